Background: an optimization exercise with open tools, aiming at small area and a short achievable clock period. Do not read the settings as production practice.
Where RTL was checked, it was by simulation tests only, not by an equivalence proof against the original.
Order is by start time. A run may have started before the one above it ended, and the first run may already hold edits.
The series may have gaps, and a smaller design here may also do less where the tests do not look.
Only the layout flow was run in runs 2, 3, 5, 12, 15, 18, 19, 25 to 28, 38, 39 and 41; the RTL was not checked for function there.
Power and IR drop assume default switching activity.

<file path="flow/constraint.sdc">
create_clock -name core_clock -period 4.5 [get_ports {clk}]
set_input_delay 0.9000 -clock core_clock [delete_from_list [all_inputs] [get_ports {clk}]]
set_output_delay 0.9000 -clock core_clock [all_outputs]
set_load 0.01 [all_outputs]
</file>
<file path="flow/run.sh">
#!/bin/bash
# synth_recipe.tcl (not shown) runs the flow's synth.tcl, then flattens the netlist and writes it again
# the make line also repeats each setting of config.mk as NAME=value (left out here)
make -C /OpenROAD-flow-scripts/flow DESIGN_CONFIG=/design/flow/config.mk WORK_HOME=/design/flow/orfs CLKGATE_MAP_FILE= SYNTH_SCRIPT=/design/flow/synth_recipe.tcl finish
</file>
<file path="flow/design.v">
module multiplier_int(
  clk,
  aresetn,
  opp_a,
  opp_b,
  out
);
  parameter OPP_W = 4;
  input clk;
  input aresetn;
  input [OPP_W - 1:0] opp_a;
  input [OPP_W - 1:0] opp_b;
  output [2 * OPP_W - 1:0] out;
  reg [OPP_W - 1:0] opp_a_pipe [0:OPP_W - 1];
  reg [OPP_W - 1:0] opp_b_pipe [0:OPP_W - 1];
  reg opp_a_sign [0:OPP_W];
  reg opp_b_sign [0:OPP_W];
  reg [2 * OPP_W - 1:0] acc [0:OPP_W - 1];
  reg [2 * OPP_W - 1:0] p_product [0:OPP_W - 1];
  integer i;
  always@(posedge clk, negedge aresetn) begin
    if(aresetn == 0) begin
      for(i = 0; i < OPP_W; i = i + 1) begin
        opp_a_pipe[i] <= 0;
        opp_b_pipe[i] <= 0;
        acc[i] <= 0;
      end
      for(i = 0; i <= OPP_W; i = i + 1) begin
        opp_a_sign[i] <= 0;
        opp_b_sign[i] <= 0;
      end
    end else begin
      opp_a_pipe[0] <= opp_a[OPP_W - 1] ? -opp_a : opp_a;
      opp_b_pipe[0] <= opp_b[OPP_W - 1] ? -opp_b : opp_b;
      opp_a_sign[0] <= opp_a[OPP_W - 1];
      opp_b_sign[0] <= opp_b[OPP_W - 1];
      for(i = 1; i < OPP_W; i = i + 1) begin
        opp_a_pipe[i] <= opp_a_pipe[i - 1];
        opp_b_pipe[i] <= opp_b_pipe[i - 1];
        opp_a_sign[i] <= opp_a_sign[i - 1];
        opp_b_sign[i] <= opp_b_sign[i - 1];
      end
      opp_a_sign[OPP_W] <= opp_a_sign[OPP_W - 1];
      opp_b_sign[OPP_W] <= opp_b_sign[OPP_W - 1];
      acc[0] <= p_product[0];
      for(i = 1; i < OPP_W; i = i + 1) begin
        acc[i] <= acc[i - 1] + p_product[i];
      end
    end
  end
  assign out = (opp_a_sign[OPP_W] ^ opp_b_sign[OPP_W]) ? 
    -acc[OPP_W - 1] : acc[OPP_W - 1];
  always@(*) begin
    for(i = 0; i < OPP_W; i = i + 1) begin
      p_product[i] = (opp_a_pipe[i] & {OPP_W{opp_b_pipe[i][i]}}) << i;
    end
  end
endmodule
module multiply_accumulate(
  clk,
  aresetn,
  reset,
  data,
  multi,
  result,
  overflow
);
  parameter I_OPP_W = 16;
  parameter O_OPP_W = 2 * I_OPP_W;
  input clk;
  input aresetn;
  input reset;
  input [I_OPP_W - 1:0] data;
  input [I_OPP_W - 1:0] multi;
  output reg [O_OPP_W - 1:0] result;
  output reg overflow;
  wire [2 * I_OPP_W - 1:0] product;
  always@(posedge clk, negedge aresetn) begin
    if(aresetn == 0) begin
      result <= 0;
      overflow <= 0;
    end else if(reset == 1) begin
      result <= 0;
      overflow <= 0;
    end else begin
      result <= result + product;
      overflow <= result[O_OPP_W - 1] ^ product[2 * I_OPP_W - 1];
    end
  end
  multiplier_int#(
    .OPP_W(I_OPP_W)
  ) u0(
    .clk(clk),
    .aresetn(aresetn),
    .opp_a(data),
    .opp_b(multi),
    .out(product)
  );
endmodule
</file>
<file path="flow/config.mk">
export PLATFORM = sky130hd
export DESIGN_NAME = multiply_accumulate
export DESIGN_NICKNAME = multiply_accumulate
export VERILOG_FILES = /design/flow/design.v
export SDC_FILE = /design/flow/constraint.sdc
export NUM_CORES = 4
export LEC_CHECK = 0
export CAP_MARGIN = 20
export CORE_MARGIN = 2
export CORE_UTILIZATION = 40
export SLEW_MARGIN = 20
</file>
==> results of run 1 <==
[sequential cells by signal (all words and copies together), names as in the netlist]
signal / flops
result: 32
u0.opp_b_pipe: 136
u0.opp_b_sign: 17
u0.opp_a_sign: 17
u0.opp_a_pipe: 256
u0.acc: 391
overflow: 1
[final cells by class]
| type | count | area (sq um) | share of cell area (%) |
|---|---|---|---|
| inverter | 118 | 442.9 | 1.072 |
| timing repair buffer | 86 | 918.4 | 2.223 |
| clock inverter | 44 | 666.9 | 1.614 |
| clock buffer | 115 | 2485 | 6.014 |
| antenna | 1 | 2.502 | 0.006056 |
| sequential | 850 | 21270 | 51.48 |
| multi-input combinational | 1953 | 14080 | 34.07 |
| tap | 1165 | 1458 | 3.528 |
[worst max path at each step]
| stage | to | depth (start not counted) |
|---|---|---|
| detailed placement | result[27] | 15 |
| global placement | result[27] | 15 |
| finish | result[27] | 15 |
| global route | result[27] | 15 |
| CTS | result[27] | 15 |
| floorplan | result[27] | 16 |
[layer usage]
metal	vias up	global-route usage, %	wire, um
li1	10430	-	-
met1	10296	14.08	22580
met2	259	25.42	32130
met3	132	2.523	1867
met4	0	5.299	2164
met5	-	0	0
[power groups by stage]
| stage | clock [uW] | sequential [uW] | combinational, uW |
|---|---|---|---|
| final | 7690 | 10500 | 8900 |
| after global routing | 8310 | 10700 | 10100 |
| after CTS | 7960 | 10500 | 8980 |
| after detailed placement | 0 | 10600 | 8910 |
| after global placement | 0 | 10600 | 8850 |
| after floorplan | 0 | 10400 | 6940 |
[critical path: stages (launching register included)]
cell and delay [ps]:
dfrtp_1 410, or4_4 530, or3_4 360, or3_4 370, nor2b_4 190, nor2_1 70, xor2_1 150, ha_1 390
a21oi_1 250, o21ai_0 180, nor2b_1 180, nor4b_1 300, nor2_1 170, o31ai_1 270, xor2_1 180, nor2_1 50
[cell families (layout without fill, tap and decap cells)]
kind of cell             after synthesis  after routing
flip-flops                           850            850
AND/OR/NAND/NOR                      808            808
AO/OA/AOI/OAI                        563            563
adder cells (fa/ha/maj)              295            295
XOR/XNOR                             287            287
buffers and inverters                150            363
other                                  0              1
[through the flow]
| step | std cells | utilization, % | setup slack (ps) |
|---|---|---|---|
| floorplan | 2953 | - | 725.3 |
| finish | 4332 | 46.61 | 310.2 |
| global route | 4331 | 46.61 | 49.14 |
| CTS | 4331 | 46.61 | 309.7 |
| global placement | 4172 | 43.05 | 419.0 |
| detailed placement | 4172 | 43.05 | 335.1 |
[placed cells by master, fill, tap and decap left out, drive strengths merged, types with 3 or more instances in the layout]
cell and count:
ha 279, nand4 22, nor2 202, nand3 44, or4 5, nand2 121, fa 16, o21bai 31
o31a 3, nor2b 29, a31oi 35, nor3b 7, o21a 22, or3 17, or2 4, dfrtp 850
o211ai 26, nand2b 17, a21oi 189, xor2 67, a211oi 9, o41ai 10, a41o 3, a21o 82
clkdlybuf4s50 66, and3 8, o311ai 16, buf 20, nor3 65, bufinv 15, inv 121, clkinvlp 3
clkinv 23, xnor2 220, o31ai 14, o21ai 100, clkbuf 115, and2 247, and4 3, nor4 15
==> metrics.md, run 1 <==
| Metric | Value |
|---|---|
| Outcome | complete, no violations |
| Synth Area in Compound Gates | 9.954% |
| Largest family of logic cells by synthesized area | simple AND/OR/NAND/NOR gates |
| Synth Flop Type | dfrtp_1 |
| Largest net degree at the start of global routing | 126 |
| Reg clk slew, reported paths | 60 ps |
| Syn nets | 3283 |
| Drt drc | 0 |
| Register area share after synthesis | 59.23% |
| Nets | 3428 |
| Final period util | 93.11% |
| CP max FO | 8 |
| Max_slew headroom | 40.98% |
| Synthesized area per cell | 12.16 sq um |
| Top cell type's share of synthesized area | 59.23% |
| Area contributors post-synth | dfrtp_1 59%, ha_1 9.7%, xnor2_1 5.4% |
| All-Layer GR Usage | 13.22% |
| Least-Margin Pin Slew | 863.0 ps |
| Endpoint class of the critical path | register |
| WL/cell | 13.56 um |
| Worst setup SP type | register |
| Pwr dens | 654.8 mW/mm^2 |
| Final ANT Viol Nets | 0 |
| Final instance area | 0.04132 sq mm |
| Post-Syn Instances | 2953 |
| Yosys warns | 8 |
| Post-synthesis xor/xnor area fraction | 7.000% |
| Clock Path Buffers | 3 |
| Mux cell area share after synthesis | 0% |
| Number of vias per cell | 4.875 |
| 1st-iter DRT viols | 795 |
| WL final | 58740 um |
| Number of synthesized flops with an enable pin | 0 |
| Number of global-route vias before repair | 22326 |
| Netlist Area Pre-Place | 0.03591 sq mm |
| Setup Crit Path Kind | register to register |
| CP Launch Point | u0.acc[15][6] |
| Drt pass-1 iters | 4 |
| Remaining Overflow, GRT | 0 |
| Clock power share | 28.4% |
| R2r endpoint | result[27] |
| Tot Pwr | 27060 uW |
| Rows | 109 |
| Post-DP Area | 0.03817 sq mm |
| Post-cts resize count | 0 |
| Post-route setup TNS | 0 ps |
| Worst Hold Class | input port to async pin |
| IO Pins | 68 |
| Hold Vio Cnt, Final | 0 |
| Cts bufs inserted | 89 |
| First-pass GRT wire length | 102700 um |
| Share of layout cells above drive strength 1 | 5.970% |
| Worst EP arrival | 4680 ps |
| Clock Skew | 19.62 ps |
| Global placement routability congestion | 0.8450 |
| Fmax achieved | 238.7 MHz |
| Clock Sink Count | 850 |
| Max VDD drop | 0.3761 mV |
| DR vias | 21117 |
| Async set or reset register ratio after synthesis | 100.0% |
| RR Startpoint | u0.acc[15][6] |
| Die Ht | 303.6 um |
| Core area | 0.08865 sq mm |
| Hold WS | 250.1 ps |
| Leak | 0.01917 uW |
| # fillers | 8021 |
| Worst-Skew Late Latency | 620 ps |
| Synth Area in Simple Gates | 11.63% |
| Starting Density | 40.51% |
| Root Buffer | clkbuf_16 |
| Initial antenna violation count | 0 |
| Net switching power | 8647 uW |
| Max-cap violations | 0 |
| Seq pwr share | 38.7% |
| Pint | 18410 uW |
| P&R area growth vs syn | 15.07% |
| Reg2Reg Setup Slack | 310 ps |
| Synth Area in Adders | 10.61% |
| Seq cells post-synth | 850 |
| CP required | 4990 ps |
| Final setup violation count | 0 |
| Setup bufs post-CTS | 0 |
| Hold-fix buffers, CTS | 0 |
| Die width | 303.6 um |
| Gate power share | 32.9% |
| Post-synth cell types | 62 |
| Placed wire-length estimate | 42910 um |
| Final min period | 4190 ps |
| Die area | 0.09219 sq mm |
| H-tree levels | 3 |
| Sw frac | 31.96% |
| RSZ-0062 raised after global routing | no |
| Count leader, synth | dfrtp_1 |
| Final Max Tran Viols | 0 |
| Post-synth top area cell | dfrtp_1 |
| Worst reg2reg path depth | 15 |
| Post-synth top cells | 850 x dfrtp_1, 279 x ha_1, 247 x and2_1, 220 x xnor2_1, 202 x nor2_1 |
| IO buf count | 67 |
| CTS tree | yes |
## Run 2: large edit since run 1, in outline
flow/design.v: 99 -> 1008 lines; modules unchanged: 0
  multiplier_int: edited, 58 -> 951 lines, shown in part
  multiply_accumulate: edited, 41 -> 57 lines, not shown
==> module multiplier_int as of run 2, first 123 of 951 lines <==
module multiplier_int(clk, a, b, p);
  input clk;
  input [15:0] a;
  input [15:0] b;
  output [31:0] p;
  reg [15:0] a_r;
  reg [15:0] b_r;
  wire one0;
  wire two0;
  wire neg0;
  wire pp0_0;
  wire pp0_1;
  wire pp0_2;
  wire pp0_3;
  wire pp0_4;
  wire pp0_5;
  wire pp0_6;
  wire pp0_7;
  wire pp0_8;
  wire pp0_9;
  wire pp0_10;
  wire pp0_11;
  wire pp0_12;
  wire pp0_13;
  wire pp0_14;
  wire pp0_15;
  wire pp0_16;
  wire one1;
  wire two1;
  wire neg1;
  wire pp1_0;
  wire pp1_1;
  wire pp1_2;
  wire pp1_3;
  wire pp1_4;
  wire pp1_5;
  wire pp1_6;
  wire pp1_7;
  wire pp1_8;
  wire pp1_9;
  wire pp1_10;
  wire pp1_11;
  wire pp1_12;
  wire pp1_13;
  wire pp1_14;
  wire pp1_15;
  wire pp1_16;
  wire one2;
  wire two2;
  wire neg2;
  wire pp2_0;
  wire pp2_1;
  wire pp2_2;
  wire pp2_3;
  wire pp2_4;
  wire pp2_5;
  wire pp2_6;
  wire pp2_7;
  wire pp2_8;
  wire pp2_9;
  wire pp2_10;
  wire pp2_11;
  wire pp2_12;
  wire pp2_13;
  wire pp2_14;
  wire pp2_15;
  wire pp2_16;
  wire one3;
  wire two3;
  wire neg3;
  wire pp3_0;
  wire pp3_1;
  wire pp3_2;
  wire pp3_3;
  wire pp3_4;
  wire pp3_5;
  wire pp3_6;
  wire pp3_7;
  wire pp3_8;
  wire pp3_9;
  wire pp3_10;
  wire pp3_11;
  wire pp3_12;
  wire pp3_13;
  wire pp3_14;
  wire pp3_15;
  wire pp3_16;
  wire one4;
  wire two4;
  wire neg4;
  wire pp4_0;
  wire pp4_1;
  wire pp4_2;
  wire pp4_3;
  wire pp4_4;
  wire pp4_5;
  wire pp4_6;
  wire pp4_7;
  wire pp4_8;
  wire pp4_9;
  wire pp4_10;
  wire pp4_11;
  wire pp4_12;
  wire pp4_13;
  wire pp4_14;
  wire pp4_15;
  wire pp4_16;
  wire one5;
  wire two5;
  wire neg5;
  wire pp5_0;
  wire pp5_1;
  wire pp5_2;
  wire pp5_3;
  wire pp5_4;
  wire pp5_5;
  wire pp5_6;
  wire pp5_7;
  wire pp5_8;
  wire pp5_9;
  wire pp5_10;
  wire pp5_11;
  wire pp5_12;
--- a/flow/config.mk
+++ b/flow/config.mk
@@ -9,3 +9,4 @@
 export CORE_MARGIN = 2
 export CORE_UTILIZATION = 40
+export SETUP_SLACK_MARGIN = 2.0
 export SLEW_MARGIN = 20
==> metrics.md, run 2 <==
| Metric | Value |
|---|---|
| Number of vias per cell | 5.267 (+8.0%) |
| Share of layout cells above drive strength 1 | 28.97% (+23 points) |
| CP Launch Point | u0.a_r[9] |
| Cts bufs inserted | 60 (-33%) |
| Final min period | 2976 ps (-1214 ps) |
| Max stage delay on crit path | 600 ps (+70 ps) |
| Core area | 0.05880 sq mm (-34%) |
| RR Startpoint | u0.a_r[9] |
| Yosys warns | 3 (-5) |
| Reg clk slew, reported paths | 60 ps (about the same) |
| Final Max Tran Viols | 0 (unchanged) |
| Root Buffer | clkbuf_16 |
| Top cell type's share of synthesized area | 49.12% (-10 points) |
| Worst-path cell chain | buf_12 > buf_12 > a21oi_2 > a21oi_1 > o22ai_1 > a21oi_2 > fa_1 > inv_2 > fa_1 > inv_2 > fa_2 |
| First-pass GRT wire length | 91350 um (-11%) |
| Area contributors post-synth | dfxtp_1 49%, fa_1 7.2%, ha_1 4.5% |
| Max VDD drop | 0.4931 mV (+31%) |
| Global placement routability congestion | 0.8735 (+3.4%) |
| Syn nets | 2502 (-24%) |
| Worst setup SP type | register |
| Post-route setup TNS | 0 ps (unchanged) |
| CP max FO | 5 (-3) |
| 1st-iter DRT viols | 1427 (+79%) |
| CTS tree | yes |
| Netlist Area Pre-Place | 0.02368 sq mm (-34%) |
| Largest registers | pd (465), result (32) |
| Ant. Diodes | 0 (-1) |
| Final worst slack | 1524 ps (+1214 ps) |
| Clock Sink Count | 620 (-27%) |
| Max reg flops | 465 (+19%) |
| R2r endpoint | u0.t3_13_0 |
| Worst EP arrival | 3520 ps (-1160 ps) |
| Final ANT Viol Nets | 0 (unchanged) |
| Leak | 0.01341 uW (-30%) |
| Largest net degree at the start of global routing | 46 (-63%) |
| RSZ-0062 raised after global routing | yes |
| # fillers | 4918 (-39%) |
| Synthesized area per cell | 10.31 sq um (-15%) |
| Least-Margin Pin Slew | 945.1 ps (+82.15 ps) |
| Critical path endpoint | u0.t3_13_0 |
| Count leader, synth | dfxtp_1 |
| Outcome | complete, no violations |
| Synth Flop Type | dfxtp_1 |
| Worst reg2reg path depth | 11 (-4) |
| Setup slack at placement | 1112 ps (+776.7 ps) |
| Setup Crit Path Kind | register to register |
| Number of synthesized flops with an enable pin | 0 (unchanged) |
| Clock Path Buffers | 3 (unchanged) |
| Die Ht | 247.3 um (-19%) |
| Pwr dens | 783.2 mW/mm^2 (+20%) |
| DR vias | 17597 (-17%) |
| Drt drc | 0 (unchanged) |
| Starting Density | 40.27% (-0.24 points) |
| Final period util | 66.13% (-27 points) |
| Rows | 89 (-18%) |
| Post-synth cell types | 70 (+13%) |
| Max-cap violations | 0 (unchanged) |
| Worst Hold Class | register to register |
| Register area share after synthesis | 53.24% (-6.0 points) |
| Remaining Overflow, GRT | 0 (unchanged) |
| Most frequent cells in the layout | 554 x dfxtp_1, 181 x nor2_1, 147 x buf_4 |
| Most common cell after layout, fill and taps aside | dfxtp_1 |
| Number of global-route vias before repair | 16960 (-24%) |
| WL/cell | 17.93 um (+32%) |
| Nets | 2726 (-20%) |
| Endpoint class of the critical path | register |
| Final setup violation count | 0 (unchanged) |
| H-tree levels | 2 (-1) |
| IO buf count | 67 (unchanged) |
| Max_slew headroom | 36.99% (-4.0 points) |
| Placed wire-length estimate | 35670 um (-17%) |
| Die area | 0.06116 sq mm (-34%) |
| Reg2Reg Setup Slack | 1520 ps (+1210 ps) |
| Clock Skew | 20.10 ps (+0.4822 ps) |
| Seq cells post-synth | 620 (-27%) |
| Fmax achieved | 336.0 MHz (+41%) |
| Initial antenna violation count | 0 (unchanged) |
| Post-synth top area cell | dfxtp_1 |
| Drt pass-1 iters | 5 (+1) |
| Async set or reset register ratio after synthesis | 6.290% (-94 points) |
| P&R area growth vs syn | 35.73% |
| IO Pins | 68 (unchanged) |
| CP required | 5050 ps (+60 ps) |
| All-Layer GR Usage | 18.89% (+5.7 points) |
| Post-synth top cells | 581 x dfxtp_1, 196 x nor2_1, 193 x a21oi_1, 152 x nand2_1, 133 x clkbuf_1 |
| Slowest-stage cell, CP | fa_1 |
| Die width | 247.3 um (-19%) |
| WL final | 59920 um (+2.0%) |
| Worst-Skew Late Latency | 620 ps (about the same) |
| Post-Syn Instances | 2296 (-22%) |
| Hold Vio Cnt, Final | 0 (unchanged) |
| Largest Register | pd |
run 2: cell types whose count changed after synthesis, sizes merged, moves of 38 or more:
cell	change
dfrtp	-811
dfxtp	+581
and2	-202
ha	-193
xnor2	-162
clkbuf	+102
fa	+69
nor3	-52
o22ai	+52
a21o	-46
a211oi	+39
a221oi	+38
run 2: metrics by stage:
step	hold slack (ps)	utilization [%]	power, uW	std cells	instance area, sq um
after floorplan	309.6	-	14460	2296	24240
after global placement	309.7	42.93	16120	3007	25240
final	307.0	54.66	25170	3341	32140
after CTS	301.9	51.91	23870	3265	30520
after detailed placement	312.1	42.93	16370	3007	25240
after global routing	302.9	54.66	26750	3341	32140
run 2: critical path: cells and delay by family, from the launching register on:
family,cells,cell delay (ps)
fa+ha+maj,3,1690
compound gates,4,500
buf+inv,4,380
flops,1,350
run 2: power breakdown:
group	switching [uW]	internal (uW)	leakage [uW]
Sequential	727	8040	0.00541
Combinational	5450	5280	0.00687
Clock	2130	3540	0.00114
Total	8310	16900	0.0134
run 2: how the worst min path moves through the flow:
stage | startpoint | end | slack [ps] | cells after the start
after floorplan | pd[9][0] | pd[10][0] | 310 | 0
after global placement | pd[12][28] | pd[13][28] | 310 | 0
after detailed placement | pd[9][2] | pd[10][2] | 310 | 0
after CTS | pd[0][2] | pd[1][2] | 300 | 0
after global routing | pd[0][2] | pd[1][2] | 300 | 0
final | pd[4][22] | pd[5][22] | 310 | 0
run 2: layout make-up:
type                       instances  area (sq um)  share of cell area, %
sequential                       620         12700                  39.51
multi-input combinational       1408         11980                  37.28
timing repair buffer             328          3709                  11.54
clock buffer                      79          1734                  5.396
tap                              773         967.2                  3.009
clock inverter                    31         609.3                  1.896
inverter                          99         422.9                  1.316
timing repair inverter             3         20.02                0.06229
run 2: cells by family (layout without fill, tap and decap cells):
group / Yosys count / in the layout / share of synthesized area, %
fa+ha+maj: 207 / 207 / 13.25
mux: 5 / 5 / 0.2272
xor+xnor: 89 / 89 / 3.292
compound gates: 607 / 607 / 16.38
flops: 620 / 620 / 53.24
buf+inv: 270 / 540 / 4.365
simple gates: 498 / 500 / 9.242
run 2: timing repair:
item	CTS	global route
cloned	17	9
pin swaps	109	144
buffers inserted	131	67
hold buffers	0	0
gates resized for setup	387	211
endpoints found under the setup margin	90	94
run 2: layer usage:
layer / GRT usage [%] / up-vias / wire length [um]
li1: - / 8338 / -
met2: 33.69 / 583 / 29710
met4: 9.105 / 0 / 2963
met3: 2.843 / 186 / 3364
met5: 0 / - / 0
met1: 22.16 / 8490 / 23880
==> run 3, diff against run 2 <==
--- a/flow/config.mk
+++ b/flow/config.mk
@@ -9,4 +9,3 @@
 export CORE_MARGIN = 2
 export CORE_UTILIZATION = 40
-export SETUP_SLACK_MARGIN = 2.0
 export SLEW_MARGIN = 20
==> metrics.md, run 3 <==
| Metric | Value |
|---|---|
| Number of global-route vias before repair | 15469 (-8.8%) |
| Largest Register | pd |
| Largest net degree at the start of global routing | 45 (-2.2%) |
| Seq cells post-synth | 620 (unchanged) |
| Rows | 89 (unchanged) |
| Worst-Skew Late Latency | 630 ps (about the same) |
| First-pass GRT wire length | 81030 um (-11%) |
| Synthesized area per cell | 10.31 sq um (unchanged) |
| Setup Crit Path Kind | register to register |
| Global placement routability congestion | 0.9166 (+4.9%) |
| Least-Margin Pin Slew | 979.8 ps (+34.64 ps) |
| Final setup violation count | 0 (unchanged) |
| Hold-fix buffers, CTS | 0 (unchanged) |
| CP required | 5000 ps (-50 ps) |
| Post-route setup TNS | 0 ps (unchanged) |
| Number of synthesized flops with an enable pin | 0 (unchanged) |
| All-Layer GR Usage | 16.63% (-2.3 points) |
| Share of layout cells above drive strength 1 | 7.656% (-21 points) |
| Worst EP arrival | 4350 ps (+830 ps) |
| Die area | 0.06116 sq mm (unchanged) |
| Die width | 247.3 um (unchanged) |
| Final min period | 3853 ps (+876.7 ps) |
| Top cell type's share of synthesized area | 49.12% (unchanged) |
| Register area share after synthesis | 53.24% (unchanged) |
| WL final | 50410 um (-16%) |
| Area of the multi-input gates | 0.01004 sq mm (-16%) |
| Die Ht | 247.3 um (unchanged) |
| Outcome | complete, no violations |
| FF+latch area | 0.01261 sq mm (-0.65%) |
| RSZ-0062 raised after global routing | no |
| Fmax achieved | 259.6 MHz (-23%) |
| Endpoint class of the critical path | register |
| Count leader, synth | dfxtp_1 |
| Hold WS | 305.5 ps (-1.528 ps) |
| Max VDD drop | 0.3907 mV (-21%) |
| Max_slew headroom | 34.59% (-2.4 points) |
| P&R area growth vs syn | 14.65% |
| Crit-path most repeated cell | fa_1 |
| Setup bufs post-CTS | 0 (-100%) |
| 1st-iter DRT viols | 957 (-33%) |
| Remaining Overflow, GRT | 0 (unchanged) |
| Tot Pwr | 21060 uW (-16%) |
| H-tree levels | 2 (unchanged) |
| Syn nets | 2502 (unchanged) |
| WL/cell | 16.14 um (-10%) |
| Ant. Diodes | 0 (unchanged) |
| Max reg flops | 465 (unchanged) |
| Post-Syn Instances | 2296 (unchanged) |
| Nets | 2509 (-8.0%) |
| Drt drc | 0 (unchanged) |
| Synth Flop Type | dfxtp_1 |
| Post-synth top cells | 581 x dfxtp_1, 196 x nor2_1, 193 x a21oi_1, 152 x nand2_1, 133 x clkbuf_1 |
| Clock Skew | 26.36 ps (+6.256 ps) |
| Drt pass-1 iters | 5 (unchanged) |
| IO buf count | 67 (unchanged) |
| Clock Path Buffers | 3 (unchanged) |
| Post-synth top area cell | dfxtp_1 |
| Most common cell after layout, fill and taps aside | dfxtp_1 |
| Pwr dens | 775.7 mW/mm^2 (-0.96%) |
| Max stage delay on crit path | 960 ps (+360 ps) |
| Post-synth cell types | 70 (unchanged) |
| Most frequent cells in the layout | 575 x dfxtp_1, 196 x nor2_1, 193 x a21oi_1 |
| Leak | 0.01128 uW (-16%) |
| Core area | 0.05880 sq mm (unchanged) |
| Worst-path cell chain | inv_1 > o311a_1 > o22ai_1 > fa_1 > fa_1 > inv_1 > fa_1 |
| Netlist Area Pre-Place | 0.02368 sq mm (unchanged) |
| Reg clk slew, reported paths | 60 ps (about the same) |
| Clock Sink Count | 620 (unchanged) |
| Final period util | 85.61% (+19 points) |
| Max-cap violations | 0 (unchanged) |
| Root Buffer | clkbuf_16 |
| Yosys warns | 3 (unchanged) |
| Async set or reset register ratio after synthesis | 6.290% (unchanged) |
| Final Max Tran Viols | 0 (unchanged) |
| Starting Density | 40.27% (unchanged) |
| Cts bufs inserted | 61 (+1.7%) |
| CP max FO | 28 (+23) |
| CTS tree | yes |
| Slowest-stage cell, CP | dfxtp_1 |
| Placed wire-length estimate | 35850 um (+0.49%) |
| Initial antenna violation count | 0 (unchanged) |
| Final ANT Viol Nets | 0 (unchanged) |
| Worst Hold Class | register to register |
| # fillers | 5421 (+10%) |
| Area contributors post-synth | dfxtp_1 49%, fa_1 7.2%, ha_1 4.5% |
| Worst setup SP type | register |
| DR vias | 16079 (-8.6%) |
| Hold Vio Cnt, Final | 0 (unchanged) |
| IO Pins | 68 (unchanged) |
| Post-cts resize count | 0 (-100%) |
| Number of vias per cell | 5.147 (-2.3%) |
| Largest registers | pd (465), result (32) |
run 3: cell families after synthesis:
kind of cell	after synthesis	share of synthesized area, %
AOI/OAI and AO/OA	607	16.38
xor gates and xnor gates	89	3.292
adders and majority gates	207	13.25
buffers and inverters	270	4.365
DFF	620	53.24
muxes	5	0.2272
and+or+nand+nor	498	9.242
run 3: layout make-up:
class / instances / share of cell area [%]
inverter: 99 / 1.369
clock buffer: 78 / 6.309
sequential: 620 / 46.47
tap: 773 / 3.563
clock inverter: 33 / 1.539
multi-input combinational: 1406 / 36.98
timing repair buffer: 115 / 3.779
run 3: metal layers:
layer  share of wire, %  global-route usage (%)  wire length [um]  vias to the layer above
li1                   -                       -                 -                     7882
met2                 47                   28.23             23790                      470
met3                5.9                   2.909              2959                      120
met5                  0                       0                 0                        -
met4                3.6                   7.045              1796                        0
met1                 43                   20.84             21860                     7607
run 3: per-stage QoR:
step | instances | cell area, sq um | util (%) | setup WS, ps
after global placement | 3013 | 25020 | 42.55 | 808.2
final | 3124 | 27150 | 46.17 | 647.5
after global routing | 3124 | 27150 | 46.17 | 448.6
after floorplan | 2296 | 23680 | - | 1261
after CTS | 3124 | 27150 | 46.17 | 693.2
after detailed placement | 3013 | 25020 | 42.55 | 716.4
run 3: worst paths after layout:
path                       startpoint          to  slack (ps)  cells after the start
min in group asynchronous     aresetn   result[3]         440                      1
hold / removal              pd[6][13]   pd[7][13]         310                      0
hold reg to reg             pd[6][13]   pd[7][13]         310                      0
max in group asynchronous     aresetn      cnt[0]        3450                      1
setup reg to reg            u0.b_r[4]  u0.t3_17_0         650                      7
setup / recovery            u0.b_r[4]  u0.t3_17_0         650                      7
run 3: worst max-delay path, delay by kind of cell (launching register included):
family,cells,cell delay [ps]
adders and majority gates,3,1450
buffers and inverters,2,660
AOI/OAI and AO/OA,2,640
DFF,1,960
run 3: power breakdown:
| part | switching (uW) | internal, uW | total, uW | leakage, uW |
|---|---|---|---|---|
| logic | 4000 | 3120 | 7120 | 0.00484 |
| registers | 716 | 8040 | 8760 | 0.00540 |
| clock network | 2110 | 3070 | 5180 | 0.00105 |
| total | 6830 | 14200 | 21100 | 0.0113 |
==> run 4: too many edits to list; what changed since run 3 <==
flow/design.v: 1008 -> 967 lines; modules unchanged: 0
  multiplier_int: edited, 951 -> 904 lines, shown in part
  multiply_accumulate: edited, 57 -> 63 lines, not shown
==> module multiplier_int, changes in run 4, first 97 of 436 lines <==
@@ -1,12 +1,10 @@
-module multiplier_int(clk, a, b, p);
+module multiplier_int(clk, a, one, two, neg, b, p);
   input clk;
   input [15:0] a;
+  input [7:0] one, two, neg;
   input [15:0] b;
   output [31:0] p;
   reg [15:0] a_r;
-  reg [15:0] b_r;
-  wire one0;
-  wire two0;
-  wire neg0;
+  reg [7:0] one_r, two_r, neg_r;
   wire pp0_0;
   wire pp0_1;
@@ -26,7 +24,4 @@
   wire pp0_15;
   wire pp0_16;
-  wire one1;
-  wire two1;
-  wire neg1;
   wire pp1_0;
   wire pp1_1;
@@ -46,7 +41,4 @@
   wire pp1_15;
   wire pp1_16;
-  wire one2;
-  wire two2;
-  wire neg2;
   wire pp2_0;
   wire pp2_1;
@@ -66,7 +58,4 @@
   wire pp2_15;
   wire pp2_16;
-  wire one3;
-  wire two3;
-  wire neg3;
   wire pp3_0;
   wire pp3_1;
@@ -86,7 +75,4 @@
   wire pp3_15;
   wire pp3_16;
-  wire one4;
-  wire two4;
-  wire neg4;
   wire pp4_0;
   wire pp4_1;
@@ -106,7 +92,4 @@
   wire pp4_15;
   wire pp4_16;
-  wire one5;
-  wire two5;
-  wire neg5;
   wire pp5_0;
   wire pp5_1;
@@ -126,7 +109,4 @@
   wire pp5_15;
   wire pp5_16;
-  wire one6;
-  wire two6;
-  wire neg6;
   wire pp6_0;
   wire pp6_1;
@@ -146,7 +126,4 @@
   wire pp6_15;
   wire pp6_16;
-  wire one7;
-  wire two7;
-  wire neg7;
   wire pp7_0;
   wire pp7_1;
@@ -476,21 +453,21 @@
   always @(posedge clk) begin
     a_r <= a;
-    b_r <= b;
+    one_r <= one; two_r <= two; neg_r <= neg;
     t3_0_0 <= pp0_0;
-    t3_0_1 <= neg0;
+    t3_0_1 <= neg_r[0];
     t3_1_0 <= pp0_1;
     t3_2_0 <= pp0_2;
     t3_2_1 <= pp1_0;
-    t3_2_2 <= neg1;
+    t3_2_2 <= neg_r[1];
     t3_3_0 <= pp0_3;
     t3_3_1 <= pp1_1;
     t3_4_0 <= s121;
     t3_4_1 <= pp2_0;
-    t3_4_2 <= neg2;
+    t3_4_2 <= neg_r[2];
     t3_5_0 <= s123;
     t3_5_1 <= pp2_1;
     t3_5_2 <= c122;
     t3_6_0 <= s125;
-    t3_6_1 <= neg3;
+    t3_6_1 <= neg_r[3];
--- a/flow/config.mk
+++ b/flow/config.mk
@@ -9,3 +9,4 @@
 export CORE_MARGIN = 2
 export CORE_UTILIZATION = 40
+export SETUP_SLACK_MARGIN = 2.0
 export SLEW_MARGIN = 20
==> metrics.md, run 4 <==
| Metric | Value |
|---|---|
| Die width | 238.2 um (-3.7%) |
| Post-Syn Instances | 1793 (-22%) |
| 1st-iter DRT viols | 634 (-34%) |
| Setup Crit Path Kind | register to register |
| Starting Density | 40.60% (+0.33 points) |
| Reg clk slew, reported paths | 60 ps (about the same) |
| Hold Vio Cnt, Final | 0 (unchanged) |
| IO buf count | 67 (unchanged) |
| CTS tree | yes |
| Synth Flop Type | dfxtp_1 |
| Final setup violation count | 0 (unchanged) |
| Endpoint class of the critical path | register |
| Post-DP Area | 0.02331 sq mm (-6.8%) |
| All-Layer GR Usage | 14.72% (-1.9 points) |
| Post-synthesis xor/xnor area fraction | 7.746% (+4.5 points) |
| Die area | 0.05672 sq mm (-7.3%) |
| Synth Area in Compound Gates | 11.01% (-5.4 points) |
| Netlist Area Pre-Place | 0.02193 sq mm (-7.4%) |
| Hold WS | 275.6 ps (-29.92 ps) |
| Outcome | complete, no violations |
| Root Buffer | clkbuf_16 |
| Final min period | 2593 ps (-1259 ps) |
| Die Ht | 238.2 um (-3.7%) |
| Register area share after synthesis | 58.91% (+5.7 points) |
| Top cell type's share of synthesized area | 50.93% (+1.8 points) |
| Worst EP arrival | 3100 ps (-1250 ps) |
| Most common cell after layout, fill and taps aside | dfxtp_1 |
| P&R area growth vs syn | 24.02% |
| Count leader, synth | dfxtp_1 |
| Synth Area in Simple Gates | 5.910% (-3.3 points) |
| Initial antenna violation count | 0 (unchanged) |
| Ant. Diodes | 0 (unchanged) |
| DR vias | 12954 (-19%) |
| CP max FO | 4 (-86%) |
| Synth Area in Adders | 12.66% (-0.59 points) |
| Area contributors post-synth | dfxtp_1 51%, dfrtp_1 8.0%, fa_1 7.8% |
| WL/cell | 15.64 um (-3.1%) |
| Nets | 2131 (-15%) |
| RSZ-0062 raised after global routing | yes |
| Syn nets | 1999 (-20%) |
| Drt pass-1 iters | 5 (unchanged) |
| Clock Sink Count | 628 (+1.3%) |
| Clock Path Buffers | 3 (unchanged) |
| Core area | 0.05403 sq mm (-8.1%) |
| CP required | 5010 ps (about the same) |
| Util after Layout | 50.35% (+4.2 points) |
| Post-synth top cells | 558 x dfxtp_1, 124 x a22oi_1, 124 x xnor2_1, 95 x clkbuf_1, 86 x ha_1 |
| Worst Hold Class | register to register |
| Post-synth cell types | 62 (-11%) |
| Async set or reset register ratio after synthesis | 11.15% (+4.9 points) |
| Fmax achieved | 385.6 MHz (+49%) |
| Seq cells post-synth | 628 (+1.3%) |
| Max reg flops | 434 (-6.7%) |
| Rows | 85 (-4.5%) |
| Post-synth top area cell | dfxtp_1 |
| Max_slew headroom | 51.57% (+17 points) |
| Mux cell area share after synthesis | 0.4563% (+0.23 points) |
| Max-cap violations | 0 (unchanged) |
| Global placement routability congestion | 0.8484 (-7.4%) |
| Clock Skew | 50.74 ps (+24.39 ps) |
| WL final | 41810 um (-17%) |
| Final Max Tran Viols | 0 (unchanged) |
| Share of layout cells above drive strength 1 | 20.88% (+13 points) |
| Number of global-route vias before repair | 13308 (-14%) |
| First-pass GRT wire length | 67390 um (-17%) |
| Drt drc | 0 (unchanged) |
| # fillers | 4728 (-13%) |
| Largest family of logic cells by synthesized area | adder cells |
| Number of synthesized flops with an enable pin | 0 (unchanged) |
| H-tree levels | 2 (unchanged) |
| Least-Margin Pin Slew | 726.4 ps (-253.3 ps) |
| Remaining Overflow, GRT | 0 (unchanged) |
| Worst-Skew Late Latency | 630 ps (about the same) |
| IO Pins | 68 (unchanged) |
| Worst setup SP type | register |
| Synthesized area per cell | 12.23 sq um (+19%) |
| Largest registers | pd (434), q (32), result (32) |
| Post-route setup TNS | 0 ps (unchanged) |
| Cts bufs inserted | 61 (unchanged) |
| Final ANT Viol Nets | 0 (unchanged) |
| Largest Register | pd |
| Number of vias per cell | 4.844 (-5.9%) |
| Placed wire-length estimate | 27380 um (-24%) |
| Yosys warns | 3 (unchanged) |
| Largest net degree at the start of global routing | 41 (-8.9%) |
| Hold-fix buffers, CTS | 0 (unchanged) |
| Final instance area | 0.02720 sq mm (+0.20%) |
| Most frequent cells in the layout | 523 x dfxtp_1, 114 x xnor2_1, 90 x buf_4 |
| Final period util | 57.63% (-28 points) |
[run 4: changes by cell type after synthesis, sizes merged, moves of 31 or more]
cell    before  now
xor2        31   70
xnor2       58  124
nand2      152   57
clkbuf     134   95
o22ai       52    2
maj3        36    0
o21ai      123   47
a221oi      38    6
a211oi      48    8
nor2       196   55
dfrtp       39   70
a21oi      194   68
a22oi       17  124
[run 4: logic make-up after synthesis]
kind of cell,Yosys count
DFF,628
and+or+nand+nor,253
AOI/OAI and AO/OA,351
muxes,9
xor gates and xnor gates,194
adders and majority gates,171
buffers and inverters,187
[run 4: path summary, 6_finish.rpt]
| kind | end | startpoint | cells past startpoint | slack (ps) |
|---|---|---|---|---|
| max | result[25] | q[1] | 7 | 1910 |
| min reg2reg | pd[2][25] | pd[1][25] | 0 | 280 |
| min in group asynchronous | result[4] | aresetn | 1 | 330 |
| min | pd[2][25] | pd[1][25] | 0 | 280 |
| max in group asynchronous | q[1] | aresetn | 2 | 3180 |
| max reg2reg | result[25] | q[1] | 7 | 1910 |
[run 4: layer usage]
| metal | vias up | part of all wire, % | GRT usage [%] |
|---|---|---|---|
| met1 | 6227 | 43 | 17.14 |
| met2 | 277 | 50 | 26.31 |
| met4 | 0 | 3.7 | 6.799 |
| met5 | - | 0 | 0 |
| met3 | 105 | 3.8 | 2.603 |
| li1 | 6345 | - | - |
[run 4: layout make-up]
class | instances | area, sq um | share of cell area (%)
Tap cell | 696 | 870.8 | 3.201
Clock inverter | 24 | 292.8 | 1.076
Timing Repair Buffer | 172 | 1553 | 5.708
Inverter | 84 | 315.3 | 1.159
Clock buffer | 92 | 1886 | 6.931
Multi-Input combinational cell | 978 | 9241 | 33.97
Sequential cell | 628 | 13050 | 47.95
[run 4: repair_timing]
| item | CTS | global route |
|---|---|---|
| setup endpoints to repair | 66 | 62 |
| endpoints found under the hold margin | 0 | 0 |
| buffers inserted | 76 | 19 |
| gates resized for setup | 156 | 105 |
| pin swaps | 57 | 59 |
[run 4: worst max-delay path: stages (launching register included)]
cell	delay [ps]
dfrtp_2	440
ha_4	250
a211o_1	290
a211o_1	340
a21o_4	260
a2111oi_4	400
a31oi_1	160
mux2_1	340
[run 4: through the flow]
stage          setup slack (ps)  instances
2_1_floorplan              1960       1793
3_3_place_gp               1443       2463
3_5_place_dp               1397       2463
4_1_cts                    1862       2655
5_1_grt                    1856       2674
6_report                   1907       2674
Power of run 4 is not shown: the default activity estimate is doubtful for this run.
==> run 5, diff against run 4 <==
--- a/flow/design.v
+++ b/flow/design.v
@@ -367,175 +367,337 @@
   wire s223;
   wire c224;
-  reg t3_0_0;
-  reg t3_0_1;
-  reg t3_1_0;
-  reg t3_2_0;
-  reg t3_2_1;
-  reg t3_2_2;
-  reg t3_3_0;
-  reg t3_3_1;
-  reg t3_4_0;
-  reg t3_4_1;
-  reg t3_4_2;
-  reg t3_5_0;
-  reg t3_5_1;
-  reg t3_5_2;
-  reg t3_6_0;
-  reg t3_6_1;
-  reg t3_6_2;
-  reg t3_7_0;
-  reg t3_7_1;
-  reg t3_7_2;
-  reg t3_8_0;
-  reg t3_8_1;
-  reg t3_8_2;
-  reg t3_9_0;
-  reg t3_9_1;
-  reg t3_9_2;
-  reg t3_10_0;
-  reg t3_10_1;
-  reg t3_10_2;
-  reg t3_11_0;
-  reg t3_11_1;
-  reg t3_11_2;
-  reg t3_12_0;
-  reg t3_12_1;
-  reg t3_12_2;
-  reg t3_13_0;
-  reg t3_13_1;
-  reg t3_13_2;
-  reg t3_14_0;
-  reg t3_14_1;
-  reg t3_14_2;
-  reg t3_15_0;
-  reg t3_15_1;
-  reg t3_15_2;
-  reg t3_16_0;
-  reg t3_16_1;
-  reg t3_16_2;
-  reg t3_17_0;
-  reg t3_17_1;
-  reg t3_17_2;
-  reg t3_18_0;
-  reg t3_18_1;
-  reg t3_18_2;
-  reg t3_19_0;
-  reg t3_19_1;
-  reg t3_19_2;
-  reg t3_20_0;
-  reg t3_20_1;
-  reg t3_20_2;
-  reg t3_21_0;
-  reg t3_21_1;
-  reg t3_21_2;
-  reg t3_22_0;
-  reg t3_22_1;
-  reg t3_22_2;
-  reg t3_23_0;
-  reg t3_23_1;
-  reg t3_23_2;
-  reg t3_24_0;
-  reg t3_24_1;
-  reg t3_24_2;
-  reg t3_25_0;
-  reg t3_25_1;
-  reg t3_25_2;
-  reg t3_26_0;
-  reg t3_26_1;
-  reg t3_26_2;
-  reg t3_27_0;
-  reg t3_27_2;
-  reg t3_28_0;
-  reg t3_28_1;
-  reg t3_28_2;
-  reg t3_29_0;
-  reg t3_30_0;
+  reg t2_0_0;
+  reg t2_0_1;
+  reg t2_1_0;
+  reg t2_2_0;
+  reg t2_2_1;
+  reg t2_2_2;
+  reg t2_3_0;
+  reg t2_3_1;
+  reg t2_4_0;
+  reg t2_4_1;
+  reg t2_4_2;
+  reg t2_4_3;
+  reg t2_5_0;
+  reg t2_5_1;
+  reg t2_5_2;
+  reg t2_6_0;
+  reg t2_6_1;
+  reg t2_6_2;
+  reg t2_6_3;
+  reg t2_7_0;
+  reg t2_7_1;
+  reg t2_7_2;
+  reg t2_7_3;
+  reg t2_8_0;
+  reg t2_8_1;
+  reg t2_8_2;
+  reg t2_8_3;
+  reg t2_9_0;
+  reg t2_9_1;
+  reg t2_9_2;
+  reg t2_9_3;
+  reg t2_10_0;
+  reg t2_10_1;
+  reg t2_10_2;
+  reg t2_10_3;
+  reg t2_11_0;
+  reg t2_11_1;
+  reg t2_11_2;
+  reg t2_11_3;
+  reg t2_12_0;
+  reg t2_12_1;
+  reg t2_12_2;
+  reg t2_12_3;
+  reg t2_13_0;
+  reg t2_13_1;
+  reg t2_13_2;
+  reg t2_13_3;
+  reg t2_14_0;
+  reg t2_14_1;
+  reg t2_14_2;
+  reg t2_14_3;
+  reg t2_15_0;
+  reg t2_15_1;
+  reg t2_15_2;
+  reg t2_15_3;
+  reg t2_16_0;
+  reg t2_16_1;
+  reg t2_16_2;
+  reg t2_16_3;
+  reg t2_17_0;
+  reg t2_17_1;
+  reg t2_17_2;
+  reg t2_17_3;
+  reg t2_18_0;
+  reg t2_18_1;
+  reg t2_18_2;
+  reg t2_18_3;
+  reg t2_19_0;
+  reg t2_19_1;
+  reg t2_19_2;
+  reg t2_19_3;
+  reg t2_20_0;
+  reg t2_20_1;
+  reg t2_20_2;
+  reg t2_20_3;
+  reg t2_21_0;
+  reg t2_21_1;
+  reg t2_21_2;
+  reg t2_21_3;
+  reg t2_22_0;
+  reg t2_22_1;
+  reg t2_22_2;
+  reg t2_22_3;
+  reg t2_23_0;
+  reg t2_23_1;
+  reg t2_23_2;
+  reg t2_23_3;
+  reg t2_24_0;
+  reg t2_24_1;
+  reg t2_24_2;
+  reg t2_24_3;
+  reg t2_25_0;
+  reg t2_25_1;
+  reg t2_25_3;
+  reg t2_26_0;
+  reg t2_26_1;
+  reg t2_26_2;
+  reg t2_26_3;
+  reg t2_27_0;
+  reg t2_27_1;
+  reg t2_28_0;
+  reg t2_28_1;
+  reg t2_29_0;
+  reg t2_30_0;
+  reg t4_0_0;
+  reg t4_0_1;
+  reg t4_1_0;
+  reg t4_2_0;
+  reg t4_2_1;
+  reg t4_3_0;
+  reg t4_3_1;
+  reg t4_4_0;
+  reg t4_4_1;
+  reg t4_5_0;
+  reg t4_5_1;
+  reg t4_6_0;
+  reg t4_6_1;
+  reg t4_7_0;
+  reg t4_7_1;
+  reg t4_8_0;
+  reg t4_8_1;
+  reg t4_9_0;
+  reg t4_9_1;
+  reg t4_10_0;
+  reg t4_10_1;
+  reg t4_11_0;
+  reg t4_11_1;
+  reg t4_12_0;
+  reg t4_12_1;
+  reg t4_13_0;
+  reg t4_13_1;
+  reg t4_14_0;
+  reg t4_14_1;
+  reg t4_15_0;
+  reg t4_15_1;
+  reg t4_16_0;
+  reg t4_16_1;
+  reg t4_17_0;
+  reg t4_17_1;
+  reg t4_18_0;
+  reg t4_18_1;
+  reg t4_19_0;
+  reg t4_19_1;
+  reg t4_20_0;
+  reg t4_20_1;
+  reg t4_21_0;
+  reg t4_21_1;
+  reg t4_22_0;
+  reg t4_22_1;
+  reg t4_23_0;
+  reg t4_23_1;
+  reg t4_24_0;
+  reg t4_24_1;
+  reg t4_25_0;
+  reg t4_25_1;
+  reg t4_26_0;
+  reg t4_26_1;
+  reg t4_27_0;
+  reg t4_27_1;
+  reg t4_28_0;
+  reg t4_28_1;
+  reg t4_29_0;
+  reg t4_29_1;
+  reg t4_30_0;
+  reg t4_30_1;
   always @(posedge clk) begin
     a_r <= a;
     one_r <= one; two_r <= two; neg_r <= neg;
-    t3_0_0 <= pp0_0;
-    t3_0_1 <= neg_r[0];
-    t3_1_0 <= pp0_1;
-    t3_2_0 <= pp0_2;
-    t3_2_1 <= pp1_0;
-    t3_2_2 <= neg_r[1];
-    t3_3_0 <= pp0_3;
-    t3_3_1 <= pp1_1;
-    t3_4_0 <= s121;
-    t3_4_1 <= pp2_0;
-    t3_4_2 <= neg_r[2];
-    t3_5_0 <= s123;
-    t3_5_1 <= pp2_1;
-    t3_5_2 <= c122;
-    t3_6_0 <= s125;
-    t3_6_1 <= neg_r[3];
-    t3_6_2 <= c124;
-    t3_7_0 <= s127;
-    t3_7_1 <= c50;
-    t3_7_2 <= c126;
-    t3_8_0 <= s129;
-    t3_8_1 <= c52;
-    t3_8_2 <= c128;
-    t3_9_0 <= s131;
-    t3_9_1 <= c56;
-    t3_9_2 <= c130;
-    t3_10_0 <= s133;
-    t3_10_1 <= c60;
-    t3_10_2 <= c132;
-    t3_11_0 <= s135;
-    t3_11_1 <= c64;
-    t3_11_2 <= c134;
-    t3_12_0 <= s137;
-    t3_12_1 <= c68;
-    t3_12_2 <= c136;
-    t3_13_0 <= s139;
-    t3_13_1 <= c72;
-    t3_13_2 <= c138;
-    t3_14_0 <= s141;
-    t3_14_1 <= c76;
-    t3_14_2 <= c140;
-    t3_15_0 <= s143;
-    t3_15_1 <= c80;
-    t3_15_2 <= c142;
-    t3_16_0 <= s145;
-    t3_16_1 <= c84;
-    t3_16_2 <= c144;
-    t3_17_0 <= s147;
-    t3_17_1 <= c88;
-    t3_17_2 <= c146;
-    t3_18_0 <= s149;
-    t3_18_1 <= c92;
-    t3_18_2 <= c148;
-    t3_19_0 <= s151;
-    t3_19_1 <= c96;
-    t3_19_2 <= c150;
-    t3_20_0 <= s153;
-    t3_20_1 <= c100;
-    t3_20_2 <= c152;
-    t3_21_0 <= s155;
-    t3_21_1 <= c104;
-    t3_21_2 <= c154;
-    t3_22_0 <= s157;
-    t3_22_1 <= c108;
-    t3_22_2 <= c156;
-    t3_23_0 <= s159;
-    t3_23_1 <= c112;
-    t3_23_2 <= c158;
-    t3_24_0 <= s161;
-    t3_24_1 <= c116;
-    t3_24_2 <= c160;
-    t3_25_0 <= s163;
-    t3_25_1 <= c118;
-    t3_25_2 <= c162;
-    t3_26_0 <= s165;
-    t3_26_1 <= c120;
-    t3_26_2 <= c164;
-    t3_27_0 <= s167;
-    t3_27_2 <= c166;
-    t3_28_0 <= pp6_16;
-    t3_28_1 <= pp7_14;
-    t3_28_2 <= c168;
-    t3_29_0 <= pp7_15;
-    t3_30_0 <= pp7_16;
+    t2_0_0 <= pp0_0;
+    t2_0_1 <= neg_r[0];
+    t2_1_0 <= pp0_1;
+    t2_2_0 <= pp0_2;
+    t2_2_1 <= pp1_0;
+    t2_2_2 <= neg_r[1];
+    t2_3_0 <= pp0_3;
+    t2_3_1 <= pp1_1;
+    t2_4_0 <= pp0_4;
+    t2_4_1 <= pp1_2;
+    t2_4_2 <= pp2_0;
+    t2_4_3 <= neg_r[2];
+    t2_5_0 <= pp0_5;
+    t2_5_1 <= pp1_3;
+    t2_5_2 <= pp2_1;
+    t2_6_0 <= s49;
+    t2_6_1 <= pp2_2;
+    t2_6_2 <= pp3_0;
+    t2_6_3 <= neg_r[3];
+    t2_7_0 <= s51;
+    t2_7_1 <= pp2_3;
+    t2_7_2 <= pp3_1;
+    t2_7_3 <= c50;
+    t2_8_0 <= s53;
+    t2_8_1 <= s55;
+    t2_8_2 <= neg_r[4];
+    t2_8_3 <= c52;
+    t2_9_0 <= s57;
+    t2_9_1 <= s59;
+    t2_9_2 <= c54;
+    t2_9_3 <= c56;
+    t2_10_0 <= s61;
+    t2_10_1 <= s63;
+    t2_10_2 <= c58;
+    t2_10_3 <= c60;
+    t2_11_0 <= s65;
+    t2_11_1 <= s67;
+    t2_11_2 <= c62;
+    t2_11_3 <= c64;
+    t2_12_0 <= s69;
+    t2_12_1 <= s71;
+    t2_12_2 <= c66;
+    t2_12_3 <= c68;
+    t2_13_0 <= s73;
+    t2_13_1 <= s75;
+    t2_13_2 <= c70;
+    t2_13_3 <= c72;
+    t2_14_0 <= s77;
+    t2_14_1 <= s79;
+    t2_14_2 <= c74;
+    t2_14_3 <= c76;
+    t2_15_0 <= s81;
+    t2_15_1 <= s83;
+    t2_15_2 <= c78;
+    t2_15_3 <= c80;
+    t2_16_0 <= s85;
+    t2_16_1 <= s87;
+    t2_16_2 <= c82;
+    t2_16_3 <= c84;
+    t2_17_0 <= s89;
+    t2_17_1 <= s91;
+    t2_17_2 <= c86;
+    t2_17_3 <= c88;
+    t2_18_0 <= s93;
+    t2_18_1 <= s95;
+    t2_18_2 <= c90;
+    t2_18_3 <= c92;
+    t2_19_0 <= s97;
+    t2_19_1 <= s99;
+    t2_19_2 <= c94;
+    t2_19_3 <= c96;
+    t2_20_0 <= s101;
+    t2_20_1 <= s103;
+    t2_20_2 <= c98;
+    t2_20_3 <= c100;
+    t2_21_0 <= s105;
+    t2_21_1 <= s107;
+    t2_21_2 <= c102;
+    t2_21_3 <= c104;
+    t2_22_0 <= s109;
+    t2_22_1 <= s111;
+    t2_22_2 <= c106;
+    t2_22_3 <= c108;
+    t2_23_0 <= s113;
+    t2_23_1 <= s115;
+    t2_23_2 <= c110;
+    t2_23_3 <= c112;
+    t2_24_0 <= s117;
+    t2_24_1 <= pp7_10;
+    t2_24_2 <= c114;
+    t2_24_3 <= c116;
+    t2_25_0 <= s119;
+    t2_25_1 <= pp7_11;
+    t2_25_3 <= c118;
+    t2_26_0 <= pp5_16;
+    t2_26_1 <= pp6_14;
+    t2_26_2 <= pp7_12;
+    t2_26_3 <= c120;
+    t2_27_0 <= pp6_15;
+    t2_27_1 <= pp7_13;
+    t2_28_0 <= pp6_16;
+    t2_28_1 <= pp7_14;
+    t2_29_0 <= pp7_15;
+    t2_30_0 <= pp7_16;
+    t4_0_0 <= t2_0_0;
+    t4_0_1 <= t2_0_1;
+    t4_1_0 <= t2_1_0;
+    t4_2_0 <= s169;
+    t4_2_1 <= t2_2_2;
+    t4_3_0 <= s171;
+    t4_3_1 <= c170;
+    t4_4_0 <= s173;
+    t4_4_1 <= c172;
+    t4_5_0 <= s175;
+    t4_5_1 <= c174;
+    t4_6_0 <= s177;
+    t4_6_1 <= c176;
+    t4_7_0 <= s179;
+    t4_7_1 <= c178;
+    t4_8_0 <= s181;
+    t4_8_1 <= c180;
+    t4_9_0 <= s183;
+    t4_9_1 <= c182;
+    t4_10_0 <= s185;
+    t4_10_1 <= c184;
+    t4_11_0 <= s187;
+    t4_11_1 <= c186;
+    t4_12_0 <= s189;
+    t4_12_1 <= c188;
+    t4_13_0 <= s191;
+    t4_13_1 <= c190;
+    t4_14_0 <= s193;
+    t4_14_1 <= c192;
+    t4_15_0 <= s195;
+    t4_15_1 <= c194;
+    t4_16_0 <= s197;
+    t4_16_1 <= c196;
+    t4_17_0 <= s199;
+    t4_17_1 <= c198;
+    t4_18_0 <= s201;
+    t4_18_1 <= c200;
+    t4_19_0 <= s203;
+    t4_19_1 <= c202;
+    t4_20_0 <= s205;
+    t4_20_1 <= c204;
+    t4_21_0 <= s207;
+    t4_21_1 <= c206;
+    t4_22_0 <= s209;
+    t4_22_1 <= c208;
+    t4_23_0 <= s211;
+    t4_23_1 <= c210;
+    t4_24_0 <= s213;
+    t4_24_1 <= c212;
+    t4_25_0 <= s215;
+    t4_25_1 <= c214;
+    t4_26_0 <= s217;
+    t4_26_1 <= c216;
+    t4_27_0 <= s219;
+    t4_27_1 <= c218;
+    t4_28_0 <= s221;
+    t4_28_1 <= c220;
+    t4_29_0 <= s223;
+    t4_29_1 <= c222;
+    t4_30_0 <= t2_30_0;
+    t4_30_1 <= c224;
   end
   assign pp0_0 = (one_r[0] & a_r[0]) ^ neg_r[0];
@@ -795,110 +957,110 @@
   assign s119 = pp5_15 ^ pp6_13;
   assign c120 = pp5_15 & pp6_13;
-  assign s121 = pp0_4 ^ pp1_2;
-  assign c122 = pp0_4 & pp1_2;
-  assign s123 = pp0_5 ^ pp1_3;
-  assign c124 = pp0_5 & pp1_3;
-  assign s125 = s49 ^ pp2_2 ^ pp3_0;
-  assign c126 = (s49 & pp2_2) | (s49 & pp3_0) | (pp2_2 & pp3_0);
-  assign s127 = s51 ^ pp2_3 ^ pp3_1;
-  assign c128 = (s51 & pp2_3) | (s51 & pp3_1) | (pp2_3 & pp3_1);
-  assign s129 = s53 ^ s55 ^ neg_r[4];
-  assign c130 = (s53 & s55) | (s53 & neg_r[4]) | (s55 & neg_r[4]);
-  assign s131 = s57 ^ s59 ^ c54;
-  assign c132 = (s57 & s59) | (s57 & c54) | (s59 & c54);
-  assign s133 = s61 ^ s63 ^ c58;
-  assign c134 = (s61 & s63) | (s61 & c58) | (s63 & c58);
-  assign s135 = s65 ^ s67 ^ c62;
-  assign c136 = (s65 & s67) | (s65 & c62) | (s67 & c62);
-  assign s137 = s69 ^ s71 ^ c66;
-  assign c138 = (s69 & s71) | (s69 & c66) | (s71 & c66);
-  assign s139 = s73 ^ s75 ^ c70;
-  assign c140 = (s73 & s75) | (s73 & c70) | (s75 & c70);
-  assign s141 = s77 ^ s79 ^ c74;
-  assign c142 = (s77 & s79) | (s77 & c74) | (s79 & c74);
-  assign s143 = s81 ^ s83 ^ c78;
-  assign c144 = (s81 & s83) | (s81 & c78) | (s83 & c78);
-  assign s145 = s85 ^ s87 ^ c82;
-  assign c146 = (s85 & s87) | (s85 & c82) | (s87 & c82);
-  assign s147 = s89 ^ s91 ^ c86;
-  assign c148 = (s89 & s91) | (s89 & c86) | (s91 & c86);
-  assign s149 = s93 ^ s95 ^ c90;
-  assign c150 = (s93 & s95) | (s93 & c90) | (s95 & c90);
-  assign s151 = s97 ^ s99 ^ c94;
-  assign c152 = (s97 & s99) | (s97 & c94) | (s99 & c94);
-  assign s153 = s101 ^ s103 ^ c98;
-  assign c154 = (s101 & s103) | (s101 & c98) | (s103 & c98);
-  assign s155 = s105 ^ s107 ^ c102;
-  assign c156 = (s105 & s107) | (s105 & c102) | (s107 & c102);
-  assign s157 = s109 ^ s111 ^ c106;
-  assign c158 = (s109 & s111) | (s109 & c106) | (s111 & c106);
-  assign s159 = s113 ^ s115 ^ c110;
-  assign c160 = (s113 & s115) | (s113 & c110) | (s115 & c110);
-  assign s161 = s117 ^ pp7_10 ^ c114;
-  assign c162 = (s117 & pp7_10) | (s117 & c114) | (pp7_10 & c114);
-  assign s163 = s119 ^ pp7_11 ^ 1'b1;
-  assign c164 = (s119 & pp7_11) | (s119 & 1'b1) | (pp7_11 & 1'b1);
-  assign s165 = pp5_16 ^ pp6_14 ^ pp7_12;
-  assign c166 = (pp5_16 & pp6_14) | (pp5_16 & pp7_12) | (pp6_14 & pp7_12);
-  assign s167 = pp6_15 ^ pp7_13;
-  assign c168 = pp6_15 & pp7_13;
-  assign s169 = t3_2_0 ^ t3_2_1;
-  assign c170 = t3_2_0 & t3_2_1;
-  assign s171 = t3_3_0 ^ t3_3_1;
-  assign c172 = t3_3_0 & t3_3_1;
-  assign s173 = t3_4_0 ^ t3_4_1 ^ t3_4_2;
-  assign c174 = (t3_4_0 & t3_4_1) | (t3_4_0 & t3_4_2) | (t3_4_1 & t3_4_2);
-  assign s175 = t3_5_0 ^ t3_5_1 ^ t3_5_2;
-  assign c176 = (t3_5_0 & t3_5_1) | (t3_5_0 & t3_5_2) | (t3_5_1 & t3_5_2);
-  assign s177 = t3_6_0 ^ t3_6_1 ^ t3_6_2;
-  assign c178 = (t3_6_0 & t3_6_1) | (t3_6_0 & t3_6_2) | (t3_6_1 & t3_6_2);
-  assign s179 = t3_7_0 ^ t3_7_1 ^ t3_7_2;
-  assign c180 = (t3_7_0 & t3_7_1) | (t3_7_0 & t3_7_2) | (t3_7_1 & t3_7_2);
-  assign s181 = t3_8_0 ^ t3_8_1 ^ t3_8_2;
-  assign c182 = (t3_8_0 & t3_8_1) | (t3_8_0 & t3_8_2) | (t3_8_1 & t3_8_2);
-  assign s183 = t3_9_0 ^ t3_9_1 ^ t3_9_2;
-  assign c184 = (t3_9_0 & t3_9_1) | (t3_9_0 & t3_9_2) | (t3_9_1 & t3_9_2);
-  assign s185 = t3_10_0 ^ t3_10_1 ^ t3_10_2;
-  assign c186 = (t3_10_0 & t3_10_1) | (t3_10_0 & t3_10_2) | (t3_10_1 & t3_10_2);
-  assign s187 = t3_11_0 ^ t3_11_1 ^ t3_11_2;
-  assign c188 = (t3_11_0 & t3_11_1) | (t3_11_0 & t3_11_2) | (t3_11_1 & t3_11_2);
-  assign s189 = t3_12_0 ^ t3_12_1 ^ t3_12_2;
-  assign c190 = (t3_12_0 & t3_12_1) | (t3_12_0 & t3_12_2) | (t3_12_1 & t3_12_2);
-  assign s191 = t3_13_0 ^ t3_13_1 ^ t3_13_2;
-  assign c192 = (t3_13_0 & t3_13_1) | (t3_13_0 & t3_13_2) | (t3_13_1 & t3_13_2);
-  assign s193 = t3_14_0 ^ t3_14_1 ^ t3_14_2;
-  assign c194 = (t3_14_0 & t3_14_1) | (t3_14_0 & t3_14_2) | (t3_14_1 & t3_14_2);
-  assign s195 = t3_15_0 ^ t3_15_1 ^ t3_15_2;
-  assign c196 = (t3_15_0 & t3_15_1) | (t3_15_0 & t3_15_2) | (t3_15_1 & t3_15_2);
-  assign s197 = t3_16_0 ^ t3_16_1 ^ t3_16_2;
-  assign c198 = (t3_16_0 & t3_16_1) | (t3_16_0 & t3_16_2) | (t3_16_1 & t3_16_2);
-  assign s199 = t3_17_0 ^ t3_17_1 ^ t3_17_2;
-  assign c200 = (t3_17_0 & t3_17_1) | (t3_17_0 & t3_17_2) | (t3_17_1 & t3_17_2);
-  assign s201 = t3_18_0 ^ t3_18_1 ^ t3_18_2;
-  assign c202 = (t3_18_0 & t3_18_1) | (t3_18_0 & t3_18_2) | (t3_18_1 & t3_18_2);
-  assign s203 = t3_19_0 ^ t3_19_1 ^ t3_19_2;
-  assign c204 = (t3_19_0 & t3_19_1) | (t3_19_0 & t3_19_2) | (t3_19_1 & t3_19_2);
-  assign s205 = t3_20_0 ^ t3_20_1 ^ t3_20_2;
-  assign c206 = (t3_20_0 & t3_20_1) | (t3_20_0 & t3_20_2) | (t3_20_1 & t3_20_2);
-  assign s207 = t3_21_0 ^ t3_21_1 ^ t3_21_2;
-  assign c208 = (t3_21_0 & t3_21_1) | (t3_21_0 & t3_21_2) | (t3_21_1 & t3_21_2);
-  assign s209 = t3_22_0 ^ t3_22_1 ^ t3_22_2;
-  assign c210 = (t3_22_0 & t3_22_1) | (t3_22_0 & t3_22_2) | (t3_22_1 & t3_22_2);
-  assign s211 = t3_23_0 ^ t3_23_1 ^ t3_23_2;
-  assign c212 = (t3_23_0 & t3_23_1) | (t3_23_0 & t3_23_2) | (t3_23_1 & t3_23_2);
-  assign s213 = t3_24_0 ^ t3_24_1 ^ t3_24_2;
-  assign c214 = (t3_24_0 & t3_24_1) | (t3_24_0 & t3_24_2) | (t3_24_1 & t3_24_2);
-  assign s215 = t3_25_0 ^ t3_25_1 ^ t3_25_2;
-  assign c216 = (t3_25_0 & t3_25_1) | (t3_25_0 & t3_25_2) | (t3_25_1 & t3_25_2);
-  assign s217 = t3_26_0 ^ t3_26_1 ^ t3_26_2;
-  assign c218 = (t3_26_0 & t3_26_1) | (t3_26_0 & t3_26_2) | (t3_26_1 & t3_26_2);
-  assign s219 = t3_27_0 ^ 1'b1 ^ t3_27_2;
-  assign c220 = (t3_27_0 & 1'b1) | (t3_27_0 & t3_27_2) | (1'b1 & t3_27_2);
-  assign s221 = t3_28_0 ^ t3_28_1 ^ t3_28_2;
-  assign c222 = (t3_28_0 & t3_28_1) | (t3_28_0 & t3_28_2) | (t3_28_1 & t3_28_2);
-  assign s223 = t3_29_0 ^ 1'b1;
-  assign c224 = t3_29_0 & 1'b1;
-  wire [31:0] rowA = {1'b1, t3_30_0, s223, s221, s219, s217, s215, s213, s211, s209, s207, s205, s203, s201, s199, s197, s195, s193, s191, s189, s187, s185, s183, s181, s179, s177, s175, s173, s171, s169, t3_1_0, t3_0_0};
-  wire [31:0] rowB = {1'b0, c224, c222, c220, c218, c216, c214, c212, c210, c208, c206, c204, c202, c200, c198, c196, c194, c192, c190, c188, c186, c184, c182, c180, c178, c176, c174, c172, c170, t3_2_2, 1'b0, t3_0_1};
+  assign s121 = t2_4_0 ^ t2_4_1;
+  assign c122 = t2_4_0 & t2_4_1;
+  assign s123 = t2_5_0 ^ t2_5_1;
+  assign c124 = t2_5_0 & t2_5_1;
+  assign s125 = t2_6_0 ^ t2_6_1 ^ t2_6_2;
+  assign c126 = (t2_6_0 & t2_6_1) | (t2_6_0 & t2_6_2) | (t2_6_1 & t2_6_2);
+  assign s127 = t2_7_0 ^ t2_7_1 ^ t2_7_2;
+  assign c128 = (t2_7_0 & t2_7_1) | (t2_7_0 & t2_7_2) | (t2_7_1 & t2_7_2);
+  assign s129 = t2_8_0 ^ t2_8_1 ^ t2_8_2;
+  assign c130 = (t2_8_0 & t2_8_1) | (t2_8_0 & t2_8_2) | (t2_8_1 & t2_8_2);
+  assign s131 = t2_9_0 ^ t2_9_1 ^ t2_9_2;
+  assign c132 = (t2_9_0 & t2_9_1) | (t2_9_0 & t2_9_2) | (t2_9_1 & t2_9_2);
+  assign s133 = t2_10_0 ^ t2_10_1 ^ t2_10_2;
+  assign c134 = (t2_10_0 & t2_10_1) | (t2_10_0 & t2_10_2) | (t2_10_1 & t2_10_2);
+  assign s135 = t2_11_0 ^ t2_11_1 ^ t2_11_2;
+  assign c136 = (t2_11_0 & t2_11_1) | (t2_11_0 & t2_11_2) | (t2_11_1 & t2_11_2);
+  assign s137 = t2_12_0 ^ t2_12_1 ^ t2_12_2;
+  assign c138 = (t2_12_0 & t2_12_1) | (t2_12_0 & t2_12_2) | (t2_12_1 & t2_12_2);
+  assign s139 = t2_13_0 ^ t2_13_1 ^ t2_13_2;
+  assign c140 = (t2_13_0 & t2_13_1) | (t2_13_0 & t2_13_2) | (t2_13_1 & t2_13_2);
+  assign s141 = t2_14_0 ^ t2_14_1 ^ t2_14_2;
+  assign c142 = (t2_14_0 & t2_14_1) | (t2_14_0 & t2_14_2) | (t2_14_1 & t2_14_2);
+  assign s143 = t2_15_0 ^ t2_15_1 ^ t2_15_2;
+  assign c144 = (t2_15_0 & t2_15_1) | (t2_15_0 & t2_15_2) | (t2_15_1 & t2_15_2);
+  assign s145 = t2_16_0 ^ t2_16_1 ^ t2_16_2;
+  assign c146 = (t2_16_0 & t2_16_1) | (t2_16_0 & t2_16_2) | (t2_16_1 & t2_16_2);
+  assign s147 = t2_17_0 ^ t2_17_1 ^ t2_17_2;
+  assign c148 = (t2_17_0 & t2_17_1) | (t2_17_0 & t2_17_2) | (t2_17_1 & t2_17_2);
+  assign s149 = t2_18_0 ^ t2_18_1 ^ t2_18_2;
+  assign c150 = (t2_18_0 & t2_18_1) | (t2_18_0 & t2_18_2) | (t2_18_1 & t2_18_2);
+  assign s151 = t2_19_0 ^ t2_19_1 ^ t2_19_2;
+  assign c152 = (t2_19_0 & t2_19_1) | (t2_19_0 & t2_19_2) | (t2_19_1 & t2_19_2);
+  assign s153 = t2_20_0 ^ t2_20_1 ^ t2_20_2;
+  assign c154 = (t2_20_0 & t2_20_1) | (t2_20_0 & t2_20_2) | (t2_20_1 & t2_20_2);
+  assign s155 = t2_21_0 ^ t2_21_1 ^ t2_21_2;
+  assign c156 = (t2_21_0 & t2_21_1) | (t2_21_0 & t2_21_2) | (t2_21_1 & t2_21_2);
+  assign s157 = t2_22_0 ^ t2_22_1 ^ t2_22_2;
+  assign c158 = (t2_22_0 & t2_22_1) | (t2_22_0 & t2_22_2) | (t2_22_1 & t2_22_2);
+  assign s159 = t2_23_0 ^ t2_23_1 ^ t2_23_2;
+  assign c160 = (t2_23_0 & t2_23_1) | (t2_23_0 & t2_23_2) | (t2_23_1 & t2_23_2);
+  assign s161 = t2_24_0 ^ t2_24_1 ^ t2_24_2;
+  assign c162 = (t2_24_0 & t2_24_1) | (t2_24_0 & t2_24_2) | (t2_24_1 & t2_24_2);
+  assign s163 = t2_25_0 ^ t2_25_1 ^ 1'b1;
+  assign c164 = (t2_25_0 & t2_25_1) | (t2_25_0 & 1'b1) | (t2_25_1 & 1'b1);
+  assign s165 = t2_26_0 ^ t2_26_1 ^ t2_26_2;
+  assign c166 = (t2_26_0 & t2_26_1) | (t2_26_0 & t2_26_2) | (t2_26_1 & t2_26_2);
+  assign s167 = t2_27_0 ^ t2_27_1;
+  assign c168 = t2_27_0 & t2_27_1;
+  assign s169 = t2_2_0 ^ t2_2_1;
+  assign c170 = t2_2_0 & t2_2_1;
+  assign s171 = t2_3_0 ^ t2_3_1;
+  assign c172 = t2_3_0 & t2_3_1;
+  assign s173 = s121 ^ t2_4_2 ^ t2_4_3;
+  assign c174 = (s121 & t2_4_2) | (s121 & t2_4_3) | (t2_4_2 & t2_4_3);
+  assign s175 = s123 ^ t2_5_2 ^ c122;
+  assign c176 = (s123 & t2_5_2) | (s123 & c122) | (t2_5_2 & c122);
+  assign s177 = s125 ^ t2_6_3 ^ c124;
+  assign c178 = (s125 & t2_6_3) | (s125 & c124) | (t2_6_3 & c124);
+  assign s179 = s127 ^ t2_7_3 ^ c126;
+  assign c180 = (s127 & t2_7_3) | (s127 & c126) | (t2_7_3 & c126);
+  assign s181 = s129 ^ t2_8_3 ^ c128;
+  assign c182 = (s129 & t2_8_3) | (s129 & c128) | (t2_8_3 & c128);
+  assign s183 = s131 ^ t2_9_3 ^ c130;
+  assign c184 = (s131 & t2_9_3) | (s131 & c130) | (t2_9_3 & c130);
+  assign s185 = s133 ^ t2_10_3 ^ c132;
+  assign c186 = (s133 & t2_10_3) | (s133 & c132) | (t2_10_3 & c132);
+  assign s187 = s135 ^ t2_11_3 ^ c134;
+  assign c188 = (s135 & t2_11_3) | (s135 & c134) | (t2_11_3 & c134);
+  assign s189 = s137 ^ t2_12_3 ^ c136;
+  assign c190 = (s137 & t2_12_3) | (s137 & c136) | (t2_12_3 & c136);
+  assign s191 = s139 ^ t2_13_3 ^ c138;
+  assign c192 = (s139 & t2_13_3) | (s139 & c138) | (t2_13_3 & c138);
+  assign s193 = s141 ^ t2_14_3 ^ c140;
+  assign c194 = (s141 & t2_14_3) | (s141 & c140) | (t2_14_3 & c140);
+  assign s195 = s143 ^ t2_15_3 ^ c142;
+  assign c196 = (s143 & t2_15_3) | (s143 & c142) | (t2_15_3 & c142);
+  assign s197 = s145 ^ t2_16_3 ^ c144;
+  assign c198 = (s145 & t2_16_3) | (s145 & c144) | (t2_16_3 & c144);
+  assign s199 = s147 ^ t2_17_3 ^ c146;
+  assign c200 = (s147 & t2_17_3) | (s147 & c146) | (t2_17_3 & c146);
+  assign s201 = s149 ^ t2_18_3 ^ c148;
+  assign c202 = (s149 & t2_18_3) | (s149 & c148) | (t2_18_3 & c148);
+  assign s203 = s151 ^ t2_19_3 ^ c150;
+  assign c204 = (s151 & t2_19_3) | (s151 & c150) | (t2_19_3 & c150);
+  assign s205 = s153 ^ t2_20_3 ^ c152;
+  assign c206 = (s153 & t2_20_3) | (s153 & c152) | (t2_20_3 & c152);
+  assign s207 = s155 ^ t2_21_3 ^ c154;
+  assign c208 = (s155 & t2_21_3) | (s155 & c154) | (t2_21_3 & c154);
+  assign s209 = s157 ^ t2_22_3 ^ c156;
+  assign c210 = (s157 & t2_22_3) | (s157 & c156) | (t2_22_3 & c156);
+  assign s211 = s159 ^ t2_23_3 ^ c158;
+  assign c212 = (s159 & t2_23_3) | (s159 & c158) | (t2_23_3 & c158);
+  assign s213 = s161 ^ t2_24_3 ^ c160;
+  assign c214 = (s161 & t2_24_3) | (s161 & c160) | (t2_24_3 & c160);
+  assign s215 = s163 ^ t2_25_3 ^ c162;
+  assign c216 = (s163 & t2_25_3) | (s163 & c162) | (t2_25_3 & c162);
+  assign s217 = s165 ^ t2_26_3 ^ c164;
+  assign c218 = (s165 & t2_26_3) | (s165 & c164) | (t2_26_3 & c164);
+  assign s219 = s167 ^ 1'b1 ^ c166;
+  assign c220 = (s167 & 1'b1) | (s167 & c166) | (1'b1 & c166);
+  assign s221 = t2_28_0 ^ t2_28_1 ^ c168;
+  assign c222 = (t2_28_0 & t2_28_1) | (t2_28_0 & c168) | (t2_28_1 & c168);
+  assign s223 = t2_29_0 ^ 1'b1;
+  assign c224 = t2_29_0 & 1'b1;
+  wire [31:0] rowA = {1'b1, t4_30_0, t4_29_0, t4_28_0, t4_27_0, t4_26_0, t4_25_0, t4_24_0, t4_23_0, t4_22_0, t4_21_0, t4_20_0, t4_19_0, t4_18_0, t4_17_0, t4_16_0, t4_15_0, t4_14_0, t4_13_0, t4_12_0, t4_11_0, t4_10_0, t4_9_0, t4_8_0, t4_7_0, t4_6_0, t4_5_0, t4_4_0, t4_3_0, t4_2_0, t4_1_0, t4_0_0};
+  wire [31:0] rowB = {1'b0, t4_30_1, t4_29_1, t4_28_1, t4_27_1, t4_26_1, t4_25_1, t4_24_1, t4_23_1, t4_22_1, t4_21_1, t4_20_1, t4_19_1, t4_18_1, t4_17_1, t4_16_1, t4_15_1, t4_14_1, t4_13_1, t4_12_1, t4_11_1, t4_10_1, t4_9_1, t4_8_1, t4_7_1, t4_6_1, t4_5_1, t4_4_1, t4_3_1, t4_2_1, 1'b0, t4_0_1};
   assign p = rowA + rowB;
 endmodule
@@ -931,5 +1093,5 @@
   wire [31:0] prod;
   multiplier_int u0(.clk(clk), .a(data), .one(one), .two(two), .neg(neg), .b(multi), .p(prod));
-  localparam ND = 15;
+  localparam ND = 14;
   reg [30:0] pd [0:ND-2];
   integer i;
==> metrics.md, run 5 <==
| Metric | Value |
|---|---|
| Final period util | 59.74% (+2.1 points) |
| Max-cap violations | 0 (unchanged) |
| Area contributors post-synth | dfxtp_1 54%, dfrtp_1 7.8%, fa_1 7.5% |
| Outcome | complete, no violations |
| Yosys warns | 3 (unchanged) |
| WP depth | 13 (+6) |
| CTS tree | yes |
| CP Launch Point | result[0] |
| Max VDD drop | 0.3332 mV |
| Most common cell after layout, fill and taps aside | dfxtp_1 |
| Tot Pwr | 21930 uW |
| WL/cell | 14.85 um (-5.0%) |
| Final ANT Viol Nets | 0 (unchanged) |
| Largest Register | pd |
| Worst EP arrival | 3140 ps (+40 ps) |
| Share of layout cells above drive strength 1 | 12.15% (-8.7 points) |
| Die area | 0.05841 sq mm (+3.0%) |
| Worst reg2reg path depth | 13 (+6) |
| Worst-path cell chain | ha_2 > inv_2 > fa_2 > nor2b_4 > o2111ai_2 > a31oi_2 > o211ai_1 > o21ai_2 > a31o_4 > buf_6 > buf_6 > a211oi_2 > nor3_2 |
| Synthesized area per cell | 12.65 sq um (+3.4%) |
| Top cell type's share of synthesized area | 53.86% (+2.9 points) |
| DR vias | 12685 (-2.1%) |
| Final std cells w/o fill | 2666 (-0.30%) |
| WL final | 39580 um (-5.3%) |
| Register area share after synthesis | 61.62% (+2.7 points) |
| Syn nets | 1992 (-0.35%) |
| Post-synth top cells | 608 x dfxtp_1, 141 x xnor2_1, 121 x a22oi_1, 86 x clkbuf_1, 86 x ha_1 |
| Worst Hold Class | input port to async pin |
| Number of global-route vias before repair | 13126 (-1.4%) |
| Final min period | 2688 ps (+94.92 ps) |
| Reg clk slew, reported paths | 60 ps (about the same) |
| Crit-path most repeated cell | buf_6 |
| Nets | 2065 (-3.1%) |
| Synth Flop Type | dfxtp_1 |
| CP max FO | 4 (unchanged) |
| Async set or reset register ratio after synthesis | 10.32% (-0.82 points) |
| RR Startpoint | result[0] |
| Placed insts | 2528 (+2.6%) |
| Leak | 0.01116 uW |
| Count leader, synth | dfxtp_1 |
| 1st-iter DRT viols | 785 (+24%) |
| Post-Syn Instances | 1786 (-0.39%) |
| Placed wire-length estimate | 26020 um (-5.0%) |
| Worst setup SP type | register |
| Final Max Tran Viols | 0 (unchanged) |
| Met3 GRT Util | 3.319% (+0.72 points) |
| Met2 usage | 22.97% (-3.3 points) |
| RSZ-0062 raised after global routing | yes |
| Drt drc | 0 (unchanged) |
| Post-route setup TNS | 0 ps (unchanged) |
| Net switching power | 6720 uW |
| Post-synth top area cell | dfxtp_1 |
| Max_slew headroom | 46.54% (-5.0 points) |
| Pint | 15210 uW |
| Largest net degree at the start of global routing | 47 (+15%) |
| Post-synth cell types | 63 (+1.6%) |
| Global route hottest layer | met2 |
| Number of vias per cell | 4.758 (-1.8%) |
| Starting Density | 40.23% (-0.37 points) |
| Die Ht | 241.7 um (+1.5%) |
| All-Layer GR Usage | 13.61% (-1.1 points) |
| Met1 GRT Util | 16.20% (-0.94 points) |
| IO buf count | 67 (unchanged) |
| Critical path endpoint | result[24] |
| R2r endpoint | result[24] |
| Clock Skew | 21.65 ps (-29.09 ps) |
| Gate power share | 30.6% |
| Root Buffer | clkbuf_16 |
| Seq pwr share | 43.9% |
| IO Pins | 68 (unchanged) |
| Clock Sink Count | 678 (+8.0%) |
| Worst-Skew Late Latency | 600 ps (-30 ps) |
| Hold Vio Cnt, Final | 0 (unchanged) |
| Util after Layout | 47.67% (-2.7 points) |
| Initial antenna violation count | 0 (unchanged) |
| Clock power share | 25.4% |
| Core area | 0.05617 sq mm (+4.0%) |
| Remaining Overflow, GRT | 0 (unchanged) |
| Rows | 87 (+2.4%) |
| Ant. Diodes | 0 (unchanged) |
| Buf/Inv on CP | 3 (+3) |
| Endpoint class of the critical path | register |
| Clock Path Buffers | 3 (unchanged) |
| First-pass GRT wire length | 65630 um (-2.6%) |
| Most frequent cells in the layout | 579 x dfxtp_1, 139 x xnor2_1, 121 x a22oi_1 |
| Setup Crit Path Kind | register to register |
| Reg2Reg Setup Slack | 1810 ps (-90 ps) |
| Top delay family on crit path | compound AO/OA/AOI/OAI gates |
| Largest registers | pd (403), q (32), result (32) |
| Number of synthesized flops with an enable pin | 0 (unchanged) |
| Max reg flops | 403 (-7.1%) |
| Drt pass-1 iters | 5 (unchanged) |
| Sw frac | 30.64% |
| Seq cells post-synth | 678 (+8.0%) |
| Slowest-stage cell, CP | o211ai_1 |
| Netlist Area Pre-Place | 0.02260 sq mm (+3.0%) |
| Global placement routability congestion | 0.8567 (+0.98%) |
| Pwr dens | 819.2 mW/mm^2 |
| Cts bufs inserted | 68 (+11%) |
| Max stage delay on crit path | 430 ps (about the same) |
| Least-Margin Pin Slew | 800.9 ps (+74.42 ps) |
| CP required | 4960 ps (-50 ps) |
| Fmax achieved | 372.0 MHz (-3.5%) |
| H-tree levels | 3 (+1) |
| Die width | 241.7 um (+1.5%) |
| P&R area growth vs syn | 18.48% |
| Final setup violation count | 0 (unchanged) |
## run 5: kinds of logic (layout without fill, tap and decap cells)
logic type               count (synthesis)  after routing  synth area share (%)
AND/OR/NAND/NOR                        255            255                 5.831
flip-flops                             678            678                 61.62
buffers and inverters                  159            283                 2.674
AO/OA/AOI/OAI                          322            322                 9.718
multiplexers                             8              8                0.3876
XOR/XNOR                               193            193                 7.481
adder cells (fa/ha/maj)                171            171                 12.29
## run 5: power by group through the flow
| stage | clock (uW) | combinational [uW] | sequential [uW] |
|---|---|---|---|
| finish | 5580 | 6720 | 9630 |
| global placement | 0 | 5950 | 9670 |
| global route | 6040 | 7520 | 9920 |
| detailed placement | 0 | 6020 | 9770 |
| CTS | 5770 | 6440 | 9670 |
| floorplan | 0 | 4570 | 9440 |
## run 5: final cells by class
cell class / count / area, sq um
repair buffers: 92 / 874.6
clock buffers: 94 / 1922
well taps: 756 / 945.9
fillers: 5017 / 29400
clock inverters: 27 / 351.6
flip-flops and latches: 678 / 13960
multi-input cells: 949 / 8457
inverters: 70 / 262.8
## run 5: repair_timing
action                     CTS  global route
gates cloned                 0             0
pin swaps                   24            29
setup buffers                9             8
hold buffers                 0             0
setup endpoints to repair   34            40
resized for setup           56            55
## run 5: worst min path at each step
| stage | cells past startpoint | from | slack [ps] | to |
|---|---|---|---|---|
| after detailed placement | 0 | pd[9][19] | 310 | pd[10][19] |
| after floorplan | 0 | pd[9][0] | 310 | pd[10][0] |
| after global routing | 0 | pd[3][28] | 310 | pd[4][28] |
| after global placement | 0 | pd[5][15] | 310 | pd[6][15] |
| after CTS | 0 | pd[2][25] | 310 | pd[3][25] |
| final | 1 | aresetn | 310 | result[7] |
## run 5: per-stage QoR
stage / setup slack (ps) / hold slack [ps] / instance area, sq um
after floorplan: 1973 / 309.6 / 22600
after global placement: 1622 / 309.6 / 23940
after detailed placement: 1585 / 312.1 / 23940
after CTS: 1780 / 309.6 / 26540
after global routing: 1662 / 313.8 / 26770
final: 1812 / 308.6 / 26770
## run 5: layer usage
metal	share of wire [%]	vias to the layer above	routed length, um
met3	5.6	134	2235
met4	4.3	0	1704
met5	0	-	0
met2	47	370	18470
met1	43	6033	17170
li1	-	6148	-
## run 5: worst register-to-register path, cell delays in order (launching register included)
cell	delay (ps)
dfrtp_1	380
ha_2	200
inv_2	50
fa_2	220
nor2b_4	50
o2111ai_2	200
a31oi_2	140
o211ai_1	430
o21ai_2	150
a31o_4	260
buf_6	110
buf_6	110
a211oi_2	200
nor3_2	60
==> run 6, diff against run 5 <==
==> flow/design.v: back to that of run 4 <==
--- a/flow/config.mk
+++ b/flow/config.mk
@@ -8,5 +8,6 @@
 export CAP_MARGIN = 20
 export CORE_MARGIN = 2
-export CORE_UTILIZATION = 40
-export SETUP_SLACK_MARGIN = 2.0
+export CORE_UTILIZATION = 60
+export CTS_BUF_LIST = sky130_fd_sc_hd__clkbuf_4 sky130_fd_sc_hd__clkbuf_8
+export SETUP_SLACK_MARGIN = 1.7
 export SLEW_MARGIN = 20
==> metrics.md, run 6 <==
| Metric | Value |
|---|---|
| Outcome | complete, no violations |
| H-tree levels | 3 (unchanged) |
| Share of layout cells above drive strength 1 | 12.75% (+0.60 points) |
| Largest net degree at the start of global routing | 41 (-13%) |
| Initial antenna violation count | 1 (+1) |
| Largest Register | pd |
| Hold_sp | pd[5][9] |
| Drt pass-1 iters | 5 (unchanged) |
| Hold endpoint | pd[6][9] |
| Reg clk slew, reported paths | 60 ps (about the same) |
| Starting Density | 60.35% (+20 points) |
| Worst EP arrival | 3270 ps (+130 ps) |
| Worst-Skew Late Latency | 650 ps (+50 ps) |
| Yosys warns | 3 (unchanged) |
| Drt drc | 0 (unchanged) |
| Die area | 0.03810 sq mm (-35%) |
| Worst reg2reg path depth | 7 (-6) |
| Cts bufs inserted | 94 (+38%) |
| Syn nets | 1999 (+0.35%) |
| WL final | 38870 um (-1.8%) |
| Clock Sink Count | 628 (-7.4%) |
| WHS Path Cells | 0 |
| Post-synth top cells | 558 x dfxtp_1, 124 x a22oi_1, 124 x xnor2_1, 95 x clkbuf_1, 86 x ha_1 |
| Die Ht | 195.2 um (-19%) |
| R2r endpoint | result[25] |
| First-pass GRT wire length | 64350 um (-2.0%) |
| Least-Margin Pin Slew | 905.7 ps (+104.9 ps) |
| Clock Skew | 18.60 ps (-3.047 ps) |
| Placed wire-length estimate | 26650 um (+2.4%) |
| IO Pins | 68 (unchanged) |
| Setup Crit Path Kind | register to register |
| Ant. Diodes | 0 (unchanged) |
| Largest registers | pd (434), q (32), result (32) |
| Final min period | 2761 ps (+73.28 ps) |
| Count leader, synth | dfxtp_1 |
| Post-synth cell types | 62 (-1.6%) |
| Number of vias per cell | 5.345 (+12%) |
| 1st-iter DRT viols | 480 (-39%) |
| Post-Syn Instances | 1793 (+0.39%) |
| RR Startpoint | result[1] |
| Fmax achieved | 362.1 MHz (-2.7%) |
| Top cell type's share of synthesized area | 50.93% (-2.9 points) |
| Max_slew headroom | 39.62% (-6.9 points) |
| Register area share after synthesis | 58.91% (-2.7 points) |
| Nets | 2075 (+0.48%) |
| Root Buffer | clkbuf_8 |
| Global placement routability congestion | 0.8654 (+1.0%) |
| P&R area growth vs syn | 15.11% |
| Final period util | 61.36% (+1.6 points) |
| Worst Hold Class | register to register |
| Netlist Area Pre-Place | 0.02193 sq mm (-2.9%) |
| CP required | 5010 ps (+50 ps) |
| IO buf count | 67 (unchanged) |
| WL/cell | 16.16 um (+8.8%) |
| Core area | 0.03635 sq mm (-35%) |
| Most frequent cells in the layout | 529 x dfxtp_1, 124 x xnor2_1, 122 x a22oi_1 |
| Rows | 70 (-20%) |
| DR vias | 12859 (+1.4%) |
| Die width | 195.2 um (-19%) |
| Hold-fix buffers, CTS | 0 (unchanged) |
| All-Layer GR Usage | 21.02% (+7.4 points) |
| Remaining Overflow, GRT | 0 (unchanged) |
| Reg2Reg Setup Slack | 1740 ps (-70 ps) |
| Synth Flop Type | dfxtp_1 |
| Number of global-route vias before repair | 13268 (+1.1%) |
| # fillers | 2595 (-48%) |
| Most common cell after layout, fill and taps aside | dfxtp_1 |
| Async set or reset register ratio after synthesis | 11.15% (+0.82 points) |
| Final Max Tran Viols | 0 (unchanged) |
| Seq cells post-synth | 628 (-7.4%) |
| Final setup violation count | 0 (unchanged) |
| Worst setup SP type | register |
| Final ANT Viol Nets | 0 (unchanged) |
| RSZ-0062 raised after global routing | yes |
| Post-synth top area cell | dfxtp_1 |
| Max reg flops | 434 (+7.7%) |
| Post-route setup TNS | 0 ps (unchanged) |
| Endpoint class of the critical path | register |
| Number of synthesized flops with an enable pin | 0 (unchanged) |
| CTS tree | yes |
| Clock Path Buffers | 3 (unchanged) |
| Area contributors post-synth | dfxtp_1 51%, dfrtp_1 8.0%, fa_1 7.8% |
| CP max FO | 4 (unchanged) |
| Max-cap violations | 0 (unchanged) |
| Hold Vio Cnt, Final | 0 (unchanged) |
| Synthesized area per cell | 12.23 sq um (-3.3%) |
run 6: cell types whose count changed after synthesis, moves of 5 or more:
cell,change
a21o_1,-9
a21oi_1,+11
clkbuf_1,+9
dfxtp_1,-50
inv_1,+14
nand2b_1,-5
nor3_1,-6
o221ai_1,+7
xnor2_1,-17
xor2_1,+18
run 6: worst max-delay path by stage:
stage	start	end	depth (start not counted)
6_report	result[1]	result[25]	7
5_1_grt	u0.t3_4_2	pd[0][27]	8
4_1_cts	u0.t3_5_2	pd[0][30]	8
3_5_place_dp	u0.t3_5_2	pd[0][30]	8
3_3_place_gp	u0.t3_5_2	pd[0][30]	8
2_1_floorplan	u0.one_r[1]	u0.t3_14_0	9
run 6: timing repair:
item,in CTS,in global routing
pin swaps,1,9
resized for setup,34,31
setup buffers,0,4
setup endpoints to repair,30,26
run 6: cell families (layout without fill, tap and decap cells):
logic type	count (synthesis)	count (layout)	share of synthesized area, %
flops	628	628	58.91
compound gates	351	351	11.01
xor+xnor	194	194	7.746
fa+ha+maj	171	171	12.66
buf+inv	187	332	3.303
simple gates	253	253	5.910
mux	9	9	0.4564
run 6: worst max-delay path, cell delays in order, from the launching register on:
cell       delay (ps)
dfrtp_1           400
ha_1              320
a211o_1           320
a211o_1           310
a21o_4            250
a2111oi_4         510
a31oi_2           190
mux2_1            340
run 6: cell type report:
type,instances,area [sq um],area share (%)
flip-flops and latches,628,12970,51.38
inverters,84,315.3,1.249
clock inverters,26,367.9,1.457
clock buffers,139,1763,6.982
repair buffers,83,785.8,3.112
multi-input cells,978,8458,33.50
well taps,468,585.6,2.319
run 6: per-stage QoR:
| stage | worst slack (ps) | utilization, % | hold slack, ps | std cells | area (sq um) |
|---|---|---|---|---|---|
| floorplan | 1706 | - | 309.6 | 1793 | 21950 |
| global placement | 1376 | 62.93 | 309.5 | 2237 | 22870 |
| detailed placement | 1372 | 62.93 | 312.1 | 2237 | 22870 |
| CTS | 1608 | 68.97 | 313.9 | 2402 | 25070 |
| global route | 1566 | 69.47 | 320.2 | 2406 | 25250 |
| finish | 1739 | 69.47 | 311.2 | 2406 | 25250 |
run 6: routing by layer:
metal | vias up | global-route usage [%] | wire, um
met1 | 6104 | 23.81 | 15880
met5 | - | 0 | 13
met2 | 394 | 36.84 | 19360
li1 | 6240 | - | -
met3 | 119 | 5.009 | 2200
met4 | 2 | 11.22 | 1424
Power of run 6 is not shown: the default activity estimate is doubtful for this run.
==> run 7, diff against run 6 <==
--- a/flow/config.mk
+++ b/flow/config.mk
@@ -10,4 +10,4 @@
 export CORE_UTILIZATION = 60
 export CTS_BUF_LIST = sky130_fd_sc_hd__clkbuf_4 sky130_fd_sc_hd__clkbuf_8
-export SETUP_SLACK_MARGIN = 1.7
+export SETUP_SLACK_MARGIN = 2.0
 export SLEW_MARGIN = 20
==> metrics.md, run 7 <==
| Metric | Value |
|---|---|
| Outcome | complete, no violations |
| Number of vias per cell | 5.347 (about the same) |
| Crit-path most repeated cell | a211o_1 |
| Drt drc | 0 (unchanged) |
| Max_slew headroom | 37.38% (-2.2 points) |
| Rows | 70 (unchanged) |
| Endpoint class of the critical path | register |
| All-Layer GR Usage | 22.37% (+1.4 points) |
| Syn nets | 1999 (unchanged) |
| Worst EP arrival | 3110 ps (-160 ps) |
| Setup Crit Path Kind | register to register |
| Share of layout cells above drive strength 1 | 22.67% (+9.9 points) |
| Final setup violation count | 0 (unchanged) |
| Number of global-route vias before repair | 13850 (+4.4%) |
| Final period util | 57.80% (-3.6 points) |
| Most frequent cells in the layout | 526 x dfxtp_1, 117 x xnor2_1, 108 x clkbuf_8 |
| Largest Register | pd |
| WL/cell | 17.09 um (+5.8%) |
| Post-synth top area cell | dfxtp_1 |
| Starting Density | 60.35% (unchanged) |
| Netlist Area Pre-Place | 0.02193 sq mm (unchanged) |
| P&R area growth vs syn | 22.23% |
| Most common cell after layout, fill and taps aside | dfxtp_1 |
| Die Ht | 195.2 um (unchanged) |
| IO buf count | 67 (unchanged) |
| Max reg flops | 434 (unchanged) |
| H-tree levels | 3 (unchanged) |
| Nets | 2162 (+4.2%) |
| CP required | 5010 ps (about the same) |
| Hold Vio Cnt, Final | 0 (unchanged) |
| Post-route setup TNS | 0 ps (unchanged) |
| RSZ-0062 raised after global routing | yes |
| Clock Path Buffers | 3 (unchanged) |
| Count leader, synth | dfxtp_1 |
| DR vias | 13330 (+3.7%) |
| Final Max Tran Viols | 0 (unchanged) |
| CP max FO | 3 (-1) |
| WL final | 42610 um (+9.6%) |
| Number of synthesized flops with an enable pin | 0 (unchanged) |
| Synthesized area per cell | 12.23 sq um (unchanged) |
| Worst-Skew Late Latency | 640 ps (about the same) |
| Max stage delay on crit path | 410 ps (-100 ps) |
| Die width | 195.2 um (unchanged) |
| Worst-path cell chain | ha_4 > a211o_1 > a211o_1 > a21o_4 > a2111oi_4 > a31oi_2 > mux2_4 |
| First-pass GRT wire length | 67700 um (+5.2%) |
| Drt pass-1 iters | 5 (unchanged) |
| Max-cap violations | 0 (unchanged) |
| 1st-iter DRT viols | 517 (+7.7%) |
| Post-synth top cells | 558 x dfxtp_1, 124 x a22oi_1, 124 x xnor2_1, 95 x clkbuf_1, 86 x ha_1 |
| Least-Margin Pin Slew | 939.4 ps (+33.66 ps) |
| Top delay family on crit path | compound AO/OA/AOI/OAI gates |
| Register area share after synthesis | 58.91% (unchanged) |
| Post-synth cell types | 62 (unchanged) |
| Cts bufs inserted | 90 (-4.3%) |
| Initial antenna violation count | 1 (unchanged) |
| CTS tree | yes |
| Largest net degree at the start of global routing | 42 (+2.4%) |
| Seq cells post-synth | 628 (unchanged) |
| Worst Hold Class | register to register |
| Area of the multi-input gates | 0.009305 sq mm (+10%) |
| Ant. Diodes | 0 (unchanged) |
| Largest registers | pd (434), q (32), result (32) |
| Remaining Overflow, GRT | 0 (unchanged) |
| # fillers | 2406 (-7.3%) |
| Slowest-stage cell, CP | dfrtp_1 |
| Buf/Inv on CP | 0 (unchanged) |
| Util after Layout | 73.76% (+4.3 points) |
| Die area | 0.03810 sq mm (unchanged) |
| Worst setup SP type | register |
| Hold-fix buffers, CTS | 0 (unchanged) |
| Area contributors post-synth | dfxtp_1 51%, dfrtp_1 8.0%, fa_1 7.8% |
| Global placement routability congestion | 0.9138 (+5.6%) |
| Placed wire-length estimate | 27230 um (+2.2%) |
| Clock Sink Count | 628 (unchanged) |
| FF+latch area | 0.01303 sq mm (+0.43%) |
| Core area | 0.03635 sq mm (unchanged) |
| Top cell type's share of synthesized area | 50.93% (unchanged) |
| Final ANT Viol Nets | 0 (unchanged) |
| Yosys warns | 3 (unchanged) |
| IO Pins | 68 (unchanged) |
| Root Buffer | clkbuf_8 |
| Final min period | 2601 ps (-160.6 ps) |
| Async set or reset register ratio after synthesis | 11.15% (unchanged) |
| Clock Skew | 21.32 ps (+2.721 ps) |
| Reg clk slew, reported paths | 60 ps (about the same) |
| Synth Flop Type | dfxtp_1 |
| Post-Syn Instances | 1793 (unchanged) |
| Fmax achieved | 384.5 MHz (+6.2%) |
[run 7: cell types whose count changed in the layout (fill, tap and decap cells not counted), sizes merged, moves of 2 or more]
cell           delta
buf              +91
clkdlybuf4s50    -26
dlygate4sd2      +17
dlymetal6s2s      +9
clkbuf            -3
bufinv            -2
[run 7: cell families (layout without fill, tap and decap cells)]
| group | count (synthesis) | after routing | share of synthesized area [%] |
|---|---|---|---|
| multiplexers | 9 | 9 | 0.4564 |
| flip-flops | 628 | 628 | 58.91 |
| buffers and inverters | 187 | 419 | 3.303 |
| AO/OA/AOI/OAI | 351 | 351 | 11.01 |
| XOR/XNOR | 194 | 194 | 7.746 |
| AND/OR/NAND/NOR | 253 | 253 | 5.910 |
| adder cells (fa/ha/maj) | 171 | 171 | 12.66 |
[run 7: path summary, 6_finish.rpt]
kind	depth (start not counted)	slack [ps]	from	to
worst min register to register	0	320	pd[0][20]	pd[1][20]
worst min-delay path	0	320	pd[0][20]	pd[1][20]
max in group asynchronous	2	3160	aresetn	q[30]
worst max register to register	7	1900	result[1]	result[25]
worst max-delay path	7	1900	result[1]	result[25]
min in group asynchronous	1	400	aresetn	q[5]
[run 7: worst reg2reg max path, stage by stage (launching register included)]
cell and delay [ps]:
dfrtp_1 410, ha_4 250, a211o_1 310, a211o_1 360
a21o_4 250, a2111oi_4 390, a31oi_2 180, mux2_4 320
[run 7: layer usage]
layer	share of wire [%]	vias to the layer above	GRT usage [%]
li1	-	6413	-
met1	39	6419	24.49
met2	52	368	40.75
met3	4.8	128	4.888
met4	4.0	2	11.42
met5	0.038	-	0
[run 7: area by class of cell]
type,count,area share (%)
Sequential cell,628,48.60
Timing Repair Buffer,174,5.908
Multi-Input combinational cell,978,34.71
Clock buffer,136,6.328
Tap cell,468,2.184
Clock inverter,25,1.097
Inverter,84,1.176
[run 7: what timing repair did]
item                       4_1_cts  5_1_grt
pin swaps                       28       67
setup endpoints to repair       76       52
setup buffers                   55       37
gates resized for setup        162      102
[run 7: through the flow]
stage,cell area (sq um),cells,hold WS [ps],setup slack [ps]
after floorplan,22480,1793,309.6,1960
after CTS,26030,2456,310.2,1803
after global routing,26810,2493,317.1,1821
after global placement,23060,2240,309.6,1406
after detailed placement,23060,2240,312.1,1410
final,26810,2493,316.7,1899
Power of run 7 is not shown: the default activity estimate is doubtful for this run.
==> run 8, diff against run 7 <==
--- a/flow/config.mk
+++ b/flow/config.mk
@@ -8,6 +8,8 @@
 export CAP_MARGIN = 20
 export CORE_MARGIN = 2
-export CORE_UTILIZATION = 60
-export CTS_BUF_LIST = sky130_fd_sc_hd__clkbuf_4 sky130_fd_sc_hd__clkbuf_8
+export CORE_UTILIZATION = 65
+export CTS_BUF_LIST = sky130_fd_sc_hd__clkbuf_8 sky130_fd_sc_hd__clkbuf_16
+export CTS_CLUSTER_DIAMETER = 50
+export CTS_CLUSTER_SIZE = 20
 export SETUP_SLACK_MARGIN = 2.0
 export SLEW_MARGIN = 20
==> metrics.md, run 8 <==
| Metric | Value |
|---|---|
| Buf/Inv on CP | 1 (+1) |
| WL/cell | 18.39 um (+7.6%) |
| Post-synth top area cell | dfxtp_1 |
| Largest net degree at the start of global routing | 41 (-2.4%) |
| R2r endpoint | pd[0][20] |
| P&R area growth vs syn | 20.73% |
| WL final | 44260 um (+3.9%) |
| Rows | 67 (-4.3%) |
| Max reg flops | 434 (unchanged) |
| H-tree levels | 2 (-1) |
| Setup slack at placement | 1417 ps (+7.320 ps) |
| Largest registers | pd (434), q (32), result (32) |
| CP max FO | 5 (+2) |
| Placed insts | 2216 (-1.1%) |
| Final ANT Viol Nets | 0 (unchanged) |
| Global placement routability congestion | 0.9090 (-0.53%) |
| Final std cells w/o fill | 2406 (-3.5%) |
| Outcome | complete, no violations |
| IO buf count | 67 (unchanged) |
| Cts bufs inserted | 49 (-46%) |
| Setup Crit Path Kind | register to register |
| Ant. Diodes | 0 (unchanged) |
| RSZ-0062 raised after global routing | yes |
| Post-synth top cells | 558 x dfxtp_1, 124 x a22oi_1, 124 x xnor2_1, 95 x clkbuf_1, 86 x ha_1 |
| Most common cell after layout, fill and taps aside | dfxtp_1 |
| Worst setup SP type | register |
| Hold_sp | pd[2][24] |
| Seq cells post-synth | 628 (unchanged) |
| Synth Flop Type | dfxtp_1 |
| Worst-Skew Late Latency | 600 ps (-40 ps) |
| Final worst slack | 1849 ps (-50.67 ps) |
| Worst-path cell chain | fa_1 > ha_4 > a21oi_2 > o31ai_4 > o221ai_4 > buf_4 > o21ai_4 > a2111o_1 > nand3_1 |
| Share of layout cells above drive strength 1 | 20.28% (-2.4 points) |
| Final Max Tran Viols | 0 (unchanged) |
| Register area share after synthesis | 58.91% (unchanged) |
| Max stage delay on crit path | 600 ps (+190 ps) |
| Post-route setup TNS | 0 ps (unchanged) |
| Placed wire-length estimate | 26630 um (-2.2%) |
| Die width | 187.7 um (-3.8%) |
| Remaining Overflow, GRT | 0 (unchanged) |
| Fmax achieved | 377.1 MHz (-1.9%) |
| First-pass GRT wire length | 67430 um (-0.40%) |
| Syn nets | 1999 (unchanged) |
| Number of vias per cell | 5.610 (+4.9%) |
| Worst Hold Class | register to register |
| Reg clk slew, reported paths | 80 ps (+20 ps) |
| Slowest-stage cell, CP | fa_1 |
| Die Ht | 187.7 um (-3.8%) |
| Final instance area | 0.02648 sq mm (-1.2%) |
| Max-cap violations | 0 (unchanged) |
| Worst EP arrival | 3180 ps (+70 ps) |
| Most frequent cells in the layout | 522 x dfxtp_1, 115 x xnor2_1, 107 x buf_4 |
| All-Layer GR Usage | 23.72% (+1.4 points) |
| Largest Register | pd |
| Nets | 2135 (-1.2%) |
| Count leader, synth | dfxtp_1 |
| IO Pins | 68 (unchanged) |
| Core area | 0.03336 sq mm (-8.2%) |
| Post-DP Area | 0.02301 sq mm (-0.24%) |
| Async set or reset register ratio after synthesis | 11.15% (unchanged) |
| Top cell type's share of synthesized area | 50.93% (unchanged) |
| Worst reg2reg path depth | 9 (+2) |
| Clock Path Buffers | 3 (unchanged) |
| Final period util | 58.92% (+1.1 points) |
| Final min period | 2651 ps (+50.67 ps) |
| CP required | 5030 ps (+20 ps) |
| Clock Skew | 30.84 ps (+9.520 ps) |
| Starting Density | 65.74% (+5.4 points) |
| Top delay family on crit path | compound AO/OA/AOI/OAI gates |
| Netlist Area Pre-Place | 0.02193 sq mm (unchanged) |
| Post-Syn Instances | 1793 (unchanged) |
| Clock Sink Count | 628 (unchanged) |
| Area contributors post-synth | dfxtp_1 51%, dfrtp_1 8.0%, fa_1 7.8% |
| Hold Vio Cnt, Final | 0 (unchanged) |
| Yosys warns | 3 (unchanged) |
| 1st-iter DRT viols | 736 (+42%) |
| RR Startpoint | u0.t3_5_0 |
| FF+latch area | 0.01304 sq mm (about the same) |
| Root Buffer | clkbuf_16 |
| CTS tree | yes |
| Initial antenna violation count | 0 (-1) |
| WHS Path Cells | 0 (unchanged) |
| Die area | 0.03523 sq mm (-7.5%) |
| Least-Margin Pin Slew | 711.8 ps (-227.6 ps) |
| Final setup violation count | 0 (unchanged) |
| Max_slew headroom | 52.55% (+15 points) |
| Drt drc | 0 (unchanged) |
| Area of the multi-input gates | 0.009330 sq mm (+0.27%) |
| Hold endpoint | pd[3][24] |
| DR vias | 13498 (+1.3%) |
| Reg2Reg Setup Slack | 1850 ps (-50 ps) |
| Post-synth cell types | 62 (unchanged) |
| Number of global-route vias before repair | 13650 (-1.4%) |
| Number of synthesized flops with an enable pin | 0 (unchanged) |
| Endpoint class of the critical path | register |
| Synthesized area per cell | 12.23 sq um (unchanged) |
| # fillers | 1981 (-18%) |
| Hold-fix buffers, CTS | 0 (unchanged) |
| Drt pass-1 iters | 5 (unchanged) |
## run 8: routing by layer
layer  track usage, %  part of all wire [%]
met4            12.39                   4.3
met3            4.005                   4.9
met5                0                     0
met1            27.35                    40
met2            42.41                    51
## run 8: logic make-up (layout without fill, tap and decap cells)
family | Yosys count | after routing | synth area share [%]
compound gates | 351 | 351 | 11.01
xor+xnor | 194 | 194 | 7.746
fa+ha+maj | 171 | 171 | 12.66
buf+inv | 187 | 352 | 3.303
flops | 628 | 628 | 58.91
mux | 9 | 9 | 0.4564
simple gates | 253 | 253 | 5.910
## run 8: worst max-delay path by stage
stage	endpoint	start	depth (start not counted)	slack, ps
3_5_place_dp	pd[0][27]	u0.t3_6_2	8	1420
4_1_cts	result[25]	result[1]	7	1820
3_3_place_gp	pd[0][27]	u0.t3_6_2	8	1460
6_report	pd[0][20]	u0.t3_5_0	9	1850
5_1_grt	result[25]	result[1]	7	1790
2_1_floorplan	u0.t3_18_0	u0.one_r[3]	9	1960
## run 8: cell type report
| cell class | count | share of cell area [%] |
|---|---|---|
| Inverter | 84 | 1.191 |
| Clock buffer | 50 | 4.682 |
| Sequential cell | 628 | 49.25 |
| Multi-Input combinational cell | 978 | 35.23 |
| Timing Repair Buffer | 188 | 6.227 |
| Tap cell | 448 | 2.117 |
| Clock inverter | 30 | 1.304 |
## run 8: metrics by stage
stage	util [%]	hold slack [ps]
3_3_place_gp	68.95	309.5
4_1_cts	76.75	307.0
5_1_grt	79.37	296.6
6_report	79.37	307.6
3_5_place_dp	68.95	312.1
2_1_floorplan	-	309.6
## run 8: timing repair
item / 4_1_cts / 5_1_grt
gates resized for setup: 148 / 108
pin swaps: 40 / 57
endpoints found under the setup margin: 54 / 52
gates cloned: 0 / 0
buffers inserted: 61 / 49
Power of run 8 is not shown: the default activity estimate is doubtful for this run.
==> run 9, diff against run 8 <==
--- a/flow/config.mk
+++ b/flow/config.mk
@@ -9,7 +9,7 @@
 export CORE_MARGIN = 2
 export CORE_UTILIZATION = 65
-export CTS_BUF_LIST = sky130_fd_sc_hd__clkbuf_8 sky130_fd_sc_hd__clkbuf_16
-export CTS_CLUSTER_DIAMETER = 50
-export CTS_CLUSTER_SIZE = 20
+export CTS_BUF_LIST = sky130_fd_sc_hd__clkbuf_8
+export CTS_CLUSTER_DIAMETER = 60
+export CTS_CLUSTER_SIZE = 15
 export SETUP_SLACK_MARGIN = 2.0
 export SLEW_MARGIN = 20
==> metrics.md, run 9 <==
| Metric | Value |
|---|---|
| IO buf count | 67 (unchanged) |
| Final ANT Viol Nets | 0 (unchanged) |
| All-Layer GR Usage | 22.57% (-1.2 points) |
| Placed wire-length estimate | 26630 um (unchanged) |
| Rows | 67 (unchanged) |
| Least-Margin Pin Slew | 705.7 ps (-6.138 ps) |
| Crit-path most repeated cell | a211o_1 |
| Hold Vio Cnt, Final | 0 (unchanged) |
| Setup Crit Path Kind | register to register |
| Root Buffer | clkbuf_8 |
| Core area | 0.03336 sq mm (unchanged) |
| Max stage delay on crit path | 440 ps (-160 ps) |
| Max_slew headroom | 52.96% (+0.41 points) |
| Max-cap violations | 0 (unchanged) |
| First-pass GRT wire length | 64460 um (-4.4%) |
| Register area share after synthesis | 58.91% (unchanged) |
| Drt pass-1 iters | 5 (unchanged) |
| Top cell type's share of synthesized area | 50.93% (unchanged) |
| Netlist Area Pre-Place | 0.02193 sq mm (unchanged) |
| Async set or reset register ratio after synthesis | 11.15% (unchanged) |
| RSZ-0062 raised after global routing | yes |
| Starting Density | 65.74% (unchanged) |
| H-tree levels | 2 (unchanged) |
| Number of global-route vias before repair | 13369 (-2.1%) |
| Clock Skew | 18.89 ps (-11.95 ps) |
| Setup slack at placement | 1417 ps (unchanged) |
| Buf/Inv on CP | 0 (-1) |
| Synthesized area per cell | 12.23 sq um (unchanged) |
| Clock Path Buffers | 3 (unchanged) |
| Final Max Tran Viols | 0 (unchanged) |
| Remaining Overflow, GRT | 0 (unchanged) |
| Initial antenna violation count | 0 (unchanged) |
| Outcome | complete, no violations |
| Post-route setup TNS | 0 ps (unchanged) |
| Nets | 2124 (-0.52%) |
| CP required | 5010 ps (-20 ps) |
| Area contributors post-synth | dfxtp_1 51%, dfrtp_1 8.0%, fa_1 7.8% |
| Final period util | 58.84% (-0.084 points) |
| Reg clk slew, reported paths | 90 ps (about the same) |
| WL final | 41140 um (-7.0%) |
| 1st-iter DRT viols | 719 (-2.3%) |
| Final worst slack | 1852 ps (+3.770 ps) |
| Endpoint class of the critical path | register |
| Slowest-stage cell, CP | dfrtp_1 |
| Hold-fix buffers, CTS | 0 (unchanged) |
| Most frequent cells in the layout | 521 x dfxtp_1, 118 x xnor2_1, 90 x buf_4 |
| RR Startpoint | q[1] |
| Die area | 0.03523 sq mm (unchanged) |
| DR vias | 13218 (-2.1%) |
| Die width | 187.7 um (unchanged) |
| Final instance area | 0.02578 sq mm (-2.7%) |
| Post-synth top area cell | dfxtp_1 |
| CP max FO | 4 (-1) |
| Worst EP arrival | 3160 ps (-20 ps) |
| Fmax achieved | 377.7 MHz (+0.14%) |
| Worst setup SP type | register |
| Worst-Skew Late Latency | 640 ps (+40 ps) |
| Largest net degree at the start of global routing | 41 (unchanged) |
| Synth Flop Type | dfxtp_1 |
| Post-Syn Instances | 1793 (unchanged) |
| Largest registers | pd (434), q (32), result (32) |
| Post-synth cell types | 62 (unchanged) |
| Yosys warns | 3 (unchanged) |
| P&R area growth vs syn | 17.52% |
| FF+latch area | 0.01305 sq mm (about the same) |
| Most common cell after layout, fill and taps aside | dfxtp_1 |
| Share of layout cells above drive strength 1 | 19.52% (-0.76 points) |
| Worst reg2reg path depth | 7 (-2) |
| Top delay family on crit path | compound AO/OA/AOI/OAI gates |
| WL/cell | 17.21 um (-6.4%) |
| CTS tree | yes |
| Post-DP Area | 0.02301 sq mm (unchanged) |
| Number of vias per cell | 5.531 (-1.4%) |
| Clock Sink Count | 628 (unchanged) |
| Worst-path cell chain | ha_4 > a211o_1 > a211o_1 > a21o_4 > a2111oi_4 > a31oi_2 > mux2_4 |
| R2r endpoint | result[25] |
| Max reg flops | 434 (unchanged) |
| Seq cells post-synth | 628 (unchanged) |
| Count leader, synth | dfxtp_1 |
| Ant. Diodes | 0 (unchanged) |
| Worst Hold Class | input port to async pin |
| Reg2Reg Setup Slack | 1850 ps (about the same) |
| Final min period | 2648 ps (-3.770 ps) |
| Area of the multi-input gates | 0.009310 sq mm (-0.21%) |
| Die Ht | 187.7 um (unchanged) |
| Cts bufs inserted | 52 (+6.1%) |
| Final setup violation count | 0 (unchanged) |
| Post-synth top cells | 558 x dfxtp_1, 124 x a22oi_1, 124 x xnor2_1, 95 x clkbuf_1, 86 x ha_1 |
| Syn nets | 1999 (unchanged) |
| IO Pins | 68 (unchanged) |
| Number of synthesized flops with an enable pin | 0 (unchanged) |
| # fillers | 2114 (+6.7%) |
| Drt drc | 0 (unchanged) |
| Largest Register | pd |
| Global placement routability congestion | 0.9090 (unchanged) |
## run 9: cells by family after synthesis
logic type,share of synthesized area (%)
DFF,58.91
AOI/OAI and AO/OA,11.01
and+or+nand+nor,5.910
xor gates and xnor gates,7.746
buffers and inverters,3.303
adders and majority gates,12.66
muxes,0.4564
## run 9: area by class of cell
class / count / share of cell area, %
flip-flops and latches: 628 / 50.61
multi-input cells: 978 / 36.12
repair buffers: 174 / 6.019
clock buffers: 55 / 2.937
well taps: 448 / 2.175
inverters: 84 / 1.223
clock inverters: 23 / 0.9174
## run 9: timing repair
action | in CTS | in global routing
endpoints found under the hold margin | 0 | 0
gates resized for setup | 160 | 116
endpoints found under the setup margin | 67 | 59
setup buffers | 51 | 45
pin swaps | 35 | 71
## run 9: stage by stage
stage	util (%)	std cells	hold slack, ps
2_1_floorplan	-	1793	309.6
3_3_place_gp	68.95	2216	309.5
3_5_place_dp	68.95	2216	312.1
4_1_cts	74.70	2345	285.7
5_1_grt	77.26	2390	323.7
6_report	77.26	2390	312.7
## run 9: how the worst max path moves through the flow
stage                      end  slack [ps]  depth (start not counted)   startpoint
floorplan           u0.t3_18_0        1960                          9  u0.one_r[3]
global placement     pd[0][27]        1460                          8    u0.t3_6_2
detailed placement   pd[0][27]        1420                          8    u0.t3_6_2
CTS                 result[25]        1800                          7         q[1]
global route         pd[0][27]        1790                          8    u0.t3_4_2
finish              result[25]        1850                          7         q[1]
## run 9: routing by layer
layer	part of all wire [%]	GRT usage, %
met2	50	40.23
met3	4.7	3.687
met1	40	25.97
met4	4.9	12.33
met5	0	0
Power of run 9 is not shown: the default activity estimate is doubtful for this run.
==> run 10, diff against run 9 <==
--- a/flow/config.mk
+++ b/flow/config.mk
@@ -6,4 +6,5 @@
 export NUM_CORES = 4
 export LEC_CHECK = 0
+export ABC_AREA = 1
 export CAP_MARGIN = 20
 export CORE_MARGIN = 2
==> metrics.md, run 10 <==
| Metric | Value |
|---|---|
| Post-synth top area cell | dfxtp_1 |
| Synth Flop Type | dfxtp_1 |
| Synthesized area per cell | 10.31 sq um (-16%) |
| 1st-iter DRT viols | 712 (-0.97%) |
| Largest registers | pd (434), q (32), result (32) |
| RSZ-0062 raised after global routing | yes |
| Endpoint class of the critical path | register |
| Outcome | complete, no violations |
| Initial antenna violation count | 0 (unchanged) |
| DR vias | 14721 (+11%) |
| Max reg flops | 434 (unchanged) |
| Clock Path Buffers | 3 (unchanged) |
| Post-synth top cells | 558 x dfxtp_1, 346 x nand2_1, 309 x inv_1, 160 x nor2_1, 153 x xor2_1 |
| All-Layer GR Usage | 28.21% (+5.6 points) |
| CTS tree | yes |
| Least-Margin Pin Slew | 987.7 ps (+282.0 ps) |
| Cts bufs inserted | 53 (+1.9%) |
| Final std cells w/o fill | 2821 (+18%) |
| CP max FO | 5 (+1) |
| Slowest-stage cell, CP | fa_1 |
| Clock Sink Count | 628 (unchanged) |
| Most frequent cells in the layout | 535 x dfxtp_1, 340 x nand2_1, 278 x inv_1 |
| Ant. Diodes | 0 (unchanged) |
| Rows | 68 (+1.5%) |
| Reg clk slew, reported paths | 90 ps (about the same) |
| Placed insts | 2663 (+20%) |
| Max-cap violations | 0 (unchanged) |
| IO buf count | 67 (unchanged) |
| Post-route setup TNS | 0 ps (unchanged) |
| Number of synthesized flops with an enable pin | 0 (unchanged) |
| Drt pass-1 iters | 5 (unchanged) |
| Most common cell after layout, fill and taps aside | dfxtp_1 |
| Syn nets | 2385 (+19%) |
| Drt drc | 0 (unchanged) |
| Final ANT Viol Nets | 0 (unchanged) |
| WL/cell | 17.51 um (+1.7%) |
| Max stage delay on crit path | 490 ps (+50 ps) |
| Share of layout cells above drive strength 1 | 14.33% (-5.2 points) |
| Number of vias per cell | 5.218 (-5.6%) |
| Fmax achieved | 372.8 MHz (-1.3%) |
| Worst EP arrival | 3180 ps (+20 ps) |
| Root Buffer | clkbuf_8 |
| Worst Hold Class | register to register |
| Hold Vio Cnt, Final | 0 (unchanged) |
| Largest net degree at the start of global routing | 38 (-7.3%) |
| Nets | 2550 (+20%) |
| Seq cells post-synth | 628 (unchanged) |
| Yosys warns | 3 (unchanged) |
| Remaining Overflow, GRT | 0 (unchanged) |
| Core area | 0.03429 sq mm (+2.8%) |
| Setup Crit Path Kind | register to register |
| Final setup violation count | 0 (unchanged) |
| Die Ht | 189.9 um (+1.2%) |
| First-pass GRT wire length | 78250 um (+21%) |
| WL final | 49410 um (+20%) |
| Worst setup SP type | register |
| Netlist Area Pre-Place | 0.02247 sq mm (+2.4%) |
| P&R area growth vs syn | 15.15% |
| Count leader, synth | dfxtp_1 |
| Die area | 0.03608 sq mm (+2.4%) |
| Async set or reset register ratio after synthesis | 11.15% (unchanged) |
| Global placement routability congestion | 0.9487 (+4.4%) |
| Top delay family on crit path | adder cells |
| Largest Register | pd |
| Worst-path cell chain | clkinvlp_4 > o22ai_2 > xor2_1 > fa_1 > fa_1 > inv_1 > fa_1 |
| Final Max Tran Viols | 0 (unchanged) |
| Die width | 189.9 um (+1.2%) |
| Clock Skew | 52.99 ps (+34.10 ps) |
| Max_slew headroom | 34.08% (-19 points) |
| Register area share after synthesis | 57.51% (-1.4 points) |
| Post-synth cell types | 37 (-40%) |
| H-tree levels | 2 (unchanged) |
| Crit-path most repeated cell | fa_1 |
| Final min period | 2682 ps (+34.70 ps) |
| Worst-Skew Late Latency | 660 ps (+20 ps) |
| CP required | 5000 ps (about the same) |
| Area contributors post-synth | dfxtp_1 50%, dfrtp_1 7.8%, fa_1 7.6% |
| Top cell type's share of synthesized area | 49.71% (-1.2 points) |
| Post-Syn Instances | 2179 (+22%) |
| IO Pins | 68 (unchanged) |
| Final period util | 59.61% (+0.77 points) |
| Placed wire-length estimate | 34600 um (+30%) |
| # fillers | 2288 (+8.2%) |
| Starting Density | 65.54% (-0.21 points) |
| Buf/Inv on CP | 2 (+2) |
| Number of global-route vias before repair | 15677 (+17%) |
==> run 10: cell count changes after synthesis, sizes merged, moves of 22 or more <==
cell	previous run	this run
buf	8	30
and2	38	1
nor2	55	163
nand3	17	43
nand2	57	361
xor2	70	153
o22ai	2	120
inv	84	314
xnor2	124	11
a21o	25	1
a22oi	124	0
clkbuf	95	18
==> run 10: timing repair <==
| item | in CTS | in global routing |
|---|---|---|
| endpoints found under the setup margin | 44 | 43 |
| resized for setup | 136 | 70 |
| buffers inserted | 63 | 13 |
| hold buffers | 0 | 0 |
| pin swaps | 43 | 31 |
| cloned | 5 | 0 |
==> run 10: cell families after synthesis <==
kind of cell	Yosys count	synth area share, %
buffers and inverters	364	6.186
AOI/OAI and AO/OA	236	6.097
adders and majority gates	171	12.36
and+or+nand+nor	608	11.06
muxes	8	0.4009
xor gates and xnor gates	164	6.392
DFF	628	57.51
==> run 10: per-layer routing <==
metal / up-vias / track usage (%) / share of wire, %
met5: - / 0 / 0
met4: 0 / 18.55 / 6.6
met3: 192 / 4.003 / 4.5
met2: 450 / 52.60 / 52
met1: 6956 / 29.52 / 37
li1: 7123 / - / -
==> run 10: final timing paths <==
| path | start | end | slack (ps) | depth (start not counted) |
|---|---|---|---|---|
| max | u0.a_r[8] | u0.t3_17_0 | 1820 | 7 |
| min | pd[3][18] | pd[4][18] | 300 | 0 |
| max reg2reg | u0.a_r[8] | u0.t3_17_0 | 1820 | 7 |
| min reg2reg | pd[3][18] | pd[4][18] | 300 | 0 |
| max in group asynchronous | aresetn | result[27] | 3150 | 2 |
| min in group asynchronous | aresetn | result[2] | 320 | 1 |
==> run 10: per-stage QoR <==
stage | hold slack [ps] | area [sq um] | util [%] | setup WS [ps]
floorplan | 309.6 | 22760 | - | 1997
global placement | 309.6 | 23680 | 69.07 | 1552
detailed placement | 312.1 | 23680 | 69.07 | 1507
CTS | 277.5 | 25490 | 74.35 | 1841
global route | 295.2 | 25880 | 75.47 | 1708
finish | 303.9 | 25880 | 75.47 | 1818
==> run 10: area by class of cell <==
| class | count | area (sq um) | share of cell area [%] |
|---|---|---|---|
| flip-flops and latches | 628 | 12980 | 50.15 |
| repair inverters | 5 | 33.78 | 0.1306 |
| multi-input cells | 1187 | 8636 | 33.37 |
| repair buffers | 153 | 1433 | 5.536 |
| clock inverters | 24 | 171.4 | 0.6624 |
| well taps | 455 | 569.3 | 2.200 |
| clock buffers | 53 | 729.5 | 2.819 |
| inverters | 316 | 1328 | 5.130 |
Power of run 10 is not shown: the default activity estimate is doubtful for this run.
==> run 11, diff against run 10 <==
--- a/flow/config.mk
+++ b/flow/config.mk
@@ -6,5 +6,4 @@
 export NUM_CORES = 4
 export LEC_CHECK = 0
-export ABC_AREA = 1
 export CAP_MARGIN = 20
 export CORE_MARGIN = 2
@@ -13,4 +12,4 @@
 export CTS_CLUSTER_DIAMETER = 60
 export CTS_CLUSTER_SIZE = 15
-export SETUP_SLACK_MARGIN = 2.0
+export SETUP_SLACK_MARGIN = 2.3
 export SLEW_MARGIN = 20
==> metrics.md, run 11 <==
| Metric | Value |
|---|---|
| Outcome | complete, no violations |
| Nets | 2177 (-15%) |
| IO buf count | 67 (unchanged) |
| Cts bufs inserted | 51 (-3.8%) |
| Yosys warns | 3 (unchanged) |
| Area of the multi-input gates | 0.009868 sq mm (+14%) |
| Top cell type's share of synthesized area | 50.93% (+1.2 points) |
| Ant. Diodes | 0 (unchanged) |
| Starting Density | 65.74% (+0.21 points) |
| WL final | 44670 um (-9.6%) |
| Final ANT Viol Nets | 0 (unchanged) |
| Post-synth top area cell | dfxtp_1 |
| Worst setup SP type | register |
| DR vias | 13438 (-8.7%) |
| Max_slew headroom | 58.82% (+25 points) |
| Worst Hold Class | input port to async pin |
| Synth Flop Type | dfxtp_1 |
| Synthesized area per cell | 12.23 sq um (+19%) |
| Rows | 67 (-1.5%) |
| Clock Skew | 51.20 ps (-1.793 ps) |
| Fmax achieved | 364.5 MHz (-2.2%) |
| Worst EP arrival | 3230 ps (+50 ps) |
| Post-route setup TNS | 0 ps (unchanged) |
| CP max FO | 6 (+1) |
| Most common cell after layout, fill and taps aside | dfxtp_1 |
| Largest net degree at the start of global routing | 50 (+32%) |
| Clock Path Buffers | 3 (unchanged) |
| Die Ht | 187.7 um (-1.2%) |
| Placed wire-length estimate | 27110 um (-22%) |
| Share of layout cells above drive strength 1 | 27.01% (+13 points) |
| Clock Sink Count | 628 (unchanged) |
| Least-Margin Pin Slew | 617.7 ps (-370.0 ps) |
| Post-synth top cells | 558 x dfxtp_1, 124 x a22oi_1, 124 x xnor2_1, 95 x clkbuf_1, 86 x ha_1 |
| Die area | 0.03523 sq mm (-2.3%) |
| Netlist Area Pre-Place | 0.02193 sq mm (-2.4%) |
| Hold Vio Cnt, Final | 0 (unchanged) |
| Register area share after synthesis | 58.91% (+1.4 points) |
| RSZ-0062 raised after global routing | yes |
| CTS tree | yes |
| WL/cell | 18.34 um (+4.7%) |
| Count leader, synth | dfxtp_1 |
| Post-Syn Instances | 1793 (-18%) |
| 1st-iter DRT viols | 791 (+11%) |
| Number of synthesized flops with an enable pin | 0 (unchanged) |
| Number of global-route vias before repair | 13655 (-13%) |
| Max reg flops | 434 (unchanged) |
| Remaining Overflow, GRT | 0 (unchanged) |
| Area contributors post-synth | dfxtp_1 51%, dfrtp_1 8.0%, fa_1 7.8% |
| Post-synth cell types | 62 (+68%) |
| Final min period | 2744 ps (+61.25 ps) |
| Setup Crit Path Kind | register to register |
| Final Max Tran Viols | 0 (unchanged) |
| Reg clk slew, reported paths | 100 ps (about the same) |
| Final setup violation count | 0 (unchanged) |
| IO Pins | 68 (unchanged) |
| Drt drc | 0 (unchanged) |
| Number of vias per cell | 5.516 (+5.7%) |
| FF+latch area | 0.01305 sq mm (+0.54%) |
| Async set or reset register ratio after synthesis | 11.15% (unchanged) |
| Largest registers | pd (434), q (32), result (32) |
| Most frequent cells in the layout | 517 x dfxtp_1, 105 x xnor2_1, 95 x buf_4 |
| # fillers | 1950 (-15%) |
| H-tree levels | 2 (unchanged) |
| CP required | 4990 ps (about the same) |
| Global placement routability congestion | 0.8950 (-5.7%) |
| P&R area growth vs syn | 21.89% |
| Largest Register | pd |
| All-Layer GR Usage | 24.42% (-3.8 points) |
| Die width | 187.7 um (-1.2%) |
| Worst-Skew Late Latency | 640 ps (-20 ps) |
| Core area | 0.03336 sq mm (-2.7%) |
| Final period util | 60.97% (+1.4 points) |
| Seq cells post-synth | 628 (unchanged) |
| Initial antenna violation count | 0 (unchanged) |
| Max-cap violations | 0 (unchanged) |
| Endpoint class of the critical path | register |
| Root Buffer | clkbuf_8 |
| First-pass GRT wire length | 68960 um (-12%) |
| Syn nets | 1999 (-16%) |
| Drt pass-1 iters | 5 (unchanged) |
## run 11: cell count changes after synthesis, sizes merged, moves of 83 or more
cell and change:
xnor2 +113, nand2 -304, o22ai -118, a22oi +124, xor2 -83, inv -230, nor2 -108
## run 11: worst paths after layout
check	from	end	slack [ps]	depth (start not counted)
min	aresetn	result[3]	250	1
max	u0.t3_11_2	pd[0][30]	1760	8
min reg2reg	pd[5][9]	pd[6][9]	300	0
min in group core_clock	pd[5][9]	pd[6][9]	300	0
max in group asynchronous	aresetn	result[26]	3230	2
max reg2reg	u0.t3_11_2	pd[0][30]	1760	8
## run 11: cell type report
type | count | share of cell area, %
inverters | 84 | 1.179
well taps | 448 | 2.097
clock inverters | 18 | 0.5569
multi-input cells | 978 | 36.91
repair buffers | 228 | 7.783
flip-flops and latches | 628 | 48.80
clock buffers | 52 | 2.677
## run 11: critical path, stage by stage, from the launching register on
cell and delay, ps:
dfxtp_1 330, fa_1 540, ha_4 390, a21oi_4 110, o21ai_4 280, o2111ai_4 180
a221oi_4 390, o2111a_1 230, o221ai_2 130
## run 11: what timing repair did
action | 4_1_cts | 5_1_grt
hold buffers | 0 | 0
pin swaps | 116 | 104
resized for setup | 329 | 139
hold endpoints to repair | 0 | 0
setup endpoints to repair | 113 | 101
buffers inserted | 109 | 40
## run 11: metrics by stage
step	worst slack, ps	instance area [sq um]	util (%)	hold WS [ps]	std cells
2_1_floorplan	1962	22840	-	309.6	1793
3_3_place_gp	1563	23260	69.71	309.6	2217
3_5_place_dp	1527	23260	69.71	312.1	2217
4_1_cts	1864	25940	77.75	214.7	2396
5_1_grt	1686	26740	80.13	246.0	2436
6_report	1756	26740	80.13	252.7	2436
## run 11: metal layers
layer	track usage [%]	up-vias	share of wire, %
li1	-	6371	-
met1	28.94	6490	39
met5	0	-	0
met3	3.856	136	4.7
met4	10.69	0	4.2
met2	43.95	441	52
## run 11: kinds of logic (layout without fill, tap and decap cells)
logic type      Yosys count  count (layout)  share of synthesized area (%)
compound gates          351             351                          11.01
simple gates            253             253                          5.910
mux                       9               9                         0.4564
xor+xnor                194             194                          7.746
fa+ha+maj               171             171                          12.66
buf+inv                 187             382                          3.303
flops                   628             628                          58.91
Power of run 11 is not shown: the default activity estimate is doubtful for this run.
## Run 12: large edit since run 11, in outline
flow/design.v: 967 -> 937 lines; modules unchanged: 1
  multiplier_int: edited, 904 -> 874 lines, not shown
--- a/flow/config.mk
+++ b/flow/config.mk
@@ -12,4 +12,4 @@
 export CTS_CLUSTER_DIAMETER = 60
 export CTS_CLUSTER_SIZE = 15
-export SETUP_SLACK_MARGIN = 2.3
+export SETUP_SLACK_MARGIN = 2.0
 export SLEW_MARGIN = 20
==> metrics.md, run 12 <==
| Metric | Value |
|---|---|
| Max-cap violations | 0 (unchanged) |
| Clock Path Buffers | 3 (unchanged) |
| CP required | 5000 ps (about the same) |
| WL/cell | 16.78 um (-8.5%) |
| Drt drc | 0 (unchanged) |
| Register area share after synthesis | 59.21% (+0.29 points) |
| Root Buffer | clkbuf_8 |
| Die width | 185.1 um (-1.4%) |
| Most frequent cells in the layout | 503 x dfxtp_1, 125 x xnor2_1, 110 x a22oi_1 |
| Netlist Area Pre-Place | 0.02132 sq mm (-2.8%) |
| Global placement routability congestion | 0.9378 (+4.8%) |
| Outcome | complete, no violations |
| Final period util | 65.07% (+4.1 points) |
| Most common cell after layout, fill and taps aside | dfxtp_1 |
| Reg clk slew, reported paths | 80 ps (-20 ps) |
| Nets | 2051 (-5.8%) |
| Largest family of logic cells by synthesized area | adder cells |
| Yosys warns | 3 (unchanged) |
| Cts bufs inserted | 50 (-2.0%) |
| Post-synth cell types | 52 (-16%) |
| Rows | 66 (-1.5%) |
| Count leader, synth | dfxtp_1 |
| Final ANT Viol Nets | 0 (unchanged) |
| H-tree levels | 2 (unchanged) |
| Synthesized area per cell | 12.29 sq um (+0.44%) |
| Synth Area in Simple Gates | 5.523% (-0.39 points) |
| Synth Area in Adders | 13.10% (+0.44 points) |
| Final min period | 2928 ps (+184.5 ps) |
| Die Ht | 185.1 um (-1.4%) |
| Worst-Skew Late Latency | 630 ps (about the same) |
| Largest Register | pd |
| Area contributors post-synth | dfxtp_1 51%, dfrtp_1 8.2%, fa_1 8.2% |
| Mux cell area share after synthesis | 0.4754% (+0.019 points) |
| Post-synth top area cell | dfxtp_1 |
| All-Layer GR Usage | 22.43% (-2.0 points) |
| Largest registers | pd (434), q (32), result (32) |
| Post-synthesis xor/xnor area fraction | 7.929% (+0.18 points) |
| P&R area growth vs syn | 15.15% |
| Worst Hold Class | register to register |
| RSZ-0062 raised after global routing | yes |
| Least-Margin Pin Slew | 761.1 ps (+143.4 ps) |
| Endpoint class of the critical path | register |
| Clock Skew | 33.22 ps (-17.98 ps) |
| Syn nets | 1941 (-2.9%) |
| WL final | 38740 um (-13%) |
| Starting Density | 65.69% (about the same) |
| Fmax achieved | 341.5 MHz (-6.3%) |
| Synth Flop Type | dfxtp_1 |
| First-pass GRT wire length | 61180 um (-11%) |
| Number of synthesized flops with an enable pin | 0 (unchanged) |
| Share of layout cells above drive strength 1 | 15.86% (-11 points) |
| Clock Sink Count | 613 (-2.4%) |
| DR vias | 12568 (-6.5%) |
| Largest net degree at the start of global routing | 40 (-20%) |
| 1st-iter DRT viols | 677 (-14%) |
| Final setup violation count | 0 (unchanged) |
| Hold Vio Cnt, Final | 0 (unchanged) |
| IO Pins | 68 (unchanged) |
| Core area | 0.03245 sq mm (-2.7%) |
| Initial antenna violation count | 0 (unchanged) |
| Number of vias per cell | 5.445 (-1.3%) |
| Max reg flops | 434 (unchanged) |
| Final Max Tran Viols | 0 (unchanged) |
| CTS tree | yes |
| Drt pass-1 iters | 6 (+1) |
| Max_slew headroom | 49.26% (-9.6 points) |
| Post-route setup TNS | 0 ps (unchanged) |
| Number of global-route vias before repair | 12507 (-8.4%) |
| Post-Syn Instances | 1735 (-3.2%) |
| Worst setup SP type | register |
| Synth Area in Compound Gates | 10.34% (-0.67 points) |
| Die area | 0.03426 sq mm (-2.7%) |
| Top cell type's share of synthesized area | 50.99% (+0.062 points) |
| CP max FO | 5 (-1) |
| Setup Crit Path Kind | register to register |
| IO buf count | 67 (unchanged) |
| Async set or reset register ratio after synthesis | 11.42% (+0.27 points) |
| Seq cells post-synth | 613 (-2.4%) |
| Remaining Overflow, GRT | 0 (unchanged) |
| Ant. Diodes | 0 (unchanged) |
| Placed wire-length estimate | 25770 um (-5.0%) |
| Post-synth top cells | 543 x dfxtp_1, 128 x xnor2_1, 122 x a22oi_1, 99 x inv_1, 90 x clkbuf_1 |
| Worst EP arrival | 3430 ps (+200 ps) |
-- run 12: changes by cell type after synthesis, moves of 5 or more --
cell / previous run / this run
dfxtp_1: 558 / 543
inv_1: 84 / 99
a21oi_1: 68 / 54
nand2_1: 57 / 44
nand4_1: 16 / 9
a221oi_1: 6 / 0
o221ai_1: 7 / 1
clkbuf_1: 95 / 90
xor2_1: 70 / 65
-- run 12: repair_timing --
action | in CTS | in global routing
setup endpoints to repair | 69 | 51
resized for setup | 132 | 77
hold buffers | 0 | 0
buffers inserted | 23 | 54
pin swaps | 32 | 35
-- run 12: area by class of cell --
cell class,count,area [sq um]
clock buffer,51,701.9
clock inverter,22,203.9
fill,2085,7904
inverter,101,385.4
multi-input combinational,927,8606
sequential,613,12760
tap,442,553.0
timing repair buffer,152,1336
-- run 12: final timing paths --
path	cells past startpoint	slack, ps	from	end
max	9	1570	u0.t1_16_2	pd[0][27]
min	0	320	pd[5][18]	pd[6][18]
max reg2reg	9	1570	u0.t1_16_2	pd[0][27]
min reg2reg	0	320	pd[5][18]	pd[6][18]
max in group asynchronous	2	3170	aresetn	q[21]
min in group asynchronous	1	330	aresetn	q[1]
-- run 12: metal layers --
layer / global-route usage (%) / vias up / part of all wire (%)
met5: 0 / - / 0
met4: 10.22 / 0 / 4.8
met3: 3.952 / 142 / 5.0
met2: 40.16 / 458 / 50
met1: 26.27 / 5968 / 40
li1: - / 6000 / -
-- run 12: cell families (layout without fill, tap and decap cells) --
group                      count (synthesis)  count (layout)
DFF                                      613             613
xor gates and xnor gates                 193             193
buffers and inverters                    195             326
and+or+nand+nor                          233             233
adders and majority gates                171             171
muxes                                      9               9
AOI/OAI and AO/OA                        321             321
-- run 12: critical path: stages, from the launching register on --
cell and delay, ps:
dfxtp_2 340, fa_2 570, fa_1 450, ha_4 330, nand3_1 250, o21ai_2 260
o31ai_4 100, nor4_2 220, o22ai_1 150, xnor2_1 140
-- run 12: metrics by stage --
| step | area, sq um | setup WS [ps] | std cells | hold slack (ps) | utilization, % |
|---|---|---|---|---|---|
| floorplan | 21570 | 1876 | 1735 | 309.6 | - |
| global placement | 22390 | 1568 | 2158 | 309.5 | 69.00 |
| detailed placement | 22390 | 1448 | 2158 | 312.1 | 69.00 |
| CTS | 23850 | 1654 | 2254 | 310.5 | 73.50 |
| global route | 24550 | 1526 | 2308 | 314.9 | 75.65 |
| finish | 24550 | 1572 | 2308 | 315.0 | 75.65 |
Power of run 12 is not shown: the default activity estimate is doubtful for this run.
==> run 13, diff against run 12 <==
==> flow/design.v: back to that of run 4 <==
--- a/flow/config.mk
+++ b/flow/config.mk
@@ -14,2 +14,3 @@
 export SETUP_SLACK_MARGIN = 2.0
 export SLEW_MARGIN = 20
+export TNS_END_PERCENT = 5
==> metrics.md, run 13 <==
| Metric | Value |
|---|---|
| Outcome | complete, no violations |
| Worst-Skew Late Latency | 620 ps (about the same) |
| P&R area growth vs syn | 14.33% |
| Hold Vio Cnt, Final | 0 (unchanged) |
| Worst Hold Class | register to register |
| Final std cells w/o fill | 2370 (+2.7%) |
| Yosys warns | 3 (unchanged) |
| Cts bufs inserted | 53 (+6.0%) |
| Most common cell after layout, fill and taps aside | dfxtp_1 |
| Final Max Tran Viols | 0 (unchanged) |
| Post-Syn Instances | 1793 (+3.3%) |
| IO Pins | 68 (unchanged) |
| Max reg flops | 434 (unchanged) |
| First-pass GRT wire length | 64320 um (+5.1%) |
| Worst setup SP type | register |
| Largest registers | pd (434), q (32), result (32) |
| Final period util | 58.07% (-7.0 points) |
| Async set or reset register ratio after synthesis | 11.15% (-0.27 points) |
| Clock Sink Count | 628 (+2.4%) |
| Fmax achieved | 382.7 MHz (+12%) |
| Rows | 67 (+1.5%) |
| H-tree levels | 2 (unchanged) |
| Syn nets | 1999 (+3.0%) |
| Global placement routability congestion | 0.8941 (-4.7%) |
| Starting Density | 65.74% (about the same) |
| Most frequent cells in the layout | 524 x dfxtp_1, 122 x xnor2_1, 89 x inv_1 |
| Register area share after synthesis | 58.91% (-0.29 points) |
| Placed wire-length estimate | 26630 um (+3.4%) |
| Worst EP arrival | 3120 ps (-310 ps) |
| CTS tree | yes |
| Count leader, synth | dfxtp_1 |
| Die area | 0.03523 sq mm (+2.8%) |
| WL final | 39400 um (+1.7%) |
| Die width | 187.7 um (+1.4%) |
| Die Ht | 187.7 um (+1.4%) |
| Final min period | 2613 ps (-314.8 ps) |
| Util after Layout | 75.16% (-0.48 points) |
| Top cell type's share of synthesized area | 50.93% (-0.062 points) |
| Drt drc | 0 (unchanged) |
| Post-synth cell types | 62 (+19%) |
| Final setup violation count | 0 (unchanged) |
| Synthesized area per cell | 12.23 sq um (-0.44%) |
| Number of synthesized flops with an enable pin | 0 (unchanged) |
| Largest Register | pd |
| Clock Skew | 23.69 ps (-9.527 ps) |
| Placed insts | 2218 (+2.8%) |
| Drt pass-1 iters | 5 (-1) |
| Post-route setup TNS | 0 ps (unchanged) |
| Number of vias per cell | 5.470 (+0.45%) |
| Share of layout cells above drive strength 1 | 15.30% (-0.57 points) |
| WL/cell | 16.62 um (-0.96%) |
| Root Buffer | clkbuf_8 |
| Nets | 2108 (+2.8%) |
| Post-synth top cells | 558 x dfxtp_1, 124 x a22oi_1, 124 x xnor2_1, 95 x clkbuf_1, 86 x ha_1 |
| Post-synth top area cell | dfxtp_1 |
| All-Layer GR Usage | 22.38% (-0.044 points) |
| CP required | 5010 ps (about the same) |
| CP max FO | 3 (-2) |
| Reg clk slew, reported paths | 90 ps (about the same) |
| IO buf count | 67 (unchanged) |
| Setup Crit Path Kind | register to register |
| Initial antenna violation count | 0 (unchanged) |
| Ant. Diodes | 0 (unchanged) |
| Remaining Overflow, GRT | 0 (unchanged) |
| Netlist Area Pre-Place | 0.02193 sq mm (+2.9%) |
| Endpoint class of the critical path | register |
| 1st-iter DRT viols | 674 (-0.44%) |
| Synth Flop Type | dfxtp_1 |
| Max-cap violations | 0 (unchanged) |
| Clock Path Buffers | 3 (unchanged) |
| Final ANT Viol Nets | 0 (unchanged) |
| RSZ-0062 raised after global routing | yes |
| Max_slew headroom | 53.21% (+4.0 points) |
| Seq cells post-synth | 628 (+2.4%) |
| Core area | 0.03336 sq mm (+2.8%) |
| Least-Margin Pin Slew | 698.0 ps (-63.08 ps) |
| Number of global-route vias before repair | 13241 (+5.9%) |
| Area contributors post-synth | dfxtp_1 51%, dfrtp_1 8.0%, fa_1 7.8% |
| Largest net degree at the start of global routing | 42 (+5.0%) |
| DR vias | 12964 (+3.2%) |
## run 13: cells by family after synthesis
family | after synthesis | share of synthesized area (%)
buf+inv | 187 | 3.303
flops | 628 | 58.91
fa+ha+maj | 171 | 12.66
simple gates | 253 | 5.910
xor+xnor | 194 | 7.746
mux | 9 | 0.4564
compound gates | 351 | 11.01
## run 13: stage by stage
step                cell area [sq um]  worst slack (ps)  hold WS (ps)
global route                    25080              1790         319.0
CTS                             24540              1881         300.9
floorplan                       22460              1957         309.6
global placement                23000              1438         309.5
finish                          25080              1887         314.4
detailed placement              23000              1388         312.1
## run 13: what timing repair did
item,CTS,global route
buffers inserted,23,54
hold buffers,0,0
pin swaps,18,11
resized for setup,112,34
setup endpoints to repair,58,61
## run 13: worst paths after layout
kind,start,end,slack (ps),cells after the start
setup / recovery,result[1],result[30],1890,8
hold / removal,pd[4][1],pd[5][1],310,0
setup reg to reg,result[1],result[30],1890,8
hold reg to reg,pd[4][1],pd[5][1],310,0
max in group asynchronous,aresetn,result[27],3230,2
min in group asynchronous,aresetn,result[3],320,1
## run 13: critical path, cell delays in order (launching register included)
cell and delay, ps:
dfrtp_1 400, buf_4 150, fa_2 410, a21o_1 220, a221o_1 380, a22oi_2 300
a211oi_4 120, a31oi_1 200, mux2_2 350
## run 13: layout make-up
type / instances / area [sq um]
clock inverter: 22 / 216.5
sequential: 628 / 13030
tap: 448 / 560.5
inverter: 84 / 315.3
fill: 2246 / 8287
clock buffer: 53 / 729.5
timing repair buffer: 157 / 1369
multi-input combinational: 978 / 8855
## run 13: per-layer routing
| metal | track usage, % | vias up | part of all wire, % |
|---|---|---|---|
| met5 | 0 | - | 0 |
| li1 | - | 6248 | - |
| met1 | 26.49 | 6261 | 41 |
| met4 | 10.54 | 0 | 4.0 |
| met2 | 39.93 | 351 | 51 |
| met3 | 3.575 | 104 | 4.4 |
Power of run 13 is not shown: the default activity estimate is doubtful for this run.
==> run 14, diff against run 13 <==
--- a/flow/config.mk
+++ b/flow/config.mk
@@ -14,3 +14,3 @@
 export SETUP_SLACK_MARGIN = 2.0
 export SLEW_MARGIN = 20
-export TNS_END_PERCENT = 5
+export TNS_END_PERCENT = 1
==> metrics.md, run 14 <==
| Metric | Value |
|---|---|
| Outcome | complete, no violations |
| IO Pins | 68 (unchanged) |
| Ant. Diodes | 0 (unchanged) |
| Rows | 67 (unchanged) |
| Post-synth top cells | 558 x dfxtp_1, 124 x a22oi_1, 124 x xnor2_1, 95 x clkbuf_1, 86 x ha_1 |
| Synth Flop Type | dfxtp_1 |
| Cts bufs inserted | 53 (unchanged) |
| Post-synth cell types | 62 (unchanged) |
| Final min period | 2623 ps (+9.960 ps) |
| Reg2Reg Setup Slack | 1880 ps (about the same) |
| Largest Register | pd |
| Die area | 0.03523 sq mm (unchanged) |
| Top delay family on crit path | adder cells |
| Drt pass-1 iters | 5 (unchanged) |
| Most common cell after layout, fill and taps aside | dfxtp_1 |
| Register area share after synthesis | 58.91% (unchanged) |
| Worst EP arrival | 3120 ps (about the same) |
| Placed wire-length estimate | 26630 um (unchanged) |
| Hold-fix buffers, CTS | 0 (unchanged) |
| Most frequent cells in the layout | 527 x dfxtp_1, 124 x xnor2_1, 91 x a22oi_1 |
| Seq cells post-synth | 628 (unchanged) |
| Worst setup SP type | register |
| Die width | 187.7 um (unchanged) |
| Worst-Skew Late Latency | 620 ps (about the same) |
| IO buf count | 67 (unchanged) |
| Fmax achieved | 381.2 MHz (-0.38%) |
| Final ANT Viol Nets | 0 (unchanged) |
| Final Max Tran Viols | 0 (unchanged) |
| P&R area growth vs syn | 11.75% |
| Netlist Area Pre-Place | 0.02193 sq mm (unchanged) |
| WL/cell | 16.47 um (-0.91%) |
| Worst-path cell chain | a22oi_2 > xor2_1 > fa_1 > fa_1 > inv_1 > fa_1 |
| Max-cap violations | 0 (unchanged) |
| Area contributors post-synth | dfxtp_1 51%, dfrtp_1 8.0%, fa_1 7.8% |
| CP required | 4990 ps (-20 ps) |
| Clock Path Buffers | 3 (unchanged) |
| Starting Density | 65.74% (unchanged) |
| Slowest-stage cell, CP | dfxtp_2 |
| Post-route setup TNS | 0 ps (unchanged) |
| Global placement routability congestion | 0.8941 (unchanged) |
| WL final | 38200 um (-3.0%) |
| Share of layout cells above drive strength 1 | 12.19% (-3.1 points) |
| Least-Margin Pin Slew | 699.9 ps (+1.869 ps) |
| All-Layer GR Usage | 22.33% (-0.057 points) |
| Core area | 0.03336 sq mm (unchanged) |
| Post-synth top area cell | dfxtp_1 |
| Count leader, synth | dfxtp_1 |
| Drt drc | 0 (unchanged) |
| Worst Hold Class | register to register |
| Final period util | 58.29% (+0.22 points) |
| Number of synthesized flops with an enable pin | 0 (unchanged) |
| Number of global-route vias before repair | 13204 (-0.28%) |
| Max reg flops | 434 (unchanged) |
| Die Ht | 187.7 um (unchanged) |
| Nets | 2057 (-2.4%) |
| Root Buffer | clkbuf_8 |
| Synthesized area per cell | 12.23 sq um (unchanged) |
| Setup Crit Path Kind | register to register |
| 1st-iter DRT viols | 711 (+5.5%) |
| Crit-path most repeated cell | fa_1 |
| CTS tree | yes |
| Clock Sink Count | 628 (unchanged) |
| DR vias | 12716 (-1.9%) |
| Hold Vio Cnt, Final | 0 (unchanged) |
| Initial antenna violation count | 0 (unchanged) |
| Final setup violation count | 0 (unchanged) |
| Async set or reset register ratio after synthesis | 11.15% (unchanged) |
| Endpoint class of the critical path | register |
| Max_slew headroom | 53.09% (-0.13 points) |
| Clock Skew | 28.94 ps (+5.248 ps) |
| Top cell type's share of synthesized area | 50.93% (unchanged) |
| Remaining Overflow, GRT | 0 (unchanged) |
| CP max FO | 16 (+13) |
| First-pass GRT wire length | 64150 um (-0.27%) |
| Post-Syn Instances | 1793 (unchanged) |
| H-tree levels | 2 (unchanged) |
| RSZ-0062 raised after global routing | yes |
| Number of vias per cell | 5.483 (+0.24%) |
| Yosys warns | 3 (unchanged) |
| Buf/Inv on CP | 1 (unchanged) |
| Max stage delay on crit path | 600 ps (+190 ps) |
| Syn nets | 1999 (unchanged) |
| Largest net degree at the start of global routing | 42 (unchanged) |
| Reg clk slew, reported paths | 80 ps (about the same) |
| Largest registers | pd (434), q (32), result (32) |
[run 14: worst paths after layout]
check / start / to / cells past startpoint
setup / recovery: u0.a_r[4] / u0.t3_14_0 / 6
hold / removal: pd[4][1] / pd[5][1] / 0
min in group asynchronous: aresetn / result[3] / 1
setup reg to reg: u0.a_r[4] / u0.t3_14_0 / 6
hold reg to reg: pd[4][1] / pd[5][1] / 0
max in group asynchronous: aresetn / result[27] / 2
[run 14: logic make-up (layout without fill, tap and decap cells)]
family                     Yosys count  in the layout  share of synthesized area, %
AOI/OAI and AO/OA                  351            351                         11.01
xor gates and xnor gates           194            194                         7.746
adders and majority gates          171            171                         12.66
buffers and inverters              187            265                         3.303
DFF                                628            628                         58.91
muxes                                9              9                        0.4564
and+or+nand+nor                    253            253                         5.910
[run 14: per-stage QoR]
step	util (%)	cell area, sq um	hold slack [ps]	instances	worst slack [ps]
after floorplan	-	22460	309.6	1793	1957
after global placement	68.95	23000	309.5	2218	1438
after detailed placement	68.95	23000	312.1	2218	1388
after CTS	73.21	24430	300.9	2316	1881
after global routing	73.47	24510	322.0	2319	1781
final	73.47	24510	309.0	2319	1877
[run 14: layout make-up]
class	count	area, sq um
Fill cell	2312	8852
Inverter	84	315.3
Tap cell	448	560.5
Clock inverter	22	216.5
Multi-Input combinational cell	978	8707
Sequential cell	628	13020
Timing Repair Buffer	106	962.2
Clock buffer	53	729.5
[run 14: worst register-to-register path, cell delays in order, from the launching register on]
cell	delay, ps
dfxtp_2	600
a22oi_2	160
xor2_1	200
fa_1	520
fa_1	510
inv_1	50
fa_1	460
[run 14: metal layers]
layer | GRT usage, % | wire [um] | vias to the layer above
met5 | 0 | 0 | -
met4 | 9.843 | 1389 | 0
met3 | 3.575 | 1753 | 93
met2 | 40.10 | 19420 | 334
met1 | 26.46 | 15630 | 6149
li1 | - | - | 6140
[run 14: repair_timing]
action                                  CTS  global route
pin swaps                                15             3
buffers inserted                         23             3
endpoints found under the setup margin   58            62
cloned                                    0             0
gates resized for setup                  96            18
Power of run 14 is not shown: the default activity estimate is doubtful for this run.
==> run 15, diff against run 14 <==
==> flow/design.v: back to that of run 12 <==
--- a/flow/config.mk
+++ b/flow/config.mk
@@ -12,5 +12,5 @@
 export CTS_CLUSTER_DIAMETER = 60
 export CTS_CLUSTER_SIZE = 15
-export SETUP_SLACK_MARGIN = 2.0
+export SETUP_SLACK_MARGIN = 2.2
 export SLEW_MARGIN = 20
-export TNS_END_PERCENT = 1
+export TNS_END_PERCENT = 0
==> metrics.md, run 15 <==
| Metric | Value |
|---|---|
| Outcome | complete, no violations |
| Share of layout cells above drive strength 1 | 6.637% (-5.5 points) |
| Largest family of logic cells by synthesized area | adder cells |
| Post-synth top cells | 543 x dfxtp_1, 128 x xnor2_1, 122 x a22oi_1, 99 x inv_1, 90 x clkbuf_1 |
| Clock Skew | 27.40 ps (-1.540 ps) |
| Hold WS | 295.3 ps (-13.63 ps) |
| Synthesized area per cell | 12.29 sq um (+0.44%) |
| Post-synth top area cell | dfxtp_1 |
| Post-DP Area | 0.02235 sq mm (-2.9%) |
| Endpoint class of the critical path | register |
| Post-synthesis xor/xnor area fraction | 7.929% (+0.18 points) |
| Syn nets | 1941 (-2.9%) |
| Largest net degree at the start of global routing | 45 (+7.1%) |
| Post-route setup TNS | 0 ps (unchanged) |
| Post-synth cell types | 52 (-16%) |
| CTS tree | yes |
| Rows | 66 (-1.5%) |
| Starting Density | 65.69% (about the same) |
| Setup Crit Path Kind | register to register |
| RSZ-0062 raised after global routing | yes |
| Final instance area | 0.02332 sq mm (-4.9%) |
| First-pass GRT wire length | 60530 um (-5.6%) |
| Final min period | 2934 ps (+310.8 ps) |
| Max_slew headroom | 32.05% (-21 points) |
| Netlist Area Pre-Place | 0.02132 sq mm (-2.8%) |
| All-Layer GR Usage | 22.29% (-0.035 points) |
| CP required | 5000 ps (about the same) |
| Worst Hold Class | input port to async pin |
| Die width | 185.1 um (-1.4%) |
| Placed wire-length estimate | 26240 um (-1.5%) |
| Synth Area in Simple Gates | 5.523% (-0.39 points) |
| Final ANT Viol Nets | 0 (unchanged) |
| Cts bufs inserted | 51 (-3.8%) |
| Die Ht | 185.1 um (-1.4%) |
| Worst setup SP type | register |
| Yosys warns | 3 (unchanged) |
| Global placement routability congestion | 0.9139 (+2.2%) |
| Mux cell area share after synthesis | 0.4754% (+0.019 points) |
| Area contributors post-synth | dfxtp_1 51%, dfrtp_1 8.2%, fa_1 8.2% |
| Hold Vio Cnt, Final | 0 (unchanged) |
| Synth Flop Type | dfxtp_1 |
| Clock Sink Count | 613 (-2.4%) |
| WL final | 36760 um (-3.8%) |
| Ant. Diodes | 0 (unchanged) |
| Drt drc | 0 (unchanged) |
| Seq cells post-synth | 613 (-2.4%) |
| Most frequent cells in the layout | 542 x dfxtp_1, 128 x xnor2_1, 121 x a22oi_1 |
| IO Pins | 68 (unchanged) |
| Final setup violation count | 0 (unchanged) |
| Remaining Overflow, GRT | 0 (unchanged) |
| Final period util | 65.20% (+6.9 points) |
| Register area share after synthesis | 59.21% (+0.29 points) |
| Async set or reset register ratio after synthesis | 11.42% (+0.27 points) |
| P&R area growth vs syn | 9.396% |
| Fmax achieved | 340.8 MHz (-11%) |
| Top cell type's share of synthesized area | 50.99% (+0.062 points) |
| Most common cell after layout, fill and taps aside | dfxtp_1 |
| Number of global-route vias before repair | 12381 (-6.2%) |
| Largest Register | pd |
| CP max FO | 10 (-6) |
| Core area | 0.03245 sq mm (-2.7%) |
| Worst EP arrival | 3440 ps (+320 ps) |
| Number of vias per cell | 5.404 (-1.4%) |
| Synth Area in Compound Gates | 10.34% (-0.67 points) |
| Max-cap violations | 0 (unchanged) |
| 1st-iter DRT viols | 610 (-14%) |
| Clock Path Buffers | 3 (unchanged) |
| Drt pass-1 iters | 6 (+1) |
| Max reg flops | 434 (unchanged) |
| Synth Area in Adders | 13.10% (+0.44 points) |
| Largest registers | pd (434), q (32), result (32) |
| Worst-Skew Late Latency | 620 ps (about the same) |
| DR vias | 12078 (-5.0%) |
| WL/cell | 16.45 um (-0.15%) |
| IO buf count | 67 (unchanged) |
| H-tree levels | 2 (unchanged) |
| Final Max Tran Viols | 0 (unchanged) |
| Least-Margin Pin Slew | 1018 ps (+317.9 ps) |
| Initial antenna violation count | 0 (unchanged) |
| Number of synthesized flops with an enable pin | 0 (unchanged) |
| Root Buffer | clkbuf_8 |
| Count leader, synth | dfxtp_1 |
| Reg clk slew, reported paths | 90 ps (about the same) |
| Nets | 1977 (-3.9%) |
| Die area | 0.03426 sq mm (-2.7%) |
| Post-Syn Instances | 1735 (-3.2%) |
==> run 15: layout make-up <==
class,instances,area (sq um)
sequential,613,12620
clock buffer,52,715.7
multi-input combinational,927,8140
inverter,101,379.1
clock inverter,23,167.7
fill,2252,9131
tap,442,553.0
timing repair buffer,77,743.2
==> run 15: cell families (layout without fill, tap and decap cells) <==
logic type                 count (synthesis)  after routing
adders and majority gates                171            171
AOI/OAI and AO/OA                        321            321
muxes                                      9              9
xor gates and xnor gates                 193            193
and+or+nand+nor                          233            233
buffers and inverters                    195            253
DFF                                      613            613
==> run 15: what timing repair did <==
| action | in CTS | in global routing |
|---|---|---|
| endpoints found under the setup margin | 116 | 127 |
| pin swaps | 1 | 3 |
| gates resized for setup | 7 | 10 |
| setup buffers | 0 | 3 |
| hold buffers | 0 | 0 |
==> run 15: path summary, 6_finish.rpt <==
path | startpoint | to | slack [ps] | depth (start not counted)
setup / recovery | u0.neg_r[3] | u0.t1_11_1 | 1570 | 6
hold / removal | aresetn | result[4] | 300 | 1
setup reg to reg | u0.neg_r[3] | u0.t1_11_1 | 1570 | 6
hold reg to reg | pd[11][15] | pd[12][15] | 320 | 0
max in group asynchronous | aresetn | result[12] | 3420 | 2
min in group core_clock | pd[11][15] | pd[12][15] | 320 | 0
==> run 15: per-layer routing <==
layer / GRT usage, % / part of all wire (%) / vias to the layer above
met5: 0 / 0 / -
met4: 8.698 / 2.7 / 0
met3: 3.343 / 5.2 / 76
met2: 40.69 / 51 / 383
met1: 26.44 / 41 / 5788
li1: - / - / 5831
==> run 15: critical path: stages (launching register included) <==
cell     delay [ps]
dfxtp_1         770
inv_2           320
xnor2_1         240
fa_1            450
fa_1            550
inv_1            60
fa_1            430
==> run 15: metrics by stage <==
stage               utilization [%]  setup WS [ps]  instances
finish                        71.86           1566       2235
global route                  71.86           1446       2235
CTS                           71.66           1570       2232
detailed placement            68.86           1415       2157
global placement              68.86           1455       2157
floorplan                         -           1872       1735
Power of run 15 is not shown: the default activity estimate is doubtful for this run.
==> run 16, diff against run 15 <==
==> flow/design.v: back to that of run 4 <==
--- a/flow/config.mk
+++ b/flow/config.mk
@@ -12,5 +12,5 @@
 export CTS_CLUSTER_DIAMETER = 60
 export CTS_CLUSTER_SIZE = 15
-export SETUP_SLACK_MARGIN = 2.2
+export SETUP_SLACK_MARGIN = 2.5
 export SLEW_MARGIN = 20
 export TNS_END_PERCENT = 0
==> metrics.md, run 16 <==
| Metric | Value |
|---|---|
| Outcome | complete, no violations |
| Syn nets | 1999 (+3.0%) |
| Hold-fix buffers, CTS | 0 (unchanged) |
| Most common cell after layout, fill and taps aside | dfxtp_1 |
| Share of layout cells above drive strength 1 | 11.30% (+4.7 points) |
| R2r endpoint | pd[0][30] |
| Initial antenna violation count | 0 (unchanged) |
| Critical path endpoint | pd[0][30] |
| Final ANT Viol Nets | 0 (unchanged) |
| Final setup violation count | 0 (unchanged) |
| 1st-iter DRT viols | 556 (-8.9%) |
| Post-synth top area cell | dfxtp_1 |
| RSZ-0062 raised after global routing | yes |
| # fillers | 2355 (+4.6%) |
| Reg2Reg Setup Slack | 1850 ps (+280 ps) |
| Largest Register | pd |
| Post-synth cell types | 62 (+19%) |
| Clock Skew | 18.92 ps (-8.485 ps) |
| Post-route setup TNS | 0 ps (unchanged) |
| Max_slew headroom | 51.94% (+20 points) |
| Number of global-route vias before repair | 13073 (+5.6%) |
| Worst Hold Class | input port to async pin |
| Yosys warns | 3 (unchanged) |
| Number of synthesized flops with an enable pin | 0 (unchanged) |
| Die width | 187.7 um (+1.4%) |
| Hold Vio Cnt, Final | 0 (unchanged) |
| Final Max Tran Viols | 0 (unchanged) |
| CTS tree | yes |
| Largest registers | pd (434), q (32), result (32) |
| IO Pins | 68 (unchanged) |
| WL final | 37940 um (+3.2%) |
| Rows | 67 (+1.5%) |
| Async set or reset register ratio after synthesis | 11.15% (-0.27 points) |
| Core area | 0.03336 sq mm (+2.8%) |
| DR vias | 12695 (+5.1%) |
| Post-DP Area | 0.02300 sq mm (+2.9%) |
| Synth Flop Type | dfxtp_1 |
| Drt drc | 0 (unchanged) |
| Starting Density | 65.74% (about the same) |
| RR Startpoint | u0.t3_10_2 |
| CP required | 5010 ps (about the same) |
| Worst EP arrival | 3160 ps (-280 ps) |
| Area contributors post-synth | dfxtp_1 51%, dfrtp_1 8.0%, fa_1 7.8% |
| Die Ht | 187.7 um (+1.4%) |
| Placed wire-length estimate | 26910 um (+2.5%) |
| Max-cap violations | 0 (unchanged) |
| Worst setup SP type | register |
| Number of vias per cell | 5.505 (+1.9%) |
| Cts bufs inserted | 52 (+2.0%) |
| Fmax achieved | 376.8 MHz (+11%) |
| Most frequent cells in the layout | 527 x dfxtp_1, 124 x xnor2_1, 92 x a22oi_1 |
| Final instance area | 0.02440 sq mm (+4.6%) |
| Root Buffer | clkbuf_8 |
| Ant. Diodes | 0 (unchanged) |
| Endpoint class of the critical path | register |
| Die area | 0.03523 sq mm (+2.8%) |
| WL/cell | 16.45 um (about the same) |
| Remaining Overflow, GRT | 0 (unchanged) |
| Final period util | 58.97% (-6.2 points) |
| IO buf count | 67 (unchanged) |
| Nets | 2043 (+3.3%) |
| Clock Sink Count | 628 (+2.4%) |
| Clock Path Buffers | 3 (unchanged) |
| P&R area growth vs syn | 11.26% |
| Netlist Area Pre-Place | 0.02193 sq mm (+2.9%) |
| Seq cells post-synth | 628 (+2.4%) |
| Final min period | 2654 ps (-280.4 ps) |
| Post-Syn Instances | 1793 (+3.3%) |
| Largest net degree at the start of global routing | 41 (-8.9%) |
| Post-synth top cells | 558 x dfxtp_1, 124 x a22oi_1, 124 x xnor2_1, 95 x clkbuf_1, 86 x ha_1 |
| Synthesized area per cell | 12.23 sq um (-0.44%) |
| Register area share after synthesis | 58.91% (-0.29 points) |
| Top cell type's share of synthesized area | 50.93% (-0.062 points) |
| Reg clk slew, reported paths | 90 ps (about the same) |
| Drt pass-1 iters | 5 (-1) |
| H-tree levels | 2 (unchanged) |
| Worst reg2reg path depth | 7 (+1) |
| FF+latch area | 0.01302 sq mm (+3.2%) |
| Setup Crit Path Kind | register to register |
| Least-Margin Pin Slew | 720.9 ps (-296.9 ps) |
| Max reg flops | 434 (unchanged) |
| Global placement routability congestion | 0.9052 (-0.95%) |
| CP max FO | 8 (-2) |
| Worst-Skew Late Latency | 640 ps (+20 ps) |
| Count leader, synth | dfxtp_1 |
| First-pass GRT wire length | 63430 um (+4.8%) |
| CP Launch Point | u0.t3_10_2 |
| All-Layer GR Usage | 22.13% (-0.16 points) |
| Area of the multi-input gates | 0.008697 sq mm (+6.8%) |
-- run 16: cell count changes in the layout (fill, tap and decap cells not counted), moves of 6 or more --
cell     before  now
nand2_1      44   57
nand4_1       9   16
dfxtp_1     542  527
a22oi_1     121   92
dfxtp_4       0   24
dfxtp_2       1    7
buf_4        11   26
a21oi_1      52   64
inv_1       108   90
ha_2          1   10
a22oi_2       1   32
-- run 16: kinds of logic after synthesis --
logic type,Yosys count,share of synthesized area [%]
flip-flops,628,58.91
multiplexers,9,0.4564
adder cells (fa/ha/maj),171,12.66
buffers and inverters,187,3.303
AO/OA/AOI/OAI,351,11.01
AND/OR/NAND/NOR,253,5.910
XOR/XNOR,194,7.746
-- run 16: final cells by class --
class                   count  share of cell area [%]
repair buffers             93                   3.522
flip-flops and latches    628                   53.36
inverters                  84                   1.292
clock buffers              55                   3.102
well taps                 448                   2.297
clock inverters            20                  0.7947
multi-input cells         978                   35.64
-- run 16: stage by stage --
stage | utilization, % | cells | hold WS [ps] | setup slack (ps)
4_1_cts | 72.90 | 2302 | 268.9 | 1866
5_1_grt | 73.15 | 2306 | 322.9 | 1782
3_5_place_dp | 68.95 | 2217 | 312.1 | 1393
2_1_floorplan | - | 1793 | 309.6 | 1960
6_report | 73.15 | 2306 | 315.3 | 1846
3_3_place_gp | 68.95 | 2217 | 309.6 | 1450
-- run 16: worst max-delay path: stages, from the launching register on --
cell and delay, ps:
dfxtp_1 330, fa_1 480, ha_2 430, and4_2 310, o2111ai_1 250, a221oi_4 410
o2111a_1 210, o221ai_1 90
-- run 16: how the worst min path moves through the flow --
stage / from / endpoint / slack [ps]
2_1_floorplan: pd[9][0] / pd[10][0] / 310
3_3_place_gp: pd[5][26] / pd[6][26] / 310
3_5_place_dp: pd[11][27] / pd[12][27] / 310
4_1_cts: aresetn / result[0] / 270
5_1_grt: aresetn / result[1] / 320
6_report: aresetn / result[1] / 320
-- run 16: what timing repair did --
| action | CTS | global route |
|---|---|---|
| endpoints found under the setup margin | 131 | 127 |
| pin swaps | 14 | 6 |
| buffers inserted | 10 | 4 |
| gates resized for setup | 90 | 16 |
-- run 16: per-layer routing --
metal  global-route usage, %  routed length [um]  part of all wire [%]
met1                   25.98               15730                    41
met2                   40.64               19420                    51
met3                   4.024                1761                   4.6
met4                   7.692                1029                   2.7
met5                       0                   0                     0
Power of run 16 is not shown: the default activity estimate is doubtful for this run.
==> run 17, diff against run 16 <==
--- a/flow/config.mk
+++ b/flow/config.mk
@@ -12,5 +12,5 @@
 export CTS_CLUSTER_DIAMETER = 60
 export CTS_CLUSTER_SIZE = 15
-export SETUP_SLACK_MARGIN = 2.5
+export SETUP_SLACK_MARGIN = 2.2
 export SLEW_MARGIN = 20
 export TNS_END_PERCENT = 0
==> metrics.md, run 17 <==
| Metric | Value |
|---|---|
| Outcome | complete, no violations |
| Synthesized area per cell | 12.23 sq um (unchanged) |
| WL final | 37940 um (unchanged) |
| Post-synth top cells | 558 x dfxtp_1, 124 x a22oi_1, 124 x xnor2_1, 95 x clkbuf_1, 86 x ha_1 |
| Initial antenna violation count | 0 (unchanged) |
| Root Buffer | clkbuf_8 |
| Endpoint class of the critical path | register |
| Post-route setup TNS | 0 ps (unchanged) |
| Final Max Tran Viols | 0 (unchanged) |
| Max reg flops | 434 (unchanged) |
| Synth Area in Simple Gates | 5.910% (unchanged) |
| Top delay family on crit path | compound AO/OA/AOI/OAI gates |
| All-Layer GR Usage | 22.13% (unchanged) |
| Final setup violation count | 0 (unchanged) |
| Syn nets | 1999 (unchanged) |
| Setup Crit Path Kind | register to register |
| Post-synthesis xor/xnor area fraction | 7.746% (unchanged) |
| Post-Syn Instances | 1793 (unchanged) |
| Worst-Skew Late Latency | 640 ps (about the same) |
| Largest net degree at the start of global routing | 41 (unchanged) |
| Global placement routability congestion | 0.9052 (unchanged) |
| DR vias | 12695 (unchanged) |
| WL/cell | 16.45 um (unchanged) |
| Drt pass-1 iters | 5 (unchanged) |
| Clock Skew | 18.92 ps (unchanged) |
| Final period util | 58.97% (unchanged) |
| Die width | 187.7 um (unchanged) |
| Fmax achieved | 376.8 MHz (unchanged) |
| Core area | 0.03336 sq mm (unchanged) |
| Reg clk slew, reported paths | 90 ps (about the same) |
| Rows | 67 (unchanged) |
| Synth Area in Adders | 12.66% (unchanged) |
| First-pass GRT wire length | 63430 um (unchanged) |
| CP max FO | 8 (unchanged) |
| Worst Hold Class | input port to async pin |
| Largest registers | pd (434), q (32), result (32) |
| Post-synth cell types | 62 (unchanged) |
| Seq cells post-synth | 628 (unchanged) |
| Remaining Overflow, GRT | 0 (unchanged) |
| Die area | 0.03523 sq mm (unchanged) |
| Largest Register | pd |
| Number of synthesized flops with an enable pin | 0 (unchanged) |
| Clock Sink Count | 628 (unchanged) |
| Die Ht | 187.7 um (unchanged) |
| P&R area growth vs syn | 11.26% (unchanged) |
| Number of global-route vias before repair | 13073 (unchanged) |
| Netlist Area Pre-Place | 0.02193 sq mm (unchanged) |
| Placed wire-length estimate | 26910 um (unchanged) |
| Area contributors post-synth | dfxtp_1 51%, dfrtp_1 8.0%, fa_1 7.8% |
| Yosys warns | 3 (unchanged) |
| Least-Margin Pin Slew | 720.9 ps (unchanged) |
| Worst-path cell chain | fa_1 > ha_2 > and4_2 > o2111ai_1 > a221oi_4 > o2111a_1 > o221ai_1 |
| Nets | 2043 (unchanged) |
| Drt drc | 0 (unchanged) |
| Final ANT Viol Nets | 0 (unchanged) |
| Hold Vio Cnt, Final | 0 (unchanged) |
| CTS tree | yes |
| Async set or reset register ratio after synthesis | 11.15% (unchanged) |
| Max_slew headroom | 51.94% (unchanged) |
| Buf/Inv on CP | 0 (unchanged) |
| Number of vias per cell | 5.505 (unchanged) |
| Synth Flop Type | dfxtp_1 |
| Largest family of logic cells by synthesized area | adder cells |
| Max stage delay on crit path | 480 ps (about the same) |
| 1st-iter DRT viols | 556 (unchanged) |
| Post-synth top area cell | dfxtp_1 |
| H-tree levels | 2 (unchanged) |
| Final min period | 2654 ps (unchanged) |
| Worst setup SP type | register |
| Ant. Diodes | 0 (unchanged) |
| RSZ-0062 raised after global routing | yes |
| Starting Density | 65.74% (unchanged) |
| Count leader, synth | dfxtp_1 |
| Most common cell after layout, fill and taps aside | dfxtp_1 |
| Slowest-stage cell, CP | fa_1 |
| Most frequent cells in the layout | 527 x dfxtp_1, 124 x xnor2_1, 92 x a22oi_1 |
| Register area share after synthesis | 58.91% (unchanged) |
| Top cell type's share of synthesized area | 50.93% (unchanged) |
| Cts bufs inserted | 52 (unchanged) |
| Synth Area in Compound Gates | 11.01% (unchanged) |
| Clock Path Buffers | 3 (unchanged) |
| Worst EP arrival | 3160 ps (about the same) |
| IO Pins | 68 (unchanged) |
| Share of layout cells above drive strength 1 | 11.30% (unchanged) |
| CP required | 5010 ps (about the same) |
| Max-cap violations | 0 (unchanged) |
| IO buf count | 67 (unchanged) |
| Mux cell area share after synthesis | 0.4563% (unchanged) |
-- run 17: cell counts after synthesis --
Identical to the previous run, type by type.
-- run 17: kinds of logic after synthesis --
group | Yosys count
AOI/OAI and AO/OA | 351
xor gates and xnor gates | 194
adders and majority gates | 171
buffers and inverters | 187
DFF | 628
muxes | 9
and+or+nand+nor | 253
-- run 17: layout make-up --
class	instances	area [sq um]
clock inverter	20	193.9
multi-input combinational	978	8697
tap	448	560.5
sequential	628	13020
timing repair buffer	93	859.6
inverter	84	315.3
fill	2355	8960
clock buffer	55	757.0
-- run 17: metal layers --
| metal | vias up | track usage (%) | routed length [um] | share of wire, % |
|---|---|---|---|---|
| met5 | - | 0 | 0 | 0 |
| met3 | 80 | 4.024 | 1761 | 4.6 |
| met4 | 0 | 7.692 | 1029 | 2.7 |
| met2 | 309 | 40.64 | 19420 | 51 |
| li1 | 6128 | - | - | - |
| met1 | 6178 | 25.98 | 15730 | 41 |
-- run 17: final timing paths --
kind	from	to	slack, ps	cells past startpoint
worst max-delay path	u0.t3_10_2	pd[0][30]	1850	7
worst min-delay path	aresetn	result[1]	320	1
worst max register to register	u0.t3_10_2	pd[0][30]	1850	7
worst min register to register	pd[12][29]	pd[13][29]	320	0
max in group asynchronous	aresetn	q[30]	3220	2
min in group core_clock	pd[12][29]	pd[13][29]	320	0
-- run 17: per-stage QoR --
step | util [%] | hold slack, ps | std cells | cell area, sq um | worst slack, ps
floorplan | - | 309.6 | 1793 | 22470 | 1960
global placement | 68.95 | 309.6 | 2217 | 23000 | 1450
detailed placement | 68.95 | 312.1 | 2217 | 23000 | 1393
CTS | 72.90 | 268.9 | 2302 | 24320 | 1866
global route | 73.15 | 322.9 | 2306 | 24400 | 1782
finish | 73.15 | 315.3 | 2306 | 24400 | 1846
-- run 17: what timing repair did --
action | CTS | global route
setup buffers | 10 | 4
gates resized for setup | 90 | 16
setup endpoints to repair | 112 | 103
hold buffers | 0 | 0
pin swaps | 14 | 6
-- run 17: worst reg2reg max path, delay by kind of cell, from the launching register on --
family | cells | cell delay [ps]
AND/OR/NAND/NOR | 1 | 310
flip-flops | 1 | 330
adder cells (fa/ha/maj) | 2 | 910
AO/OA/AOI/OAI | 4 | 960
Power of run 17 is not shown: the default activity estimate is doubtful for this run.
--- run 18: outline of the changes from run 17 ---
flow/design.v: 967 -> 957 lines; modules unchanged: 1
  multiplier_int: edited, 904 -> 894 lines, not shown
removed: flow/run.sh
==> flow/flow/run.sh (new file) <==
#!/bin/bash
export BUFFER_PORTS_ARGS="-buffer_cell sky130_fd_sc_hd__buf_1"
bash standard.sh > standard.log 2>&1
==> flow/standard.sh (new file) <==
#!/bin/bash
# synth_recipe.tcl (not shown) runs the flow's synth.tcl, then flattens the netlist and writes it again
# the make line also repeats each setting of config.mk as NAME=value (left out here)
make -C /OpenROAD-flow-scripts/flow DESIGN_CONFIG=/design/flow/config.mk WORK_HOME=/design/flow/orfs CLKGATE_MAP_FILE= SYNTH_SCRIPT=/design/flow/synth_recipe.tcl "${@:-finish}"
==> metrics.md, run 18 <==
| Metric | Value |
|---|---|
| Largest registers | pd (434), q (32), result (32) |
| Netlist Area Pre-Place | 0.02136 sq mm (-2.6%) |
| Clock Path Buffers | 3 (unchanged) |
| Synth Flop Type | dfxtp_1 |
| Util after Layout | 71.64% (-1.5 points) |
| Drt drc | 0 (unchanged) |
| Number of vias per cell | 5.400 (-1.9%) |
| Starting Density | 65.81% (about the same) |
| Max_slew headroom | 27.64% (-24 points) |
| All-Layer GR Usage | 20.56% (-1.6 points) |
| Final period util | 62.87% (+3.9 points) |
| # fillers | 2287 (-2.9%) |
| Hold Vio Cnt, Final | 0 (unchanged) |
| Root Buffer | clkbuf_8 |
| IO buf count | 67 (unchanged) |
| WL/cell | 15.67 um (-4.8%) |
| Global placement routability congestion | 0.9134 (+0.91%) |
| Fmax achieved | 353.4 MHz (-6.2%) |
| Die area | 0.03432 sq mm (-2.6%) |
| Least-Margin Pin Slew | 1084 ps (+363.1 ps) |
| Largest net degree at the start of global routing | 49 (+20%) |
| Endpoint class of the critical path | register |
| Core area | 0.03245 sq mm (-2.7%) |
| Final worst slack | 1671 ps (-175.6 ps) |
| Outcome | complete, no violations |
| Post-synth top area cell | dfxtp_1 |
| H-tree levels | 2 (unchanged) |
| Post-synth top cells | 553 x dfxtp_1, 143 x xnor2_1, 121 x a22oi_1, 88 x fa_1, 82 x ha_1 |
| Placed insts | 2109 (-4.9%) |
| DR vias | 11843 (-6.7%) |
| Largest Register | pd |
| Drt pass-1 iters | 6 (+1) |
| Worst Hold Class | input port to async pin |
| Final setup violation count | 0 (unchanged) |
| Share of layout cells above drive strength 1 | 9.880% (-1.4 points) |
| Die width | 185.3 um (-1.3%) |
| P&R area growth vs syn | 8.870% |
| Area contributors post-synth | dfxtp_1 52%, fa_1 8.2%, dfrtp_1 8.2% |
| Ant. Diodes | 0 (unchanged) |
| Seq cells post-synth | 623 (-0.80%) |
| RSZ-0062 raised after global routing | yes |
| Final ANT Viol Nets | 0 (unchanged) |
| Remaining Overflow, GRT | 0 (unchanged) |
| Number of global-route vias before repair | 12129 (-7.2%) |
| Clock Skew | 21.64 ps (+2.727 ps) |
| Worst-Skew Late Latency | 640 ps (about the same) |
| Post-Syn Instances | 1671 (-6.8%) |
| CP required | 5030 ps (+20 ps) |
| Yosys warns | 3 (unchanged) |
| CTS tree | yes |
| Die Ht | 185.3 um (-1.3%) |
| Nets | 1939 (-5.1%) |
| Async set or reset register ratio after synthesis | 11.24% (+0.089 points) |
| First-pass GRT wire length | 56230 um (-11%) |
| IO Pins | 68 (unchanged) |
| Synthesized area per cell | 12.78 sq um (+4.5%) |
| Setup slack at placement | 1583 ps (+189.6 ps) |
| 1st-iter DRT viols | 652 (+17%) |
| Final min period | 2829 ps (+175.6 ps) |
| Count leader, synth | dfxtp_1 |
| Final std cells w/o fill | 2193 (-4.9%) |
| Cts bufs inserted | 50 (-3.8%) |
| Post-synth cell types | 77 (+24%) |
| Placed wire-length estimate | 23560 um (-12%) |
| Most frequent cells in the layout | 536 x dfxtp_1, 143 x xnor2_1, 121 x a22oi_1 |
| Clock Sink Count | 623 (-0.80%) |
| Reg clk slew, reported paths | 90 ps (about the same) |
| Final Max Tran Viols | 0 (unchanged) |
| Rows | 66 (-1.5%) |
| Syn nets | 1876 (-6.2%) |
| Number of synthesized flops with an enable pin | 0 (unchanged) |
| Worst EP arrival | 3360 ps (+200 ps) |
| CP max FO | 4 (-4) |
| Max reg flops | 434 (unchanged) |
| Worst setup SP type | register |
| Initial antenna violation count | 0 (unchanged) |
| Top cell type's share of synthesized area | 51.84% (+0.91 points) |
| Most common cell after layout, fill and taps aside | dfxtp_1 |
| Max-cap violations | 0 (unchanged) |
| Register area share after synthesis | 60.04% (+1.1 points) |
| Setup Crit Path Kind | register to register |
| Post-route setup TNS | 0 ps (unchanged) |
| WL final | 34360 um (-9.4%) |
-- run 18: cell types whose count changed after synthesis, sizes merged, moves of 15 or more --
cell | previous run | this run
a21oi | 68 | 52
clkbuf | 95 | 77
inv | 84 | 69
nand2 | 57 | 38
xnor2 | 124 | 143
xor2 | 70 | 45
-- run 18: timing repair --
action,CTS,global route
setup endpoints to repair,80,88
pin swaps,25,13
setup buffers,12,3
hold buffers,0,0
gates resized for setup,21,33
-- run 18: routing by layer --
layer / GRT usage (%) / share of wire [%] / vias up
met4: 11.11 / 3.8 / 0
li1: - / - / 5718
met5: 0 / 0 / -
met3: 3.401 / 5.3 / 91
met1: 23.11 / 41 / 5693
met2: 37.21 / 50 / 341
-- run 18: worst paths after layout --
check                               start        end  slack (ps)  depth (start not counted)
worst max-delay path            u0.t1_5_2  pd[0][28]        1670                         10
worst min-delay path              aresetn  result[1]         250                          1
worst max register to register  u0.t1_5_2  pd[0][28]        1670                         10
worst min register to register  pd[5][14]  pd[6][14]         320                          0
max in group asynchronous         aresetn     cnt[0]        3530                          2
min in group core_clock         pd[5][14]  pd[6][14]         320                          0
-- run 18: final cells by class --
type                    count  area, sq um  share of cell area (%)
clock buffers              51        701.9                   3.019
well taps                 442        553.0                   2.379
multi-input cells         897         8270                   35.57
flip-flops and latches    623        12840                   55.24
repair buffers             92        442.9                   1.905
clock inverters            18        176.4                  0.7588
inverters                  70        262.8                   1.130
-- run 18: per-stage QoR --
step	hold slack, ps	instance area (sq um)
6_report	254.5	23250
4_1_cts	288.8	23080
3_5_place_dp	312.1	22010
2_1_floorplan	309.6	21440
3_3_place_gp	309.7	22010
5_1_grt	259.9	23250
-- run 18: critical path, stage by stage (launching register included) --
cell and delay (ps):
dfxtp_1 320, fa_1 480, ha_2 350, o21a_4 150
a2bb2oi_4 220, a311oi_4 140, o311ai_4 390, a21oi_2 120
o21a_4 230, o21ba_4 190, xnor2_1 120
-- run 18: kinds of logic (layout without fill, tap and decap cells) --
family,Yosys count,in the layout,share of synthesized area (%)
AOI/OAI and AO/OA,314,314,10.97
xor gates and xnor gates,188,188,7.710
adders and majority gates,170,170,13.05
buffers and inverters,151,231,2.660
DFF,623,623,60.04
muxes,7,7,0.3866
and+or+nand+nor,218,218,5.185
Power of run 18 is not shown: the default activity estimate is doubtful for this run.
==> run 19, diff against run 18 <==
--- a/flow/design.v
+++ b/flow/design.v
@@ -432,7 +432,6 @@
   reg t1_22_2;
   reg t1_23_0;
-  reg t1_23_1;
-  reg t1_23_2;
   reg t1_24_0;
+  reg t1_24_1;
   reg t1_25_0;
   reg t1_25_1;
@@ -513,19 +512,18 @@
     t1_22_1 <= s157;
     t1_22_2 <= c156;
-    t1_23_0 <= c112;
-    t1_23_1 <= s159;
-    t1_23_2 <= c158;
-    t1_24_0 <= s171;
-    t1_25_0 <= c172;
-    t1_25_1 <= s173;
-    t1_26_0 <= s175;
-    t1_26_1 <= c174;
-    t1_27_0 <= s177;
-    t1_27_1 <= c176;
-    t1_28_0 <= s179;
-    t1_28_1 <= c178;
-    t1_29_0 <= s181;
+    t1_23_0 <= s171;
+    t1_24_0 <= s173;
+    t1_24_1 <= c172;
+    t1_25_0 <= c174;
+    t1_25_1 <= s175;
+    t1_26_0 <= s177;
+    t1_26_1 <= c176;
+    t1_27_0 <= s179;
+    t1_27_1 <= c178;
+    t1_28_0 <= s181;
+    t1_28_1 <= c180;
+    t1_29_0 <= s183;
     t1_30_0 <= pp7_16;
-    t1_30_1 <= c182;
+    t1_30_1 <= c184;
   end
   assign pp0_0 = (one_r[0] & a_r[0]) ^ neg_r[0];
@@ -835,60 +833,60 @@
   assign s169 = neg_r[1] ^ pp0_2 ^ pp1_0;
   assign c170 = (neg_r[1] & pp0_2) | (neg_r[1] & pp1_0) | (pp0_2 & pp1_0);
-  assign s171 = s117 ^ c160 ^ s161;
-  assign c172 = (s117 & c160) | (s117 & s161) | (c160 & s161);
-  assign s173 = c118 ^ c162 ^ s163;
-  assign c174 = (c118 & c162) | (c118 & s163) | (c162 & s163);
-  assign s175 = c120 ^ s165 ^ c164;
-  assign c176 = (c120 & s165) | (c120 & c164) | (s165 & c164);
-  assign s177 = pp7_13 ^ s167 ^ c166;
-  assign c178 = (pp7_13 & s167) | (pp7_13 & c166) | (s167 & c166);
-  assign s179 = pp6_16 ^ pp7_14 ^ c168;
-  assign c180 = (pp6_16 & pp7_14) | (pp6_16 & c168) | (pp7_14 & c168);
-  assign s181 = 1'b1 ^ pp7_15 ^ c180;
-  assign c182 = (1'b1 & pp7_15) | (1'b1 & c180) | (pp7_15 & c180);
-  assign s183 = t1_3_0 ^ t1_3_1;
-  assign c184 = t1_3_0 & t1_3_1;
-  assign s185 = t1_4_0 ^ t1_4_1 ^ t1_4_2;
-  assign c186 = (t1_4_0 & t1_4_1) | (t1_4_0 & t1_4_2) | (t1_4_1 & t1_4_2);
-  assign s187 = t1_5_0 ^ t1_5_1 ^ t1_5_2;
-  assign c188 = (t1_5_0 & t1_5_1) | (t1_5_0 & t1_5_2) | (t1_5_1 & t1_5_2);
-  assign s189 = t1_6_0 ^ t1_6_1 ^ t1_6_2;
-  assign c190 = (t1_6_0 & t1_6_1) | (t1_6_0 & t1_6_2) | (t1_6_1 & t1_6_2);
-  assign s191 = t1_7_0 ^ t1_7_1 ^ t1_7_2;
-  assign c192 = (t1_7_0 & t1_7_1) | (t1_7_0 & t1_7_2) | (t1_7_1 & t1_7_2);
-  assign s193 = t1_8_0 ^ t1_8_1 ^ t1_8_2;
-  assign c194 = (t1_8_0 & t1_8_1) | (t1_8_0 & t1_8_2) | (t1_8_1 & t1_8_2);
-  assign s195 = t1_9_0 ^ t1_9_1 ^ t1_9_2;
-  assign c196 = (t1_9_0 & t1_9_1) | (t1_9_0 & t1_9_2) | (t1_9_1 & t1_9_2);
-  assign s197 = t1_10_0 ^ t1_10_1 ^ t1_10_2;
-  assign c198 = (t1_10_0 & t1_10_1) | (t1_10_0 & t1_10_2) | (t1_10_1 & t1_10_2);
-  assign s199 = t1_11_0 ^ t1_11_1 ^ t1_11_2;
-  assign c200 = (t1_11_0 & t1_11_1) | (t1_11_0 & t1_11_2) | (t1_11_1 & t1_11_2);
-  assign s201 = t1_12_0 ^ t1_12_1 ^ t1_12_2;
-  assign c202 = (t1_12_0 & t1_12_1) | (t1_12_0 & t1_12_2) | (t1_12_1 & t1_12_2);
-  assign s203 = t1_13_0 ^ t1_13_1 ^ t1_13_2;
-  assign c204 = (t1_13_0 & t1_13_1) | (t1_13_0 & t1_13_2) | (t1_13_1 & t1_13_2);
-  assign s205 = t1_14_0 ^ t1_14_1 ^ t1_14_2;
-  assign c206 = (t1_14_0 & t1_14_1) | (t1_14_0 & t1_14_2) | (t1_14_1 & t1_14_2);
-  assign s207 = t1_15_0 ^ t1_15_1 ^ t1_15_2;
-  assign c208 = (t1_15_0 & t1_15_1) | (t1_15_0 & t1_15_2) | (t1_15_1 & t1_15_2);
-  assign s209 = t1_16_0 ^ t1_16_1 ^ t1_16_2;
-  assign c210 = (t1_16_0 & t1_16_1) | (t1_16_0 & t1_16_2) | (t1_16_1 & t1_16_2);
-  assign s211 = t1_17_0 ^ t1_17_1 ^ t1_17_2;
-  assign c212 = (t1_17_0 & t1_17_1) | (t1_17_0 & t1_17_2) | (t1_17_1 & t1_17_2);
-  assign s213 = t1_18_0 ^ t1_18_1 ^ t1_18_2;
-  assign c214 = (t1_18_0 & t1_18_1) | (t1_18_0 & t1_18_2) | (t1_18_1 & t1_18_2);
-  assign s215 = t1_19_0 ^ t1_19_1 ^ t1_19_2;
-  assign c216 = (t1_19_0 & t1_19_1) | (t1_19_0 & t1_19_2) | (t1_19_1 & t1_19_2);
-  assign s217 = t1_20_0 ^ t1_20_1 ^ t1_20_2;
-  assign c218 = (t1_20_0 & t1_20_1) | (t1_20_0 & t1_20_2) | (t1_20_1 & t1_20_2);
-  assign s219 = t1_21_0 ^ t1_21_1 ^ t1_21_2;
-  assign c220 = (t1_21_0 & t1_21_1) | (t1_21_0 & t1_21_2) | (t1_21_1 & t1_21_2);
-  assign s221 = t1_22_0 ^ t1_22_1 ^ t1_22_2;
-  assign c222 = (t1_22_0 & t1_22_1) | (t1_22_0 & t1_22_2) | (t1_22_1 & t1_22_2);
-  assign s223 = t1_23_0 ^ t1_23_1 ^ t1_23_2;
-  assign c224 = (t1_23_0 & t1_23_1) | (t1_23_0 & t1_23_2) | (t1_23_1 & t1_23_2);
-  wire [31:0] rowA = {1'b1, t1_30_0, t1_29_0, t1_28_0, t1_27_0, t1_26_0, t1_25_0, t1_24_0, s223, s221, s219, s217, s215, s213, s211, s209, s207, s205, s203, s201, s199, s197, s195, s193, s191, s189, s187, s185, s183, t1_2_0, t1_1_0, t1_0_0};
-  wire [31:0] rowB = {1'b0, t1_30_1, 1'b0, t1_28_1, t1_27_1, t1_26_1, t1_25_1, c224, c222, c220, c218, c216, c214, c212, c210, c208, c206, c204, c202, c200, c198, c196, c194, c192, c190, c188, c186, c184, t1_3_2, 1'b0, 1'b0, t1_0_1};
+  assign s171 = c112 ^ s159 ^ c158;
+  assign c172 = (c112 & s159) | (c112 & c158) | (s159 & c158);
+  assign s173 = s117 ^ c160 ^ s161;
+  assign c174 = (s117 & c160) | (s117 & s161) | (c160 & s161);
+  assign s175 = c118 ^ c162 ^ s163;
+  assign c176 = (c118 & c162) | (c118 & s163) | (c162 & s163);
+  assign s177 = c120 ^ s165 ^ c164;
+  assign c178 = (c120 & s165) | (c120 & c164) | (s165 & c164);
+  assign s179 = pp7_13 ^ s167 ^ c166;
+  assign c180 = (pp7_13 & s167) | (pp7_13 & c166) | (s167 & c166);
+  assign s181 = pp6_16 ^ pp7_14 ^ c168;
+  assign c182 = (pp6_16 & pp7_14) | (pp6_16 & c168) | (pp7_14 & c168);
+  assign s183 = 1'b1 ^ pp7_15 ^ c182;
+  assign c184 = (1'b1 & pp7_15) | (1'b1 & c182) | (pp7_15 & c182);
+  assign s185 = t1_3_0 ^ t1_3_1;
+  assign c186 = t1_3_0 & t1_3_1;
+  assign s187 = t1_4_0 ^ t1_4_1 ^ t1_4_2;
+  assign c188 = (t1_4_0 & t1_4_1) | (t1_4_0 & t1_4_2) | (t1_4_1 & t1_4_2);
+  assign s189 = t1_5_0 ^ t1_5_1 ^ t1_5_2;
+  assign c190 = (t1_5_0 & t1_5_1) | (t1_5_0 & t1_5_2) | (t1_5_1 & t1_5_2);
+  assign s191 = t1_6_0 ^ t1_6_1 ^ t1_6_2;
+  assign c192 = (t1_6_0 & t1_6_1) | (t1_6_0 & t1_6_2) | (t1_6_1 & t1_6_2);
+  assign s193 = t1_7_0 ^ t1_7_1 ^ t1_7_2;
+  assign c194 = (t1_7_0 & t1_7_1) | (t1_7_0 & t1_7_2) | (t1_7_1 & t1_7_2);
+  assign s195 = t1_8_0 ^ t1_8_1 ^ t1_8_2;
+  assign c196 = (t1_8_0 & t1_8_1) | (t1_8_0 & t1_8_2) | (t1_8_1 & t1_8_2);
+  assign s197 = t1_9_0 ^ t1_9_1 ^ t1_9_2;
+  assign c198 = (t1_9_0 & t1_9_1) | (t1_9_0 & t1_9_2) | (t1_9_1 & t1_9_2);
+  assign s199 = t1_10_0 ^ t1_10_1 ^ t1_10_2;
+  assign c200 = (t1_10_0 & t1_10_1) | (t1_10_0 & t1_10_2) | (t1_10_1 & t1_10_2);
+  assign s201 = t1_11_0 ^ t1_11_1 ^ t1_11_2;
+  assign c202 = (t1_11_0 & t1_11_1) | (t1_11_0 & t1_11_2) | (t1_11_1 & t1_11_2);
+  assign s203 = t1_12_0 ^ t1_12_1 ^ t1_12_2;
+  assign c204 = (t1_12_0 & t1_12_1) | (t1_12_0 & t1_12_2) | (t1_12_1 & t1_12_2);
+  assign s205 = t1_13_0 ^ t1_13_1 ^ t1_13_2;
+  assign c206 = (t1_13_0 & t1_13_1) | (t1_13_0 & t1_13_2) | (t1_13_1 & t1_13_2);
+  assign s207 = t1_14_0 ^ t1_14_1 ^ t1_14_2;
+  assign c208 = (t1_14_0 & t1_14_1) | (t1_14_0 & t1_14_2) | (t1_14_1 & t1_14_2);
+  assign s209 = t1_15_0 ^ t1_15_1 ^ t1_15_2;
+  assign c210 = (t1_15_0 & t1_15_1) | (t1_15_0 & t1_15_2) | (t1_15_1 & t1_15_2);
+  assign s211 = t1_16_0 ^ t1_16_1 ^ t1_16_2;
+  assign c212 = (t1_16_0 & t1_16_1) | (t1_16_0 & t1_16_2) | (t1_16_1 & t1_16_2);
+  assign s213 = t1_17_0 ^ t1_17_1 ^ t1_17_2;
+  assign c214 = (t1_17_0 & t1_17_1) | (t1_17_0 & t1_17_2) | (t1_17_1 & t1_17_2);
+  assign s215 = t1_18_0 ^ t1_18_1 ^ t1_18_2;
+  assign c216 = (t1_18_0 & t1_18_1) | (t1_18_0 & t1_18_2) | (t1_18_1 & t1_18_2);
+  assign s217 = t1_19_0 ^ t1_19_1 ^ t1_19_2;
+  assign c218 = (t1_19_0 & t1_19_1) | (t1_19_0 & t1_19_2) | (t1_19_1 & t1_19_2);
+  assign s219 = t1_20_0 ^ t1_20_1 ^ t1_20_2;
+  assign c220 = (t1_20_0 & t1_20_1) | (t1_20_0 & t1_20_2) | (t1_20_1 & t1_20_2);
+  assign s221 = t1_21_0 ^ t1_21_1 ^ t1_21_2;
+  assign c222 = (t1_21_0 & t1_21_1) | (t1_21_0 & t1_21_2) | (t1_21_1 & t1_21_2);
+  assign s223 = t1_22_0 ^ t1_22_1 ^ t1_22_2;
+  assign c224 = (t1_22_0 & t1_22_1) | (t1_22_0 & t1_22_2) | (t1_22_1 & t1_22_2);
+  wire [31:0] rowA = {1'b1, t1_30_0, t1_29_0, t1_28_0, t1_27_0, t1_26_0, t1_25_0, t1_24_0, t1_23_0, s223, s221, s219, s217, s215, s213, s211, s209, s207, s205, s203, s201, s199, s197, s195, s193, s191, s189, s187, s185, t1_2_0, t1_1_0, t1_0_0};
+  wire [31:0] rowB = {1'b0, t1_30_1, 1'b0, t1_28_1, t1_27_1, t1_26_1, t1_25_1, t1_24_1, c224, c222, c220, c218, c216, c214, c212, c210, c208, c206, c204, c202, c200, c198, c196, c194, c192, c190, c188, c186, t1_3_2, 1'b0, 1'b0, t1_0_1};
   assign p = rowA + rowB;
 endmodule
==> metrics.md, run 19 <==
| Metric | Value |
|---|---|
| Outcome | complete, no violations |
| Area contributors post-synth | dfxtp_1 51%, fa_1 8.2%, dfrtp_1 8.2% |
| Share of layout cells above drive strength 1 | 8.110% (-1.8 points) |
| Syn nets | 1924 (+2.6%) |
| Nets | 1974 (+1.8%) |
| Register area share after synthesis | 59.66% (-0.38 points) |
| CP required | 5020 ps (about the same) |
| Largest registers | pd (434), q (32), result (32) |
| Netlist Area Pre-Place | 0.02146 sq mm (+0.48%) |
| Setup Crit Path Kind | register to register |
| Final setup violation count | 0 (unchanged) |
| Most common cell after layout, fill and taps aside | dfxtp_1 |
| Async set or reset register ratio after synthesis | 11.25% (+0.018 points) |
| Cts bufs inserted | 51 (+2.0%) |
| Die Ht | 185.7 um (+0.23%) |
| Most frequent cells in the layout | 533 x dfxtp_1, 141 x xnor2_1, 120 x a22oi_1 |
| Fmax achieved | 359.6 MHz (+1.8%) |
| Worst-Skew Late Latency | 600 ps (-40 ps) |
| All-Layer GR Usage | 20.63% (+0.070 points) |
| 1st-iter DRT viols | 604 (-7.4%) |
| Post-synth cell types | 62 (-19%) |
| IO buf count | 67 (unchanged) |
| Starting Density | 65.96% (+0.15 points) |
| Max-cap violations | 0 (unchanged) |
| Largest net degree at the start of global routing | 40 (-18%) |
| Root Buffer | clkbuf_8 |
| Global placement routability congestion | 0.8544 (-6.5%) |
| WL/cell | 15.40 um (-1.7%) |
| Synthesized area per cell | 12.48 sq um (-2.3%) |
| Post-synth top area cell | dfxtp_1 |
| Final std cells w/o fill | 2230 (+1.7%) |
| FF+latch area | 0.01283 sq mm (-0.14%) |
| Placed insts | 2149 (+1.9%) |
| Worst setup SP type | register |
| P&R area growth vs syn | 7.685% |
| Seq cells post-synth | 622 (-0.16%) |
| Final min period | 2781 ps (-48.71 ps) |
| Final instance area | 0.02311 sq mm (-0.61%) |
| H-tree levels | 2 (unchanged) |
| CTS tree | yes |
| Reg clk slew, reported paths | 90 ps (about the same) |
| Ant. Diodes | 0 (unchanged) |
| Top cell type's share of synthesized area | 51.50% (-0.34 points) |
| CP max FO | 5 (+1) |
| WL final | 34340 um (about the same) |
| Die area | 0.03448 sq mm (+0.47%) |
| Die width | 185.7 um (+0.23%) |
| Endpoint class of the critical path | register |
| Least-Margin Pin Slew | 767.9 ps (-316.1 ps) |
| Hold-fix buffers, CTS | 0 (unchanged) |
| Hold Vio Cnt, Final | 0 (unchanged) |
| Placed wire-length estimate | 24280 um (+3.1%) |
| Area of the multi-input gates | 0.008199 sq mm (-0.86%) |
| Clock Skew | 24.22 ps (+2.579 ps) |
| Synth Flop Type | dfxtp_1 |
| Worst Hold Class | register to register |
| Worst EP arrival | 3300 ps (-60 ps) |
| IO Pins | 68 (unchanged) |
| Drt pass-1 iters | 5 (-1) |
| Initial antenna violation count | 0 (unchanged) |
| Post-synth top cells | 552 x dfxtp_1, 141 x xnor2_1, 120 x a22oi_1, 88 x fa_1, 86 x clkbuf_1 |
| Final Max Tran Viols | 0 (unchanged) |
| Number of vias per cell | 5.352 (-0.90%) |
| First-pass GRT wire length | 57390 um (+2.1%) |
| Clock Sink Count | 622 (-0.16%) |
| Number of synthesized flops with an enable pin | 0 (unchanged) |
| Rows | 66 (unchanged) |
| Clock Path Buffers | 3 (unchanged) |
| Largest Register | pd |
| Drt drc | 0 (unchanged) |
| Max reg flops | 434 (unchanged) |
| Number of global-route vias before repair | 11960 (-1.4%) |
| Post-route setup TNS | 0 ps (unchanged) |
| Remaining Overflow, GRT | 0 (unchanged) |
| # fillers | 2340 (+2.3%) |
| Max_slew headroom | 48.73% (+21 points) |
| DR vias | 11935 (+0.78%) |
| Core area | 0.03254 sq mm (+0.25%) |
| Final ANT Viol Nets | 0 (unchanged) |
| Post-Syn Instances | 1719 (+2.9%) |
| RSZ-0062 raised after global routing | yes |
| Count leader, synth | dfxtp_1 |
| Post-DP Area | 0.02205 sq mm (+0.20%) |
| Yosys warns | 3 (unchanged) |
| Final period util | 61.79% (-1.1 points) |
## run 19: cell count changes in the layout (fill, tap and decap cells not counted), sizes merged, moves of 5 or more
cell    delta
nand2     +21
xor2      +10
a21oi      +7
a31oi      +6
buf        -6
o211ai     +5
## run 19: per-stage QoR
stage               util (%)  hold slack [ps]  setup WS [ps]
global route           71.02            322.8           1618
floorplan                  -            309.6           1831
finish                 71.02            316.7           1719
CTS                    70.75            320.0           1701
global placement       67.79            309.5           1634
detailed placement     67.79            312.1           1601
## run 19: cells by family (layout without fill, tap and decap cells)
logic type,count (synthesis),after routing,synth area share [%]
fa+ha+maj,170,170,12.99
simple gates,243,243,5.813
buf+inv,159,228,2.781
xor+xnor,196,196,8.000
flops,622,622,59.66
compound gates,323,323,10.43
mux,6,6,0.3323
## run 19: what timing repair did
action	CTS	global route
setup buffers	6	3
pin swaps	9	11
resized for setup	14	25
endpoints found under the setup margin	81	91
## run 19: layer usage
metal  global-route usage (%)  wire length [um]
met1                    24.70             14390
met3                    3.444              1799
met5                        0                 0
met4                    8.031              1045
met2                    37.09             17100
## run 19: path summary, 6_finish.rpt
check,slack [ps],cells after the start,start,end
hold reg to reg,320,0,pd[11][20],pd[12][20]
setup reg to reg,1720,9,u0.t1_5_0,pd[0][22]
max in group asynchronous,3180,2,aresetn,q[21]
setup / recovery,1720,9,u0.t1_5_0,pd[0][22]
min in group asynchronous,360,1,aresetn,result[1]
hold / removal,320,0,pd[11][20],pd[12][20]
## run 19: critical path, stage by stage (launching register included)
cell and delay [ps]:
dfxtp_2 330, fa_1 570, ha_4 230, and2_4 170, a221oi_4 270, o21ai_2 120
a41o_4 320, o31a_4 330, a31oi_4 210, xnor2_1 140
## run 19: final cells by class
class                      count  share of cell area [%]
clock buffer                  53                   3.157
inverter                      70                   1.137
sequential                   622                   55.50
timing repair buffer          86                   1.711
multi-input combinational    938                   35.48
clock inverter                19                  0.6173
tap                          442                   2.393
Power of run 19 is not shown: the default activity estimate is doubtful for this run.
==> run 20, diff against run 19 <==
==> flow/design.v: back to that of run 4 <==
==> flow/flow/run.sh (replaced) <==
#!/bin/bash
bash standard.sh MATCH_CELL_FOOTPRINT=0 "BUFFER_PORTS_ARGS=-buffer_cell sky130_fd_sc_hd__buf_1" finish > standard.log 2>&1
--- a/flow/config.mk
+++ b/flow/config.mk
@@ -14,3 +14,3 @@
 export SETUP_SLACK_MARGIN = 2.2
 export SLEW_MARGIN = 20
-export TNS_END_PERCENT = 0
+export TNS_END_PERCENT = 5
==> metrics.md, run 20 <==
| Metric | Value |
|---|---|
| Final min period | 2643 ps (-137.1 ps) |
| P&R area growth vs syn | 13.66% |
| Final Max Tran Viols | 0 (unchanged) |
| Endpoint class of the critical path | register |
| Area contributors post-synth | dfxtp_1 51%, dfrtp_1 8.0%, fa_1 7.8% |
| WL final | 39250 um (+14%) |
| All-Layer GR Usage | 22.26% (+1.6 points) |
| Most frequent cells in the layout | 521 x dfxtp_1, 123 x xnor2_1, 93 x buf_4 |
| Hold Vio Cnt, Final | 0 (unchanged) |
| Starting Density | 65.74% (-0.21 points) |
| Worst-Skew Late Latency | 640 ps (+40 ps) |
| Die area | 0.03523 sq mm (+2.2%) |
| Drt pass-1 iters | 5 (unchanged) |
| IO buf count | 67 (unchanged) |
| Clock Sink Count | 628 (+0.96%) |
| Async set or reset register ratio after synthesis | 11.15% (-0.11 points) |
| Clock Path Buffers | 3 (unchanged) |
| Rows | 67 (+1.5%) |
| H-tree levels | 2 (unchanged) |
| Initial antenna violation count | 0 (unchanged) |
| WL/cell | 16.48 um (+7.0%) |
| Outcome | complete, no violations |
| Post-route setup TNS | 0 ps (unchanged) |
| Post-synth top area cell | dfxtp_1 |
| Nets | 2119 (+7.3%) |
| Post-synth cell types | 62 (unchanged) |
| Worst setup SP type | register |
| Synth Flop Type | dfxtp_1 |
| Netlist Area Pre-Place | 0.02193 sq mm (+2.2%) |
| Final ANT Viol Nets | 0 (unchanged) |
| RSZ-0062 raised after global routing | yes |
| Max reg flops | 434 (unchanged) |
| CP max FO | 8 (+3) |
| IO Pins | 68 (unchanged) |
| Top cell type's share of synthesized area | 50.93% (-0.57 points) |
| Largest net degree at the start of global routing | 42 (+5.0%) |
| Worst EP arrival | 3160 ps (-140 ps) |
| CTS tree | yes |
| Largest Register | pd |
| Die Ht | 187.7 um (+1.1%) |
| Area of the multi-input gates | 0.009021 sq mm (+10%) |
| FF+latch area | 0.01304 sq mm (+1.6%) |
| Largest registers | pd (434), q (32), result (32) |
| Global placement routability congestion | 0.8726 (+2.1%) |
| Most common cell after layout, fill and taps aside | dfxtp_1 |
| CP required | 5010 ps (about the same) |
| Placed wire-length estimate | 26120 um (+7.6%) |
| Core area | 0.03336 sq mm (+2.5%) |
| Fmax achieved | 378.3 MHz (+5.2%) |
| Seq cells post-synth | 628 (+0.96%) |
| Final period util | 58.74% (-3.0 points) |
| Reg clk slew, reported paths | 100 ps (about the same) |
| 1st-iter DRT viols | 602 (-0.33%) |
| Register area share after synthesis | 58.91% (-0.75 points) |
| Synthesized area per cell | 12.23 sq um (-2.0%) |
| # fillers | 2236 (-4.4%) |
| Clock Skew | 37.49 ps (+13.27 ps) |
| Post-synth top cells | 558 x dfxtp_1, 124 x a22oi_1, 124 x xnor2_1, 95 x clkbuf_1, 86 x ha_1 |
| Count leader, synth | dfxtp_1 |
| Cts bufs inserted | 52 (+2.0%) |
| Post-Syn Instances | 1793 (+4.3%) |
| Share of layout cells above drive strength 1 | 16.76% (+8.7 points) |
| Remaining Overflow, GRT | 0 (unchanged) |
| Number of global-route vias before repair | 13220 (+11%) |
| Yosys warns | 3 (unchanged) |
| Setup Crit Path Kind | register to register |
| Least-Margin Pin Slew | 692.4 ps (-75.53 ps) |
| Drt drc | 0 (unchanged) |
| DR vias | 13095 (+9.7%) |
| Worst Hold Class | input port to async pin |
| Number of vias per cell | 5.497 (+2.7%) |
| First-pass GRT wire length | 63780 um (+11%) |
| Final setup violation count | 0 (unchanged) |
| Number of synthesized flops with an enable pin | 0 (unchanged) |
| Root Buffer | clkbuf_8 |
| Max-cap violations | 0 (unchanged) |
| Die width | 187.7 um (+1.1%) |
| Max_slew headroom | 53.59% (+4.9 points) |
| Syn nets | 1999 (+3.9%) |
[run 20: cell count changes after synthesis, sizes merged, moves of 5 or more]
cell / before / now
nand4: 11 / 16
buf: 3 / 8
a21o: 30 / 25
xor2: 55 / 70
o221ai: 2 / 7
inv: 70 / 84
clkbuf: 86 / 95
nand3: 10 / 17
xnor2: 141 / 124
dfxtp: 552 / 558
a21oi: 59 / 68
[run 20: cell families after synthesis]
kind of cell / Yosys count / synth area share (%)
flip-flops: 628 / 58.91
AO/OA/AOI/OAI: 351 / 11.01
AND/OR/NAND/NOR: 253 / 5.910
XOR/XNOR: 194 / 7.746
buffers and inverters: 187 / 3.303
adder cells (fa/ha/maj): 171 / 12.66
multiplexers: 9 / 0.4564
[run 20: per-layer routing]
metal	GRT usage [%]	wire (um)	vias to the layer above
li1	-	-	6291
met1	26.05	15930	6283
met2	39.25	19560	390
met3	3.818	1838	131
met4	11.75	1925	0
met5	0	0	-
[run 20: layout make-up]
type | count | area share [%]
inverter | 84 | 1.265
sequential | 628 | 52.29
clock buffer | 52 | 2.871
timing repair buffer | 169 | 4.376
multi-input combinational | 978 | 36.19
clock inverter | 22 | 0.7528
tap | 448 | 2.248
antenna | 1 | 0.01004
[run 20: repair_timing]
item / 4_1_cts / 5_1_grt
pin swaps: 21 / 31
hold buffers: 0 / 0
buffers inserted: 73 / 16
setup endpoints to repair: 79 / 70
gates resized for setup: 98 / 72
[run 20: metrics by stage]
step | instance area, sq um | worst slack (ps) | util (%) | hold slack [ps] | std cells
after CTS | 24430 | 1828 | 73.21 | 244.5 | 2365
after floorplan | 22450 | 2000 | - | 309.6 | 1793
after global placement | 22640 | 1451 | 67.85 | 309.5 | 2218
after global routing | 24930 | 1808 | 74.71 | 288.5 | 2381
final | 24930 | 1857 | 74.72 | 273.1 | 2382
after detailed placement | 22640 | 1417 | 67.85 | 312.1 | 2218
[run 20: worst max-delay path, stage by stage, from the launching register on]
cell and delay (ps):
dfxtp_1 330, fa_1 530, ha_2 450, nand2_1 110
nor2_1 220, nand3_1 270, nor4b_4 420, nor2_1 100
xnor2_1 130
[run 20: path summary, 6_finish.rpt]
| kind | start | end | slack, ps | cells past startpoint |
|---|---|---|---|---|
| worst max-delay path | u0.t3_25_2 | pd[0][29] | 1860 | 8 |
| worst min-delay path | aresetn | result[4] | 270 | 1 |
| worst max register to register | u0.t3_25_2 | pd[0][29] | 1860 | 8 |
| worst min register to register | pd[2][16] | pd[3][16] | 310 | 0 |
| max in group asynchronous | aresetn | result[31] | 3250 | 2 |
| min in group core_clock | pd[2][16] | pd[3][16] | 310 | 0 |
Power of run 20 is not shown: the default activity estimate is doubtful for this run.
==> run 21, diff against run 20 <==
--- a/flow/config.mk
+++ b/flow/config.mk
@@ -14,3 +14,3 @@
 export SETUP_SLACK_MARGIN = 2.2
 export SLEW_MARGIN = 20
-export TNS_END_PERCENT = 5
+export TNS_END_PERCENT = 0
==> metrics.md, run 21 <==
| Metric | Value |
|---|---|
| Hold_sp | pd[11][0] |
| Seq cells post-synth | 628 (unchanged) |
| Outcome | complete, no violations |
| All-Layer GR Usage | 22.25% (about the same) |
| FF+latch area | 0.01304 sq mm (about the same) |
| Least-Margin Pin Slew | 713.0 ps (+20.56 ps) |
| Rows | 67 (unchanged) |
| Largest net degree at the start of global routing | 40 (-4.8%) |
| Synth Flop Type | dfxtp_1 |
| Syn nets | 1999 (unchanged) |
| Largest Register | pd |
| Worst Hold Class | register to register |
| Netlist Area Pre-Place | 0.02193 sq mm (unchanged) |
| Number of global-route vias before repair | 12935 (-2.2%) |
| Root Buffer | clkbuf_8 |
| CP Launch Point | u0.t3_8_2 |
| Core area | 0.03336 sq mm (unchanged) |
| Max-cap violations | 0 (unchanged) |
| Most common cell after layout, fill and taps aside | dfxtp_1 |
| Final Max Tran Viols | 0 (unchanged) |
| Hold Vio Cnt, Final | 0 (unchanged) |
| Drt pass-1 iters | 5 (unchanged) |
| Ant. Diodes | 0 (-1) |
| Post-synth cell types | 62 (unchanged) |
| Final ANT Viol Nets | 0 (unchanged) |
| Die Ht | 187.7 um (unchanged) |
| Hold WS | 322.3 ps (+49.22 ps) |
| Drt drc | 0 (unchanged) |
| Placed wire-length estimate | 26610 um (+1.9%) |
| WL/cell | 16.66 um (+1.1%) |
| Synthesized area per cell | 12.23 sq um (unchanged) |
| First-pass GRT wire length | 63840 um (about the same) |
| Die width | 187.7 um (unchanged) |
| Die area | 0.03523 sq mm (unchanged) |
| Mux cell area share after synthesis | 0.4563% (unchanged) |
| Clock Sink Count | 628 (unchanged) |
| Max reg flops | 434 (unchanged) |
| Register area share after synthesis | 58.91% (unchanged) |
| Setup slack at placement | 1344 ps (-73.11 ps) |
| Hold-fix buffers, CTS | 0 (unchanged) |
| Worst EP arrival | 3240 ps (+80 ps) |
| Yosys warns | 3 (unchanged) |
| CTS tree | yes |
| CP required | 5050 ps (+40 ps) |
| Starting Density | 65.74% (unchanged) |
| Synth Area in Compound Gates | 11.01% (unchanged) |
| DR vias | 12763 (-2.5%) |
| Post-Syn Instances | 1793 (unchanged) |
| Cts bufs inserted | 52 (unchanged) |
| Setup Crit Path Kind | register to register |
| Nets | 2064 (-2.6%) |
| Area of the multi-input gates | 0.008874 sq mm (-1.6%) |
| # fillers | 2350 (+5.1%) |
| Async set or reset register ratio after synthesis | 11.15% (unchanged) |
| Post-route setup TNS | 0 ps (unchanged) |
| RSZ-0062 raised after global routing | yes |
| Most frequent cells in the layout | 524 x dfxtp_1, 124 x xnor2_1, 92 x inv_1 |
| Clock Path Buffers | 3 (unchanged) |
| Largest registers | pd (434), q (32), result (32) |
| Final period util | 59.72% (+0.97 points) |
| H-tree levels | 2 (unchanged) |
| Max_slew headroom | 52.47% (-1.1 points) |
| Worst setup SP type | register |
| IO buf count | 67 (unchanged) |
| Area contributors post-synth | dfxtp_1 51%, dfrtp_1 8.0%, fa_1 7.8% |
| Post-synth top area cell | dfxtp_1 |
| RR Startpoint | u0.t3_8_2 |
| Reg clk slew, reported paths | 90 ps (about the same) |
| Final worst slack | 1813 ps (-43.72 ps) |
| Count leader, synth | dfxtp_1 |
| Post-synth top cells | 558 x dfxtp_1, 124 x a22oi_1, 124 x xnor2_1, 95 x clkbuf_1, 86 x ha_1 |
| Share of layout cells above drive strength 1 | 13.51% (-3.3 points) |
| P&R area growth vs syn | 10.94% |
| WL final | 38790 um (-1.2%) |
| Number of vias per cell | 5.482 (-0.27%) |
| Final setup violation count | 0 (unchanged) |
| Global placement routability congestion | 0.8593 (-1.5%) |
| Synth Area in Simple Gates | 5.910% (unchanged) |
| CP max FO | 6 (-2) |
| Worst-Skew Late Latency | 620 ps (-20 ps) |
| Synth Area in Adders | 12.66% (unchanged) |
| Final min period | 2687 ps (+43.72 ps) |
| IO Pins | 68 (unchanged) |
| Largest family of logic cells by synthesized area | adder cells |
| Remaining Overflow, GRT | 0 (unchanged) |
| 1st-iter DRT viols | 567 (-5.8%) |
| Top cell type's share of synthesized area | 50.93% (unchanged) |
| Clock Skew | 18.92 ps (-18.57 ps) |
| Number of synthesized flops with an enable pin | 0 (unchanged) |
| Initial antenna violation count | 0 (unchanged) |
| Endpoint class of the critical path | register |
| Post-synthesis xor/xnor area fraction | 7.746% (unchanged) |
| Fmax achieved | 372.1 MHz (-1.6%) |
==> run 21: per-layer routing <==
layer  routed length (um)  up-vias  track usage (%)
met1                16240     6167            26.40
met4                 1290        0            8.419
met3                 1532      104            3.462
li1                     -     6164                -
met2                19720      328            40.66
met5                    0        -                0
==> run 21: critical path, stage by stage (launching register included) <==
cell and delay, ps:
dfxtp_1 320, fa_1 530, ha_2 330, a21oi_4 180
o211ai_1 110, a21oi_1 490, nor2_1 180, a21boi_0 320
xnor2_1 150
==> run 21: cells by family (layout without fill, tap and decap cells) <==
logic type	Yosys count	after routing
xor gates and xnor gates	194	194
adders and majority gates	171	171
buffers and inverters	187	274
AOI/OAI and AO/OA	351	351
muxes	9	9
DFF	628	628
and+or+nand+nor	253	253
==> run 21: path summary, 6_finish.rpt <==
| kind | endpoint | slack, ps | cells after the start |
|---|---|---|---|
| max in group asynchronous | q[7] | 3200 | 2 |
| min in group asynchronous | result[3] | 330 | 1 |
| worst min-delay path | pd[12][0] | 320 | 0 |
| worst max-delay path | pd[0][21] | 1810 | 8 |
| worst min register to register | pd[12][0] | 320 | 0 |
| worst max register to register | pd[0][21] | 1810 | 8 |
==> run 21: layout make-up <==
type | count | area share, %
clock inverter | 22 | 0.8278
tap | 448 | 2.303
clock buffer | 54 | 3.054
sequential | 628 | 53.57
multi-input combinational | 978 | 36.46
inverter | 84 | 1.296
timing repair buffer | 114 | 2.489
==> run 21: through the flow <==
step                util (%)  cells  cell area, sq um
finish                 72.94   2328             24330
global route           72.94   2328             24330
CTS                    71.39   2298             23820
detailed placement     67.79   2215             22620
global placement       67.79   2215             22620
floorplan                  -   1793             22450
==> run 21: what timing repair did <==
item | CTS | global route
hold endpoints to repair | 0 | 0
setup buffers | 7 | 30
gates resized for setup | 69 | 63
pin swaps | 13 | 14
cloned | 0 | 0
setup endpoints to repair | 80 | 67
Power of run 21 is not shown: the default activity estimate is doubtful for this run.
==> run 22, diff against run 21 <==
==> flow/flow/run.sh (replaced) <==
#!/bin/bash
export BUFFER_PORTS_ARGS="-buffer_cell sky130_fd_sc_hd__buf_1"
bash standard.sh > standard.log 2>&1
==> metrics.md, run 22 <==
| Metric | Value |
|---|---|
| Clock Sink Count | 628 (unchanged) |
| Root Buffer | clkbuf_8 |
| CP max FO | 3 (-3) |
| Most frequent cells in the layout | 527 x dfxtp_1, 124 x xnor2_1, 92 x a22oi_1 |
| Max-cap violations | 0 (unchanged) |
| Worst Hold Class | input port to async pin |
| Least-Margin Pin Slew | 849.9 ps (+137.0 ps) |
| Count leader, synth | dfxtp_1 |
| P&R area growth vs syn | 9.423% |
| Post-Syn Instances | 1793 (unchanged) |
| Async set or reset register ratio after synthesis | 11.15% (unchanged) |
| Post-synth top area cell | dfxtp_1 |
| Ant. Diodes | 0 (unchanged) |
| Cts bufs inserted | 52 (unchanged) |
| Remaining Overflow, GRT | 0 (unchanged) |
| Number of vias per cell | 5.441 (-0.75%) |
| IO buf count | 67 (unchanged) |
| Global placement routability congestion | 0.8749 (+1.8%) |
| Rows | 67 (unchanged) |
| Post-synth cell types | 62 (unchanged) |
| IO Pins | 68 (unchanged) |
| Routed met2 length | 19040 um (-3.5%) |
| CP required | 5030 ps (-20 ps) |
| Met1 WL | 16000 um (-1.5%) |
| Worst-path cell chain | buf_4 > fa_2 > a21o_1 > a221o_1 > a22oi_2 > a211oi_4 > a31oi_1 > mux2_2 |
| Post-synth top cells | 558 x dfxtp_1, 124 x a22oi_1, 124 x xnor2_1, 95 x clkbuf_1, 86 x ha_1 |
| Area contributors post-synth | dfxtp_1 51%, dfrtp_1 8.0%, fa_1 7.8% |
| Top sig layer | met4 |
| Top cell type's share of synthesized area | 50.93% (unchanged) |
| Number of global-route vias before repair | 12911 (-0.19%) |
| Syn nets | 1999 (unchanged) |
| All-Layer GR Usage | 21.89% (-0.36 points) |
| Seq cells post-synth | 628 (unchanged) |
| Outcome | complete, no violations |
| Worst setup SP type | register |
| Core area | 0.03336 sq mm (unchanged) |
| Die area | 0.03523 sq mm (unchanged) |
| Reg clk slew, reported paths | 100 ps (about the same) |
| WL/cell | 16.31 um (-2.1%) |
| Share of layout cells above drive strength 1 | 11.47% (-2.0 points) |
| Final min period | 2675 ps (-12.62 ps) |
| Clock Skew | 22.31 ps (+3.395 ps) |
| CTS tree | yes |
| Drt pass-1 iters | 5 (unchanged) |
| First-pass GRT wire length | 62720 um (-1.7%) |
| RSZ-0062 raised after global routing | yes |
| Placed wire-length estimate | 26470 um (-0.51%) |
| RR Startpoint | result[1] |
| Number of synthesized flops with an enable pin | 0 (unchanged) |
| Endpoint class of the critical path | register |
| H-tree levels | 2 (unchanged) |
| Post-route setup TNS | 0 ps (unchanged) |
| Max stage delay on crit path | 430 ps (-100 ps) |
| Die width | 187.7 um (unchanged) |
| Max reg flops | 434 (unchanged) |
| Netlist Area Pre-Place | 0.02193 sq mm (unchanged) |
| WL final | 37730 um (-2.7%) |
| R2r endpoint | result[30] |
| Buf/Inv on CP | 1 (+1) |
| Critical path endpoint | result[30] |
| Yosys warns | 3 (unchanged) |
| Synth Flop Type | dfxtp_1 |
| Final ANT Viol Nets | 0 (unchanged) |
| CP Launch Point | result[1] |
| Slowest-stage cell, CP | dfrtp_1 |
| 1st-iter DRT viols | 562 (-0.88%) |
| Largest registers | pd (434), q (32), result (32) |
| # fillers | 2338 (-0.51%) |
| Most common cell after layout, fill and taps aside | dfxtp_1 |
| Starting Density | 65.74% (unchanged) |
| Util after Layout | 71.94% (-1.0 points) |
| Worst reg2reg path depth | 8 (unchanged) |
| Clock Path Buffers | 3 (unchanged) |
| Largest Register | pd |
| Final Max Tran Viols | 0 (unchanged) |
| Synthesized area per cell | 12.23 sq um (unchanged) |
| Final period util | 59.44% (-0.28 points) |
| Hold WS | 248.1 ps (-74.19 ps) |
| DR vias | 12586 (-1.4%) |
| Hold Vio Cnt, Final | 0 (unchanged) |
| Register area share after synthesis | 58.91% (unchanged) |
| Initial antenna violation count | 0 (unchanged) |
| Max_slew headroom | 43.34% (-9.1 points) |
| Final setup violation count | 0 (unchanged) |
| Final std cells w/o fill | 2313 (-0.64%) |
| Placed insts | 2218 (+0.14%) |
| Top delay family on crit path | compound AO/OA/AOI/OAI gates |
| Drt drc | 0 (unchanged) |
| WP depth | 8 (unchanged) |
| Fmax achieved | 373.9 MHz (+0.47%) |
| Setup Crit Path Kind | register to register |
| Largest net degree at the start of global routing | 46 (+15%) |
| Worst EP arrival | 3210 ps (-30 ps) |
| Reg2Reg Setup Slack | 1830 ps (about the same) |
| WL met3 | 1444 um (-5.7%) |
| Nets | 2049 (-0.73%) |
| Worst-Skew Late Latency | 650 ps (+30 ps) |
| Die Ht | 187.7 um (unchanged) |
## run 22: how the worst min path moves through the flow
| stage | cells past startpoint | from | end | slack [ps] |
|---|---|---|---|---|
| CTS | 1 | data[1] | u0.a_r[1] | 290 |
| global route | 1 | aresetn | result[3] | 240 |
| detailed placement | 0 | pd[9][14] | pd[10][14] | 310 |
| finish | 1 | aresetn | result[3] | 250 |
| global placement | 0 | pd[2][25] | pd[3][25] | 310 |
| floorplan | 0 | pd[9][0] | pd[10][0] | 310 |
## run 22: stage by stage
stage	setup WS, ps	instance area [sq um]
global route	1763	24000
detailed placement	1376	22600
CTS	1857	23830
global placement	1467	22600
floorplan	1960	22470
finish	1825	24000
## run 22: cell families after synthesis
group	count (synthesis)	synth area share, %
buffers and inverters	187	3.303
muxes	9	0.4564
DFF	628	58.91
adders and majority gates	171	12.66
AOI/OAI and AO/OA	351	11.01
xor gates and xnor gates	194	7.746
and+or+nand+nor	253	5.910
## run 22: routing by layer
metal / track usage [%] / up-vias
met5: 0 / -
met4: 9.933 / 0
met3: 3.388 / 92
met2: 39.07 / 294
met1: 26.11 / 6058
li1: - / 6142
## run 22: worst reg2reg max path: stages (launching register included)
cell and delay (ps):
dfrtp_1 430, buf_4 170, fa_2 390, a21o_1 210
a221o_1 390, a22oi_2 300, a211oi_4 130, a31oi_1 200
mux2_2 350
## run 22: cell type report
class	count	area, sq um	area share [%]
multi-input cells	978	8683	36.18
clock buffers	55	757.0	3.154
flip-flops and latches	628	13000	54.18
repair buffers	99	495.5	2.064
well taps	448	560.5	2.335
inverters	84	315.3	1.314
clock inverters	21	186.4	0.7767
## run 22: timing repair
item / in CTS / in global routing
endpoints found under the setup margin: 76 / 71
hold buffers: 0 / 0
pin swaps: 10 / 10
buffers inserted: 12 / 7
gates resized for setup: 70 / 23
Power of run 22 is not shown: the default activity estimate is doubtful for this run.
==> run 23, diff against run 22 <==
--- a/flow/config.mk
+++ b/flow/config.mk
@@ -10,6 +10,6 @@
 export CORE_UTILIZATION = 65
 export CTS_BUF_LIST = sky130_fd_sc_hd__clkbuf_8
-export CTS_CLUSTER_DIAMETER = 60
-export CTS_CLUSTER_SIZE = 15
+export CTS_CLUSTER_DIAMETER = 35
+export CTS_CLUSTER_SIZE = 25
 export SETUP_SLACK_MARGIN = 2.2
 export SLEW_MARGIN = 20
==> metrics.md, run 23 <==
| Metric | Value |
|---|---|
| Largest registers | pd (434), q (32), result (32) |
| Nets | 2068 (+0.93%) |
| CTS tree | yes |
| Top delay family on crit path | compound AO/OA/AOI/OAI gates |
| WL/cell | 16.38 um (+0.46%) |
| Worst-path cell chain | fa_1 > ha_2 > a21oi_2 > o221ai_2 > a31oi_4 > o221ai_1 > a311o_1 > xor2_1 |
| RR Startpoint | u0.t3_8_2 |
| Clock Sink Count | 628 (unchanged) |
| P&R area growth vs syn | 12.96% |
| First-pass GRT wire length | 64830 um (+3.4%) |
| Die area | 0.03523 sq mm (unchanged) |
| Final ANT Viol Nets | 0 (unchanged) |
| Endpoint class of the critical path | register |
| Netlist Area Pre-Place | 0.02193 sq mm (unchanged) |
| Number of global-route vias before repair | 13231 (+2.5%) |
| Register area share after synthesis | 58.91% (unchanged) |
| Synthesized area per cell | 12.23 sq um (unchanged) |
| Async set or reset register ratio after synthesis | 11.15% (unchanged) |
| Clock Skew | 51.89 ps (+29.58 ps) |
| Die Ht | 187.7 um (unchanged) |
| Worst setup SP type | register |
| Fmax achieved | 376.5 MHz (+0.70%) |
| Least-Margin Pin Slew | 846.6 ps (-3.334 ps) |
| Drt drc | 0 (unchanged) |
| Count leader, synth | dfxtp_1 |
| Most frequent cells in the layout | 528 x dfxtp_1, 124 x xnor2_1, 92 x a22oi_1 |
| Drt pass-1 iters | 6 (+1) |
| Max-cap violations | 0 (unchanged) |
| Largest net degree at the start of global routing | 46 (unchanged) |
| # fillers | 2259 (-3.4%) |
| Number of vias per cell | 5.421 (-0.38%) |
| CP required | 5010 ps (-20 ps) |
| Core area | 0.03336 sq mm (unchanged) |
| Final worst slack | 1844 ps (+18.63 ps) |
| Final min period | 2656 ps (-18.63 ps) |
| Final setup violation count | 0 (unchanged) |
| Area contributors post-synth | dfxtp_1 51%, dfrtp_1 8.0%, fa_1 7.8% |
| Worst-Skew Late Latency | 660 ps (about the same) |
| All-Layer GR Usage | 22.90% (+1.0 points) |
| Setup Crit Path Kind | register to register |
| Synth Flop Type | dfxtp_1 |
| Post-route setup TNS | 0 ps (unchanged) |
| Post-synth top cells | 558 x dfxtp_1, 124 x a22oi_1, 124 x xnor2_1, 95 x clkbuf_1, 86 x ha_1 |
| Top cell type's share of synthesized area | 50.93% (unchanged) |
| Worst reg2reg path depth | 8 (unchanged) |
| Largest Register | pd |
| Final Max Tran Viols | 0 (unchanged) |
| Post-synth top area cell | dfxtp_1 |
| Clock Path Buffers | 3 (unchanged) |
| Share of layout cells above drive strength 1 | 14.15% (+2.7 points) |
| Number of synthesized flops with an enable pin | 0 (unchanged) |
| Initial antenna violation count | 0 (unchanged) |
| Setup slack at placement | 1376 ps (unchanged) |
| Remaining Overflow, GRT | 0 (unchanged) |
| Seq cells post-synth | 628 (unchanged) |
| 1st-iter DRT viols | 523 (-6.9%) |
| RSZ-0062 raised after global routing | yes |
| Global placement routability congestion | 0.8749 (unchanged) |
| WL final | 38830 um (+2.9%) |
| Outcome | complete, no violations |
| Placed wire-length estimate | 26470 um (unchanged) |
| Rows | 67 (unchanged) |
| R2r endpoint | pd[0][25] |
| Syn nets | 1999 (unchanged) |
| Reg clk slew, reported paths | 90 ps (about the same) |
| Post-synth cell types | 62 (unchanged) |
| Slowest-stage cell, CP | fa_1 |
| Hold Vio Cnt, Final | 0 (unchanged) |
| H-tree levels | 3 (+1) |
| Worst Hold Class | input port to async pin |
| Reg2Reg Setup Slack | 1840 ps (+20 ps) |
| Most common cell after layout, fill and taps aside | dfxtp_1 |
| Post-Syn Instances | 1793 (unchanged) |
| Max_slew headroom | 43.56% (+0.22 points) |
| Worst EP arrival | 3160 ps (-50 ps) |
| Util after Layout | 74.26% (+2.3 points) |
| IO buf count | 67 (unchanged) |
| DR vias | 12847 (+2.1%) |
| CP max FO | 6 (+3) |
| FF+latch area | 0.01300 sq mm (about the same) |
| Area of the multi-input gates | 0.008655 sq mm (-0.33%) |
| Root Buffer | clkbuf_8 |
| IO Pins | 68 (unchanged) |
| Max stage delay on crit path | 540 ps (+110 ps) |
| Die width | 187.7 um (unchanged) |
| Final period util | 59.02% (-0.41 points) |
| Buf/Inv on CP | 0 (-1) |
| Ant. Diodes | 0 (unchanged) |
| Cts bufs inserted | 73 (+40%) |
| Max reg flops | 434 (unchanged) |
| Yosys warns | 3 (unchanged) |
| Starting Density | 65.74% (unchanged) |
[run 23: final cells by class]
type / count / share of cell area [%]
Inverter: 84 / 1.273
Tap cell: 448 / 2.262
Sequential cell: 628 / 52.47
Clock inverter: 55 / 2.686
Timing Repair Buffer: 97 / 1.939
Multi-Input combinational cell: 978 / 34.93
Clock buffer: 80 / 4.444
[run 23: metal layers]
layer / vias up / routed length [um] / global-route usage [%]
li1: 6229 / - / -
met1: 6162 / 15820 / 26.52
met2: 340 / 19870 / 40.97
met3: 116 / 1692 / 4.567
met4: 0 / 1455 / 10.45
met5: - / 0 / 0
[run 23: how the worst max path moves through the flow]
stage                      startpoint          to  slack, ps  cells past startpoint
after floorplan           u0.one_r[3]  u0.t3_18_0       1960                      9
after global placement     u0.a_r[14]  u0.t3_16_0       1470                      7
after detailed placement    u0.t3_8_2   pd[0][27]       1380                      8
after CTS                   result[1]  result[25]       1870                      7
after global routing        result[1]  result[25]       1760                      7
final                       u0.t3_8_2   pd[0][25]       1840                      8
[run 23: through the flow]
| stage | hold slack [ps] | instance area (sq um) | std cells |
|---|---|---|---|
| floorplan | 309.6 | 22470 | 1793 |
| global placement | 309.5 | 22600 | 2218 |
| detailed placement | 312.1 | 22600 | 2218 |
| CTS | 270.3 | 24720 | 2370 |
| global route | 242.5 | 24780 | 2370 |
| finish | 241.3 | 24780 | 2370 |
[run 23: worst register-to-register path, stage by stage (launching register included)]
cell	delay [ps]
dfxtp_1	320
fa_1	540
ha_2	310
a21oi_2	230
o221ai_2	170
a31oi_4	270
o221ai_1	190
a311o_1	380
xor2_1	150
[run 23: repair_timing]
action	in CTS	in global routing
hold buffers	0	0
pin swaps	16	1
buffers inserted	17	0
resized for setup	74	12
endpoints found under the setup margin	76	70
[run 23: kinds of logic after synthesis]
kind of cell	synth area share [%]
fa+ha+maj	12.66
compound gates	11.01
xor+xnor	7.746
buf+inv	3.303
flops	58.91
mux	0.4564
simple gates	5.910
Power of run 23 is not shown: the default activity estimate is doubtful for this run.
==> run 24, diff against run 23 <==
--- a/flow/config.mk
+++ b/flow/config.mk
@@ -10,6 +10,6 @@
 export CORE_UTILIZATION = 65
 export CTS_BUF_LIST = sky130_fd_sc_hd__clkbuf_8
-export CTS_CLUSTER_DIAMETER = 35
-export CTS_CLUSTER_SIZE = 25
+export CTS_CLUSTER_DIAMETER = 40
+export CTS_CLUSTER_SIZE = 20
 export SETUP_SLACK_MARGIN = 2.2
 export SLEW_MARGIN = 20
==> metrics.md, run 24 <==
| Metric | Value |
|---|---|
| Final Max Tran Viols | 0 (unchanged) |
| Post-synth top area cell | dfxtp_1 |
| Die area | 0.03523 sq mm (unchanged) |
| Ant. Diodes | 0 (unchanged) |
| Synthesized area per cell | 12.23 sq um (unchanged) |
| H-tree levels | 2 (-1) |
| WL/cell | 16.41 um (+0.18%) |
| WL final | 38490 um (-0.87%) |
| Post-synth cell types | 62 (unchanged) |
| Worst setup SP type | register |
| Final ANT Viol Nets | 0 (unchanged) |
| Cts bufs inserted | 59 (-19%) |
| Most frequent cells in the layout | 527 x dfxtp_1, 124 x xnor2_1, 92 x a22oi_1 |
| Clock Sink Count | 628 (unchanged) |
| Post-synth top cells | 558 x dfxtp_1, 124 x a22oi_1, 124 x xnor2_1, 95 x clkbuf_1, 86 x ha_1 |
| Slowest-stage cell, CP | dfrtp_1 |
| Die Ht | 187.7 um (unchanged) |
| 1st-iter DRT viols | 547 (+4.6%) |
| Rows | 67 (unchanged) |
| IO buf count | 67 (unchanged) |
| Reg2Reg Setup Slack | 1840 ps (about the same) |
| Max stage delay on crit path | 430 ps (-110 ps) |
| Initial antenna violation count | 0 (unchanged) |
| Largest registers | pd (434), q (32), result (32) |
| Seq cells post-synth | 628 (unchanged) |
| Least-Margin Pin Slew | 836.7 ps (-9.889 ps) |
| P&R area growth vs syn | 11.99% |
| Routed met2 length | 19550 um (-1.6%) |
| Setup Crit Path Kind | register to register |
| Outcome | complete, no violations |
| Starting Density | 65.74% (unchanged) |
| First-pass GRT wire length | 64510 um (-0.49%) |
| Placed wire-length estimate | 26470 um (unchanged) |
| Share of layout cells above drive strength 1 | 13.28% (-0.87 points) |
| Met1 WL | 15820 um (about the same) |
| Clock Path Buffers | 3 (unchanged) |
| Top sig layer | met4 |
| Hold-fix buffers, CTS | 0 (unchanged) |
| Number of vias per cell | 5.427 (+0.11%) |
| Count leader, synth | dfxtp_1 |
| Syn nets | 1999 (unchanged) |
| Worst-Skew Late Latency | 660 ps (about the same) |
| Worst EP arrival | 3210 ps (+50 ps) |
| Worst reg2reg path depth | 8 (unchanged) |
| Post-Syn Instances | 1793 (unchanged) |
| WL met3 | 1865 um (+10%) |
| Die width | 187.7 um (unchanged) |
| Remaining Overflow, GRT | 0 (unchanged) |
| Fmax achieved | 375.3 MHz (-0.32%) |
| Most common cell after layout, fill and taps aside | dfxtp_1 |
| Largest Register | pd |
| All-Layer GR Usage | 22.58% (-0.32 points) |
| Top cell type's share of synthesized area | 50.93% (unchanged) |
| Number of synthesized flops with an enable pin | 0 (unchanged) |
| IO Pins | 68 (unchanged) |
| Area contributors post-synth | dfxtp_1 51%, dfrtp_1 8.0%, fa_1 7.8% |
| Synth Flop Type | dfxtp_1 |
| Worst-path cell chain | buf_4 > fa_2 > a21o_1 > a221o_1 > a22oi_2 > a211oi_4 > a31oi_1 > mux2_2 |
| Register area share after synthesis | 58.91% (unchanged) |
| Final period util | 59.21% (+0.19 points) |
| Root Buffer | clkbuf_8 |
| Nets | 2054 (-0.68%) |
| R2r endpoint | result[30] |
| Netlist Area Pre-Place | 0.02193 sq mm (unchanged) |
| Async set or reset register ratio after synthesis | 11.15% (unchanged) |
| Final min period | 2665 ps (+8.620 ps) |
| CTS tree | yes |
| Worst Hold Class | input port to async pin |
| Core area | 0.03336 sq mm (unchanged) |
| Drt pass-1 iters | 8 (+2) |
| Global placement routability congestion | 0.8749 (unchanged) |
| Endpoint class of the critical path | register |
| RR Startpoint | q[1] |
| Hold Vio Cnt, Final | 0 (unchanged) |
| Max_slew headroom | 44.22% (+0.66 points) |
| Number of global-route vias before repair | 13150 (-0.61%) |
| Final setup violation count | 0 (unchanged) |
| Max-cap violations | 0 (unchanged) |
| CP max FO | 3 (-3) |
| Max reg flops | 434 (unchanged) |
| # fillers | 2291 (+1.4%) |
| Clock Skew | 23.90 ps (-27.99 ps) |
| DR vias | 12726 (-0.94%) |
| CP required | 5040 ps (+30 ps) |
| RSZ-0062 raised after global routing | yes |
| Post-route setup TNS | 0 ps (unchanged) |
| Reg clk slew, reported paths | 100 ps (about the same) |
| Largest net degree at the start of global routing | 46 (unchanged) |
| Yosys warns | 3 (unchanged) |
| Drt drc | 0 (unchanged) |
run 24: logic make-up after synthesis:
family / share of synthesized area (%)
AOI/OAI and AO/OA: 11.01
xor gates and xnor gates: 7.746
adders and majority gates: 12.66
buffers and inverters: 3.303
DFF: 58.91
muxes: 0.4564
and+or+nand+nor: 5.910
run 24: metrics by stage:
stage / setup slack (ps) / utilization [%] / cell area (sq um) / hold WS [ps] / std cells
6_report: 1835 / 73.63 / 24560 / 229.8 / 2345
5_1_grt: 1768 / 73.63 / 24560 / 220.2 / 2345
4_1_cts: 1859 / 73.03 / 24360 / 269.3 / 2341
3_5_place_dp: 1376 / 67.73 / 22600 / 312.1 / 2218
3_3_place_gp: 1467 / 67.73 / 22600 / 309.5 / 2218
2_1_floorplan: 1960 / - / 22470 / 309.6 / 1793
run 24: how the worst max path moves through the flow:
stage / from / end / slack [ps] / depth (start not counted)
floorplan: u0.one_r[3] / u0.t3_18_0 / 1960 / 9
global route: q[1] / result[30] / 1770 / 8
finish: q[1] / result[30] / 1840 / 8
detailed placement: u0.t3_8_2 / pd[0][27] / 1380 / 8
global placement: u0.a_r[14] / u0.t3_16_0 / 1470 / 7
CTS: result[0] / result[30] / 1860 / 8
run 24: metal layers:
metal,track usage [%],vias up
met5,0,-
met4,8.661,0
met3,4.623,95
met2,40.97,310
met1,26.25,6134
li1,-,6187
run 24: timing repair:
item                       CTS  global route
pin swaps                   11            19
setup endpoints to repair   77            69
buffers inserted            13             4
resized for setup           72            34
run 24: layout make-up:
| class | instances | area (sq um) | share of cell area (%) |
|---|---|---|---|
| clock buffers | 62 | 853.3 | 3.474 |
| clock inverters | 48 | 606.8 | 2.470 |
| inverters | 84 | 315.3 | 1.284 |
| multi-input cells | 978 | 8731 | 35.54 |
| flip-flops and latches | 628 | 13010 | 52.98 |
| well taps | 448 | 560.5 | 2.282 |
| repair buffers | 97 | 484.2 | 1.971 |
run 24: worst max-delay path: cells and delay by family (launching register included):
family	cells	cell delay, ps
buffers and inverters	1	160
muxes	1	350
AOI/OAI and AO/OA	5	1230
DFF	1	430
adders and majority gates	1	400
Power of run 24 is not shown: the default activity estimate is doubtful for this run.
==> run 25, diff against run 24 <==
==> flow/design.v: back to that of run 18 <==
--- a/flow/config.mk
+++ b/flow/config.mk
@@ -10,7 +10,7 @@
 export CORE_UTILIZATION = 65
 export CTS_BUF_LIST = sky130_fd_sc_hd__clkbuf_8
-export CTS_CLUSTER_DIAMETER = 40
-export CTS_CLUSTER_SIZE = 20
+export CTS_CLUSTER_DIAMETER = 60
+export CTS_CLUSTER_SIZE = 15
 export SETUP_SLACK_MARGIN = 2.2
 export SLEW_MARGIN = 20
-export TNS_END_PERCENT = 0
+export TNS_END_PERCENT = 5
==> metrics.md, run 25 <==
| Metric | Value |
|---|---|
| Outcome | complete, no violations |
| Clock Path Buffers | 3 (unchanged) |
| Final ANT Viol Nets | 0 (unchanged) |
| Largest Register | pd |
| Top delay family on crit path | compound AO/OA/AOI/OAI gates |
| Worst EP arrival | 3420 ps (+210 ps) |
| Die area | 0.03432 sq mm (-2.6%) |
| Number of synthesized flops with an enable pin | 0 (unchanged) |
| Setup Crit Path Kind | register to register |
| Worst setup SP type | register |
| Max stage delay on crit path | 530 ps (+100 ps) |
| Yosys warns | 3 (unchanged) |
| Async set or reset register ratio after synthesis | 11.24% (+0.089 points) |
| CP required | 5030 ps (about the same) |
| Post-Syn Instances | 1671 (-6.8%) |
| Most common cell after layout, fill and taps aside | dfxtp_1 |
| Synthesized area per cell | 12.78 sq um (+4.5%) |
| Root Buffer | clkbuf_8 |
| RSZ-0062 raised after global routing | yes |
| WL/cell | 15.77 um (-3.9%) |
| Seq cells post-synth | 623 (-0.80%) |
| CP max FO | 4 (+1) |
| Starting Density | 65.81% (about the same) |
| Most frequent cells in the layout | 546 x dfxtp_1, 143 x xnor2_1, 113 x a22oi_1 |
| Max_slew headroom | 36.25% (-8.0 points) |
| IO Pins | 68 (unchanged) |
| Area contributors post-synth | dfxtp_1 52%, fa_1 8.2%, dfrtp_1 8.2% |
| Least-Margin Pin Slew | 956.3 ps (+119.6 ps) |
| Remaining Overflow, GRT | 0 (unchanged) |
| Final period util | 64.06% (+4.8 points) |
| Endpoint class of the critical path | register |
| Placed insts | 2110 (-4.9%) |
| Final min period | 2883 ps (+217.9 ps) |
| Register area share after synthesis | 60.04% (+1.1 points) |
| Slowest-stage cell, CP | fa_1 |
| Core area | 0.03245 sq mm (-2.7%) |
| Fmax achieved | 346.9 MHz (-7.6%) |
| First-pass GRT wire length | 56700 um (-12%) |
| Max reg flops | 434 (unchanged) |
| Buf/Inv on CP | 0 (-1) |
| Final Max Tran Viols | 0 (unchanged) |
| Count leader, synth | dfxtp_1 |
| Worst-path cell chain | fa_1 > ha_4 > and3_4 > o211a_4 > o2111ai_4 > a211oi_2 > o31ai_2 > or3_1 > a21oi_2 > xor2_1 |
| Number of global-route vias before repair | 12292 (-6.5%) |
| Syn nets | 1876 (-6.2%) |
| Largest registers | pd (434), q (32), result (32) |
| Number of vias per cell | 5.417 (-0.17%) |
| Reg clk slew, reported paths | 100 ps (about the same) |
| Die width | 185.3 um (-1.3%) |
| H-tree levels | 2 (unchanged) |
| Cts bufs inserted | 51 (-14%) |
| Nets | 1953 (-4.9%) |
| DR vias | 11967 (-6.0%) |
| Top cell type's share of synthesized area | 51.84% (+0.91 points) |
| Max-cap violations | 0 (unchanged) |
| Largest net degree at the start of global routing | 50 (+8.7%) |
| Drt drc | 0 (unchanged) |
| Clock Skew | 24.58 ps (+0.6755 ps) |
| Post-route setup TNS | 0 ps (unchanged) |
| Share of layout cells above drive strength 1 | 11.09% (-2.2 points) |
| Worst Hold Class | input port to async pin |
| CTS tree | yes |
| # fillers | 2304 (+0.57%) |
| Synth Flop Type | dfxtp_1 |
| Final std cells w/o fill | 2209 (-5.8%) |
| Initial antenna violation count | 0 (unchanged) |
| Ant. Diodes | 0 (unchanged) |
| Rows | 66 (-1.5%) |
| 1st-iter DRT viols | 613 (+12%) |
| WL final | 34840 um (-9.5%) |
| IO buf count | 67 (unchanged) |
| All-Layer GR Usage | 20.57% (-2.0 points) |
| Global placement routability congestion | 0.9309 (+6.4%) |
| Post-synth top area cell | dfxtp_1 |
| P&R area growth vs syn | 10.05% |
| Placed wire-length estimate | 23810 um (-10%) |
| Hold Vio Cnt, Final | 0 (unchanged) |
| Clock Sink Count | 623 (-0.80%) |
| Worst-Skew Late Latency | 610 ps (-50 ps) |
| Post-synth cell types | 77 (+24%) |
| Netlist Area Pre-Place | 0.02136 sq mm (-2.6%) |
| Die Ht | 185.3 um (-1.3%) |
| Drt pass-1 iters | 5 (-3) |
| Final setup violation count | 0 (unchanged) |
| Post-synth top cells | 553 x dfxtp_1, 143 x xnor2_1, 121 x a22oi_1, 88 x fa_1, 82 x ha_1 |
run 25: cell types whose count changed in the layout (fill, tap and decap cells not counted), sizes merged, moves of 6 or more:
cell,previous run,this run
inv,121,81
xor2,70,45
nand2,57,38
xnor2,124,143
a21oi,68,52
clkbuf,62,53
a31oi,11,3
buf,97,105
nand4,16,8
o221ai,7,0
and2,38,32
nor3,10,16
run 25: kinds of logic after synthesis:
kind of cell    Yosys count  share of synthesized area (%)
flops                   623                          60.04
compound gates          314                          10.97
simple gates            218                          5.185
xor+xnor                188                          7.710
fa+ha+maj               170                          13.05
buf+inv                 151                          2.660
mux                       7                         0.3866
run 25: final timing paths:
check / startpoint / slack, ps / cells after the start / endpoint
max: u0.t1_7_0 / 1620 / 10 / pd[0][29]
min: aresetn / 290 / 1 / result[3]
max reg2reg: u0.t1_7_0 / 1620 / 10 / pd[0][29]
min reg2reg: pd[11][0] / 310 / 0 / pd[12][0]
max in group asynchronous: aresetn / 3500 / 2 / q[6]
min in group core_clock: pd[11][0] / 310 / 0 / pd[12][0]
run 25: area by class of cell:
type / instances / area [sq um] / share of cell area, %
Clock inverter: 19 / 153.9 / 0.6548
Inverter: 70 / 262.8 / 1.118
Sequential cell: 623 / 12830 / 54.59
Clock buffer: 53 / 729.5 / 3.104
Timing Repair Buffer: 105 / 568.0 / 2.417
Tap cell: 442 / 553.0 / 2.353
Multi-Input combinational cell: 897 / 8404 / 35.76
run 25: routing by layer:
| layer | wire (um) | share of wire [%] | vias up | GRT usage (%) |
|---|---|---|---|---|
| met3 | 2113 | 6.1 | 91 | 3.834 |
| met4 | 1269 | 3.6 | 0 | 9.714 |
| met2 | 17580 | 50 | 398 | 37.48 |
| met5 | 0 | 0 | - | 0 |
| li1 | - | - | 5744 | - |
| met1 | 13880 | 40 | 5734 | 23.20 |
run 25: timing repair:
| action | 4_1_cts | 5_1_grt |
|---|---|---|
| pin swaps | 23 | 29 |
| hold buffers | 0 | 0 |
| endpoints found under the setup margin | 80 | 87 |
| setup buffers | 11 | 15 |
| resized for setup | 20 | 37 |
run 25: through the flow:
step	worst slack, ps	utilization (%)	hold slack (ps)	instance area, sq um
after global routing	1511	72.42	301.8	23500
after detailed placement	1563	67.98	312.1	22060
final	1617	72.42	287.9	23500
after global placement	1648	67.98	309.5	22060
after floorplan	1862	-	309.6	21760
after CTS	1657	71.32	318.8	23150
Power of run 25 is not shown: the default activity estimate is doubtful for this run.
==> run 26, diff against run 25 <==
==> flow/design.v: back to that of run 19 <==
==> metrics.md, run 26 <==
| Metric | Value |
|---|---|
| Post-synth cell types | 62 (-19%) |
| Endpoint class of the critical path | register |
| Cts bufs inserted | 50 (-2.0%) |
| Most common cell after layout, fill and taps aside | dfxtp_1 |
| Number of vias per cell | 5.400 (-0.32%) |
| CP required | 4970 ps (-60 ps) |
| H-tree levels | 2 (unchanged) |
| 1st-iter DRT viols | 627 (+2.3%) |
| Clock Path Buffers | 3 (unchanged) |
| First-pass GRT wire length | 59040 um (+4.1%) |
| Largest registers | pd (434), q (32), result (32) |
| Die width | 185.7 um (+0.23%) |
| IO buf count | 67 (unchanged) |
| Async set or reset register ratio after synthesis | 11.25% (+0.018 points) |
| Count leader, synth | dfxtp_1 |
| Hold Vio Cnt, Final | 0 (unchanged) |
| Largest net degree at the start of global routing | 43 (-14%) |
| Number of synthesized flops with an enable pin | 0 (unchanged) |
| Worst EP arrival | 3260 ps (-160 ps) |
| Register area share after synthesis | 59.66% (-0.38 points) |
| Reg clk slew, reported paths | 90 ps (about the same) |
| Final min period | 2788 ps (-94.42 ps) |
| Post-synth top area cell | dfxtp_1 |
| Initial antenna violation count | 0 (unchanged) |
| Clock Skew | 23.36 ps (-1.212 ps) |
| Post-synth top cells | 552 x dfxtp_1, 141 x xnor2_1, 120 x a22oi_1, 88 x fa_1, 86 x clkbuf_1 |
| WL/cell | 16.53 um (+4.8%) |
| DR vias | 12447 (+4.0%) |
| Synthesized area per cell | 12.48 sq um (-2.3%) |
| Hold-fix buffers, CTS | 0 (unchanged) |
| Post-route setup TNS | 0 ps (unchanged) |
| Drt drc | 0 (unchanged) |
| Core area | 0.03254 sq mm (+0.25%) |
| Post-Syn Instances | 1719 (+2.9%) |
| Drt pass-1 iters | 5 (unchanged) |
| Top cell type's share of synthesized area | 51.50% (-0.34 points) |
| Setup Crit Path Kind | register to register |
| Netlist Area Pre-Place | 0.02146 sq mm (+0.48%) |
| Least-Margin Pin Slew | 937.6 ps (-18.74 ps) |
| Ant. Diodes | 0 (unchanged) |
| Final setup violation count | 0 (unchanged) |
| Rows | 66 (unchanged) |
| Final period util | 61.96% (-2.1 points) |
| Die area | 0.03448 sq mm (+0.47%) |
| Worst-Skew Late Latency | 600 ps (about the same) |
| Worst Hold Class | register to register |
| Nets | 2050 (+5.0%) |
| Worst setup SP type | register |
| Placed wire-length estimate | 24580 um (+3.3%) |
| Die Ht | 185.7 um (+0.23%) |
| Seq cells post-synth | 622 (-0.16%) |
| FF+latch area | 0.01293 sq mm (+0.81%) |
| CP max FO | 3 (-1) |
| Max_slew headroom | 37.49% (+1.2 points) |
| Remaining Overflow, GRT | 0 (unchanged) |
| Share of layout cells above drive strength 1 | 14.71% (+3.6 points) |
| Area contributors post-synth | dfxtp_1 51%, fa_1 8.2%, dfrtp_1 8.2% |
| Most frequent cells in the layout | 514 x dfxtp_1, 139 x xnor2_1, 101 x a22oi_1 |
| All-Layer GR Usage | 21.42% (+0.85 points) |
| Max reg flops | 434 (unchanged) |
| Max-cap violations | 0 (unchanged) |
| Syn nets | 1924 (+2.6%) |
| CTS tree | yes |
| Global placement routability congestion | 0.9094 (-2.3%) |
| Number of global-route vias before repair | 12285 (-0.057%) |
| Final Max Tran Viols | 0 (unchanged) |
| RSZ-0062 raised after global routing | yes |
| Largest Register | pd |
| Starting Density | 65.96% (+0.15 points) |
| Yosys warns | 3 (unchanged) |
| Fmax achieved | 358.7 MHz (+3.4%) |
| WL final | 38100 um (+9.4%) |
| Root Buffer | clkbuf_8 |
| # fillers | 2184 (-5.2%) |
| Outcome | complete, no violations |
| Synth Flop Type | dfxtp_1 |
| IO Pins | 68 (unchanged) |
| P&R area growth vs syn | 12.25% |
| Final ANT Viol Nets | 0 (unchanged) |
| Clock Sink Count | 622 (-0.16%) |
| Area of the multi-input gates | 0.008422 sq mm (+0.21%) |
-- run 26: changes by cell type after synthesis, moves of 4 or more --
cell	change
clkbuf_1	+9
a31oi_1	+5
nor3_1	-4
a21boi_0	+4
xor2_1	+10
o211ai_1	+5
o21ai_0	+5
a21oi_1	+9
nand2_1	+21
-- run 26: worst paths after layout --
kind                       startpoint         end  slack (ps)  depth (start not counted)
min reg2reg                 pd[4][17]   pd[5][17]         310                          0
max reg2reg                 result[0]  result[26]        1710                         10
max in group asynchronous     aresetn       q[23]        3130                          2
max                         result[0]  result[26]        1710                         10
min                         pd[4][17]   pd[5][17]         310                          0
min in group asynchronous     aresetn        q[5]         430                          1
-- run 26: through the flow --
stage | setup WS [ps] | std cells | cell area (sq um) | hold WS, ps | utilization [%]
finish | 1712 | 2305 | 24090 | 310.6 | 74.03
global placement | 1639 | 2149 | 22100 | 309.7 | 67.92
global route | 1592 | 2305 | 24090 | 323.3 | 74.03
CTS | 1696 | 2232 | 23240 | 318.7 | 71.42
floorplan | 1831 | 1719 | 21850 | 309.6 | -
detailed placement | 1620 | 2149 | 22100 | 312.1 | 67.92
-- run 26: layer usage --
metal	wire (um)	track usage, %	share of wire [%]	vias to the layer above
met1	15090	25.24	40	5818
met5	0	0	0	-
met4	2051	9.165	5.4	0
met3	2366	3.581	6.2	153
li1	-	-	-	5994
met2	18590	38.57	49	482
-- run 26: worst max-delay path, stage by stage, from the launching register on --
cell and delay (ps):
dfrtp_1 420, ha_4 170, fa_2 340, a21o_1 230, a221oi_4 350, a21oi_4 150
buf_12 160, o21ai_4 170, o21ai_4 90, a31oi_1 210, mux2_2 370
-- run 26: final cells by class --
type	instances	share of cell area (%)
timing repair buffer	163	4.207
clock inverter	18	0.7739
multi-input combinational	938	34.96
clock buffer	52	2.971
inverter	70	1.091
tap	442	2.296
sequential	622	53.70
-- run 26: cell families after synthesis --
kind of cell,Yosys count,share of synthesized area (%)
multiplexers,6,0.3323
AND/OR/NAND/NOR,243,5.813
AO/OA/AOI/OAI,323,10.43
XOR/XNOR,196,8.000
flip-flops,622,59.66
buffers and inverters,159,2.781
adder cells (fa/ha/maj),170,12.99
-- run 26: repair_timing --
item | 4_1_cts | 5_1_grt
resized for setup | 27 | 107
pin swaps | 21 | 21
setup buffers | 13 | 73
setup endpoints to repair | 83 | 91
Power of run 26 is not shown: the default activity estimate is doubtful for this run.
==> run 27: too many edits to list; what changed since run 26 <==
flow/design.v: 955 -> 1197 lines; modules unchanged: 1
  multiplier_int: edited, 892 -> 1134 lines, not shown
--- a/flow/config.mk
+++ b/flow/config.mk
@@ -14,3 +14,3 @@
 export SETUP_SLACK_MARGIN = 2.2
 export SLEW_MARGIN = 20
-export TNS_END_PERCENT = 5
+export TNS_END_PERCENT = 0
==> metrics.md, run 27 <==
| Metric | Value |
|---|---|
| Outcome | complete, no violations |
| Starting Density | 66.12% (+0.17 points) |
| Clock Path Buffers | 3 (unchanged) |
| Initial antenna violation count | 0 (unchanged) |
| Rows | 66 (unchanged) |
| Cts bufs inserted | 51 (+2.0%) |
| Final ANT Viol Nets | 0 (unchanged) |
| Worst-path cell chain | a22oi_1 > xnor2_1 > fa_1 > inv_1 > fa_1 > inv_1 > fa_1 |
| WL/cell | 15.37 um (-7.0%) |
| Synth Flop Type | dfxtp_1 |
| Post-synth top area cell | dfxtp_1 |
| Most frequent cells in the layout | 539 x dfxtp_1, 126 x xnor2_1, 120 x a22oi_1 |
| All-Layer GR Usage | 20.39% (-1.0 points) |
| Largest registers | pd (434), q (32), result (32) |
| Core area | 0.03254 sq mm (unchanged) |
| Drt pass-1 iters | 7 (+2) |
| Die width | 185.9 um (+0.12%) |
| Register area share after synthesis | 60.06% (+0.41 points) |
| First-pass GRT wire length | 56860 um (-3.7%) |
| Final min period | 2931 ps (+143.2 ps) |
| Number of global-route vias before repair | 11955 (-2.7%) |
| Setup Crit Path Kind | register to register |
| WL final | 34060 um (-11%) |
| H-tree levels | 2 (unchanged) |
| Die area | 0.03457 sq mm (+0.25%) |
| Ant. Diodes | 0 (unchanged) |
| Worst EP arrival | 3390 ps (+130 ps) |
| Slowest-stage cell, CP | dfxtp_1 |
| Final period util | 65.14% (+3.2 points) |
| Worst Hold Class | input port to async pin |
| CP max FO | 16 (+13) |
| Area contributors post-synth | dfxtp_1 52%, dfrtp_1 8.1%, fa_1 7.9% |
| IO Pins | 68 (unchanged) |
| Number of vias per cell | 5.281 (-2.2%) |
| Die Ht | 185.9 um (+0.12%) |
| Post-Syn Instances | 1704 (-0.87%) |
| Most common cell after layout, fill and taps aside | dfxtp_1 |
| Number of synthesized flops with an enable pin | 0 (unchanged) |
| Fmax achieved | 341.1 MHz (-4.9%) |
| Worst setup SP type | register |
| Max reg flops | 434 (unchanged) |
| Hold-fix buffers, CTS | 0 (unchanged) |
| Drt drc | 0 (unchanged) |
| Reg clk slew, reported paths | 90 ps (about the same) |
| Share of layout cells above drive strength 1 | 8.343% (-6.4 points) |
| RSZ-0062 raised after global routing | yes |
| Post-route setup TNS | 0 ps (unchanged) |
| Max_slew headroom | 44.11% (+6.6 points) |
| Clock Sink Count | 628 (+0.96%) |
| Root Buffer | clkbuf_8 |
| Crit-path most repeated cell | fa_1 |
| Netlist Area Pre-Place | 0.02151 sq mm (+0.26%) |
| Max-cap violations | 0 (unchanged) |
| Clock Skew | 24.98 ps (+1.622 ps) |
| Synthesized area per cell | 12.63 sq um (+1.1%) |
| Largest Register | pd |
| Max stage delay on crit path | 780 ps (+360 ps) |
| P&R area growth vs syn | 7.979% |
| Nets | 1961 (-4.3%) |
| Hold Vio Cnt, Final | 0 (unchanged) |
| 1st-iter DRT viols | 547 (-13%) |
| CTS tree | yes |
| Yosys warns | 3 (unchanged) |
| IO buf count | 67 (unchanged) |
| Placed wire-length estimate | 23650 um (-3.8%) |
| Async set or reset register ratio after synthesis | 11.15% (-0.11 points) |
| Endpoint class of the critical path | register |
| Syn nets | 1910 (-0.73%) |
| Final Max Tran Viols | 0 (unchanged) |
| DR vias | 11702 (-6.0%) |
| Top cell type's share of synthesized area | 51.92% (+0.43 points) |
| Remaining Overflow, GRT | 0 (unchanged) |
| Worst-Skew Late Latency | 590 ps (about the same) |
| Least-Margin Pin Slew | 838.3 ps (-99.24 ps) |
| Global placement routability congestion | 0.9000 (-1.0%) |
| Largest net degree at the start of global routing | 51 (+19%) |
| Post-synth cell types | 71 (+15%) |
| Final setup violation count | 0 (unchanged) |
| Seq cells post-synth | 628 (+0.96%) |
| Count leader, synth | dfxtp_1 |
| CP required | 4960 ps (about the same) |
| Post-synth top cells | 558 x dfxtp_1, 126 x xnor2_1, 120 x a22oi_1, 87 x inv_1, 86 x ha_1 |
run 27: cell types whose count changed after synthesis, moves of 10 or more:
cell / delta
xnor2_1: -15
nor2_1: -10
nand2_1: -28
xor2_1: +19
inv_1: +18
a21o_1: +13
run 27: worst paths after layout:
kind,depth (start not counted),slack [ps],endpoint,from
max,7,1570,u0.t3_18_0,u0.a_r[9]
min,1,310,cnt[4],aresetn
max reg2reg,7,1570,u0.t3_18_0,u0.a_r[9]
min reg2reg,0,310,pd[6][22],pd[5][22]
max in group asynchronous,2,3470,q[24],aresetn
min in group core_clock,0,310,pd[6][22],pd[5][22]
run 27: what timing repair did:
action | CTS | global route
cloned | 0 | 0
endpoints found under the setup margin | 69 | 77
pin swaps | 17 | 11
hold endpoints to repair | 0 | 0
resized for setup | 18 | 21
buffers inserted | 7 | 4
run 27: cell type report:
| type | count | area (sq um) |
|---|---|---|
| clock buffer | 54 | 743.2 |
| clock inverter | 18 | 175.2 |
| fill | 2281 | 9305 |
| inverter | 87 | 326.6 |
| multi-input combinational | 898 | 8066 |
| sequential | 628 | 12950 |
| tap | 442 | 553.0 |
| timing repair buffer | 89 | 420.4 |
run 27: metrics by stage:
stage / hold WS (ps) / worst slack (ps) / cell area [sq um] / utilization (%) / std cells
after floorplan: 309.6 / 1754 / 21560 / - / 1704
after global placement: 309.8 / 1502 / 22080 / 67.87 / 2133
after detailed placement: 312.1 / 1466 / 22080 / 67.87 / 2133
after CTS: 307.5 / 1574 / 23130 / 71.09 / 2212
after global routing: 319.8 / 1455 / 23230 / 71.40 / 2216
final: 314.2 / 1569 / 23230 / 71.40 / 2216
run 27: per-layer routing:
| metal | GRT usage [%] | up-vias | share of wire (%) |
|---|---|---|---|
| li1 | - | 5767 | - |
| met1 | 24.69 | 5560 | 43 |
| met2 | 36.83 | 311 | 50 |
| met3 | 3.698 | 64 | 5.5 |
| met4 | 6.394 | 0 | 2.1 |
| met5 | 0 | - | 0 |
run 27: kinds of logic (layout without fill, tap and decap cells):
group	after synthesis	count (layout)	synth area share, %
flops	628	628	60.06
xor+xnor	200	200	8.142
mux	6	6	0.3082
buf+inv	178	248	3.111
simple gates	205	205	5.205
fa+ha+maj	171	171	12.91
compound gates	316	316	10.26
run 27: critical path: cells and delay by family, from the launching register on:
kind,cells,cell delay (ps)
adders and majority gates,3,1510
AOI/OAI and AO/OA,1,210
DFF,1,780
buffers and inverters,2,110
xor gates and xnor gates,1,190
Power of run 27 is not shown: the default activity estimate is doubtful for this run.
## Run 28: large edit since run 27, in outline
flow/design.v: 1197 -> 1360 lines; modules unchanged: 0
  multiplier_int: edited, 1134 -> 1067 lines, not shown
  multiply_accumulate: edited, 63 -> 293 lines, not shown
==> metrics.md, run 28 <==
| Metric | Value |
|---|---|
| Outcome | complete, no violations |
| WL met3 | 1972 um (+5.7%) |
| Clock Sink Count | 628 (unchanged) |
| Hold_sp | pd[3][14] |
| All-Layer GR Usage | 20.29% (-0.10 points) |
| Synthesized area per cell | 12.69 sq um (+0.52%) |
| RR Startpoint | u0.t3_12_0 |
| Crit-path most repeated cell | inv_2 |
| # fillers | 2320 (+1.7%) |
| Remaining Overflow, GRT | 0 (unchanged) |
| Max_slew headroom | 39.76% (-4.4 points) |
| Least-Margin Pin Slew | 903.6 ps (+65.28 ps) |
| Worst setup SP type | register |
| Post-synth top area cell | dfxtp_1 |
| Post-synth cell types | 67 (-5.6%) |
| Drt pass-1 iters | 5 (-2) |
| Syn nets | 1901 (-0.47%) |
| Nets | 1954 (-0.36%) |
| Top sig layer | met4 |
| Yosys warns | 3 (unchanged) |
| Hold Vio Cnt, Final | 0 (unchanged) |
| Buf/Inv on CP | 3 (+1) |
| Most frequent cells in the layout | 529 x dfxtp_1, 122 x inv_1, 120 x a22oi_1 |
| Most common cell after layout, fill and taps aside | dfxtp_1 |
| IO Pins | 68 (unchanged) |
| WHS Path Cells | 0 |
| Share of layout cells above drive strength 1 | 9.014% (+0.67 points) |
| Cts bufs inserted | 50 (-2.0%) |
| Post-Syn Instances | 1691 (-0.76%) |
| H-tree levels | 2 (unchanged) |
| Max reg flops | 434 (unchanged) |
| Post-route setup TNS | 0 ps (unchanged) |
| Die Ht | 185.7 um (-0.12%) |
| Clock Skew | 35.79 ps (+10.81 ps) |
| Fmax achieved | 342.0 MHz (+0.25%) |
| Top delay family on crit path | simple AND/OR/NAND/NOR gates |
| Final period util | 64.98% (-0.16 points) |
| Largest registers | pd (434), q (32), result (32) |
| Post-synth top cells | 558 x dfxtp_1, 120 x a22oi_1, 113 x inv_1, 113 x xnor2_1, 89 x fa_1 |
| Seq cells post-synth | 628 (unchanged) |
| Number of global-route vias before repair | 11995 (+0.33%) |
| Die width | 185.7 um (-0.12%) |
| Worst Hold Class | register to register |
| Global placement routability congestion | 0.9122 (+1.4%) |
| Core area | 0.03254 sq mm (unchanged) |
| CP max FO | 5 (-11) |
| CTS tree | yes |
| Endpoint class of the critical path | register |
| Starting Density | 65.96% (-0.17 points) |
| Final ANT Viol Nets | 0 (unchanged) |
| Count leader, synth | dfxtp_1 |
| Largest net degree at the start of global routing | 42 (-18%) |
| WL final | 33980 um (-0.23%) |
| Setup Crit Path Kind | register to register |
| Final setup violation count | 0 (unchanged) |
| Netlist Area Pre-Place | 0.02146 sq mm (-0.25%) |
| First-pass GRT wire length | 56130 um (-1.3%) |
| Final Max Tran Viols | 0 (unchanged) |
| CP required | 5020 ps (+60 ps) |
| Area contributors post-synth | dfxtp_1 52%, fa_1 8.3%, dfrtp_1 8.2% |
| WL/cell | 15.40 um (+0.22%) |
| Worst reg2reg path depth | 12 (+5) |
| CP Launch Point | u0.t3_12_0 |
| Top cell type's share of synthesized area | 52.05% (+0.13 points) |
| Routed met2 length | 16820 um (-0.97%) |
| Root Buffer | clkbuf_8 |
| 1st-iter DRT viols | 484 (-12%) |
| Clock Path Buffers | 3 (unchanged) |
| Worst-path cell chain | inv_2 > fa_1 > inv_2 > ha_4 > and3_4 > a221o_1 > or3b_4 > a31oi_4 > buf_12 > o31ai_4 > nand4_1 > nor3b_2 |
| Worst EP arrival | 3440 ps (+50 ps) |
| IO buf count | 67 (unchanged) |
| Die area | 0.03449 sq mm (-0.24%) |
| Met1 WL | 14270 um (-1.6%) |
| Final min period | 2924 ps (-7.350 ps) |
| Largest Register | pd |
| Initial antenna violation count | 0 (unchanged) |
| Number of synthesized flops with an enable pin | 0 (unchanged) |
| Slowest-stage cell, CP | fa_1 |
| Max-cap violations | 0 (unchanged) |
| P&R area growth vs syn | 8.011% (about the same) |
| WP depth | 12 (+5) |
| Drt drc | 0 (unchanged) |
| Rows | 66 (unchanged) |
| Register area share after synthesis | 60.21% (+0.15 points) |
| Placed wire-length estimate | 23720 um (+0.29%) |
| Max stage delay on crit path | 550 ps (-230 ps) |
| Synth Flop Type | dfxtp_1 |
| DR vias | 11674 (-0.24%) |
| Reg clk slew, reported paths | 90 ps (about the same) |
| RSZ-0062 raised after global routing | yes |
| Async set or reset register ratio after synthesis | 11.15% (unchanged) |
| Worst-Skew Late Latency | 630 ps (+40 ps) |
| Number of vias per cell | 5.292 (+0.21%) |
| Ant. Diodes | 0 (unchanged) |
## run 28: changes by cell type after synthesis, sizes merged, moves of 8 or more
cell,previous run,this run
inv,87,113
a21oi,52,40
xnor2,126,113
o21ai,41,28
clkbuf,85,77
a21o,43,33
## run 28: cell families after synthesis
group                    synth area share, %
flip-flops                             60.21
AO/OA/AOI/OAI                          9.894
AND/OR/NAND/NOR                        5.084
buffers and inverters                  3.446
XOR/XNOR                               7.632
adder cells (fa/ha/maj)                13.32
multiplexers                          0.4139
## run 28: metal layers
| metal | GRT usage, % | vias up |
|---|---|---|
| met3 | 3.463 | 73 |
| met5 | 0 | - |
| met4 | 8.661 | 0 |
| li1 | - | 5722 |
| met2 | 36.19 | 344 |
| met1 | 24.18 | 5535 |
## run 28: timing repair
| item | CTS | global route |
|---|---|---|
| setup endpoints to repair | 72 | 79 |
| resized for setup | 8 | 47 |
| pin swaps | 1 | 16 |
| gates cloned | 0 | 1 |
| hold buffers | 0 | 0 |
| setup buffers | 0 | 5 |
## run 28: stage by stage
step                setup WS, ps  hold WS [ps]  util (%)  instances  cell area [sq um]
detailed placement          1521         312.1     67.94       2128              22100
CTS                         1569         314.5     70.67       2200              22990
finish                      1576         314.1     71.24       2206              23180
floorplan                   1745         309.6         -       1691              21550
global route                1487         324.0     71.24       2206              23180
global placement            1554         309.6     67.94       2128              22100
## run 28: final timing paths
path                                    to  slack (ps)
min in group asynchronous        result[2]         420
worst max register to register   pd[0][30]        1580
worst min register to register   pd[4][14]         310
worst max-delay path             pd[0][30]        1580
worst min-delay path             pd[4][14]         310
max in group asynchronous       result[22]        3150
## run 28: final cells by class
class                      count  area (sq um)  share of cell area [%]
multi-input combinational    867          7999                   34.51
clock buffer                  50         688.2                   2.969
clock inverter                22         163.9                  0.7071
tap                          442         553.0                   2.386
timing repair buffer          84         392.9                   1.695
sequential                   628         12960                   55.91
inverter                     113         424.2                   1.830
Power of run 28 is not shown: the default activity estimate is doubtful for this run.
==> run 29, diff against run 28 <==
==> flow/design.v: back to that of run 4 <==
--- a/flow/config.mk
+++ b/flow/config.mk
@@ -8,5 +8,5 @@
 export CAP_MARGIN = 20
 export CORE_MARGIN = 2
-export CORE_UTILIZATION = 65
+export CORE_UTILIZATION = 70
 export CTS_BUF_LIST = sky130_fd_sc_hd__clkbuf_8
 export CTS_CLUSTER_DIAMETER = 60
==> metrics.md, run 29 <==
| Metric | Value |
|---|---|
| Clock Skew | 32.20 ps (-3.592 ps) |
| Worst-Skew Late Latency | 610 ps (-20 ps) |
| WL final | 39840 um (+17%) |
| Number of vias per cell | 5.644 (+6.7%) |
| Async set or reset register ratio after synthesis | 11.15% (unchanged) |
| Starting Density | 71.33% (+5.4 points) |
| Max stage delay on crit path | 570 ps (+20 ps) |
| Largest registers | pd (434), q (32), result (32) |
| CP required | 5050 ps (+30 ps) |
| Max-cap violations | 0 (unchanged) |
| Core area | 0.03075 sq mm (-5.5%) |
| CP Launch Point | u0.t3_11_2 |
| IO Pins | 68 (unchanged) |
| Hold Vio Cnt, Final | 0 (unchanged) |
| Worst reg2reg path depth | 8 (-4) |
| Worst Hold Class | register to register |
| Max reg flops | 434 (unchanged) |
| Least-Margin Pin Slew | 904.4 ps (+0.7877 ps) |
| Hold_sp | pd[1][21] |
| Final period util | 59.57% (-5.4 points) |
| Final min period | 2681 ps (-243.4 ps) |
| Endpoint class of the critical path | register |
| Most frequent cells in the layout | 526 x dfxtp_1, 124 x xnor2_1, 92 x inv_1 |
| CP max FO | 6 (+1) |
| CTS tree | yes |
| Post-synth top area cell | dfxtp_1 |
| Post-route setup TNS | 0 ps (unchanged) |
| Clock Path Buffers | 3 (unchanged) |
| All-Layer GR Usage | 24.03% (+3.7 points) |
| Worst EP arrival | 3230 ps (-210 ps) |
| Synthesized area per cell | 12.23 sq um (-3.6%) |
| Clock Sink Count | 628 (unchanged) |
| Number of synthesized flops with an enable pin | 0 (unchanged) |
| Ant. Diodes | 0 (unchanged) |
| WHS Path Cells | 0 (unchanged) |
| H-tree levels | 2 (unchanged) |
| Global placement routability congestion | 0.8796 (-3.6%) |
| Die Ht | 181.0 um (-2.5%) |
| Worst setup SP type | register |
| WL/cell | 17.57 um (+14%) |
| Netlist Area Pre-Place | 0.02193 sq mm (+2.2%) |
| 1st-iter DRT viols | 615 (+27%) |
| Die area | 0.03277 sq mm (-5.0%) |
| First-pass GRT wire length | 64130 um (+14%) |
| Slowest-stage cell, CP | fa_1 |
| Top cell type's share of synthesized area | 50.93% (-1.1 points) |
| Placed wire-length estimate | 27250 um (+15%) |
| Setup Crit Path Kind | register to register |
| RSZ-0062 raised after global routing | yes |
| Largest Register | pd |
| Worst-path cell chain | fa_1 > ha_2 > a21oi_2 > o21ai_2 > nor4_2 > a22oi_1 > a21oi_1 > xnor2_1 |
| # fillers | 1832 (-21%) |
| Initial antenna violation count | 0 (unchanged) |
| Area contributors post-synth | dfxtp_1 51%, dfrtp_1 8.0%, fa_1 7.8% |
| Most common cell after layout, fill and taps aside | dfxtp_1 |
| Cts bufs inserted | 51 (+2.0%) |
| Register area share after synthesis | 58.91% (-1.3 points) |
| Synth Flop Type | dfxtp_1 |
| Syn nets | 1999 (+5.2%) |
| Largest net degree at the start of global routing | 41 (-2.4%) |
| Seq cells post-synth | 628 (unchanged) |
| Yosys warns | 3 (unchanged) |
| DR vias | 12801 (+9.7%) |
| Nets | 2059 (+5.4%) |
| Fmax achieved | 373.0 MHz (+9.1%) |
| P&R area growth vs syn | 9.817% |
| Final setup violation count | 0 (unchanged) |
| Drt drc | 0 (unchanged) |
| Max_slew headroom | 39.71% (-0.053 points) |
| Root Buffer | clkbuf_8 |
| Remaining Overflow, GRT | 0 (unchanged) |
| Post-synth top cells | 558 x dfxtp_1, 124 x a22oi_1, 124 x xnor2_1, 95 x clkbuf_1, 86 x ha_1 |
| Post-Syn Instances | 1793 (+6.0%) |
| Reg clk slew, reported paths | 100 ps (about the same) |
| Hold-fix buffers, CTS | 0 (unchanged) |
| Die width | 181.0 um (-2.5%) |
| Number of global-route vias before repair | 13046 (+8.8%) |
| Count leader, synth | dfxtp_1 |
| Final ANT Viol Nets | 0 (unchanged) |
| IO buf count | 67 (unchanged) |
| Final Max Tran Viols | 0 (unchanged) |
| Share of layout cells above drive strength 1 | 12.45% (+3.4 points) |
| Rows | 64 (-3.0%) |
| Post-synth cell types | 62 (-7.5%) |
| Drt pass-1 iters | 5 (unchanged) |
| Outcome | complete, no violations |
| RR Startpoint | u0.t3_11_2 |
## run 29: cell type report
class                      instances  area (sq um)  share of cell area [%]
inverter                          84         315.3                   1.309
tap                              396         495.5                   2.057
clock inverter                    17         156.4                  0.6493
clock buffer                      55         757.0                   3.143
multi-input combinational        978          8738                   36.28
sequential                       628         13030                   54.09
timing repair buffer             110         595.6                   2.472
## run 29: per-layer routing
metal	up-vias	wire [um]	track usage [%]
li1	6154	-	-
met1	6203	16380	28.31
met2	344	20610	44.65
met3	100	1628	3.507
met4	0	1223	8.618
met5	-	0	0
## run 29: timing repair
item / 4_1_cts / 5_1_grt
resized for setup: 67 / 55
setup buffers: 10 / 21
pin swaps: 13 / 21
gates cloned: 0 / 0
endpoints found under the setup margin: 76 / 68
## run 29: kinds of logic after synthesis
family	synth area share [%]
buffers and inverters	3.303
DFF	58.91
and+or+nand+nor	5.910
muxes	0.4564
AOI/OAI and AO/OA	11.01
xor gates and xnor gates	7.746
adders and majority gates	12.66
## run 29: critical path, delay by kind of cell (launching register included)
family,cells,cell delay (ps)
XOR/XNOR,1,140
adder cells (fa/ha/maj),2,900
AND/OR/NAND/NOR,1,400
AO/OA/AOI/OAI,4,830
flip-flops,1,340
## run 29: worst paths after layout
path | end | slack [ps]
setup / recovery | pd[0][26] | 1820
hold / removal | pd[2][21] | 320
setup reg to reg | pd[0][26] | 1820
hold reg to reg | pd[2][21] | 320
max in group asynchronous | result[27] | 3140
min in group asynchronous | result[4] | 410
## run 29: per-stage QoR
| step | hold WS, ps | area, sq um | cells | worst slack (ps) | util (%) |
|---|---|---|---|---|---|
| floorplan | 309.6 | 22470 | 1793 | 1960 | - |
| global placement | 309.5 | 22530 | 2165 | 1482 | 73.25 |
| detailed placement | 312.1 | 22530 | 2165 | 1370 | 73.25 |
| CTS | 313.9 | 23690 | 2247 | 1836 | 77.05 |
| global route | 330.0 | 24090 | 2268 | 1718 | 78.34 |
| finish | 316.9 | 24090 | 2268 | 1819 | 78.34 |
Power of run 29 is not shown: the default activity estimate is doubtful for this run.
==> run 30, diff against run 29 <==
--- a/flow/config.mk
+++ b/flow/config.mk
@@ -8,8 +8,9 @@
 export CAP_MARGIN = 20
 export CORE_MARGIN = 2
-export CORE_UTILIZATION = 70
+export CORE_UTILIZATION = 65
 export CTS_BUF_LIST = sky130_fd_sc_hd__clkbuf_8
 export CTS_CLUSTER_DIAMETER = 60
 export CTS_CLUSTER_SIZE = 15
+export PLACE_DENSITY = 0.75
 export SETUP_SLACK_MARGIN = 2.2
 export SLEW_MARGIN = 20
==> metrics.md, run 30 <==
| Metric | Value |
|---|---|
| Most frequent cells in the layout | 526 x dfxtp_1, 124 x xnor2_1, 94 x inv_1 |
| Area contributors post-synth | dfxtp_1 51%, dfrtp_1 8.0%, fa_1 7.8% |
| DR vias | 12644 (-1.2%) |
| Post-synth top area cell | dfxtp_1 |
| Post-synth cell types | 62 (unchanged) |
| Final period util | 58.86% (-0.71 points) |
| Initial antenna violation count | 0 (unchanged) |
| Number of synthesized flops with an enable pin | 0 (unchanged) |
| RSZ-0062 raised after global routing | yes |
| Hold WS | 308.6 ps (-8.368 ps) |
| Hold Vio Cnt, Final | 0 (unchanged) |
| First-pass GRT wire length | 62500 um (-2.5%) |
| Die area | 0.03523 sq mm (+7.5%) |
| Cts bufs inserted | 53 (+3.9%) |
| Drt drc | 0 (unchanged) |
| Nets | 2057 (-0.097%) |
| Die Ht | 187.7 um (+3.7%) |
| Starting Density | 65.74% (-5.6 points) |
| Largest registers | pd (434), q (32), result (32) |
| Seq cells post-synth | 628 (unchanged) |
| Least-Margin Pin Slew | 790.4 ps (-114.0 ps) |
| P&R area growth vs syn | 9.994% |
| Clock Sink Count | 628 (unchanged) |
| Most common cell after layout, fill and taps aside | dfxtp_1 |
| All-Layer GR Usage | 21.84% (-2.2 points) |
| Setup Crit Path Kind | register to register |
| Yosys warns | 3 (unchanged) |
| Outcome | complete, no violations |
| Max reg flops | 434 (unchanged) |
| Fmax achieved | 377.6 MHz (+1.2%) |
| 1st-iter DRT viols | 574 (-6.7%) |
| Worst-Skew Late Latency | 630 ps (+20 ps) |
| Final setup violation count | 0 (unchanged) |
| Clock Skew | 22.60 ps (-9.595 ps) |
| Post-Syn Instances | 1793 (unchanged) |
| Number of vias per cell | 5.443 (-3.6%) |
| Top delay family on crit path | compound AO/OA/AOI/OAI gates |
| Final Max Tran Viols | 0 (unchanged) |
| CP required | 5000 ps (-50 ps) |
| Endpoint class of the critical path | register |
| Hold-fix buffers, CTS | 0 (unchanged) |
| Max-cap violations | 0 (unchanged) |
| Async set or reset register ratio after synthesis | 11.15% (unchanged) |
| Buf/Inv on CP | 0 (unchanged) |
| Drt pass-1 iters | 5 (unchanged) |
| Netlist Area Pre-Place | 0.02193 sq mm (unchanged) |
| Syn nets | 1999 (unchanged) |
| WL final | 37510 um (-5.9%) |
| Final min period | 2649 ps (-32.12 ps) |
| Die width | 187.7 um (+3.7%) |
| Root Buffer | clkbuf_8 |
| CTS tree | yes |
| CP max FO | 7 (+1) |
| Worst EP arrival | 3140 ps (-90 ps) |
| Reg clk slew, reported paths | 90 ps (about the same) |
| Synthesized area per cell | 12.23 sq um (unchanged) |
| WL/cell | 16.15 um (-8.1%) |
| Worst Hold Class | register to register |
| IO buf count | 67 (unchanged) |
| Slowest-stage cell, CP | fa_1 |
| Rows | 67 (+4.7%) |
| Post-synth top cells | 558 x dfxtp_1, 124 x a22oi_1, 124 x xnor2_1, 95 x clkbuf_1, 86 x ha_1 |
| Count leader, synth | dfxtp_1 |
| Clock Path Buffers | 3 (unchanged) |
| Worst-path cell chain | fa_1 > ha_2 > nand2_1 > o21ai_4 > o2111ai_2 > a221oi_4 > o2111a_1 > o221ai_1 |
| H-tree levels | 2 (unchanged) |
| Largest net degree at the start of global routing | 37 (-9.8%) |
| Remaining Overflow, GRT | 0 (unchanged) |
| # fillers | 2273 (+24%) |
| Number of global-route vias before repair | 12982 (-0.49%) |
| Synth Flop Type | dfxtp_1 |
| Register area share after synthesis | 58.91% (unchanged) |
| Ant. Diodes | 0 (unchanged) |
| Max_slew headroom | 47.30% (+7.6 points) |
| Final ANT Viol Nets | 0 (unchanged) |
| Share of layout cells above drive strength 1 | 12.11% (-0.34 points) |
| Largest Register | pd |
| Global placement routability congestion | 0.8916 (+1.4%) |
| Post-route setup TNS | 0 ps (unchanged) |
| Worst setup SP type | register |
| IO Pins | 68 (unchanged) |
| Max stage delay on crit path | 480 ps (-90 ps) |
| Top cell type's share of synthesized area | 50.93% (unchanged) |
| Core area | 0.03336 sq mm (+8.5%) |
| Placed wire-length estimate | 26250 um (-3.7%) |
[run 30: cell count changes in the layout (fill, tap and decap cells not counted), moves of 2 or more]
cell	delta
a21oi_1	+2
a21oi_2	-2
buf_6	-2
ha_1	+5
ha_4	-4
inv_1	+2
inv_6	+3
o21ai_0	+2
o21ai_1	-3
o21ai_4	+2
[run 30: final timing paths]
| check | start | endpoint | cells past startpoint | slack, ps |
|---|---|---|---|---|
| max | u0.t3_13_2 | pd[0][30] | 8 | 1850 |
| min | pd[2][10] | pd[3][10] | 0 | 310 |
| max reg2reg | u0.t3_13_2 | pd[0][30] | 8 | 1850 |
| min reg2reg | pd[2][10] | pd[3][10] | 0 | 310 |
| max in group asynchronous | aresetn | q[27] | 2 | 3220 |
| min in group asynchronous | aresetn | result[1] | 1 | 340 |
[run 30: routing by layer]
layer  vias up  track usage (%)  share of wire, %
met3       107            4.136               5.2
li1       6155                -                 -
met1      5996            25.28                41
met2       386            39.34                50
met4         0            9.782               3.6
met5         -                0                 0
[run 30: cell type report]
class / count / area, sq um / share of cell area (%)
Tap cell: 448 / 560.5 / 2.323
Clock inverter: 25 / 229.0 / 0.9490
Clock buffer: 54 / 743.2 / 3.080
Timing Repair Buffer: 106 / 545.5 / 2.261
Sequential cell: 628 / 13030 / 54.00
Inverter: 84 / 315.3 / 1.307
Multi-Input combinational cell: 978 / 8706 / 36.08
[run 30: timing repair]
item / in CTS / in global routing
pin swaps: 15 / 1
endpoints found under the setup margin: 77 / 69
resized for setup: 99 / 11
setup buffers: 27 / 1
[run 30: cells by family (layout without fill, tap and decap cells)]
kind of cell / after synthesis / after routing / share of synthesized area [%]
simple gates: 253 / 253 / 5.910
fa+ha+maj: 171 / 171 / 12.66
flops: 628 / 628 / 58.91
compound gates: 351 / 351 / 11.01
buf+inv: 187 / 269 / 3.303
xor+xnor: 194 / 194 / 7.746
mux: 9 / 9 / 0.4564
[run 30: stage by stage]
stage | setup WS (ps) | util [%] | cells | cell area (sq um)
final | 1852 | 72.31 | 2323 | 24130
after floorplan | 1960 | - | 1793 | 22470
after CTS | 1900 | 72.15 | 2322 | 24070
after global routing | 1753 | 72.31 | 2323 | 24130
after detailed placement | 1369 | 67.69 | 2216 | 22580
after global placement | 1437 | 67.69 | 2216 | 22580
Power of run 30 is not shown: the default activity estimate is doubtful for this run.
==> run 31, diff against run 30 <==
--- a/flow/config.mk
+++ b/flow/config.mk
@@ -12,5 +12,5 @@
 export CTS_CLUSTER_DIAMETER = 60
 export CTS_CLUSTER_SIZE = 15
-export PLACE_DENSITY = 0.75
+export PLACE_DENSITY = 0.5
 export SETUP_SLACK_MARGIN = 2.2
 export SLEW_MARGIN = 20
==> metrics.md, run 31 <==
| Metric | Value |
|---|---|
| Most frequent cells in the layout | 527 x dfxtp_1, 124 x xnor2_1, 92 x a22oi_1 |
| Post-synth top cells | 558 x dfxtp_1, 124 x a22oi_1, 124 x xnor2_1, 95 x clkbuf_1, 86 x ha_1 |
| Remaining Overflow, GRT | 0 (unchanged) |
| P&R area growth vs syn | 9.423% |
| Worst EP arrival | 3210 ps (+70 ps) |
| Worst Hold Class | input port to async pin |
| Hold Vio Cnt, Final | 0 (unchanged) |
| Die width | 187.7 um (unchanged) |
| CP Launch Point | result[1] |
| Final setup violation count | 0 (unchanged) |
| Mux cell area share after synthesis | 0.4563% (unchanged) |
| Post-synthesis xor/xnor area fraction | 7.746% (unchanged) |
| Met1 GRT Util | 26.11% (+0.84 points) |
| Endpoint class of the critical path | register |
| Outcome | complete, no violations |
| Clock Path Buffers | 3 (unchanged) |
| Number of synthesized flops with an enable pin | 0 (unchanged) |
| Least-Margin Pin Slew | 849.9 ps (+59.50 ps) |
| Most common cell after layout, fill and taps aside | dfxtp_1 |
| Syn nets | 1999 (unchanged) |
| Post-synth top area cell | dfxtp_1 |
| Number of global-route vias before repair | 12911 (-0.55%) |
| Largest family of logic cells by synthesized area | adder cells |
| Clock Sink Count | 628 (unchanged) |
| R2r endpoint | result[30] |
| RR Startpoint | result[1] |
| Final Max Tran Viols | 0 (unchanged) |
| CP max FO | 3 (-4) |
| Post-synth cell types | 62 (unchanged) |
| Met2 usage | 39.07% (-0.27 points) |
| Util after Layout | 71.94% (-0.38 points) |
| Synth Area in Simple Gates | 5.910% (unchanged) |
| WL final | 37730 um (+0.58%) |
| All-Layer GR Usage | 21.89% (+0.050 points) |
| Final period util | 59.44% (+0.58 points) |
| Synthesized area per cell | 12.23 sq um (unchanged) |
| Critical path endpoint | result[30] |
| RSZ-0062 raised after global routing | yes |
| WL/cell | 16.31 um (+1.0%) |
| Synth Flop Type | dfxtp_1 |
| Share of layout cells above drive strength 1 | 11.47% (-0.63 points) |
| Worst setup SP type | register |
| Drt pass-1 iters | 5 (unchanged) |
| CTS tree | yes |
| Global placement routability congestion | 0.8749 (-1.9%) |
| Die area | 0.03523 sq mm (unchanged) |
| Area contributors post-synth | dfxtp_1 51%, dfrtp_1 8.0%, fa_1 7.8% |
| IO Pins | 68 (unchanged) |
| Fmax achieved | 373.9 MHz (-0.98%) |
| Setup Crit Path Kind | register to register |
| Core area | 0.03336 sq mm (unchanged) |
| H-tree levels | 2 (unchanged) |
| Nets | 2049 (-0.39%) |
| IO buf count | 67 (unchanged) |
| Hold-fix buffers, CTS | 0 (unchanged) |
| Rows | 67 (unchanged) |
| Yosys warns | 3 (unchanged) |
| CP required | 5030 ps (+30 ps) |
| Number of vias per cell | 5.441 (about the same) |
| Seq cells post-synth | 628 (unchanged) |
| Max_slew headroom | 43.34% (-4.0 points) |
| Root Buffer | clkbuf_8 |
| Cts bufs inserted | 52 (-1.9%) |
| Largest registers | pd (434), q (32), result (32) |
| Largest net degree at the start of global routing | 46 (+24%) |
| Reg clk slew, reported paths | 100 ps (about the same) |
| 1st-iter DRT viols | 562 (-2.1%) |
| Final ANT Viol Nets | 0 (unchanged) |
| Reg2Reg Setup Slack | 1830 ps (-30 ps) |
| Die Ht | 187.7 um (unchanged) |
| Top cell type's share of synthesized area | 50.93% (unchanged) |
| Met3 GRT Util | 3.388% (-0.75 points) |
| Max-cap violations | 0 (unchanged) |
| Synth Area in Compound Gates | 11.01% (unchanged) |
| Final min period | 2675 ps (+26.08 ps) |
| Async set or reset register ratio after synthesis | 11.15% (unchanged) |
| Hold WS | 248.1 ps (-60.46 ps) |
| Placed wire-length estimate | 26470 um (+0.84%) |
| Netlist Area Pre-Place | 0.02193 sq mm (unchanged) |
| Initial antenna violation count | 0 (unchanged) |
| First-pass GRT wire length | 62720 um (+0.35%) |
| Global route hottest layer | met2 |
| Ant. Diodes | 0 (unchanged) |
| Starting Density | 65.74% (unchanged) |
| Count leader, synth | dfxtp_1 |
| Worst-Skew Late Latency | 650 ps (+20 ps) |
| Post-Syn Instances | 1793 (unchanged) |
| Synth Area in Adders | 12.66% (unchanged) |
| Max reg flops | 434 (unchanged) |
| Drt drc | 0 (unchanged) |
| Clock Skew | 22.31 ps (-0.2920 ps) |
| Register area share after synthesis | 58.91% (unchanged) |
| Worst reg2reg path depth | 8 (unchanged) |
| Post-route setup TNS | 0 ps (unchanged) |
| Largest Register | pd |
| DR vias | 12586 (-0.46%) |
run 31: layer usage:
metal / vias to the layer above / share of wire (%)
met5: - / 0
met4: 0 / 3.3
met3: 92 / 3.8
met2: 294 / 50
met1: 6058 / 42
li1: 6142 / -
run 31: worst min-delay path by stage:
stage / to / slack [ps] / from / cells past startpoint
global placement: pd[3][25] / 310 / pd[2][25] / 0
CTS: u0.a_r[1] / 290 / data[1] / 1
global route: result[3] / 240 / aresetn / 1
finish: result[3] / 250 / aresetn / 1
detailed placement: pd[10][14] / 310 / pd[9][14] / 0
floorplan: pd[10][0] / 310 / pd[9][0] / 0
run 31: cell type report:
| class | count | area [sq um] |
|---|---|---|
| clock buffer | 55 | 757.0 |
| tap | 448 | 560.5 |
| sequential | 628 | 13000 |
| clock inverter | 21 | 186.4 |
| multi-input combinational | 978 | 8683 |
| timing repair buffer | 99 | 495.5 |
| fill | 2338 | 9363 |
| inverter | 84 | 315.3 |
run 31: critical path, stage by stage, from the launching register on:
cell      delay (ps)
dfrtp_1          430
buf_4            170
fa_2             390
a21o_1           210
a221o_1          390
a22oi_2          300
a211oi_4         130
a31oi_1          190
mux2_2           350
run 31: timing repair:
item                       4_1_cts  5_1_grt
buffers inserted                12        7
gates resized for setup         70       23
pin swaps                       10       10
gates cloned                     0        0
setup endpoints to repair       76       71
run 31: logic make-up (layout without fill, tap and decap cells):
logic type,after synthesis,count (layout)
and+or+nand+nor,253,253
adders and majority gates,171,171
DFF,628,628
muxes,9,9
buffers and inverters,187,259
xor gates and xnor gates,194,194
AOI/OAI and AO/OA,351,351
run 31: stage by stage:
step           instance area [sq um]  std cells  worst slack, ps
2_1_floorplan                  22470       1793             1960
3_3_place_gp                   22600       2218             1467
3_5_place_dp                   22600       2218             1376
4_1_cts                        23830       2306             1857
5_1_grt                        24000       2313             1763
6_report                       24000       2313             1825
Power of run 31 is not shown: the default activity estimate is doubtful for this run.
==> run 32, diff against run 31 <==
==> flow/flow/run.sh (replaced) <==
#!/bin/bash
# The standard layout (standard.sh), with these changes to how it is made:
# - synthesis runs flow/synth.tcl: the standard flow's synthesis script, with ABC mapping
#   the logic for delay (flow/abc_delay.script);
# - Yosys does not map full/half adders to the library's fa/ha cells
#   (ADDER_MAP_FILE empty), so ABC maps that logic too;
# - port buffers are sky130_fd_sc_hd__buf_1, the smallest buffer.
export MY_FLOW_DIR=$PWD/flow
bash standard.sh "SYNTH_SCRIPT=$PWD/flow/synth.tcl" "ADDER_MAP_FILE=" \
  "BUFFER_PORTS_ARGS=-buffer_cell sky130_fd_sc_hd__buf_1" finish > standard.log 2>&1
==> flow/flow/abc_delay.script (new file) <==
&get -n
&st
&dch
&nf -D 1500
&put
buffer -c
topo
stime -c
upsize -c -D 1500
dnsize -c -D 1500
==> flow/flow/synth.tcl (new file) <==
# The standard flow's synthesis script (synth_recipe.tcl, which runs ORFS's synth.tcl) with
# one change: ABC maps the combinational logic with flow/abc_delay.script, a
# delay-driven script, instead of ORFS's abc_speed.script.  Registers are
# mapped before ABC runs and are not changed by it.
proc abc {args} {
  set i [lsearch -exact $args -script]
  if {$i >= 0} {
    set args [lreplace $args [expr {$i + 1}] [expr {$i + 1}] $::env(MY_FLOW_DIR)/abc_delay.script]
  }
  puts "flow/synth.tcl: abc $args"
  yosys abc {*}$args
}
source $::env(MY_FLOW_DIR)/../synth_recipe.tcl
--- a/flow/config.mk
+++ b/flow/config.mk
@@ -12,6 +12,5 @@
 export CTS_CLUSTER_DIAMETER = 60
 export CTS_CLUSTER_SIZE = 15
-export PLACE_DENSITY = 0.5
-export SETUP_SLACK_MARGIN = 2.2
+export SETUP_SLACK_MARGIN = 2.5
 export SLEW_MARGIN = 20
 export TNS_END_PERCENT = 0
==> metrics.md, run 32 <==
| Metric | Value |
|---|---|
| Worst-path cell chain | xor3_1 > xnor2_2 > o21ai_0 > a211oi_1 > o21ai_0 > a221oi_1 > xor2_1 |
| Post-synth top cells | 558 x dfxtp_1, 271 x xnor2_1, 157 x nor2_1, 138 x nand2_1, 122 x a22oi_1 |
| Reg2Reg Setup Slack | 1930 ps (+110 ps) |
| CP required | 5030 ps (about the same) |
| Global route hottest layer | met2 |
| Clock Skew | 23.27 ps (+0.9611 ps) |
| Final std cells w/o fill | 2519 (+8.9%) |
| Cts bufs inserted | 53 (+1.9%) |
| Reg clk slew, reported paths | 90 ps (about the same) |
| CP max FO | 4 (+1) |
| Post-Syn Instances | 1977 (+10%) |
| Hold-fix buffers, CTS | 0 (unchanged) |
| Count leader, synth | dfxtp_1 |
| P&R area growth vs syn | 9.029% |
| DR vias | 14004 (+11%) |
| Root Buffer | clkbuf_8 |
| Fmax achieved | 389.3 MHz (+4.1%) |
| Initial antenna violation count | 0 (unchanged) |
| Placed wire-length estimate | 31340 um (+18%) |
| WL/cell | 17.93 um (+9.9%) |
| Remaining Overflow, GRT | 0 (unchanged) |
| Worst EP arrival | 3100 ps (-110 ps) |
| Max stage delay on crit path | 480 ps (+50 ps) |
| Largest net degree at the start of global routing | 38 (-17%) |
| Max_slew headroom | 45.97% (+2.6 points) |
| Syn nets | 2012 (+0.65%) |
| Hold WS | 313.5 ps (+65.35 ps) |
| Post-DP Area | 0.02294 sq mm (+1.5%) |
| Most common cell after layout, fill and taps aside | dfxtp_1 |
| IO Pins | 68 (unchanged) |
| Final setup violation count | 0 (unchanged) |
| Clock Path Buffers | 3 (unchanged) |
| Outcome | complete, no violations |
| Final ANT Viol Nets | 0 (unchanged) |
| Clock Sink Count | 628 (unchanged) |
| IO buf count | 67 (unchanged) |
| Placed insts | 2421 (+9.2%) |
| All-Layer GR Usage | 25.43% (+3.5 points) |
| Top delay family on crit path | compound AO/OA/AOI/OAI gates |
| Core area | 0.03429 sq mm (+2.8%) |
| Endpoint class of the critical path | register |
| Buf/Inv on CP | 0 (-1) |
| Max reg flops | 434 (unchanged) |
| Final period util | 57.08% (-2.4 points) |
| Ant. Diodes | 0 (unchanged) |
| Setup Crit Path Kind | register to register |
| Share of layout cells above drive strength 1 | 10.13% (-1.3 points) |
| Seq cells post-synth | 628 (unchanged) |
| CTS tree | yes |
| Top cell type's share of synthesized area | 49.73% (-1.2 points) |
| Number of synthesized flops with an enable pin | 0 (unchanged) |
| RR Startpoint | u0.t3_26_1 |
| Met1 GRT Util | 29.00% (+2.9 points) |
| Largest registers | pd (434), q (32), result (32) |
| Final Max Tran Viols | 0 (unchanged) |
| H-tree levels | 2 (unchanged) |
| Worst reg2reg path depth | 7 (-1) |
| Post-synth top area cell | dfxtp_1 |
| Max-cap violations | 0 (unchanged) |
| Worst-Skew Late Latency | 660 ps (about the same) |
| Post-synth cell types | 63 (+1.6%) |
| Global placement routability congestion | 0.9077 (+3.7%) |
| Drt drc | 0 (unchanged) |
| Synth Flop Type | dfxtp_1 |
| Register area share after synthesis | 57.53% (-1.4 points) |
| Met3 GRT Util | 3.837% (+0.45 points) |
| Post-route setup TNS | 0 ps (unchanged) |
| Met2 usage | 46.01% (+6.9 points) |
| Async set or reset register ratio after synthesis | 11.15% (unchanged) |
| Area contributors post-synth | dfxtp_1 50%, xnor2_1 11%, dfrtp_1 7.8% |
| Crit-path most repeated cell | o21ai_0 |
| 1st-iter DRT viols | 706 (+26%) |
| Final min period | 2569 ps (-105.8 ps) |
| R2r endpoint | pd[0][29] |
| Drt pass-1 iters | 7 (+2) |
| First-pass GRT wire length | 72500 um (+16%) |
| Slowest-stage cell, CP | xor3_1 |
| Final instance area | 0.02449 sq mm (+2.0%) |
| RSZ-0062 raised after global routing | yes |
| Die area | 0.03606 sq mm (+2.4%) |
| Worst Hold Class | input port to async pin |
| Yosys warns | 3 (unchanged) |
| Most frequent cells in the layout | 522 x dfxtp_1, 257 x xnor2_1, 154 x nor2_1 |
| Netlist Area Pre-Place | 0.02246 sq mm (+2.4%) |
| Synthesized area per cell | 11.36 sq um (-7.1%) |
| Least-Margin Pin Slew | 810.4 ps (-39.50 ps) |
| Number of vias per cell | 5.559 (+2.2%) |
| Worst setup SP type | register |
| WL final | 45160 um (+20%) |
| Nets | 2074 (+1.2%) |
| Die Ht | 189.9 um (+1.2%) |
| Number of global-route vias before repair | 14143 (+9.5%) |
| Rows | 68 (+1.5%) |
| Largest Register | pd |
| Starting Density | 65.51% (-0.23 points) |
| Die width | 189.9 um (+1.2%) |
| Hold Vio Cnt, Final | 0 (unchanged) |
[run 32: worst max-delay path by stage]
stage	start	to	slack (ps)	cells after the start
2_1_floorplan	u0.t3_4_2	pd[0][26]	2360	7
3_3_place_gp	u0.neg_r[3]	u0.t3_20_0	1700	6
3_5_place_dp	u0.neg_r[1]	u0.t3_18_0	1760	6
4_1_cts	u0.t3_5_1	pd[0][22]	2090	9
5_1_grt	u0.t3_4_1	pd[0][22]	1920	9
6_report	u0.t3_26_1	pd[0][29]	1930	7
[run 32: timing repair]
| action | 4_1_cts | 5_1_grt |
|---|---|---|
| pin swaps | 15 | 6 |
| setup buffers | 15 | 3 |
| resized for setup | 80 | 12 |
| setup endpoints to repair | 127 | 120 |
[run 32: metrics by stage]
step	utilization (%)	setup slack, ps
global route	71.43	1920
global placement	66.91	1704
CTS	71.23	2091
floorplan	-	2355
detailed placement	66.91	1757
finish	71.43	1931
[run 32: logic make-up (layout without fill, tap and decap cells)]
kind of cell	count (synthesis)	in the layout	synth area share, %
simple gates	416	416	8.177
buf+inv	91	178	1.883
compound gates	377	377	10.98
fa+ha+maj	72	72	3.242
mux	1	1	0.05013
xor+xnor	392	392	18.14
flops	628	628	57.53
[run 32: area by class of cell]
| cell class | instances | area (sq um) |
|---|---|---|
| Timing Repair Buffer | 90 | 439.2 |
| Multi-Input combinational cell | 1258 | 9474 |
| Clock inverter | 24 | 237.7 |
| Tap cell | 455 | 569.3 |
| Sequential cell | 628 | 12970 |
| Clock buffer | 56 | 770.7 |
| Inverter | 8 | 30.03 |
| Fill cell | 2439 | 9797 |
[run 32: routing by layer]
layer  wire length, um  share of wire, %
met5                 0                 0
met4              2069               4.6
met3              2037               4.5
met2             23100                51
met1             17950                40
Power of run 32 is not shown: the default activity estimate is doubtful for this run.
==> run 33, diff against run 32 <==
--- a/flow/flow/run.sh
+++ b/flow/flow/run.sh
@@ -5,6 +5,7 @@
 # - Yosys does not map full/half adders to the library's fa/ha cells
 #   (ADDER_MAP_FILE empty), so ABC maps that logic too;
+# - timing repair may resize cells to a different footprint;
 # - port buffers are sky130_fd_sc_hd__buf_1, the smallest buffer.
 export MY_FLOW_DIR=$PWD/flow
-bash standard.sh "SYNTH_SCRIPT=$PWD/flow/synth.tcl" "ADDER_MAP_FILE=" \
+bash standard.sh "SYNTH_SCRIPT=$PWD/flow/synth.tcl" "ADDER_MAP_FILE=" "MATCH_CELL_FOOTPRINT=0" \
   "BUFFER_PORTS_ARGS=-buffer_cell sky130_fd_sc_hd__buf_1" finish > standard.log 2>&1
--- a/flow/config.mk
+++ b/flow/config.mk
@@ -14,3 +14,3 @@
 export SETUP_SLACK_MARGIN = 2.5
 export SLEW_MARGIN = 20
-export TNS_END_PERCENT = 0
+export TNS_END_PERCENT = 20
==> metrics.md, run 33 <==
| Metric | Value |
|---|---|
| R2r endpoint | pd[0][26] |
| Max-cap violations | 0 (unchanged) |
| Top cell type's share of synthesized area | 49.73% (unchanged) |
| Post-synth top area cell | dfxtp_1 |
| Die width | 189.9 um (unchanged) |
| Root Buffer | clkbuf_8 |
| Final worst slack | 1996 ps (+64.68 ps) |
| Async set or reset register ratio after synthesis | 11.15% (unchanged) |
| CP Launch Point | u0.t3_4_1 |
| Drt drc | 0 (unchanged) |
| Core area | 0.03429 sq mm (unchanged) |
| Placed wire-length estimate | 32010 um (+2.1%) |
| Register area share after synthesis | 57.53% (unchanged) |
| Rows | 68 (unchanged) |
| RR Startpoint | u0.t3_4_1 |
| Clock Sink Count | 628 (unchanged) |
| Max_slew headroom | 42.52% (-3.5 points) |
| Area contributors post-synth | dfxtp_1 50%, xnor2_1 11%, dfrtp_1 7.8% |
| Setup slack at placement | 1724 ps (-32.84 ps) |
| Clock Path Buffers | 3 (unchanged) |
| Final period util | 55.65% (-1.4 points) |
| Reg2Reg Setup Slack | 2000 ps (+60 ps) |
| All-Layer GR Usage | 26.95% (+1.5 points) |
| First-pass GRT wire length | 76300 um (+5.2%) |
| Remaining Overflow, GRT | 0 (unchanged) |
| Final ANT Viol Nets | 0 (unchanged) |
| Reg clk slew, reported paths | 90 ps (about the same) |
| Least-Margin Pin Slew | 862.2 ps (+51.81 ps) |
| Number of vias per cell | 5.677 (+2.1%) |
| Hold Vio Cnt, Final | 0 (unchanged) |
| Most frequent cells in the layout | 512 x dfxtp_1, 215 x xnor2_1, 142 x nor2_1 |
| Netlist Area Pre-Place | 0.02246 sq mm (unchanged) |
| Post-route setup TNS | 0 ps (unchanged) |
| Cts bufs inserted | 51 (-3.8%) |
| Share of layout cells above drive strength 1 | 22.94% (+13 points) |
| CP required | 5030 ps (about the same) |
| Post-synth cell types | 63 (unchanged) |
| Nets | 2212 (+6.7%) |
| Synthesized area per cell | 11.36 sq um (unchanged) |
| Starting Density | 65.51% (unchanged) |
| Hold WS | 310.6 ps (-2.813 ps) |
| CTS tree | yes |
| Critical path endpoint | pd[0][26] |
| Worst Hold Class | register to register |
| Number of synthesized flops with an enable pin | 0 (unchanged) |
| Largest registers | pd (434), q (32), result (32) |
| Clock Skew | 34.49 ps (+11.21 ps) |
| Die Ht | 189.9 um (unchanged) |
| Die area | 0.03606 sq mm (unchanged) |
| Final min period | 2504 ps (-64.68 ps) |
| Number of global-route vias before repair | 14812 (+4.7%) |
| Yosys warns | 3 (unchanged) |
| 1st-iter DRT viols | 774 (+9.6%) |
| Final Max Tran Viols | 0 (unchanged) |
| Worst EP arrival | 3030 ps (-70 ps) |
| Count leader, synth | dfxtp_1 |
| Most common cell after layout, fill and taps aside | dfxtp_1 |
| Synth Flop Type | dfxtp_1 |
| WL/cell | 18.96 um (+5.7%) |
| Worst setup SP type | register |
| Worst-Skew Late Latency | 660 ps (about the same) |
| Post-Syn Instances | 1977 (unchanged) |
| Endpoint class of the critical path | register |
| Fmax achieved | 399.3 MHz (+2.6%) |
| Seq cells post-synth | 628 (unchanged) |
| CP max FO | 5 (+1) |
| RSZ-0062 raised after global routing | yes |
| # fillers | 2145 (-12%) |
| Drt pass-1 iters | 5 (-2) |
| Setup Crit Path Kind | register to register |
| Initial antenna violation count | 0 (unchanged) |
| H-tree levels | 2 (unchanged) |
| Worst reg2reg path depth | 8 (+1) |
| Max reg flops | 434 (unchanged) |
| Post-synth top cells | 558 x dfxtp_1, 271 x xnor2_1, 157 x nor2_1, 138 x nand2_1, 122 x a22oi_1 |
| Syn nets | 2012 (unchanged) |
| WL final | 50280 um (+11%) |
| DR vias | 15055 (+7.5%) |
| Global placement routability congestion | 0.9346 (+3.0%) |
| IO Pins | 68 (unchanged) |
| Largest Register | pd |
| P&R area growth vs syn | 18.83% |
| Outcome | complete, no violations |
| Ant. Diodes | 0 (unchanged) |
| Final setup violation count | 0 (unchanged) |
| Largest net degree at the start of global routing | 39 (+2.6%) |
| IO buf count | 67 (unchanged) |
## run 33: critical path: stages, from the launching register on
cell and delay, ps:
dfxtp_2 340, xor3_4 550, xor2_4 220, a2111oi_4 350
buf_6 190, o21ai_4 100, a2111oi_4 380, a211oi_2 90
xor2_1 160
## run 33: metal layers
layer | vias to the layer above | routed length, um | track usage (%)
li1 | 7147 | - | -
met1 | 7169 | 18810 | 29.94
met2 | 556 | 25880 | 48.95
met3 | 183 | 2750 | 4.501
met4 | 0 | 2839 | 15.06
met5 | - | 0 | 0
## run 33: kinds of logic (layout without fill, tap and decap cells)
kind of cell / Yosys count / after routing / synth area share, %
muxes: 1 / 1 / 0.05013
AOI/OAI and AO/OA: 377 / 377 / 10.98
and+or+nand+nor: 416 / 416 / 8.177
xor gates and xnor gates: 392 / 392 / 18.14
DFF: 628 / 628 / 57.53
adders and majority gates: 72 / 72 / 3.242
buffers and inverters: 91 / 311 / 1.883
## run 33: what timing repair did
action / in CTS / in global routing
setup endpoints to repair: 129 / 117
gates resized for setup: 230 / 133
buffers inserted: 120 / 38
hold buffers: 0 / 0
hold endpoints to repair: 0 / 0
pin swaps: 86 / 50
## run 33: area by class of cell
type	count	area [sq um]	share of cell area [%]
Sequential cell	628	13080	48.99
Timing Repair Buffer	230	1609	6.028
Inverter	8	30.03	0.1125
Multi-Input combinational cell	1258	10520	39.39
Clock buffer	52	715.7	2.681
Tap cell	455	569.3	2.133
Clock inverter	21	177.7	0.6656
## run 33: how the worst min path moves through the flow
stage | startpoint | endpoint | slack (ps) | depth (start not counted)
2_1_floorplan | pd[9][0] | pd[10][0] | 310 | 0
3_3_place_gp | pd[0][0] | pd[1][0] | 310 | 0
3_5_place_dp | pd[9][18] | pd[10][18] | 310 | 0
4_1_cts | data[14] | u0.a_r[14] | 290 | 1
5_1_grt | data[15] | u0.a_r[15] | 300 | 1
6_report | pd[4][23] | pd[5][23] | 310 | 0
## run 33: metrics by stage
stage	std cells	utilization, %	area [sq um]
CTS	2614	75.07	25740
global route	2652	77.85	26690
global placement	2421	66.91	22940
finish	2652	77.85	26690
floorplan	1977	-	22470
detailed placement	2421	66.91	22940
Power of run 33 is not shown: the default activity estimate is doubtful for this run.
==> run 34, diff against run 33 <==
--- a/flow/config.mk
+++ b/flow/config.mk
@@ -14,3 +14,3 @@
 export SETUP_SLACK_MARGIN = 2.5
 export SLEW_MARGIN = 20
-export TNS_END_PERCENT = 20
+export TNS_END_PERCENT = 0
==> metrics.md, run 34 <==
| Metric | Value |
|---|---|
| Outcome | complete, no violations |
| CTS tree | yes |
| Worst-path cell chain | xor3_1 > xnor2_2 > o21ai_0 > a211oi_1 > o21ai_0 > a221oi_1 > xor2_1 |
| CP max FO | 4 (-1) |
| Most common cell after layout, fill and taps aside | dfxtp_1 |
| Worst reg2reg path depth | 7 (-1) |
| Most frequent cells in the layout | 522 x dfxtp_1, 257 x xnor2_1, 154 x nor2_1 |
| Cts bufs inserted | 53 (+3.9%) |
| Rows | 68 (unchanged) |
| Largest net degree at the start of global routing | 38 (-2.6%) |
| Remaining Overflow, GRT | 0 (unchanged) |
| 1st-iter DRT viols | 706 (-8.8%) |
| Netlist Area Pre-Place | 0.02246 sq mm (unchanged) |
| Worst-Skew Late Latency | 660 ps (about the same) |
| Global placement routability congestion | 0.9077 (-2.9%) |
| Setup Crit Path Kind | register to register |
| Async set or reset register ratio after synthesis | 11.15% (unchanged) |
| Crit-path most repeated cell | o21ai_0 |
| Core area | 0.03429 sq mm (unchanged) |
| Hold Vio Cnt, Final | 0 (unchanged) |
| All-Layer GR Usage | 25.43% (-1.5 points) |
| Synth Area in Compound Gates | 10.98% (unchanged) |
| Final min period | 2569 ps (+64.68 ps) |
| Die width | 189.9 um (unchanged) |
| Synthesized area per cell | 11.36 sq um (unchanged) |
| Die Ht | 189.9 um (unchanged) |
| Die area | 0.03606 sq mm (unchanged) |
| Clock Sink Count | 628 (unchanged) |
| P&R area growth vs syn | 9.029% |
| Share of layout cells above drive strength 1 | 10.13% (-13 points) |
| First-pass GRT wire length | 72500 um (-5.0%) |
| Nets | 2074 (-6.2%) |
| Starting Density | 65.51% (unchanged) |
| Ant. Diodes | 0 (unchanged) |
| IO buf count | 67 (unchanged) |
| Initial antenna violation count | 0 (unchanged) |
| Root Buffer | clkbuf_8 |
| Fmax achieved | 389.3 MHz (-2.5%) |
| Seq cells post-synth | 628 (unchanged) |
| Max stage delay on crit path | 480 ps (-70 ps) |
| Area contributors post-synth | dfxtp_1 50%, xnor2_1 11%, dfrtp_1 7.8% |
| Reg clk slew, reported paths | 90 ps (about the same) |
| Final period util | 57.08% (+1.4 points) |
| Number of vias per cell | 5.559 (-2.1%) |
| WL final | 45160 um (-10%) |
| Yosys warns | 3 (unchanged) |
| Final Max Tran Viols | 0 (unchanged) |
| Final setup violation count | 0 (unchanged) |
| CP required | 5030 ps (about the same) |
| Post-synth top area cell | dfxtp_1 |
| Largest Register | pd |
| RSZ-0062 raised after global routing | yes |
| Synth Area in Simple Gates | 8.177% (unchanged) |
| Number of synthesized flops with an enable pin | 0 (unchanged) |
| Mux cell area share after synthesis | 0.05013% (unchanged) |
| Max-cap violations | 0 (unchanged) |
| WL/cell | 17.93 um (-5.4%) |
| Post-synth cell types | 63 (unchanged) |
| Clock Skew | 23.27 ps (-11.21 ps) |
| Register area share after synthesis | 57.53% (unchanged) |
| Worst setup SP type | register |
| Post-synthesis xor/xnor area fraction | 18.14% (unchanged) |
| Post-synth top cells | 558 x dfxtp_1, 271 x xnor2_1, 157 x nor2_1, 138 x nand2_1, 122 x a22oi_1 |
| Synth Flop Type | dfxtp_1 |
| Largest family of logic cells by synthesized area | XOR/XNOR gates |
| Least-Margin Pin Slew | 810.4 ps (-51.81 ps) |
| Post-route setup TNS | 0 ps (unchanged) |
| Number of global-route vias before repair | 14143 (-4.5%) |
| Max reg flops | 434 (unchanged) |
| Clock Path Buffers | 3 (unchanged) |
| Endpoint class of the critical path | register |
| Final ANT Viol Nets | 0 (unchanged) |
| Drt pass-1 iters | 7 (+2) |
| Worst Hold Class | input port to async pin |
| Max_slew headroom | 45.97% (+3.5 points) |
| DR vias | 14004 (-7.0%) |
| Count leader, synth | dfxtp_1 |
| Largest registers | pd (434), q (32), result (32) |
| Worst EP arrival | 3100 ps (+70 ps) |
| H-tree levels | 2 (unchanged) |
| Slowest-stage cell, CP | xor3_1 |
| Synth Area in Adders | 3.242% (unchanged) |
| # fillers | 2439 (+14%) |
| IO Pins | 68 (unchanged) |
| Syn nets | 2012 (unchanged) |
| Drt drc | 0 (unchanged) |
| Top cell type's share of synthesized area | 49.73% (unchanged) |
| Placed wire-length estimate | 31340 um (-2.1%) |
| Post-Syn Instances | 1977 (unchanged) |
[run 34: cell count changes in the layout (fill, tap and decap cells not counted), sizes merged]
cell / change
clkinvlp: +1
buf: -139
clkbuf: +3
clkinv: +1
inv: +1
[run 34: final timing paths]
check	slack [ps]	from	end
setup / recovery	1930	u0.t3_26_1	pd[0][29]
hold / removal	310	aresetn	result[3]
setup reg to reg	1930	u0.t3_26_1	pd[0][29]
hold reg to reg	310	pd[10][13]	pd[11][13]
max in group asynchronous	3210	aresetn	q[21]
min in group core_clock	310	pd[10][13]	pd[11][13]
[run 34: metal layers]
layer	vias up	part of all wire (%)	GRT usage [%]	wire, um
met4	0	4.6	13.42	2069
met1	6584	40	29.00	17950
met2	435	51	46.01	23100
met3	141	4.5	3.837	2037
li1	6844	-	-	-
met5	-	0	0	0
[run 34: cell families after synthesis]
group           after synthesis
compound gates              377
buf+inv                      91
fa+ha+maj                    72
xor+xnor                    392
simple gates                416
mux                           1
flops                       628
[run 34: timing repair]
action,in CTS,in global routing
resized for setup,80,12
pin swaps,15,6
hold buffers,0,0
endpoints found under the setup margin,127,120
setup buffers,15,3
[run 34: layout make-up]
class | instances | area [sq um] | share of cell area [%]
clock buffers | 56 | 770.7 | 3.147
clock inverters | 24 | 237.7 | 0.9707
inverters | 8 | 30.03 | 0.1226
multi-input cells | 1258 | 9474 | 38.68
flip-flops and latches | 628 | 12970 | 52.96
well taps | 455 | 569.3 | 2.325
repair buffers | 90 | 439.2 | 1.793
[run 34: through the flow]
| stage | utilization [%] | cells | hold WS, ps | setup WS [ps] | area [sq um] |
|---|---|---|---|---|---|
| after floorplan | - | 1977 | 309.6 | 2355 | 22470 |
| after global routing | 71.43 | 2519 | 287.9 | 1920 | 24490 |
| after detailed placement | 66.91 | 2421 | 312.1 | 1757 | 22940 |
| final | 71.43 | 2519 | 313.5 | 1931 | 24490 |
| after CTS | 71.23 | 2516 | 277.4 | 2091 | 24420 |
| after global placement | 66.91 | 2421 | 309.6 | 1704 | 22940 |
[run 34: worst max-delay path: cells and delay by family, from the launching register on]
kind           cells  cell delay, ps
AO/OA/AOI/OAI      4            1270
flip-flops         1             340
XOR/XNOR           3             830
Power of run 34 is not shown: the default activity estimate is doubtful for this run.
==> run 35, diff against run 34 <==
==> flow/flow/run.sh (replaced) <==
#!/bin/bash
# The standard layout (standard.sh), with these changes to how it is made:
# - synthesis runs flow/synth.tcl: the standard flow's synthesis script, with ABC mapping
#   the logic for delay (flow/abc_delay.script);
# - Yosys does not map full/half adders to the library's fa/ha cells
#   (ADDER_MAP_FILE empty), so ABC maps that logic too;
# - port buffers are sky130_fd_sc_hd__buf_1, the smallest buffer.
export MY_FLOW_DIR=$PWD/flow
bash standard.sh "SYNTH_SCRIPT=$PWD/flow/synth.tcl" "ADDER_MAP_FILE=" \
  "BUFFER_PORTS_ARGS=-buffer_cell sky130_fd_sc_hd__buf_1" finish > standard.log 2>&1
==> flow/flow/abc_delay.script (replaced) <==
strash
&get -n
&st
&dch -f
&nf -D 1500
&put
buffer -c
topo
upsize -c -D 1500
dnsize -c -D 1500
--- a/flow/config.mk
+++ b/flow/config.mk
@@ -12,5 +12,5 @@
 export CTS_CLUSTER_DIAMETER = 60
 export CTS_CLUSTER_SIZE = 15
-export SETUP_SLACK_MARGIN = 2.5
+export SETUP_SLACK_MARGIN = 2.2
 export SLEW_MARGIN = 20
-export TNS_END_PERCENT = 0
+export TNS_END_PERCENT = 5
==> metrics.md, run 35 <==
| Metric | Value |
|---|---|
| WL final | 46270 um (+2.4%) |
| Nets | 2116 (+2.0%) |
| Count leader, synth | dfxtp_1 |
| Reg2Reg Setup Slack | 2050 ps (+120 ps) |
| Least-Margin Pin Slew | 951.4 ps (+140.9 ps) |
| Netlist Area Pre-Place | 0.02309 sq mm (+2.8%) |
| Rows | 69 (+1.5%) |
| Worst Hold Class | register to register |
| CP max FO | 7 (+3) |
| Drt drc | 0 (unchanged) |
| Largest registers | pd (434), q (32), result (32) |
| Top cell type's share of synthesized area | 48.37% (-1.4 points) |
| Clock Path Buffers | 3 (unchanged) |
| Final period util | 54.50% (-2.6 points) |
| Synth Flop Type | dfxtp_1 |
| Final setup violation count | 0 (unchanged) |
| Max-cap violations | 0 (unchanged) |
| H-tree levels | 2 (unchanged) |
| RR Startpoint | u0.t3_10_2 |
| Hold_sp | pd[1][2] |
| DR vias | 14408 (+2.9%) |
| Largest Register | pd |
| Cts bufs inserted | 51 (-3.8%) |
| Largest net degree at the start of global routing | 44 (+16%) |
| Max stage delay on crit path | 510 ps (+30 ps) |
| Endpoint class of the critical path | register |
| Starting Density | 65.40% (-0.11 points) |
| R2r endpoint | pd[0][20] |
| Most frequent cells in the layout | 520 x dfxtp_1, 261 x xnor2_1, 146 x nor2_1 |
| WL/cell | 18.05 um (+0.68%) |
| Remaining Overflow, GRT | 0 (unchanged) |
| Setup Crit Path Kind | register to register |
| Post-Syn Instances | 2002 (+1.3%) |
| Max_slew headroom | 36.37% (-9.6 points) |
| Post-synth top area cell | dfxtp_1 |
| Root Buffer | clkbuf_8 |
| Share of layout cells above drive strength 1 | 14.22% (+4.1 points) |
| Clock Skew | 15.69 ps (-7.580 ps) |
| IO Pins | 68 (unchanged) |
| Post-synth cell types | 63 (unchanged) |
| Die Ht | 192.5 um (+1.4%) |
| Register area share after synthesis | 55.96% (-1.6 points) |
| Worst reg2reg path depth | 8 (+1) |
| Worst EP arrival | 2990 ps (-110 ps) |
| Worst-path cell chain | xor3_2 > xnor2_4 > buf_4 > nor4_4 > nand4_1 > o211ai_4 > a31o_2 > xnor2_1 |
| All-Layer GR Usage | 24.63% (-0.80 points) |
| Clock Sink Count | 628 (unchanged) |
| Most common cell after layout, fill and taps aside | dfxtp_1 |
| Placed wire-length estimate | 32770 um (+4.6%) |
| Worst setup SP type | register |
| Yosys warns | 3 (unchanged) |
| First-pass GRT wire length | 71620 um (-1.2%) |
| Post-route setup TNS | 0 ps (unchanged) |
| Global placement routability congestion | 0.9454 (+4.2%) |
| Drt pass-1 iters | 6 (-1) |
| IO buf count | 67 (unchanged) |
| 1st-iter DRT viols | 725 (+2.7%) |
| Number of synthesized flops with an enable pin | 0 (unchanged) |
| Die width | 192.5 um (+1.4%) |
| WHS Path Cells | 0 |
| Hold Vio Cnt, Final | 0 (unchanged) |
| Final Max Tran Viols | 0 (unchanged) |
| Core area | 0.03531 sq mm (+3.0%) |
| Synthesized area per cell | 11.54 sq um (+1.5%) |
| CP required | 5040 ps (about the same) |
| Outcome | complete, no violations |
| Final min period | 2452 ps (-116.5 ps) |
| Reg clk slew, reported paths | 90 ps (about the same) |
| Hold endpoint | pd[2][2] |
| Post-synth top cells | 558 x dfxtp_1, 278 x xnor2_1, 151 x nor2_1, 135 x nand2_1, 111 x a22oi_1 |
| Die area | 0.03705 sq mm (+2.7%) |
| Buf/Inv on CP | 1 (+1) |
| Fmax achieved | 407.8 MHz (+4.7%) |
| CTS tree | yes |
| Max reg flops | 434 (unchanged) |
| Area contributors post-synth | dfxtp_1 48%, xnor2_1 11%, dfrtp_1 7.6% |
| Top delay family on crit path | XOR/XNOR gates |
| Seq cells post-synth | 628 (unchanged) |
| P&R area growth vs syn | 10.29% |
| Async set or reset register ratio after synthesis | 11.15% (unchanged) |
| Ant. Diodes | 0 (unchanged) |
| Slowest-stage cell, CP | xor3_2 |
| Syn nets | 2037 (+1.2%) |
| Number of global-route vias before repair | 14321 (+1.3%) |
| RSZ-0062 raised after global routing | yes |
| Worst-Skew Late Latency | 640 ps (-20 ps) |
| Number of vias per cell | 5.622 (+1.1%) |
| Final ANT Viol Nets | 0 (unchanged) |
| Initial antenna violation count | 0 (unchanged) |
[run 35: cell count changes after synthesis, moves of 9 or more]
cell	change
a21oi_1	-14
a22oi_1	-11
buf_2	+10
clkbuf_1	-11
o21a_1	-9
o21ai_0	-17
o21ai_1	+17
xnor2_2	+11
xor2_1	-19
xor3_2	+10
[run 35: worst register-to-register path, delay by kind of cell (launching register included)]
family,cells,cell delay [ps]
and+or+nand+nor,2,550
AOI/OAI and AO/OA,2,400
buffers and inverters,1,170
DFF,1,360
xor gates and xnor gates,3,880
[run 35: worst max-delay path by stage]
stage,slack [ps],to,depth (start not counted),startpoint
after floorplan,2380,pd[0][25],7,u0.t3_4_1
after global placement,1800,u0.t3_16_0,6,u0.neg_r[4]
after detailed placement,1800,u0.t3_22_2,4,u0.neg_r[2]
after CTS,2070,pd[0][25],8,u0.t3_8_1
after global routing,1950,result[29],7,result[4]
final,2050,pd[0][20],8,u0.t3_10_2
[run 35: area by class of cell]
cell class | instances | area, sq um
multi-input cells | 1278 | 10320
repair buffers | 108 | 569.3
clock buffers | 52 | 715.7
flip-flops and latches | 628 | 12990
clock inverters | 22 | 245.2
fillers | 2455 | 9839
well taps | 461 | 576.8
inverters | 14 | 52.55
[run 35: kinds of logic (layout without fill, tap and decap cells)]
logic type	Yosys count	in the layout	share of synthesized area (%)
DFF	628	628	55.96
and+or+nand+nor	435	435	8.696
xor gates and xnor gates	404	405	19.34
AOI/OAI and AO/OA	364	364	10.64
buffers and inverters	97	196	2.118
adders and majority gates	73	73	3.207
muxes	1	1	0.04876
[run 35: what timing repair did]
action                                 4_1_cts  5_1_grt
pin swaps                                   22       31
endpoints found under the hold margin        0        0
hold buffers                                 0        0
setup endpoints to repair                   61       58
buffers inserted                            20       19
resized for setup                           86       63
gates cloned                                 1        0
[run 35: per-stage QoR]
step	cells	util (%)	hold slack, ps	instance area (sq um)	setup slack (ps)
5_1_grt	2563	72.13	296.9	25470	1954
3_5_place_dp	2449	66.60	312.1	23520	1796
2_1_floorplan	2002	-	309.6	23090	2378
3_3_place_gp	2449	66.59	309.5	23510	1801
6_report	2563	72.13	324.2	25470	2048
4_1_cts	2544	70.78	290.4	24990	2073
[run 35: metal layers]
metal | up-vias | part of all wire, % | track usage [%] | wire, um
met5 | - | 0 | 0 | 0
met4 | 0 | 4.7 | 12.27 | 2196
met3 | 143 | 4.8 | 4.346 | 2240
met2 | 446 | 51 | 44.91 | 23770
met1 | 6850 | 39 | 27.61 | 18060
li1 | 6969 | - | - | -
Power of run 35 is not shown: the default activity estimate is doubtful for this run.
==> run 36, diff against run 35 <==
--- a/flow/config.mk
+++ b/flow/config.mk
@@ -12,5 +12,5 @@
 export CTS_CLUSTER_DIAMETER = 60
 export CTS_CLUSTER_SIZE = 15
-export SETUP_SLACK_MARGIN = 2.2
+export SETUP_SLACK_MARGIN = 2.5
 export SLEW_MARGIN = 20
-export TNS_END_PERCENT = 5
+export TNS_END_PERCENT = 0
==> metrics.md, run 36 <==
| Metric | Value |
|---|---|
| Crit-path most repeated cell | buf_6 |
| Synth Flop Type | dfxtp_1 |
| Post-synth top cells | 558 x dfxtp_1, 278 x xnor2_1, 151 x nor2_1, 135 x nand2_1, 111 x a22oi_1 |
| Die Ht | 192.5 um (unchanged) |
| Largest net degree at the start of global routing | 46 (+4.5%) |
| 1st-iter DRT viols | 622 (-14%) |
| Fmax achieved | 395.0 MHz (-3.1%) |
| Ant. Diodes | 0 (unchanged) |
| Number of synthesized flops with an enable pin | 0 (unchanged) |
| CP required | 5070 ps (+30 ps) |
| Rows | 69 (unchanged) |
| Post-synth top area cell | dfxtp_1 |
| Post-route setup TNS | 0 ps (unchanged) |
| RSZ-0062 raised after global routing | yes |
| Most common cell after layout, fill and taps aside | dfxtp_1 |
| Placed wire-length estimate | 32740 um (-0.10%) |
| Placed insts | 2451 (+0.082%) |
| Die area | 0.03705 sq mm (unchanged) |
| DR vias | 14368 (-0.28%) |
| Post-synth cell types | 63 (unchanged) |
| Cts bufs inserted | 52 (+2.0%) |
| Final instance area | 0.02533 sq mm (-0.54%) |
| Final setup violation count | 0 (unchanged) |
| Remaining Overflow, GRT | 0 (unchanged) |
| Final ANT Viol Nets | 0 (unchanged) |
| Async set or reset register ratio after synthesis | 11.15% (unchanged) |
| All-Layer GR Usage | 24.51% (-0.11 points) |
| Buf/Inv on CP | 3 (+2) |
| Yosys warns | 3 (unchanged) |
| Number of vias per cell | 5.593 (-0.51%) |
| Clock Skew | 35.37 ps (+19.67 ps) |
| IO buf count | 67 (unchanged) |
| Max stage delay on crit path | 510 ps (about the same) |
| CP max FO | 4 (-3) |
| Netlist Area Pre-Place | 0.02309 sq mm (unchanged) |
| Max-cap violations | 0 (unchanged) |
| Register area share after synthesis | 55.96% (unchanged) |
| Worst Hold Class | input port to async pin |
| Synthesized area per cell | 11.54 sq um (unchanged) |
| Share of layout cells above drive strength 1 | 13.90% (-0.33 points) |
| Initial antenna violation count | 0 (unchanged) |
| Hold Vio Cnt, Final | 0 (unchanged) |
| Hold WS | 231.7 ps (-92.45 ps) |
| Worst EP arrival | 3100 ps (+110 ps) |
| # fillers | 2508 (+2.2%) |
| Slowest-stage cell, CP | xor3_2 |
| Core area | 0.03531 sq mm (unchanged) |
| WL/cell | 17.76 um (-1.6%) |
| Seq cells post-synth | 628 (unchanged) |
| Outcome | complete, no violations |
| Reg2Reg Setup Slack | 1970 ps (-80 ps) |
| WL final | 45620 um (-1.4%) |
| Die width | 192.5 um (unchanged) |
| Endpoint class of the critical path | register |
| Max_slew headroom | 49.40% (+13 points) |
| Post-Syn Instances | 2002 (unchanged) |
| Count leader, synth | dfxtp_1 |
| Drt drc | 0 (unchanged) |
| Final Max Tran Viols | 0 (unchanged) |
| P&R area growth vs syn | 9.704% |
| Setup Crit Path Kind | register to register |
| CTS tree | yes |
| H-tree levels | 2 (unchanged) |
| Reg clk slew, reported paths | 90 ps (about the same) |
| Drt pass-1 iters | 5 (-1) |
| Worst-Skew Late Latency | 670 ps (+30 ps) |
| Most frequent cells in the layout | 519 x dfxtp_1, 268 x xnor2_1, 148 x nor2_1 |
| Area contributors post-synth | dfxtp_1 48%, xnor2_1 11%, dfrtp_1 7.6% |
| First-pass GRT wire length | 71210 um (-0.57%) |
| Nets | 2120 (+0.19%) |
| Clock Path Buffers | 3 (unchanged) |
| Largest registers | pd (434), q (32), result (32) |
| Top cell type's share of synthesized area | 48.37% (unchanged) |
| Final std cells w/o fill | 2569 (+0.23%) |
| Root Buffer | clkbuf_8 |
| Least-Margin Pin Slew | 758.0 ps (-193.3 ps) |
| Final period util | 56.25% (+1.8 points) |
| Global placement routability congestion | 0.9740 (+3.0%) |
| Clock Sink Count | 628 (unchanged) |
| Worst-path cell chain | xor3_2 > xnor2_4 > buf_6 > buf_6 > nor4_4 > buf_4 > nand4_1 > o211ai_4 > a31o_2 > xnor2_1 |
| IO Pins | 68 (unchanged) |
| Largest Register | pd |
| Syn nets | 2037 (unchanged) |
| Post-DP Area | 0.02355 sq mm (+0.15%) |
| Final min period | 2531 ps (+79.08 ps) |
| Worst setup SP type | register |
| Top delay family on crit path | XOR/XNOR gates |
| Max reg flops | 434 (unchanged) |
| Starting Density | 65.40% (unchanged) |
| Number of global-route vias before repair | 14166 (-1.1%) |
==> run 36: logic make-up after synthesis <==
logic type / Yosys count / synth area share [%]
mux: 1 / 0.04876
compound gates: 364 / 10.64
flops: 628 / 55.96
fa+ha+maj: 73 / 3.207
buf+inv: 97 / 2.118
xor+xnor: 404 / 19.34
simple gates: 435 / 8.696
==> run 36: timing repair <==
action,in CTS,in global routing
setup buffers,17,24
cloned,0,0
endpoints found under the setup margin,126,122
pin swaps,16,35
gates resized for setup,57,70
hold buffers,0,0
==> run 36: worst paths after layout <==
| check | from | to | cells after the start |
|---|---|---|---|
| worst min register to register | pd[3][12] | pd[4][12] | 0 |
| worst max-delay path | u0.t3_8_2 | pd[0][20] | 10 |
| worst min-delay path | aresetn | q[16] | 1 |
| min in group core_clock | pd[3][12] | pd[4][12] | 0 |
| max in group asynchronous | aresetn | result[16] | 2 |
| worst max register to register | u0.t3_8_2 | pd[0][20] | 10 |
==> run 36: cell type report <==
cell class / count / area, sq um / share of cell area [%]
clock buffer: 54 / 743.2 / 2.934
clock inverter: 23 / 187.7 / 0.7408
inverter: 14 / 52.55 / 0.2074
multi-input combinational: 1277 / 10140 / 40.02
sequential: 628 / 13000 / 51.30
tap: 461 / 576.8 / 2.277
timing repair buffer: 112 / 638.1 / 2.519
==> run 36: metrics by stage <==
stage | util, % | worst slack [ps]
final | 71.75 | 1969
after global routing | 71.75 | 1947
after CTS | 70.34 | 2026
after detailed placement | 66.70 | 1733
after global placement | 66.70 | 1734
after floorplan | - | 2439
==> run 36: layer usage <==
layer / vias to the layer above / wire, um / global-route usage (%)
met5: - / 0 / 0
met4: 0 / 2070 / 11.60
met3: 155 / 2207 / 4.110
met2: 432 / 23490 / 45.24
met1: 6799 / 17850 / 27.40
li1: 6982 / - / -
Power of run 36 is not shown: the default activity estimate is doubtful for this run.
==> run 37, diff against run 36 <==
==> flow/flow/abc_delay.script (replaced) <==
&get -n
&st
&dch
&nf -D 1500
&put
buffer -c
topo
stime -c
upsize -c -D 1500
dnsize -c -D 1500
--- a/flow/config.mk
+++ b/flow/config.mk
@@ -12,5 +12,5 @@
 export CTS_CLUSTER_DIAMETER = 60
 export CTS_CLUSTER_SIZE = 15
-export SETUP_SLACK_MARGIN = 2.5
+export SETUP_SLACK_MARGIN = 2.2
 export SLEW_MARGIN = 20
 export TNS_END_PERCENT = 0
==> metrics.md, run 37 <==
| Metric | Value |
|---|---|
| Largest net degree at the start of global routing | 39 (-15%) |
| Reg clk slew, reported paths | 90 ps (about the same) |
| Ant. Diodes | 0 (unchanged) |
| Placed insts | 2422 (-1.2%) |
| Post-route setup TNS | 0 ps (unchanged) |
| Outcome | complete, no violations |
| Worst setup SP type | register |
| Most common cell after layout, fill and taps aside | dfxtp_1 |
| Final std cells w/o fill | 2514 (-2.1%) |
| Async set or reset register ratio after synthesis | 11.15% (unchanged) |
| Clock Sink Count | 628 (unchanged) |
| Clock Skew | 21.05 ps (-14.32 ps) |
| DR vias | 14019 (-2.4%) |
| Setup Crit Path Kind | register to register |
| Max-cap violations | 0 (unchanged) |
| 1st-iter DRT viols | 673 (+8.2%) |
| Final Max Tran Viols | 0 (unchanged) |
| Worst-Skew Late Latency | 660 ps (about the same) |
| Starting Density | 65.51% (+0.11 points) |
| Synth Flop Type | dfxtp_1 |
| Rows | 68 (-1.4%) |
| Final worst slack | 1913 ps (-55.56 ps) |
| R2r endpoint | pd[0][27] |
| Hold Vio Cnt, Final | 0 (unchanged) |
| Critical path endpoint | pd[0][27] |
| Synthesized area per cell | 11.36 sq um (-1.5%) |
| Most frequent cells in the layout | 524 x dfxtp_1, 261 x xnor2_1, 155 x nor2_1 |
| Nets | 2071 (-2.3%) |
| Placed wire-length estimate | 30790 um (-6.0%) |
| Final min period | 2587 ps (+55.56 ps) |
| Worst EP arrival | 3170 ps (+70 ps) |
| Fmax achieved | 386.6 MHz (-2.1%) |
| WP depth | 7 (-3) |
| RSZ-0062 raised after global routing | yes |
| Register area share after synthesis | 57.53% (+1.6 points) |
| Initial antenna violation count | 0 (unchanged) |
| Final ANT Viol Nets | 0 (unchanged) |
| Drt drc | 0 (unchanged) |
| Root Buffer | clkbuf_8 |
| Area of the multi-input gates | 0.009375 sq mm (-7.5%) |
| Area contributors post-synth | dfxtp_1 50%, xnor2_1 11%, dfrtp_1 7.8% |
| CP required | 5080 ps (about the same) |
| Top delay family on crit path | compound AO/OA/AOI/OAI gates |
| Netlist Area Pre-Place | 0.02246 sq mm (-2.7%) |
| H-tree levels | 2 (unchanged) |
| Final setup violation count | 0 (unchanged) |
| Setup slack at placement | 1768 ps (+35.05 ps) |
| Remaining Overflow, GRT | 0 (unchanged) |
| Global placement routability congestion | 0.9478 (-2.7%) |
| First-pass GRT wire length | 70430 um (-1.1%) |
| Die Ht | 189.9 um (-1.3%) |
| All-Layer GR Usage | 24.70% (+0.19 points) |
| Number of vias per cell | 5.576 (-0.29%) |
| Max_slew headroom | 44.28% (-5.1 points) |
| Number of global-route vias before repair | 14070 (-0.68%) |
| CTS tree | yes |
| WL/cell | 17.70 um (-0.35%) |
| Cts bufs inserted | 53 (+1.9%) |
| Die area | 0.03606 sq mm (-2.7%) |
| Drt pass-1 iters | 7 (+2) |
| Worst Hold Class | register to register |
| Worst reg2reg path depth | 7 (-3) |
| FF+latch area | 0.01296 sq mm (-0.24%) |
| Buf/Inv on CP | 0 (-3) |
| Worst-path cell chain | xor3_4 > xor2_4 > nor4_1 > a211oi_2 > o21ai_2 > a221oi_2 > xor2_1 |
| Syn nets | 2012 (-1.2%) |
| Share of layout cells above drive strength 1 | 9.373% (-4.5 points) |
| Largest Register | pd |
| Yosys warns | 3 (unchanged) |
| Slowest-stage cell, CP | xor3_4 |
| Least-Margin Pin Slew | 835.8 ps (+77.76 ps) |
| CP Launch Point | u0.t3_4_2 |
| WHS Path Cells | 0 |
| Core area | 0.03429 sq mm (-2.9%) |
| Final period util | 57.49% (+1.2 points) |
| Post-synth cell types | 63 (unchanged) |
| Max stage delay on crit path | 560 ps (+50 ps) |
| Endpoint class of the critical path | register |
| Post-synth top area cell | dfxtp_1 |
| # fillers | 2469 (-1.6%) |
| Seq cells post-synth | 628 (unchanged) |
| Max reg flops | 434 (unchanged) |
| Die width | 189.9 um (-1.3%) |
| RR Startpoint | u0.t3_4_2 |
| Largest registers | pd (434), q (32), result (32) |
| Post-Syn Instances | 1977 (-1.2%) |
| P&R area growth vs syn | 8.227% |
| CP max FO | 5 (+1) |
| WL final | 44490 um (-2.5%) |
| IO buf count | 67 (unchanged) |
| Reg2Reg Setup Slack | 1910 ps (-60 ps) |
| Top cell type's share of synthesized area | 49.73% (+1.4 points) |
| Clock Path Buffers | 3 (unchanged) |
| Post-synth top cells | 558 x dfxtp_1, 271 x xnor2_1, 157 x nor2_1, 138 x nand2_1, 122 x a22oi_1 |
| IO Pins | 68 (unchanged) |
| Hold_sp | pd[5][15] |
| Number of synthesized flops with an enable pin | 0 (unchanged) |
| Count leader, synth | dfxtp_1 |
## run 37: changes by cell type after synthesis, sizes merged, moves of 7 or more
cell	before	now
nand3	19	11
a31oi	14	7
a21oi	72	84
xnor2	303	277
nor3	21	13
xor2	63	78
o211ai	19	10
clkbuf	25	38
o21a	2	11
buf	58	45
## run 37: per-layer routing
layer	vias up	track usage, %	wire (um)
li1	6837	-	-
met1	6572	28.46	17660
met2	478	44.19	22630
met3	132	4.446	2453
met4	0	12.22	1737
met5	-	0	0
## run 37: cell type report
cell class              count  area share [%]
inverters                   8          0.1235
multi-input cells        1258           38.56
well taps                 455           2.342
clock buffers              53           3.001
flip-flops and latches    628           53.33
clock inverters            25          0.9779
repair buffers             87           1.662
## run 37: through the flow
step,area [sq um],utilization [%],hold slack (ps)
final,24310,70.90,315.0
after global routing,24310,70.90,289.1
after CTS,24040,70.11,276.8
after detailed placement,22940,66.92,312.1
after global placement,22940,66.91,309.6
after floorplan,22460,-,309.6
## run 37: what timing repair did
| item | 4_1_cts | 5_1_grt |
|---|---|---|
| hold buffers | 0 | 0 |
| setup buffers | 3 | 11 |
| setup endpoints to repair | 64 | 65 |
| resized for setup | 33 | 47 |
| pin swaps | 7 | 16 |
## run 37: worst min-delay path by stage
stage,end
floorplan,pd[10][0]
global placement,pd[11][6]
detailed placement,pd[10][23]
CTS,u0.a_r[9]
global route,u0.a_r[2]
finish,pd[6][15]
## run 37: kinds of logic after synthesis
family,Yosys count,share of synthesized area (%)
XOR/XNOR,392,18.14
AND/OR/NAND/NOR,416,8.177
multiplexers,1,0.05013
AO/OA/AOI/OAI,377,10.98
flip-flops,628,57.53
adder cells (fa/ha/maj),72,3.242
buffers and inverters,91,1.883
## run 37: worst reg2reg max path: stages, from the launching register on
cell and delay [ps]:
dfxtp_2 340, xor3_4 560, xor2_4 270, nor4_1 110
a211oi_2 430, o21ai_2 180, a221oi_2 440, xor2_1 180
Power of run 37 is not shown: the default activity estimate is doubtful for this run.
==> run 38, diff against run 37 <==
==> flow/design.v: back to that of run 19 <==
==> metrics.md, run 38 <==
| Metric | Value |
|---|---|
| Number of global-route vias before repair | 14564 (+3.5%) |
| Worst setup SP type | register |
| Rows | 67 (-1.5%) |
| Core area | 0.03362 sq mm (-2.0%) |
| Global placement routability congestion | 0.9264 (-2.3%) |
| Endpoint class of the critical path | register |
| Synthesized area per cell | 11.00 sq um (-3.1%) |
| Largest Register | pd |
| Hold WS | 297.5 ps (-17.55 ps) |
| Drt drc | 0 (unchanged) |
| Yosys warns | 3 (unchanged) |
| RSZ-0062 raised after global routing | yes |
| Final period util | 56.25% (-1.2 points) |
| Share of layout cells above drive strength 1 | 9.442% (+0.069 points) |
| Largest family of logic cells by synthesized area | XOR/XNOR gates |
| Setup Crit Path Kind | register to register |
| Max_slew headroom | 37.08% (-7.2 points) |
| Ant. Diodes | 0 (unchanged) |
| CTS tree | yes |
| Largest net degree at the start of global routing | 44 (+13%) |
| Post-synth top cells | 552 x dfxtp_1, 288 x xnor2_1, 171 x nor2_1, 153 x nand2_1, 125 x a22oi_1 |
| Fmax achieved | 395.1 MHz (+2.2%) |
| Final setup violation count | 0 (unchanged) |
| Clock Sink Count | 622 (-0.96%) |
| Clock Skew | 50.82 ps (+29.78 ps) |
| Initial antenna violation count | 0 (unchanged) |
| Max-cap violations | 0 (unchanged) |
| Max stage delay on crit path | 490 ps (-70 ps) |
| Placed wire-length estimate | 32160 um (+4.5%) |
| Crit-path most repeated cell | xnor2_2 |
| Most frequent cells in the layout | 516 x dfxtp_1, 273 x xnor2_1, 167 x nor2_1 |
| Setup slack at placement | 1732 ps (-36.39 ps) |
| First-pass GRT wire length | 73970 um (+5.0%) |
| Hold-fix buffers, CTS | 0 (unchanged) |
| Max reg flops | 434 (unchanged) |
| 1st-iter DRT viols | 855 (+27%) |
| Most common cell after layout, fill and taps aside | dfxtp_1 |
| Remaining Overflow, GRT | 0 (unchanged) |
| Mux cell area share after synthesis | 0.05066% (+0.00053 points) |
| CP required | 5020 ps (-60 ps) |
| Hold Vio Cnt, Final | 0 (unchanged) |
| Root Buffer | clkbuf_8 |
| Drt pass-1 iters | 5 (-2) |
| Die width | 188.9 um (-0.51%) |
| Seq cells post-synth | 622 (-0.96%) |
| Number of synthesized flops with an enable pin | 0 (unchanged) |
| Async set or reset register ratio after synthesis | 11.25% (+0.11 points) |
| Final Max Tran Viols | 0 (unchanged) |
| Die area | 0.03569 sq mm (-1.0%) |
| IO buf count | 67 (unchanged) |
| Syn nets | 2055 (+2.1%) |
| Number of vias per cell | 5.659 (+1.5%) |
| Post-synth cell types | 56 (-11%) |
| IO Pins | 68 (unchanged) |
| Post-synthesis xor/xnor area fraction | 17.55% (-0.59 points) |
| Outcome | complete, no violations |
| Top cell type's share of synthesized area | 49.71% (about the same) |
| Worst-Skew Late Latency | 660 ps (about the same) |
| WL final | 46260 um (+4.0%) |
| Worst-path cell chain | xor3_1 > xnor2_2 > o21ai_0 > a2bb2oi_2 > o221ai_4 > a211o_1 > xnor2_2 |
| Count leader, synth | dfxtp_1 |
| WL/cell | 18.18 um (+2.7%) |
| Slowest-stage cell, CP | xor3_1 |
| Starting Density | 66.13% (+0.61 points) |
| Nets | 2111 (+1.9%) |
| Synth Area in Compound Gates | 11.45% (+0.46 points) |
| Synth Flop Type | dfxtp_1 |
| H-tree levels | 2 (unchanged) |
| Netlist Area Pre-Place | 0.02223 sq mm (-1.0%) |
| Register area share after synthesis | 57.59% (+0.065 points) |
| CP max FO | 4 (-1) |
| Final worst slack | 1969 ps (+55.75 ps) |
| Worst Hold Class | register to register |
| Area contributors post-synth | dfxtp_1 50%, xnor2_1 11%, dfrtp_1 7.9% |
| Final ANT Viol Nets | 0 (unchanged) |
| All-Layer GR Usage | 26.19% (+1.5 points) |
| Reg clk slew, reported paths | 90 ps (about the same) |
| Die Ht | 188.9 um (-0.51%) |
| Largest registers | pd (434), q (32), result (32) |
| Util after Layout | 71.99% (+1.1 points) |
| Least-Margin Pin Slew | 943.8 ps (+108.0 ps) |
| Worst EP arrival | 3050 ps (-120 ps) |
| Synth Area in Adders | 2.572% (-0.67 points) |
| Post-route setup TNS | 0 ps (unchanged) |
| P&R area growth vs syn | 8.865% |
| DR vias | 14403 (+2.7%) |
| Cts bufs inserted | 51 (-3.8%) |
| Clock Path Buffers | 3 (unchanged) |
| Synth Area in Simple Gates | 9.135% (+0.96 points) |
| Post-synth top area cell | dfxtp_1 |
| Final min period | 2531 ps (-55.75 ps) |
| Post-Syn Instances | 2020 (+2.2%) |
-- run 38: final timing paths --
path	cells past startpoint	slack [ps]	start	endpoint
max in group asynchronous	2	3150	aresetn	q[24]
worst max register to register	7	1970	u0.t1_11_1	pd[0][30]
worst min register to register	0	300	pd[1][15]	pd[2][15]
worst max-delay path	7	1970	u0.t1_11_1	pd[0][30]
worst min-delay path	0	300	pd[1][15]	pd[2][15]
min in group asynchronous	1	400	aresetn	result[17]
-- run 38: logic make-up (layout without fill, tap and decap cells) --
group,count (synthesis),in the layout
and+or+nand+nor,458,458
AOI/OAI and AO/OA,390,390
adders and majority gates,57,57
DFF,622,622
buffers and inverters,89,166
xor gates and xnor gates,403,403
muxes,1,1
-- run 38: per-layer routing --
metal	vias up	wire (um)	GRT usage (%)
met5	-	0	0
met3	142	2046	4.115
met1	6856	18590	30.13
li1	6948	-	-
met4	0	2199	13.16
met2	457	23430	47.24
-- run 38: critical path: cells and delay by family, from the launching register on --
family	cells	cell delay, ps
XOR/XNOR	3	940
flip-flops	1	400
AO/OA/AOI/OAI	4	1050
-- run 38: through the flow --
step | instances | instance area (sq um)
final | 2545 | 24200
after global routing | 2545 | 24200
after CTS | 2545 | 24160
after detailed placement | 2457 | 22740
after global placement | 2457 | 22740
after floorplan | 2020 | 22230
-- run 38: area by class of cell --
type | count | area [sq um]
flip-flops and latches | 622 | 12850
multi-input cells | 1309 | 9459
fillers | 2407 | 9417
clock buffers | 54 | 743.2
well taps | 448 | 560.5
repair buffers | 85 | 400.4
clock inverters | 20 | 162.7
inverters | 7 | 26.28
-- run 38: repair_timing --
action                     in CTS  in global routing
gates resized for setup        92                  8
buffers inserted               14                  0
pin swaps                      19                  0
setup endpoints to repair      59                 60
Power of run 38 is not shown: the default activity estimate is doubtful for this run.
==> run 39, diff against run 38 <==
==> flow/flow/abc_delay.script (replaced) <==
&get -n
&st
&dch
&nf -D 2000
&put
buffer -c
topo
stime -c
upsize -c -D 2000
dnsize -c -D 2000
==> metrics.md, run 39 <==
| Metric | Value |
|---|---|
| Worst reg2reg path depth | 7 (unchanged) |
| First-pass GRT wire length | 72190 um (-2.4%) |
| Util after Layout | 73.89% (+1.9 points) |
| Fmax achieved | 384.0 MHz (-2.8%) |
| Top cell type's share of synthesized area | 49.92% (+0.21 points) |
| Area of the multi-input gates | 0.009831 sq mm (+3.9%) |
| Initial antenna violation count | 0 (unchanged) |
| Max reg flops | 434 (unchanged) |
| Max-cap violations | 0 (unchanged) |
| Met1 WL | 18370 um (-1.2%) |
| Yosys warns | 3 (unchanged) |
| Post-synth top cells | 552 x dfxtp_1, 291 x xnor2_1, 172 x nor2_1, 153 x nand2_1, 125 x a22oi_1 |
| Die width | 188.5 um (-0.20%) |
| Post-synth top area cell | dfxtp_1 |
| Most frequent cells in the layout | 503 x dfxtp_1, 261 x xnor2_1, 162 x nor2_1 |
| Starting Density | 66.02% (-0.11 points) |
| Number of vias per cell | 5.710 (+0.89%) |
| Placed wire-length estimate | 31260 um (-2.8%) |
| All-Layer GR Usage | 25.47% (-0.71 points) |
| Hold Vio Cnt, Final | 0 (unchanged) |
| Top delay family on crit path | XOR/XNOR gates |
| Root Buffer | clkbuf_8 |
| Final worst slack | 1895 ps (-73.29 ps) |
| Worst setup SP type | register |
| Syn nets | 2055 (unchanged) |
| Worst-path cell chain | xor3_1 > xnor2_2 > o21ai_1 > a2bb2oi_2 > o21ai_0 > a211oi_1 > xnor2_1 |
| Setup slack at placement | 1727 ps (-4.780 ps) |
| IO Pins | 68 (unchanged) |
| Largest net degree at the start of global routing | 37 (-16%) |
| Ant. Diodes | 0 (unchanged) |
| Worst-Skew Late Latency | 690 ps (+30 ps) |
| 1st-iter DRT viols | 872 (+2.0%) |
| Setup Crit Path Kind | register to register |
| Least-Margin Pin Slew | 830.0 ps (-113.8 ps) |
| Die Ht | 188.5 um (-0.20%) |
| Max stage delay on crit path | 530 ps (+40 ps) |
| IO buf count | 67 (unchanged) |
| Worst EP arrival | 3140 ps (+90 ps) |
| WL/cell | 18.68 um (+2.8%) |
| Drt drc | 0 (unchanged) |
| Post-Syn Instances | 2020 (unchanged) |
| Remaining Overflow, GRT | 0 (unchanged) |
| Count leader, synth | dfxtp_1 |
| Global placement routability congestion | 0.9163 (-1.1%) |
| Largest Register | pd |
| Most common cell after layout, fill and taps aside | dfxtp_1 |
| Buf/Inv on CP | 0 (unchanged) |
| Nets | 2134 (+1.1%) |
| P&R area growth vs syn | 11.93% |
| # fillers | 2357 (-2.1%) |
| Final min period | 2605 ps (+73.29 ps) |
| Routed met2 length | 24790 um (+5.8%) |
| Register area share after synthesis | 57.83% (+0.24 points) |
| Seq cells post-synth | 622 (unchanged) |
| Post-synth cell types | 51 (-8.9%) |
| Clock Path Buffers | 3 (unchanged) |
| Largest registers | pd (434), q (32), result (32) |
| CP max FO | 3 (-1) |
| Die area | 0.03555 sq mm (-0.40%) |
| Final setup violation count | 0 (unchanged) |
| Area contributors post-synth | dfxtp_1 50%, xnor2_1 12%, dfrtp_1 7.9% |
| Final Max Tran Viols | 0 (unchanged) |
| Netlist Area Pre-Place | 0.02214 sq mm (-0.41%) |
| Number of synthesized flops with an enable pin | 0 (unchanged) |
| Post-route setup TNS | 0 ps (unchanged) |
| RSZ-0062 raised after global routing | yes |
| Worst Hold Class | input port to async pin |
| DR vias | 14674 (+1.9%) |
| H-tree levels | 2 (unchanged) |
| Synth Flop Type | dfxtp_1 |
| WP depth | 7 (unchanged) |
| CP required | 5040 ps (+20 ps) |
| Share of layout cells above drive strength 1 | 12.96% (+3.5 points) |
| Endpoint class of the critical path | register |
| Top sig layer | met4 |
| Outcome | complete, no violations |
| Drt pass-1 iters | 5 (unchanged) |
| CTS tree | yes |
| FF+latch area | 0.01287 sq mm (+0.16%) |
| Core area | 0.03353 sq mm (-0.25%) |
| Final period util | 57.88% (+1.6 points) |
| Clock Skew | 43.62 ps (-7.200 ps) |
| Synthesized area per cell | 10.96 sq um (-0.41%) |
| Rows | 67 (unchanged) |
| WL met3 | 2533 um (+24%) |
| Cts bufs inserted | 52 (+2.0%) |
| Async set or reset register ratio after synthesis | 11.25% (unchanged) |
| Number of global-route vias before repair | 14380 (-1.3%) |
| Max_slew headroom | 44.67% (+7.6 points) |
| Clock Sink Count | 622 (unchanged) |
| Reg clk slew, reported paths | 110 ps (+20 ps) |
| Final ANT Viol Nets | 0 (unchanged) |
| Slowest-stage cell, CP | xor3_1 |
| WL final | 48010 um (+3.8%) |
==> run 39: logic make-up after synthesis <==
logic type	Yosys count	synth area share (%)
XOR/XNOR	403	17.41
flip-flops	622	57.83
buffers and inverters	89	1.594
multiplexers	1	0.05086
AND/OR/NAND/NOR	458	9.105
adder cells (fa/ha/maj)	57	2.583
AO/OA/AOI/OAI	390	11.42
==> run 39: cell type report <==
cell class,instances,area share [%]
clock buffers,54,3.000
repair buffers,107,2.298
flip-flops and latches,622,51.93
well taps,448,2.262
inverters,7,0.1060
multi-input cells,1309,39.68
clock inverters,23,0.7272
==> run 39: final timing paths <==
| path | end | slack [ps] | from |
|---|---|---|---|
| max | pd[0][26] | 1900 | u0.t1_11_1 |
| max in group asynchronous | q[22] | 3200 | aresetn |
| min in group core_clock | pd[3][10] | 310 | pd[2][10] |
| min reg2reg | pd[3][10] | 310 | pd[2][10] |
| max reg2reg | pd[0][26] | 1900 | u0.t1_11_1 |
| min | result[1] | 310 | aresetn |
==> run 39: timing repair <==
item,CTS,global route
resized for setup,106,99
endpoints found under the setup margin,61,51
pin swaps,16,38
hold buffers,0,0
buffers inserted,14,22
==> run 39: per-stage QoR <==
| stage | std cells | cell area, sq um | hold WS (ps) |
|---|---|---|---|
| 3_5_place_dp | 2457 | 22660 | 312.1 |
| 6_report | 2570 | 24780 | 305.3 |
| 4_1_cts | 2548 | 24110 | 276.6 |
| 2_1_floorplan | 2020 | 22140 | 309.6 |
| 3_3_place_gp | 2457 | 22660 | 309.7 |
| 5_1_grt | 2570 | 24780 | 282.4 |
==> run 39: per-layer routing <==
metal  GRT usage, %  up-vias
li1               -     7014
met1          28.84     6949
met2          45.93      536
met3          3.967      175
met4          14.06        0
met5              0        -
Power of run 39 is not shown: the default activity estimate is doubtful for this run.
==> run 40, diff against run 39 <==
--- a/flow/design.v
+++ b/flow/design.v
@@ -372,64 +372,44 @@
   reg t1_2_0;
   reg t1_3_0;
-  reg t1_3_1;
-  reg t1_3_2;
   reg t1_4_0;
   reg t1_4_1;
-  reg t1_4_2;
   reg t1_5_0;
   reg t1_5_1;
-  reg t1_5_2;
   reg t1_6_0;
   reg t1_6_1;
-  reg t1_6_2;
   reg t1_7_0;
   reg t1_7_1;
-  reg t1_7_2;
   reg t1_8_0;
   reg t1_8_1;
-  reg t1_8_2;
   reg t1_9_0;
   reg t1_9_1;
-  reg t1_9_2;
   reg t1_10_0;
   reg t1_10_1;
-  reg t1_10_2;
   reg t1_11_0;
   reg t1_11_1;
-  reg t1_11_2;
   reg t1_12_0;
   reg t1_12_1;
-  reg t1_12_2;
   reg t1_13_0;
   reg t1_13_1;
-  reg t1_13_2;
   reg t1_14_0;
   reg t1_14_1;
-  reg t1_14_2;
   reg t1_15_0;
   reg t1_15_1;
-  reg t1_15_2;
   reg t1_16_0;
   reg t1_16_1;
-  reg t1_16_2;
   reg t1_17_0;
   reg t1_17_1;
-  reg t1_17_2;
   reg t1_18_0;
   reg t1_18_1;
-  reg t1_18_2;
   reg t1_19_0;
   reg t1_19_1;
-  reg t1_19_2;
   reg t1_20_0;
   reg t1_20_1;
-  reg t1_20_2;
   reg t1_21_0;
   reg t1_21_1;
-  reg t1_21_2;
   reg t1_22_0;
   reg t1_22_1;
-  reg t1_22_2;
   reg t1_23_0;
+  reg t1_23_1;
   reg t1_24_0;
   reg t1_24_1;
@@ -452,78 +432,58 @@
     t1_1_0 <= pp0_1;
     t1_2_0 <= s169;
-    t1_3_0 <= pp0_3;
-    t1_3_1 <= pp1_1;
-    t1_3_2 <= c170;
-    t1_4_0 <= pp1_2;
-    t1_4_1 <= pp2_0;
-    t1_4_2 <= s121;
-    t1_5_0 <= pp2_1;
-    t1_5_1 <= c122;
-    t1_5_2 <= s123;
-    t1_6_0 <= c124;
-    t1_6_1 <= s49;
-    t1_6_2 <= s125;
-    t1_7_0 <= s51;
-    t1_7_1 <= c126;
-    t1_7_2 <= s127;
-    t1_8_0 <= s53;
-    t1_8_1 <= c128;
-    t1_8_2 <= s129;
-    t1_9_0 <= s57;
-    t1_9_1 <= c130;
-    t1_9_2 <= s131;
-    t1_10_0 <= c132;
-    t1_10_1 <= s63;
-    t1_10_2 <= s133;
-    t1_11_0 <= s67;
-    t1_11_1 <= c134;
-    t1_11_2 <= s135;
-    t1_12_0 <= s71;
-    t1_12_1 <= c136;
-    t1_12_2 <= s137;
-    t1_13_0 <= s75;
-    t1_13_1 <= c138;
-    t1_13_2 <= s139;
-    t1_14_0 <= s79;
-    t1_14_1 <= c140;
-    t1_14_2 <= s141;
-    t1_15_0 <= s83;
-    t1_15_1 <= c142;
-    t1_15_2 <= s143;
-    t1_16_0 <= s87;
-    t1_16_1 <= c144;
-    t1_16_2 <= s145;
-    t1_17_0 <= s91;
-    t1_17_1 <= c146;
-    t1_17_2 <= s147;
-    t1_18_0 <= s95;
-    t1_18_1 <= c148;
-    t1_18_2 <= s149;
-    t1_19_0 <= s99;
-    t1_19_1 <= c150;
-    t1_19_2 <= s151;
-    t1_20_0 <= s103;
-    t1_20_1 <= c152;
-    t1_20_2 <= s153;
-    t1_21_0 <= s107;
-    t1_21_1 <= c154;
-    t1_21_2 <= s155;
-    t1_22_0 <= c108;
-    t1_22_1 <= s157;
-    t1_22_2 <= c156;
-    t1_23_0 <= s171;
-    t1_24_0 <= s173;
-    t1_24_1 <= c172;
-    t1_25_0 <= c174;
-    t1_25_1 <= s175;
-    t1_26_0 <= s177;
-    t1_26_1 <= c176;
-    t1_27_0 <= s179;
-    t1_27_1 <= c178;
-    t1_28_0 <= s181;
-    t1_28_1 <= c180;
-    t1_29_0 <= s183;
+    t1_3_0 <= s171;
+    t1_4_0 <= c172;
+    t1_4_1 <= s173;
+    t1_5_0 <= c174;
+    t1_5_1 <= s175;
+    t1_6_0 <= c176;
+    t1_6_1 <= s177;
+    t1_7_0 <= c178;
+    t1_7_1 <= s179;
+    t1_8_0 <= c180;
+    t1_8_1 <= s181;
+    t1_9_0 <= c182;
+    t1_9_1 <= s183;
+    t1_10_0 <= c184;
+    t1_10_1 <= s185;
+    t1_11_0 <= c186;
+    t1_11_1 <= s187;
+    t1_12_0 <= c188;
+    t1_12_1 <= s189;
+    t1_13_0 <= c190;
+    t1_13_1 <= s191;
+    t1_14_0 <= c192;
+    t1_14_1 <= s193;
+    t1_15_0 <= c194;
+    t1_15_1 <= s195;
+    t1_16_0 <= c196;
+    t1_16_1 <= s197;
+    t1_17_0 <= c198;
+    t1_17_1 <= s199;
+    t1_18_0 <= c200;
+    t1_18_1 <= s201;
+    t1_19_0 <= c202;
+    t1_19_1 <= s203;
+    t1_20_0 <= c204;
+    t1_20_1 <= s205;
+    t1_21_0 <= c206;
+    t1_21_1 <= s207;
+    t1_22_0 <= c208;
+    t1_22_1 <= s209;
+    t1_23_0 <= s211;
+    t1_23_1 <= c210;
+    t1_24_0 <= s213;
+    t1_24_1 <= c212;
+    t1_25_0 <= c214;
+    t1_25_1 <= s215;
+    t1_26_0 <= s217;
+    t1_26_1 <= c216;
+    t1_27_0 <= s219;
+    t1_27_1 <= c218;
+    t1_28_0 <= s221;
+    t1_28_1 <= c220;
+    t1_29_0 <= s223;
     t1_30_0 <= pp7_16;
-    t1_30_1 <= c184;
+    t1_30_1 <= c224;
   end
   assign pp0_0 = (one_r[0] & a_r[0]) ^ neg_r[0];
@@ -833,60 +793,60 @@
   assign s169 = neg_r[1] ^ pp0_2 ^ pp1_0;
   assign c170 = (neg_r[1] & pp0_2) | (neg_r[1] & pp1_0) | (pp0_2 & pp1_0);
-  assign s171 = c112 ^ s159 ^ c158;
-  assign c172 = (c112 & s159) | (c112 & c158) | (s159 & c158);
-  assign s173 = s117 ^ c160 ^ s161;
-  assign c174 = (s117 & c160) | (s117 & s161) | (c160 & s161);
-  assign s175 = c118 ^ c162 ^ s163;
-  assign c176 = (c118 & c162) | (c118 & s163) | (c162 & s163);
-  assign s177 = c120 ^ s165 ^ c164;
-  assign c178 = (c120 & s165) | (c120 & c164) | (s165 & c164);
-  assign s179 = pp7_13 ^ s167 ^ c166;
-  assign c180 = (pp7_13 & s167) | (pp7_13 & c166) | (s167 & c166);
-  assign s181 = pp6_16 ^ pp7_14 ^ c168;
-  assign c182 = (pp6_16 & pp7_14) | (pp6_16 & c168) | (pp7_14 & c168);
-  assign s183 = 1'b1 ^ pp7_15 ^ c182;
-  assign c184 = (1'b1 & pp7_15) | (1'b1 & c182) | (pp7_15 & c182);
-  assign s185 = t1_3_0 ^ t1_3_1;
-  assign c186 = t1_3_0 & t1_3_1;
-  assign s187 = t1_4_0 ^ t1_4_1 ^ t1_4_2;
-  assign c188 = (t1_4_0 & t1_4_1) | (t1_4_0 & t1_4_2) | (t1_4_1 & t1_4_2);
-  assign s189 = t1_5_0 ^ t1_5_1 ^ t1_5_2;
-  assign c190 = (t1_5_0 & t1_5_1) | (t1_5_0 & t1_5_2) | (t1_5_1 & t1_5_2);
-  assign s191 = t1_6_0 ^ t1_6_1 ^ t1_6_2;
-  assign c192 = (t1_6_0 & t1_6_1) | (t1_6_0 & t1_6_2) | (t1_6_1 & t1_6_2);
-  assign s193 = t1_7_0 ^ t1_7_1 ^ t1_7_2;
-  assign c194 = (t1_7_0 & t1_7_1) | (t1_7_0 & t1_7_2) | (t1_7_1 & t1_7_2);
-  assign s195 = t1_8_0 ^ t1_8_1 ^ t1_8_2;
-  assign c196 = (t1_8_0 & t1_8_1) | (t1_8_0 & t1_8_2) | (t1_8_1 & t1_8_2);
-  assign s197 = t1_9_0 ^ t1_9_1 ^ t1_9_2;
-  assign c198 = (t1_9_0 & t1_9_1) | (t1_9_0 & t1_9_2) | (t1_9_1 & t1_9_2);
-  assign s199 = t1_10_0 ^ t1_10_1 ^ t1_10_2;
-  assign c200 = (t1_10_0 & t1_10_1) | (t1_10_0 & t1_10_2) | (t1_10_1 & t1_10_2);
-  assign s201 = t1_11_0 ^ t1_11_1 ^ t1_11_2;
-  assign c202 = (t1_11_0 & t1_11_1) | (t1_11_0 & t1_11_2) | (t1_11_1 & t1_11_2);
-  assign s203 = t1_12_0 ^ t1_12_1 ^ t1_12_2;
-  assign c204 = (t1_12_0 & t1_12_1) | (t1_12_0 & t1_12_2) | (t1_12_1 & t1_12_2);
-  assign s205 = t1_13_0 ^ t1_13_1 ^ t1_13_2;
-  assign c206 = (t1_13_0 & t1_13_1) | (t1_13_0 & t1_13_2) | (t1_13_1 & t1_13_2);
-  assign s207 = t1_14_0 ^ t1_14_1 ^ t1_14_2;
-  assign c208 = (t1_14_0 & t1_14_1) | (t1_14_0 & t1_14_2) | (t1_14_1 & t1_14_2);
-  assign s209 = t1_15_0 ^ t1_15_1 ^ t1_15_2;
-  assign c210 = (t1_15_0 & t1_15_1) | (t1_15_0 & t1_15_2) | (t1_15_1 & t1_15_2);
-  assign s211 = t1_16_0 ^ t1_16_1 ^ t1_16_2;
-  assign c212 = (t1_16_0 & t1_16_1) | (t1_16_0 & t1_16_2) | (t1_16_1 & t1_16_2);
-  assign s213 = t1_17_0 ^ t1_17_1 ^ t1_17_2;
-  assign c214 = (t1_17_0 & t1_17_1) | (t1_17_0 & t1_17_2) | (t1_17_1 & t1_17_2);
-  assign s215 = t1_18_0 ^ t1_18_1 ^ t1_18_2;
-  assign c216 = (t1_18_0 & t1_18_1) | (t1_18_0 & t1_18_2) | (t1_18_1 & t1_18_2);
-  assign s217 = t1_19_0 ^ t1_19_1 ^ t1_19_2;
-  assign c218 = (t1_19_0 & t1_19_1) | (t1_19_0 & t1_19_2) | (t1_19_1 & t1_19_2);
-  assign s219 = t1_20_0 ^ t1_20_1 ^ t1_20_2;
-  assign c220 = (t1_20_0 & t1_20_1) | (t1_20_0 & t1_20_2) | (t1_20_1 & t1_20_2);
-  assign s221 = t1_21_0 ^ t1_21_1 ^ t1_21_2;
-  assign c222 = (t1_21_0 & t1_21_1) | (t1_21_0 & t1_21_2) | (t1_21_1 & t1_21_2);
-  assign s223 = t1_22_0 ^ t1_22_1 ^ t1_22_2;
-  assign c224 = (t1_22_0 & t1_22_1) | (t1_22_0 & t1_22_2) | (t1_22_1 & t1_22_2);
-  wire [31:0] rowA = {1'b1, t1_30_0, t1_29_0, t1_28_0, t1_27_0, t1_26_0, t1_25_0, t1_24_0, t1_23_0, s223, s221, s219, s217, s215, s213, s211, s209, s207, s205, s203, s201, s199, s197, s195, s193, s191, s189, s187, s185, t1_2_0, t1_1_0, t1_0_0};
-  wire [31:0] rowB = {1'b0, t1_30_1, 1'b0, t1_28_1, t1_27_1, t1_26_1, t1_25_1, t1_24_1, c224, c222, c220, c218, c216, c214, c212, c210, c208, c206, c204, c202, c200, c198, c196, c194, c192, c190, c188, c186, t1_3_2, 1'b0, 1'b0, t1_0_1};
+  assign s171 = pp0_3 ^ pp1_1 ^ c170;
+  assign c172 = (pp0_3 & pp1_1) | (pp0_3 & c170) | (pp1_1 & c170);
+  assign s173 = pp1_2 ^ pp2_0 ^ s121;
+  assign c174 = (pp1_2 & pp2_0) | (pp1_2 & s121) | (pp2_0 & s121);
+  assign s175 = pp2_1 ^ c122 ^ s123;
+  assign c176 = (pp2_1 & c122) | (pp2_1 & s123) | (c122 & s123);
+  assign s177 = c124 ^ s49 ^ s125;
+  assign c178 = (c124 & s49) | (c124 & s125) | (s49 & s125);
+  assign s179 = s51 ^ c126 ^ s127;
+  assign c180 = (s51 & c126) | (s51 & s127) | (c126 & s127);
+  assign s181 = s53 ^ c128 ^ s129;
+  assign c182 = (s53 & c128) | (s53 & s129) | (c128 & s129);
+  assign s183 = s57 ^ c130 ^ s131;
+  assign c184 = (s57 & c130) | (s57 & s131) | (c130 & s131);
+  assign s185 = c132 ^ s63 ^ s133;
+  assign c186 = (c132 & s63) | (c132 & s133) | (s63 & s133);
+  assign s187 = s67 ^ c134 ^ s135;
+  assign c188 = (s67 & c134) | (s67 & s135) | (c134 & s135);
+  assign s189 = s71 ^ c136 ^ s137;
+  assign c190 = (s71 & c136) | (s71 & s137) | (c136 & s137);
+  assign s191 = s75 ^ c138 ^ s139;
+  assign c192 = (s75 & c138) | (s75 & s139) | (c138 & s139);
+  assign s193 = s79 ^ c140 ^ s141;
+  assign c194 = (s79 & c140) | (s79 & s141) | (c140 & s141);
+  assign s195 = s83 ^ c142 ^ s143;
+  assign c196 = (s83 & c142) | (s83 & s143) | (c142 & s143);
+  assign s197 = s87 ^ c144 ^ s145;
+  assign c198 = (s87 & c144) | (s87 & s145) | (c144 & s145);
+  assign s199 = s91 ^ c146 ^ s147;
+  assign c200 = (s91 & c146) | (s91 & s147) | (c146 & s147);
+  assign s201 = s95 ^ c148 ^ s149;
+  assign c202 = (s95 & c148) | (s95 & s149) | (c148 & s149);
+  assign s203 = s99 ^ c150 ^ s151;
+  assign c204 = (s99 & c150) | (s99 & s151) | (c150 & s151);
+  assign s205 = s103 ^ c152 ^ s153;
+  assign c206 = (s103 & c152) | (s103 & s153) | (c152 & s153);
+  assign s207 = s107 ^ c154 ^ s155;
+  assign c208 = (s107 & c154) | (s107 & s155) | (c154 & s155);
+  assign s209 = c108 ^ s157 ^ c156;
+  assign c210 = (c108 & s157) | (c108 & c156) | (s157 & c156);
+  assign s211 = c112 ^ s159 ^ c158;
+  assign c212 = (c112 & s159) | (c112 & c158) | (s159 & c158);
+  assign s213 = s117 ^ c160 ^ s161;
+  assign c214 = (s117 & c160) | (s117 & s161) | (c160 & s161);
+  assign s215 = c118 ^ c162 ^ s163;
+  assign c216 = (c118 & c162) | (c118 & s163) | (c162 & s163);
+  assign s217 = c120 ^ s165 ^ c164;
+  assign c218 = (c120 & s165) | (c120 & c164) | (s165 & c164);
+  assign s219 = pp7_13 ^ s167 ^ c166;
+  assign c220 = (pp7_13 & s167) | (pp7_13 & c166) | (s167 & c166);
+  assign s221 = pp6_16 ^ pp7_14 ^ c168;
+  assign c222 = (pp6_16 & pp7_14) | (pp6_16 & c168) | (pp7_14 & c168);
+  assign s223 = 1'b1 ^ pp7_15 ^ c222;
+  assign c224 = (1'b1 & pp7_15) | (1'b1 & c222) | (pp7_15 & c222);
+  wire [31:0] rowA = {1'b1, t1_30_0, t1_29_0, t1_28_0, t1_27_0, t1_26_0, t1_25_0, t1_24_0, t1_23_0, t1_22_0, t1_21_0, t1_20_0, t1_19_0, t1_18_0, t1_17_0, t1_16_0, t1_15_0, t1_14_0, t1_13_0, t1_12_0, t1_11_0, t1_10_0, t1_9_0, t1_8_0, t1_7_0, t1_6_0, t1_5_0, t1_4_0, t1_3_0, t1_2_0, t1_1_0, t1_0_0};
+  wire [31:0] rowB = {1'b0, t1_30_1, 1'b0, t1_28_1, t1_27_1, t1_26_1, t1_25_1, t1_24_1, t1_23_1, t1_22_1, t1_21_1, t1_20_1, t1_19_1, t1_18_1, t1_17_1, t1_16_1, t1_15_1, t1_14_1, t1_13_1, t1_12_1, t1_11_1, t1_10_1, t1_9_1, t1_8_1, t1_7_1, t1_6_1, t1_5_1, t1_4_1, 1'b0, 1'b0, 1'b0, t1_0_1};
   assign p = rowA + rowB;
 endmodule
==> flow/flow/abc_delay.script (replaced) <==
&get -n
&st
&dch
&nf -D 1500
&put
buffer -c
topo
stime -c
upsize -c -D 1500
dnsize -c -D 1500
==> metrics.md, run 40 <==
| Metric | Value |
|---|---|
| Outcome | complete, no violations |
| Clock Skew | 19.19 ps (-24.44 ps) |
| Setup Crit Path Kind | register to register |
| Max-cap violations | 0 (unchanged) |
| Clock Path Buffers | 3 (unchanged) |
| Area of the multi-input gates | 0.009424 sq mm (-4.1%) |
| Hold-fix buffers, CTS | 0 (unchanged) |
| Placed wire-length estimate | 28280 um (-9.5%) |
| Top cell type's share of synthesized area | 49.26% (-0.65 points) |
| Most frequent cells in the layout | 495 x dfxtp_1, 279 x xnor2_1, 142 x nand2_1 |
| Share of layout cells above drive strength 1 | 15.76% (+2.8 points) |
| 1st-iter DRT viols | 669 (-23%) |
| Remaining Overflow, GRT | 0 (unchanged) |
| Post-route setup TNS | 0 ps (unchanged) |
| Synthesized area per cell | 11.16 sq um (+1.8%) |
| Die width | 186.4 um (-1.2%) |
| Hold Vio Cnt, Final | 0 (unchanged) |
| Nets | 2080 (-2.5%) |
| Syn nets | 1972 (-4.0%) |
| Reg2Reg Setup Slack | 2050 ps (+150 ps) |
| P&R area growth vs syn | 12.28% |
| WL/cell | 16.47 um (-12%) |
| Post-DP Area | 0.02201 sq mm (-2.9%) |
| Number of global-route vias before repair | 13592 (-5.5%) |
| Leak | 0.009465 uW |
| Most common cell after layout, fill and taps aside | dfxtp_1 |
| Final setup violation count | 0 (unchanged) |
| Register area share after synthesis | 57.37% (-0.46 points) |
| WL final | 41240 um (-14%) |
| Initial antenna violation count | 0 (unchanged) |
| Endpoint class of the critical path | register |
| # fillers | 2231 (-5.3%) |
| All-Layer GR Usage | 23.27% (-2.2 points) |
| Worst-Skew Late Latency | 610 ps (-80 ps) |
| Largest registers | pd (434), q (32), result (32) |
| Die area | 0.03473 sq mm (-2.3%) |
| H-tree levels | 2 (unchanged) |
| Global placement routability congestion | 0.9458 (+3.2%) |
| Area contributors post-synth | dfxtp_1 49%, xnor2_1 13%, dfrtp_1 8.1% |
| Die Ht | 186.4 um (-1.2%) |
| Netlist Area Pre-Place | 0.02162 sq mm (-2.3%) |
| Max reg flops | 434 (unchanged) |
| Pwr dens | 783.6 mW/mm^2 |
| CTS tree | yes |
| Largest Register | pd |
| Clock Sink Count | 602 (-3.2%) |
| Fmax achieved | 407.4 MHz (+6.1%) |
| Number of synthesized flops with an enable pin | 0 (unchanged) |
| First-pass GRT wire length | 66010 um (-8.6%) |
| IO Pins | 68 (unchanged) |
| Final instance area | 0.02427 sq mm (-2.0%) |
| IO buf count | 67 (unchanged) |
| Drt drc | 0 (unchanged) |
| Worst reg2reg path depth | 8 (+1) |
| Worst EP arrival | 2940 ps (-200 ps) |
| Post-synth top cells | 532 x dfxtp_1, 314 x xnor2_1, 142 x nand2_1, 139 x nor2_1, 111 x a22oi_1 |
| RSZ-0062 raised after global routing | yes |
| Starting Density | 66.28% (+0.26 points) |
| Final period util | 54.55% (-3.3 points) |
| Rows | 66 (-1.5%) |
| Number of vias per cell | 5.465 (-4.3%) |
| Root Buffer | clkbuf_8 |
| FF+latch area | 0.01254 sq mm (-2.5%) |
| Count leader, synth | dfxtp_1 |
| Reg clk slew, reported paths | 90 ps (-20 ps) |
| Post-synth cell types | 55 (+7.8%) |
| Largest net degree at the start of global routing | 46 (+24%) |
| Least-Margin Pin Slew | 933.0 ps (+103.0 ps) |
| CP required | 4980 ps (-60 ps) |
| Seq cells post-synth | 602 (-3.2%) |
| Post-Syn Instances | 1937 (-4.1%) |
| Ant. Diodes | 0 (unchanged) |
| Cts bufs inserted | 48 (-7.7%) |
| Synth Flop Type | dfxtp_1 |
| Worst Hold Class | input port to async pin |
| Worst setup SP type | register |
| Max_slew headroom | 37.80% (-6.9 points) |
| Yosys warns | 3 (unchanged) |
| Max VDD drop | 0.3527 mV |
| DR vias | 13684 (-6.7%) |
| Final ANT Viol Nets | 0 (unchanged) |
| Async set or reset register ratio after synthesis | 11.63% (+0.37 points) |
| Final min period | 2455 ps (-149.9 ps) |
| Final Max Tran Viols | 0 (unchanged) |
| CP max FO | 5 (+2) |
| Post-synth top area cell | dfxtp_1 |
| Core area | 0.03262 sq mm (-2.7%) |
| Drt pass-1 iters | 5 (unchanged) |
-- run 40: cell types whose count changed in the layout (fill, tap and decap cells not counted), sizes merged, moves of 10 or more --
cell and change:
buf +34, nor2 -33, xnor2 +26, a21oi -24, dfxtp -20, xor3 -17
nand2 -11, nor2b -10
-- run 40: cells by family (layout without fill, tap and decap cells) --
group,Yosys count,count (layout),synth area share [%]
AO/OA/AOI/OAI,357,357,10.96
AND/OR/NAND/NOR,397,397,8.143
multiplexers,1,1,0.04630
flip-flops,602,602,57.37
buffers and inverters,97,222,2.477
XOR/XNOR,426,426,18.24
adder cells (fa/ha/maj),57,57,2.767
-- run 40: per-stage QoR --
step / hold slack [ps] / power (uW) / utilization [%] / setup slack (ps) / cells
after floorplan: 309.6 / 13850 / - / 2191 / 1937
after global placement: 309.5 / 15060 / 67.46 / 1626 / 2371
after detailed placement: 312.1 / 15380 / 67.46 / 1572 / 2371
after CTS: 311.6 / 18450 / 71.67 / 2041 / 2459
after global routing: 282.9 / 20300 / 74.41 / 1964 / 2504
final: 277.0 / 19020 / 74.41 / 2045 / 2504
-- run 40: area by class of cell --
| type | count | share of cell area (%) |
|---|---|---|
| inverters | 14 | 0.2165 |
| well taps | 442 | 2.278 |
| repair buffers | 141 | 3.644 |
| flip-flops and latches | 602 | 51.68 |
| multi-input cells | 1238 | 38.82 |
| clock buffers | 49 | 2.778 |
| clock inverters | 18 | 0.5773 |
-- run 40: final timing paths --
check | endpoint | startpoint
setup / recovery | pd[0][26] | u0.t1_1_0
hold / removal | result[4] | aresetn
setup reg to reg | pd[0][26] | u0.t1_1_0
hold reg to reg | pd[2][2] | pd[1][2]
max in group asynchronous | q[27] | aresetn
min in group core_clock | pd[2][2] | pd[1][2]
-- run 40: metal layers --
| metal | part of all wire (%) | wire length, um | GRT usage [%] |
|---|---|---|---|
| met4 | 3.6 | 1470 | 9.046 |
| met5 | 0 | 0 | 0 |
| met1 | 40 | 16520 | 27.13 |
| met2 | 51 | 21230 | 43.17 |
| met3 | 4.9 | 2010 | 3.235 |
-- run 40: critical path: stages (launching register included) --
cell and delay, ps:
dfxtp_1 340, and4_2 300, a31oi_2 350, a21oi_2 150
a31oi_2 290, o21ai_2 150, a41oi_1 410, o21ai_0 170
xnor2_1 160
-- run 40: timing repair --
item / in CTS / in global routing
pin swaps: 9 / 41
gates resized for setup: 109 / 104
buffers inserted: 21 / 45
endpoints found under the setup margin: 64 / 63
-- run 40: report_power, final --
part,leakage [uW],total [uW],switching (uW),internal (uW)
registers,0.00536,8980,1090,7890
clock network,0.000458,2680,1600,1080
logic,0.00365,7360,4070,3290
total,0.00946,19000,6760,12300
==> run 41: too many edits to list; what changed since run 40 <==
flow/design.v: 915 -> 921 lines; modules unchanged: 1
  multiplier_int: edited, 852 -> 858 lines, not shown
==> metrics.md, run 41 <==
| Metric | Value |
|---|---|
| Outcome | complete, no violations |
| Post-route setup TNS | 0 ps (unchanged) |
| Max VDD drop | 0.3451 mV (-2.2%) |
| Largest registers | pd (434), q (32), result (32) |
| Hold Vio Cnt, Final | 0 (unchanged) |
| All-Layer GR Usage | 20.63% (-2.6 points) |
| 1st-iter DRT viols | 733 (+9.6%) |
| CP max FO | 10 (+5) |
| Worst-Skew Late Latency | 600 ps (about the same) |
| Die Ht | 186.7 um (+0.20%) |
| Worst-path cell chain | buf_4 > a22oi_2 > xnor2_2 > xor2_1 > xnor2_1 > xor3_2 > xnor2_2 > xnor2_2 > xor2_1 > xnor2_1 |
| Register area share after synthesis | 57.41% (about the same) |
| Max_slew headroom | 59.79% (+22 points) |
| Most frequent cells in the layout | 497 x dfxtp_1, 255 x xnor2_1, 154 x nand2_1 |
| Hold WS | 304.9 ps (+27.91 ps) |
| Post-Syn Instances | 1942 (+0.26%) |
| Most common cell after layout, fill and taps aside | dfxtp_1 |
| Number of global-route vias before repair | 12738 (-6.3%) |
| Worst Hold Class | input port to async pin |
| Nets | 2089 (+0.43%) |
| Clock Path Buffers | 3 (unchanged) |
| CP required | 5030 ps (+50 ps) |
| Tot Pwr | 18820 uW (-1.1%) |
| Cts bufs inserted | 48 (unchanged) |
| Global placement routability congestion | 0.9026 (-4.6%) |
| Hold-fix buffers, CTS | 0 (unchanged) |
| Final Max Tran Viols | 0 (unchanged) |
| First-pass GRT wire length | 59790 um (-9.4%) |
| IO buf count | 67 (unchanged) |
| Drt drc | 0 (unchanged) |
| Rows | 66 (unchanged) |
| Remaining Overflow, GRT | 0 (unchanged) |
| WL final | 36620 um (-11%) |
| Final ANT Viol Nets | 0 (unchanged) |
| Starting Density | 66.38% (+0.10 points) |
| Die area | 0.03487 sq mm (+0.40%) |
| Drt pass-1 iters | 5 (unchanged) |
| Initial antenna violation count | 0 (unchanged) |
| H-tree levels | 2 (unchanged) |
| Final min period | 2588 ps (+133.7 ps) |
| Top delay family on crit path | XOR/XNOR gates |
| Area contributors post-synth | dfxtp_1 49%, xnor2_1 11%, dfrtp_1 8.1% |
| Ant. Diodes | 0 (unchanged) |
| Fmax achieved | 386.4 MHz (-5.2%) |
| IO Pins | 68 (unchanged) |
| DR vias | 13279 (-3.0%) |
| Placed wire-length estimate | 25330 um (-10%) |
| Count leader, synth | dfxtp_1 |
| Post-synth top area cell | dfxtp_1 |
| Max reg flops | 434 (unchanged) |
| Final setup violation count | 0 (unchanged) |
| Yosys warns | 3 (unchanged) |
| Endpoint class of the critical path | register |
| Die width | 186.7 um (+0.20%) |
| Leak | 0.009658 uW (+2.0%) |
| Synthesized area per cell | 11.18 sq um (+0.15%) |
| # fillers | 2257 (+1.2%) |
| Number of vias per cell | 5.280 (-3.4%) |
| Seq cells post-synth | 605 (+0.50%) |
| Share of layout cells above drive strength 1 | 14.57% (-1.2 points) |
| Setup Crit Path Kind | register to register |
| Largest Register | pd |
| Syn nets | 1977 (+0.25%) |
| Crit-path most repeated cell | xnor2_2 |
| Setup slack at placement | 1479 ps (-92.90 ps) |
| Slowest-stage cell, CP | xor3_2 |
| Clock Skew | 32.17 ps (+12.99 ps) |
| Final period util | 57.52% (+3.0 points) |
| Final std cells w/o fill | 2515 (+0.44%) |
| Post-synth cell types | 57 (+3.6%) |
| CTS tree | yes |
| Largest net degree at the start of global routing | 50 (+8.7%) |
| Pwr dens | 781.1 mW/mm^2 (-0.32%) |
| Final worst slack | 1912 ps (-133.7 ps) |
| Core area | 0.03270 sq mm (+0.25%) |
| P&R area growth vs syn | 11.01% |
| FF+latch area | 0.01259 sq mm (+0.34%) |
| Top cell type's share of synthesized area | 49.34% (+0.078 points) |
| Root Buffer | clkbuf_8 |
| Area of the multi-input gates | 0.009151 sq mm (-2.9%) |
| Netlist Area Pre-Place | 0.02171 sq mm (+0.41%) |
| Synth Flop Type | dfxtp_1 |
| Worst setup SP type | register |
| Buf/Inv on CP | 1 (+1) |
| Number of synthesized flops with an enable pin | 0 (unchanged) |
| Clock Sink Count | 605 (+0.50%) |
| Least-Margin Pin Slew | 603.1 ps (-329.9 ps) |
| Post-synth top cells | 535 x dfxtp_1, 283 x xnor2_1, 154 x nand2_1, 144 x nor2_1, 115 x xor2_1 |
| Max stage delay on crit path | 510 ps (+100 ps) |
| Placed insts | 2379 (+0.34%) |
| Async set or reset register ratio after synthesis | 11.57% (-0.058 points) |
| RSZ-0062 raised after global routing | yes |
| Reg clk slew, reported paths | 90 ps (about the same) |
| Worst EP arrival | 3120 ps (+180 ps) |
| WL/cell | 14.56 um (-12%) |
| Max-cap violations | 0 (unchanged) |
-- run 41: cell families (layout without fill, tap and decap cells) --
kind of cell,count (synthesis),in the layout,synth area share (%)
fa+ha+maj,48,48,2.248
buf+inv,107,238,2.727
compound gates,350,350,10.57
simple gates,399,399,8.013
xor+xnor,431,431,18.94
mux,2,2,0.09799
flops,605,605,57.41
-- run 41: worst paths after layout --
path	startpoint	end	slack (ps)	cells past startpoint
max in group asynchronous	aresetn	q[7]	3490	2
max reg2reg	u0.a_r[13]	u0.t4_18_0	1910	10
min	aresetn	result[8]	300	1
min in group core_clock	pd[3][4]	pd[4][4]	310	0
max	u0.a_r[13]	u0.t4_18_0	1910	10
min reg2reg	pd[3][4]	pd[4][4]	300	0
-- run 41: report_power, final --
group | internal [uW] | switching (uW) | total [uW]
clock | 1090 | 1570 | 2660
sequential | 7950 | 953 | 8900
combinational | 3350 | 3900 | 7260
-- run 41: layout make-up --
cell class	count	area share, %
multi-input cells	1230	37.98
inverters	24	0.3739
well taps	442	2.295
clock inverters	19	0.5764
repair buffers	145	3.682
flip-flops and latches	605	52.24
clock buffers	50	2.856
-- run 41: metal layers --
layer / GRT usage [%] / part of all wire [%] / up-vias
met3: 3.160 / 5.3 / 108
li1: - / - / 6672
met5: 0 / 0 / -
met4: 8.822 / 3.8 / 0
met1: 24.76 / 41 / 6144
met2: 36.82 / 50 / 355
-- run 41: worst reg2reg max path, stage by stage, from the launching register on --
cell and delay [ps]:
dfxtp_4 390, buf_4 190, a22oi_2 180, xnor2_2 160, xor2_1 220, xnor2_1 180, xor3_2 510, xnor2_2 170
xnor2_2 210, xor2_1 190, xnor2_1 130
-- run 41: metrics by stage --
stage          util, %  instance area [sq um]
3_3_place_gp     67.68                  22130
5_1_grt          73.68                  24100
6_report         73.68                  24100
4_1_cts          72.50                  23710
3_5_place_dp     67.68                  22130
2_1_floorplan        -                  21740
-- run 41: repair_timing --
action / CTS / global route
resized for setup: 128 / 30
pin swaps: 31 / 36
hold endpoints to repair: 0 / 0
gates cloned: 0 / 0
endpoints found under the setup margin: 61 / 58
setup buffers: 40 / 27
==> run 42, diff against run 41 <==
==> flow/design.v: back to that of run 40 <==
--- a/flow/config.mk
+++ b/flow/config.mk
@@ -8,5 +8,5 @@
 export CAP_MARGIN = 20
 export CORE_MARGIN = 2
-export CORE_UTILIZATION = 65
+export CORE_UTILIZATION = 70
 export CTS_BUF_LIST = sky130_fd_sc_hd__clkbuf_8
 export CTS_CLUSTER_DIAMETER = 60
==> metrics.md, run 42 <==
| Metric | Value |
|---|---|
| Max_slew headroom | 40.17% (-20 points) |
| Worst-path cell chain | xnor2_1 > o21ai_0 > a21oi_1 > o21ai_2 > a41oi_2 > o21ai_1 > xnor2_1 |
| Final min period | 2510 ps (-78.68 ps) |
| IO Pins | 68 (unchanged) |
| Max VDD drop | 0.3807 mV (+10%) |
| Number of global-route vias before repair | 13793 (+8.3%) |
| IO buf count | 67 (unchanged) |
| Largest registers | pd (434), q (32), result (32) |
| Die Ht | 179.7 um (-3.8%) |
| Synthesized area per cell | 11.16 sq um (-0.15%) |
| Setup slack at placement | 1591 ps (+111.6 ps) |
| Crit-path most repeated cell | xnor2_1 |
| Pint | 12430 uW (+0.25%) |
| Sw frac | 37.16% (+3.0 points) |
| Pwr dens | 812.2 mW/mm^2 (+4.0%) |
| RSZ-0062 raised after global routing | yes |
| Nets | 2090 (+0.048%) |
| Final instance area | 0.02435 sq mm (+1.0%) |
| Async set or reset register ratio after synthesis | 11.63% (+0.058 points) |
| Share of layout cells above drive strength 1 | 16.60% (+2.0 points) |
| Leak | 0.009579 uW (-0.82%) |
| Remaining Overflow, GRT | 0 (unchanged) |
| P&R area growth vs syn | 12.62% |
| Count leader, synth | dfxtp_1 |
| Setup Crit Path Kind | register to register |
| Number of vias per cell | 5.632 (+6.7%) |
| DR vias | 13899 (+4.7%) |
| Outcome | complete, no violations |
| Post-synthesis xor/xnor area fraction | 18.24% (-0.70 points) |
| Endpoint class of the critical path | register |
| CP max FO | 4 (-6) |
| CTS tree | yes |
| Clock Sink Count | 602 (-0.50%) |
| Gate power share | 40.1% (+1.5 points) |
| Post-Syn Instances | 1937 (-0.26%) |
| Final worst slack | 1990 ps (+78.68 ps) |
| Final Max Tran Viols | 0 (unchanged) |
| Buf/Inv on CP | 0 (-1) |
| Largest net degree at the start of global routing | 40 (-20%) |
| Most frequent cells in the layout | 495 x dfxtp_1, 270 x xnor2_1, 142 x nand2_1 |
| Clock power share | 13.9% (-0.3 points) |
| Synth Area in Compound Gates | 10.96% (+0.40 points) |
| Most common cell after layout, fill and taps aside | dfxtp_1 |
| Net switching power | 7348 uW (+14%) |
| Largest family of logic cells by synthesized area | XOR/XNOR gates |
| Drt pass-1 iters | 5 (unchanged) |
| Root Buffer | clkbuf_8 |
| 1st-iter DRT viols | 979 (+34%) |
| Least-Margin Pin Slew | 897.4 ps (+294.2 ps) |
| Synth Area in Simple Gates | 8.143% (+0.13 points) |
| Die width | 179.7 um (-3.8%) |
| Syn nets | 1972 (-0.25%) |
| Cts bufs inserted | 48 (unchanged) |
| Hold-fix buffers, CTS | 0 (unchanged) |
| Placed wire-length estimate | 28990 um (+14%) |
| # fillers | 1771 (-22%) |
| Die area | 0.03230 sq mm (-7.4%) |
| Top cell type's share of synthesized area | 49.26% (-0.078 points) |
| Fmax achieved | 398.5 MHz (+3.1%) |
| Register area share after synthesis | 57.37% (about the same) |
| Post-synth cell types | 55 (-3.5%) |
| Final setup violation count | 0 (unchanged) |
| WL/cell | 17.96 um (+23%) |
| Worst EP arrival | 3000 ps (-120 ps) |
| Clock Skew | 25.02 ps (-7.155 ps) |
| Synth Flop Type | dfxtp_1 |
| H-tree levels | 2 (unchanged) |
| Synth Area in Adders | 2.767% (+0.52 points) |
| Final period util | 55.77% (-1.7 points) |
| Core area | 0.03051 sq mm (-6.7%) |
| Initial antenna violation count | 0 (unchanged) |
| Max stage delay on crit path | 550 ps (+40 ps) |
| Drt drc | 0 (unchanged) |
| Post-synth top cells | 532 x dfxtp_1, 314 x xnor2_1, 142 x nand2_1, 139 x nor2_1, 111 x a22oi_1 |
| Yosys warns | 3 (unchanged) |
| Netlist Area Pre-Place | 0.02162 sq mm (-0.40%) |
| Worst-Skew Late Latency | 610 ps (about the same) |
| Worst Hold Class | register to register |
| Seq cells post-synth | 602 (-0.50%) |
| Largest Register | pd |
| CP required | 4990 ps (-40 ps) |
| Post-synth top area cell | dfxtp_1 |
| Starting Density | 70.86% (+4.5 points) |
| Final ANT Viol Nets | 0 (unchanged) |
| Number of synthesized flops with an enable pin | 0 (unchanged) |
| First-pass GRT wire length | 68750 um (+15%) |
| Post-route setup TNS | 0 ps (unchanged) |
| Seq pwr share | 46.0% (-1.3 points) |
| Slowest-stage cell, CP | xnor2_1 |
| Max reg flops | 434 (unchanged) |
| Post-DP Area | 0.02196 sq mm (-0.76%) |
| Ant. Diodes | 0 (unchanged) |
| WL final | 44320 um (+21%) |
| Reg clk slew, reported paths | 100 ps (about the same) |
| Hold Vio Cnt, Final | 0 (unchanged) |
| Global placement routability congestion | 0.9486 (+5.1%) |
| Top delay family on crit path | compound AO/OA/AOI/OAI gates |
| Rows | 64 (-3.0%) |
| Clock Path Buffers | 3 (unchanged) |
| All-Layer GR Usage | 26.14% (+5.5 points) |
| Worst setup SP type | register |
| Mux cell area share after synthesis | 0.04630% (-0.052 points) |
| Max-cap violations | 0 (unchanged) |
| Area contributors post-synth | dfxtp_1 49%, xnor2_1 13%, dfrtp_1 8.1% |
run 42: per-layer routing:
layer	track usage (%)	wire [um]	vias up	part of all wire (%)
li1	-	-	6705	-
met1	30.64	17390	6578	39
met2	48.08	23100	469	52
met3	3.485	1995	147	4.5
met4	10.89	1838	0	4.1
met5	0	0	-	0
run 42: kinds of logic after synthesis:
logic type                 Yosys count
and+or+nand+nor                    397
buffers and inverters               97
DFF                                602
adders and majority gates           57
AOI/OAI and AO/OA                  357
muxes                                1
xor gates and xnor gates           426
run 42: stage by stage:
stage	cells	power, uW	util, %	hold slack [ps]
floorplan	1937	13850	-	309.6
global placement	2327	15050	71.99	309.5
detailed placement	2327	15510	71.99	312.1
CTS	2429	18900	77.42	317.9
global route	2468	20850	79.80	318.9
finish	2468	19770	79.80	315.8
run 42: power groups by stage:
stage	logic, uW	clock network [uW]	registers [uW]
floorplan	5200	0	8650
global placement	6190	0	8850
detailed placement	6450	0	9060
CTS	7070	2800	9030
global route	8530	3010	9310
finish	7930	2750	9100
run 42: layout make-up:
| type | instances | area [sq um] | share of cell area [%] |
|---|---|---|---|
| clock buffers | 51 | 701.9 | 2.883 |
| repair buffers | 151 | 978.4 | 4.019 |
| inverters | 14 | 52.55 | 0.2158 |
| clock inverters | 16 | 123.9 | 0.5088 |
| flip-flops and latches | 602 | 12530 | 51.48 |
| well taps | 396 | 495.5 | 2.035 |
| multi-input cells | 1238 | 9460 | 38.86 |
run 42: path summary, 6_finish.rpt:
kind | from | to | slack [ps] | cells past startpoint
min in group asynchronous | aresetn | result[4] | 350 | 1
hold / removal | pd[1][14] | pd[2][14] | 320 | 0
setup / recovery | u0.t1_11_0 | pd[0][26] | 1990 | 7
max in group asynchronous | aresetn | q[31] | 3160 | 2
hold reg to reg | pd[1][14] | pd[2][14] | 320 | 0
setup reg to reg | u0.t1_11_0 | pd[0][26] | 1990 | 7
run 42: repair_timing:
action | in CTS | in global routing
resized for setup | 137 | 79
gates cloned | 0 | 0
endpoints found under the setup margin | 63 | 51
pin swaps | 20 | 42
setup buffers | 35 | 39
hold endpoints to repair | 0 | 0
run 42: worst register-to-register path, stage by stage, from the launching register on:
cell	delay, ps
dfxtp_1	360
xnor2_1	550
o21ai_0	290
a21oi_1	380
o21ai_2	210
a41oi_2	350
o21ai_1	120
xnor2_1	130
==> run 43, diff against run 42 <==
--- a/flow/config.mk
+++ b/flow/config.mk
@@ -8,9 +8,9 @@
 export CAP_MARGIN = 20
 export CORE_MARGIN = 2
-export CORE_UTILIZATION = 70
+export CORE_UTILIZATION = 65
 export CTS_BUF_LIST = sky130_fd_sc_hd__clkbuf_8
 export CTS_CLUSTER_DIAMETER = 60
 export CTS_CLUSTER_SIZE = 15
-export SETUP_SLACK_MARGIN = 2.2
+export SETUP_SLACK_MARGIN = 3.0
 export SLEW_MARGIN = 20
 export TNS_END_PERCENT = 0
==> metrics.md, run 43 <==
| Metric | Value |
|---|---|
| Outcome | complete, no violations |
| Number of synthesized flops with an enable pin | 0 (unchanged) |
| Placed insts | 2371 (+1.9%) |
| Number of vias per cell | 5.465 (-3.0%) |
| Least-Margin Pin Slew | 929.0 ps (+31.60 ps) |
| Root Buffer | clkbuf_8 |
| Worst EP arrival | 2950 ps (-50 ps) |
| Leak | 0.009427 uW (-1.6%) |
| Endpoint class of the critical path | register |
| Synth Flop Type | dfxtp_1 |
| Final worst slack | 2055 ps (+64.95 ps) |
| Final std cells w/o fill | 2505 (+1.5%) |
| Tot Pwr | 18900 uW (-4.4%) |
| Final ANT Viol Nets | 0 (unchanged) |
| Nets | 2081 (-0.43%) |
| Count leader, synth | dfxtp_1 |
| Final Max Tran Viols | 0 (unchanged) |
| Remaining Overflow, GRT | 0 (unchanged) |
| WL final | 40960 um (-7.6%) |
| Hold Vio Cnt, Final | 0 (unchanged) |
| Max-cap violations | 0 (unchanged) |
| Global placement routability congestion | 0.9458 (-0.30%) |
| Yosys warns | 3 (unchanged) |
| Initial antenna violation count | 0 (unchanged) |
| RSZ-0062 raised after global routing | yes |
| Clock Sink Count | 602 (unchanged) |
| H-tree levels | 2 (unchanged) |
| Top cell type's share of synthesized area | 49.26% (unchanged) |
| Reg clk slew, reported paths | 90 ps (about the same) |
| Area contributors post-synth | dfxtp_1 49%, xnor2_1 13%, dfrtp_1 8.1% |
| Fmax achieved | 409.1 MHz (+2.7%) |
| Number of global-route vias before repair | 13785 (-0.058%) |
| Max VDD drop | 0.3527 mV (-7.4%) |
| Die Ht | 186.4 um (+3.7%) |
| Post-route setup TNS | 0 ps (unchanged) |
| Worst setup SP type | register |
| Worst-Skew Late Latency | 610 ps (about the same) |
| All-Layer GR Usage | 23.51% (-2.6 points) |
| DR vias | 13689 (-1.5%) |
| Clock Path Buffers | 3 (unchanged) |
| Register area share after synthesis | 57.37% (unchanged) |
| Final period util | 54.33% (-1.4 points) |
| Setup slack at placement | 1572 ps (-18.73 ps) |
| Async set or reset register ratio after synthesis | 11.63% (unchanged) |
| Largest Register | pd |
| Final setup violation count | 0 (unchanged) |
| Synthesized area per cell | 11.16 sq um (unchanged) |
| Placed wire-length estimate | 28280 um (-2.4%) |
| Share of layout cells above drive strength 1 | 14.88% (-1.7 points) |
| IO Pins | 68 (unchanged) |
| Largest registers | pd (434), q (32), result (32) |
| Pwr dens | 782.9 mW/mm^2 (-3.6%) |
| Post-synth cell types | 55 (unchanged) |
| 1st-iter DRT viols | 640 (-35%) |
| CP required | 5000 ps (about the same) |
| Largest net degree at the start of global routing | 46 (+15%) |
| Most common cell after layout, fill and taps aside | dfxtp_1 |
| Drt drc | 0 (unchanged) |
| P&R area growth vs syn | 11.64% |
| Ant. Diodes | 0 (unchanged) |
| Starting Density | 66.28% (-4.6 points) |
| Setup Crit Path Kind | register to register |
| Most frequent cells in the layout | 495 x dfxtp_1, 285 x xnor2_1, 142 x nand2_1 |
| Netlist Area Pre-Place | 0.02162 sq mm (unchanged) |
| Final min period | 2445 ps (-64.95 ps) |
| First-pass GRT wire length | 66720 um (-3.0%) |
| Post-Syn Instances | 1937 (unchanged) |
| Cts bufs inserted | 48 (unchanged) |
| CTS tree | yes |
| Syn nets | 1972 (unchanged) |
| Max reg flops | 434 (unchanged) |
| Worst Hold Class | input port to async pin |
| Clock Skew | 16.74 ps (-8.277 ps) |
| Seq cells post-synth | 602 (unchanged) |
| Post-synth top cells | 532 x dfxtp_1, 314 x xnor2_1, 142 x nand2_1, 139 x nor2_1, 111 x a22oi_1 |
| CP max FO | 12 (+8) |
| Die width | 186.4 um (+3.7%) |
| Post-synth top area cell | dfxtp_1 |
| Max_slew headroom | 38.07% (-2.1 points) |
| Drt pass-1 iters | 6 (+1) |
| Hold WS | 278.4 ps (-37.39 ps) |
| Rows | 66 (+3.1%) |
| IO buf count | 67 (unchanged) |
| WL/cell | 16.35 um (-9.0%) |
| Die area | 0.03473 sq mm (+7.5%) |
| # fillers | 2242 (+27%) |
| Core area | 0.03262 sq mm (+6.9%) |
[run 43: cell counts after synthesis]
No cell type changed its count.
[run 43: layer usage]
metal,GRT usage (%),vias to the layer above,part of all wire [%]
li1,-,6698,-
met4,9.292,0,3.3
met2,43.50,398,51
met5,0,-,0
met3,3.291,112,4.8
met1,27.43,6481,40
[run 43: path summary, 6_finish.rpt]
| kind | from | slack, ps | depth (start not counted) | to |
|---|---|---|---|---|
| worst max register to register | u0.neg_r[2] | 2060 | 7 | u0.t1_18_1 |
| min in group core_clock | pd[12][2] | 320 | 0 | pd[13][2] |
| max in group asynchronous | aresetn | 3440 | 2 | q[27] |
| worst min-delay path | aresetn | 280 | 1 | result[3] |
| worst max-delay path | u0.neg_r[2] | 2060 | 7 | u0.t1_18_1 |
| worst min register to register | pd[12][2] | 320 | 0 | pd[13][2] |
[run 43: where the power goes]
| part | switching, uW | internal [uW] | total, uW |
|---|---|---|---|
| Sequential | 1050 | 7890 | 8940 |
| Combinational | 4050 | 3220 | 7270 |
| Clock | 1600 | 1080 | 2680 |
[run 43: layout make-up]
cell class                 count  area (sq um)  area share [%]
sequential                   602         12540           51.97
multi-input combinational   1238          9273           38.42
timing repair buffer         142         899.6           3.727
clock buffer                  49         674.4           2.794
tap                          442         553.0           2.291
clock inverter                18         140.1          0.5806
inverter                      14         52.55          0.2177
[run 43: cells by family after synthesis]
| family | after synthesis | synth area share, % |
|---|---|---|
| flip-flops | 602 | 57.37 |
| XOR/XNOR | 426 | 18.24 |
| AO/OA/AOI/OAI | 357 | 10.96 |
| multiplexers | 1 | 0.04630 |
| AND/OR/NAND/NOR | 397 | 8.143 |
| buffers and inverters | 97 | 2.477 |
| adder cells (fa/ha/maj) | 57 | 2.767 |
[run 43: what timing repair did]
| action | CTS | global route |
|---|---|---|
| pin swaps | 14 | 33 |
| setup buffers | 47 | 20 |
| endpoints found under the setup margin | 174 | 177 |
| gates resized for setup | 128 | 56 |
| endpoints found under the hold margin | 0 | 0 |
| hold buffers | 0 | 0 |
[run 43: critical path: stages, from the launching register on]
cell	delay (ps)
dfxtp_4	460
buf_4	240
xnor2_1	190
xor3_1	430
maj3_2	370
maj3_2	330
xor2_1	170
xnor2_1	140
[run 43: stage by stage]
stage	utilization [%]	instance area [sq um]
global placement	67.46	22010
finish	73.99	24140
detailed placement	67.46	22010
global route	73.99	24140
CTS	72.57	23670
floorplan	-	21620
==> run 44, diff against run 43 <==
--- a/flow/config.mk
+++ b/flow/config.mk
@@ -12,5 +12,5 @@
 export CTS_CLUSTER_DIAMETER = 60
 export CTS_CLUSTER_SIZE = 15
-export SETUP_SLACK_MARGIN = 3.0
+export SETUP_SLACK_MARGIN = 2.5
 export SLEW_MARGIN = 20
 export TNS_END_PERCENT = 0
==> metrics.md, run 44 <==
| Metric | Value |
|---|---|
| Outcome | complete, no violations |
| Nets | 2081 (unchanged) |
| Drt drc | 0 (unchanged) |
| Yosys warns | 3 (unchanged) |
| Netlist Area Pre-Place | 0.02162 sq mm (unchanged) |
| Util after Layout | 73.99% (unchanged) |
| Worst-path cell chain | buf_4 > xnor2_1 > xor3_1 > maj3_2 > maj3_2 > xor2_1 > xnor2_1 |
| Count leader, synth | dfxtp_1 |
| Largest Register | pd |
| Async set or reset register ratio after synthesis | 11.63% (unchanged) |
| Setup Crit Path Kind | register to register |
| Number of global-route vias before repair | 13785 (unchanged) |
| Net switching power | 6699 uW (unchanged) |
| R2r endpoint | u0.t1_18_1 |
| Slowest-stage cell, CP | dfxtp_4 |
| Starting Density | 66.28% (unchanged) |
| Share of layout cells above drive strength 1 | 14.88% (unchanged) |
| Max stage delay on crit path | 460 ps (about the same) |
| Global placement routability congestion | 0.9458 (unchanged) |
| CP Launch Point | u0.neg_r[2] |
| Post-route setup TNS | 0 ps (unchanged) |
| Most common cell after layout, fill and taps aside | dfxtp_1 |
| Area contributors post-synth | dfxtp_1 49%, xnor2_1 13%, dfrtp_1 8.1% |
| Die width | 186.4 um (unchanged) |
| Clock Skew | 16.74 ps (unchanged) |
| Top cell type's share of synthesized area | 49.26% (unchanged) |
| Leak | 0.009427 uW (unchanged) |
| Hold Vio Cnt, Final | 0 (unchanged) |
| Register area share after synthesis | 57.37% (unchanged) |
| Die area | 0.03473 sq mm (unchanged) |
| Post-Syn Instances | 1937 (unchanged) |
| Synthesized area per cell | 11.16 sq um (unchanged) |
| Post-synth cell types | 55 (unchanged) |
| Number of vias per cell | 5.465 (unchanged) |
| 1st-iter DRT viols | 640 (unchanged) |
| Worst setup SP type | register |
| Core area | 0.03262 sq mm (unchanged) |
| # fillers | 2242 (unchanged) |
| H-tree levels | 2 (unchanged) |
| Pwr dens | 782.9 mW/mm^2 (unchanged) |
| RR Startpoint | u0.neg_r[2] |
| Pint | 12200 uW (unchanged) |
| Final Max Tran Viols | 0 (unchanged) |
| Worst Hold Class | input port to async pin |
| Number of synthesized flops with an enable pin | 0 (unchanged) |
| IO Pins | 68 (unchanged) |
| Final min period | 2445 ps (unchanged) |
| Area of the multi-input gates | 0.009273 sq mm (unchanged) |
| Remaining Overflow, GRT | 0 (unchanged) |
| Die Ht | 186.4 um (unchanged) |
| WL final | 40960 um (unchanged) |
| RSZ-0062 raised after global routing | yes |
| Placed wire-length estimate | 28280 um (unchanged) |
| Post-synth top area cell | dfxtp_1 |
| First-pass GRT wire length | 66720 um (unchanged) |
| Syn nets | 1972 (unchanged) |
| Initial antenna violation count | 0 (unchanged) |
| Drt pass-1 iters | 6 (unchanged) |
| Reg clk slew, reported paths | 90 ps (about the same) |
| All-Layer GR Usage | 23.51% (unchanged) |
| Worst EP arrival | 2950 ps (about the same) |
| Fmax achieved | 409.1 MHz (unchanged) |
| Gate power share | 38.5% (about the same) |
| Ant. Diodes | 0 (unchanged) |
| CP required | 5000 ps (about the same) |
| Final std cells w/o fill | 2505 (unchanged) |
| Clock Sink Count | 602 (unchanged) |
| Final setup violation count | 0 (unchanged) |
| Max-cap violations | 0 (unchanged) |
| Final ANT Viol Nets | 0 (unchanged) |
| Seq pwr share | 47.3% (about the same) |
| P&R area growth vs syn | 11.64% (unchanged) |
| Reg2Reg Setup Slack | 2060 ps (about the same) |
| Endpoint class of the critical path | register |
| Sw frac | 35.45% (unchanged) |
| Largest net degree at the start of global routing | 46 (unchanged) |
| Most frequent cells in the layout | 495 x dfxtp_1, 285 x xnor2_1, 142 x nand2_1 |
| WL/cell | 16.35 um (unchanged) |
| Rows | 66 (unchanged) |
| CTS tree | yes |
| Clock power share | 14.2% (about the same) |
| Largest registers | pd (434), q (32), result (32) |
| Worst-Skew Late Latency | 610 ps (about the same) |
| Synth Flop Type | dfxtp_1 |
| Final period util | 54.33% (unchanged) |
| Seq cells post-synth | 602 (unchanged) |
| DR vias | 13689 (unchanged) |
| Max VDD drop | 0.3527 mV (unchanged) |
| Placed insts | 2371 (unchanged) |
| Root Buffer | clkbuf_8 |
| Max reg flops | 434 (unchanged) |
| Least-Margin Pin Slew | 929.0 ps (unchanged) |
| Worst reg2reg path depth | 7 (unchanged) |
| Post-synth top cells | 532 x dfxtp_1, 314 x xnor2_1, 142 x nand2_1, 139 x nor2_1, 111 x a22oi_1 |
| Max_slew headroom | 38.07% (unchanged) |
| FF+latch area | 0.01254 sq mm (unchanged) |
| Clock Path Buffers | 3 (unchanged) |
| Cts bufs inserted | 48 (unchanged) |
| CP max FO | 12 (unchanged) |
| IO buf count | 67 (unchanged) |
## run 44: critical path, delay by kind of cell, from the launching register on
kind | cells | cell delay (ps)
adder cells (fa/ha/maj) | 2 | 700
buffers and inverters | 1 | 240
XOR/XNOR | 4 | 930
flip-flops | 1 | 460
## run 44: what timing repair did
action	CTS	global route
hold buffers	0	0
endpoints found under the setup margin	122	120
pin swaps	14	33
buffers inserted	47	20
gates resized for setup	128	56
endpoints found under the hold margin	0	0
## run 44: worst max-delay path by stage
stage | to | slack (ps) | depth (start not counted)
after detailed placement | u0.t1_21_1 | 1570 | 8
after global placement | u0.t1_18_1 | 1630 | 7
after floorplan | u0.t1_18_1 | 2190 | 8
after global routing | pd[0][27] | 1890 | 9
after CTS | result[28] | 2090 | 8
final | u0.t1_18_1 | 2060 | 7
## run 44: layout make-up
type                            instances  area share [%]
Clock buffer                           49           2.794
Clock inverter                         18          0.5806
Inverter                               14          0.2177
Multi-Input combinational cell       1238           38.42
Sequential cell                       602           51.97
Tap cell                              442           2.291
Timing Repair Buffer                  142           3.727
## run 44: kinds of logic after synthesis
| kind of cell | Yosys count | synth area share (%) |
|---|---|---|
| AOI/OAI and AO/OA | 357 | 10.96 |
| DFF | 602 | 57.37 |
| and+or+nand+nor | 397 | 8.143 |
| muxes | 1 | 0.04630 |
| adders and majority gates | 57 | 2.767 |
| buffers and inverters | 97 | 2.477 |
| xor gates and xnor gates | 426 | 18.24 |
## run 44: power groups by stage
stage,registers (uW),logic [uW],clock network (uW)
6_report,8940,7270,2680
2_1_floorplan,8650,5200,0
4_1_cts,8940,6870,2780
3_3_place_gp,8850,6200,0
5_1_grt,9200,7990,2990
3_5_place_dp,9040,6340,0
## run 44: through the flow
stage	setup slack (ps)	cell area, sq um	power, uW	hold WS, ps
3_3_place_gp	1626	22010	15060	309.5
4_1_cts	2087	23670	18590	311.6
6_report	2055	24140	18900	278.4
2_1_floorplan	2191	21620	13850	309.6
5_1_grt	1895	24140	20180	286.8
3_5_place_dp	1572	22010	15380	312.1
## run 44: metal layers
metal	up-vias	track usage (%)	part of all wire, %
met2	398	43.50	51
met1	6481	27.43	40
met4	0	9.292	3.3
met3	112	3.291	4.8
li1	6698	-	-
met5	-	0	0
==> run 45, diff against run 44 <==
--- a/flow/config.mk
+++ b/flow/config.mk
@@ -8,5 +8,5 @@
 export CAP_MARGIN = 20
 export CORE_MARGIN = 2
-export CORE_UTILIZATION = 65
+export CORE_UTILIZATION = 60
 export CTS_BUF_LIST = sky130_fd_sc_hd__clkbuf_8
 export CTS_CLUSTER_DIAMETER = 60
==> metrics.md, run 45 <==
| Metric | Value |
|---|---|
| Sw frac | 34.79% (-0.66 points) |
| Tot Pwr | 18700 uW (-1.1%) |
| All-Layer GR Usage | 20.90% (-2.6 points) |
| Seq pwr share | 47.6% (+0.3 points) |
| IO Pins | 68 (unchanged) |
| Root Buffer | clkbuf_8 |
| Yosys warns | 3 (unchanged) |
| Clock Sink Count | 602 (unchanged) |
| Leak | 0.009440 uW (+0.14%) |
| CP required | 5000 ps (about the same) |
| Starting Density | 60.93% (-5.3 points) |
| Worst setup SP type | register |
| Final instance area | 0.02417 sq mm (+0.13%) |
| Max stage delay on crit path | 510 ps (+50 ps) |
| Post-synth top area cell | dfxtp_1 |
| Pwr dens | 773.6 mW/mm^2 (-1.2%) |
| Met3 GRT Util | 3.340% (+0.048 points) |
| Post-Syn Instances | 1937 (unchanged) |
| Most common cell after layout, fill and taps aside | dfxtp_1 |
| CTS tree | yes |
| Reg clk slew, reported paths | 80 ps (about the same) |
| H-tree levels | 2 (unchanged) |
| Nets | 2090 (+0.43%) |
| Pint | 12190 uW (about the same) |
| Netlist Area Pre-Place | 0.02162 sq mm (unchanged) |
| Worst EP arrival | 2930 ps (-20 ps) |
| WL/cell | 15.52 um (-5.1%) |
| Clock power share | 14.1% (about the same) |
| Initial antenna violation count | 0 (unchanged) |
| Setup slack at placement | 1549 ps (-23.49 ps) |
| Worst-Skew Late Latency | 620 ps (about the same) |
| Max reg flops | 434 (unchanged) |
| Post-synth cell types | 55 (unchanged) |
| IO buf count | 67 (unchanged) |
| Least-Margin Pin Slew | 922.2 ps (-6.750 ps) |
| Final min period | 2431 ps (-13.20 ps) |
| First-pass GRT wire length | 64240 um (-3.7%) |
| Outcome | complete, no violations |
| Slowest-stage cell, CP | xnor3_2 |
| Max_slew headroom | 38.52% (+0.45 points) |
| # fillers | 2650 (+18%) |
| Most frequent cells in the layout | 496 x dfxtp_1, 289 x xnor2_1, 142 x nand2_1 |
| Largest net degree at the start of global routing | 38 (-17%) |
| Cts bufs inserted | 48 (unchanged) |
| Final ANT Viol Nets | 0 (unchanged) |
| Hold Vio Cnt, Final | 0 (unchanged) |
| Async set or reset register ratio after synthesis | 11.63% (unchanged) |
| Count leader, synth | dfxtp_1 |
| Die width | 193.8 um (+4.0%) |
| Number of synthesized flops with an enable pin | 0 (unchanged) |
| Rows | 69 (+4.5%) |
| Worst Hold Class | register to register |
| FF+latch area | 0.01253 sq mm (-0.13%) |
| Hold-fix buffers, CTS | 0 (unchanged) |
| Setup Crit Path Kind | register to register |
| Net switching power | 6505 uW (-2.9%) |
| Global route hottest layer | met2 |
| Area of the multi-input gates | 0.009248 sq mm (-0.27%) |
| Die area | 0.03756 sq mm (+8.1%) |
| WL final | 39320 um (-4.0%) |
| DR vias | 13453 (-1.7%) |
| Remaining Overflow, GRT | 0 (unchanged) |
| Syn nets | 1972 (unchanged) |
| Clock Skew | 21.61 ps (+4.866 ps) |
| Post-DP Area | 0.02204 sq mm (+0.18%) |
| Ant. Diodes | 0 (unchanged) |
| Fmax achieved | 411.3 MHz (+0.54%) |
| Register area share after synthesis | 57.37% (unchanged) |
| Endpoint class of the critical path | register |
| Final period util | 54.03% (-0.29 points) |
| Seq cells post-synth | 602 (unchanged) |
| Core area | 0.03548 sq mm (+8.8%) |
| Largest Register | pd |
| Number of global-route vias before repair | 13203 (-4.2%) |
| Drt drc | 0 (unchanged) |
| Top cell type's share of synthesized area | 49.26% (unchanged) |
| Placed wire-length estimate | 27530 um (-2.7%) |
| Final worst slack | 2069 ps (+13.20 ps) |
| Global placement routability congestion | 0.9086 (-3.9%) |
| Clock Path Buffers | 3 (unchanged) |
| Drt pass-1 iters | 5 (-1) |
| Number of vias per cell | 5.311 (-2.8%) |
| Share of layout cells above drive strength 1 | 14.86% (-0.016 points) |
| Die Ht | 193.8 um (+4.0%) |
| Met1 GRT Util | 24.46% (-3.0 points) |
| Largest registers | pd (434), q (32), result (32) |
| CP max FO | 9 (-3) |
| Post-synth top cells | 532 x dfxtp_1, 314 x xnor2_1, 142 x nand2_1, 139 x nor2_1, 111 x a22oi_1 |
| Synthesized area per cell | 11.16 sq um (unchanged) |
| Final setup violation count | 0 (unchanged) |
| Met2 usage | 37.78% (-5.7 points) |
| Worst-path cell chain | a22oi_2 > xor2_1 > xnor3_2 > maj3_2 > nor2_1 > a21oi_1 > maj3_1 |
| Max VDD drop | 0.4629 mV (+31%) |
| Gate power share | 38.3% (-0.2 points) |
| Post-route setup TNS | 0 ps (unchanged) |
| 1st-iter DRT viols | 656 (+2.5%) |
| Synth Flop Type | dfxtp_1 |
| Max-cap violations | 0 (unchanged) |
| Util after Layout | 68.11% (-5.9 points) |
| Area contributors post-synth | dfxtp_1 49%, xnor2_1 13%, dfrtp_1 8.1% |
| P&R area growth vs syn | 11.79% |
| RSZ-0062 raised after global routing | yes |
| Final Max Tran Viols | 0 (unchanged) |
## run 45: changes by cell type in the layout (fill, tap and decap cells not counted), sizes merged
| cell | delta |
|---|---|
| buf | +8 |
| clkbuf | +3 |
| inv | -3 |
| clkinv | +2 |
| bufinv | -1 |
## run 45: layout make-up
cell class	count	share of cell area, %
Timing Repair Buffer	151	3.971
Multi-Input combinational cell	1238	38.27
Clock inverter	16	0.4194
Tap cell	461	2.387
Sequential cell	602	51.84
Clock buffer	51	2.904
Inverter	14	0.2174
## run 45: final timing paths
| check | slack (ps) | start | cells after the start | to |
|---|---|---|---|---|
| max reg2reg | 2070 | u0.one_r[5] | 7 | u0.t1_20_0 |
| max | 2070 | u0.one_r[5] | 7 | u0.t1_20_0 |
| min reg2reg | 320 | pd[7][9] | 0 | pd[8][9] |
| min in group asynchronous | 380 | aresetn | 1 | cnt[3] |
| min | 320 | pd[7][9] | 0 | pd[8][9] |
| max in group asynchronous | 3170 | aresetn | 2 | q[17] |
## run 45: cells by family (layout without fill, tap and decap cells)
group | Yosys count | in the layout | share of synthesized area (%)
simple gates | 397 | 397 | 8.143
xor+xnor | 426 | 426 | 18.24
fa+ha+maj | 57 | 57 | 2.767
buf+inv | 97 | 232 | 2.477
compound gates | 357 | 357 | 10.96
mux | 1 | 1 | 0.04630
flops | 602 | 602 | 57.37
## run 45: worst max-delay path: cells and delay by family (launching register included)
kind / cells / cell delay, ps
AND/OR/NAND/NOR: 1 / 110
flip-flops: 1 / 400
AO/OA/AOI/OAI: 2 / 280
XOR/XNOR: 2 / 830
adder cells (fa/ha/maj): 2 / 700
## run 45: timing repair
item | CTS | global route
buffers inserted | 56 | 18
setup endpoints to repair | 118 | 111
pin swaps | 16 | 25
gates resized for setup | 134 | 44
## run 45: through the flow
step | hold slack, ps | instances
floorplan | 309.6 | 1937
global placement | 309.7 | 2392
detailed placement | 312.1 | 2392
CTS | 315.8 | 2515
global route | 315.8 | 2533
finish | 319.7 | 2533
## run 45: routing by layer
metal  vias up  part of all wire, %
met4         0                  3.7
met2       388                   50
met5         -                    0
li1       6709                    -
met3       116                  5.1
met1      6240                   41
## run 45: power by group through the flow
stage / clock network (uW) / logic (uW) / registers, uW
after floorplan: 0 / 5200 / 8650
after global placement: 0 / 6260 / 8870
after detailed placement: 0 / 6320 / 9000
after CTS: 2770 / 6890 / 8920
after global routing: 2960 / 7910 / 9170
final: 2640 / 7170 / 8900
==> run 46, diff against run 45 <==
--- a/flow/config.mk
+++ b/flow/config.mk
@@ -8,5 +8,5 @@
 export CAP_MARGIN = 20
 export CORE_MARGIN = 2
-export CORE_UTILIZATION = 60
+export CORE_UTILIZATION = 50
 export CTS_BUF_LIST = sky130_fd_sc_hd__clkbuf_8
 export CTS_CLUSTER_DIAMETER = 60
==> metrics.md, run 46 <==
| Metric | Value |
|---|---|
| Outcome | complete, no violations |
| Util after Layout | 57.61% (-11 points) |
| WL/cell | 15.34 um (-1.2%) |
| Netlist Area Pre-Place | 0.02162 sq mm (unchanged) |
| Seq cells post-synth | 602 (unchanged) |
| Die width | 211.9 um (+9.3%) |
| Number of synthesized flops with an enable pin | 0 (unchanged) |
| Drt pass-1 iters | 5 (unchanged) |
| Max stage delay on crit path | 390 ps (-120 ps) |
| Rows | 76 (+10%) |
| Buf/Inv on CP | 2 (+2) |
| Max VDD drop | 0.3201 mV (-31%) |
| Post-Syn Instances | 1937 (unchanged) |
| Core area | 0.04289 sq mm (+21%) |
| Largest Register | pd |
| Final min period | 2384 ps (-47.67 ps) |
| DR vias | 13430 (-0.17%) |
| Count leader, synth | dfxtp_1 |
| Final period util | 52.97% (-1.1 points) |
| Placed wire-length estimate | 28710 um (+4.3%) |
| CP max FO | 7 (-2) |
| Final setup violation count | 0 (unchanged) |
| Largest registers | pd (434), q (32), result (32) |
| P&R area growth vs syn | 14.28% |
| Most common cell after layout, fill and taps aside | dfxtp_1 |
| Async set or reset register ratio after synthesis | 11.63% (unchanged) |
| Final ANT Viol Nets | 0 (unchanged) |
| Clock power share | 14.4% (+0.3 points) |
| Clock Path Buffers | 3 (unchanged) |
| Top delay family on crit path | adder cells |
| Worst EP arrival | 2900 ps (-30 ps) |
| Least-Margin Pin Slew | 937.2 ps (+14.97 ps) |
| Worst-path cell chain | buf_6 > a22oi_4 > xor2_2 > inv_1 > maj3_2 > maj3_2 > maj3_2 > maj3_2 |
| Max reg flops | 434 (unchanged) |
| Crit-path most repeated cell | maj3_2 |
| Slowest-stage cell, CP | dfxtp_4 |
| Setup Crit Path Kind | register to register |
| Share of layout cells above drive strength 1 | 17.51% (+2.6 points) |
| Fmax achieved | 419.5 MHz (+2.0%) |
| Synth Flop Type | dfxtp_1 |
| Post-synth top cells | 532 x dfxtp_1, 314 x xnor2_1, 142 x nand2_1, 139 x nor2_1, 111 x a22oi_1 |
| Pwr dens | 777.2 mW/mm^2 (+0.47%) |
| 1st-iter DRT viols | 766 (+17%) |
| CP required | 5010 ps (about the same) |
| Synthesized area per cell | 11.16 sq um (unchanged) |
| Post-route setup TNS | 0 ps (unchanged) |
| Top cell type's share of synthesized area | 49.26% (unchanged) |
| Post-synth cell types | 55 (unchanged) |
| RSZ-0062 raised after global routing | yes |
| CTS tree | yes |
| Global placement routability congestion | 0.9579 (+5.4%) |
| Number of global-route vias before repair | 13062 (-1.1%) |
| IO buf count | 67 (unchanged) |
| Starting Density | 50.41% (-11 points) |
| Die area | 0.04492 sq mm (+20%) |
| Net switching power | 6754 uW (+3.8%) |
| Max-cap violations | 0 (unchanged) |
| Hold-fix buffers, CTS | 0 (unchanged) |
| Worst-Skew Late Latency | 630 ps (about the same) |
| Ant. Diodes | 0 (unchanged) |
| Die Ht | 211.9 um (+9.3%) |
| Seq pwr share | 46.4% (-1.2 points) |
| Sw frac | 35.18% (+0.38 points) |
| H-tree levels | 2 (unchanged) |
| Area contributors post-synth | dfxtp_1 49%, xnor2_1 13%, dfrtp_1 8.1% |
| Post-synth top area cell | dfxtp_1 |
| Endpoint class of the critical path | register |
| Root Buffer | clkbuf_8 |
| Number of vias per cell | 5.021 (-5.5%) |
| Pint | 12450 uW (+2.1%) |
| Yosys warns | 3 (unchanged) |
| Max_slew headroom | 37.52% (-1.0 points) |
| Reg clk slew, reported paths | 90 ps (about the same) |
| Syn nets | 1972 (unchanged) |
| Cts bufs inserted | 50 (+4.2%) |
| Clock Sink Count | 602 (unchanged) |
| Final Max Tran Viols | 0 (unchanged) |
| First-pass GRT wire length | 65630 um (+2.2%) |
| Setup slack at placement | 1515 ps (-34.05 ps) |
| Clock Skew | 31.65 ps (+10.05 ps) |
| Worst Hold Class | input port to async pin |
| Gate power share | 39.2% (+0.9 points) |
| IO Pins | 68 (unchanged) |
| All-Layer GR Usage | 18.36% (-2.5 points) |
| Hold Vio Cnt, Final | 0 (unchanged) |
| Reg2Reg Setup Slack | 2120 ps (+50 ps) |
| Worst setup SP type | register |
| Leak | 0.009603 uW (+1.7%) |
| Drt drc | 0 (unchanged) |
| Register area share after synthesis | 57.37% (unchanged) |
| Initial antenna violation count | 0 (unchanged) |
| WL final | 41040 um (+4.4%) |
| Largest net degree at the start of global routing | 45 (+18%) |
| Final worst slack | 2116 ps (+47.67 ps) |
| Most frequent cells in the layout | 493 x dfxtp_1, 277 x xnor2_1, 142 x nand2_1 |
| Nets | 2108 (+0.86%) |
| Remaining Overflow, GRT | 0 (unchanged) |
run 46: repair_timing:
action / CTS / global route
gates resized for setup: 141 / 78
setup buffers: 62 / 30
setup endpoints to repair: 123 / 114
pin swaps: 29 / 37
run 46: final timing paths:
check | end | cells past startpoint | start
max | u0.t1_18_0 | 8 | u0.one_r[4]
min | q[12] | 1 | aresetn
max reg2reg | u0.t1_18_0 | 8 | u0.one_r[4]
min reg2reg | pd[3][13] | 0 | pd[2][13]
max in group asynchronous | result[11] | 2 | aresetn
min in group core_clock | pd[3][13] | 0 | pd[2][13]
run 46: cell families (layout without fill, tap and decap cells):
kind of cell / after synthesis / count (layout) / synth area share (%)
AOI/OAI and AO/OA: 357 / 357 / 10.96
xor gates and xnor gates: 426 / 426 / 18.24
adders and majority gates: 57 / 57 / 2.767
buffers and inverters: 97 / 250 / 2.477
DFF: 602 / 602 / 57.37
muxes: 1 / 1 / 0.04630
and+or+nand+nor: 397 / 397 / 8.143
run 46: stage by stage:
step,cells,area (sq um),total power (uW),hold slack (ps)
CTS,2645,24070,18840,282.3
detailed placement,2514,22190,15380,312.1
floorplan,1937,21620,13850,309.6
global placement,2514,22190,15260,309.5
finish,2675,24700,19200,271.9
global route,2675,24700,20560,258.0
run 46: layout make-up:
type | instances | area [sq um]
fillers | 3674 | 18180
flip-flops and latches | 602 | 12550
multi-input cells | 1238 | 9440
repair buffers | 167 | 1077
well taps | 585 | 732.0
clock buffers | 50 | 688.2
clock inverters | 19 | 166.4
inverters | 14 | 52.55
run 46: power groups by stage:
stage	sequential [uW]	combinational, uW	clock (uW)
finish	8900	7530	2770
detailed placement	8990	6390	0
global route	9170	8270	3110
CTS	8900	7020	2920
global placement	8890	6370	0
floorplan	8650	5200	0
run 46: metal layers:
layer	vias to the layer above	GRT usage [%]	part of all wire (%)
met5	-	0	0
met4	0	7.649	3.6
met3	98	3.382	4.6
met2	293	32.82	49
met1	6318	21.58	43
li1	6721	-	-
==> run 47, diff against run 46 <==
--- a/flow/config.mk
+++ b/flow/config.mk
@@ -8,5 +8,5 @@
 export CAP_MARGIN = 20
 export CORE_MARGIN = 2
-export CORE_UTILIZATION = 50
+export CORE_UTILIZATION = 55
 export CTS_BUF_LIST = sky130_fd_sc_hd__clkbuf_8
 export CTS_CLUSTER_DIAMETER = 60
==> metrics.md, run 47 <==
| Metric | Value |
|---|---|
| Number of vias per cell | 5.169 (+2.9%) |
| Final ANT Viol Nets | 0 (unchanged) |
| Rows | 72 (-5.3%) |
| Hold Vio Cnt, Final | 0 (unchanged) |
| Netlist Area Pre-Place | 0.02162 sq mm (unchanged) |
| Max VDD drop | 0.3151 mV (-1.6%) |
| P&R area growth vs syn | 13.28% |
| Post-synth cell types | 55 (unchanged) |
| Placed wire-length estimate | 28010 um (-2.4%) |
| 1st-iter DRT viols | 667 (-13%) |
| Clock Path Buffers | 3 (unchanged) |
| Die area | 0.04091 sq mm (-8.9%) |
| Initial antenna violation count | 0 (unchanged) |
| Most common cell after layout, fill and taps aside | dfxtp_1 |
| Tot Pwr | 18950 uW (-1.3%) |
| First-pass GRT wire length | 65330 um (-0.46%) |
| Largest registers | pd (434), q (32), result (32) |
| Sw frac | 35.16% (about the same) |
| Post-Syn Instances | 1937 (unchanged) |
| Seq cells post-synth | 602 (unchanged) |
| Util after Layout | 63.22% (+5.6 points) |
| Ant. Diodes | 0 (unchanged) |
| Number of synthesized flops with an enable pin | 0 (unchanged) |
| Fmax achieved | 420.0 MHz (+0.13%) |
| Gate power share | 38.8% (-0.4 points) |
| Clock power share | 14.3% (about the same) |
| Die Ht | 202.3 um (-4.6%) |
| Final setup violation count | 0 (unchanged) |
| H-tree levels | 2 (unchanged) |
| Root Buffer | clkbuf_8 |
| RSZ-0062 raised after global routing | yes |
| Pwr dens | 773.8 mW/mm^2 (-0.44%) |
| Final Max Tran Viols | 0 (unchanged) |
| Largest Register | pd |
| Top cell type's share of synthesized area | 49.26% (unchanged) |
| Clock Skew | 14.90 ps (-16.76 ps) |
| Post-synth top area cell | dfxtp_1 |
| Max_slew headroom | 41.18% (+3.7 points) |
| Area contributors post-synth | dfxtp_1 49%, xnor2_1 13%, dfrtp_1 8.1% |
| Nets | 2095 (-0.62%) |
| Post-synth top cells | 532 x dfxtp_1, 314 x xnor2_1, 142 x nand2_1, 139 x nor2_1, 111 x a22oi_1 |
| Count leader, synth | dfxtp_1 |
| Clock Sink Count | 602 (unchanged) |
| Final min period | 2381 ps (-3.000 ps) |
| IO Pins | 68 (unchanged) |
| Synthesized area per cell | 11.16 sq um (unchanged) |
| Hold WS | 292.2 ps (+20.36 ps) |
| CTS tree | yes |
| Yosys warns | 3 (unchanged) |
| Share of layout cells above drive strength 1 | 16.78% (-0.73 points) |
| Seq pwr share | 46.9% (+0.5 points) |
| Post-route setup TNS | 0 ps (unchanged) |
| WL final | 40110 um (-2.3%) |
| Drt pass-1 iters | 5 (unchanged) |
| Final period util | 52.91% (-0.067 points) |
| Cts bufs inserted | 50 (unchanged) |
| Worst EP arrival | 2890 ps (about the same) |
| IO buf count | 67 (unchanged) |
| Worst setup SP type | register |
| Pint | 12290 uW (-1.3%) |
| Largest net degree at the start of global routing | 48 (+6.7%) |
| Endpoint class of the critical path | register |
| Setup Crit Path Kind | register to register |
| Syn nets | 1972 (unchanged) |
| Register area share after synthesis | 57.37% (unchanged) |
| Max-cap violations | 0 (unchanged) |
| Hold-fix buffers, CTS | 0 (unchanged) |
| Worst-Skew Late Latency | 620 ps (about the same) |
| Starting Density | 55.81% (+5.4 points) |
| All-Layer GR Usage | 19.79% (+1.4 points) |
| Global placement routability congestion | 0.9060 (-5.4%) |
| Drt drc | 0 (unchanged) |
| CP required | 5010 ps (about the same) |
| Most frequent cells in the layout | 492 x dfxtp_1, 283 x xnor2_1, 142 x nand2_1 |
| Remaining Overflow, GRT | 0 (unchanged) |
| Net switching power | 6662 uW (-1.4%) |
| Number of global-route vias before repair | 13311 (+1.9%) |
| Leak | 0.009521 uW (-0.86%) |
| Placed insts | 2450 (-2.5%) |
| Reg clk slew, reported paths | 90 ps (about the same) |
| Least-Margin Pin Slew | 882.2 ps (-54.97 ps) |
| Final std cells w/o fill | 2598 (-2.9%) |
| Async set or reset register ratio after synthesis | 11.63% (unchanged) |
| Outcome | complete, no violations |
| WL/cell | 15.44 um (+0.64%) |
| DR vias | 13428 (-0.015%) |
| Worst Hold Class | input port to async pin |
| Core area | 0.03874 sq mm (-9.7%) |
| Die width | 202.3 um (-4.6%) |
| Max reg flops | 434 (unchanged) |
| Synth Flop Type | dfxtp_1 |
| CP max FO | 7 (unchanged) |
[run 47: cell types whose count changed in the layout (fill, tap and decap cells not counted), moves of 3 or more]
cell      before  now
a21oi_1       71   68
a21oi_2        3    6
buf_4         92   77
clkinv_2       0    3
xnor2_1      277  283
xnor2_2       34   29
[run 47: final cells by class]
class                           count  area [sq um]
Inverter                           14         52.55
Clock inverter                     21         141.4
Clock buffer                       51         701.9
Timing Repair Buffer              154          1005
Sequential cell                   602         12550
Multi-Input combinational cell   1238          9394
Tap cell                          518         648.1
Fill cell                        3177         14250
[run 47: timing repair]
action / in CTS / in global routing
resized for setup: 155 / 58
buffers inserted: 62 / 14
setup endpoints to repair: 121 / 112
pin swaps: 36 / 31
[run 47: critical path: stages (launching register included)]
cell and delay [ps]:
dfxtp_4 410, buf_12 140, a22oi_4 130, xor2_2 280, buf_4 180, o21a_1 130, a21oi_2 40, maj3_2 320
maj3_2 340, xor2_1 170, xnor2_1 140
[run 47: power by group through the flow]
stage	logic, uW	registers, uW	clock network [uW]
after floorplan	5200	8650	0
after global placement	6290	8890	0
after detailed placement	6340	9000	0
after CTS	7070	8920	2830
after global routing	8090	9170	3050
final	7350	8890	2710
[run 47: kinds of logic after synthesis]
kind of cell               after synthesis  synth area share, %
DFF                                    602                57.37
xor gates and xnor gates               426                18.24
and+or+nand+nor                        397                8.143
AOI/OAI and AO/OA                      357                10.96
buffers and inverters                   97                2.477
adders and majority gates               57                2.767
muxes                                    1              0.04630
[run 47: metal layers]
metal	wire, um	global-route usage (%)	up-vias
met5	0	0	-
met4	1141	8.029	0
met3	1831	3.418	94
met2	20240	35.58	346
met1	16900	23.39	6276
li1	-	-	6712
[run 47: stage by stage]
step | cell area [sq um] | setup WS [ps]
floorplan | 21620 | 2191
global route | 24490 | 2021
CTS | 24120 | 2152
global placement | 22120 | 1562
finish | 24490 | 2119
detailed placement | 22120 | 1499
[run 47: path summary, 6_finish.rpt]
check                                  end         from  cells after the start  slack, ps
worst max-delay path            u0.t1_21_1  u0.one_r[4]                     10       2120
worst min-delay path                  q[4]      aresetn                      1        290
worst max register to register  u0.t1_21_1  u0.one_r[4]                     10       2120
worst min register to register   pd[9][12]    pd[8][12]                      0        320
max in group asynchronous            q[22]      aresetn                      2       3460
min in group core_clock          pd[9][12]    pd[8][12]                      0        320

[afterwards: timing with drivers on the ports]
How much do the figures lean on ideal ports? The routed layouts below were timed once more, with nothing changed but the port constraints.
Step 1 sets driving cells, clkbuf_16 on the clock port and buf_2 on the other inputs (assumed; they add their load-dependent delay and slew).
Step 2 also shifts input and output timing later by t, the mid clock arrival at the registers, as if the neighbouring blocks saw the same clock.
Three values: no drivers, after step 1, after step 2; two values: the first two.
| run | shift t [ns] | slack for setup (ns) | hold slack, ns | worst setup path after step 2 | pins driven straight from the clock port |
|---|---|---|---|---|---|
| run 1 | 0.680 | 0.310 / 0.310 / 0.310 | 0.250 / 0.238 / 0.336 | register to register | 1 |
| run 2 | 0.671 | 1.524 / 1.524 / 1.524 | 0.307 / 0.307 / 0.307 | register to register | 1 |
| run 3 | 0.673 | 0.647 / 0.647 / 0.647 | 0.306 / 0.306 / 0.306 | register to register | 1 |
| run 4 | 0.656 | 1.907 / 1.907 / 1.752 | 0.276 / 0.276 / 0.276 | input to register | 1 |
| run 5 | 0.639 | 1.812 / 1.812 / 1.780 | 0.309 / 0.285 / 0.312 | input to register | 1 |
| run 6 | 0.688 | 1.739 / 1.739 / 1.611 | 0.311 / 0.311 / 0.311 | input to register | 1 |
| run 7 | 0.682 | 1.899 / 1.899 / 1.757 | 0.317 / 0.317 / 0.317 | input to register | 1 |
| run 8 | 0.639 | 1.849 / 1.849 / 1.669 | 0.308 / 0.308 / 0.308 | input to register | 1 |
| run 9 | 0.676 | 1.852 / 1.852 / 1.634 | 0.313 / 0.286 / 0.319 | input to register | 1 |
| run 10 | 0.684 | 1.818 / 1.818 / 1.685 | 0.304 / 0.292 / 0.304 | input to register | 1 |
| run 11 | 0.663 | 1.756 / 1.756 / 1.756 | 0.253 / 0.226 / 0.298 | register to register | 1 |
| run 12 | 0.659 | 1.572 / 1.572 / 1.572 | 0.315 / 0.311 / 0.315 | register to register | 1 |
| run 13 | 0.661 | 1.887 / 1.887 / 1.687 | 0.314 / 0.291 / 0.314 | input to register | 1 |
| run 14 | 0.661 | 1.877 / 1.877 / 1.678 | 0.309 / 0.294 / 0.309 | input to register | 1 |
| run 15 | 0.651 | 1.566 / 1.566 / 1.566 | 0.295 / 0.274 / 0.319 | register to register | 1 |
| run 16 | 0.679 | 1.846 / 1.833 / 1.709 | 0.315 / 0.288 / 0.320 | input to register | 1 |
| run 17 | 0.679 | 1.846 / 1.833 / 1.709 | 0.315 / 0.288 / 0.320 | input to register | 1 |
| run 18 | 0.673 | 1.671 / 1.671 / 1.671 | 0.254 / 0.233 / 0.321 | register to register | 1 |
| run 19 | 0.638 | 1.719 / 1.719 / 1.719 | 0.317 / 0.317 / 0.317 | register to register | 1 |
| run 20 | 0.669 | 1.857 / 1.857 / 1.857 | 0.273 / 0.246 / 0.310 | register to register | 1 |
| run 21 | 0.655 | 1.813 / 1.813 / 1.813 | 0.322 / 0.308 / 0.322 | register to register | 1 |
| run 22 | 0.686 | 1.825 / 1.825 / 1.825 | 0.248 / 0.221 / 0.310 | register to register | 1 |
| run 23 | 0.691 | 1.844 / 1.844 / 1.798 | 0.241 / 0.216 / 0.274 | input to register | 1 |
| run 24 | 0.704 | 1.835 / 1.835 / 1.835 | 0.230 / 0.202 / 0.311 | register to register | 1 |
| run 25 | 0.639 | 1.617 / 1.617 / 1.617 | 0.288 / 0.267 / 0.313 | register to register | 1 |
| run 26 | 0.637 | 1.712 / 1.712 / 1.712 | 0.311 / 0.311 / 0.311 | register to register | 1 |
| run 27 | 0.632 | 1.569 / 1.569 / 1.569 | 0.314 / 0.289 / 0.314 | register to register | 1 |
| run 28 | 0.655 | 1.576 / 1.576 / 1.576 | 0.314 / 0.314 / 0.314 | register to register | 1 |
| run 29 | 0.647 | 1.819 / 1.819 / 1.819 | 0.317 / 0.317 / 0.317 | register to register | 1 |
| run 30 | 0.667 | 1.852 / 1.852 / 1.852 | 0.309 / 0.309 / 0.309 | register to register | 1 |
| run 31 | 0.686 | 1.825 / 1.825 / 1.825 | 0.248 / 0.221 / 0.310 | register to register | 1 |
| run 32 | 0.702 | 1.931 / 1.931 / 1.931 | 0.313 / 0.285 / 0.314 | register to register | 1 |
| run 33 | 0.691 | 1.996 / 1.996 / 1.996 | 0.311 / 0.289 / 0.311 | register to register | 1 |
| run 34 | 0.702 | 1.931 / 1.931 / 1.931 | 0.313 / 0.285 / 0.314 | register to register | 1 |
| run 35 | 0.680 | 2.048 / 2.048 / 2.048 | 0.324 / 0.320 / 0.324 | register to register | 1 |
| run 36 | 0.704 | 1.969 / 1.969 / 1.969 | 0.232 / 0.206 / 0.307 | register to register | 1 |
| run 37 | 0.695 | 1.913 / 1.913 / 1.913 | 0.315 / 0.299 / 0.315 | register to register | 1 |
| run 38 | 0.681 | 1.969 / 1.969 / 1.969 | 0.297 / 0.297 / 0.297 | register to register | 1 |
| run 39 | 0.720 | 1.895 / 1.895 / 1.895 | 0.305 / 0.282 / 0.305 | register to register | 1 |
| run 40 | 0.653 | 2.045 / 2.045 / 2.045 | 0.277 / 0.249 / 0.321 | register to register | 1 |
| run 41 | 0.637 | 1.912 / 1.912 / 1.912 | 0.305 / 0.280 / 0.310 | register to register | 1 |
| run 42 | 0.645 | 1.990 / 1.990 / 1.990 | 0.316 / 0.316 / 0.316 | register to register | 1 |
| run 43 | 0.645 | 2.055 / 2.055 / 2.055 | 0.278 / 0.256 / 0.321 | register to register | 1 |
| run 44 | 0.645 | 2.055 / 2.055 / 2.055 | 0.278 / 0.256 / 0.321 | register to register | 1 |
| run 45 | 0.656 | 2.069 / 2.069 / 2.069 | 0.320 / 0.320 / 0.320 | register to register | 1 |
| run 46 | 0.670 | 2.116 / 2.116 / 2.116 | 0.272 / 0.246 / 0.309 | register to register | 1 |
| run 47 | 0.662 | 2.119 / 2.119 / 2.119 | 0.292 / 0.266 / 0.323 | register to register | 1 |
After both steps every run listed still meets setup and hold. The setup slack of run 9, which loses most, moves by 0.000 ns with the drivers and by -0.218 ns with both steps.
